Context: an optimization exercise on an open-source flow, tuned for small area, a short achievable clock period and few clock cycles per item. The choices shown serve that exercise and are no tape-out recipe.
Where RTL was checked, it was by simulation tests only, not by an equivalence proof against the original.
The runs stand in the order in which they began. Some may have run side by side, so a run need not build on the results above it, and the first need not be the original design.
Not every run is shown, and edits may drop behaviour that the tests do not exercise.
Only the layout flow was run in runs 2 to 6, 9, 10, 12 to 18, 20 to 24, 27 to 30, 35, 37, 38, 40 and 43; the RTL was not checked for function there.

[design.v]
`timescale 1ns / 1ps
module Add_Sub #(parameter dw = 'h10)
(	input [dw-1: 0] a, b,
	input add,
	output [dw-1: 0] c
    );
assign c = add ? a + b : a - b;
endmodule
`timescale 1ns / 1ps
module arith_rsh #(parameter dw = 'h10, shw = 4)
(  input [shw-1:0] p,
	input [dw-1:0] i,
	output [dw-1:0] o
    );
assign o = $signed(i) >>> p;
endmodule
`timescale 1ns / 1ps
module cntr #(parameter rndw = 4)
(  input clk, clr, c_up,
	output reg [rndw-1:0] q
    );
always @(posedge clk) begin
	if(clr) q <= 0;
	if(c_up) q <= q + 1;
end
endmodule
`timescale 1ns / 1ps
module mux_sel1 #(parameter dw='h10)
(  input [dw-1:0] IN_0, IN_1,
	input sel,
	output [dw-1:0] OUT
    );
assign OUT = sel ? IN_1 : IN_0;
endmodule
`timescale 1ns / 1ps
module rgst #(parameter dw = 'h10, clr_val = {dw{1'b0}})
(  input ld,
	input [dw-1:0] d,
	input clr,
	input clk,
	output reg [dw-1:0] q
    );
always @(posedge clk) begin
	if(clr) q <= clr_val;
	if(ld) q <= d;
end
endmodule
`timescale 1ns / 1ps
module ROM_Mem #(parameter aw='h10, dw=8)
(	input [aw-1:0] addr,
	output [dw-1:0] data
    );
reg [dw-1:0] mem[0:2**aw-1];
initial $readmemh("rom_file_arctan.hex", mem, 0, 2**aw-1);
assign data = mem[addr];
endmodule
`timescale 1ns / 1ps
module cordicctrl #(parameter rndw = 4)
(	input bgn, clk, rst_b,
	input [rndw-1:0] itr,
	output reg init, ld, fin
    );
localparam S_WAIT = 2'b00;
localparam S_EXEC = 2'b01;
localparam S_END = 2'b10;
reg[1:0] state, state_next;
always @(posedge clk, negedge rst_b) begin
	if(rst_b == 0) state <= S_WAIT;
	else state <= state_next;
end
always @(state, bgn, itr) begin
	ld = 1'b0;
	init = 1'b0;
	fin = 1'b0;
	state_next = S_WAIT;
	case(state)
		S_WAIT: 
			if(bgn) begin
				ld = 1'b1;
				init = 1'b1;
				state_next = S_EXEC;
			end
			else begin
				state_next = S_WAIT;
			end
		S_EXEC:
			if(itr == 15) begin
				ld = 1'b1;
				state_next = S_END;
			end
			else begin
				ld = 1'b1;
				state_next = S_EXEC;
			end
		S_END:
			begin
				fin = 1'b1;
				state_next = S_WAIT;
			end
		default:
			state_next = S_WAIT;
		endcase
end
endmodule
`timescale 1ns / 1ps
module cordi_arch
(
	input [15:0] theta, 
	input bgn,
	input clk,
	input rst_b,
	output [15:0] cos,
	output fin
);
wire[15:0] Xi, Xi_add, Xi_reg, Xi_sh, Yi, Yi_add, Yi_reg, Yi_sh, Zi, Zi_add, Zi_reg, arctan_const;
wire init, ld;
wire[3:0] iter;
mux_sel1 #(.dw(16)) MUX_X (.IN_1(16'h26dd), .IN_0(Xi_add), .sel(init), .OUT(Xi_reg));
mux_sel1 #(.dw(16)) MUX_Y (.IN_1(0), .IN_0(Yi_add), .sel(init), .OUT(Yi_reg));
mux_sel1 #(.dw(16)) MUX_Z (.IN_1(theta), .IN_0(Zi_add), .sel(init), .OUT(Zi_reg));
rgst #(.dw(16)) rgst_X (.d(Xi_reg), .clr(1'b0), .clk(clk), .ld(ld), .q(Xi));
rgst #(.dw(16)) rgst_Y (.d(Yi_reg), .clr(1'b0), .clk(clk), .ld(ld), .q(Yi));
rgst #(.dw(16)) rgst_Z (.d(Zi_reg), .clr(1'b0), .clk(clk), .ld(ld), .q(Zi));
cntr #(.rndw(4)) cntr_ (.clk(clk), .clr(init), .c_up(~init & ld), .q(iter));
cordicctrl #(.rndw(4)) ctrl_ (.clk(clk), .init(init), .ld(ld), .fin(fin), .bgn(bgn), .itr(iter), .rst_b(rst_b));
ROM_Mem #(.aw(4), .dw(16)) rom (.addr(iter), .data(arctan_const));
arith_rsh #(.dw(16), .shw(4)) arshX (.i(Xi), .p(iter), .o(Xi_sh));
arith_rsh #(.dw(16), .shw(4)) arshY (.i(Yi), .p(iter), .o(Yi_sh));
Add_Sub #(.dw(16)) AddSub_X (.a(Xi), .b(Yi_sh), .c(Xi_add), .add(Zi[15]));
Add_Sub #(.dw(16)) AddSub_Y (.a(Yi), .b(Xi_sh), .c(Yi_add), .add(~Zi[15]));
Add_Sub #(.dw(16)) AddSub_Z (.a(Zi), .b(arctan_const), .c(Zi_add), .add(Zi[15]));
assign cos = Xi;
endmodule
[rom_file_arctan.hex]
3244
1dac
0fae
07f5
03ff
0200
0100
0080
0040
0020
0010
0008
0004
0002
0001
0000
[run.sh]
#!/bin/bash
# synth_recipe.tcl (not shown) runs the flow's synth.tcl, then flattens the netlist and writes it again
# the make line also repeats each setting of config.mk as NAME=value (left out here)
make -C /OpenROAD-flow-scripts/flow DESIGN_CONFIG=/design/flow/config.mk WORK_HOME=/design/flow/orfs CLKGATE_MAP_FILE= SYNTH_SCRIPT=/design/flow/synth_recipe.tcl finish
[config.mk]
export PLATFORM = sky130hd
export DESIGN_NAME = cordi_arch
export DESIGN_NICKNAME = cordi_arch
export VERILOG_FILES = /design/flow/design.v
export SDC_FILE = /design/flow/constraint.sdc
export NUM_CORES = 4
export LEC_CHECK = 0
export CAP_MARGIN = 20
export CORE_MARGIN = 2
export CORE_UTILIZATION = 40
export SLEW_MARGIN = 20
[constraint.sdc]
create_clock -name core_clock -period 10.0 [get_ports {clk}]
set_input_delay 2.0000 -clock core_clock [delete_from_list [all_inputs] [get_ports {clk}]]
set_output_delay 2.0000 -clock core_clock [all_outputs]
set_load 0.01 [all_outputs]
==> flow_summary.json, run 1 <==
{
  "outcome": "complete, no violations",
  "hold_depth": 3,
  "final_nets": 894,
  "postSynthCellCount": 793,
  "final_area_sq_mm": 0.00789,
  "reg2reg_to": "rgst_Y.q[14]",
  "num_vias": 5975,
  "critPathMaxStageDelay_ns": 0.57,
  "ff2ff_path_depth": 17,
  "synth-adder-area-share_pct": 11.2,
  "tritoncts": "built",
  "maxCapViolations": 0,
  "synth.top_cell.area_share_pct": 22.2,
  "place.gp.congestion": 0.891,
  "yosysTopAreaCell": "edfxtp_1",
  "grt_max_degree": 52,
  "synth_top_family_by_area": "compound AO/OA/AOI/OAI gates",
  "finalCriticalPeriod_ns": 5.25,
  "crit_arrival_ns": 5.33,
  "cts_setup_buffers": 0,
  "rsz0062_at_grt": "no",
  "fmax_ghz": 0.190,
  "drc_errors": 0,
  "overflow": 0,
  "crit_fanout": 51,
  "ys_warn_count": 5,
  "wl_mm": 18.0,
  "drive_gt1_share_pct": 8.67,
  "synth_area_leaders": "edfxtp_1, ha_1, mux4_2, xor2_1, a21oi_1",
  "slew_violations": 0,
  "syn_area_per_cell_sq_um": 8.88,
  "synthToLayoutAreaGrowth_pct": 12.0,
  "cts.htree.levels": 3,
  "worst_slew_pin_slew_ns": 0.817,
  "track_usage_pct": 20.1,
  "end_kind": "register",
  "antenna_found_initial": 0,
  "synth-seq-cells": 68,
  "postCtsHoldBufs": 0,
  "cts-resized-gates": 0,
  "critPathKind": "register to register",
  "hold_viol": 0,
  "diodes": 0,
  "clock_latency_ns": 0.36,
  "clk_pin_slew_ns": 0.06,
  "start_util_pct": 40.9,
  "die_area_sq_mm": 0.0187,
  "core_area_sq_mm": 0.0172,
  "cts-buffers-inserted": 9,
  "via_per_inst": 5.72,
  "synth-compound-area-share_pct": 19.3,
  "die-width_um": 137,
  "dp_hpwl_mm": 13.1,
  "synth_simple_gate_area_share_pct": 17.0,
  "hold_class": "register to register",
  "num_rows": 48,
  "cp-start-kind": "register",
  "grt_pass1_wl_mm": 29.3,
  "clockRootBuffer": "clkbuf_16",
  "clk_path_buf_depth": 2,
  "ant_nets": 0,
  "synth-xor-area-share_pct": 9.82,
  "relSlewSlack_pct": 44.9,
  "required_ns": 10.08,
  "crit_slowest_cell": "mux4_2",
  "syn-num-nets": 873,
  "clock_skew_ns": 0.0162,
  "fin_crit_sh_pct": 52.5,
  "io_buffers": 35,
  "path_common_cell": "o21ai_0",
  "drt_first_pass_iters": 5,
  "drt_iter0_drc": 550,
  "async_reset_ff_share_pct": 2.94,
  "worstPathCellList": "buf_4 > mux4_2 > nand2_1 > o21ai_0 > o21ai_0 > ha_1 > nor3b_1 > a21oi_1 > xnor2_1 > ha_1 > or3_1 > a21oi_1 > o21ai_0 > o41ai_1 > o21ai_0 > xnor2_1 > nor2_1",
  "setup_viol": 0,
  "place_area_sq_mm": 0.00759,
  "wl_per_cell_um": 17.3,
  "nFillCells": 1674,
  "hold_start": "ctrl_.state[1]",
  "grt_pass1_vias": 5604,
  "r2r-start": "cntr_.q[1]",
  "rrSetupSlack_ns": 4.75,
  "syn_area_sq_mm": 0.00705,
  "synth_ff_type": "edfxtp_1",
  "die_height_um": 137,
  "min_to": "ctrl_.state[0]",
  "synth_edf_count": 52,
  "cts.sinks": 68,
  "synthMuxAreaShare_pct": 11.6,
  "ys_seq_area_share_pct": 26.9,
  "fin_setup_tns_ns": 0,
  "ios": 36,
  "synth.distinct_cells": 70
}
## metrics by stage
| step | worst slack (ns) | instances | util [%] | hold WS, ns |
|---|---|---|---|---|
| global placement | 4.94 | 1028 | 44.0 | 0.607 |
| finish | 4.75 | 1044 | 45.8 | 0.624 |
| CTS | 4.80 | 1044 | 45.8 | 0.621 |
| floorplan | 5.39 | 793 | - | 0.537 |
| global route | 4.28 | 1044 | 45.8 | 0.678 |
| detailed placement | 4.81 | 1028 | 44.0 | 0.610 |
## per-layer routing
metal  vias to the layer above  GRT usage, %  wire length (um)
li1                       2976             -                 -
met1                      2791          28.3              8570
met2                       183          31.7              8240
met3                        25          2.41               879
met4                         0          7.06               352
met5                         -             0                 0
## cells by family (layout without fill, tap and decap cells)
| logic type | after synthesis | count (layout) |
|---|---|---|
| compound gates | 214 | 214 |
| xor+xnor | 79 | 79 |
| fa+ha+maj | 61 | 61 |
| buf+inv | 71 | 97 |
| flops | 68 | 68 |
| mux | 46 | 46 |
| simple gates | 254 | 254 |
## Yosys cell counts, drive strengths merged (14+ instances only)
cell    number
clkbuf      21
nand2       63
nor3        19
xnor2       35
nor2        95
edfxtp      52
xor2        44
inv         37
o21ai       38
ha          58
a21oi       74
mux4        27
dfxtp       14
a21o        15
## worst max path at each step
stage | to | from
floorplan | rgst_Y.q[15] | cntr_.q[3]
detailed placement | rgst_X.q[14] | cntr_.q[1]
global placement | rgst_X.q[14] | cntr_.q[1]
CTS | rgst_X.q[14] | cntr_.q[1]
global route | rgst_Y.q[15] | cntr_.q[1]
finish | rgst_Y.q[14] | cntr_.q[1]
## layout make-up
| type | count | area, sq um | share of cell area, % |
|---|---|---|---|
| timing repair buffer | 44 | 418 | 5.30 |
| clock buffer | 9 | 225 | 2.85 |
| inverter | 37 | 139 | 1.76 |
| tap | 225 | 282 | 3.57 |
| clock inverter | 7 | 75.1 | 0.952 |
| sequential | 68 | 1890 | 24.0 |
| multi-input combinational | 654 | 4860 | 61.6 |
## registers in the layout, summed over array words and instances, names as in the netlist
name         flops
ctrl_.state      2
AddSub_Z.b      14
rgst_X.q        16
rgst_Y.q        16
cntr_.q          4
rgst_Z.q        16
## cell usage in the layout (no fill, tap or decap), types with 10 or more instances in the layout
cell type        count
nand3_1             11
xor2_1              44
nor3_1              19
a21o_1              15
a31oi_1             11
inv_1               36
nand2b_1            10
edfxtp_1            52
a21oi_1             74
ha_1                58
dfxtp_1             14
clkdlybuf4s50_1     35
xnor2_1             35
o21ai_0             38
nor2_1              95
mux2i_1             10
nand2_1             62
mux4_2              24
nor2b_1             11
## critical path: cells and delay by family (launching register included)
kind	cells	cell delay, ns
buffers and inverters	1	0.49
AOI/OAI and AO/OA	7	1.72
xor gates and xnor gates	2	0.32
DFF	1	0.32
muxes	1	0.57
adders and majority gates	2	0.45
and+or+nand+nor	4	1.08
Testbench counts, summed over its fixed seeds: cycles 36,864, items 2,048.
Power of run 1 is left out: the tool's default activity adds up to more than one toggle a clock period on the data nets, which glitch-free logic cannot reach.
==> run 2: changes to the inputs <==
==> design.v (replaced) <==
module cordi_arch
(
	input [15:0] theta,
	input bgn,
	input clk,
	input rst_b,
	output [15:0] cos,
	output fin
);
reg [15:0] x, y, z;
reg [3:0] i;
reg busy, first, fin_r;
reg [15:0] atan;
always @(*) begin
	case (i)
	4'd0: atan = 16'h3244;
	4'd1: atan = 16'h1dac;
	4'd2: atan = 16'h0fae;
	4'd3: atan = 16'h07f5;
	4'd4: atan = 16'h03ff;
	4'd5: atan = 16'h0200;
	4'd6: atan = 16'h0100;
	4'd7: atan = 16'h0080;
	4'd8: atan = 16'h0040;
	4'd9: atan = 16'h0020;
	4'd10: atan = 16'h0010;
	4'd11: atan = 16'h0008;
	4'd12: atan = 16'h0004;
	4'd13: atan = 16'h0002;
	4'd14: atan = 16'h0001;
	default: atan = 16'h0000;
	endcase
end
wire neg = z[15];
wire [15:0] xs = $signed(x) >>> i;
wire [15:0] ys = $signed(y) >>> i;
wire [15:0] x_add = x + (ys ^ {16{~neg}}) + {15'd0, ~neg};
wire [15:0] y_add = y + (xs ^ {16{neg}}) + {15'd0, neg};
wire [15:0] z_add = z + (atan ^ {16{~neg}}) + {15'd0, ~neg};
always @(posedge clk) begin
	if (busy) x <= first ? 16'h26dd : x_add;
	y <= first ? (neg ? 16'hd923 : 16'h26dd) : y_add;
	z <= busy ? z_add : theta;
	i <= busy ? i + 4'd1 : 4'd0;
	first <= bgn & ~busy;
end
always @(posedge clk or negedge rst_b) begin
	if (!rst_b) begin
		busy <= 1'b0;
		fin_r <= 1'b0;
	end else begin
		busy <= busy ? (i != 4'd15) : bgn;
		fin_r <= busy & (i == 4'd15);
	end
end
assign cos = x;
assign fin = fin_r;
endmodule
removed: rom_file_arctan.hex
==> run 2 against run 1 <==
- still clean on timing, DRC and antenna
- final area shrank 14%
- die area down 14%
- maximum frequency increased by 15%
- critical path depth decreased by 1
==> flow_summary.json, run 2 <==
{
  "yosysTopAreaCell": "dfxtp_1",
  "syn-num-nets": 772,
  "fmax_ghz": 0.219,
  "io_buffers": 35,
  "crit_arrival_ns": 4.80,
  "final_nets": 788,
  "mostFrequentLayoutCells": "nand2_1, xnor2_1, a21oi_1",
  "ios": 36,
  "nFillCells": 1407,
  "num_vias": 5099,
  "antenna_found_initial": 0,
  "cts.htree.levels": 3,
  "yosysMostFrequentCell": "nand2_1",
  "r2r-start": "i[1]",
  "final_cells": 905,
  "clk_path_buf_depth": 2,
  "synthTopCellsByCount": "nand2_1, xnor2_1, a21oi_1",
  "synth.top_cell.area_share_pct": 17.0,
  "required_ns": 10.23,
  "diodes": 0,
  "grt_max_degree": 55,
  "wl_mm": 14.9,
  "reg2reg_to": "y[14]",
  "rrSetupSlack_ns": 5.43,
  "finalCriticalPeriod_ns": 4.57,
  "syn_area_per_cell_sq_um": 8.57,
  "end_kind": "register",
  "drt_first_pass_iters": 5,
  "cts-resized-gates": 0,
  "critPathKind": "register to register",
  "hold_viol": 0,
  "post-place-ws_ns": 5.46,
  "largestRegisters": "x: 16 flops, y: 16 flops, z: 16 flops",
  "num_rows": 44,
  "cts-buffers-inserted": 9,
  "drc_errors": 0,
  "final_util_pct": 46.3,
  "grt_pass1_vias": 5002,
  "clock_latency_ns": 0.35,
  "ff2ff_path_depth": 16,
  "clock_skew_ns": 0.00773,
  "synth_area_leaders": "dfxtp_1, ha_1, xnor2_1, edfxtp_1, mux2i_1",
  "die_height_um": 126,
  "maxCapViolations": 0,
  "worst_slew_pin_slew_ns": 1.02,
  "critPathCapture": "y[14]",
  "tritoncts": "built",
  "outcome": "complete, no violations",
  "clockRootBuffer": "clkbuf_16",
  "multi_input_area_sq_mm": 0.00421,
  "syn_area_sq_mm": 0.00600,
  "ys_warn_count": 1,
  "clk_pin_slew_ns": 0.07,
  "drt_iter0_drc": 312,
  "drive_gt1_share_pct": 7.91,
  "die-width_um": 126,
  "synth_ff_type": "dfxtp_1",
  "synthToLayoutAreaGrowth_pct": 12.5,
  "ant_nets": 0,
  "grt_pass1_wl_mm": 25.0,
  "start_util_pct": 41.1,
  "synth.distinct_cells": 60,
  "via_per_inst": 5.63,
  "die_area_sq_mm": 0.0160,
  "setup_viol": 0,
  "postCtsHoldBufs": 0,
  "cp-start-kind": "register",
  "place.gp.congestion": 0.856,
  "postSynthCellCount": 700,
  "async_reset_ff_share_pct": 2.90,
  "timing.final.ws_setup_ns": 5.43,
  "dp.cells": 889,
  "hold_class": "register to register",
  "seq_area_sq_mm": 0.00156,
  "dp_hpwl_mm": 10.9,
  "fin_crit_sh_pct": 45.7,
  "core_area_sq_mm": 0.0146,
  "rsz0062_at_grt": "no",
  "cts_setup_buffers": 0,
  "cts.sinks": 69,
  "crit_fanout": 42,
  "synth_edf_count": 16,
  "synth-seq-cells": 69,
  "final_common_cell": "nand2_1",
  "track_usage_pct": 19.2,
  "fin_setup_tns_ns": 0,
  "ys_seq_area_share_pct": 25.9,
  "overflow": 0,
  "wl_per_cell_um": 16.4,
  "startpoint": "i[1]",
  "slew_violations": 0,
  "relSlewSlack_pct": 32.3
}
==> run 2: critical path, stage by stage, from the launching register on <==
cell,delay [ns]
dfxtp_2,1.00
mux4_2,0.61
mux2_2,0.31
nand2_1,0.07
o21ai_1,0.12
nand2_1,0.11
o21ai_0,0.11
fa_1,0.44
a21o_1,0.17
a21oi_1,0.24
o21ai_1,0.15
a21o_1,0.19
a21oi_1,0.31
o211ai_1,0.15
a31oi_1,0.22
xor2_1,0.16
o21ai_1,0.07
==> run 2: worst min-delay path by stage <==
| stage | start | end | slack, ns | cells past startpoint |
|---|---|---|---|---|
| after floorplan | z[0] | z[0] | 0.46 | 2 |
| after global placement | z[0] | z[0] | 0.47 | 2 |
| after detailed placement | z[0] | z[0] | 0.49 | 2 |
| after global routing | z[0] | z[0] | 0.54 | 2 |
| after CTS | z[0] | z[0] | 0.50 | 2 |
| final | z[0] | z[0] | 0.50 | 2 |
==> run 2: logic make-up (layout without fill, tap and decap cells) <==
| kind of cell | after synthesis | count (layout) | synth area share, % |
|---|---|---|---|
| AOI/OAI and AO/OA | 189 | 189 | 19.6 |
| and+or+nand+nor | 189 | 189 | 14.5 |
| xor gates and xnor gates | 79 | 79 | 11.5 |
| DFF | 69 | 69 | 25.9 |
| muxes | 65 | 65 | 13.1 |
| buffers and inverters | 56 | 77 | 3.96 |
| adders and majority gates | 53 | 53 | 11.4 |
==> run 2: area by class of cell <==
cell class                      instances  area share (%)
Tap cell                              184            3.41
Inverter                               22            1.22
Clock inverter                          7           0.927
Multi-Input combinational cell        575            62.4
Timing Repair Buffer                   39            5.64
Clock buffer                            9            3.34
Sequential cell                        69            23.1
==> run 2: layer usage <==
| layer | routed length (um) | share of wire, % | GRT usage, % |
|---|---|---|---|
| met1 | 6720 | 45 | 24.6 |
| met2 | 7290 | 49 | 33.2 |
| met3 | 658 | 4.4 | 4.13 |
| met4 | 214 | 1.4 | 4.20 |
| met5 | 0 | 0 | 0 |
==> run 2: stage by stage <==
stage                     hold slack, ns  cell area, sq um
after floorplan                    0.459              6000
after global placement             0.474              6460
after detailed placement           0.487              6460
after CTS                          0.503              6750
after global routing               0.540              6750
final                              0.503              6750
Power of run 2 is left out for the same reason.
==> run 3: changes to the inputs <==
--- a/config.mk
+++ b/config.mk
@@ -7,2 +7,3 @@
 export LEC_CHECK = 0
+export ABC_CLOCK_PERIOD_IN_PS = 2500
 export CAP_MARGIN = 20
==> run 3 against run 2 <==
- final area stayed put
- worst hold slack stayed put
- worst setup slack stayed put
- critical endpoint unchanged
- still clean on timing, DRC and antenna
- synthesized cell count stayed put
- register-to-register slack hardly changed
- final cell count stayed put
- via count stayed put
==> flow_summary.json, run 3 <==
{
  "cts.sinks": 69,
  "final_common_cell": "nand2_1",
  "wl_mm": 14.9,
  "ff2ff_path_depth": 16,
  "via_per_inst": 5.63,
  "worstPathCellList": "mux4_2 > mux2_2 > nand2_1 > o21ai_1 > nand2_1 > o21ai_0 > fa_1 > a21o_1 > a21oi_1 > o21ai_1 > a21o_1 > a21oi_1 > o211ai_1 > a31oi_1 > xor2_1 > o21ai_1",
  "synthToLayoutAreaGrowth_pct": 12.5,
  "cts-resized-gates": 0,
  "fin_crit_sh_pct": 45.7,
  "fin_hold_ws_ns": 0.503,
  "ios": 36,
  "fin_setup_tns_ns": 0,
  "die-width_um": 126,
  "clock_skew_ns": 0.00773,
  "grt_pass1_vias": 5002,
  "largestRegisters": "x: 16 flops, y: 16 flops, z: 16 flops",
  "required_ns": 10.23,
  "relSlewSlack_pct": 32.3,
  "nFillCells": 1407,
  "num_rows": 44,
  "hold_viol": 0,
  "drt_first_pass_iters": 5,
  "path_common_cell": "o21ai_1",
  "reg2reg_to": "y[14]",
  "yosysTopAreaCell": "dfxtp_1",
  "clockRootBuffer": "clkbuf_16",
  "tritoncts": "built",
  "synth.top_cell.area_share_pct": 17.0,
  "synthTopCellsByCount": "nand2_1, xnor2_1, a21oi_1",
  "drc_errors": 0,
  "cp-start-kind": "register",
  "clock_latency_ns": 0.35,
  "crit_arrival_ns": 4.80,
  "min_to": "z[0]",
  "drive_gt1_share_pct": 7.91,
  "rrSetupSlack_ns": 5.43,
  "end_kind": "register",
  "rsz0062_at_grt": "no",
  "syn_area_per_cell_sq_um": 8.57,
  "syn-num-nets": 772,
  "start_util_pct": 41.1,
  "cts.htree.levels": 3,
  "diodes": 0,
  "mostFrequentLayoutCells": "nand2_1, xnor2_1, a21oi_1",
  "setup_viol": 0,
  "critPathMaxStageDelay_ns": 1.00,
  "synth_area_leaders": "dfxtp_1, ha_1, xnor2_1, edfxtp_1, mux2i_1",
  "io_buffers": 35,
  "die_height_um": 126,
  "place.gp.congestion": 0.856,
  "synth_edf_count": 16,
  "crit_slowest_cell": "dfxtp_2",
  "ant_nets": 0,
  "clk_path_buf_depth": 2,
  "die_area_sq_mm": 0.0160,
  "synth-seq-cells": 69,
  "overflow": 0,
  "worst_slew_pin_slew_ns": 1.02,
  "hold_start": "z[0]",
  "cts_setup_buffers": 0,
  "fmax_ghz": 0.219,
  "synth.distinct_cells": 60,
  "grt_pass1_wl_mm": 25.0,
  "synth_ff_type": "dfxtp_1",
  "num_vias": 5099,
  "r2r-start": "i[1]",
  "hold_depth": 2,
  "ys_warn_count": 1,
  "async_reset_ff_share_pct": 2.90,
  "antenna_found_initial": 0,
  "outcome": "complete, no violations",
  "final_nets": 788,
  "postCtsHoldBufs": 0,
  "ys_seq_area_share_pct": 25.9,
  "drt_iter0_drc": 312,
  "maxCapViolations": 0,
  "crit_fanout": 42,
  "syn_area_sq_mm": 0.00600,
  "clk_pin_slew_ns": 0.07,
  "critPathKind": "register to register",
  "track_usage_pct": 19.2,
  "yosysMostFrequentCell": "nand2_1",
  "cts-buffers-inserted": 9,
  "postSynthCellCount": 700,
  "wl_per_cell_um": 16.4,
  "grt_max_degree": 55,
  "slew_violations": 0,
  "core_area_sq_mm": 0.0146,
  "dp_hpwl_mm": 10.9,
  "hold_class": "register to register",
  "finalCriticalPeriod_ns": 4.57
}
## run 3: cell counts after synthesis
Identical to the previous run, type by type.
## run 3: cells by family (layout without fill, tap and decap cells)
family / count (synthesis) / after routing / synth area share [%]
adder cells (fa/ha/maj): 53 / 53 / 11.4
AO/OA/AOI/OAI: 189 / 189 / 19.6
multiplexers: 65 / 65 / 13.1
XOR/XNOR: 79 / 79 / 11.5
buffers and inverters: 56 / 77 / 3.96
flip-flops: 69 / 69 / 25.9
AND/OR/NAND/NOR: 189 / 189 / 14.5
## run 3: worst max-delay path by stage
stage / depth (start not counted) / from / to
4_1_cts: 16 / i[1] / y[14]
5_1_grt: 16 / i[1] / y[14]
3_5_place_dp: 16 / i[1] / y[14]
2_1_floorplan: 19 / i[2] / y[14]
3_3_place_gp: 16 / i[1] / y[14]
6_report: 16 / i[1] / y[14]
## run 3: layout make-up
cell class	instances	area [sq um]	area share, %
multi-input cells	575	4210	62.4
flip-flops and latches	69	1560	23.1
repair buffers	39	380	5.64
well taps	184	230	3.41
clock buffers	9	225	3.34
inverters	22	82.6	1.22
clock inverters	7	62.6	0.927
## run 3: routing by layer
metal / GRT usage (%) / routed length [um]
met5: 0 / 0
met4: 4.20 / 214
met3: 4.13 / 658
met2: 33.2 / 7290
met1: 24.6 / 6720
## run 3: through the flow
step                setup slack, ns  utilization, %  instances  instance area [sq um]
floorplan                      6.13               -        700                   6000
global placement               5.61            44.3        889                   6460
detailed placement             5.46            44.3        889                   6460
CTS                            5.46            46.3        905                   6750
global route                   5.09            46.3        905                   6750
finish                         5.43            46.3        905                   6750
## run 3: critical path: cells and delay by family (launching register included)
family	cells	cell delay [ns]
compound gates	10	1.73
xor+xnor	1	0.16
fa+ha+maj	1	0.44
flops	1	1.00
mux	2	0.92
simple gates	2	0.18
Power of run 3 is left out for the same reason.
==> run 4: changes to the inputs <==
==> flow/run.sh (new file) <==
#!/bin/bash
# Standard ORFS layout, with repair_timing aiming for a larger setup margin.
set -euo pipefail
bash standard.sh SETUP_SLACK_MARGIN=7.5 finish > standard_flow.log 2>&1
==> standard.sh (new file) <==
#!/bin/bash
# synth_recipe.tcl (not shown) runs the flow's synth.tcl, then flattens the netlist and writes it again
# the make line also repeats each setting of config.mk as NAME=value (left out here)
make -C /OpenROAD-flow-scripts/flow DESIGN_CONFIG=/design/flow/config.mk WORK_HOME=/design/flow/orfs CLKGATE_MAP_FILE= SYNTH_SCRIPT=/design/flow/synth_recipe.tcl "${@:-finish}"
--- a/config.mk
+++ b/config.mk
@@ -7,3 +7,2 @@
 export LEC_CHECK = 0
-export ABC_CLOCK_PERIOD_IN_PS = 2500
 export CAP_MARGIN = 20
removed: run.sh
==> run 4 against run 3 <==
- worst setup slack gained 0.96 ns
- critical path depth decreased by 3
- critical endpoint is now y[15]
- wire length rose by 15%
- via count grew 10%
- maximum frequency up 27%
- first-iteration DRC count rose by 8.7%
- non-clock buffer count grew 93
- final area grew 23%
- synthesized cell count stayed put
- count of clock-buffer cells in the layout rose by 7
==> flow_summary.json, run 4 <==
{
  "mostFrequentLayoutCells": "buf_4, nand2_1, xnor2_1",
  "synth-seq-cells": 69,
  "clock_skew_ns": 0.00721,
  "num_rows": 44,
  "final_util_pct": 56.8,
  "synthToLayoutAreaGrowth_pct": 38.2,
  "hold_class": "register to register",
  "finalCriticalPeriod_ns": 3.61,
  "syn_area_sq_mm": 0.00600,
  "async_reset_ff_share_pct": 2.90,
  "crit_arrival_ns": 3.82,
  "die_area_sq_mm": 0.0160,
  "synthTopCellsByCount": "nand2_1, xnor2_1, a21oi_1",
  "worst_slew_pin_slew_ns": 0.603,
  "final_common_cell": "buf_4",
  "end_kind": "register",
  "rsz0062_at_grt": "yes",
  "die-width_um": 126,
  "wl_per_cell_um": 17.2,
  "start_util_pct": 41.1,
  "critPathKind": "register to register",
  "overflow": 0,
  "ios": 36,
  "dp_hpwl_mm": 10.8,
  "fin_setup_tns_ns": 0,
  "crit_fanout": 6,
  "maxCapViolations": 0,
  "clockRootBuffer": "clkbuf_16",
  "hold_depth": 2,
  "synth.distinct_cells": 60,
  "die_height_um": 126,
  "fin_crit_sh_pct": 36.1,
  "num_vias": 5619,
  "ys_seq_area_share_pct": 25.9,
  "ys_warn_count": 1,
  "synth_area_leaders": "dfxtp_1, ha_1, xnor2_1, edfxtp_1, mux2i_1",
  "syn-num-nets": 772,
  "via_per_inst": 5.62,
  "largestRegisters": "x: 16 flops, y: 16 flops, z: 16 flops",
  "grt_max_degree": 55,
  "cp-start-kind": "register",
  "place.gp.congestion": 0.936,
  "cts.sinks": 69,
  "drive_gt1_share_pct": 31.6,
  "drt_first_pass_iters": 5,
  "synth_edf_count": 16,
  "grt_pass1_vias": 5688,
  "drc_errors": 0,
  "outcome": "complete, no violations",
  "dp.cells": 889,
  "ff2ff_path_depth": 13,
  "core_area_sq_mm": 0.0146,
  "final_cells": 1000,
  "fmax_ghz": 0.277,
  "final_nets": 883,
  "cts-buffers-inserted": 9,
  "nFillCells": 1240,
  "multi_input_area_sq_mm": 0.00482,
  "yosysTopAreaCell": "dfxtp_1",
  "io_buffers": 35,
  "final_area_sq_mm": 0.00829,
  "drt_iter0_drc": 339,
  "setup_viol": 0,
  "place_area_sq_mm": 0.00661,
  "grt_pass1_wl_mm": 28.0,
  "cts.htree.levels": 3,
  "postSynthCellCount": 700,
  "syn_area_per_cell_sq_um": 8.57,
  "ant_nets": 0,
  "rrSetupSlack_ns": 6.39,
  "clk_path_buf_depth": 2,
  "tritoncts": "built",
  "synth_ff_type": "dfxtp_1",
  "required_ns": 10.21,
  "postCtsHoldBufs": 0,
  "synth.top_cell.area_share_pct": 17.0,
  "slew_violations": 0,
  "clk_pin_slew_ns": 0.06,
  "seq_area_sq_mm": 0.00157,
  "clock_latency_ns": 0.35,
  "antenna_found_initial": 0,
  "relSlewSlack_pct": 59.8,
  "track_usage_pct": 21.7,
  "hold_viol": 0,
  "diodes": 0,
  "yosysMostFrequentCell": "nand2_1",
  "wl_mm": 17.2
}
[run 4: per-layer routing]
metal  share of wire [%]  vias to the layer above  track usage (%)
met5                   0                        -                0
met4                 2.4                        0             9.18
met3                 5.8                       43             3.50
met2                  47                      158             35.0
met1                  44                     2685             28.9
li1                    -                     2733                -
[run 4: path summary, 6_finish.rpt]
check / from / endpoint
worst max-delay path: i[0] / y[15]
worst min-delay path: z[0] / z[0]
worst max register to register: i[0] / y[15]
worst min register to register: z[0] / z[0]
max in group asynchronous: rst_b / busy
min in group asynchronous: rst_b / fin_r
[run 4: critical path, stage by stage, from the launching register on]
cell and delay [ns]:
dfxtp_4 0.42, buf_4 0.14, mux4_2 0.52, mux4_2 0.51, xnor2_2 0.21, ha_4 0.25, o21a_1 0.20, nor2_4 0.16
and4b_1 0.21, a221o_1 0.31, a31oi_2 0.19, xor2_1 0.16, nor2_1 0.06, xnor2_1 0.13
[run 4: timing repair]
| item | 4_1_cts | 5_1_grt |
|---|---|---|
| setup buffers | 77 | 15 |
| endpoints found under the setup margin | 58 | 58 |
| gates cloned | 3 | 0 |
| resized for setup | 150 | 68 |
| pin swaps | 46 | 34 |
[run 4: layout make-up]
type,instances,area share (%)
Sequential cell,69,18.9
Tap cell,184,2.78
Timing Repair Buffer,132,15.3
Clock buffer,16,3.65
Inverter,22,1.04
Timing Repair inverter,2,0.151
Multi-Input combinational cell,575,58.1
[run 4: cells by family after synthesis]
| family | Yosys count | share of synthesized area [%] |
|---|---|---|
| AO/OA/AOI/OAI | 189 | 19.6 |
| AND/OR/NAND/NOR | 189 | 14.5 |
| XOR/XNOR | 79 | 11.5 |
| flip-flops | 69 | 25.9 |
| multiplexers | 65 | 13.1 |
| buffers and inverters | 56 | 3.96 |
| adder cells (fa/ha/maj) | 53 | 11.4 |
[run 4: per-stage QoR]
| stage | hold slack, ns | setup slack [ns] |
|---|---|---|
| after floorplan | 0.459 | 6.59 |
| after global placement | 0.472 | 5.83 |
| after detailed placement | 0.478 | 5.74 |
| after CTS | 0.487 | 6.46 |
| after global routing | 0.522 | 6.24 |
| final | 0.491 | 6.39 |
Power of run 4 is left out for the same reason.
==> run 5: changes to the inputs <==
==> run.sh (new file) <==
#!/bin/bash
# synth_recipe.tcl (not shown) runs the flow's synth.tcl, then flattens the netlist and writes it again
# the make line also repeats each setting of config.mk as NAME=value (left out here)
make -C /OpenROAD-flow-scripts/flow DESIGN_CONFIG=/design/flow/config.mk WORK_HOME=/design/flow/orfs CLKGATE_MAP_FILE= SYNTH_SCRIPT=/design/flow/synth_recipe.tcl finish
--- a/config.mk
+++ b/config.mk
@@ -7,2 +7,3 @@
 export LEC_CHECK = 0
+export ABC_AREA = 1
 export CAP_MARGIN = 20
removed: flow/run.sh
removed: standard.sh
==> run 5 against run 4 <==
- still clean
- synthesized cell count up 23%
- first-iteration DRC count rose by 13%
- maximum frequency decreased by 14%
- wire length fell by 11%
- non-clock buffer count shrank 92
- sequential cell count did not move
- final area shrank 17%
- count of clock-buffer cells in the layout fell by 7
- clock skew up 0.0010 ns
- critical path type unchanged
==> flow_summary.json, run 5 <==
{
  "ys_seq_area_share_pct": 25.4,
  "core_area_sq_mm": 0.0151,
  "via_per_inst": 5.17,
  "crit_arrival_ns": 4.29,
  "wl_mm": 15.2,
  "setup_viol": 0,
  "dr_wl_met2_mm": 6.47,
  "critPathKind": "register to register",
  "async_reset_ff_share_pct": 2.90,
  "synthToLayoutAreaGrowth_pct": 12.0,
  "start_util_pct": 40.5,
  "grt_pass1_wl_mm": 25.7,
  "syn_area_sq_mm": 0.00611,
  "cts.htree.levels": 3,
  "mostFrequentLayoutCells": "nand2_1, nand3_1, inv_1",
  "hold_viol": 0,
  "ant_nets": 0,
  "finalCriticalPeriod_ns": 4.19,
  "outcome": "complete, no violations",
  "dr_wl_met3_um": 486,
  "clock_latency_ns": 0.34,
  "hold_class": "register to register",
  "cts-resized-gates": 0,
  "crit_fanout": 29,
  "synth-seq-cells": 69,
  "postSynthCellCount": 862,
  "drt-met1-wl_mm": 7.93,
  "synthTopCellsByCount": "nand2_1, nand3_1, inv_1",
  "drt_iter0_drc": 383,
  "yosysTopAreaCell": "dfxtp_1",
  "cts-buffers-inserted": 9,
  "drt_first_pass_iters": 5,
  "syn_area_per_cell_sq_um": 7.09,
  "drc_errors": 0,
  "diodes": 0,
  "clock_skew_ns": 0.00825,
  "synth_area_leaders": "dfxtp_1, nand2_1, ha_1, edfxtp_1, nand3_1",
  "clockRootBuffer": "clkbuf_16",
  "overflow": 0,
  "yosysMostFrequentCell": "nand2_1",
  "die-width_um": 128,
  "syn-num-nets": 934,
  "synth.distinct_cells": 49,
  "synth.top_cell.area_share_pct": 16.7,
  "cts.sinks": 69,
  "wl_per_cell_um": 14.2,
  "fin_crit_sh_pct": 41.9,
  "antenna_found_initial": 0,
  "postCtsHoldBufs": 0,
  "fmax_ghz": 0.239,
  "required_ns": 10.10,
  "slew_violations": 0,
  "tritoncts": "built",
  "ios": 36,
  "rsz0062_at_grt": "no",
  "dp_hpwl_mm": 11.4,
  "die_area_sq_mm": 0.0163,
  "io_buffers": 35,
  "place.gp.congestion": 0.879,
  "relSlewSlack_pct": 38.4,
  "worst_slew_pin_slew_ns": 0.923,
  "track_usage_pct": 19.7,
  "die_height_um": 128,
  "drive_gt1_share_pct": 9.39,
  "clk_path_buf_depth": 2,
  "num_rows": 45,
  "clk_pin_slew_ns": 0.06,
  "ys_warn_count": 1,
  "cts_setup_buffers": 0,
  "synth_edf_count": 16,
  "maxCapViolations": 0,
  "grt_max_degree": 41,
  "maxUsedRoutingLayer": "met4",
  "final_nets": 951,
  "largestRegisters": "x: 16 flops, y: 16 flops, z: 16 flops",
  "fin_setup_tns_ns": 0,
  "synth_ff_type": "dfxtp_1",
  "cp-start-kind": "register",
  "end_kind": "register",
  "final_common_cell": "nand2_1",
  "num_vias": 5547,
  "grt_pass1_vias": 5330
}
[run 5: worst paths after layout]
check | from | end | slack [ns] | depth (start not counted)
worst min register to register | atan[0] | z[0] | 0.51 | 2
worst max-delay path | i[2] | x[12] | 5.81 | 15
max in group asynchronous | rst_b | busy | 8.07 | 1
worst max register to register | i[2] | x[12] | 5.81 | 15
worst min-delay path | atan[0] | z[0] | 0.51 | 2
min in group asynchronous | rst_b | fin_r | 1.82 | 1
[run 5: cells by family after synthesis]
group           share of synthesized area [%]
compound gates                           16.8
mux                                     0.655
simple gates                             29.2
buf+inv                                  7.51
xor+xnor                                 9.15
fa+ha+maj                                11.2
flops                                    25.4
[run 5: routing by layer]
metal / track usage [%] / up-vias
met5: 0 / -
met3: 3.02 / 23
met1: 27.9 / 2484
li1: - / 2930
met4: 8.02 / 0
met2: 30.0 / 110
[run 5: layout make-up]
cell class | instances | area, sq um
clock buffers | 9 | 225
clock inverters | 7 | 73.8
fillers | 1597 | 8240
inverters | 72 | 270
multi-input cells | 687 | 4100
flip-flops and latches | 69 | 1550
well taps | 188 | 235
repair buffers | 40 | 388
[run 5: worst max-delay path, cell delays in order (launching register included)]
cell and delay (ns):
dfxtp_1 0.93, inv_1 0.67, nand2_1 0.24, o21ai_2 0.08, o22a_1 0.25, xor2_2 0.17, fa_1 0.43, o21ai_1 0.14
inv_1 0.07, o21a_1 0.20, o21ai_1 0.21, a31oi_1 0.17, o21ai_1 0.19, nand2_1 0.07, nand2_1 0.06, nor2_1 0.05
[run 5: metrics by stage]
| stage | hold WS, ns | utilization, % | std cells | cell area, sq um | worst slack [ns] |
|---|---|---|---|---|---|
| 2_1_floorplan | 0.471 | - | 862 | 6110 | 6.87 |
| 4_1_cts | 0.510 | 45.4 | 1072 | 6850 | 5.84 |
| 3_3_place_gp | 0.495 | 43.4 | 1056 | 6550 | 5.95 |
| 3_5_place_dp | 0.502 | 43.4 | 1056 | 6550 | 5.84 |
| 6_report | 0.507 | 45.4 | 1072 | 6850 | 5.81 |
| 5_1_grt | 0.565 | 45.4 | 1072 | 6850 | 5.34 |
Power of run 5 is left out for the same reason.
==> run 6: changes to the inputs <==
--- a/config.mk
+++ b/config.mk
@@ -11,2 +11,3 @@
 export CORE_UTILIZATION = 40
+export GPL_TIMING_DRIVEN = 0
 export SLEW_MARGIN = 20
==> run 6 against run 5 <==
- die area stayed put
- global-route usage is 2.6 points higher
- count of clock-buffer cells in the layout is 2 higher
- non-clock buffer count up 29
- final cell count grew 2.7%
- critical path type unchanged
- critical endpoint is now y[12]
==> flow_summary.json, run 6 <==
{
  "diodes": 0,
  "grt_max_degree": 19,
  "synth_edf_count": 16,
  "core_area_sq_mm": 0.0151,
  "num_vias": 5720,
  "synthToLayoutAreaGrowth_pct": 14.3,
  "cts-buffers-inserted": 9,
  "fin_setup_tns_ns": 0,
  "drc_errors": 0,
  "cts.htree.levels": 3,
  "clk_pin_slew_ns": 0.06,
  "clock_latency_ns": 0.35,
  "die-width_um": 128,
  "synth.distinct_cells": 49,
  "antenna_found_initial": 0,
  "setup_viol": 0,
  "syn-num-nets": 934,
  "cts.sinks": 69,
  "synth_ff_type": "dfxtp_1",
  "critPathMaxStageDelay_ns": 0.51,
  "path_buf_inv": 3,
  "syn_area_sq_mm": 0.00611,
  "place.gp.congestion": 0.949,
  "fin_crit_sh_pct": 38.2,
  "worstPathCellList": "buf_6 > buf_4 > buf_6 > nand2_1 > nand2_1 > nor2_1 > a31oi_1 > nand2_1 > nand3_1 > nand2_1 > xor2_1 > fa_1 > nand3_1 > nand2_1 > a21oi_1 > o21ai_1 > a21boi_1 > o21ai_1 > xor2_1 > o21ai_1",
  "outcome": "complete, no violations",
  "multi_input_area_sq_mm": 0.00410,
  "hold_viol": 0,
  "drt_first_pass_iters": 5,
  "final_util_pct": 46.3,
  "via_per_inst": 5.20,
  "overflow": 0,
  "synth.top_cell.area_share_pct": 16.7,
  "finalCriticalPeriod_ns": 3.82,
  "drive_gt1_share_pct": 9.97,
  "ys_seq_area_share_pct": 25.4,
  "clockRootBuffer": "clkbuf_16",
  "wl_mm": 17.3,
  "cp-start-kind": "register",
  "crit_arrival_ns": 4.04,
  "grt_pass1_wl_mm": 28.3,
  "die_height_um": 128,
  "ys_warn_count": 1,
  "cts_setup_buffers": 0,
  "hold_class": "register to register",
  "worst_slew_pin_slew_ns": 0.793,
  "io_buffers": 35,
  "grt_pass1_vias": 5493,
  "wl_per_cell_um": 15.7,
  "cts-resized-gates": 0,
  "synthTopCellsByCount": "nand2_1, nand3_1, inv_1",
  "rsz0062_at_grt": "no",
  "final_nets": 980,
  "end_kind": "register",
  "crit_slowest_cell": "dfxtp_1",
  "largestRegisters": "x: 16 flops, y: 16 flops, z: 16 flops",
  "yosysMostFrequentCell": "nand2_1",
  "start_util_pct": 40.5,
  "postSynthCellCount": 862,
  "clk_path_buf_depth": 2,
  "nFillCells": 1568,
  "fmax_ghz": 0.262,
  "seq_area_sq_mm": 0.00155,
  "cp_top_family": "compound AO/OA/AOI/OAI gates",
  "ant_nets": 0,
  "num_rows": 45,
  "critPathKind": "register to register",
  "track_usage_pct": 22.3,
  "async_reset_ff_share_pct": 2.90,
  "slew_violations": 0,
  "drt_iter0_drc": 516,
  "synth_area_leaders": "dfxtp_1, nand2_1, ha_1, edfxtp_1, nand3_1",
  "clock_skew_ns": 0.0147,
  "relSlewSlack_pct": 47.2,
  "die_area_sq_mm": 0.0163,
  "mostFrequentLayoutCells": "nand2_1, nand3_1, inv_1",
  "path_common_cell": "nand2_1",
  "final_common_cell": "nand2_1",
  "dp_hpwl_mm": 13.4,
  "crit_fanout": 10,
  "tritoncts": "built",
  "synth-seq-cells": 69,
  "required_ns": 10.21,
  "postCtsHoldBufs": 0,
  "syn_area_per_cell_sq_um": 7.09,
  "ios": 36,
  "maxCapViolations": 0,
  "yosysTopAreaCell": "dfxtp_1"
}
[run 6: cell counts after synthesis]
No cell type changed its count.
[run 6: area by class of cell]
type | count | share of cell area (%)
inverter | 72 | 3.87
clock buffer | 11 | 3.48
buffer | 34 | 2.71
tap | 188 | 3.37
clock inverter | 5 | 0.627
multi-input combinational | 687 | 58.7
timing repair buffer | 35 | 5.02
sequential | 69 | 22.2
[run 6: tightest hold or removal path: cells and delay by family, from the launching register on]
family / cells / cell delay [ns]
DFF: 1 / 0.33
and+or+nand+nor: 2 / 0.12
[run 6: per-layer routing]
metal / GRT usage [%] / part of all wire, %
met1: 31.3 / 51
met4: 6.08 / 1.8
met2: 34.2 / 43
met3: 5.19 / 5.0
met5: 0 / 0
[run 6: final timing paths]
kind / start / endpoint / slack [ns] / cells after the start
min in group asynchronous: rst_b / fin_r / 1.81 / 1
min: y[0] / y[0] / 0.50 / 2
max: i[0] / y[12] / 6.18 / 20
max reg2reg: i[0] / y[12] / 6.18 / 20
max in group asynchronous: rst_b / busy / 8.08 / 1
min reg2reg: y[0] / y[0] / 0.50 / 2
[run 6: logic make-up (layout without fill, tap and decap cells)]
logic type | after synthesis | after routing | synth area share [%]
simple gates | 384 | 384 | 29.2
compound gates | 183 | 183 | 16.8
buf+inv | 106 | 157 | 7.51
flops | 69 | 69 | 25.4
xor+xnor | 63 | 63 | 9.15
fa+ha+maj | 53 | 53 | 11.2
mux | 4 | 4 | 0.655
[run 6: per-stage QoR]
stage	hold WS [ns]	std cells	worst slack [ns]	instance area [sq um]
after floorplan	0.471	862	6.87	6110
after global placement	0.490	1085	6.27	6700
after detailed placement	0.495	1085	6.28	6700
after CTS	0.503	1101	6.22	6980
after global routing	0.536	1101	5.83	6980
final	0.501	1101	6.18	6980
Power of run 6 is left out for the same reason.
==> run 7: changes to the inputs <==
--- a/design.v
+++ b/design.v
@@ -11,3 +11,3 @@
 reg [3:0] i;
-reg busy, first, fin_r;
+reg busy, first, last, fin_r;
 reg [15:0] atan;
@@ -34,4 +34,26 @@
 wire neg = z[15];
-wire [15:0] xs = $signed(x) >>> i;
-wire [15:0] ys = $signed(y) >>> i;
+reg [3:0] hsx, lsx, hsy, lsy;
+function [15:0] ash;
+	input [15:0] v;
+	input [3:0] h, l;
+	reg [15:0] m;
+	integer j;
+	begin
+		for (j = 0; j < 16; j = j + 1)
+			m[j] = (h[0] & v[j]) | (h[1] & v[j+4 > 15 ? 15 : j+4]) |
+			       (h[2] & v[j+8 > 15 ? 15 : j+8]) | (h[3] & v[j+12 > 15 ? 15 : j+12]);
+		for (j = 0; j < 16; j = j + 1)
+			ash[j] = (l[0] & m[j]) | (l[1] & m[j+1 > 15 ? 15 : j+1]) |
+			         (l[2] & m[j+2 > 15 ? 15 : j+2]) | (l[3] & m[j+3 > 15 ? 15 : j+3]);
+	end
+endfunction
+wire [3:0] in = busy ? i + 4'd1 : 4'd0;
+wire [3:0] hn = 4'b0001 << in[3:2];
+wire [3:0] ln = 4'b0001 << in[1:0];
+always @(posedge clk) begin
+	hsx <= hn; lsx <= ln;
+	hsy <= ~hn; lsy <= ~ln;
+end
+wire [15:0] xs = ash(x, hsx, lsx);
+wire [15:0] ys = ash(y, ~hsy, ~lsy);
 wire [15:0] x_add = x + (ys ^ {16{~neg}}) + {15'd0, ~neg};
@@ -40,7 +62,8 @@
 always @(posedge clk) begin
-	if (busy) x <= first ? 16'h26dd : x_add;
-	y <= first ? (neg ? 16'hd923 : 16'h26dd) : y_add;
+	x <= first ? 16'h26dd : x_add;
+	y <= first ? (neg ? 16'hd923 : 16'h26dd) : ((busy & ~last) ? y_add : 16'h0000);
 	z <= busy ? z_add : theta;
-	i <= busy ? i + 4'd1 : 4'd0;
+	i <= in;
 	first <= bgn & ~busy;
+	last <= busy & (i == 4'd14);
 end
@@ -51,4 +74,4 @@
 	end else begin
-		busy <= busy ? (i != 4'd15) : bgn;
-		fin_r <= busy & (i == 4'd15);
+		busy <= busy ? ~last : bgn;
+		fin_r <= busy & last;
 	end
==> run 7 against run 6 <==
- die area is 1.2% higher
- count of clock-buffer cells in the layout fell by 2
- maximum frequency grew 1.7%
- synthesized cell count is 2.7% higher
- worst hold slack worse by 0.062 ns
- wire length decreased by 6.0%
- critical path depth is 2 lower
- synthesized area up 1.2%
- sequential share of layout area grew 2.3 points
==> flow_summary.json, run 7 <==
{
  "outcome": "complete, no violations",
  "critPathKind": "register to register",
  "path_common_cell": "nand2_1",
  "core_area_sq_mm": 0.0151,
  "num_vias": 5848,
  "track_usage_pct": 20.3,
  "hold_viol": 0,
  "yosysTopAreaCell": "dfxtp_1",
  "drt_first_pass_iters": 5,
  "via_per_inst": 5.20,
  "synthToLayoutAreaGrowth_pct": 14.0,
  "synthTopCellsByCount": "nand2_1, inv_1, dfxtp_1",
  "ios": 36,
  "dp_hpwl_mm": 12.8,
  "hold_class": "register to register",
  "postCtsHoldBufs": 0,
  "place.gp.congestion": 0.937,
  "syn_area_sq_mm": 0.00619,
  "cp-start-kind": "register",
  "syn-num-nets": 960,
  "slew_violations": 0,
  "synth-seq-cells": 86,
  "grt.met1_usage_pct": 28.9,
  "num_rows": 45,
  "grt_pass1_wl_mm": 26.3,
  "wl_per_cell_um": 14.5,
  "synth_ff_type": "dfxtp_1",
  "crit_slowest_cell": "fa_1",
  "die_height_um": 128,
  "io_buffers": 35,
  "clockRootBuffer": "clkbuf_16",
  "diodes": 0,
  "fmax_ghz": 0.266,
  "busiest_layer": "met2",
  "clk_path_buf_depth": 2,
  "final_common_cell": "nand2_1",
  "critPathMaxStageDelay_ns": 0.42,
  "finalCriticalPeriod_ns": 3.76,
  "synth.distinct_cells": 45,
  "drc_errors": 0,
  "fin_crit_sh_pct": 37.6,
  "maxCapViolations": 0,
  "drive_gt1_share_pct": 6.20,
  "cts_setup_buffers": 0,
  "synth_edf_count": 0,
  "post-place-ws_ns": 6.35,
  "cp_top_family": "compound AO/OA/AOI/OAI gates",
  "start_util_pct": 40.9,
  "die_area_sq_mm": 0.0165,
  "gr-usage-met3_pct": 4.37,
  "largestRegisters": "x: 16 flops, y: 16 flops, z: 16 flops",
  "mostFrequentLayoutCells": "nand2_1, inv_1, dfxtp_1",
  "rrSetupSlack_ns": 6.24,
  "crit_fanout": 10,
  "cts.sinks": 86,
  "synth.top_cell.area_share_pct": 27.2,
  "cts.htree.levels": 3,
  "crit_arrival_ns": 4.01,
  "grt_max_degree": 17,
  "async_reset_ff_share_pct": 2.33,
  "tritoncts": "built",
  "final_nets": 1006,
  "ys_seq_area_share_pct": 28.0,
  "worstPathCellList": "inv_2 > buf_6 > nand2_1 > nand2_1 > a221oi_1 > inv_1 > a21oi_1 > o221ai_1 > xor2_1 > fa_1 > o21ai_0 > a31oi_1 > o21ai_0 > a21boi_0 > o21ai_0 > nand2_1 > nand2_1 > nor2_1",
  "clock_latency_ns": 0.35,
  "clock_skew_ns": 0.00996,
  "grt_util_met2_pct": 31.1,
  "rsz0062_at_grt": "no",
  "worst_slew_pin_slew_ns": 0.903,
  "relSlewSlack_pct": 39.8,
  "overflow": 0,
  "die-width_um": 128,
  "cts-resized-gates": 0,
  "antenna_found_initial": 0,
  "grt_pass1_vias": 5254,
  "ys_warn_count": 1,
  "synth_area_leaders": "dfxtp_1, nand2_1, ha_1, inv_1, o21ai_0",
  "yosysMostFrequentCell": "nand2_1",
  "setup_viol": 0,
  "fin_setup_tns_ns": 0,
  "wl_mm": 16.3,
  "required_ns": 10.26,
  "postSynthCellCount": 885,
  "drt_iter0_drc": 444,
  "clk_pin_slew_ns": 0.07,
  "syn_area_per_cell_sq_um": 6.99,
  "cts-buffers-inserted": 9,
  "end_kind": "register",
  "ant_nets": 0,
  "timing.final.ws_setup_ns": 6.24,
  "path_buf_inv": 3
}
[run 7: cell types whose count changed after synthesis, moves of 14 or more]
| cell | previous run | this run |
|---|---|---|
| dfxtp_1 | 51 | 84 |
| inv_1 | 66 | 98 |
| nand2_2 | 23 | 9 |
| o21ai_0 | 41 | 68 |
| o21ai_1 | 44 | 8 |
| a221oi_1 | 1 | 19 |
| o22ai_1 | 0 | 15 |
| nor2_1 | 42 | 73 |
| edfxtp_1 | 16 | 0 |
| nand3_2 | 18 | 3 |
| nand3_1 | 68 | 30 |
[run 7: final cells by class]
class | instances | area (sq um)
well taps | 188 | 235
clock buffers | 9 | 225
repair buffers | 35 | 350
inverters | 103 | 387
flip-flops and latches | 86 | 1730
multi-input cells | 677 | 3980
plain buffers | 19 | 92.6
fillers | 1515 | 8090
clock inverters | 7 | 56.3
[run 7: final timing paths]
kind,startpoint,endpoint,cells past startpoint
min,last,fin_r,2
max,hsy[0],x[12],18
max reg2reg,hsy[0],x[12],18
min reg2reg,last,fin_r,2
min in group asynchronous,rst_b,busy,1
max in group asynchronous,rst_b,fin_r,1
[run 7: worst register-to-register path, cell delays in order, from the launching register on]
cell and delay, ns:
dfxtp_1 0.41, inv_2 0.06, buf_6 0.14, nand2_1 0.06
nand2_1 0.05, a221oi_1 0.33, inv_1 0.18, a21oi_1 0.15
o221ai_1 0.14, xor2_1 0.19, fa_1 0.42, o21ai_0 0.28
a31oi_1 0.19, o21ai_0 0.35, a21boi_0 0.21, o21ai_0 0.31
nand2_1 0.08, nand2_1 0.07, nor2_1 0.03
[run 7: routing by layer]
metal	up-vias	share of wire, %
met2	156	43
met5	-	0
met3	20	4.6
met4	0	1.5
li1	3044	-
met1	2628	51
[run 7: logic make-up after synthesis]
group	Yosys count	synth area share, %
xor+xnor	58	8.21
buf+inv	122	7.74
fa+ha+maj	56	11.7
simple gates	352	24.2
flops	86	28.0
compound gates	211	20.2
[run 7: through the flow]
| step | area [sq um] | hold WS, ns | utilization (%) | std cells |
|---|---|---|---|---|
| floorplan | 6190 | 0.411 | - | 885 |
| detailed placement | 6770 | 0.437 | 44.7 | 1108 |
| global placement | 6770 | 0.433 | 44.7 | 1108 |
| global route | 7060 | 0.463 | 46.6 | 1124 |
| CTS | 7060 | 0.446 | 46.6 | 1124 |
| finish | 7060 | 0.439 | 46.6 | 1124 |
Testbench counts for the RTL of run 7, summed over its fixed seeds: cycles 36,864, items 2,048.
Power of run 7 is left out for the same reason.
==> run 8: changes to the inputs <==
==> flow/run.sh (new file) <==
#!/bin/bash
# Standard ORFS layout; repair_timing aims for a larger setup margin.
set -euo pipefail
bash standard.sh SETUP_SLACK_MARGIN=7.2 finish > standard_flow.log 2>&1
==> standard.sh (new file) <==
#!/bin/bash
# synth_recipe.tcl (not shown) runs the flow's synth.tcl, then flattens the netlist and writes it again
# the make line also repeats each setting of config.mk as NAME=value (left out here)
make -C /OpenROAD-flow-scripts/flow DESIGN_CONFIG=/design/flow/config.mk WORK_HOME=/design/flow/orfs CLKGATE_MAP_FILE= SYNTH_SCRIPT=/design/flow/synth_recipe.tcl "${@:-finish}"
removed: run.sh
==> run 8 against run 7 <==
- still clean
- count of clock-buffer cells in the layout is 2 higher
- clock skew is 0.0034 ns lower
- die area stayed put
- worst setup slack better by 0.74 ns
- worst hold slack better by 0.0059 ns
- synthesized area stayed put
==> flow_summary.json, run 8 <==
{
  "postCtsHoldBufs": 0,
  "drt_iter0_drc": 325,
  "async_reset_ff_share_pct": 2.33,
  "drive_gt1_share_pct": 29.3,
  "critPathKind": "register to register",
  "postSynthCellCount": 885,
  "ios": 36,
  "crit_fanout": 8,
  "num_rows": 45,
  "hold_start": "last",
  "io_buffers": 35,
  "synth_ff_type": "dfxtp_1",
  "finalCriticalPeriod_ns": 3.02,
  "via_per_inst": 5.26,
  "largestRegisters": "x: 16 flops, y: 16 flops, z: 16 flops",
  "syn_area_sq_mm": 0.00619,
  "hold_viol": 0,
  "hold_class": "register to register",
  "path_buf_inv": 3,
  "grt_max_degree": 15,
  "synth_edf_count": 0,
  "dp_hpwl_mm": 12.9,
  "cts.sinks": 86,
  "wl_mm": 18.4,
  "fin_crit_sh_pct": 30.2,
  "maxCapViolations": 0,
  "start_util_pct": 40.9,
  "clk_pin_slew_ns": 0.07,
  "antenna_found_initial": 0,
  "synthToLayoutAreaGrowth_pct": 34.7,
  "reg2reg_to": "y[15]",
  "hold_depth": 2,
  "seq_area_sq_mm": 0.00181,
  "ys_warn_count": 1,
  "die-width_um": 128,
  "tritoncts": "built",
  "die_area_sq_mm": 0.0165,
  "clockRootBuffer": "clkbuf_16",
  "required_ns": 10.22,
  "min_to": "fin_r",
  "mostFrequentLayoutCells": "nand2_1, inv_1, nor2_1",
  "final_nets": 1057,
  "ant_nets": 0,
  "grt_pass1_vias": 5817,
  "r2r-start": "hsx[2]",
  "overflow": 0,
  "syn_area_per_cell_sq_um": 6.99,
  "cp-start-kind": "register",
  "setup_viol": 0,
  "wl_per_cell_um": 15.7,
  "rsz0062_at_grt": "yes",
  "yosysTopAreaCell": "dfxtp_1",
  "cts-buffers-inserted": 9,
  "yosysMostFrequentCell": "nand2_1",
  "synthTopCellsByCount": "nand2_1, inv_1, dfxtp_1",
  "worst_slew_pin_slew_ns": 0.748,
  "drt_first_pass_iters": 5,
  "track_usage_pct": 22.2,
  "clock_skew_ns": 0.00655,
  "relSlewSlack_pct": 50.1,
  "cts.htree.levels": 3,
  "ys_seq_area_share_pct": 28.0,
  "grt_pass1_wl_mm": 29.0,
  "nFillCells": 1436,
  "rrSetupSlack_ns": 6.98,
  "num_vias": 6177,
  "final_common_cell": "nand2_1",
  "final_util_pct": 55.1,
  "slew_violations": 0,
  "synth.distinct_cells": 45,
  "place.gp.congestion": 0.921,
  "ff2ff_path_depth": 18,
  "clock_latency_ns": 0.35,
  "end_kind": "register",
  "die_height_um": 128,
  "multi_input_area_sq_mm": 0.00470,
  "core_area_sq_mm": 0.0151,
  "fin_setup_tns_ns": 0,
  "crit_arrival_ns": 3.24,
  "synth_area_leaders": "dfxtp_1, nand2_1, ha_1, inv_1, o21ai_0",
  "outcome": "complete, no violations",
  "synth.top_cell.area_share_pct": 27.2,
  "drc_errors": 0,
  "synth-seq-cells": 86,
  "cp_top_family": "compound AO/OA/AOI/OAI gates",
  "fmax_ghz": 0.331,
  "syn-num-nets": 960,
  "clk_path_buf_depth": 2,
  "critPathMaxStageDelay_ns": 0.34,
  "crit_slowest_cell": "ha_2",
  "worstPathCellList": "buf_8 > o21ai_4 > o21ai_2 > inv_2 > o21ai_4 > nand2_2 > o21ai_2 > a221oi_2 > xor2_1 > ha_2 > a21oi_2 > inv_2 > a31oi_4 > nor2_2 > a211oi_2 > nand3_2 > nand3_2 > nand2_1",
  "diodes": 0
}
-- run 8: worst max-delay path by stage --
stage	from	cells after the start	to	slack [ns]
final	hsx[2]	18	y[15]	6.98
after global routing	hsx[0]	23	y[12]	6.85
after CTS	hsy[0]	22	x[15]	7.09
after detailed placement	z[15]	12	z[12]	6.57
after global placement	z[15]	12	z[12]	6.50
after floorplan	hsy[0]	16	x[12]	7.20
-- run 8: kinds of logic after synthesis --
family          count (synthesis)  synth area share [%]
simple gates                  352                  24.2
compound gates                211                  20.2
buf+inv                       122                  7.74
flops                          86                  28.0
xor+xnor                       58                  8.21
fa+ha+maj                      56                  11.7
-- run 8: metrics by stage --
step	cell area (sq um)	setup slack (ns)	cells	hold slack [ns]
2_1_floorplan	6190	7.20	885	0.411
3_3_place_gp	6780	6.50	1108	0.442
3_5_place_dp	6780	6.57	1108	0.446
4_1_cts	7840	7.09	1163	0.456
5_1_grt	8340	6.85	1174	0.478
6_report	8340	6.98	1174	0.445
-- run 8: layout make-up --
| type | count | share of cell area (%) |
|---|---|---|
| clock buffer | 11 | 3.03 |
| multi-input combinational | 677 | 56.4 |
| clock inverter | 4 | 0.660 |
| sequential | 86 | 21.7 |
| tap | 188 | 2.82 |
| buffer | 19 | 1.59 |
| timing repair buffer | 86 | 9.14 |
| inverter | 103 | 4.70 |
-- run 8: repair_timing --
item                                    in CTS  in global routing
gates cloned                                 1                  0
endpoints found under the setup margin      49                 46
gates resized for setup                    219                114
pin swaps                                   38                 52
setup buffers                               39                 11
-- run 8: worst reg2reg max path, delay by kind of cell (launching register included) --
| kind | cells | cell delay [ns] |
|---|---|---|
| AOI/OAI and AO/OA | 8 | 1.27 |
| adders and majority gates | 1 | 0.34 |
| DFF | 1 | 0.33 |
| and+or+nand+nor | 5 | 0.38 |
| buffers and inverters | 3 | 0.32 |
| xor gates and xnor gates | 1 | 0.25 |
-- run 8: metal layers --
layer / GRT usage (%) / share of wire [%] / vias up
met5: 0 / 0 / -
met4: 5.17 / 1.3 / 0
met3: 4.37 / 3.5 / 21
met2: 37.0 / 47 / 119
met1: 29.8 / 48 / 2893
li1: - / - / 3144
Power of run 8 is left out for the same reason.
==> run 9: changes to the inputs <==
==> design.v (replaced) <==
module cordi_arch
(
	input [15:0] theta,
	input bgn,
	input clk,
	input rst_b,
	output [15:0] cos,
	output fin
);
reg [15:0] x, y, z;
reg [3:0] i;
reg busy, first, last, fin_r;
reg xsub;
reg [3:0] hsx, lsx, hsy, lsy;
wire [3:0] in = busy ? i + 4'd1 : 4'd0;
wire [3:0] hn = 4'b0001 << in[3:2];
wire [3:0] ln = 4'b0001 << in[1:0];
wire [15:0] atan = (i == 4'd0) ? 16'h3244 :
                   (i == 4'd1) ? 16'h1dac :
                   (i == 4'd2) ? 16'h0fae :
                   (i == 4'd3) ? 16'h07f5 :
                   (i == 4'd4) ? 16'h03ff : (16'h4000 >> i);
function [15:0] ash;
	input [15:0] v;
	input [3:0] h, l;
	reg [15:0] m;
	integer j;
	begin
		for (j = 0; j < 16; j = j + 1)
			m[j] = (h[0] & v[j]) | (h[1] & v[j+4 > 15 ? 15 : j+4]) |
			       (h[2] & v[j+8 > 15 ? 15 : j+8]) | (h[3] & v[j+12 > 15 ? 15 : j+12]);
		for (j = 0; j < 16; j = j + 1)
			ash[j] = (l[0] & m[j]) | (l[1] & m[j+1 > 15 ? 15 : j+1]) |
			         (l[2] & m[j+2 > 15 ? 15 : j+2]) | (l[3] & m[j+3 > 15 ? 15 : j+3]);
	end
endfunction
wire neg = z[15];
wire [15:0] ysc = ash(y ^ {16{xsub}}, hsx, lsx);
wire [15:0] xsc = ash(x ^ {16{neg}}, ~hsy, ~lsy);
wire [15:0] x_add = x + ysc + {15'd0, xsub};
wire [15:0] y_add = y + xsc + {15'd0, neg};
wire [15:0] z_add = z + (atan ^ {16{~neg}}) + {15'd0, ~neg};
wire [15:0] z_nxt = busy ? z_add : theta;
always @(posedge clk) begin
	x <= first ? 16'h26dd : x_add;
	y <= first ? (neg ? 16'hd923 : 16'h26dd) : ((busy & ~last) ? y_add : 16'h0000);
	z <= z_nxt;
	xsub <= ~z_nxt[15];
	i <= in;
	hsx <= hn; lsx <= ln;
	hsy <= ~hn; lsy <= ~ln;
	first <= bgn & ~busy;
	last <= busy & (i == 4'd14);
end
always @(posedge clk or negedge rst_b) begin
	if (!rst_b) begin
		busy <= 1'b0;
		fin_r <= 1'b0;
	end else begin
		busy <= busy ? ~last : bgn;
		fin_r <= busy & last;
	end
end
assign cos = x;
assign fin = fin_r;
endmodule
==> run.sh (new file) <==
#!/bin/bash
# synth_recipe.tcl (not shown) runs the flow's synth.tcl, then flattens the netlist and writes it again
# the make line also repeats each setting of config.mk as NAME=value (left out here)
make -C /OpenROAD-flow-scripts/flow DESIGN_CONFIG=/design/flow/config.mk WORK_HOME=/design/flow/orfs CLKGATE_MAP_FILE= SYNTH_SCRIPT=/design/flow/synth_recipe.tcl finish
removed: flow/run.sh
removed: standard.sh
==> run 9 against run 8 <==
- critical endpoint is now y[14]
- final area shrank 13%
- die area grew 1.5%
- worst setup slack lost 0.44 ns
- non-clock buffer count shrank 49
- count of clock-buffer cells in the layout is the same
- clock skew grew 0.0037 ns
- wire length shrank 2.0%
- worst hold slack gained 0.013 ns
==> flow_summary.json, run 9 <==
{
  "syn_area_per_cell_sq_um": 6.50,
  "ys_seq_area_share_pct": 23.4,
  "fin_setup_tns_ns": 0,
  "final_nets": 1084,
  "overflow": 0,
  "relSlewSlack_pct": 55.8,
  "cts.htree.levels": 3,
  "fmax_ghz": 0.290,
  "num_rows": 45,
  "hold_depth": 2,
  "cts.sinks": 73,
  "tritoncts": "built",
  "yosysMostFrequentCell": "nand2_1",
  "hold_start": "last",
  "min_to": "fin_r",
  "synth-seq-cells": 73,
  "synth_edf_count": 0,
  "num_vias": 6499,
  "final_util_pct": 47.4,
  "die_area_sq_mm": 0.0167,
  "setup_viol": 0,
  "r2r-start": "z[15]",
  "yosysTopAreaCell": "dfxtp_1",
  "syn-num-nets": 1038,
  "wl_mm": 18.0,
  "hold_viol": 0,
  "cts-resized-gates": 0,
  "drive_gt1_share_pct": 6.19,
  "place.gp.congestion": 0.975,
  "clock_skew_ns": 0.0102,
  "finalCriticalPeriod_ns": 3.45,
  "crit_fanout": 10,
  "fin_crit_sh_pct": 34.5,
  "grt_pass1_vias": 5575,
  "slew_violations": 0,
  "syn_area_sq_mm": 0.00628,
  "postSynthCellCount": 966,
  "io_buffers": 35,
  "drc_errors": 0,
  "clock_latency_ns": 0.35,
  "worst_slew_pin_slew_ns": 0.663,
  "outcome": "complete, no violations",
  "synth.distinct_cells": 53,
  "mostFrequentLayoutCells": "nand2_1, inv_1, nor2_1",
  "fin_hold_ws_ns": 0.458,
  "core_area_sq_mm": 0.0153,
  "ios": 36,
  "maxCapViolations": 0,
  "clockRootBuffer": "clkbuf_16",
  "cts_setup_buffers": 0,
  "drt_iter0_drc": 607,
  "diodes": 0,
  "via_per_inst": 5.29,
  "drt_first_pass_iters": 5,
  "ff2ff_path_depth": 16,
  "cp-start-kind": "register",
  "hold_class": "register to register",
  "track_usage_pct": 22.0,
  "start_util_pct": 41.2,
  "synth_area_leaders": "dfxtp_1, nand2_1, ha_1, inv_1, a21oi_1",
  "synthTopCellsByCount": "nand2_1, inv_1, nor2_1",
  "required_ns": 10.21,
  "ys_warn_count": 1,
  "largestRegisters": "x: 16 flops, y: 16 flops, z: 16 flops",
  "rrSetupSlack_ns": 6.55,
  "final_common_cell": "nand2_1",
  "clk_path_buf_depth": 2,
  "grt_pass1_wl_mm": 28.8,
  "die_height_um": 129,
  "clk_pin_slew_ns": 0.06,
  "synthToLayoutAreaGrowth_pct": 15.1,
  "rsz0062_at_grt": "no",
  "synth.top_cell.area_share_pct": 22.6,
  "die-width_um": 129,
  "reg2reg_to": "y[14]",
  "ant_nets": 0,
  "cts-buffers-inserted": 9,
  "antenna_found_initial": 0,
  "end_kind": "register",
  "async_reset_ff_share_pct": 2.74,
  "postCtsHoldBufs": 0,
  "dp_hpwl_mm": 14.3,
  "wl_per_cell_um": 14.7,
  "grt_max_degree": 13,
  "crit_arrival_ns": 3.66,
  "critPathKind": "register to register",
  "synth_ff_type": "dfxtp_1"
}
[run 9: changes by cell type after synthesis, moves of 6 or more]
cell,change
nand2_1,+51
inv_1,+10
xor2_1,-17
a221oi_1,-18
dfxtp_1,-13
nor3_1,+11
a22oi_1,+10
o21ai_0,-9
nand3_1,+26
xnor2_1,-6
o2111ai_1,+10
o22ai_1,-9
[run 9: cell type report]
cell class / instances / area, sq um
Buffer: 21 / 123
Clock buffer: 11 / 233
Clock inverter: 5 / 104
Fill cell: 1609 / 8030
Inverter: 118 / 443
Multi-Input combinational cell: 754 / 4240
Sequential cell: 73 / 1470
Tap cell: 211 / 264
Timing Repair Buffer: 35 / 350
[run 9: metrics by stage]
stage | instances | setup slack [ns] | cell area, sq um
2_1_floorplan | 966 | 7.22 | 6280
3_3_place_gp | 1212 | 6.54 | 6900
3_5_place_dp | 1212 | 6.54 | 6900
4_1_cts | 1228 | 6.52 | 7230
5_1_grt | 1228 | 6.26 | 7230
6_report | 1228 | 6.55 | 7230
[run 9: cell families after synthesis]
kind of cell	share of synthesized area (%)
and+or+nand+nor	30.8
AOI/OAI and AO/OA	20.5
buffers and inverters	9.00
DFF	23.4
adders and majority gates	11.2
xor gates and xnor gates	5.14
[run 9: worst max-delay path, cell delays in order (launching register included)]
cell,delay [ns]
dfxtp_1,0.32
buf_6,0.15
buf_2,0.32
xnor2_1,0.22
o21ai_0,0.12
nor3_1,0.21
o22ai_1,0.10
nor3_1,0.38
fa_1,0.27
inv_1,0.06
fa_1,0.45
nand3_1,0.12
nand3_1,0.16
a21oi_1,0.23
nand2_1,0.07
nand2_1,0.05
o21ai_0,0.08
[run 9: layer usage]
layer	vias up	part of all wire, %	wire length [um]	global-route usage, %
met2	177	45	8120	34.7
li1	3330	-	-	-
met3	16	4.9	875	4.17
met1	2976	49	8770	31.1
met4	0	1.4	253	5.37
met5	-	0	0	0
[run 9: worst max path at each step]
stage,start,end,depth (start not counted)
after CTS,z[15],y[14],16
after global routing,z[15],y[14],16
after global placement,z[15],y[14],16
after floorplan,xsub,x[12],20
final,z[15],y[14],16
after detailed placement,z[15],y[14],16
Power of run 9 is left out for the same reason.
==> run 10: changes to the inputs <==
==> flow/run.sh (new file) <==
#!/bin/bash
# Standard ORFS layout; repair_timing aims for a larger setup margin.
set -euo pipefail
bash standard.sh SETUP_SLACK_MARGIN=6.8 finish > standard_flow.log 2>&1
==> standard.sh (new file) <==
#!/bin/bash
# synth_recipe.tcl (not shown) runs the flow's synth.tcl, then flattens the netlist and writes it again
# the make line also repeats each setting of config.mk as NAME=value (left out here)
make -C /OpenROAD-flow-scripts/flow DESIGN_CONFIG=/design/flow/config.mk WORK_HOME=/design/flow/orfs CLKGATE_MAP_FILE= SYNTH_SCRIPT=/design/flow/synth_recipe.tcl "${@:-finish}"
removed: run.sh
==> run 10 against run 9 <==
- synthesized area stayed put
- first-iteration DRC count grew 1.8%
- worst setup slack better by 0.27 ns
- via count rose by 1.0%
- count of clock-buffer cells in the layout stayed put
- global-route usage hardly changed
- worst hold slack improved by 0.0054 ns
- non-clock buffer count up 13
==> flow_summary.json, run 10 <==
{
  "drt_first_pass_iters": 5,
  "die_height_um": 129,
  "core_area_sq_mm": 0.0153,
  "final_common_cell": "nand2_1",
  "clk_pin_slew_ns": 0.06,
  "grt_pass1_vias": 5592,
  "ys_seq_area_share_pct": 23.4,
  "ant_nets": 0,
  "reg2reg_to": "x[12]",
  "async_reset_ff_share_pct": 2.74,
  "critPathKind": "register to register",
  "slew_violations": 0,
  "wl_per_cell_um": 15.0,
  "relSlewSlack_pct": 56.7,
  "place_area_sq_mm": 0.00690,
  "hold_depth": 2,
  "syn_area_per_cell_sq_um": 6.50,
  "rrSetupSlack_ns": 6.82,
  "num_rows": 45,
  "hold_class": "register to register",
  "via_per_inst": 5.29,
  "yosysTopAreaCell": "dfxtp_1",
  "min_to": "fin_r",
  "postCtsHoldBufs": 0,
  "overflow": 0,
  "synth_ff_type": "dfxtp_1",
  "final_area_sq_mm": 0.00775,
  "maxCapViolations": 0,
  "grt_max_degree": 13,
  "fin_setup_tns_ns": 0,
  "mostFrequentLayoutCells": "nand2_1, inv_1, nor2_1",
  "clock_latency_ns": 0.35,
  "drive_gt1_share_pct": 15.0,
  "ff2ff_path_depth": 23,
  "clk_path_buf_depth": 2,
  "outcome": "complete, no violations",
  "dp.cells": 1212,
  "syn_area_sq_mm": 0.00628,
  "rsz0062_at_grt": "yes",
  "synth_area_leaders": "dfxtp_1, nand2_1, ha_1, inv_1, a21oi_1",
  "fmax_ghz": 0.314,
  "hold_start": "last",
  "largestRegisters": "x: 16 flops, y: 16 flops, z: 16 flops",
  "syn-num-nets": 1038,
  "post-place-ws_ns": 6.54,
  "place.gp.congestion": 0.975,
  "wl_mm": 18.7,
  "grt_pass1_wl_mm": 28.8,
  "crit_arrival_ns": 3.45,
  "synth.distinct_cells": 53,
  "track_usage_pct": 22.0,
  "synth-seq-cells": 73,
  "die_area_sq_mm": 0.0167,
  "tritoncts": "built",
  "finalCriticalPeriod_ns": 3.18,
  "setup_viol": 0,
  "postSynthCellCount": 966,
  "cts.sinks": 73,
  "die-width_um": 129,
  "drc_errors": 0,
  "cp-start-kind": "register",
  "cts-buffers-inserted": 9,
  "ios": 36,
  "cts.htree.levels": 3,
  "crit_fanout": 5,
  "synthToLayoutAreaGrowth_pct": 23.4,
  "start_util_pct": 41.2,
  "ys_warn_count": 1,
  "diodes": 0,
  "synthTopCellsByCount": "nand2_1, inv_1, nor2_1",
  "num_vias": 6565,
  "required_ns": 10.27,
  "fin_crit_sh_pct": 31.8,
  "dp_hpwl_mm": 14.3,
  "antenna_found_initial": 0,
  "end_kind": "register",
  "io_buffers": 35,
  "yosysMostFrequentCell": "nand2_1",
  "final_nets": 1097,
  "timing.final.ws_setup_ns": 6.82,
  "hold_viol": 0,
  "startpoint": "xsub",
  "clock_skew_ns": 0.00959,
  "worst_slew_pin_slew_ns": 0.650,
  "clockRootBuffer": "clkbuf_16",
  "r2r-start": "xsub",
  "final_cells": 1241,
  "synth_edf_count": 0,
  "drt_iter0_drc": 618,
  "synth.top_cell.area_share_pct": 22.6
}
[run 10: worst max-delay path by stage]
| stage | to | slack (ns) | cells after the start |
|---|---|---|---|
| 6_report | x[12] | 6.82 | 23 |
| 5_1_grt | x[12] | 6.70 | 23 |
| 4_1_cts | y[14] | 6.76 | 16 |
| 3_5_place_dp | y[14] | 6.54 | 16 |
| 3_3_place_gp | y[14] | 6.54 | 16 |
| 2_1_floorplan | x[12] | 7.22 | 20 |
[run 10: stage by stage]
step / util, % / hold WS, ns
4_1_cts: 47.6 / 0.469
5_1_grt: 50.8 / 0.488
3_3_place_gp: 45.2 / 0.458
6_report: 50.8 / 0.464
3_5_place_dp: 45.2 / 0.461
2_1_floorplan: - / 0.410
[run 10: cell type report]
| class | count | area [sq um] |
|---|---|---|
| fillers | 1535 | 7510 |
| plain buffers | 21 | 169 |
| inverters | 118 | 445 |
| repair buffers | 48 | 459 |
| clock buffers | 11 | 233 |
| flip-flops and latches | 73 | 1490 |
| clock inverters | 5 | 104 |
| multi-input cells | 754 | 4580 |
| well taps | 211 | 264 |
[run 10: timing repair]
action                     4_1_cts  5_1_grt
buffers inserted                 0       10
pin swaps                        0       26
cloned                           0        3
setup endpoints to repair       27       26
resized for setup               38       86
[run 10: worst max-delay path: stages, from the launching register on]
cell and delay, ns:
dfxtp_2 0.33, buf_6 0.14, buf_12 0.14, xnor2_4 0.15, inv_2 0.05, nand2_1 0.05
nand2_1 0.05, o31ai_1 0.26, o21ai_1 0.12, nor3_2 0.25, fa_2 0.28, inv_2 0.06
fa_2 0.41, nand3_2 0.08, nand3_2 0.07, inv_2 0.08, o21bai_4 0.09, nand2_1 0.07
nand2_1 0.07, inv_2 0.07, o21ai_2 0.05, nand2_1 0.07, nand2_1 0.05, nor2_1 0.12
[run 10: per-layer routing]
metal  share of wire [%]  global-route usage [%]
met1                  47                    31.1
met4                 1.4                    4.60
met5                   0                       0
met2                  46                    35.2
met3                 5.2                    4.09
[run 10: logic make-up after synthesis]
kind of cell    after synthesis  synth area share (%)
compound gates              212                  20.5
flops                        73                  23.4
simple gates                453                  30.8
xor+xnor                     36                  5.14
buf+inv                     139                  9.00
fa+ha+maj                    53                  11.2
Power of run 10 is left out for the same reason.
==> run 11: changes to the inputs <==
--- a/design.v
+++ b/design.v
@@ -12,12 +12,25 @@
 reg busy, first, last, fin_r;
-reg xsub;
+reg [15:0] atan;
+always @(*) begin
+	case (i)
+	4'd0: atan = 16'h3244;
+	4'd1: atan = 16'h1dac;
+	4'd2: atan = 16'h0fae;
+	4'd3: atan = 16'h07f5;
+	4'd4: atan = 16'h03ff;
+	4'd5: atan = 16'h0200;
+	4'd6: atan = 16'h0100;
+	4'd7: atan = 16'h0080;
+	4'd8: atan = 16'h0040;
+	4'd9: atan = 16'h0020;
+	4'd10: atan = 16'h0010;
+	4'd11: atan = 16'h0008;
+	4'd12: atan = 16'h0004;
+	4'd13: atan = 16'h0002;
+	4'd14: atan = 16'h0001;
+	default: atan = 16'h0000;
+	endcase
+end
+wire neg = z[15];
 reg [3:0] hsx, lsx, hsy, lsy;
-wire [3:0] in = busy ? i + 4'd1 : 4'd0;
-wire [3:0] hn = 4'b0001 << in[3:2];
-wire [3:0] ln = 4'b0001 << in[1:0];
-wire [15:0] atan = (i == 4'd0) ? 16'h3244 :
-                   (i == 4'd1) ? 16'h1dac :
-                   (i == 4'd2) ? 16'h0fae :
-                   (i == 4'd3) ? 16'h07f5 :
-                   (i == 4'd4) ? 16'h03ff : (16'h4000 >> i);
 function [15:0] ash;
@@ -36,9 +49,14 @@
 endfunction
-wire neg = z[15];
-wire [15:0] ysc = ash(y ^ {16{xsub}}, hsx, lsx);
-wire [15:0] xsc = ash(x ^ {16{neg}}, ~hsy, ~lsy);
-wire [15:0] x_add = x + ysc + {15'd0, xsub};
-wire [15:0] y_add = y + xsc + {15'd0, neg};
+wire [3:0] in = busy ? i + 4'd1 : 4'd0;
+wire [3:0] hn = 4'b0001 << in[3:2];
+wire [3:0] ln = 4'b0001 << in[1:0];
+always @(posedge clk) begin
+	hsx <= hn; lsx <= ln;
+	hsy <= ~hn; lsy <= ~ln;
+end
+wire [15:0] xs = ash(x, hsx, lsx);
+wire [15:0] ys = ash(y, ~hsy, ~lsy);
+wire [15:0] x_add = x + (ys ^ {16{~neg}}) + {15'd0, ~neg};
+wire [15:0] y_add = y + (xs ^ {16{neg}}) + {15'd0, neg};
 wire [15:0] z_add = z + (atan ^ {16{~neg}}) + {15'd0, ~neg};
-wire [15:0] z_nxt = busy ? z_add : theta;
 always @(posedge clk) begin
@@ -46,7 +64,4 @@
 	y <= first ? (neg ? 16'hd923 : 16'h26dd) : ((busy & ~last) ? y_add : 16'h0000);
-	z <= z_nxt;
-	xsub <= ~z_nxt[15];
+	z <= busy ? z_add : theta;
 	i <= in;
-	hsx <= hn; lsx <= ln;
-	hsy <= ~hn; lsy <= ~ln;
 	first <= bgn & ~busy;
==> flow/run.sh (replaced) <==
#!/bin/bash
# Standard ORFS layout; repair_timing aims for a larger setup margin.
set -euo pipefail
bash standard.sh SETUP_SLACK_MARGIN=6.5 finish > standard_flow.log 2>&1
==> run 11 against run 10 <==
- synthesized area down 1.5%
- maximum frequency down 8.3%
- die area down 1.4%
- first-iteration DRC count down 34%
- critical path type is now register to primary output
- critical endpoint is now cos[8]
- largest cell class unchanged
- highest routed layer unchanged
==> flow_summary.json, run 11 <==
{
  "outcome": "complete, no violations",
  "cts.sinks": 86,
  "crit_slowest_cell": "clkdlybuf4s50_1",
  "synthToLayoutAreaGrowth_pct": 15.4,
  "diodes": 0,
  "dp_hpwl_mm": 12.8,
  "die_height_um": 128,
  "yosysTopAreaCell": "dfxtp_1",
  "postCtsHoldBufs": 0,
  "largestRegisters": "x: 16 flops, y: 16 flops, z: 16 flops",
  "antenna_found_initial": 0,
  "fin_setup_tns_ns": 0,
  "clockRootBuffer": "clkbuf_16",
  "required_ns": 8.00,
  "synth.distinct_cells": 45,
  "clock_skew_ns": 0.0107,
  "yosysMostFrequentCell": "nand2_1",
  "setup_viol": 0,
  "slew_violations": 0,
  "cts.htree.levels": 3,
  "grt_pass1_vias": 5253,
  "synth_area_leaders": "dfxtp_1, nand2_1, ha_1, inv_1, o21ai_0",
  "postSynthCellCount": 885,
  "ant_nets": 0,
  "via_per_inst": 5.17,
  "clk_pin_slew_ns": 0.06,
  "die_area_sq_mm": 0.0165,
  "tritoncts": "built",
  "cts-buffers-inserted": 9,
  "track_usage_pct": 20.3,
  "crit_arrival_ns": 1.47,
  "mostFrequentLayoutCells": "nand2_1, inv_1, dfxtp_1",
  "clock_latency_ns": 0.35,
  "nFillCells": 1517,
  "drt_iter0_drc": 405,
  "rsz0062_at_grt": "yes",
  "ys_seq_area_share_pct": 28.0,
  "syn_area_sq_mm": 0.00619,
  "io_buffers": 35,
  "cp_top_family": "buffers and inverters",
  "final_nets": 1007,
  "drt_first_pass_iters": 5,
  "critPathKind": "register to primary output",
  "worst_slew_pin_slew_ns": 0.903,
  "synth_edf_count": 0,
  "grt_max_degree": 17,
  "end_kind": "primary output",
  "relSlewSlack_pct": 39.8,
  "synth_ff_type": "dfxtp_1",
  "wl_mm": 16.5,
  "num_vias": 5817,
  "synth-seq-cells": 86,
  "wl_per_cell_um": 14.7,
  "fmax_ghz": 0.288,
  "synth.top_cell.area_share_pct": 27.2,
  "syn-num-nets": 960,
  "fin_crit_sh_pct": 34.7,
  "start_util_pct": 40.9,
  "grt_pass1_wl_mm": 26.3,
  "syn_area_per_cell_sq_um": 6.99,
  "drc_errors": 0,
  "num_rows": 45,
  "crit_fanout": 5,
  "finalCriticalPeriod_ns": 3.47,
  "cp-start-kind": "register",
  "drive_gt1_share_pct": 7.68,
  "hold_viol": 0,
  "hold_class": "register to register",
  "synthTopCellsByCount": "nand2_1, inv_1, dfxtp_1",
  "ys_warn_count": 1,
  "worstPathCellList": "clkdlybuf4s50_1",
  "clk_path_buf_depth": 2,
  "critPathMaxStageDelay_ns": 0.60,
  "path_buf_inv": 1,
  "core_area_sq_mm": 0.0151,
  "overflow": 0,
  "async_reset_ff_share_pct": 2.33,
  "final_common_cell": "nand2_1",
  "ios": 36,
  "die-width_um": 128,
  "place.gp.congestion": 0.937,
  "maxCapViolations": 0
}
run 11: changes by cell type after synthesis, sizes merged, moves of 6 or more:
| cell | change |
|---|---|
| nand3 | -27 |
| o2111ai | -10 |
| nor3 | -13 |
| o21bai | -6 |
| xnor2 | +6 |
| inv | -12 |
| dfxtp | +13 |
| xor2 | +16 |
| or2 | -6 |
| a22oi | -10 |
| a221oi | +18 |
| o22ai | +9 |
| nand2 | -46 |
run 11: worst min-delay path, delay by kind of cell, from the launching register on:
family                 cells  cell delay [ns]
flip-flops                 1             0.31
AND/OR/NAND/NOR            1             0.06
buffers and inverters      1             0.04
run 11: cell type report:
type	instances	area [sq um]	share of cell area, %
tap	188	235	3.29
sequential	86	1730	24.2
inverter	103	387	5.41
multi-input combinational	677	4050	56.7
clock inverter	7	56.3	0.788
timing repair buffer	36	358	5.01
buffer	19	96.3	1.35
clock buffer	9	225	3.15
run 11: logic make-up after synthesis:
kind of cell | Yosys count | share of synthesized area (%)
XOR/XNOR | 58 | 8.21
buffers and inverters | 122 | 7.74
adder cells (fa/ha/maj) | 56 | 11.7
flip-flops | 86 | 28.0
AND/OR/NAND/NOR | 352 | 24.2
AO/OA/AOI/OAI | 211 | 20.2
run 11: final timing paths:
path                             start      to  slack [ns]  cells past startpoint
worst max-delay path              x[8]  cos[8]        6.53                      1
worst min-delay path              last   fin_r        0.44                      2
worst max register to register  hsy[0]   x[12]        6.69                     18
worst min register to register    last   fin_r        0.44                      2
max in group asynchronous        rst_b   fin_r        8.05                      1
min in group asynchronous        rst_b    busy        1.82                      1
run 11: timing repair:
action                     CTS  global route
gates resized for setup      3            19
pin swaps                    0             2
setup endpoints to repair    3            15
buffers inserted             0             1
run 11: metrics by stage:
step                      utilization (%)  worst slack (ns)  instances  hold slack, ns  area [sq um]
after floorplan                         -              7.02        885           0.411          6190
after global placement               44.7              6.28       1108           0.433          6770
after detailed placement             44.7              6.35       1108           0.437          6770
after CTS                            46.6              6.52       1124           0.446          7060
after global routing                 47.2              6.37       1125           0.463          7140
final                                47.2              6.53       1125           0.439          7140
run 11: per-layer routing:
layer	GRT usage, %	vias to the layer above	wire length, um
li1	-	3044	-
met3	4.37	17	678
met5	0	-	0
met2	31.1	138	7140
met4	5.24	0	214
met1	28.9	2618	8450
Testbench counts for the RTL of run 11, summed over its fixed seeds: cycles 36,864, items 2,048.
Power of run 11 is left out for the same reason.
==> run 12: changes to the inputs <==
==> design.v (replaced) <==
module cordi_arch
(
	input [15:0] theta,
	input bgn,
	input clk,
	input rst_b,
	output [15:0] cos,
	output fin
);
reg [15:0] x, y, z;
reg [3:0] i;
reg busy, first, last, fin_r;
reg n1;
reg xsub;
reg [3:0] hsx, lsx, hsy, lsy;
wire [3:0] in = busy ? i + {3'd0, i == 4'd0} + 4'd1 : 4'd0;
wire [3:0] hn = 4'b0001 << in[3:2];
wire [3:0] ln = 4'b0001 << in[1:0];
wire neg = z[15];
wire [15:0] atan = (i == 4'd0) ? ((neg ^ n1) ? 16'h1498 : 16'h4ff0) :
                   (i == 4'd1) ? 16'h1dac :
                   (i == 4'd2) ? 16'h0fae :
                   (i == 4'd3) ? 16'h07f5 :
                   (i == 4'd4) ? 16'h03ff : (16'h4000 >> i);
function [15:0] ash;
	input [15:0] v;
	input [3:0] h, l;
	reg [15:0] m;
	integer j;
	begin
		for (j = 0; j < 16; j = j + 1)
			m[j] = (h[0] & v[j]) | (h[1] & v[j+4 > 15 ? 15 : j+4]) |
			       (h[2] & v[j+8 > 15 ? 15 : j+8]) | (h[3] & v[j+12 > 15 ? 15 : j+12]);
		for (j = 0; j < 16; j = j + 1)
			ash[j] = (l[0] & m[j]) | (l[1] & m[j+1 > 15 ? 15 : j+1]) |
			         (l[2] & m[j+2 > 15 ? 15 : j+2]) | (l[3] & m[j+3 > 15 ? 15 : j+3]);
	end
endfunction
wire [15:0] ysc = ash(y ^ {16{xsub}}, hsx, lsx);
wire [15:0] xsc = ash(x ^ {16{neg}}, ~hsy, ~lsy);
wire [15:0] x_add = x + ysc + {15'd0, xsub};
wire [15:0] y_add = y + xsc + {15'd0, neg};
wire [15:0] z_add = z + (atan ^ {16{~neg}}) + {15'd0, ~neg};
wire [15:0] z_nxt = busy ? z_add : theta;
wire busy_nxt = busy ? ~last : bgn;
wire [15:0] x2 = neg ? (n1 ? 16'd4974 : 16'd14924) : (n1 ? 16'd14923 : 16'd4975);
wire [15:0] y2 = neg ? (n1 ? -16'sd14923 : -16'sd4975) : (n1 ? 16'd4975 : 16'd14923);
wire n1_nxt = theta[14:0] < (theta[15] ? 15'h4dbc : 15'h3244);
always @(posedge clk) begin
	x <= first ? x2 : x_add;
	y <= first ? y2 : ((busy & ~last) ? y_add : 16'h0000);
	z <= z_nxt;
	xsub <= ~z_nxt[15] & busy_nxt;
	n1 <= n1_nxt;
	i <= in;
	hsx <= hn; lsx <= ln;
	hsy <= ~hn; lsy <= ~ln;
	first <= bgn & ~busy;
	last <= busy & (i == 4'd14);
end
always @(posedge clk or negedge rst_b) begin
	if (!rst_b) begin
		busy <= 1'b0;
		fin_r <= 1'b0;
	end else begin
		busy <= busy_nxt;
		fin_r <= busy & last;
	end
end
assign cos = x;
assign fin = fin_r;
endmodule
==> flow/run.sh (replaced) <==
#!/bin/bash
# Standard ORFS layout; repair_timing aims for a larger setup margin.
set -euo pipefail
bash standard.sh SETUP_SLACK_MARGIN=6.9 finish > standard_flow.log 2>&1
==> run 12 against run 11 <==
- still clean on timing, DRC and antenna
- maximum frequency rose by 12%
- global-route usage up 2.6 points
- worst setup slack improved by 0.36 ns
- synthesized cell count grew 14%
- critical endpoint is now n1
==> flow_summary.json, run 12 <==
{
  "outcome": "complete, no violations",
  "final_common_cell": "nand2_1",
  "largestRegisters": "x: 16 flops, y: 16 flops, z: 16 flops",
  "die_area_sq_mm": 0.0179,
  "cts.sinks": 74,
  "overflow": 0,
  "wl_per_cell_um": 15.6,
  "multi_input_area_sq_mm": 0.00498,
  "ys_seq_area_share_pct": 22.1,
  "synth-seq-cells": 74,
  "synth_edf_count": 0,
  "syn_area_per_cell_sq_um": 6.68,
  "drt_first_pass_iters": 5,
  "tritoncts": "built",
  "grt_pass1_vias": 6439,
  "ant_nets": 0,
  "relSlewSlack_pct": 58.1,
  "drc_errors": 0,
  "start_util_pct": 40.9,
  "core_area_sq_mm": 0.0165,
  "drive_gt1_share_pct": 16.9,
  "dp_hpwl_mm": 15.8,
  "cts.htree.levels": 3,
  "ios": 36,
  "finalCriticalPeriod_ns": 3.10,
  "num_rows": 47,
  "place_area_sq_mm": 0.00738,
  "synth_area_leaders": "dfxtp_1, nand2_1, ha_1, a21oi_1, inv_1",
  "final_nets": 1157,
  "yosysMostFrequentCell": "nand2_1",
  "fin_setup_tns_ns": 0,
  "yosysTopAreaCell": "dfxtp_1",
  "track_usage_pct": 22.9,
  "clockRootBuffer": "clkbuf_16",
  "hold_viol": 0,
  "clock_skew_ns": 0.00786,
  "clock_latency_ns": 0.35,
  "fmax_ghz": 0.322,
  "rrSetupSlack_ns": 6.99,
  "end_kind": "register",
  "seq_area_sq_mm": 0.00151,
  "post-place-ws_ns": 5.92,
  "die_height_um": 134,
  "mostFrequentLayoutCells": "nand2_1, inv_1, nor2_1",
  "io_buffers": 35,
  "worst_slew_pin_slew_ns": 0.628,
  "drt_iter0_drc": 420,
  "clk_path_buf_depth": 2,
  "synthTopCellsByCount": "nand2_1, inv_1, nor2_1",
  "fin_crit_sh_pct": 31.0,
  "rsz0062_at_grt": "yes",
  "hold_class": "register to register",
  "via_per_inst": 5.34,
  "postSynthCellCount": 1011,
  "final_area_sq_mm": 0.00818,
  "syn_area_sq_mm": 0.00676,
  "ys_warn_count": 1,
  "antenna_found_initial": 0,
  "setup_viol": 0,
  "cts-buffers-inserted": 9,
  "wl_mm": 20.3,
  "crit_fanout": 3,
  "synth.top_cell.area_share_pct": 21.3,
  "async_reset_ff_share_pct": 2.70,
  "required_ns": 10.24,
  "critPathKind": "input pin to register",
  "synth_ff_type": "dfxtp_1",
  "clk_pin_slew_ns": 0.06,
  "num_vias": 6948,
  "grt_max_degree": 13,
  "fin_hold_ws_ns": 0.466,
  "slew_violations": 0,
  "place.gp.congestion": 0.929,
  "crit_arrival_ns": 3.34,
  "synth.distinct_cells": 62,
  "maxCapViolations": 0,
  "die-width_um": 134,
  "nFillCells": 1674,
  "cp-start-kind": "input pin",
  "syn-num-nets": 1093,
  "synthToLayoutAreaGrowth_pct": 21.0,
  "diodes": 0,
  "timing.final.ws_setup_ns": 6.90,
  "grt_pass1_wl_mm": 32.6
}
run 12: what timing repair did:
action / in CTS / in global routing
gates resized for setup: 54 / 66
pin swaps: 2 / 20
gates cloned: 0 / 2
hold buffers: 0 / 0
setup buffers: 2 / 14
setup endpoints to repair: 28 / 28
run 12: cells by family (layout without fill, tap and decap cells):
| logic type | Yosys count | count (layout) | share of synthesized area, % |
|---|---|---|---|
| flops | 74 | 74 | 22.1 |
| fa+ha+maj | 63 | 63 | 12.2 |
| xor+xnor | 38 | 38 | 5.65 |
| mux | 1 | 1 | 0.167 |
| buf+inv | 138 | 207 | 8.50 |
| simple gates | 471 | 471 | 31.0 |
| compound gates | 226 | 226 | 20.4 |
run 12: final cells by class:
class | instances | area share (%)
Clock inverter | 4 | 0.306
Tap cell | 220 | 3.37
Timing Repair Buffer | 53 | 6.20
Clock buffer | 12 | 3.26
Multi-Input combinational cell | 799 | 60.9
Buffer | 25 | 2.23
Sequential cell | 74 | 18.5
Inverter | 113 | 5.23
run 12: worst max-delay path, cell delays in order:
cell and delay (ns):
clkdlybuf4s50_1 0.45, ha_4 0.29, nand4_1 0.11, o221ai_2 0.18, nand2_1 0.11, a21oi_2 0.14, nor2_1 0.06
run 12: per-stage QoR:
step                utilization [%]  instances
finish                         49.5       1300
global route                   49.5       1300
CTS                            47.1       1284
detailed placement             44.7       1266
global placement               44.7       1266
floorplan                         -       1011
run 12: worst paths after layout:
path | startpoint | to | depth (start not counted)
hold / removal | last | fin_r | 2
setup / recovery | theta[6] | n1 | 7
setup reg to reg | z[15] | y[6] | 19
max in group asynchronous | rst_b | busy | 1
hold reg to reg | last | fin_r | 2
min in group asynchronous | rst_b | fin_r | 1
run 12: layer usage:
layer / vias to the layer above / GRT usage (%) / routed length [um]
met3: 41 / 2.83 / 861
met5: - / 0 / 0
met4: 0 / 9.04 / 602
li1: 3552 / - / -
met1: 3182 / 30.3 / 9260
met2: 173 / 38.0 / 9540
Power of run 12 is left out for the same reason.
==> run 13: changes to the inputs <==
==> flow/run.sh (replaced) <==
#!/bin/bash
# Standard ORFS layout; repair_timing aims for a larger setup margin.
set -euo pipefail
bash standard.sh SETUP_SLACK_MARGIN=6.5 finish > standard_flow.log 2>&1
==> run 13 against run 12 <==
- still clean
- count of clock-buffer cells in the layout unchanged
- final area is 5.4% lower
- worst setup slack got worse by 0.28 ns
- critical endpoint is now cos[7]
- largest cell class unchanged
==> flow_summary.json, run 13 <==
{
  "ant_nets": 0,
  "synth.top_cell.area_share_pct": 21.3,
  "die_height_um": 134,
  "wl_per_cell_um": 15.4,
  "cp_top_family": "buffers and inverters",
  "die-width_um": 134,
  "outcome": "complete, no violations",
  "mostFrequentLayoutCells": "nand2_1, inv_1, nor2_1",
  "end_kind": "primary output",
  "synth_area_leaders": "dfxtp_1, nand2_1, ha_1, a21oi_1, inv_1",
  "dp.cells": 1266,
  "die_area_sq_mm": 0.0179,
  "synthToLayoutAreaGrowth_pct": 14.5,
  "place.gp.congestion": 0.929,
  "diodes": 0,
  "fin_setup_tns_ns": 0,
  "overflow": 0,
  "tritoncts": "built",
  "wl_mm": 19.8,
  "track_usage_pct": 22.8,
  "clock_skew_ns": 0.00734,
  "final_area_sq_mm": 0.00774,
  "final_cells": 1283,
  "grt_pass1_wl_mm": 32.4,
  "place_area_sq_mm": 0.00738,
  "start_util_pct": 40.9,
  "cts.htree.levels": 3,
  "ff2ff_path_depth": 18,
  "synthTopCellsByCount": "nand2_1, inv_1, nor2_1",
  "crit_arrival_ns": 1.38,
  "drt_first_pass_iters": 5,
  "yosysTopAreaCell": "dfxtp_1",
  "cp.depth": 1,
  "finalCriticalPeriod_ns": 3.38,
  "cp-start-kind": "register",
  "via_per_inst": 5.29,
  "drive_gt1_share_pct": 9.97,
  "clock_latency_ns": 0.34,
  "setup_viol": 0,
  "crit_slowest_cell": "clkdlybuf4s50_1",
  "syn_area_sq_mm": 0.00676,
  "final_nets": 1140,
  "core_area_sq_mm": 0.0165,
  "io_buffers": 35,
  "critPathMaxStageDelay_ns": 0.58,
  "maxCapViolations": 0,
  "ios": 36,
  "synth-seq-cells": 74,
  "yosysMostFrequentCell": "nand2_1",
  "path_buf_inv": 1,
  "nFillCells": 1710,
  "syn-num-nets": 1093,
  "clockRootBuffer": "clkbuf_16",
  "synth_edf_count": 0,
  "rsz0062_at_grt": "no",
  "drc_errors": 0,
  "fin_crit_sh_pct": 33.8,
  "crit_fanout": 3,
  "num_rows": 47,
  "hold_viol": 0,
  "final_common_cell": "nand2_1",
  "synth.distinct_cells": 62,
  "drt_iter0_drc": 360,
  "antenna_found_initial": 0,
  "synth_ff_type": "dfxtp_1",
  "largestRegisters": "x: 16 flops, y: 16 flops, z: 16 flops",
  "critPathKind": "register to primary output",
  "hold_depth": 2,
  "hold_class": "register to register",
  "async_reset_ff_share_pct": 2.70,
  "cts.sinks": 74,
  "worstPathCellList": "clkdlybuf4s50_1",
  "worst_slew_pin_slew_ns": 0.627,
  "dp_hpwl_mm": 15.8,
  "grt_pass1_vias": 6370,
  "slew_violations": 0,
  "clk_path_buf_depth": 2,
  "cts-buffers-inserted": 9,
  "postSynthCellCount": 1011,
  "required_ns": 8.00,
  "ys_warn_count": 1,
  "grt_max_degree": 13,
  "postCtsHoldBufs": 0,
  "num_vias": 6788,
  "relSlewSlack_pct": 58.2,
  "syn_area_per_cell_sq_um": 6.68,
  "fmax_ghz": 0.296,
  "ys_seq_area_share_pct": 22.1,
  "clk_pin_slew_ns": 0.06
}
[run 13: cell counts after synthesis]
Identical to the previous run, type by type.
[run 13: what timing repair did]
item,in CTS,in global routing
pin swaps,0,1
gates cloned,0,0
buffers inserted,0,1
gates resized for setup,3,13
endpoints found under the setup margin,2,8
endpoints found under the hold margin,0,0
[run 13: final cells by class]
type / instances / area (sq um) / area share, %
flip-flops and latches: 74 / 1490 / 19.3
plain buffers: 25 / 154 / 1.99
multi-input cells: 799 / 4740 / 61.3
clock buffers: 12 / 267 / 3.44
repair buffers: 36 / 358 / 4.62
well taps: 220 / 275 / 3.56
inverters: 113 / 424 / 5.48
clock inverters: 4 / 25.0 / 0.323
[run 13: cell families after synthesis]
kind of cell / count (synthesis) / synth area share, %
and+or+nand+nor: 471 / 31.0
AOI/OAI and AO/OA: 226 / 20.4
buffers and inverters: 138 / 8.50
DFF: 74 / 22.1
adders and majority gates: 63 / 12.2
xor gates and xnor gates: 38 / 5.65
muxes: 1 / 0.167
[run 13: final timing paths]
path,start,endpoint,slack (ns)
worst max-delay path,x[7],cos[7],6.62
worst min-delay path,last,fin_r,0.48
worst max register to register,xsub,x[14],6.72
worst min register to register,last,fin_r,0.48
max in group asynchronous,rst_b,busy,8.06
min in group asynchronous,rst_b,fin_r,1.82
[run 13: layer usage]
layer | vias to the layer above | track usage (%) | wire, um
met4 | 0 | 8.51 | 517
met5 | - | 0 | 0
met3 | 33 | 2.80 | 724
met1 | 3093 | 30.3 | 9250
met2 | 149 | 37.8 | 9300
li1 | 3513 | - | -
[run 13: per-stage QoR]
| step | hold WS [ns] | utilization (%) | worst slack (ns) |
|---|---|---|---|
| 6_report | 0.476 | 46.8 | 6.62 |
| 5_1_grt | 0.489 | 46.8 | 6.52 |
| 4_1_cts | 0.471 | 46.4 | 6.55 |
| 3_5_place_dp | 0.459 | 44.7 | 5.92 |
| 3_3_place_gp | 0.452 | 44.7 | 5.91 |
| 2_1_floorplan | 0.411 | - | 7.04 |
Power of run 13 is left out for the same reason.
==> run 14: changes to the inputs <==
--- a/design.v
+++ b/design.v
@@ -12,6 +12,6 @@
 reg busy, first, last, fin_r;
-reg n1;
+reg n1, n2;
 reg xsub;
 reg [3:0] hsx, lsx, hsy, lsy;
-wire [3:0] in = busy ? i + {3'd0, i == 4'd0} + 4'd1 : 4'd0;
+wire [3:0] in = busy ? ((i == 4'd0) ? 4'd3 : i + 4'd1) : 4'd0;
 wire [3:0] hn = 4'b0001 << in[3:2];
@@ -19,3 +19,4 @@
 wire neg = z[15];
-wire [15:0] atan = (i == 4'd0) ? ((neg ^ n1) ? 16'h1498 : 16'h4ff0) :
+wire [15:0] atan = (i == 4'd0) ? ((neg ^ n1) ? ((neg ^ n2) ? 16'h04ea : 16'h2446) :
+                                               ((neg ^ n2) ? 16'h4042 : 16'h5f9e)) :
                    (i == 4'd1) ? 16'h1dac :
@@ -45,8 +46,21 @@
 wire busy_nxt = busy ? ~last : bgn;
-wire [15:0] x2 = neg ? (n1 ? 16'd4974 : 16'd14924) : (n1 ? 16'd14923 : 16'd4975);
-wire [15:0] y2 = neg ? (n1 ? -16'sd14923 : -16'sd4975) : (n1 ? 16'd4975 : 16'd14923);
+reg [15:0] x3, y3;
+always @(*)
+	case ({neg, n1, n2})
+	3'b000: begin x3 = 16'd1245;  y3 = 16'd16166;   end
+	3'b001: begin x3 = 16'd8705;  y3 = 16'd13680;   end
+	3'b010: begin x3 = 16'd13680; y3 = 16'd8705;    end
+	3'b011: begin x3 = 16'd16166; y3 = 16'd1245;    end
+	3'b100: begin x3 = 16'd16168; y3 = -16'sd1244;  end
+	3'b101: begin x3 = 16'd13680; y3 = -16'sd8706;  end
+	3'b110: begin x3 = 16'd8705;  y3 = -16'sd13680; end
+	default: begin x3 = 16'd1243; y3 = -16'sd16166; end
+	endcase
 wire n1_nxt = theta[14:0] < (theta[15] ? 15'h4dbc : 15'h3244);
+wire n2_a = theta[14:0] < (theta[15] ? 15'h3010 : 15'h1498);
+wire n2_b = theta[14:0] < (theta[15] ? 15'h6b68 : 15'h4ff0);
+wire n2_nxt = n1_nxt ? n2_a : n2_b;
 always @(posedge clk) begin
-	x <= first ? x2 : x_add;
-	y <= first ? y2 : ((busy & ~last) ? y_add : 16'h0000);
+	x <= first ? x3 : x_add;
+	y <= first ? y3 : ((busy & ~last) ? y_add : 16'h0000);
 	z <= z_nxt;
@@ -54,2 +68,3 @@
 	n1 <= n1_nxt;
+	n2 <= n2_nxt;
 	i <= in;
==> flow/run.sh (replaced) <==
#!/bin/bash
# Standard ORFS layout; repair_timing aims for a larger setup margin.
set -euo pipefail
bash standard.sh SETUP_SLACK_MARGIN=6.9 finish > standard_flow.log 2>&1
==> run 14 against run 13 <==
- still clean
- global-route usage up 1.1 points
- utilization up 8.0 points
- critical path depth unchanged
- worst hold slack worse by 0.049 ns
- critical endpoint is now cos[9]
==> flow_summary.json, run 14 <==
{
  "clk_path_buf_depth": 2,
  "relSlewSlack_pct": 48.9,
  "place.gp.congestion": 0.993,
  "grt_pass1_vias": 7000,
  "drt_iter0_drc": 612,
  "cp_top_family": "flip-flops",
  "rsz0062_at_grt": "yes",
  "setup_viol": 0,
  "tritoncts": "built",
  "drive_gt1_share_pct": 28.2,
  "end_kind": "primary output",
  "nFillCells": 1704,
  "hold_viol": 0,
  "antenna_found_initial": 0,
  "synth-seq-cells": 75,
  "syn_area_per_cell_sq_um": 6.68,
  "synth.distinct_cells": 60,
  "die_height_um": 138,
  "finalCriticalPeriod_ns": 3.09,
  "slew_violations": 0,
  "async_reset_ff_share_pct": 2.67,
  "clock_latency_ns": 0.35,
  "cts-buffers-inserted": 9,
  "crit_arrival_ns": 1.09,
  "track_usage_pct": 23.9,
  "grt_pass1_wl_mm": 36.7,
  "dp_hpwl_mm": 18.0,
  "worst_slew_pin_slew_ns": 0.764,
  "overflow": 0,
  "cts.htree.levels": 3,
  "cts.sinks": 75,
  "synth_ff_type": "dfxtp_1",
  "clk_pin_slew_ns": 0.06,
  "clock_skew_ns": 0.00551,
  "die_area_sq_mm": 0.0191,
  "outcome": "complete, no violations",
  "clockRootBuffer": "clkbuf_16",
  "crit_slowest_cell": "dfxtp_2",
  "fmax_ghz": 0.324,
  "hold_class": "register to register",
  "ant_nets": 0,
  "dp.cells": 1340,
  "num_vias": 7902,
  "yosysTopAreaCell": "dfxtp_1",
  "worstPathCellList": "dlygate4sd2_1",
  "required_ns": 8.00,
  "via_per_inst": 5.55,
  "postSynthCellCount": 1076,
  "synth_edf_count": 0,
  "synth.top_cell.area_share_pct": 20.3,
  "critPathKind": "register to primary output",
  "final_cells": 1425,
  "drt_first_pass_iters": 5,
  "wl_per_cell_um": 17.1,
  "drc_errors": 0,
  "path_buf_inv": 1,
  "ys_warn_count": 1,
  "crit_fanout": 3,
  "fin_setup_tns_ns": 0,
  "io_buffers": 35,
  "fin_crit_sh_pct": 30.9,
  "syn-num-nets": 1173,
  "final_common_cell": "nand2_1",
  "start_util_pct": 40.4,
  "diodes": 0,
  "maxCapViolations": 0,
  "ios": 36,
  "critPathMaxStageDelay_ns": 0.44,
  "ys_seq_area_share_pct": 21.0,
  "wl_mm": 24.4,
  "largestRegisters": "x: 16 flops, y: 16 flops, z: 16 flops",
  "num_rows": 49,
  "mostFrequentLayoutCells": "nand2_1, inv_1, nor2_1",
  "syn_area_sq_mm": 0.00719,
  "final_nets": 1288,
  "grt_max_degree": 14,
  "synthTopCellsByCount": "nand2_1, inv_1, o21ai_0",
  "core_area_sq_mm": 0.0178,
  "cp-start-kind": "register",
  "die-width_um": 138,
  "yosysMostFrequentCell": "nand2_1",
  "synthToLayoutAreaGrowth_pct": 35.6,
  "synth_area_leaders": "dfxtp_1, nand2_1, ha_1, o21ai_0, inv_1"
}
## run 14: repair_timing
action                     CTS  global route
buffers inserted            31            35
hold buffers                 0             0
pin swaps                   35           103
gates cloned                 1             2
resized for setup          105           219
setup endpoints to repair   46            35
## run 14: logic make-up after synthesis
family / count (synthesis) / synth area share (%)
AO/OA/AOI/OAI: 266 / 22.1
AND/OR/NAND/NOR: 455 / 27.9
XOR/XNOR: 45 / 5.80
flip-flops: 75 / 21.0
adder cells (fa/ha/maj): 78 / 14.1
buffers and inverters: 157 / 9.07
## run 14: layout make-up
class | count | area (sq um) | area share [%]
multi-input cells | 844 | 6010 | 61.7
flip-flops and latches | 75 | 1540 | 15.8
repair buffers | 103 | 910 | 9.33
inverters | 129 | 518 | 5.31
well taps | 229 | 287 | 2.94
clock buffers | 10 | 239 | 2.45
plain buffers | 28 | 199 | 2.04
clock inverters | 6 | 41.3 | 0.423
repair inverters | 1 | 8.76 | 0.0898
## run 14: path summary, 6_finish.rpt
kind	from	end	slack [ns]	cells after the start
worst max register to register	z[15]	y[5]	6.94	16
worst min-delay path	last	fin_r	0.43	2
worst min register to register	last	fin_r	0.43	2
max in group asynchronous	rst_b	fin_r	8.06	1
worst max-delay path	x[9]	cos[9]	6.91	1
min in group asynchronous	rst_b	busy	1.81	1
## run 14: metrics by stage
| stage | instance area, sq um | setup WS (ns) | util (%) | hold WS (ns) |
|---|---|---|---|---|
| after detailed placement | 7840 | 5.62 | 44.1 | 0.425 |
| after CTS | 8620 | 6.69 | 48.5 | 0.434 |
| final | 9750 | 6.91 | 54.8 | 0.428 |
| after global placement | 7840 | 5.59 | 44.1 | 0.423 |
| after global routing | 9750 | 6.80 | 54.8 | 0.440 |
| after floorplan | 7200 | 6.80 | - | 0.411 |
## run 14: metal layers
metal	GRT usage [%]	wire length, um
met1	32.0	10800
met2	39.6	11500
met3	4.02	1460
met4	6.98	677
met5	0	0
Power of run 14 is left out for the same reason.
==> run 15: changes to the inputs <==
--- a/design.v
+++ b/design.v
@@ -12,6 +12,6 @@
 reg busy, first, last, fin_r;
-reg n1, n2;
+reg n1;
 reg xsub;
 reg [3:0] hsx, lsx, hsy, lsy;
-wire [3:0] in = busy ? ((i == 4'd0) ? 4'd3 : i + 4'd1) : 4'd0;
+wire [3:0] in = busy ? i + {3'd0, i == 4'd0} + 4'd1 : 4'd0;
 wire [3:0] hn = 4'b0001 << in[3:2];
@@ -19,4 +19,3 @@
 wire neg = z[15];
-wire [15:0] atan = (i == 4'd0) ? ((neg ^ n1) ? ((neg ^ n2) ? 16'h04ea : 16'h2446) :
-                                               ((neg ^ n2) ? 16'h4042 : 16'h5f9e)) :
+wire [15:0] atan = (i == 4'd0) ? ((neg ^ n1) ? 16'h1498 : 16'h4ff0) :
                    (i == 4'd1) ? 16'h1dac :
@@ -46,21 +45,8 @@
 wire busy_nxt = busy ? ~last : bgn;
-reg [15:0] x3, y3;
-always @(*)
-	case ({neg, n1, n2})
-	3'b000: begin x3 = 16'd1245;  y3 = 16'd16166;   end
-	3'b001: begin x3 = 16'd8705;  y3 = 16'd13680;   end
-	3'b010: begin x3 = 16'd13680; y3 = 16'd8705;    end
-	3'b011: begin x3 = 16'd16166; y3 = 16'd1245;    end
-	3'b100: begin x3 = 16'd16168; y3 = -16'sd1244;  end
-	3'b101: begin x3 = 16'd13680; y3 = -16'sd8706;  end
-	3'b110: begin x3 = 16'd8705;  y3 = -16'sd13680; end
-	default: begin x3 = 16'd1243; y3 = -16'sd16166; end
-	endcase
+wire [15:0] x2 = neg ? (n1 ? 16'd4974 : 16'd14924) : (n1 ? 16'd14923 : 16'd4975);
+wire [15:0] y2 = neg ? (n1 ? -16'sd14923 : -16'sd4975) : (n1 ? 16'd4975 : 16'd14923);
 wire n1_nxt = theta[14:0] < (theta[15] ? 15'h4dbc : 15'h3244);
-wire n2_a = theta[14:0] < (theta[15] ? 15'h3010 : 15'h1498);
-wire n2_b = theta[14:0] < (theta[15] ? 15'h6b68 : 15'h4ff0);
-wire n2_nxt = n1_nxt ? n2_a : n2_b;
 always @(posedge clk) begin
-	x <= first ? x3 : x_add;
-	y <= first ? y3 : ((busy & ~last) ? y_add : 16'h0000);
+	x <= first ? x2 : x_add;
+	y <= first ? y2 : ((busy & ~last) ? y_add : 16'h0000);
 	z <= z_nxt;
@@ -68,3 +54,2 @@
 	n1 <= n1_nxt;
-	n2 <= n2_nxt;
 	i <= in;
==> flow/run.sh (replaced) <==
#!/bin/bash
# Standard ORFS layout; repair_timing aims for a larger setup margin.
set -euo pipefail
bash standard.sh SETUP_SLACK_MARGIN=7.3 finish > standard_flow.log 2>&1
==> run 15 against run 14 <==
- sequential share of layout area increased by 0.77 points
- final cell count decreased by 4.7%
- synthesized cell count decreased by 6.0%
- register-to-register slack about the same
- critical path depth increased by 14
- largest cell class unchanged
- highest routed layer unchanged
==> flow_summary.json, run 15 <==
{
  "outcome": "complete, no violations",
  "clockRootBuffer": "clkbuf_16",
  "syn_area_sq_mm": 0.00676,
  "die_area_sq_mm": 0.0179,
  "synth.top_cell.area_share_pct": 21.3,
  "place_area_sq_mm": 0.00743,
  "critPathKind": "register to register",
  "synth-compound-area-share_pct": 20.4,
  "clock_skew_ns": 0.0120,
  "start_util_pct": 40.9,
  "ys_seq_area_share_pct": 22.1,
  "largestRegisters": "x: 16 flops, y: 16 flops, z: 16 flops",
  "post-place-ws_ns": 5.94,
  "synth.distinct_cells": 62,
  "async_reset_ff_share_pct": 2.70,
  "end_kind": "register",
  "grt_max_degree": 14,
  "hold_start": "last",
  "tritoncts": "built",
  "overflow": 0,
  "hold_class": "register to register",
  "final_cells": 1358,
  "synthMuxAreaShare_pct": 0.167,
  "ant_nets": 0,
  "slew_violations": 0,
  "clk_pin_slew_ns": 0.07,
  "final_nets": 1215,
  "clock_latency_ns": 0.35,
  "critPathMaxStageDelay_ns": 0.39,
  "synth-seq-cells": 74,
  "drc_errors": 0,
  "finalCriticalPeriod_ns": 3.07,
  "synth-xor-area-share_pct": 5.65,
  "antenna_found_initial": 0,
  "cts.htree.levels": 3,
  "setup_viol": 0,
  "postSynthCellCount": 1011,
  "syn_area_per_cell_sq_um": 6.68,
  "synthToLayoutAreaGrowth_pct": 39.3,
  "cts.sinks": 74,
  "yosysTopAreaCell": "dfxtp_1",
  "track_usage_pct": 23.7,
  "synth_ff_type": "dfxtp_1",
  "dp_hpwl_mm": 15.6,
  "clk_path_buf_depth": 2,
  "fmax_ghz": 0.326,
  "r2r-start": "xsub",
  "yosysMostFrequentCell": "nand2_1",
  "required_ns": 10.25,
  "num_rows": 47,
  "ys_warn_count": 1,
  "io_buffers": 35,
  "num_vias": 7380,
  "timing.final.ws_setup_ns": 6.93,
  "cp_top_family": "compound AO/OA/AOI/OAI gates",
  "ios": 36,
  "final_area_sq_mm": 0.00941,
  "rsz0062_at_grt": "yes",
  "place.gp.congestion": 0.913,
  "mostFrequentLayoutCells": "nand2_1, inv_1, nor2_1",
  "maxCapViolations": 0,
  "relSlewSlack_pct": 57.9,
  "die_height_um": 134,
  "drive_gt1_share_pct": 32.2,
  "cts-buffers-inserted": 9,
  "grt_pass1_vias": 6823,
  "synth-adder-area-share_pct": 12.2,
  "synth_simple_gate_area_share_pct": 31.0,
  "crit_slowest_cell": "dfxtp_4",
  "worst_slew_pin_slew_ns": 0.632,
  "grt_pass1_wl_mm": 33.9,
  "worstPathCellList": "buf_12 > xnor2_2 > o22ai_1 > nor2_2 > o211ai_1 > a21oi_4 > fa_2 > inv_2 > fa_2 > nand3_2 > nand2_4 > a21oi_4 > o21ai_2 > xnor2_2 > o21ai_0",
  "crit_arrival_ns": 3.32,
  "final_common_cell": "nand2_1",
  "dp.cells": 1266,
  "wl_mm": 22.2,
  "via_per_inst": 5.43,
  "die-width_um": 134,
  "synth_edf_count": 0,
  "fin_setup_tns_ns": 0,
  "synth_area_leaders": "dfxtp_1, nand2_1, ha_1, a21oi_1, inv_1",
  "syn-num-nets": 1093,
  "path_buf_inv": 2,
  "crit_fanout": 5,
  "diodes": 0,
  "cp-start-kind": "register",
  "drt_iter0_drc": 545,
  "core_area_sq_mm": 0.0165,
  "drt_first_pass_iters": 5,
  "wl_per_cell_um": 16.3,
  "hold_viol": 0,
  "startpoint": "xsub",
  "synthTopCellsByCount": "nand2_1, inv_1, nor2_1",
  "synth_top_family_by_area": "simple AND/OR/NAND/NOR gates",
  "fin_crit_sh_pct": 30.7
}
[run 15: final timing paths]
check	to	slack, ns	cells past startpoint
setup / recovery	x[8]	6.93	15
hold / removal	fin_r	0.47	2
setup reg to reg	x[8]	6.93	15
hold reg to reg	fin_r	0.47	2
max in group asynchronous	busy	8.06	1
min in group asynchronous	fin_r	1.82	1
[run 15: tightest hold or removal path, stage by stage (launching register included)]
cell and delay (ns):
dfxtp_1 0.33, nand2_1 0.07, inv_1 0.04
[run 15: kinds of logic after synthesis]
group,Yosys count
simple gates,471
compound gates,226
buf+inv,138
flops,74
fa+ha+maj,63
xor+xnor,38
mux,1
[run 15: metrics by stage]
stage	util, %	hold slack [ns]
5_1_grt	56.9	0.488
3_5_place_dp	45.0	0.452
2_1_floorplan	-	0.411
6_report	56.9	0.471
3_3_place_gp	45.0	0.455
4_1_cts	52.2	0.462
[run 15: area by class of cell]
cell class                      instances  area, sq um
Fill cell                            1541         7120
Tap cell                              220          275
Clock inverter                          7         70.1
Buffer                                 25          178
Clock buffer                            9          225
Inverter                              113          449
Multi-Input combinational cell        799         5630
Sequential cell                        74         1560
Timing Repair Buffer                  111         1020
[run 15: repair_timing]
action                     4_1_cts  5_1_grt
setup buffers                   49       25
pin swaps                       59       78
resized for setup              231      139
gates cloned                     1        1
hold buffers                     0        0
setup endpoints to repair       53       56
[run 15: routing by layer]
metal | share of wire (%) | vias to the layer above | GRT usage (%)
met5 | 0 | - | 0
met4 | 3.1 | 0 | 6.97
met3 | 4.7 | 56 | 4.23
met2 | 49 | 231 | 40.9
met1 | 43 | 3428 | 30.1
li1 | - | 3665 | -
Power of run 15 is left out for the same reason.
==> run 16: changes to the inputs <==
==> flow/run.sh (replaced) <==
#!/bin/bash
# Standard ORFS layout, with port buffers of a faster cell and repair_timing
# aiming for a larger setup margin.
set -euo pipefail
bash standard.sh "BUFFER_PORTS_ARGS=-buffer_cell sky130_fd_sc_hd__buf_4" SETUP_SLACK_MARGIN=6.9 finish > standard_flow.log 2>&1
==> run 16 against run 15 <==
- wire length decreased by 7.6%
- clock skew decreased by 0.0026 ns
- non-clock buffer count decreased by 46
- first-iteration DRC count decreased by 21%
- global-route usage decreased by 0.91 points
- via count decreased by 5.0%
- worst setup slack got worse by 0.00070 ns
- sequential share of layout area increased by 1.5 points
- synthesized cell count unchanged
- register-to-register slack about the same
- utilization decreased by 6.7 points
==> flow_summary.json, run 16 <==
{
  "relSlewSlack_pct": 55.4,
  "core_area_sq_mm": 0.0165,
  "io_buffers": 35,
  "start_util_pct": 40.9,
  "ios": 36,
  "fin_crit_sh_pct": 30.7,
  "hold_class": "register to register",
  "fmax_ghz": 0.326,
  "die_height_um": 134,
  "async_reset_ff_share_pct": 2.70,
  "fin_setup_tns_ns": 0,
  "antenna_found_initial": 0,
  "drt_iter0_drc": 433,
  "diodes": 0,
  "via_per_inst": 5.35,
  "tritoncts": "built",
  "finalCriticalPeriod_ns": 3.07,
  "synthTopCellsByCount": "nand2_1, inv_1, nor2_1",
  "critPathKind": "register to register",
  "die_area_sq_mm": 0.0179,
  "yosysTopAreaCell": "dfxtp_1",
  "seq_area_sq_mm": 0.00150,
  "syn_area_sq_mm": 0.00676,
  "worst_slew_pin_slew_ns": 0.670,
  "rsz0062_at_grt": "yes",
  "overflow": 0,
  "track_usage_pct": 22.8,
  "synth.distinct_cells": 62,
  "synth.top_cell.area_share_pct": 21.3,
  "slew_violations": 0,
  "wl_mm": 20.5,
  "outcome": "complete, no violations",
  "num_vias": 7010,
  "syn-num-nets": 1093,
  "num_rows": 47,
  "mostFrequentLayoutCells": "nand2_1, inv_1, nor2_1",
  "grt_pass1_vias": 6407,
  "maxCapViolations": 0,
  "synth_edf_count": 0,
  "crit_fanout": 6,
  "final_common_cell": "nand2_1",
  "clk_pin_slew_ns": 0.06,
  "drc_errors": 0,
  "clock_latency_ns": 0.35,
  "cp-start-kind": "register",
  "ys_warn_count": 1,
  "place.gp.congestion": 0.917,
  "wl_per_cell_um": 15.6,
  "yosysMostFrequentCell": "nand2_1",
  "ant_nets": 0,
  "postSynthCellCount": 1011,
  "grt_max_degree": 12,
  "crit_arrival_ns": 3.31,
  "drt_first_pass_iters": 5,
  "clock_skew_ns": 0.00941,
  "die-width_um": 134,
  "end_kind": "register",
  "dp_hpwl_mm": 15.7,
  "clockRootBuffer": "clkbuf_16",
  "cts.htree.levels": 3,
  "synth_ff_type": "dfxtp_1",
  "grt_pass1_wl_mm": 32.3,
  "synth_area_leaders": "dfxtp_1, nand2_1, ha_1, a21oi_1, inv_1",
  "required_ns": 10.24,
  "cts.sinks": 74,
  "synthToLayoutAreaGrowth_pct": 22.9,
  "final_nets": 1169,
  "drive_gt1_share_pct": 21.0,
  "synth-seq-cells": 74,
  "clk_path_buf_depth": 2,
  "setup_viol": 0,
  "largestRegisters": "x: 16 flops, y: 16 flops, z: 16 flops",
  "nFillCells": 1694,
  "syn_area_per_cell_sq_um": 6.68,
  "ys_seq_area_share_pct": 22.1,
  "hold_viol": 0,
  "cts-buffers-inserted": 9,
  "multi_input_area_sq_mm": 0.00510
}
run 16: cell counts after synthesis:
No cell type changed its count.
run 16: area by class of cell:
| cell class | instances | area share (%) |
|---|---|---|
| clock buffers | 13 | 3.01 |
| multi-input cells | 799 | 61.4 |
| flip-flops and latches | 74 | 18.1 |
| repair buffers | 65 | 6.71 |
| clock inverters | 2 | 0.166 |
| plain buffers | 25 | 2.14 |
| inverters | 113 | 5.20 |
| well taps | 220 | 3.32 |
run 16: cell families (layout without fill, tap and decap cells):
group / count (synthesis) / count (layout) / share of synthesized area, %
buffers and inverters: 138 / 218 / 8.50
muxes: 1 / 1 / 0.167
and+or+nand+nor: 471 / 471 / 31.0
DFF: 74 / 74 / 22.1
AOI/OAI and AO/OA: 226 / 226 / 20.4
xor gates and xnor gates: 38 / 38 / 5.65
adders and majority gates: 63 / 63 / 12.2
run 16: worst paths after layout:
check	cells after the start	slack (ns)	start	end
max in group asynchronous	1	8.48	rst_b	busy
worst min-delay path	2	0.47	last	fin_r
min in group asynchronous	1	1.42	rst_b	fin_r
worst max-delay path	20	6.93	z[15]	y[8]
worst min register to register	2	0.47	last	fin_r
worst max register to register	20	6.93	z[15]	y[8]
run 16: critical path: stages, from the launching register on:
cell	delay, ns
dfxtp_4	0.37
buf_8	0.14
buf_12	0.14
xor2_4	0.18
nand2_1	0.09
o21ai_2	0.09
nor3_2	0.07
o211ai_1	0.19
a21oi_2	0.07
fa_2	0.41
inv_2	0.07
fa_2	0.22
nand3_2	0.11
nand3_4	0.10
nand2_4	0.07
a21oi_4	0.24
nand3_1	0.10
nand2_1	0.10
a21oi_1	0.06
o21ai_1	0.08
nand2_1	0.06
run 16: timing repair:
item,CTS,global route
hold buffers,0,0
endpoints found under the hold margin,0,0
buffers inserted,2,25
gates resized for setup,20,93
pin swaps,3,39
cloned,0,3
endpoints found under the setup margin,12,30
run 16: through the flow:
step           worst slack (ns)  cells  util [%]  area, sq um  hold WS (ns)
3_3_place_gp               6.49   1266      44.1         7290         0.454
6_report                   6.93   1311      50.2         8300         0.468
3_5_place_dp               6.51   1266      44.1         7290         0.444
4_1_cts                    6.88   1283      46.3         7650         0.460
2_1_floorplan              7.04   1011         -         6760         0.411
5_1_grt                    6.77   1311      50.2         8300         0.470
run 16: layer usage:
metal  track usage (%)  up-vias  share of wire (%)  wire length, um
li1                  -     3570                  -                -
met1              29.7     3228                 45             9230
met2              37.0      168                 47             9690
met3              3.44       44                4.2              866
met4              10.7        0                3.3              680
met5                 0        -                  0                0
Power of run 16 is left out for the same reason.
==> run 17: changes to the inputs <==
--- a/design.v
+++ b/design.v
@@ -12,6 +12,6 @@
 reg busy, first, last, fin_r;
-reg n1;
+reg e1, e2;
 reg xsub;
 reg [3:0] hsx, lsx, hsy, lsy;
-wire [3:0] in = busy ? i + {3'd0, i == 4'd0} + 4'd1 : 4'd0;
+wire [3:0] in = busy ? ((i == 4'd0) ? 4'd3 : i + 4'd1) : 4'd0;
 wire [3:0] hn = 4'b0001 << in[3:2];
@@ -19,5 +19,3 @@
 wire neg = z[15];
-wire [15:0] atan = (i == 4'd0) ? ((neg ^ n1) ? 16'h1498 : 16'h4ff0) :
-                   (i == 4'd1) ? 16'h1dac :
-                   (i == 4'd2) ? 16'h0fae :
+wire [15:0] atan = first ? (e1 ? (e2 ? 16'h04ea : 16'h2446) : (e2 ? 16'h4042 : 16'h5f9e)) :
                    (i == 4'd3) ? 16'h07f5 :
@@ -45,11 +43,39 @@
 wire busy_nxt = busy ? ~last : bgn;
-wire [15:0] x2 = neg ? (n1 ? 16'd4974 : 16'd14924) : (n1 ? 16'd14923 : 16'd4975);
-wire [15:0] y2 = neg ? (n1 ? -16'sd14923 : -16'sd4975) : (n1 ? 16'd4975 : 16'd14923);
-wire n1_nxt = theta[14:0] < (theta[15] ? 15'h4dbc : 15'h3244);
+reg [15:0] x3, y3;
+always @(*)
+	case ({neg, e1 ^ neg, e2 ^ neg})
+	3'b000: begin x3 = 16'd1245;  y3 = 16'd16166;   end
+	3'b001: begin x3 = 16'd8705;  y3 = 16'd13680;   end
+	3'b010: begin x3 = 16'd13680; y3 = 16'd8705;    end
+	3'b011: begin x3 = 16'd16166; y3 = 16'd1245;    end
+	3'b100: begin x3 = 16'd16168; y3 = -16'sd1244;  end
+	3'b101: begin x3 = 16'd13680; y3 = -16'sd8706;  end
+	3'b110: begin x3 = 16'd8705;  y3 = -16'sd13680; end
+	default: begin x3 = 16'd1243; y3 = -16'sd16166; end
+	endcase
+function lt15;
+	input [14:0] t, c;
+	reg eq;
+	integer k;
+	begin
+		lt15 = 1'b0;
+		eq = 1'b1;
+		for (k = 14; k >= 0; k = k - 1) begin
+			lt15 = lt15 | (eq & c[k] & ~t[k]);
+			eq = eq & ~(c[k] ^ t[k]);
+		end
+	end
+endfunction
+wire [14:0] t = theta[14:0];
+wire n1_nxt = theta[15] ? lt15(t, 15'h4dbc) : lt15(t, 15'h3244);
+wire n2_a = theta[15] ? lt15(t, 15'h3010) : lt15(t, 15'h1498);
+wire n2_b = theta[15] ? lt15(t, 15'h6b68) : lt15(t, 15'h4ff0);
+wire n2_nxt = n1_nxt ? n2_a : n2_b;
 always @(posedge clk) begin
-	x <= first ? x2 : x_add;
-	y <= first ? y2 : ((busy & ~last) ? y_add : 16'h0000);
+	x <= first ? x3 : x_add;
+	y <= first ? y3 : ((busy & ~last) ? y_add : 16'h0000);
 	z <= z_nxt;
 	xsub <= ~z_nxt[15] & busy_nxt;
-	n1 <= n1_nxt;
+	e1 <= n1_nxt ^ theta[15];
+	e2 <= n2_nxt ^ theta[15];
 	i <= in;
==> flow/run.sh (replaced) <==
#!/bin/bash
# Standard ORFS layout; repair_timing aims for a larger setup margin.
set -euo pipefail
bash standard.sh SETUP_SLACK_MARGIN=6.9 finish > standard_flow.log 2>&1
--- a/config.mk
+++ b/config.mk
@@ -13 +13,2 @@
 export SLEW_MARGIN = 20
+export TNS_END_PERCENT = 0
==> run 17 against run 16 <==
- global-route usage rose by 1.9 points
- final cell count rose by 4.7%
- still clean on timing, DRC and antenna
- non-clock buffer count fell by 18
- utilization fell by 3.2 points
- sequential share of layout area rose by 0.91 points
==> flow_summary.json, run 17 <==
{
  "ys_warn_count": 1,
  "clock_latency_ns": 0.35,
  "post-place-ws_ns": 6.42,
  "diodes": 0,
  "cp-start-kind": "register",
  "slew_violations": 0,
  "setup_viol": 0,
  "relSlewSlack_pct": 51.9,
  "synth_edf_count": 0,
  "clk_pin_slew_ns": 0.06,
  "crit_slowest_cell": "clkdlybuf4s50_1",
  "drive_gt1_share_pct": 8.97,
  "track_usage_pct": 24.7,
  "synth.top_cell.area_share_pct": 21.1,
  "clk_path_buf_depth": 2,
  "drt_first_pass_iters": 5,
  "overflow": 0,
  "postCtsHoldBufs": 0,
  "final_nets": 1221,
  "antenna_found_initial": 0,
  "io_buffers": 35,
  "die_area_sq_mm": 0.0184,
  "cp.depth": 1,
  "yosysTopAreaCell": "dfxtp_1",
  "drt_iter0_drc": 546,
  "nFillCells": 1828,
  "grt_max_degree": 14,
  "multi_input_area_sq_mm": 0.00490,
  "critPathKind": "register to primary output",
  "ios": 36,
  "cts-buffers-inserted": 9,
  "seq_area_sq_mm": 0.00153,
  "end_kind": "primary output",
  "postSynthCellCount": 1087,
  "maxCapViolations": 0,
  "critPathMaxStageDelay_ns": 0.57,
  "die_height_um": 136,
  "hold_depth": 2,
  "fin_setup_tns_ns": 0,
  "start_util_pct": 40.4,
  "outcome": "complete, no violations",
  "synth-seq-cells": 75,
  "syn_area_sq_mm": 0.00692,
  "core_area_sq_mm": 0.0171,
  "cts.htree.levels": 3,
  "synthToLayoutAreaGrowth_pct": 16.4,
  "worst_slew_pin_slew_ns": 0.722,
  "clock_skew_ns": 0.00580,
  "cts.sinks": 75,
  "final_area_sq_mm": 0.00806,
  "finalCriticalPeriod_ns": 3.32,
  "yosysMostFrequentCell": "nand2_1",
  "cp_top_family": "buffers and inverters",
  "fmax_ghz": 0.301,
  "synth_ff_type": "dfxtp_1",
  "ff2ff_path_depth": 19,
  "final_common_cell": "nand2_1",
  "clockRootBuffer": "clkbuf_16",
  "worstPathCellList": "clkdlybuf4s50_1",
  "timing.final.ws_setup_ns": 6.68,
  "mostFrequentLayoutCells": "nand2_1, inv_1, nor2_1",
  "crit_fanout": 3,
  "path_buf_inv": 1,
  "synth.distinct_cells": 53,
  "rsz0062_at_grt": "yes",
  "hold_viol": 0,
  "tritoncts": "built",
  "ys_seq_area_share_pct": 21.8,
  "wl_mm": 22.3,
  "syn-num-nets": 1165,
  "num_vias": 7371,
  "grt_pass1_wl_mm": 35.3,
  "synthTopCellsByCount": "nand2_1, inv_1, nor2_1",
  "syn_area_per_cell_sq_um": 6.37,
  "place_area_sq_mm": 0.00755,
  "synth_area_leaders": "dfxtp_1, nand2_1, ha_1, o21ai_0, inv_1",
  "dp_hpwl_mm": 17.7,
  "wl_per_cell_um": 16.3,
  "largestRegisters": "x: 16 flops, y: 16 flops, z: 16 flops",
  "required_ns": 8.00,
  "via_per_inst": 5.37,
  "fin_crit_sh_pct": 33.2,
  "hold_class": "register to register",
  "drc_errors": 0,
  "crit_arrival_ns": 1.32,
  "grt_pass1_vias": 6754,
  "num_rows": 48,
  "async_reset_ff_share_pct": 2.67,
  "die-width_um": 136,
  "ant_nets": 0,
  "place.gp.congestion": 0.936
}
-- run 17: cell count changes in the layout (fill, tap and decap cells not counted), moves of 10 or more --
cell,change
nor2_1,+22
nand2_2,-15
nand3_1,+17
a21oi_2,-11
buf_4,-50
clkdlybuf4s50_1,+31
inv_1,+11
dfxtp_2,+10
o21ai_0,+41
nand2_1,+45
-- run 17: logic make-up after synthesis --
family	Yosys count	share of synthesized area [%]
buf+inv	144	8.64
compound gates	244	20.4
xor+xnor	44	5.79
simple gates	521	32.2
flops	75	21.8
fa+ha+maj	59	11.2
-- run 17: final cells by class --
cell class | instances | area share [%]
inverters | 117 | 5.48
clock buffers | 10 | 2.97
repair buffers | 45 | 5.36
clock inverters | 6 | 0.792
well taps | 225 | 3.49
plain buffers | 27 | 2.05
flip-flops and latches | 75 | 19.0
multi-input cells | 868 | 60.9
-- run 17: what timing repair did --
item                                    CTS  global route
setup buffers                             0            10
endpoints found under the setup margin   45            53
gates resized for setup                  14            26
pin swaps                                 0            10
-- run 17: final timing paths --
kind / start / endpoint / slack, ns
min reg2reg: last / fin_r / 0.46
min: last / fin_r / 0.46
max: x[7] / cos[7] / 6.68
max reg2reg: z[15] / y[14] / 6.78
min in group asynchronous: rst_b / fin_r / 1.82
max in group asynchronous: rst_b / busy / 8.06
-- run 17: per-stage QoR --
step	util, %	hold WS [ns]	std cells
final	47.1	0.463	1373
after global routing	47.1	0.494	1373
after CTS	46.0	0.460	1363
after detailed placement	44.1	0.453	1347
after global placement	44.1	0.447	1347
after floorplan	-	0.411	1087
-- run 17: metal layers --
metal,track usage [%],vias to the layer above,routed length (um)
met5,0,-,0
met4,8.62,0,563
met3,3.78,36,1160
met2,40.6,209,10300
met1,32.9,3371,10300
li1,-,3755,-
Power of run 17 is left out for the same reason.
==> run 18: changes to the inputs <==
==> design.v (replaced) <==
module cordi_arch
(
	input [15:0] theta,
	input bgn,
	input clk,
	input rst_b,
	output [15:0] cos,
	output fin
);
reg [15:0] x, y, z;
reg [3:0] i;
reg busy, first, last, fin_r;
reg n1;
reg xsub;
reg [3:0] hsx, lsx, hsy, lsy;
wire [3:0] in = busy ? i + {3'd0, i == 4'd0} + 4'd1 : 4'd0;
wire [3:0] hn = 4'b0001 << in[3:2];
wire [3:0] ln = 4'b0001 << in[1:0];
wire neg = z[15];
wire [15:0] atan = (i == 4'd0) ? ((neg ^ n1) ? 16'h1498 : 16'h4ff0) :
                   (i == 4'd1) ? 16'h1dac :
                   (i == 4'd2) ? 16'h0fae :
                   (i == 4'd3) ? 16'h07f5 :
                   (i == 4'd4) ? 16'h03ff : (16'h4000 >> i);
function [15:0] ash;
	input [15:0] v;
	input [3:0] h, l;
	reg [15:0] m;
	integer j;
	begin
		for (j = 0; j < 16; j = j + 1)
			m[j] = (h[0] & v[j]) | (h[1] & v[j+4 > 15 ? 15 : j+4]) |
			       (h[2] & v[j+8 > 15 ? 15 : j+8]) | (h[3] & v[j+12 > 15 ? 15 : j+12]);
		for (j = 0; j < 16; j = j + 1)
			ash[j] = (l[0] & m[j]) | (l[1] & m[j+1 > 15 ? 15 : j+1]) |
			         (l[2] & m[j+2 > 15 ? 15 : j+2]) | (l[3] & m[j+3 > 15 ? 15 : j+3]);
	end
endfunction
wire [15:0] ysc = ash(y ^ {16{xsub}}, hsx, lsx);
wire [15:0] xsc = ash(x ^ {16{neg}}, ~hsy, ~lsy);
wire [16:0] x_sum = {x, 1'b1} + {ysc, xsub};
wire [16:0] y_sum = {y, 1'b1} + {xsc, neg};
wire [16:0] z_sum = {z, 1'b1} + {atan ^ {16{~neg}}, ~neg};
wire [15:0] x_add = x_sum[16:1];
wire [15:0] y_add = y_sum[16:1];
wire [15:0] z_add = z_sum[16:1];
wire [15:0] z_nxt = busy ? z_add : theta;
wire busy_nxt = busy ? ~last : bgn;
wire [15:0] x2 = neg ? (n1 ? 16'd4974 : 16'd14924) : (n1 ? 16'd14923 : 16'd4975);
wire [15:0] y2 = neg ? (n1 ? -16'sd14923 : -16'sd4975) : (n1 ? 16'd4975 : 16'd14923);
function lt15;
	input [14:0] t, c;
	reg eq;
	integer k;
	begin
		lt15 = 1'b0;
		eq = 1'b1;
		for (k = 14; k >= 0; k = k - 1) begin
			lt15 = lt15 | (eq & c[k] & ~t[k]);
			eq = eq & ~(c[k] ^ t[k]);
		end
	end
endfunction
wire n1_nxt = theta[15] ? lt15(theta[14:0], 15'h4dbc) : lt15(theta[14:0], 15'h3244);
always @(posedge clk) begin
	x <= first ? x2 : x_add;
	y <= first ? y2 : ((busy & ~last) ? y_add : 16'h0000);
	z <= z_nxt;
	xsub <= ~z_nxt[15] & busy_nxt;
	n1 <= n1_nxt;
	i <= in;
	hsx <= hn; lsx <= ln;
	hsy <= ~hn; lsy <= ~ln;
	first <= bgn & ~busy;
	last <= busy & (i == 4'd14);
end
always @(posedge clk or negedge rst_b) begin
	if (!rst_b) begin
		busy <= 1'b0;
		fin_r <= 1'b0;
	end else begin
		busy <= busy_nxt;
		fin_r <= busy & last;
	end
end
assign cos = x;
assign fin = fin_r;
endmodule
==> run 18 against run 17 <==
- final cell count is 6.7% lower
- wire length is 11% lower
- synthesized cell count is 6.8% lower
- critical endpoint is now cos[13]
- global-route usage is 1.3 points lower
- sequential cell count is 1 lower
- final area is 6.9% lower
==> flow_summary.json, run 18 <==
{
  "outcome": "complete, no violations",
  "die_height_um": 131,
  "relSlewSlack_pct": 54.4,
  "final_area_sq_mm": 0.00750,
  "mostFrequentLayoutCells": "nand2_1, inv_1, a21oi_1",
  "path_buf_inv": 1,
  "tritoncts": "built",
  "cts.htree.levels": 3,
  "num_rows": 46,
  "clockRootBuffer": "clkbuf_16",
  "fin_setup_tns_ns": 0,
  "place.gp.congestion": 0.909,
  "r2r-start": "xsub",
  "ys_warn_count": 1,
  "synthMuxAreaShare_pct": 0.155,
  "synth.distinct_cells": 51,
  "fmax_ghz": 0.299,
  "drc_errors": 0,
  "clk_path_buf_depth": 2,
  "synth_simple_gate_area_share_pct": 31.1,
  "yosysMostFrequentCell": "nand2_1",
  "drt_first_pass_iters": 5,
  "end_kind": "primary output",
  "place_area_sq_mm": 0.00708,
  "track_usage_pct": 23.3,
  "finalCriticalPeriod_ns": 3.34,
  "final_util_pct": 47.4,
  "synth_edf_count": 0,
  "diodes": 0,
  "syn-num-nets": 1083,
  "reg2reg_to": "x[8]",
  "crit_fanout": 3,
  "crit_slowest_cell": "clkdlybuf4s50_1",
  "core_area_sq_mm": 0.0158,
  "ant_nets": 0,
  "nFillCells": 1662,
  "synth_area_leaders": "dfxtp_1, nand2_1, ha_1, a21oi_1, o21ai_0",
  "cp-start-kind": "register",
  "hold_class": "register to register",
  "worst_slew_pin_slew_ns": 0.684,
  "rrSetupSlack_ns": 6.80,
  "seq_area_sq_mm": 0.00151,
  "maxCapViolations": 0,
  "clock_latency_ns": 0.35,
  "required_ns": 8.00,
  "final_nets": 1130,
  "setup_viol": 0,
  "overflow": 0,
  "synth.top_cell.area_share_pct": 22.3,
  "crit_arrival_ns": 1.34,
  "clock_skew_ns": 0.00804,
  "cp_top_family": "buffers and inverters",
  "postSynthCellCount": 1013,
  "wl_per_cell_um": 15.6,
  "startpoint": "x[13]",
  "drt_iter0_drc": 337,
  "synth_ff_type": "dfxtp_1",
  "antenna_found_initial": 0,
  "critPathMaxStageDelay_ns": 0.57,
  "multi_input_area_sq_mm": 0.00448,
  "slew_violations": 0,
  "critPathKind": "register to primary output",
  "start_util_pct": 40.8,
  "synth-xor-area-share_pct": 4.86,
  "die-width_um": 131,
  "hold_viol": 0,
  "synth-adder-area-share_pct": 10.1,
  "drive_gt1_share_pct": 8.45,
  "worstPathCellList": "clkdlybuf4s50_1",
  "rsz0062_at_grt": "yes",
  "synth_top_family_by_area": "simple AND/OR/NAND/NOR gates",
  "synth-compound-area-share_pct": 22.4,
  "ys_seq_area_share_pct": 23.1,
  "grt_pass1_vias": 6288,
  "critPathCapture": "cos[13]",
  "async_reset_ff_share_pct": 2.70,
  "fin_crit_sh_pct": 33.4,
  "num_vias": 6750,
  "yosysTopAreaCell": "dfxtp_1",
  "io_buffers": 35,
  "dp_hpwl_mm": 16.0,
  "die_area_sq_mm": 0.0172,
  "synthToLayoutAreaGrowth_pct": 16.1,
  "syn_area_per_cell_sq_um": 6.38,
  "ios": 36,
  "ff2ff_path_depth": 19,
  "grt_max_degree": 14,
  "cts-buffers-inserted": 9,
  "synthTopCellsByCount": "nand2_1, inv_1, nor2_1",
  "grt_pass1_wl_mm": 32.3,
  "wl_mm": 19.9,
  "cp.depth": 1,
  "postCtsHoldBufs": 0,
  "cts.sinks": 74,
  "synth-seq-cells": 74,
  "clk_pin_slew_ns": 0.06,
  "via_per_inst": 5.27,
  "largestRegisters": "x: 16 flops, y: 16 flops, z: 16 flops",
  "syn_area_sq_mm": 0.00646,
  "final_common_cell": "nand2_1"
}
[run 18: cell count changes after synthesis, sizes merged, moves of 6 or more]
cell / previous run / this run
nand3b: 6 / 0
xor2: 27 / 20
nor3: 18 / 11
o21ai: 102 / 91
nor2: 109 / 91
or2: 18 / 9
a21oi: 77 / 84
inv: 113 / 106
o211ai: 3 / 10
[run 18: cells by family (layout without fill, tap and decap cells)]
family / count (synthesis) / in the layout
simple gates: 472 / 472
xor+xnor: 35 / 35
fa+ha+maj: 51 / 51
flops: 74 / 74
compound gates: 247 / 247
buf+inv: 133 / 185
mux: 1 / 1
[run 18: worst min path at each step]
stage,start,to,slack (ns),depth (start not counted)
final,last,fin_r,0.47,2
after CTS,last,fin_r,0.49,2
after global routing,last,fin_r,0.49,2
after detailed placement,last,fin_r,0.47,2
after global placement,last,fin_r,0.48,2
after floorplan,last,fin_r,0.41,2
[run 18: cell type report]
class,count,area share (%)
Inverter,110,5.50
Clock buffer,9,3.00
Timing Repair Buffer,36,4.79
Tap cell,216,3.60
Clock inverter,7,1.57
Multi-Input combinational cell,806,59.7
Sequential cell,74,20.1
Buffer,23,1.77
[run 18: timing repair]
item                       in CTS  in global routing
setup endpoints to repair      36                 53
resized for setup              10                 20
pin swaps                       0                  1
buffers inserted                0                  1
[run 18: per-layer routing]
metal,GRT usage (%),wire (um),up-vias
li1,-,-,3527
met1,30.2,9180,3036
met2,39.7,9470,156
met3,3.40,882,31
met4,8.03,400,0
met5,0,0,-
[run 18: metrics by stage]
step | cells | worst slack [ns] | hold WS (ns)
6_report | 1281 | 6.66 | 0.474
2_1_floorplan | 1013 | 7.20 | 0.411
5_1_grt | 1281 | 6.61 | 0.491
3_3_place_gp | 1264 | 6.59 | 0.475
4_1_cts | 1280 | 6.67 | 0.487
3_5_place_dp | 1264 | 6.57 | 0.474
Power of run 18 is left out for the same reason.
==> run 19: changes to the inputs <==
--- a/design.v
+++ b/design.v
@@ -40,8 +40,5 @@
 wire [15:0] xsc = ash(x ^ {16{neg}}, ~hsy, ~lsy);
-wire [16:0] x_sum = {x, 1'b1} + {ysc, xsub};
-wire [16:0] y_sum = {y, 1'b1} + {xsc, neg};
-wire [16:0] z_sum = {z, 1'b1} + {atan ^ {16{~neg}}, ~neg};
-wire [15:0] x_add = x_sum[16:1];
-wire [15:0] y_add = y_sum[16:1];
-wire [15:0] z_add = z_sum[16:1];
+wire [15:0] x_add = x + ysc + {15'd0, xsub};
+wire [15:0] y_add = y + xsc + {15'd0, neg};
+wire [15:0] z_add = z + (atan ^ {16{~neg}}) + {15'd0, ~neg};
 wire [15:0] z_nxt = busy ? z_add : theta;
==> run 19 against run 18 <==
- final area is 0.27% higher
- critical endpoint is now cos[10]
- synthesized area is 0.35% lower
- count of clock-buffer cells in the layout up 3
- largest cell class unchanged
- register-to-register slack improved by 0.03 ns
- worst hold slack got worse by 0.0016 ns
- first-iteration DRC count rose by 11%
- global-route usage increased by 0.28 points
- maximum frequency rose by 1.0%
- still clean
==> flow_summary.json, run 19 <==
{
  "fin_setup_tns_ns": 0,
  "critPathKind": "register to primary output",
  "fin_crit_sh_pct": 33.1,
  "crit_slowest_cell": "clkdlybuf4s50_1",
  "synth-seq-cells": 74,
  "synthToLayoutAreaGrowth_pct": 16.8,
  "crit_arrival_ns": 1.31,
  "maxUsedRoutingLayer": "met4",
  "startpoint": "x[10]",
  "grt_max_degree": 13,
  "synth_area_leaders": "dfxtp_1, nand2_1, ha_1, inv_1, nor2_1",
  "place.gp.congestion": 0.926,
  "maxCapViolations": 0,
  "hold_start": "last",
  "mostFrequentLayoutCells": "nand2_1, inv_1, nor2_1",
  "cp_top_family": "buffers and inverters",
  "overflow": 0,
  "cp-start-kind": "register",
  "postSynthCellCount": 1003,
  "relSlewSlack_pct": 59.2,
  "die_area_sq_mm": 0.0171,
  "synthTopCellsByCount": "nand2_1, inv_1, nor2_1",
  "drive_gt1_share_pct": 9.87,
  "yosysMostFrequentCell": "nand2_1",
  "drt-met1-wl_mm": 8.74,
  "antenna_found_initial": 0,
  "start_util_pct": 40.7,
  "finalCriticalPeriod_ns": 3.31,
  "drc_errors": 0,
  "postCtsHoldBufs": 0,
  "synth_ff_type": "dfxtp_1",
  "num_vias": 6717,
  "cts.sinks": 74,
  "clock_latency_ns": 0.35,
  "required_ns": 8.00,
  "track_usage_pct": 23.6,
  "syn_area_per_cell_sq_um": 6.42,
  "core_area_sq_mm": 0.0158,
  "synth.distinct_cells": 52,
  "synth_edf_count": 0,
  "diodes": 0,
  "drt_iter0_drc": 373,
  "clk_pin_slew_ns": 0.06,
  "wl_per_cell_um": 15.1,
  "worstPathCellList": "clkdlybuf4s50_1",
  "synth.top_cell.area_share_pct": 22.4,
  "ant_nets": 0,
  "io_buffers": 35,
  "crit_fanout": 3,
  "rsz0062_at_grt": "yes",
  "dp_hpwl_mm": 15.4,
  "async_reset_ff_share_pct": 2.70,
  "rrSetupSlack_ns": 6.83,
  "tritoncts": "built",
  "outcome": "complete, no violations",
  "die-width_um": 131,
  "yosysTopAreaCell": "dfxtp_1",
  "clk_path_buf_depth": 2,
  "wl_mm": 19.2,
  "grt_pass1_wl_mm": 31.4,
  "nFillCells": 1675,
  "grt_pass1_vias": 6281,
  "via_per_inst": 5.29,
  "largestRegisters": "x: 16 flops, y: 16 flops, z: 16 flops",
  "r2r-start": "xsub",
  "final_common_cell": "nand2_1",
  "critPathMaxStageDelay_ns": 0.56,
  "cts-buffers-inserted": 9,
  "clock_skew_ns": 0.00838,
  "cts.htree.levels": 3,
  "syn_area_sq_mm": 0.00644,
  "ios": 36,
  "final_nets": 1118,
  "hold_class": "register to register",
  "setup_viol": 0,
  "dr_wl_met2_mm": 9.21,
  "syn-num-nets": 1072,
  "slew_violations": 0,
  "fmax_ghz": 0.303,
  "path_buf_inv": 1,
  "dr_wl_met3_um": 780,
  "clockRootBuffer": "clkbuf_16",
  "ys_warn_count": 1,
  "drt_first_pass_iters": 5,
  "num_rows": 46,
  "die_height_um": 131,
  "ys_seq_area_share_pct": 23.2,
  "hold_viol": 0,
  "worst_slew_pin_slew_ns": 0.612,
  "end_kind": "primary output"
}
[run 19: cell count changes in the layout (fill, tap and decap cells not counted), sizes merged, moves of 4 or more]
| cell | before | now |
|---|---|---|
| nor2 | 91 | 101 |
| nand2 | 282 | 271 |
| o21ai | 91 | 75 |
| ha | 49 | 45 |
| o22ai | 15 | 19 |
| buf | 10 | 14 |
| inv | 106 | 117 |
| a21oi | 84 | 67 |
[run 19: logic make-up after synthesis]
kind of cell	Yosys count	synth area share, %
flops	74	23.2
compound gates	222	20.9
buf+inv	144	9.11
simple gates	475	31.3
xor+xnor	38	5.28
fa+ha+maj	50	10.3
[run 19: repair_timing]
item | 4_1_cts | 5_1_grt
setup endpoints to repair | 29 | 44
endpoints found under the hold margin | 0 | 0
resized for setup | 15 | 22
pin swaps | 0 | 3
buffers inserted | 0 | 0
[run 19: path summary, 6_finish.rpt]
check / to / cells after the start
min: fin_r / 2
min reg2reg: fin_r / 2
max reg2reg: x[8] / 15
max in group asynchronous: fin_r / 1
min in group asynchronous: busy / 1
max: cos[10] / 1
[run 19: final cells by class]
cell class,instances,area (sq um),area share (%)
multi-input cells,785,4460,59.3
flip-flops and latches,74,1510,20.0
inverters,121,457,6.07
repair buffers,35,352,4.67
well taps,216,270,3.59
clock buffers,12,267,3.54
plain buffers,23,135,1.80
clock inverters,4,72.6,0.965
[run 19: worst min-delay path: stages, from the launching register on]
cell,delay [ns]
dfxtp_1,0.31
nand2_1,0.08
inv_1,0.04
[run 19: metal layers]
layer	up-vias	track usage (%)
met5	-	0
met4	0	8.45
met3	30	3.14
met2	162	40.3
met1	3068	30.6
li1	3457	-
[run 19: metrics by stage]
step / cell area, sq um / hold slack (ns) / std cells / utilization [%] / setup slack (ns)
3_3_place_gp: 7060 / 0.482 / 1254 / 44.6 / 6.67
2_1_floorplan: 6440 / 0.411 / 1003 / - / 7.30
3_5_place_dp: 7060 / 0.470 / 1254 / 44.6 / 6.67
6_report: 7520 / 0.473 / 1270 / 47.5 / 6.69
5_1_grt: 7520 / 0.514 / 1270 / 47.5 / 6.64
4_1_cts: 7430 / 0.492 / 1270 / 47.0 / 6.68
Testbench counts for the RTL of run 19, summed over its fixed seeds: cycles 34,816, items 2,048.
Power of run 19 is left out for the same reason.
==> run 20: changes to the inputs <==
--- a/design.v
+++ b/design.v
@@ -40,5 +40,8 @@
 wire [15:0] xsc = ash(x ^ {16{neg}}, ~hsy, ~lsy);
-wire [15:0] x_add = x + ysc + {15'd0, xsub};
-wire [15:0] y_add = y + xsc + {15'd0, neg};
-wire [15:0] z_add = z + (atan ^ {16{~neg}}) + {15'd0, ~neg};
+wire [16:0] x_sum = {x, 1'b1} + {ysc, xsub};
+wire [16:0] y_sum = {y, 1'b1} + {xsc, neg};
+wire [16:0] z_sum = {z, 1'b1} + {atan ^ {16{~neg}}, ~neg};
+wire [15:0] x_add = x_sum[16:1];
+wire [15:0] y_add = y_sum[16:1];
+wire [15:0] z_add = z_sum[16:1];
 wire [15:0] z_nxt = busy ? z_add : theta;
==> flow/run.sh (replaced) <==
#!/bin/bash
# Standard ORFS layout, with buf_2 port buffers and repair_timing aiming for a
# larger setup margin (on the worst path only: TNS_END_PERCENT 0 in config.mk).
set -euo pipefail
bash standard.sh "BUFFER_PORTS_ARGS=-buffer_cell sky130_fd_sc_hd__buf_2" SETUP_SLACK_MARGIN=6.9 finish > standard_flow.log 2>&1
==> run 20 against run 19 <==
- still clean
- sequential cell count did not move
- critical endpoint is now cos[6]
- final area grew 1.2%
- first-iteration DRC count grew 10%
==> flow_summary.json, run 20 <==
{
  "outcome": "complete, no violations",
  "antenna_found_initial": 0,
  "syn_area_sq_mm": 0.00646,
  "cts.sinks": 74,
  "final_nets": 1139,
  "mostFrequentLayoutCells": "nand2_1, inv_1, nor2_1, o21ai_0, a21oi_1",
  "drt_iter0_drc": 411,
  "ant_nets": 0,
  "required_ns": 8.00,
  "track_usage_pct": 23.1,
  "num_vias": 6896,
  "clock_latency_ns": 0.35,
  "finalCriticalPeriod_ns": 3.08,
  "crit_slowest_cell": "dfxtp_1",
  "core_area_sq_mm": 0.0158,
  "synth-seq-cells": 74,
  "die_height_um": 131,
  "relSlewSlack_pct": 54.9,
  "ys_warn_count": 1,
  "yosysMostFrequentCell": "nand2_1",
  "worst_slew_pin_slew_ns": 0.676,
  "fin_setup_tns_ns": 0,
  "die_area_sq_mm": 0.0172,
  "postSynthCellCount": 1013,
  "synth_edf_count": 0,
  "syn-num-nets": 1083,
  "synth.top_cell.area_share_pct": 22.3,
  "tritoncts": "built",
  "rsz0062_at_grt": "yes",
  "maxCapViolations": 0,
  "wl_mm": 20.2,
  "cp_top_family": "flip-flops",
  "drive_gt1_share_pct": 14.7,
  "io_buffers": 35,
  "dp_hpwl_mm": 15.9,
  "async_reset_ff_share_pct": 2.70,
  "hold_class": "register to register",
  "ys_seq_area_share_pct": 23.1,
  "clockRootBuffer": "clkbuf_16",
  "clock_skew_ns": 0.0105,
  "crit_fanout": 3,
  "cts-buffers-inserted": 9,
  "crit_arrival_ns": 1.08,
  "synthToLayoutAreaGrowth_pct": 17.8,
  "final_util_pct": 48.1,
  "diodes": 0,
  "hold_viol": 0,
  "path_buf_inv": 1,
  "drc_errors": 0,
  "cts.htree.levels": 3,
  "drt_first_pass_iters": 5,
  "cp-start-kind": "register",
  "synth_area_leaders": "dfxtp_1, nand2_1, ha_1, a21oi_1, o21ai_0",
  "overflow": 0,
  "via_per_inst": 5.35,
  "grt_pass1_wl_mm": 32.1,
  "grt_max_degree": 13,
  "place.gp.congestion": 0.914,
  "grt_pass1_vias": 6366,
  "start_util_pct": 40.8,
  "synthTopCellsByCount": "nand2_1, inv_1, nor2_1",
  "critPathKind": "register to primary output",
  "ios": 36,
  "clk_path_buf_depth": 2,
  "yosysTopAreaCell": "dfxtp_1",
  "slew_violations": 0,
  "fmax_ghz": 0.325,
  "synth.distinct_cells": 51,
  "final_common_cell": "nand2_1",
  "fin_crit_sh_pct": 30.8,
  "wl_per_cell_um": 15.6,
  "end_kind": "primary output",
  "worstPathCellList": "buf_2",
  "synth_ff_type": "dfxtp_1",
  "num_rows": 46,
  "critPathMaxStageDelay_ns": 0.53,
  "syn_area_per_cell_sq_um": 6.38,
  "clk_pin_slew_ns": 0.06,
  "die-width_um": 131,
  "largestRegisters": "x: 16 flops, y: 16 flops, z: 16 flops",
  "setup_viol": 0,
  "nFillCells": 1632
}
[run 20: timing repair]
action | in CTS | in global routing
gates resized for setup | 9 | 62
endpoints found under the setup margin | 17 | 32
setup buffers | 1 | 9
pin swaps | 2 | 18
hold buffers | 0 | 0
[run 20: kinds of logic (layout without fill, tap and decap cells)]
| family | Yosys count | in the layout | share of synthesized area, % |
|---|---|---|---|
| AOI/OAI and AO/OA | 247 | 247 | 22.4 |
| and+or+nand+nor | 472 | 472 | 31.1 |
| adders and majority gates | 51 | 51 | 10.1 |
| muxes | 1 | 1 | 0.155 |
| buffers and inverters | 133 | 194 | 8.31 |
| xor gates and xnor gates | 35 | 35 | 4.86 |
| DFF | 74 | 74 | 23.1 |
[run 20: worst paths after layout]
kind / startpoint / endpoint / slack [ns] / depth (start not counted)
max reg2reg: xsub / x[8] / 6.98 / 19
min reg2reg: last / fin_r / 0.47 / 2
min in group asynchronous: rst_b / fin_r / 1.44 / 1
min: last / fin_r / 0.47 / 2
max: x[6] / cos[6] / 6.92 / 1
max in group asynchronous: rst_b / busy / 8.47 / 1
[run 20: metal layers]
metal  vias up  track usage (%)  wire [um]
met5         -                0          0
met4         0             8.15        447
met3        31             2.85        951
met2       204             39.3       9690
met1      3117             30.1       9100
li1       3544                -          -
[run 20: layout make-up]
class | count | area (sq um) | area share, %
clock inverters | 5 | 125 | 1.64
multi-input cells | 806 | 4660 | 61.2
plain buffers | 23 | 149 | 1.96
well taps | 216 | 270 | 3.55
flip-flops and latches | 74 | 1500 | 19.7
inverters | 110 | 417 | 5.47
clock buffers | 11 | 243 | 3.19
repair buffers | 45 | 250 | 3.29
[run 20: metrics by stage]
| stage | area [sq um] | setup WS [ns] | hold WS [ns] | std cells |
|---|---|---|---|---|
| 5_1_grt | 7610 | 6.81 | 0.528 | 1290 |
| 6_report | 7610 | 6.92 | 0.474 | 1290 |
| 2_1_floorplan | 6460 | 7.20 | 0.411 | 1013 |
| 3_5_place_dp | 6910 | 6.65 | 0.477 | 1264 |
| 3_3_place_gp | 6910 | 6.65 | 0.477 | 1264 |
| 4_1_cts | 7310 | 6.89 | 0.491 | 1281 |
Power of run 20 is left out for the same reason.
==> run 21: changes to the inputs <==
--- a/config.mk
+++ b/config.mk
@@ -11,2 +11,4 @@
 export CORE_UTILIZATION = 40
+export CTS_BUF_LIST = sky130_fd_sc_hd__clkbuf_8
+export CTS_CLUSTER_SIZE = 30
 export GPL_TIMING_DRIVEN = 0
==> run 21 against run 20 <==
- still clean on timing, DRC and antenna
- wire length rose by 0.59%
- synthesized cell count is the same
- count of clock-buffer cells in the layout fell by 1
- non-clock buffer count shrank 1
==> flow_summary.json, run 21 <==
{
  "grt_util_met2_pct": 39.3,
  "end_kind": "primary output",
  "synth.distinct_cells": 51,
  "setup_viol": 0,
  "fmax_ghz": 0.330,
  "outcome": "complete, no violations",
  "grt_pass1_vias": 6335,
  "finalCriticalPeriod_ns": 3.03,
  "synth-seq-cells": 74,
  "required_ns": 8.00,
  "gr-usage-met3_pct": 3.09,
  "syn-num-nets": 1083,
  "synthToLayoutAreaGrowth_pct": 17.9,
  "overflow": 0,
  "synthTopCellsByCount": "nand2_1, inv_1, nor2_1",
  "cp_top_family": "flip-flops",
  "hold_class": "register to register",
  "grt_max_degree": 13,
  "final_nets": 1138,
  "diodes": 0,
  "wl_per_cell_um": 15.8,
  "tritoncts": "built",
  "crit_fanout": 3,
  "path_buf_inv": 1,
  "ant_nets": 0,
  "syn_area_per_cell_sq_um": 6.38,
  "die-width_um": 131,
  "yosysTopAreaCell": "dfxtp_1",
  "maxCapViolations": 0,
  "cp-start-kind": "register",
  "grt_pass1_wl_mm": 32.1,
  "ys_seq_area_share_pct": 23.1,
  "final_common_cell": "nand2_1",
  "worstPathCellList": "buf_2",
  "antenna_found_initial": 0,
  "synth_ff_type": "dfxtp_1",
  "crit_slowest_cell": "dfxtp_1",
  "start_util_pct": 40.8,
  "slew_violations": 0,
  "synth_area_leaders": "dfxtp_1, nand2_1, ha_1, a21oi_1, o21ai_0",
  "via_per_inst": 5.32,
  "wl_mm": 20.3,
  "io_buffers": 35,
  "drt_first_pass_iters": 5,
  "ios": 36,
  "place.gp.congestion": 0.914,
  "drive_gt1_share_pct": 16.0,
  "critPathKind": "register to primary output",
  "synth.top_cell.area_share_pct": 22.3,
  "cts-buffers-inserted": 9,
  "clock_skew_ns": 0.0199,
  "synth_edf_count": 0,
  "core_area_sq_mm": 0.0158,
  "mostFrequentLayoutCells": "nand2_1, inv_1, nor2_1",
  "fin_crit_sh_pct": 30.3,
  "critPathMaxStageDelay_ns": 0.47,
  "clk_pin_slew_ns": 0.08,
  "grt.met1_usage_pct": 30.1,
  "rsz0062_at_grt": "yes",
  "num_rows": 46,
  "drc_errors": 0,
  "cts.sinks": 74,
  "yosysMostFrequentCell": "nand2_1",
  "ys_warn_count": 1,
  "clock_latency_ns": 0.39,
  "cts.htree.levels": 3,
  "die_height_um": 131,
  "dp_hpwl_mm": 15.9,
  "largestRegisters": "x: 16 flops, y: 16 flops, z: 16 flops",
  "postSynthCellCount": 1013,
  "final_area_sq_mm": 0.00762,
  "syn_area_sq_mm": 0.00646,
  "die_area_sq_mm": 0.0172,
  "track_usage_pct": 23.2,
  "num_vias": 6862,
  "busiest_layer": "met2",
  "fin_setup_tns_ns": 0,
  "clk_path_buf_depth": 2,
  "clockRootBuffer": "clkbuf_8",
  "hold_viol": 0,
  "worst_slew_pin_slew_ns": 0.698,
  "drt_iter0_drc": 404,
  "crit_arrival_ns": 1.03,
  "postCtsHoldBufs": 0,
  "place_area_sq_mm": 0.00691,
  "relSlewSlack_pct": 53.5,
  "async_reset_ff_share_pct": 2.70
}
run 21: timing repair:
action	in CTS	in global routing
endpoints found under the setup margin	18	32
hold endpoints to repair	0	0
gates resized for setup	6	93
setup buffers	1	8
pin swaps	1	25
run 21: area by class of cell:
class	count	area, sq um
multi-input combinational	806	4760
clock inverter	6	129
tap	216	270
sequential	74	1500
buffer	23	164
fill	1641	8210
inverter	110	417
clock buffer	10	138
timing repair buffer	44	243
run 21: cells by family (layout without fill, tap and decap cells):
family	after synthesis	in the layout	synth area share, %
buf+inv	133	193	8.31
xor+xnor	35	35	4.86
simple gates	472	472	31.1
compound gates	247	247	22.4
mux	1	1	0.155
fa+ha+maj	51	51	10.1
flops	74	74	23.1
run 21: metal layers:
layer / part of all wire (%) / vias up / wire length [um]
met5: 0 / - / 0
li1: - / 3538 / -
met4: 2.4 / 0 / 479
met2: 48 / 175 / 9740
met1: 46 / 3120 / 9250
met3: 4.1 / 29 / 836
run 21: through the flow:
stage / cells / setup WS, ns / utilization, % / hold WS, ns
3_5_place_dp: 1264 / 6.65 / 43.6 / 0.477
2_1_floorplan: 1013 / 7.20 / - / 0.411
5_1_grt: 1289 / 6.83 / 48.1 / 0.536
6_report: 1289 / 6.97 / 48.1 / 0.481
3_3_place_gp: 1264 / 6.65 / 43.6 / 0.477
4_1_cts: 1281 / 6.87 / 45.5 / 0.495
run 21: path summary, 6_finish.rpt:
path	start	end	slack (ns)	depth (start not counted)
setup / recovery	x[7]	cos[7]	6.97	1
hold / removal	last	fin_r	0.48	2
setup reg to reg	xsub	x[8]	6.99	19
hold reg to reg	last	fin_r	0.48	2
max in group asynchronous	rst_b	busy	8.51	1
min in group asynchronous	rst_b	fin_r	1.40	1
Power of run 21 is left out for the same reason.
==> run 22: changes to the inputs <==
--- a/design.v
+++ b/design.v
@@ -12,6 +12,6 @@
 reg busy, first, last, fin_r;
-reg n1;
+reg e1, e2;
 reg xsub;
 reg [3:0] hsx, lsx, hsy, lsy;
-wire [3:0] in = busy ? i + {3'd0, i == 4'd0} + 4'd1 : 4'd0;
+wire [3:0] in = busy ? ((i == 4'd0) ? 4'd3 : i + 4'd1) : 4'd0;
 wire [3:0] hn = 4'b0001 << in[3:2];
@@ -19,5 +19,3 @@
 wire neg = z[15];
-wire [15:0] atan = (i == 4'd0) ? ((neg ^ n1) ? 16'h1498 : 16'h4ff0) :
-                   (i == 4'd1) ? 16'h1dac :
-                   (i == 4'd2) ? 16'h0fae :
+wire [15:0] atan = first ? (e1 ? (e2 ? 16'h04ea : 16'h2446) : (e2 ? 16'h4042 : 16'h5f9e)) :
                    (i == 4'd3) ? 16'h07f5 :
@@ -48,4 +46,14 @@
 wire busy_nxt = busy ? ~last : bgn;
-wire [15:0] x2 = neg ? (n1 ? 16'd4974 : 16'd14924) : (n1 ? 16'd14923 : 16'd4975);
-wire [15:0] y2 = neg ? (n1 ? -16'sd14923 : -16'sd4975) : (n1 ? 16'd4975 : 16'd14923);
+reg [15:0] x3, y3;
+always @(*)
+	case ({neg, e1 ^ neg, e2 ^ neg})
+	3'b000: begin x3 = 16'd1245;  y3 = 16'd16166;   end
+	3'b001: begin x3 = 16'd8705;  y3 = 16'd13680;   end
+	3'b010: begin x3 = 16'd13680; y3 = 16'd8705;    end
+	3'b011: begin x3 = 16'd16166; y3 = 16'd1245;    end
+	3'b100: begin x3 = 16'd16168; y3 = -16'sd1244;  end
+	3'b101: begin x3 = 16'd13680; y3 = -16'sd8706;  end
+	3'b110: begin x3 = 16'd8705;  y3 = -16'sd13680; end
+	default: begin x3 = 16'd1243; y3 = -16'sd16166; end
+	endcase
 function lt15;
@@ -63,9 +71,14 @@
 endfunction
-wire n1_nxt = theta[15] ? lt15(theta[14:0], 15'h4dbc) : lt15(theta[14:0], 15'h3244);
+wire [14:0] t = theta[14:0];
+wire n1_nxt = theta[15] ? lt15(t, 15'h4dbc) : lt15(t, 15'h3244);
+wire n2_a = theta[15] ? lt15(t, 15'h3010) : lt15(t, 15'h1498);
+wire n2_b = theta[15] ? lt15(t, 15'h6b68) : lt15(t, 15'h4ff0);
+wire n2_nxt = n1_nxt ? n2_a : n2_b;
 always @(posedge clk) begin
-	x <= first ? x2 : x_add;
-	y <= first ? y2 : ((busy & ~last) ? y_add : 16'h0000);
+	x <= first ? x3 : x_add;
+	y <= first ? y3 : ((busy & ~last) ? y_add : 16'h0000);
 	z <= z_nxt;
 	xsub <= ~z_nxt[15] & busy_nxt;
-	n1 <= n1_nxt;
+	e1 <= n1_nxt ^ theta[15];
+	e2 <= n2_nxt ^ theta[15];
 	i <= in;
--- a/config.mk
+++ b/config.mk
@@ -11,4 +11,2 @@
 export CORE_UTILIZATION = 40
-export CTS_BUF_LIST = sky130_fd_sc_hd__clkbuf_8
-export CTS_CLUSTER_SIZE = 30
 export GPL_TIMING_DRIVEN = 0
==> run 22 against run 21 <==
- synthesized area rose by 10%
- maximum frequency decreased by 1.7%
- critical path depth is 18 higher
- sequential share of layout area fell by 0.95 points
- count of clock-buffer cells in the layout up 3
- non-clock buffer count rose by 3
- highest routed layer unchanged
==> flow_summary.json, run 22 <==
{
  "outcome": "complete, no violations",
  "final_nets": 1231,
  "synthTopCellsByCount": "nand2_1, inv_1, nor2_1",
  "rrSetupSlack_ns": 6.92,
  "final_common_cell": "nand2_1",
  "ys_warn_count": 1,
  "nFillCells": 1823,
  "grt_max_degree": 13,
  "hold_depth": 2,
  "die_area_sq_mm": 0.0189,
  "synth-seq-cells": 75,
  "crit_arrival_ns": 3.35,
  "postCtsHoldBufs": 0,
  "synth.distinct_cells": 56,
  "tritoncts": "built",
  "wl_per_cell_um": 15.9,
  "drt_first_pass_iters": 5,
  "hold_start": "last",
  "fin_crit_sh_pct": 30.8,
  "diodes": 0,
  "wl_mm": 21.9,
  "yosysMostFrequentCell": "nand2_1",
  "num_vias": 7361,
  "maxCapViolations": 0,
  "place.gp.congestion": 0.906,
  "hold_class": "register to register",
  "cts-buffers-inserted": 9,
  "crit_fanout": 7,
  "synthToLayoutAreaGrowth_pct": 13.7,
  "ios": 36,
  "relSlewSlack_pct": 60.0,
  "grt_pass1_vias": 6880,
  "start_util_pct": 41.0,
  "async_reset_ff_share_pct": 2.67,
  "syn-num-nets": 1181,
  "cts.sinks": 75,
  "syn_area_sq_mm": 0.00711,
  "setup_viol": 0,
  "drc_errors": 0,
  "dp.cells": 1362,
  "yosysTopAreaCell": "dfxtp_1",
  "final_cells": 1383,
  "finalCriticalPeriod_ns": 3.08,
  "hold_viol": 0,
  "worst_slew_pin_slew_ns": 0.600,
  "overflow": 0,
  "synth_ff_type": "dfxtp_1",
  "r2r-start": "z[15]",
  "ff2ff_path_depth": 19,
  "clock_skew_ns": 0.0118,
  "via_per_inst": 5.32,
  "rsz0062_at_grt": "yes",
  "end_kind": "register",
  "syn_area_per_cell_sq_um": 6.45,
  "drt_iter0_drc": 602,
  "clk_path_buf_depth": 2,
  "fmax_ghz": 0.324,
  "cts.htree.levels": 3,
  "core_area_sq_mm": 0.0174,
  "fin_setup_tns_ns": 0,
  "postSynthCellCount": 1103,
  "die-width_um": 137,
  "grt_pass1_wl_mm": 34.7,
  "antenna_found_initial": 0,
  "drive_gt1_share_pct": 13.0,
  "ant_nets": 0,
  "largestRegisters": "x: 16 flops, y: 16 flops, z: 16 flops",
  "slew_violations": 0,
  "min_to": "fin_r",
  "critPathKind": "register to register",
  "dp_hpwl_mm": 17.7,
  "clock_latency_ns": 0.35,
  "clk_pin_slew_ns": 0.06,
  "synth.top_cell.area_share_pct": 20.5,
  "synth_edf_count": 0,
  "num_rows": 48,
  "mostFrequentLayoutCells": "nand2_1, inv_1, nor2_1",
  "synth_area_leaders": "dfxtp_1, nand2_1, ha_1, inv_1, o21ai_0",
  "die_height_um": 137,
  "clockRootBuffer": "clkbuf_16",
  "ys_seq_area_share_pct": 21.2,
  "cp-start-kind": "register",
  "track_usage_pct": 23.7,
  "io_buffers": 34,
  "reg2reg_to": "y[9]",
  "required_ns": 10.27
}
==> run 22: changes by cell type after synthesis, moves of 5 or more <==
cell and change:
inv_1 +20, nand2_1 +19, nand3_1 +12, a21oi_1 -9
ha_1 +8, o22ai_1 +7, a22oi_1 +6, or2_1 +6
xor2_1 +6, nand3b_1 +5, nor2_2 -5, nor3_1 +5
o2111ai_1 -5
==> run 22: routing by layer <==
metal	vias to the layer above	share of wire, %	track usage, %	wire (um)
met3	31	3.8	4.01	834
met4	0	2.0	6.82	437
met5	-	0	0	0
li1	3800	-	-	-
met2	161	47	40.7	10300
met1	3369	47	30.6	10300
==> run 22: cell type report <==
cell class,count,area (sq um),area share (%)
clock buffer,13,270,3.34
timing repair buffer,39,208,2.57
tap,225,282,3.48
clock inverter,3,21.3,0.263
inverter,125,478,5.91
sequential,75,1520,18.7
multi-input combinational,872,5100,63.0
buffer,31,216,2.68
==> run 22: worst max-delay path, cell delays in order, from the launching register on <==
cell and delay, ns:
dfxtp_2 0.36, buf_8 0.15, clkinvlp_4 0.19, buf_8 0.18, o21ai_4 0.15, o21ai_0 0.12
a21oi_1 0.13, a21oi_1 0.07, nor2_1 0.17, nand3_4 0.15, fa_2 0.40, nand3_1 0.11
nand3_2 0.11, nand2_1 0.11, nand3_2 0.11, nand2_1 0.09, nand2_1 0.06, a21oi_1 0.12
o21ai_0 0.11, a21oi_1 0.13
==> run 22: kinds of logic after synthesis <==
group | synth area share [%]
simple gates | 32.5
fa+ha+maj | 10.6
compound gates | 20.0
buf+inv | 9.31
xor+xnor | 6.35
flops | 21.2
==> run 22: how the worst max path moves through the flow <==
stage             start     to  slack, ns  depth (start not counted)
2_1_floorplan  theta[6]     e2       7.02                         11
3_3_place_gp      z[15]   y[9]       6.48                         19
3_5_place_dp      z[15]   y[9]       6.48                         19
4_1_cts            xsub  x[13]       6.84                         17
5_1_grt           z[15]  y[13]       6.74                         18
6_report          z[15]   y[9]       6.92                         19
==> run 22: what timing repair did <==
item / CTS / global route
setup buffers: 1 / 4
resized for setup: 12 / 37
setup endpoints to repair: 13 / 33
pin swaps: 1 / 6
endpoints found under the hold margin: 0 / 0
cloned: 0 / 0
==> run 22: stage by stage <==
step / area, sq um / worst slack [ns] / hold slack [ns] / util, %
finish: 8090 / 6.92 / 0.457 / 46.6
global route: 8090 / 6.74 / 0.493 / 46.6
CTS: 7900 / 6.84 / 0.466 / 45.5
detailed placement: 7560 / 6.48 / 0.455 / 43.6
global placement: 7560 / 6.48 / 0.445 / 43.6
floorplan: 7110 / 7.02 / 0.411 / -
Power of run 22 is left out for the same reason.
==> run 23: changes to the inputs <==
--- a/design.v
+++ b/design.v
@@ -12,6 +12,6 @@
 reg busy, first, last, fin_r;
-reg e1, e2;
+reg n1;
 reg xsub;
 reg [3:0] hsx, lsx, hsy, lsy;
-wire [3:0] in = busy ? ((i == 4'd0) ? 4'd3 : i + 4'd1) : 4'd0;
+wire [3:0] in = busy ? i + {3'd0, i == 4'd0} + 4'd1 : 4'd0;
 wire [3:0] hn = 4'b0001 << in[3:2];
@@ -19,3 +19,5 @@
 wire neg = z[15];
-wire [15:0] atan = first ? (e1 ? (e2 ? 16'h04ea : 16'h2446) : (e2 ? 16'h4042 : 16'h5f9e)) :
+wire [15:0] atan = (i == 4'd0) ? ((neg ^ n1) ? 16'h1498 : 16'h4ff0) :
+                   (i == 4'd1) ? 16'h1dac :
+                   (i == 4'd2) ? 16'h0fae :
                    (i == 4'd3) ? 16'h07f5 :
@@ -46,14 +48,4 @@
 wire busy_nxt = busy ? ~last : bgn;
-reg [15:0] x3, y3;
-always @(*)
-	case ({neg, e1 ^ neg, e2 ^ neg})
-	3'b000: begin x3 = 16'd1245;  y3 = 16'd16166;   end
-	3'b001: begin x3 = 16'd8705;  y3 = 16'd13680;   end
-	3'b010: begin x3 = 16'd13680; y3 = 16'd8705;    end
-	3'b011: begin x3 = 16'd16166; y3 = 16'd1245;    end
-	3'b100: begin x3 = 16'd16168; y3 = -16'sd1244;  end
-	3'b101: begin x3 = 16'd13680; y3 = -16'sd8706;  end
-	3'b110: begin x3 = 16'd8705;  y3 = -16'sd13680; end
-	default: begin x3 = 16'd1243; y3 = -16'sd16166; end
-	endcase
+wire [15:0] x2 = neg ? (n1 ? 16'd4974 : 16'd14924) : (n1 ? 16'd14923 : 16'd4975);
+wire [15:0] y2 = neg ? (n1 ? -16'sd14923 : -16'sd4975) : (n1 ? 16'd4975 : 16'd14923);
 function lt15;
@@ -71,14 +63,9 @@
 endfunction
-wire [14:0] t = theta[14:0];
-wire n1_nxt = theta[15] ? lt15(t, 15'h4dbc) : lt15(t, 15'h3244);
-wire n2_a = theta[15] ? lt15(t, 15'h3010) : lt15(t, 15'h1498);
-wire n2_b = theta[15] ? lt15(t, 15'h6b68) : lt15(t, 15'h4ff0);
-wire n2_nxt = n1_nxt ? n2_a : n2_b;
+wire n1_nxt = theta[15] ? lt15(theta[14:0], 15'h4dbc) : lt15(theta[14:0], 15'h3244);
 always @(posedge clk) begin
-	x <= first ? x3 : x_add;
-	y <= first ? y3 : ((busy & ~last) ? y_add : 16'h0000);
+	x <= first ? x2 : x_add;
+	y <= first ? y2 : ((busy & ~last) ? y_add : 16'h0000);
 	z <= z_nxt;
 	xsub <= ~z_nxt[15] & busy_nxt;
-	e1 <= n1_nxt ^ theta[15];
-	e2 <= n2_nxt ^ theta[15];
+	n1 <= n1_nxt;
 	i <= in;
==> flow/run.sh (replaced) <==
#!/bin/bash
# Standard ORFS layout, with buf_2 port buffers and repair_timing aiming for a
# larger setup margin (on the worst path only: TNS_END_PERCENT 0 in config.mk).
set -euo pipefail
bash standard.sh "BUFFER_PORTS_ARGS=-buffer_cell sky130_fd_sc_hd__buf_2" SETUP_SLACK_MARGIN=7.1 finish > standard_flow.log 2>&1
--- a/config.mk
+++ b/config.mk
@@ -11,2 +11,4 @@
 export CORE_UTILIZATION = 40
+export CTS_BUF_LIST = sky130_fd_sc_hd__clkbuf_8
+export CTS_CLUSTER_SIZE = 30
 export GPL_TIMING_DRIVEN = 0
==> run 23 against run 22 <==
- register-to-register slack improved by 0.15 ns
- synthesized cell count fell by 8.2%
- worst setup slack improved by 0.057 ns
- sequential share of layout area fell by 0.15 points
- worst hold slack improved by 0.024 ns
- maximum frequency rose by 1.9%
- sequential cell count fell by 1
- via count fell by 3.9%
- wire length fell by 3.3%
- final cell count fell by 5.3%
- global-route usage fell by 0.22 points
- count of clock-buffer cells in the layout fell by 3
- still clean on timing, DRC and antenna
==> flow_summary.json, run 23 <==
{
  "syn_area_sq_mm": 0.00646,
  "synth.top_cell.area_share_pct": 22.3,
  "crit_arrival_ns": 1.03,
  "setup_viol": 0,
  "yosysTopAreaCell": "dfxtp_1",
  "hold_class": "register to register",
  "fin_setup_tns_ns": 0,
  "cts.htree.levels": 3,
  "clock_latency_ns": 0.39,
  "relSlewSlack_pct": 50.6,
  "crit_fanout": 3,
  "synth-seq-cells": 74,
  "required_ns": 8.00,
  "drc_errors": 0,
  "drive_gt1_share_pct": 22.9,
  "syn_area_per_cell_sq_um": 6.38,
  "critPathMaxStageDelay_ns": 0.46,
  "hold_viol": 0,
  "clk_pin_slew_ns": 0.08,
  "track_usage_pct": 23.5,
  "clk_path_buf_depth": 2,
  "overflow": 0,
  "slew_violations": 0,
  "drt_first_pass_iters": 6,
  "die_height_um": 131,
  "num_rows": 46,
  "maxCapViolations": 0,
  "rsz0062_at_grt": "yes",
  "diodes": 0,
  "end_kind": "primary output",
  "wl_mm": 21.2,
  "synth.distinct_cells": 51,
  "cp_top_family": "flip-flops",
  "num_vias": 7073,
  "synthTopCellsByCount": "nand2_1, inv_1, nor2_1",
  "via_per_inst": 5.40,
  "cp-start-kind": "register",
  "core_area_sq_mm": 0.0158,
  "async_reset_ff_share_pct": 2.70,
  "finalCriticalPeriod_ns": 3.03,
  "antenna_found_initial": 0,
  "cts.sinks": 74,
  "final_nets": 1159,
  "place.gp.congestion": 0.914,
  "cts-buffers-inserted": 9,
  "io_buffers": 35,
  "largestRegisters": "x: 16 flops, y: 16 flops, z: 16 flops",
  "final_common_cell": "nand2_1",
  "dp_hpwl_mm": 15.9,
  "fmax_ghz": 0.330,
  "syn-num-nets": 1083,
  "die_area_sq_mm": 0.0172,
  "worstPathCellList": "buf_2",
  "synthToLayoutAreaGrowth_pct": 25.6,
  "tritoncts": "built",
  "ant_nets": 0,
  "ys_seq_area_share_pct": 23.1,
  "critPathKind": "register to primary output",
  "synth_edf_count": 0,
  "mostFrequentLayoutCells": "nand2_1, inv_1, nor2_1",
  "clockRootBuffer": "clkbuf_8",
  "synth_ff_type": "dfxtp_1",
  "outcome": "complete, no violations",
  "die-width_um": 131,
  "drt_iter0_drc": 455,
  "path_buf_inv": 1,
  "crit_slowest_cell": "dfxtp_1",
  "synth_area_leaders": "dfxtp_1, nand2_1, ha_1, a21oi_1, o21ai_0",
  "ys_warn_count": 1,
  "wl_per_cell_um": 16.2,
  "start_util_pct": 40.8,
  "grt_pass1_wl_mm": 32.6,
  "worst_slew_pin_slew_ns": 0.741,
  "ios": 36,
  "yosysMostFrequentCell": "nand2_1",
  "grt_pass1_vias": 6416,
  "fin_crit_sh_pct": 30.3,
  "clock_skew_ns": 0.0166,
  "grt_max_degree": 13,
  "postSynthCellCount": 1013,
  "postCtsHoldBufs": 0
}
[run 23: changes by cell type after synthesis, sizes merged, moves of 8 or more]
cell / previous run / this run
a21oi: 75 / 84
a22oi: 13 / 5
ha: 57 / 49
inv: 124 / 106
nand2: 305 / 282
nand3: 81 / 67
[run 23: through the flow]
step	utilization [%]	worst slack, ns	std cells	area, sq um	hold slack [ns]
global placement	43.6	6.65	1264	6910	0.477
CTS	46.4	7.02	1285	7340	0.495
finish	51.3	6.97	1310	8120	0.481
floorplan	-	7.20	1013	6460	0.411
detailed placement	43.6	6.65	1264	6910	0.477
global route	51.3	6.89	1310	8120	0.535
[run 23: final timing paths]
| path | start | slack (ns) | endpoint | depth (start not counted) |
|---|---|---|---|---|
| max | x[13] | 6.97 | cos[13] | 1 |
| min | last | 0.48 | fin_r | 2 |
| max reg2reg | xsub | 7.07 | x[5] | 18 |
| min reg2reg | last | 0.48 | fin_r | 2 |
| max in group asynchronous | rst_b | 8.51 | busy | 1 |
| min in group asynchronous | rst_b | 1.40 | fin_r | 1 |
[run 23: kinds of logic (layout without fill, tap and decap cells)]
family / count (synthesis) / after routing / synth area share [%]
compound gates: 247 / 247 / 22.4
buf+inv: 133 / 214 / 8.31
fa+ha+maj: 51 / 51 / 10.1
simple gates: 472 / 472 / 31.1
flops: 74 / 74 / 23.1
mux: 1 / 1 / 0.155
xor+xnor: 35 / 35 / 4.86
[run 23: layer usage]
| metal | part of all wire (%) | global-route usage, % | routed length (um) | up-vias |
|---|---|---|---|---|
| met3 | 4.5 | 2.82 | 945 | 28 |
| met4 | 2.1 | 7.91 | 454 | 0 |
| met1 | 45 | 30.5 | 9480 | 3257 |
| met2 | 49 | 40.5 | 10300 | 204 |
| met5 | 0 | 0 | 0 | - |
| li1 | - | - | - | 3584 |
[run 23: what timing repair did]
| item | 4_1_cts | 5_1_grt |
|---|---|---|
| buffers inserted | 5 | 22 |
| gates resized for setup | 39 | 144 |
| pin swaps | 10 | 56 |
| cloned | 0 | 3 |
| hold endpoints to repair | 0 | 0 |
| endpoints found under the setup margin | 51 | 53 |
[run 23: cell type report]
class / count / area (sq um)
repair buffers: 65 / 453
clock inverters: 6 / 129
fillers: 1606 / 7710
inverters: 110 / 417
well taps: 216 / 270
flip-flops and latches: 74 / 1510
multi-input cells: 806 / 5030
plain buffers: 23 / 168
clock buffers: 10 / 138
Power of run 23 is left out for the same reason.
==> run 24: changes to the inputs <==
==> flow/run.sh (replaced) <==
#!/bin/bash
# Standard ORFS layout, with buf_2 port buffers and repair_timing aiming for a
# larger setup margin (on the worst path only: TNS_END_PERCENT 0 in config.mk).
set -euo pipefail
bash standard.sh "BUFFER_PORTS_ARGS=-buffer_cell sky130_fd_sc_hd__buf_2" SETUP_SLACK_MARGIN=6.9 finish > standard_flow.log 2>&1
--- a/config.mk
+++ b/config.mk
@@ -10,3 +10,3 @@
 export CORE_MARGIN = 2
-export CORE_UTILIZATION = 40
+export CORE_UTILIZATION = 65
 export CTS_BUF_LIST = sky130_fd_sc_hd__clkbuf_8
==> run 24 against run 23 <==
- synthesized cell count unchanged
- via count up 0.48%
- worst setup slack worse by 0.019 ns
- critical endpoint is now x[8]
- highest routed layer unchanged
==> flow_summary.json, run 24 <==
{
  "num_vias": 7107,
  "die_area_sq_mm": 0.0108,
  "async_reset_ff_share_pct": 2.70,
  "maxCapViolations": 0,
  "cts.htree.levels": 3,
  "clockRootBuffer": "clkbuf_8",
  "r2r-start": "xsub",
  "critPathKind": "register to register",
  "via_per_inst": 5.86,
  "clk_pin_slew_ns": 0.09,
  "fin_setup_tns_ns": 0,
  "slew_violations": 0,
  "largestRegisters": "x: 16 flops, y: 16 flops, z: 16 flops",
  "drt_first_pass_iters": 5,
  "final_cells": 1212,
  "finalCriticalPeriod_ns": 3.05,
  "start_util_pct": 66.4,
  "nFillCells": 862,
  "num_rows": 36,
  "worst_slew_pin_slew_ns": 0.687,
  "syn-num-nets": 1083,
  "setup_viol": 0,
  "grt_pass1_vias": 6229,
  "critPathMaxStageDelay_ns": 0.36,
  "clk_path_buf_depth": 2,
  "required_ns": 10.28,
  "synth.distinct_cells": 51,
  "cts.sinks": 74,
  "dp_hpwl_mm": 14.9,
  "diodes": 0,
  "synth_top_family_by_area": "simple AND/OR/NAND/NOR gates",
  "grt_pass1_wl_mm": 29.7,
  "rrSetupSlack_ns": 6.95,
  "wl_per_cell_um": 15.9,
  "antenna_found_initial": 0,
  "reg2reg_to": "x[8]",
  "clock_skew_ns": 0.0160,
  "synth_ff_type": "dfxtp_1",
  "synthTopCellsByCount": "nand2_1, inv_1, nor2_1",
  "yosysTopAreaCell": "dfxtp_1",
  "crit_arrival_ns": 3.32,
  "grt_util_met2_pct": 58.9,
  "hold_depth": 2,
  "busiest_layer": "met2",
  "path_common_cell": "nand2_1",
  "syn_area_per_cell_sq_um": 6.38,
  "hold_viol": 0,
  "track_usage_pct": 34.5,
  "relSlewSlack_pct": 54.2,
  "crit_slowest_cell": "dfxtp_4",
  "fmax_ghz": 0.328,
  "syn_area_sq_mm": 0.00646,
  "synth-adder-area-share_pct": 10.1,
  "mostFrequentLayoutCells": "nand2_1, inv_1, nor2_1",
  "clock_latency_ns": 0.37,
  "io_buffers": 35,
  "dp.cells": 1181,
  "worstPathCellList": "buf_6 > buf_6 > xnor2_2 > o22ai_1 > nor2_1 > nor2_1 > a21oi_1 > o221ai_1 > ha_1 > nand3_2 > a31oi_4 > nor2_2 > o21ai_2 > nand2_2 > nand2_1 > nand2_1 > nand3_1 > nand2_1",
  "ant_nets": 0,
  "synth_simple_gate_area_share_pct": 31.1,
  "gr-usage-met3_pct": 4.15,
  "synth_area_leaders": "dfxtp_1, nand2_1, ha_1, a21oi_1, o21ai_0",
  "yosysMostFrequentCell": "nand2_1",
  "fin_crit_sh_pct": 30.5,
  "tritoncts": "built",
  "die_height_um": 104,
  "synth_edf_count": 0,
  "seq_area_sq_mm": 0.00150,
  "cp_top_family": "compound AO/OA/AOI/OAI gates",
  "min_to": "fin_r",
  "drc_errors": 0,
  "crit_fanout": 10,
  "core_area_sq_mm": 0.00973,
  "ys_seq_area_share_pct": 23.1,
  "die-width_um": 104,
  "synth-xor-area-share_pct": 4.86,
  "drive_gt1_share_pct": 15.7,
  "postSynthCellCount": 1013,
  "final_nets": 1144,
  "ff2ff_path_depth": 18,
  "grt_max_degree": 15,
  "postCtsHoldBufs": 0,
  "rsz0062_at_grt": "yes",
  "drt_iter0_drc": 640,
  "wl_mm": 19.3,
  "cts-buffers-inserted": 9,
  "place.gp.congestion": 1.00,
  "multi_input_area_sq_mm": 0.00467,
  "hold_class": "register to register",
  "final_common_cell": "nand2_1",
  "end_kind": "register",
  "cp-start-kind": "register",
  "synth-seq-cells": 74,
  "grt.met1_usage_pct": 43.6,
  "synth.top_cell.area_share_pct": 22.3,
  "hold_start": "last",
  "overflow": 0,
  "synth-compound-area-share_pct": 22.4,
  "synthToLayoutAreaGrowth_pct": 13.8,
  "synthMuxAreaShare_pct": 0.155,
  "outcome": "complete, no violations",
  "ios": 36,
  "path_buf_inv": 2,
  "ys_warn_count": 1
}
-- run 24: repair_timing --
action | 4_1_cts | 5_1_grt
setup buffers | 0 | 15
setup endpoints to repair | 13 | 35
pin swaps | 0 | 25
gates resized for setup | 3 | 76
-- run 24: per-stage QoR --
step,utilization [%],setup slack (ns),hold slack [ns],cell area [sq um]
floorplan,-,7.20,0.411,6460
global placement,69.9,6.71,0.426,6800
detailed placement,69.9,6.67,0.436,6800
CTS,71.7,6.78,0.448,6980
global route,75.6,6.78,0.469,7350
finish,75.6,6.95,0.446,7350
-- run 24: worst max path at each step --
stage | start | to | depth (start not counted)
2_1_floorplan | theta[8] | n1 | 6
3_3_place_gp | xsub | x[13] | 21
3_5_place_dp | xsub | x[13] | 21
4_1_cts | xsub | x[13] | 21
5_1_grt | z[15] | y[10] | 15
6_report | xsub | x[8] | 18
-- run 24: tightest hold or removal path, cell delays in order, from the launching register on --
cell     delay (ns)
dfxtp_1        0.32
nand2_1        0.06
inv_1          0.04
-- run 24: final cells by class --
cell class | instances | area share (%)
multi-input combinational | 806 | 63.5
buffer | 23 | 1.97
timing repair buffer | 50 | 3.91
tap | 133 | 2.26
clock buffer | 9 | 1.68
sequential | 74 | 20.4
clock inverter | 7 | 0.630
inverter | 110 | 5.62
-- run 24: cell families after synthesis --
kind of cell    Yosys count
xor+xnor                 35
fa+ha+maj                51
mux                       1
compound gates          247
buf+inv                 133
simple gates            472
flops                    74
-- run 24: metal layers --
| layer | vias to the layer above | share of wire (%) |
|---|---|---|
| met3 | 38 | 7.4 |
| met2 | 265 | 47 |
| met5 | - | 0 |
| li1 | 3554 | - |
| met1 | 3250 | 42 |
| met4 | 0 | 3.3 |
Power of run 24 is left out for the same reason.
==> run 25: changes to the inputs <==
--- a/design.v
+++ b/design.v
@@ -10,3 +10,2 @@
 reg [15:0] x, y, z;
-reg [3:0] i;
 reg busy, first, last, fin_r;
@@ -15,11 +14,18 @@
 reg [3:0] hsx, lsx, hsy, lsy;
-wire [3:0] in = busy ? i + {3'd0, i == 4'd0} + 4'd1 : 4'd0;
-wire [3:0] hn = 4'b0001 << in[3:2];
-wire [3:0] ln = 4'b0001 << in[1:0];
+wire [3:0] ln = ~busy ? 4'b0001 : first ? 4'b0100 : {lsx[2:0], lsx[3]};
+wire [3:0] hn = ~busy ? 4'b0001 : lsx[3] ? {hsx[2:0], hsx[3]} : hsx;
 wire neg = z[15];
-wire [15:0] atan = (i == 4'd0) ? ((neg ^ n1) ? 16'h1498 : 16'h4ff0) :
-                   (i == 4'd1) ? 16'h1dac :
-                   (i == 4'd2) ? 16'h0fae :
-                   (i == 4'd3) ? 16'h07f5 :
-                   (i == 4'd4) ? 16'h03ff : (16'h4000 >> i);
+function [15:0] atan_tab;
+	input [3:0] h, l;
+	integer k;
+	reg [15:0] a;
+	begin
+		atan_tab = 16'h0000;
+		for (k = 2; k < 16; k = k + 1) begin
+			a = (k == 2) ? 16'h0fae : (k == 3) ? 16'h07f5 : (k == 4) ? 16'h03ff : (16'h4000 >> k);
+			if (h[k / 4] & l[k % 4]) atan_tab = atan_tab | a;
+		end
+	end
+endfunction
+wire [15:0] atan = first ? ((neg ^ n1) ? 16'h1498 : 16'h4ff0) : atan_tab(hsx, lsx);
 function [15:0] ash;
@@ -70,3 +76,2 @@
 	n1 <= n1_nxt;
-	i <= in;
 	hsx <= hn; lsx <= ln;
@@ -74,3 +79,3 @@
 	first <= bgn & ~busy;
-	last <= busy & (i == 4'd14);
+	last <= busy & hsx[3] & lsx[2];
 end
==> flow/run.sh (replaced) <==
#!/bin/bash
# Standard ORFS layout, with buf_2 port buffers and repair_timing aiming for a
# larger setup margin (on the worst path only: TNS_END_PERCENT 0 in config.mk).
set -euo pipefail
bash standard.sh "BUFFER_PORTS_ARGS=-buffer_cell sky130_fd_sc_hd__buf_2" SETUP_SLACK_MARGIN=6.7 finish > standard_flow.log 2>&1
--- a/config.mk
+++ b/config.mk
@@ -10,3 +10,3 @@
 export CORE_MARGIN = 2
-export CORE_UTILIZATION = 65
+export CORE_UTILIZATION = 40
 export CTS_BUF_LIST = sky130_fd_sc_hd__clkbuf_8
==> run 25 against run 24 <==
- still clean on timing, DRC and antenna
- wire length increased by 4.8%
- synthesized area increased by 0.35%
- synthesized cell count increased by 0.59%
- critical path depth decreased by 3
- maximum frequency decreased by 5.2%
- global-route usage decreased by 11 points
- first-iteration DRC count decreased by 22%
- worst setup slack got worse by 0.17 ns
- utilization decreased by 31 points
==> flow_summary.json, run 25 <==
{
  "relSlewSlack_pct": 52.4,
  "grt_pass1_vias": 6339,
  "slew_violations": 0,
  "r2r-start": "z[15]",
  "synth_edf_count": 0,
  "finalCriticalPeriod_ns": 3.21,
  "rsz0062_at_grt": "yes",
  "largestRegisters": "x: 16 flops, y: 16 flops, z: 16 flops",
  "crit_fanout": 10,
  "drc_errors": 0,
  "place.gp.congestion": 0.936,
  "clock_latency_ns": 0.37,
  "multi_input_area_sq_mm": 0.00453,
  "postCtsHoldBufs": 0,
  "clk_path_buf_depth": 2,
  "core_area_sq_mm": 0.0159,
  "final_nets": 1133,
  "synth.top_cell.area_share_pct": 21.0,
  "track_usage_pct": 23.6,
  "synth_ff_type": "dfxtp_1",
  "synth.distinct_cells": 56,
  "tritoncts": "built",
  "synth-seq-cells": 70,
  "synthToLayoutAreaGrowth_pct": 9.59,
  "overflow": 0,
  "final_common_cell": "nand2_1",
  "diodes": 0,
  "critPathKind": "register to register",
  "fin_crit_sh_pct": 32.1,
  "num_vias": 6893,
  "syn_area_per_cell_sq_um": 6.36,
  "synthTopCellsByCount": "nand2_1, inv_1, nor2_1",
  "ys_seq_area_share_pct": 21.8,
  "ios": 36,
  "cp-start-kind": "register",
  "ant_nets": 0,
  "syn_area_sq_mm": 0.00648,
  "ff2ff_path_depth": 15,
  "reg2reg_to": "y[5]",
  "syn-num-nets": 1087,
  "hold_viol": 0,
  "drt_iter0_drc": 498,
  "die-width_um": 131,
  "nFillCells": 1726,
  "clk_pin_slew_ns": 0.07,
  "min_to": "fin_r",
  "outcome": "complete, no violations",
  "worst_slew_pin_slew_ns": 0.714,
  "hold_class": "register to register",
  "wl_mm": 20.2,
  "start_util_pct": 40.8,
  "die_height_um": 131,
  "yosysTopAreaCell": "dfxtp_1",
  "cts_setup_buffers": 0,
  "setup_viol": 0,
  "ys_warn_count": 1,
  "wl_per_cell_um": 15.7,
  "hold_start": "last",
  "hold_depth": 2,
  "fmax_ghz": 0.311,
  "rrSetupSlack_ns": 6.79,
  "synth_area_leaders": "dfxtp_1, nand2_1, ha_1, a21oi_1, inv_1",
  "mostFrequentLayoutCells": "nand2_1, inv_1, nor2_1",
  "grt_max_degree": 12,
  "cts-buffers-inserted": 9,
  "grt_pass1_wl_mm": 32.8,
  "dp_hpwl_mm": 16.1,
  "die_area_sq_mm": 0.0172,
  "clockRootBuffer": "clkbuf_8",
  "clock_skew_ns": 0.0121,
  "required_ns": 10.25,
  "maxCapViolations": 0,
  "cts.sinks": 70,
  "drive_gt1_share_pct": 11.0,
  "async_reset_ff_share_pct": 2.86,
  "end_kind": "register",
  "seq_area_sq_mm": 0.00141,
  "num_rows": 46,
  "crit_arrival_ns": 3.46,
  "postSynthCellCount": 1019,
  "io_buffers": 35,
  "via_per_inst": 5.36,
  "yosysMostFrequentCell": "nand2_1",
  "antenna_found_initial": 0,
  "drt_first_pass_iters": 5,
  "cts.htree.levels": 3,
  "fin_setup_tns_ns": 0
}
[run 25: metal layers]
metal	share of wire (%)	global-route usage (%)	vias up
li1	-	-	3526
met1	48	32.2	3153
met2	46	39.4	192
met3	4.4	3.13	22
met4	1.5	5.92	0
met5	0	0	-
[run 25: how the worst max path moves through the flow]
stage               slack, ns     to  cells after the start     start
floorplan                7.33     n1                      7  theta[2]
global placement         6.64   y[5]                     17     z[15]
detailed placement       6.63   y[5]                     17     z[15]
CTS                      6.69  x[10]                     17      xsub
global route             6.59   y[9]                     18     z[15]
finish                   6.79   y[5]                     15     z[15]
[run 25: timing repair]
| item | 4_1_cts | 5_1_grt |
|---|---|---|
| endpoints found under the setup margin | 9 | 21 |
| gates resized for setup | 1 | 4 |
| pin swaps | 0 | 1 |
| gates cloned | 0 | 0 |
[run 25: area by class of cell]
type / instances / area share (%)
buffer: 26 / 2.02
clock buffer: 11 / 2.13
clock inverter: 4 / 0.229
inverter: 109 / 5.76
multi-input combinational: 814 / 63.7
sequential: 70 / 19.9
tap: 216 / 3.80
timing repair buffer: 35 / 2.46
[run 25: cells by family (layout without fill, tap and decap cells)]
kind of cell	Yosys count	count (layout)	share of synthesized area, %
and+or+nand+nor	491	491	32.5
AOI/OAI and AO/OA	237	237	22.0
buffers and inverters	135	185	8.53
DFF	70	70	21.8
adders and majority gates	49	49	9.69
xor gates and xnor gates	37	37	5.58
[run 25: metrics by stage]
| stage | utilization, % | area, sq um | worst slack, ns | cells | hold slack (ns) |
|---|---|---|---|---|---|
| floorplan | - | 6480 | 7.33 | 1019 | 0.411 |
| global route | 44.7 | 7110 | 6.59 | 1285 | 0.508 |
| CTS | 44.7 | 7100 | 6.69 | 1285 | 0.470 |
| detailed placement | 43.6 | 6930 | 6.63 | 1270 | 0.460 |
| finish | 44.7 | 7110 | 6.79 | 1285 | 0.469 |
| global placement | 43.6 | 6930 | 6.64 | 1270 | 0.457 |
[run 25: worst max-delay path: stages (launching register included)]
cell	delay [ns]
dfxtp_2	0.51
buf_4	0.26
xnor2_1	0.23
nor2_1	0.07
nor3_1	0.17
o21ai_1	0.13
a21oi_1	0.14
o211ai_1	0.22
fa_1	0.47
nand3_1	0.10
nand3_1	0.11
nand2_1	0.12
a21oi_2	0.10
o21ai_0	0.15
a21oi_1	0.05
or2_2	0.27
Testbench counts for the RTL of run 25, summed over its fixed seeds: cycles 34,816, items 2,048.
Power of run 25 is left out for the same reason.
==> run 26: changes to the inputs <==
==> flow/run.sh (replaced) <==
#!/bin/bash
# Standard ORFS layout, with buf_2 port buffers and repair_timing aiming for a
# larger setup margin (on the worst path only: TNS_END_PERCENT 0 in config.mk).
set -euo pipefail
bash standard.sh "BUFFER_PORTS_ARGS=-buffer_cell sky130_fd_sc_hd__buf_2" SETUP_SLACK_MARGIN=6.9 finish > standard_flow.log 2>&1
==> run 26 against run 25 <==
- register-to-register slack better by 0.16 ns
- global-route usage barely moved
- clock skew shrank 0.0023 ns
- final area up 4.8%
- synthesized area is the same
- maximum frequency rose by 4.7%
- worst hold slack lost 0.00085 ns
- still clean on timing, DRC and antenna
- highest routed layer unchanged
- critical path depth decreased by 14
- synthesized cell count unchanged
- sequential cell count unchanged
- utilization increased by 2.2 points
- die area is the same
==> flow_summary.json, run 26 <==
{
  "cp_top_family": "flip-flops",
  "track_usage_pct": 23.6,
  "clock_latency_ns": 0.37,
  "synth.top_cell.area_share_pct": 21.0,
  "synth.distinct_cells": 56,
  "worst_slew_pin_slew_ns": 0.705,
  "finalCriticalPeriod_ns": 3.07,
  "wl_per_cell_um": 16.0,
  "hold_class": "register to register",
  "io_buffers": 35,
  "fmax_ghz": 0.326,
  "place.gp.congestion": 0.936,
  "drc_errors": 0,
  "drive_gt1_share_pct": 14.8,
  "tritoncts": "built",
  "required_ns": 8.00,
  "synthTopCellsByCount": "nand2_1, inv_1, nor2_1",
  "path_buf_inv": 1,
  "crit_slowest_cell": "dfxtp_1",
  "ant_nets": 0,
  "place_area_sq_mm": 0.00693,
  "rrSetupSlack_ns": 6.95,
  "synth_ff_type": "dfxtp_1",
  "num_vias": 6936,
  "grt_max_degree": 12,
  "cts-buffers-inserted": 9,
  "start_util_pct": 40.8,
  "final_util_pct": 46.9,
  "multi_input_area_sq_mm": 0.00479,
  "maxCapViolations": 0,
  "ys_seq_area_share_pct": 21.8,
  "slew_violations": 0,
  "postSynthCellCount": 1019,
  "synth_area_leaders": "dfxtp_1, nand2_1, ha_1, a21oi_1, inv_1",
  "cts.htree.levels": 3,
  "end_kind": "primary output",
  "hold_start": "last",
  "final_area_sq_mm": 0.00745,
  "seq_area_sq_mm": 0.00142,
  "syn_area_sq_mm": 0.00648,
  "startpoint": "x[0]",
  "r2r-start": "z[15]",
  "critPathMaxStageDelay_ns": 0.51,
  "num_rows": 46,
  "overflow": 0,
  "ios": 36,
  "rsz0062_at_grt": "yes",
  "fin_setup_tns_ns": 0,
  "drt_first_pass_iters": 5,
  "hold_viol": 0,
  "clk_path_buf_depth": 2,
  "synthToLayoutAreaGrowth_pct": 14.9,
  "setup_viol": 0,
  "nFillCells": 1694,
  "cp-start-kind": "register",
  "dp_hpwl_mm": 16.1,
  "fin_hold_ws_ns": 0.468,
  "cts.sinks": 70,
  "mostFrequentLayoutCells": "nand2_1, inv_1, nor2_1",
  "wl_mm": 20.7,
  "relSlewSlack_pct": 53.0,
  "fin_crit_sh_pct": 30.7,
  "clk_pin_slew_ns": 0.08,
  "clock_skew_ns": 0.00977,
  "async_reset_ff_share_pct": 2.86,
  "via_per_inst": 5.37,
  "final_common_cell": "nand2_1",
  "crit_arrival_ns": 1.07,
  "final_nets": 1139,
  "die_area_sq_mm": 0.0172,
  "antenna_found_initial": 0,
  "grt_pass1_vias": 6339,
  "synth_edf_count": 0,
  "critPathKind": "register to primary output",
  "diodes": 0,
  "die-width_um": 131,
  "worstPathCellList": "buf_2",
  "ys_warn_count": 1,
  "synth-seq-cells": 70,
  "crit_fanout": 4,
  "outcome": "complete, no violations",
  "largestRegisters": "x: 16 flops, y: 16 flops, z: 16 flops",
  "grt_pass1_wl_mm": 32.8,
  "syn_area_per_cell_sq_um": 6.36,
  "yosysMostFrequentCell": "nand2_1",
  "syn-num-nets": 1087,
  "core_area_sq_mm": 0.0159,
  "die_height_um": 131,
  "drt_iter0_drc": 473,
  "yosysTopAreaCell": "dfxtp_1",
  "clockRootBuffer": "clkbuf_8"
}
run 26: cell counts after synthesis:
Identical to the previous run, type by type.
run 26: metrics by stage:
step                      setup slack (ns)  cells
after global placement                6.64   1270
after global routing                  6.83   1291
after floorplan                       7.33   1019
after CTS                             6.90   1285
after detailed placement              6.63   1270
final                                 6.93   1291
run 26: path summary, 6_finish.rpt:
kind | depth (start not counted) | to
max in group asynchronous | 1 | busy
max | 1 | cos[0]
min | 2 | fin_r
min reg2reg | 2 | fin_r
min in group asynchronous | 1 | fin_r
max reg2reg | 14 | y[5]
run 26: layout make-up:
cell class	instances	area share, %
Sequential cell	70	19.0
Inverter	109	5.53
Multi-Input combinational cell	814	64.3
Clock buffer	11	2.03
Timing Repair Buffer	41	2.96
Tap cell	216	3.63
Buffer	26	2.25
Clock inverter	4	0.218
run 26: logic make-up (layout without fill, tap and decap cells):
family | after synthesis | count (layout) | share of synthesized area (%)
AO/OA/AOI/OAI | 237 | 237 | 22.0
XOR/XNOR | 37 | 37 | 5.58
adder cells (fa/ha/maj) | 49 | 49 | 9.69
buffers and inverters | 135 | 191 | 8.53
flip-flops | 70 | 70 | 21.8
AND/OR/NAND/NOR | 491 | 491 | 32.5
run 26: routing by layer:
metal,global-route usage [%],up-vias,part of all wire (%)
li1,-,3538,-
met1,32.2,3171,47
met2,39.4,204,46
met3,3.13,23,4.9
met4,5.92,0,1.5
met5,0,-,0
run 26: what timing repair did:
action | 4_1_cts | 5_1_grt
setup endpoints to repair | 21 | 24
pin swaps | 0 | 15
gates resized for setup | 4 | 56
setup buffers | 0 | 6
hold buffers | 0 | 0
Power of run 26 is left out for the same reason.
==> run 27: changes to the inputs <==
--- a/design.v
+++ b/design.v
@@ -11,6 +11,6 @@
 reg busy, first, last, fin_r;
-reg n1;
+reg e1, e2;
 reg xsub;
 reg [3:0] hsx, lsx, hsy, lsy;
-wire [3:0] ln = ~busy ? 4'b0001 : first ? 4'b0100 : {lsx[2:0], lsx[3]};
+wire [3:0] ln = ~busy ? 4'b0001 : first ? 4'b1000 : {lsx[2:0], lsx[3]};
 wire [3:0] hn = ~busy ? 4'b0001 : lsx[3] ? {hsx[2:0], hsx[3]} : hsx;
@@ -23,4 +23,4 @@
 		atan_tab = 16'h0000;
-		for (k = 2; k < 16; k = k + 1) begin
-			a = (k == 2) ? 16'h0fae : (k == 3) ? 16'h07f5 : (k == 4) ? 16'h03ff : (16'h4000 >> k);
+		for (k = 3; k < 16; k = k + 1) begin
+			a = (k == 3) ? 16'h07f5 : (k == 4) ? 16'h03ff : (16'h4000 >> k);
 			if (h[k / 4] & l[k % 4]) atan_tab = atan_tab | a;
@@ -29,3 +29,4 @@
 endfunction
-wire [15:0] atan = first ? ((neg ^ n1) ? 16'h1498 : 16'h4ff0) : atan_tab(hsx, lsx);
+wire [15:0] atan = first ? (e1 ? (e2 ? 16'h04ea : 16'h2446) : (e2 ? 16'h4042 : 16'h5f9e)) :
+                   atan_tab(hsx, lsx);
 function [15:0] ash;
@@ -54,4 +55,14 @@
 wire busy_nxt = busy ? ~last : bgn;
-wire [15:0] x2 = neg ? (n1 ? 16'd4974 : 16'd14924) : (n1 ? 16'd14923 : 16'd4975);
-wire [15:0] y2 = neg ? (n1 ? -16'sd14923 : -16'sd4975) : (n1 ? 16'd4975 : 16'd14923);
+reg [15:0] x3, y3;
+always @(*)
+	case ({neg, e1 ^ neg, e2 ^ neg})
+	3'b000: begin x3 = 16'd1245;  y3 = 16'd16166;   end
+	3'b001: begin x3 = 16'd8705;  y3 = 16'd13680;   end
+	3'b010: begin x3 = 16'd13680; y3 = 16'd8705;    end
+	3'b011: begin x3 = 16'd16166; y3 = 16'd1245;    end
+	3'b100: begin x3 = 16'd16168; y3 = -16'sd1244;  end
+	3'b101: begin x3 = 16'd13680; y3 = -16'sd8706;  end
+	3'b110: begin x3 = 16'd8705;  y3 = -16'sd13680; end
+	default: begin x3 = 16'd1243; y3 = -16'sd16166; end
+	endcase
 function lt15;
@@ -69,9 +80,14 @@
 endfunction
-wire n1_nxt = theta[15] ? lt15(theta[14:0], 15'h4dbc) : lt15(theta[14:0], 15'h3244);
+wire [14:0] t = theta[14:0];
+wire n1_nxt = theta[15] ? lt15(t, 15'h4dbc) : lt15(t, 15'h3244);
+wire n2_a = theta[15] ? lt15(t, 15'h3010) : lt15(t, 15'h1498);
+wire n2_b = theta[15] ? lt15(t, 15'h6b68) : lt15(t, 15'h4ff0);
+wire n2_nxt = n1_nxt ? n2_a : n2_b;
 always @(posedge clk) begin
-	x <= first ? x2 : x_add;
-	y <= first ? y2 : ((busy & ~last) ? y_add : 16'h0000);
+	x <= first ? x3 : x_add;
+	y <= first ? y3 : ((busy & ~last) ? y_add : 16'h0000);
 	z <= z_nxt;
 	xsub <= ~z_nxt[15] & busy_nxt;
-	n1 <= n1_nxt;
+	e1 <= n1_nxt ^ theta[15];
+	e2 <= n2_nxt ^ theta[15];
 	hsx <= hn; lsx <= ln;
==> run 27 against run 26 <==
- still clean on timing, DRC and antenna
- worst setup slack got worse by 0.049 ns
- critical path depth rose by 16
- synthesized area up 5.1%
- largest cell class unchanged
==> flow_summary.json, run 27 <==
{
  "outcome": "complete, no violations",
  "ys_seq_area_share_pct": 21.0,
  "maxUsedRoutingLayer": "met4",
  "worstPathCellList": "buf_6 > buf_6 > or2_1 > nand2_1 > nor2_1 > nor3_2 > inv_1 > nand2_1 > o2111ai_1 > ha_1 > a21oi_1 > o21ai_0 > a21oi_1 > nand2_1 > or2_2 > nand3_1 > nand2_1",
  "worst_slew_pin_slew_ns": 0.654,
  "synthToLayoutAreaGrowth_pct": 12.3,
  "path_buf_inv": 3,
  "clk_path_buf_depth": 2,
  "synth_edf_count": 0,
  "async_reset_ff_share_pct": 2.82,
  "via_per_inst": 5.44,
  "die_area_sq_mm": 0.0181,
  "dr_wl_met3_mm": 1.26,
  "cp_top_family": "simple AND/OR/NAND/NOR gates",
  "syn_area_sq_mm": 0.00682,
  "cts.sinks": 71,
  "synth.distinct_cells": 53,
  "grt_pass1_wl_mm": 35.1,
  "dp_hpwl_mm": 17.9,
  "grt_pass1_vias": 6761,
  "largestRegisters": "x: 16 flops, y: 16 flops, z: 16 flops",
  "clockRootBuffer": "clkbuf_8",
  "postSynthCellCount": 1092,
  "grt_max_degree": 12,
  "drc_errors": 0,
  "syn-num-nets": 1164,
  "drt_first_pass_iters": 5,
  "setup_viol": 0,
  "required_ns": 10.27,
  "synth_simple_gate_area_share_pct": 33.1,
  "clock_skew_ns": 0.0171,
  "ys_warn_count": 1,
  "finalCriticalPeriod_ns": 3.12,
  "num_rows": 47,
  "crit_fanout": 10,
  "fin_crit_sh_pct": 31.2,
  "final_nets": 1212,
  "wl_mm": 22.3,
  "ant_nets": 0,
  "drt_iter0_drc": 568,
  "place.gp.congestion": 0.943,
  "postCtsHoldBufs": 0,
  "hold_start": "last",
  "crit_arrival_ns": 3.38,
  "hold_class": "register to register",
  "dr_wl_met2_mm": 10.4,
  "die-width_um": 135,
  "overflow": 0,
  "synth_top_family_by_area": "simple AND/OR/NAND/NOR gates",
  "drive_gt1_share_pct": 12.1,
  "crit_slowest_cell": "ha_1",
  "slew_violations": 0,
  "end_kind": "register",
  "synth-adder-area-share_pct": 9.95,
  "fin_hold_ws_ns": 0.452,
  "yosysMostFrequentCell": "nand2_1",
  "cts-buffers-inserted": 9,
  "critPathKind": "register to register",
  "critPathMaxStageDelay_ns": 0.39,
  "clock_latency_ns": 0.38,
  "antenna_found_initial": 0,
  "synth_ff_type": "dfxtp_1",
  "synthMuxAreaShare_pct": 0,
  "path_common_cell": "nand2_1",
  "synth-xor-area-share_pct": 5.63,
  "num_vias": 7421,
  "syn_area_per_cell_sq_um": 6.24,
  "track_usage_pct": 24.7,
  "wl_per_cell_um": 16.3,
  "synth-seq-cells": 71,
  "nFillCells": 1838,
  "startpoint": "xsub",
  "mostFrequentLayoutCells": "nand2_1, inv_1, a21oi_1",
  "diodes": 0,
  "yosysTopAreaCell": "dfxtp_1",
  "final_common_cell": "nand2_1",
  "synthTopCellsByCount": "nand2_1, inv_1, a21oi_1",
  "rsz0062_at_grt": "yes",
  "synth_area_leaders": "dfxtp_1, nand2_1, ha_1, a21oi_1, o21ai_0",
  "hold_viol": 0,
  "synth.top_cell.area_share_pct": 20.3,
  "synth-compound-area-share_pct": 21.8,
  "clk_pin_slew_ns": 0.09,
  "relSlewSlack_pct": 56.4,
  "fin_setup_tns_ns": 0,
  "fmax_ghz": 0.321,
  "drt-met1-wl_mm": 10.2,
  "die_height_um": 135,
  "cp-start-kind": "register",
  "maxCapViolations": 0,
  "start_util_pct": 41.0,
  "io_buffers": 35,
  "cts.htree.levels": 3,
  "ios": 36,
  "tritoncts": "built",
  "core_area_sq_mm": 0.0166,
  "r2r-start": "xsub"
}
==> run 27: final cells by class <==
type	instances	area (sq um)	area share (%)
clock inverter	6	53.8	0.703
buffer	29	169	2.21
multi-input combinational	881	4980	65.1
clock buffer	10	138	1.80
inverter	111	417	5.44
sequential	71	1430	18.7
timing repair buffer	37	190	2.48
tap	220	275	3.59
==> run 27: repair_timing <==
item | 4_1_cts | 5_1_grt
pin swaps | 1 | 5
endpoints found under the hold margin | 0 | 0
setup buffers | 1 | 1
setup endpoints to repair | 8 | 33
resized for setup | 5 | 35
==> run 27: per-layer routing <==
layer,track usage (%),vias up
met1,32.7,3417
met3,4.84,31
met5,0,-
met4,6.73,0
met2,41.2,202
li1,-,3771
==> run 27: kinds of logic after synthesis <==
family,Yosys count
buffers and inverters,140
and+or+nand+nor,529
AOI/OAI and AO/OA,256
DFF,71
adders and majority gates,53
xor gates and xnor gates,43
==> run 27: per-stage QoR <==
stage | cells | cell area [sq um] | worst slack (ns) | util [%]
after floorplan | 1092 | 6820 | 7.16 | -
after global placement | 1347 | 7270 | 6.75 | 43.7
after detailed placement | 1347 | 7270 | 6.71 | 43.7
after CTS | 1364 | 7500 | 6.86 | 45.1
after global routing | 1365 | 7660 | 6.70 | 46.0
final | 1365 | 7660 | 6.88 | 46.0
==> run 27: final timing paths <==
kind,end,slack (ns),depth (start not counted)
max in group asynchronous,busy,8.50,1
min,fin_r,0.45,2
min in group asynchronous,fin_r,1.40,1
max,x[9],6.88,17
max reg2reg,x[9],6.88,17
min reg2reg,fin_r,0.45,2
==> run 27: worst reg2reg max path, delay by kind of cell (launching register included) <==
family / cells / cell delay (ns)
compound gates: 4 / 0.70
buf+inv: 3 / 0.41
simple gates: 9 / 1.23
flops: 1 / 0.31
fa+ha+maj: 1 / 0.39
Power of run 27 is left out for the same reason.
==> run 28: changes to the inputs <==
==> design.v (replaced) <==
module cordi_arch
(
	input [15:0] theta,
	input bgn,
	input clk,
	input rst_b,
	output [15:0] cos,
	output fin
);
reg [15:0] x, y, z;
reg busy, first, last, fin_r;
reg n1;
reg xsub;
reg [3:0] hsx, lsx;
wire [3:0] ln = ~busy ? 4'b0001 : first ? 4'b0100 : {lsx[2:0], lsx[3]};
wire [3:0] hn = ~busy ? 4'b0001 : lsx[3] ? {hsx[2:0], hsx[3]} : hsx;
wire neg = z[15];
function [15:0] atan_tab;
	input [3:0] h, l;
	integer k;
	reg [15:0] a;
	begin
		atan_tab = 16'h0000;
		for (k = 2; k < 16; k = k + 1) begin
			a = (k == 2) ? 16'h0fae : (k == 3) ? 16'h07f5 : (k == 4) ? 16'h03ff : (16'h4000 >> k);
			if (h[k / 4] & l[k % 4]) atan_tab = atan_tab | a;
		end
	end
endfunction
wire [15:0] atan = first ? ((neg ^ n1) ? 16'h1498 : 16'h4ff0) : atan_tab(hsx, lsx);
function [15:0] ash;
	input [15:0] v;
	input [3:0] h, l;
	reg [15:0] m;
	integer j;
	begin
		for (j = 0; j < 16; j = j + 1)
			m[j] = (h[0] & v[j]) | (h[1] & v[j+4 > 15 ? 15 : j+4]) |
			       (h[2] & v[j+8 > 15 ? 15 : j+8]) | (h[3] & v[j+12 > 15 ? 15 : j+12]);
		for (j = 0; j < 16; j = j + 1)
			ash[j] = (l[0] & m[j]) | (l[1] & m[j+1 > 15 ? 15 : j+1]) |
			         (l[2] & m[j+2 > 15 ? 15 : j+2]) | (l[3] & m[j+3 > 15 ? 15 : j+3]);
	end
endfunction
wire [15:0] ysc = ash(y ^ {16{xsub}}, hsx, lsx);
wire [15:0] xsc = ash(x ^ {16{neg}}, hsx, lsx);
wire [16:0] x_sum = {x, 1'b1} + {ysc, xsub};
wire [16:0] y_sum = {y, 1'b1} + {xsc, neg};
wire [16:0] z_sum = {z, 1'b1} + {atan ^ {16{~neg}}, ~neg};
wire [15:0] x_add = x_sum[16:1];
wire [15:0] y_add = y_sum[16:1];
wire [15:0] z_add = z_sum[16:1];
wire [15:0] z_nxt = busy ? z_add : theta;
wire busy_nxt = busy ? ~last : bgn;
wire [15:0] x2 = neg ? (n1 ? 16'd4974 : 16'd14924) : (n1 ? 16'd14923 : 16'd4975);
wire [15:0] y2 = neg ? (n1 ? -16'sd14923 : -16'sd4975) : (n1 ? 16'd4975 : 16'd14923);
function lt15;
	input [14:0] t, c;
	reg eq;
	integer k;
	begin
		lt15 = 1'b0;
		eq = 1'b1;
		for (k = 14; k >= 0; k = k - 1) begin
			lt15 = lt15 | (eq & c[k] & ~t[k]);
			eq = eq & ~(c[k] ^ t[k]);
		end
	end
endfunction
wire n1_nxt = theta[15] ? lt15(theta[14:0], 15'h4dbc) : lt15(theta[14:0], 15'h3244);
always @(posedge clk) begin
	x <= first ? x2 : x_add;
	y <= first ? y2 : ((busy & ~last) ? y_add : 16'h0000);
	z <= z_nxt;
	xsub <= ~z_nxt[15] & busy_nxt;
	n1 <= n1_nxt;
	hsx <= hn; lsx <= ln;
	first <= bgn & ~busy;
	last <= busy & hsx[3] & lsx[2];
end
always @(posedge clk or negedge rst_b) begin
	if (!rst_b) begin
		busy <= 1'b0;
		fin_r <= 1'b0;
	end else begin
		busy <= busy_nxt;
		fin_r <= busy & last;
	end
end
assign cos = x;
assign fin = fin_r;
endmodule
==> run 28 against run 27 <==
- register-to-register slack better by 0.04 ns
- critical path type unchanged
- final area is 2.6% lower
- worst setup slack better by 0.043 ns
- non-clock buffer count is 13 higher
- synthesized cell count is 7.4% lower
- die area is 7.0% lower
- via count is 6.7% lower
- still clean on timing, DRC and antenna
- worst hold slack better by 0.0041 ns
- global-route usage is 1.4 points higher
- final cell count is 6.0% lower
==> flow_summary.json, run 28 <==
{
  "outcome": "complete, no violations",
  "nFillCells": 1673,
  "cts.sinks": 62,
  "syn_area_per_cell_sq_um": 6.26,
  "critPathKind": "register to register",
  "finalCriticalPeriod_ns": 3.07,
  "drc_errors": 0,
  "setup_viol": 0,
  "track_usage_pct": 26.1,
  "required_ns": 10.26,
  "final_common_cell": "nand2_1",
  "fin_crit_sh_pct": 30.7,
  "final_nets": 1135,
  "mostFrequentLayoutCells": "nand2_1, nor2_1, inv_1",
  "worst_slew_pin_slew_ns": 0.679,
  "hold_start": "last",
  "antenna_found_initial": 0,
  "clock_skew_ns": 0.0113,
  "cp-start-kind": "register",
  "core_area_sq_mm": 0.0153,
  "grt.met1_usage_pct": 34.7,
  "synthToLayoutAreaGrowth_pct": 17.8,
  "clk_path_buf_depth": 2,
  "syn-num-nets": 1079,
  "synth-seq-cells": 62,
  "grt_pass1_wl_mm": 33.8,
  "yosysTopAreaCell": "dfxtp_1",
  "hold_class": "register to register",
  "postSynthCellCount": 1011,
  "via_per_inst": 5.40,
  "clock_latency_ns": 0.38,
  "place.gp.congestion": 0.963,
  "fmax_ghz": 0.325,
  "fin_setup_tns_ns": 0,
  "tritoncts": "built",
  "cts-buffers-inserted": 9,
  "die_height_um": 130,
  "grt_pass1_vias": 6430,
  "overflow": 0,
  "drt_first_pass_iters": 5,
  "clk_pin_slew_ns": 0.08,
  "synth.top_cell.area_share_pct": 19.0,
  "ys_warn_count": 1,
  "ant_nets": 0,
  "synth_area_leaders": "dfxtp_1, nand2_1, ha_1, a21oi_1, o21ai_0",
  "die-width_um": 130,
  "startpoint": "z[15]",
  "synth_ff_type": "dfxtp_1",
  "start_util_pct": 41.3,
  "synth_edf_count": 0,
  "wl_per_cell_um": 16.7,
  "drive_gt1_share_pct": 17.5,
  "busiest_layer": "met2",
  "syn_area_sq_mm": 0.00633,
  "clockRootBuffer": "clkbuf_8",
  "worstPathCellList": "buf_12 > or2_2 > nand2_2 > o211ai_1 > nor2_1 > nor2_1 > a21oi_2 > o211ai_1 > ha_1 > nand3_2 > nand3_4 > nand2_4 > a21oi_4 > a21oi_1 > or2_2",
  "largestRegisters": "x: 16 flops, y: 16 flops, z: 16 flops",
  "end_kind": "register",
  "ys_seq_area_share_pct": 19.8,
  "async_reset_ff_share_pct": 3.23,
  "num_rows": 45,
  "hold_viol": 0,
  "die_area_sq_mm": 0.0168,
  "postCtsHoldBufs": 0,
  "r2r-start": "z[15]",
  "maxCapViolations": 0,
  "grt_max_degree": 12,
  "wl_mm": 21.4,
  "drt_iter0_drc": 547,
  "cts.htree.levels": 3,
  "io_buffers": 35,
  "gr-usage-met3_pct": 3.90,
  "crit_arrival_ns": 3.33,
  "crit_slowest_cell": "ha_1",
  "diodes": 0,
  "relSlewSlack_pct": 54.8,
  "slew_violations": 0,
  "crit_fanout": 11,
  "grt_util_met2_pct": 42.6,
  "ios": 36,
  "dp_hpwl_mm": 16.6,
  "critPathMaxStageDelay_ns": 0.45,
  "num_vias": 6924,
  "yosysMostFrequentCell": "nand2_1",
  "synthTopCellsByCount": "nand2_1, nor2_1, a21oi_1, inv_1, o21ai_0",
  "synth.distinct_cells": 56,
  "rsz0062_at_grt": "yes"
}
run 28: metal layers:
layer | up-vias | wire length, um | part of all wire, %
met1 | 3142 | 9280 | 43
met4 | 0 | 745 | 3.5
met3 | 50 | 1270 | 5.9
met5 | - | 0 | 0
li1 | 3500 | - | -
met2 | 232 | 10100 | 47
run 28: cell families (layout without fill, tap and decap cells):
kind of cell,count (synthesis),count (layout),share of synthesized area (%)
simple gates,506,506,34.4
flops,62,62,19.8
buf+inv,126,187,8.66
xor+xnor,38,38,6.03
compound gates,230,230,21.2
fa+ha+maj,49,49,9.93
run 28: final timing paths:
| kind | to | slack [ns] | cells after the start |
|---|---|---|---|
| setup / recovery | y[5] | 6.93 | 15 |
| hold / removal | fin_r | 0.46 | 2 |
| setup reg to reg | y[5] | 6.93 | 15 |
| hold reg to reg | fin_r | 0.46 | 2 |
| max in group asynchronous | busy | 8.51 | 1 |
| min in group asynchronous | fin_r | 1.39 | 1 |
run 28: area by class of cell:
cell class,instances,area (sq um),area share (%)
clock buffer,9,124,1.66
multi-input combinational,823,4850,65.1
sequential,62,1260,16.9
clock inverter,7,90.1,1.21
timing repair buffer,45,268,3.59
inverter,92,345,4.63
buffer,34,248,3.32
tap,211,264,3.54
run 28: what timing repair did:
item                                   4_1_cts  5_1_grt
pin swaps                                    1       22
setup endpoints to repair                   21       33
endpoints found under the hold margin        0        0
cloned                                       0        1
setup buffers                                1        8
gates resized for setup                      9       83
run 28: through the flow:
step	hold WS [ns]	std cells	worst slack, ns	instance area (sq um)	utilization (%)
after floorplan	0.419	1011	7.30	6330	-
after global placement	0.450	1257	6.72	6770	44.2
after detailed placement	0.451	1257	6.70	6770	44.2
after CTS	0.462	1274	6.84	7020	45.8
after global routing	0.484	1283	6.79	7450	48.7
final	0.456	1283	6.93	7450	48.7
run 28: critical path: cells and delay by family, from the launching register on:
kind | cells | cell delay, ns
AO/OA/AOI/OAI | 5 | 0.70
buffers and inverters | 1 | 0.15
flip-flops | 1 | 0.37
adder cells (fa/ha/maj) | 1 | 0.45
AND/OR/NAND/NOR | 8 | 1.27
Power of run 28 is left out for the same reason.
==> run 29: changes to the inputs <==
==> design.v: back to that of run 27 <==
--- a/config.mk
+++ b/config.mk
@@ -10,3 +10,3 @@
 export CORE_MARGIN = 2
-export CORE_UTILIZATION = 40
+export CORE_UTILIZATION = 55
 export CTS_BUF_LIST = sky130_fd_sc_hd__clkbuf_8
==> run 29 against run 28 <==
- still clean on timing, DRC and antenna
- clock skew decreased by 0.0026 ns
- wire length increased by 2.1%
- sequential share of layout area increased by 1.3 points
- synthesized area increased by 7.8%
- via count increased by 8.5%
- non-clock buffer count decreased by 4
- global-route usage increased by 7.3 points
- maximum frequency decreased by 0.20%
- count of clock-buffer cells in the layout unchanged
- first-iteration DRC count increased by 17%
==> flow_summary.json, run 29 <==
{
  "rsz0062_at_grt": "yes",
  "die_area_sq_mm": 0.0133,
  "num_rows": 40,
  "end_kind": "primary output",
  "place.gp.congestion": 0.987,
  "grt_max_degree": 14,
  "crit_slowest_cell": "dfxtp_1",
  "place_area_sq_mm": 0.00720,
  "final_util_pct": 65.4,
  "dp.cells": 1295,
  "cts-buffers-inserted": 9,
  "reg2reg_to": "y[10]",
  "r2r-start": "z[15]",
  "cts.htree.levels": 3,
  "yosysTopAreaCell": "dfxtp_1",
  "wl_mm": 21.8,
  "ant_nets": 0,
  "synth-seq-cells": 71,
  "wl_per_cell_um": 16.5,
  "finalCriticalPeriod_ns": 3.08,
  "drc_errors": 0,
  "required_ns": 8.00,
  "postCtsHoldBufs": 0,
  "clock_skew_ns": 0.00866,
  "outcome": "complete, no violations",
  "worstPathCellList": "buf_2",
  "final_cells": 1322,
  "synth_ff_type": "dfxtp_1",
  "antenna_found_initial": 0,
  "clock_latency_ns": 0.39,
  "setup_viol": 0,
  "critPathCapture": "cos[2]",
  "die_height_um": 115,
  "critPathMaxStageDelay_ns": 0.50,
  "relSlewSlack_pct": 54.6,
  "diodes": 0,
  "async_reset_ff_share_pct": 2.82,
  "final_nets": 1221,
  "clk_path_buf_depth": 2,
  "drt_first_pass_iters": 5,
  "fmax_ghz": 0.325,
  "ios": 36,
  "maxCapViolations": 0,
  "synth.distinct_cells": 53,
  "syn_area_sq_mm": 0.00682,
  "critPathKind": "register to primary output",
  "startpoint": "x[2]",
  "postSynthCellCount": 1092,
  "final_area_sq_mm": 0.00789,
  "mostFrequentLayoutCells": "nand2_1, inv_1, nor2_1",
  "via_per_inst": 5.68,
  "cp_top_family": "flip-flops",
  "syn_area_per_cell_sq_um": 6.24,
  "cp.depth": 1,
  "ff2ff_path_depth": 17,
  "synthToLayoutAreaGrowth_pct": 15.7,
  "yosysMostFrequentCell": "nand2_1",
  "syn-num-nets": 1164,
  "hold_viol": 0,
  "dp_hpwl_mm": 17.2,
  "start_util_pct": 56.5,
  "drt_iter0_drc": 639,
  "cp-start-kind": "register",
  "final_common_cell": "nand2_1",
  "synthTopCellsByCount": "nand2_1, inv_1, a21oi_1",
  "drive_gt1_share_pct": 15.9,
  "worst_slew_pin_slew_ns": 0.681,
  "synth_edf_count": 0,
  "fin_crit_sh_pct": 30.8,
  "overflow": 0,
  "busiest_layer": "met2",
  "core_area_sq_mm": 0.0121,
  "die-width_um": 115,
  "crit_fanout": 3,
  "clk_pin_slew_ns": 0.09,
  "crit_arrival_ns": 1.08,
  "slew_violations": 0,
  "clockRootBuffer": "clkbuf_8",
  "io_buffers": 35,
  "grt_pass1_vias": 6860,
  "tritoncts": "built",
  "largestRegisters": "x: 16 flops, y: 16 flops, z: 16 flops",
  "track_usage_pct": 33.4,
  "fin_setup_tns_ns": 0,
  "grt_pass1_wl_mm": 34.2,
  "rrSetupSlack_ns": 7.00,
  "num_vias": 7512,
  "path_buf_inv": 1,
  "synth_area_leaders": "dfxtp_1, nand2_1, ha_1, a21oi_1, o21ai_0",
  "grt_util_met2_pct": 54.3,
  "cts.sinks": 71,
  "hold_class": "register to register",
  "ys_warn_count": 1,
  "ys_seq_area_share_pct": 21.0,
  "gr-usage-met3_pct": 5.01,
  "grt.met1_usage_pct": 43.8,
  "synth.top_cell.area_share_pct": 20.3
}
-- run 29: cell types whose count changed after synthesis, moves of 6 or more --
cell | before | now
dfxtp_1 | 60 | 69
a21oi_1 | 80 | 94
xor2_1 | 19 | 31
nand4_1 | 7 | 14
o2111ai_1 | 13 | 7
nand3_1 | 61 | 72
nand2_1 | 291 | 303
inv_1 | 80 | 102
o21ai_1 | 5 | 11
-- run 29: layout make-up --
class / count / area (sq um)
Inverter: 111 / 417
Sequential cell: 71 / 1430
Buffer: 29 / 189
Fill cell: 1199 / 4180
Clock inverter: 7 / 66.3
Clock buffer: 9 / 124
Timing Repair Buffer: 46 / 258
Tap cell: 168 / 210
Multi-Input combinational cell: 881 / 5190
-- run 29: worst min-delay path by stage --
stage                     start  endpoint  slack [ns]  cells after the start
after floorplan            last     fin_r        0.41                      2
after global placement     last     fin_r        0.44                      2
after detailed placement   last     fin_r        0.44                      2
after CTS                  last     fin_r        0.45                      2
after global routing       last     fin_r        0.49                      2
final                      last     fin_r        0.45                      2
-- run 29: per-stage QoR --
stage / worst slack (ns) / hold slack (ns)
6_report: 6.92 / 0.450
5_1_grt: 6.81 / 0.487
4_1_cts: 6.89 / 0.453
3_5_place_dp: 6.81 / 0.440
3_3_place_gp: 6.79 / 0.443
2_1_floorplan: 7.16 / 0.411
-- run 29: timing repair --
item                       CTS  global route
gates resized for setup      7            85
setup endpoints to repair    5            34
setup buffers                0            11
pin swaps                    1            22
-- run 29: cells by family (layout without fill, tap and decap cells) --
group,Yosys count,after routing,share of synthesized area (%)
AND/OR/NAND/NOR,529,529,33.1
AO/OA/AOI/OAI,256,256,21.8
buffers and inverters,140,202,8.57
flip-flops,71,71,21.0
adder cells (fa/ha/maj),53,53,9.95
XOR/XNOR,43,43,5.63
-- run 29: worst reg2reg max path, cell delays in order (launching register included) --
cell      delay, ns
dfxtp_2        0.35
buf_6          0.14
or2_1          0.22
nand2_2        0.10
nor2_2         0.08
inv_2          0.11
nand2_4        0.08
inv_1          0.09
o211ai_1       0.19
a21oi_1        0.19
nand2_1        0.10
ha_1           0.39
a21oi_2        0.21
o21ai_0        0.17
a21oi_1        0.16
nand2_1        0.09
o21ai_0        0.14
o21ai_0        0.09
-- run 29: routing by layer --
metal  vias to the layer above  wire length, um  share of wire [%]
met5                         -                0                  0
met4                         0              812                3.7
met3                        50             1480                6.8
met2                       254            10200                 47
met1                      3419             9330                 43
li1                       3789                -                  -
Power of run 29 is left out for the same reason.
==> run 30: changes to the inputs <==
--- a/design.v
+++ b/design.v
@@ -13,3 +13,3 @@
 reg xsub;
-reg [3:0] hsx, lsx, hsy, lsy;
+reg [3:0] hsx, lsx;
 wire [3:0] ln = ~busy ? 4'b0001 : first ? 4'b1000 : {lsx[2:0], lsx[3]};
@@ -46,3 +46,3 @@
 wire [15:0] ysc = ash(y ^ {16{xsub}}, hsx, lsx);
-wire [15:0] xsc = ash(x ^ {16{neg}}, ~hsy, ~lsy);
+wire [15:0] xsc = ash(x ^ {16{neg}}, hsx, lsx);
 wire [16:0] x_sum = {x, 1'b1} + {ysc, xsub};
@@ -93,3 +93,2 @@
 	hsx <= hn; lsx <= ln;
-	hsy <= ~hn; lsy <= ~ln;
 	first <= bgn & ~busy;
--- a/config.mk
+++ b/config.mk
@@ -10,3 +10,3 @@
 export CORE_MARGIN = 2
-export CORE_UTILIZATION = 55
+export CORE_UTILIZATION = 40
 export CTS_BUF_LIST = sky130_fd_sc_hd__clkbuf_8
==> run 30 against run 29 <==
- worst setup slack got worse by 0.016 ns
- highest routed layer unchanged
- clock skew is 0.0015 ns higher
- die area up 32%
- global-route usage decreased by 7.8 points
==> flow_summary.json, run 30 <==
{
  "syn_area_per_cell_sq_um": 6.25,
  "postSynthCellCount": 1054,
  "ios": 36,
  "relSlewSlack_pct": 56.5,
  "cp.depth": 19,
  "syn_area_sq_mm": 0.00659,
  "synth.top_cell.area_share_pct": 18.5,
  "wl_per_cell_um": 17.4,
  "slew_violations": 0,
  "cp-start-kind": "register",
  "place.gp.congestion": 0.950,
  "grt_max_degree": 13,
  "largestRegisters": "x: 16 flops, y: 16 flops, z: 16 flops",
  "mostFrequentLayoutCells": "nand2_1, nor2_1, inv_1",
  "num_vias": 7502,
  "crit_fanout": 10,
  "path_buf_inv": 5,
  "synth_simple_gate_area_share_pct": 33.0,
  "ys_warn_count": 1,
  "critPathMaxStageDelay_ns": 0.38,
  "grt_pass1_wl_mm": 35.3,
  "synth-xor-area-share_pct": 6.88,
  "reg2reg_to": "y[10]",
  "cts.sinks": 63,
  "synth_top_family_by_area": "simple AND/OR/NAND/NOR gates",
  "fmax_ghz": 0.323,
  "core_area_sq_mm": 0.0160,
  "syn-num-nets": 1126,
  "clk_path_buf_depth": 2,
  "ys_seq_area_share_pct": 19.3,
  "drive_gt1_share_pct": 17.7,
  "crit_slowest_cell": "dfxtp_4",
  "critPathCapture": "y[10]",
  "synth_ff_type": "dfxtp_1",
  "async_reset_ff_share_pct": 3.17,
  "overflow": 0,
  "clockRootBuffer": "clkbuf_8",
  "rsz0062_at_grt": "yes",
  "hold_class": "register to register",
  "yosysTopAreaCell": "dfxtp_1",
  "setup_viol": 0,
  "ff2ff_path_depth": 19,
  "rrSetupSlack_ns": 6.90,
  "startpoint": "z[15]",
  "worst_slew_pin_slew_ns": 0.653,
  "synth-seq-cells": 63,
  "maxCapViolations": 0,
  "outcome": "complete, no violations",
  "tritoncts": "built",
  "yosysMostFrequentCell": "nand2_1",
  "die_area_sq_mm": 0.0175,
  "dp.cells": 1305,
  "synthTopCellsByCount": "nand2_1, nor2_1, o21ai_0",
  "drc_errors": 0,
  "synth-compound-area-share_pct": 22.4,
  "io_buffers": 35,
  "clock_skew_ns": 0.0101,
  "synth_edf_count": 0,
  "hold_viol": 0,
  "via_per_inst": 5.61,
  "drt_iter0_drc": 698,
  "synthMuxAreaShare_pct": 0,
  "path_common_cell": "nand2_1",
  "final_common_cell": "nand2_1",
  "final_cells": 1338,
  "fin_crit_sh_pct": 31.0,
  "finalCriticalPeriod_ns": 3.10,
  "final_nets": 1189,
  "required_ns": 10.26,
  "antenna_found_initial": 0,
  "track_usage_pct": 25.5,
  "die_height_um": 132,
  "clock_latency_ns": 0.37,
  "synthToLayoutAreaGrowth_pct": 17.4,
  "worstPathCellList": "buf_8 > inv_4 > buf_8 > nand2_1 > nand2_2 > nor2_1 > nor3_2 > inv_1 > nand2_1 > o2111ai_2 > ha_1 > buf_4 > nand2_1 > nor2_2 > nand3_1 > nand3_1 > a21oi_1 > o21ai_0 > o31ai_1",
  "cp_top_family": "simple AND/OR/NAND/NOR gates",
  "die-width_um": 132,
  "synth-adder-area-share_pct": 10.3,
  "cts-buffers-inserted": 9,
  "critPathKind": "register to register",
  "cts.htree.levels": 3,
  "diodes": 0,
  "ant_nets": 0,
  "synth_area_leaders": "dfxtp_1, nand2_1, ha_1, o21ai_0, a21oi_1",
  "clk_pin_slew_ns": 0.08,
  "num_rows": 46,
  "drt_first_pass_iters": 8,
  "r2r-start": "z[15]",
  "fin_setup_tns_ns": 0,
  "dp_hpwl_mm": 17.9,
  "postCtsHoldBufs": 0,
  "wl_mm": 23.3,
  "start_util_pct": 41.2,
  "grt_pass1_vias": 6625,
  "final_util_pct": 48.3,
  "synth.distinct_cells": 52,
  "end_kind": "register",
  "crit_arrival_ns": 3.35
}
[run 30: cell count changes after synthesis, moves of 8 or more]
cell     before  now
o21ai_0      83   95
nand3_1      72   63
xnor2_1      11   20
xor2_1       31   18
o21ai_1      11    1
nand2_1     303  291
nor2_1       88  103
dfxtp_1      69   61
a21oi_1      94   85
inv_1       102   82
o22ai_1      12   25
[run 30: logic make-up (layout without fill, tap and decap cells)]
| family | count (synthesis) | after routing |
|---|---|---|
| AND/OR/NAND/NOR | 513 | 513 |
| XOR/XNOR | 44 | 44 |
| adder cells (fa/ha/maj) | 53 | 53 |
| AO/OA/AOI/OAI | 257 | 257 |
| buffers and inverters | 124 | 192 |
| flip-flops | 63 | 63 |
[run 30: worst min-delay path by stage]
stage               slack (ns)  from  endpoint  cells after the start
floorplan                 0.44  last     fin_r                      2
global placement          0.47  last     fin_r                      2
detailed placement        0.48  last     fin_r                      2
CTS                       0.49  last     fin_r                      2
global route              0.53  last     fin_r                      2
finish                    0.48  last     fin_r                      2
[run 30: what timing repair did]
| action | CTS | global route |
|---|---|---|
| gates cloned | 0 | 1 |
| gates resized for setup | 2 | 104 |
| pin swaps | 1 | 18 |
| buffers inserted | 2 | 14 |
| hold endpoints to repair | 0 | 0 |
| setup endpoints to repair | 16 | 35 |
[run 30: area by class of cell]
class,instances,area [sq um]
clock inverter,6,45.0
fill,1737,8270
buffer,36,228
timing repair buffer,52,300
multi-input combinational,867,5130
clock buffer,10,138
tap,216,270
sequential,63,1290
inverter,88,339
[run 30: per-stage QoR]
step	setup slack (ns)	hold slack (ns)	instance area, sq um
floorplan	7.16	0.436	6590
CTS	6.79	0.489	7230
finish	6.90	0.484	7730
global placement	6.63	0.473	7030
detailed placement	6.68	0.476	7030
global route	6.74	0.525	7730
[run 30: routing by layer]
metal | up-vias | track usage [%] | part of all wire [%]
li1 | 3708 | - | -
met4 | 0 | 9.20 | 3.8
met2 | 284 | 40.9 | 45
met3 | 51 | 4.15 | 6.7
met5 | - | 0 | 0
met1 | 3459 | 34.6 | 45
[run 30: worst reg2reg max path: stages (launching register included)]
cell and delay, ns:
dfxtp_4 0.38, buf_8 0.15, inv_4 0.11, buf_8 0.17
nand2_1 0.08, nand2_2 0.12, nor2_1 0.07, nor3_2 0.25
inv_1 0.11, nand2_1 0.09, o2111ai_2 0.18, ha_1 0.37
buf_4 0.15, nand2_1 0.09, nor2_2 0.17, nand3_1 0.10
nand3_1 0.12, a21oi_1 0.07, o21ai_0 0.09, o31ai_1 0.09
Power of run 30 is left out for the same reason.
==> run 31: changes to the inputs <==
--- a/design.v
+++ b/design.v
@@ -12,3 +12,3 @@
 reg e1, e2;
-reg xsub;
+reg xsub, xsub_n, yneg, yneg_n;
 reg [3:0] hsx, lsx;
@@ -45,6 +45,6 @@
 endfunction
-wire [15:0] ysc = ash(y ^ {16{xsub}}, hsx, lsx);
-wire [15:0] xsc = ash(x ^ {16{neg}}, hsx, lsx);
+wire [15:0] ysc = ash(y ^ {{8{~xsub_n}}, {8{xsub}}}, hsx, lsx);
+wire [15:0] xsc = ash(x ^ {{8{~yneg_n}}, {8{yneg}}}, hsx, lsx);
 wire [16:0] x_sum = {x, 1'b1} + {ysc, xsub};
-wire [16:0] y_sum = {y, 1'b1} + {xsc, neg};
+wire [16:0] y_sum = {y, 1'b1} + {xsc, yneg};
 wire [16:0] z_sum = {z, 1'b1} + {atan ^ {16{~neg}}, ~neg};
@@ -90,2 +90,5 @@
 	xsub <= ~z_nxt[15] & busy_nxt;
+	xsub_n <= z_nxt[15] | ~busy_nxt;
+	yneg <= z_nxt[15] & busy_nxt;
+	yneg_n <= ~z_nxt[15] | ~busy_nxt;
 	e1 <= n1_nxt ^ theta[15];
==> run 31 against run 30 <==
- wire length grew 3.0%
- count of clock-buffer cells in the layout grew 2
- final cell count grew 2.8%
- maximum frequency grew 2.0%
- synthesized area grew 1.3%
- worst setup slack gained 0.060 ns
- clock skew grew 0.012 ns
- die area grew 1.2%
- sequential share of layout area grew 0.42 points
- synthesized cell count grew 3.8%
==> flow_summary.json, run 31 <==
{
  "num_rows": 47,
  "die_area_sq_mm": 0.0177,
  "setup_viol": 0,
  "overflow": 0,
  "wl_mm": 24.1,
  "clk_pin_slew_ns": 0.08,
  "fmax_ghz": 0.329,
  "worstPathCellList": "clkbuf_4 > xnor2_1 > o22ai_1 > nor2_1 > o21ai_0 > a21oi_1 > o211ai_1 > ha_1 > a21oi_1 > nand2_2 > nand2_1 > a31oi_4 > o21ai_0 > o21ai_0",
  "path_common_cell": "o21ai_0",
  "fin_crit_sh_pct": 30.4,
  "critPathKind": "register to register",
  "yosysTopAreaCell": "dfxtp_1",
  "cts.sinks": 66,
  "io_buffers": 35,
  "outcome": "complete, no violations",
  "synth-seq-cells": 66,
  "drc_errors": 0,
  "final_common_cell": "nand2_1",
  "cts.htree.levels": 3,
  "synth.distinct_cells": 53,
  "wl_per_cell_um": 17.5,
  "synth_edf_count": 0,
  "diodes": 0,
  "mostFrequentLayoutCells": "nand2_1, o21ai_0, inv_1",
  "synth_area_leaders": "dfxtp_1, nand2_1, ha_1, o21ai_0, a21oi_1",
  "synth.top_cell.area_share_pct": 19.2,
  "drt_iter0_drc": 666,
  "tritoncts": "built",
  "cp-start-kind": "register",
  "via_per_inst": 5.54,
  "grt_max_degree": 12,
  "cts-buffers-inserted": 9,
  "crit_arrival_ns": 3.28,
  "ys_seq_area_share_pct": 20.0,
  "worst_slew_pin_slew_ns": 0.729,
  "synth_ff_type": "dfxtp_1",
  "maxCapViolations": 0,
  "place.gp.congestion": 0.985,
  "ys_warn_count": 1,
  "slew_violations": 0,
  "synthToLayoutAreaGrowth_pct": 17.6,
  "postCtsHoldBufs": 0,
  "async_reset_ff_share_pct": 3.03,
  "largestRegisters": "x: 16 flops, y: 16 flops, z: 16 flops",
  "die_height_um": 133,
  "yosysMostFrequentCell": "nand2_1",
  "drive_gt1_share_pct": 16.1,
  "finalCriticalPeriod_ns": 3.04,
  "final_nets": 1222,
  "rsz0062_at_grt": "yes",
  "clock_skew_ns": 0.0218,
  "start_util_pct": 40.5,
  "crit_slowest_cell": "dfxtp_2",
  "grt_pass1_wl_mm": 37.0,
  "required_ns": 10.24,
  "fin_setup_tns_ns": 0,
  "ant_nets": 0,
  "dp_hpwl_mm": 18.8,
  "num_vias": 7617,
  "clock_latency_ns": 0.39,
  "hold_viol": 0,
  "postSynthCellCount": 1094,
  "track_usage_pct": 26.7,
  "critPathMaxStageDelay_ns": 0.41,
  "clk_path_buf_depth": 2,
  "syn_area_sq_mm": 0.00667,
  "grt_pass1_vias": 6962,
  "syn_area_per_cell_sq_um": 6.10,
  "antenna_found_initial": 0,
  "end_kind": "register",
  "relSlewSlack_pct": 51.4,
  "drt_first_pass_iters": 5,
  "syn-num-nets": 1166,
  "die-width_um": 133,
  "synthTopCellsByCount": "nand2_1, o21ai_0, a21oi_1, nor2_1, inv_1",
  "crit_fanout": 10,
  "ios": 36,
  "hold_class": "register to register",
  "core_area_sq_mm": 0.0165,
  "clockRootBuffer": "clkbuf_8"
}
-- run 31: changes by cell type in the layout (fill, tap and decap cells not counted), sizes merged, moves of 12 or more --
cell   before  now
a21oi      85   97
inv        88  102
nand2     301  319
o22ai      25    9
xnor2      26   10
xor2       18   34
-- run 31: worst max-delay path, delay by kind of cell, from the launching register on --
kind            cells  cell delay [ns]
buf+inv             1             0.24
simple gates        3             0.35
compound gates      8             1.38
flops               1             0.41
fa+ha+maj           1             0.36
xor+xnor            1             0.17
-- run 31: layout make-up --
type	count	area, sq um
plain buffers	38	240
clock buffers	12	165
inverters	101	385
well taps	220	275
flip-flops and latches	66	1340
clock inverters	4	42.5
multi-input cells	889	5130
fillers	1777	8620
repair buffers	45	263
-- run 31: routing by layer --
| metal | GRT usage, % | up-vias | share of wire (%) |
|---|---|---|---|
| met5 | 0 | - | 0 |
| met4 | 13.7 | 0 | 4.3 |
| met3 | 2.70 | 74 | 4.7 |
| met2 | 44.0 | 267 | 45 |
| met1 | 34.8 | 3503 | 46 |
| li1 | - | 3773 | - |
-- run 31: final timing paths --
kind,startpoint,to,slack (ns),cells past startpoint
setup reg to reg,yneg,y[4],6.96,14
setup / recovery,yneg,y[4],6.96,14
hold reg to reg,last,fin_r,0.54,2
hold / removal,last,fin_r,0.54,2
max in group asynchronous,rst_b,busy,8.50,1
min in group asynchronous,rst_b,fin_r,1.40,1
-- run 31: through the flow --
| step | instance area, sq um | setup slack, ns | hold WS, ns | utilization [%] | cells |
|---|---|---|---|---|---|
| final | 7840 | 6.96 | 0.541 | 47.6 | 1375 |
| after global routing | 7840 | 6.85 | 0.565 | 47.6 | 1375 |
| after CTS | 7390 | 6.80 | 0.524 | 44.9 | 1365 |
| after detailed placement | 7120 | 6.45 | 0.513 | 43.2 | 1349 |
| after global placement | 7120 | 6.43 | 0.511 | 43.2 | 1349 |
| after floorplan | 6670 | 7.16 | 0.436 | - | 1094 |
-- run 31: cells by family (layout without fill, tap and decap cells) --
logic type | Yosys count | count (layout) | share of synthesized area [%]
AO/OA/AOI/OAI | 257 | 257 | 21.6
XOR/XNOR | 44 | 44 | 5.78
adder cells (fa/ha/maj) | 53 | 53 | 10.2
buffers and inverters | 139 | 200 | 8.59
flip-flops | 66 | 66 | 20.0
AND/OR/NAND/NOR | 535 | 535 | 33.9
-- run 31: repair_timing --
item	CTS	global route
setup endpoints to repair	26	36
setup buffers	0	10
gates resized for setup	12	107
hold endpoints to repair	0	0
pin swaps	0	30
Testbench counts for the RTL of run 31, summed over its fixed seeds: cycles 32,768, items 2,048.
Power of run 31 is left out for the same reason.
==> run 32: changes to the inputs <==
==> flow/run.sh (replaced) <==
#!/bin/bash
# Standard ORFS layout, with buf_2 port buffers and repair_timing aiming for a
# larger setup margin (on the worst path only: TNS_END_PERCENT 0 in config.mk).
set -euo pipefail
bash standard.sh "BUFFER_PORTS_ARGS=-buffer_cell sky130_fd_sc_hd__buf_2" SETUP_SLACK_MARGIN=7.05 finish > standard_flow.log 2>&1
==> run 32 against run 31 <==
- die area did not move
- wire length rose by 1.7%
- clock skew fell by 0.0040 ns
- critical path depth fell by 13
- critical path type is now register to primary output
- largest cell class unchanged
==> flow_summary.json, run 32 <==
{
  "clock_skew_ns": 0.0179,
  "ys_warn_count": 1,
  "track_usage_pct": 26.9,
  "yosysTopAreaCell": "dfxtp_1",
  "setup_viol": 0,
  "synthTopCellsByCount": "nand2_1, o21ai_0, a21oi_1, nor2_1, inv_1",
  "clk_pin_slew_ns": 0.08,
  "final_common_cell": "nand2_1",
  "cts.htree.levels": 3,
  "die-width_um": 133,
  "wl_mm": 24.5,
  "io_buffers": 35,
  "antenna_found_initial": 0,
  "critPathKind": "register to primary output",
  "cp-start-kind": "register",
  "hold_class": "register to register",
  "syn-num-nets": 1166,
  "end_kind": "primary output",
  "dp_hpwl_mm": 18.8,
  "tritoncts": "built",
  "worstPathCellList": "buf_2",
  "synth-seq-cells": 66,
  "grt_pass1_wl_mm": 37.3,
  "timing.final.ws_setup_ns": 6.98,
  "syn_area_per_cell_sq_um": 6.10,
  "ios": 36,
  "hold_viol": 0,
  "worst_slew_pin_slew_ns": 0.718,
  "fin_crit_sh_pct": 30.2,
  "drc_errors": 0,
  "cts.sinks": 66,
  "finalCriticalPeriod_ns": 3.02,
  "num_rows": 47,
  "drive_gt1_share_pct": 20.0,
  "clk_path_buf_depth": 2,
  "maxCapViolations": 0,
  "ant_nets": 0,
  "clockRootBuffer": "clkbuf_8",
  "clock_latency_ns": 0.39,
  "grt_max_degree": 12,
  "required_ns": 8.00,
  "rrSetupSlack_ns": 7.04,
  "critPathMaxStageDelay_ns": 0.46,
  "syn_area_sq_mm": 0.00667,
  "postSynthCellCount": 1094,
  "async_reset_ff_share_pct": 3.03,
  "cp.depth": 1,
  "path_buf_inv": 1,
  "outcome": "complete, no violations",
  "final_nets": 1234,
  "postCtsHoldBufs": 0,
  "drt_iter0_drc": 696,
  "num_vias": 7688,
  "synthToLayoutAreaGrowth_pct": 22.5,
  "die_height_um": 133,
  "synth_edf_count": 0,
  "ff2ff_path_depth": 16,
  "place.gp.congestion": 0.985,
  "synth.distinct_cells": 53,
  "relSlewSlack_pct": 52.1,
  "synth.top_cell.area_share_pct": 19.2,
  "core_area_sq_mm": 0.0165,
  "rsz0062_at_grt": "yes",
  "slew_violations": 0,
  "fmax_ghz": 0.331,
  "post-place-ws_ns": 6.45,
  "grt_pass1_vias": 7045,
  "ys_seq_area_share_pct": 20.0,
  "yosysMostFrequentCell": "nand2_1",
  "diodes": 0,
  "cp_top_family": "flip-flops",
  "hold_depth": 2,
  "crit_fanout": 3,
  "fin_setup_tns_ns": 0,
  "wl_per_cell_um": 17.6,
  "die_area_sq_mm": 0.0177,
  "largestRegisters": "x: 16 flops, y: 16 flops, z: 16 flops",
  "mostFrequentLayoutCells": "nand2_1, inv_1, nor2_1, o21ai_0, a21oi_1",
  "crit_slowest_cell": "dfxtp_1",
  "synth_area_leaders": "dfxtp_1, nand2_1, ha_1, o21ai_0, a21oi_1",
  "overflow": 0,
  "crit_arrival_ns": 1.02,
  "synth_ff_type": "dfxtp_1",
  "start_util_pct": 40.5,
  "via_per_inst": 5.54,
  "drt_first_pass_iters": 5,
  "cts-buffers-inserted": 9
}
==> run 32: changes by cell type in the layout (fill, tap and decap cells not counted), moves of 4 or more <==
cell / change
buf_4: +8
nand2_1: -6
o21ai_0: -6
a21oi_1: -5
a21oi_2: +5
dfxtp_1: -5
buf_8: +4
dfxtp_2: +4
ha_2: -4
nand2_2: +4
o21ai_1: +4
==> run 32: path summary, 6_finish.rpt <==
| path | from | end |
|---|---|---|
| min in group asynchronous | rst_b | fin_r |
| setup / recovery | x[6] | cos[6] |
| max in group asynchronous | rst_b | busy |
| setup reg to reg | hsx[1] | y[4] |
| hold / removal | last | fin_r |
| hold reg to reg | last | fin_r |
==> run 32: final cells by class <==
type / count / area, sq um
tap: 220 / 275
clock buffer: 12 / 165
buffer: 38 / 274
timing repair buffer: 57 / 354
clock inverter: 4 / 42.5
multi-input combinational: 889 / 5330
inverter: 101 / 390
sequential: 66 / 1350
fill: 1759 / 8290
==> run 32: what timing repair did <==
| action | 4_1_cts | 5_1_grt |
|---|---|---|
| cloned | 0 | 1 |
| endpoints found under the setup margin | 44 | 53 |
| pin swaps | 4 | 43 |
| resized for setup | 37 | 148 |
| buffers inserted | 3 | 18 |
==> run 32: routing by layer <==
metal	vias up	GRT usage [%]	routed length, um	share of wire (%)
met5	-	0	0	0
met4	0	14.7	1160	4.7
met3	82	2.97	1370	5.6
met2	296	44.0	11200	46
met1	3516	34.9	10800	44
li1	3794	-	-	-
==> run 32: per-stage QoR <==
step                hold slack [ns]  util [%]  instances  cell area, sq um
floorplan                     0.436         -       1094              6670
global placement              0.511      43.2       1349              7120
detailed placement            0.513      43.2       1349              7120
CTS                           0.524      45.8       1368              7530
global route                  0.565      49.6       1387              8170
finish                        0.535      49.6       1387              8170
==> run 32: logic make-up (layout without fill, tap and decap cells) <==
group / count (synthesis) / after routing / share of synthesized area, %
simple gates: 535 / 535 / 33.9
compound gates: 257 / 257 / 21.6
buf+inv: 139 / 212 / 8.59
flops: 66 / 66 / 20.0
fa+ha+maj: 53 / 53 / 10.2
xor+xnor: 44 / 44 / 5.78
Power of run 32 is left out for the same reason.
==> run 33: changes to the inputs <==
--- a/design.v
+++ b/design.v
@@ -11,3 +11,3 @@
 reg busy, first, last, fin_r;
-reg e1, e2;
+reg e1, e2, n0, n1, n2;
 reg xsub, xsub_n, yneg, yneg_n;
@@ -57,3 +57,3 @@
 always @(*)
-	case ({neg, e1 ^ neg, e2 ^ neg})
+	case ({n0, n1, n2})
 	3'b000: begin x3 = 16'd1245;  y3 = 16'd16166;   end
@@ -95,2 +95,5 @@
 	e2 <= n2_nxt ^ theta[15];
+	n0 <= theta[15];
+	n1 <= n1_nxt;
+	n2 <= n2_nxt;
 	hsx <= hn; lsx <= ln;
==> flow/run.sh (replaced) <==
#!/bin/bash
# Standard ORFS layout, with buf_2 port buffers and repair_timing aiming for a
# larger setup margin (on the worst path only: TNS_END_PERCENT 0 in config.mk).
set -euo pipefail
bash standard.sh "BUFFER_PORTS_ARGS=-buffer_cell sky130_fd_sc_hd__buf_2" SETUP_SLACK_MARGIN=6.9 finish > standard_flow.log 2>&1
--- a/config.mk
+++ b/config.mk
@@ -14,2 +14,3 @@
 export GPL_TIMING_DRIVEN = 0
+export PLACE_DENSITY = 0.8
 export SLEW_MARGIN = 20
==> run 33 against run 32 <==
- clock skew shrank 0.0083 ns
- global-route usage shrank 1.6 points
- final area shrank 6.0%
- final cell count shrank 1.0%
- utilization shrank 3.1 points
- wire length shrank 7.4%
- synthesized area grew 1.1%
- count of clock-buffer cells in the layout shrank 3
- first-iteration DRC count grew 38%
- critical path depth grew 18
- critical path type is now register to register
- critical endpoint is now y[15]
==> flow_summary.json, run 33 <==
{
  "outcome": "complete, no violations",
  "hold_class": "register to register",
  "synthToLayoutAreaGrowth_pct": 14.0,
  "grt.met1_usage_pct": 32.7,
  "grt_pass1_wl_mm": 36.0,
  "hold_viol": 0,
  "cts.sinks": 69,
  "place.gp.congestion": 1.04,
  "cts.htree.levels": 3,
  "rsz0062_at_grt": "yes",
  "busiest_layer": "met2",
  "maxCapViolations": 0,
  "synth_area_leaders": "dfxtp_1, nand2_1, ha_1, o21ai_0, a21oi_1",
  "ys_seq_area_share_pct": 20.6,
  "final_common_cell": "nand2_1",
  "cp-start-kind": "register",
  "synth-compound-area-share_pct": 20.8,
  "relSlewSlack_pct": 58.5,
  "cts-buffers-inserted": 9,
  "async_reset_ff_share_pct": 2.90,
  "fin_crit_sh_pct": 31.2,
  "ant_nets": 0,
  "track_usage_pct": 25.3,
  "finalCriticalPeriod_ns": 3.12,
  "grt_util_met2_pct": 40.9,
  "setup_viol": 0,
  "synth_ff_type": "dfxtp_1",
  "syn-num-nets": 1167,
  "synthMuxAreaShare_pct": 0,
  "ys_warn_count": 1,
  "num_vias": 7802,
  "synth-adder-area-share_pct": 10.2,
  "clock_skew_ns": 0.00953,
  "wl_per_cell_um": 16.5,
  "clk_path_buf_depth": 2,
  "multi_input_area_sq_mm": 0.00501,
  "overflow": 0,
  "gr-usage-met3_pct": 5.67,
  "grt_max_degree": 14,
  "cp_top_family": "compound AO/OA/AOI/OAI gates",
  "path_buf_inv": 3,
  "postSynthCellCount": 1094,
  "synth-seq-cells": 69,
  "dp.cells": 1349,
  "synth.top_cell.area_share_pct": 19.9,
  "die_area_sq_mm": 0.0179,
  "critPathKind": "register to register",
  "antenna_found_initial": 0,
  "fin_setup_tns_ns": 0,
  "final_nets": 1221,
  "synth_simple_gate_area_share_pct": 35.0,
  "synthTopCellsByCount": "nand2_1, nor2_1, inv_1",
  "io_buffers": 35,
  "die_height_um": 134,
  "slew_violations": 0,
  "ios": 36,
  "final_cells": 1373,
  "crit_slowest_cell": "fa_2",
  "critPathMaxStageDelay_ns": 0.38,
  "crit_arrival_ns": 3.39,
  "dp_hpwl_mm": 17.4,
  "worst_slew_pin_slew_ns": 0.622,
  "synth_edf_count": 0,
  "nFillCells": 1713,
  "tritoncts": "built",
  "mostFrequentLayoutCells": "nand2_1, nor2_1, inv_1",
  "start_util_pct": 40.8,
  "drc_errors": 0,
  "fmax_ghz": 0.320,
  "drive_gt1_share_pct": 13.5,
  "drt_iter0_drc": 959,
  "required_ns": 10.27,
  "drt_first_pass_iters": 6,
  "core_area_sq_mm": 0.0165,
  "clockRootBuffer": "clkbuf_8",
  "synth.distinct_cells": 48,
  "crit_fanout": 5,
  "yosysMostFrequentCell": "nand2_1",
  "synth-xor-area-share_pct": 5.44,
  "via_per_inst": 5.68,
  "largestRegisters": "x: 16 flops, y: 16 flops, z: 16 flops",
  "grt_pass1_vias": 7223,
  "end_kind": "register",
  "num_rows": 47,
  "worstPathCellList": "buf_6 > clkinvlp_4 > buf_4 > a21oi_1 > o21ai_1 > o21ai_1 > a211oi_2 > nor2_1 > a21oi_2 > nand2_1 > fa_2 > nand3_1 > nand3_2 > nand2_1 > o211ai_1 > nand3_1 > nand2_1 > nor2_1 > o21ai_1",
  "seq_area_sq_mm": 0.00140,
  "die-width_um": 134,
  "postCtsHoldBufs": 0,
  "syn_area_sq_mm": 0.00674,
  "yosysTopAreaCell": "dfxtp_1",
  "clock_latency_ns": 0.38,
  "synth_top_family_by_area": "simple AND/OR/NAND/NOR gates",
  "wl_mm": 22.7,
  "syn_area_per_cell_sq_um": 6.16,
  "clk_pin_slew_ns": 0.09,
  "diodes": 0
}
==> run 33: cell count changes in the layout (fill, tap and decap cells not counted), sizes merged, moves of 5 or more <==
cell and delta:
nand2 +13, o21ai -10, a21oi -11, o221ai +5, clkbuf -5, nand3 +5, buf -17
==> run 33: cell families after synthesis <==
kind of cell,Yosys count
flops,69
buf+inv,130
fa+ha+maj,54
compound gates,245
simple gates,555
xor+xnor,41
==> run 33: final timing paths <==
kind / end / from / cells after the start / slack [ns]
setup / recovery: y[15] / hsx[0] / 19 / 6.88
hold / removal: fin_r / last / 2 / 0.45
setup reg to reg: y[15] / hsx[0] / 19 / 6.88
hold reg to reg: fin_r / last / 2 / 0.45
max in group asynchronous: fin_r / rst_b / 1 / 8.51
min in group asynchronous: busy / rst_b / 1 / 1.40
==> run 33: stage by stage <==
| step | setup slack (ns) | area, sq um | utilization, % | hold WS (ns) |
|---|---|---|---|---|
| 2_1_floorplan | 7.14 | 6740 | - | 0.424 |
| 4_1_cts | 6.89 | 7420 | 44.9 | 0.459 |
| 3_5_place_dp | 6.64 | 7190 | 43.5 | 0.447 |
| 6_report | 6.88 | 7690 | 46.5 | 0.454 |
| 3_3_place_gp | 6.70 | 7190 | 43.5 | 0.437 |
| 5_1_grt | 6.81 | 7690 | 46.5 | 0.496 |
==> run 33: worst reg2reg max path, stage by stage (launching register included) <==
cell and delay [ns]:
dfxtp_1 0.32, buf_6 0.13, clkinvlp_4 0.12, buf_4 0.15
a21oi_1 0.04, o21ai_1 0.17, o21ai_1 0.13, a211oi_2 0.32
nor2_1 0.11, a21oi_2 0.14, nand2_1 0.14, fa_2 0.38
nand3_1 0.11, nand3_2 0.11, nand2_1 0.08, o211ai_1 0.18
nand3_1 0.13, nand2_1 0.08, nor2_1 0.11, o21ai_1 0.07
==> run 33: repair_timing <==
| action | 4_1_cts | 5_1_grt |
|---|---|---|
| buffers inserted | 1 | 7 |
| gates resized for setup | 9 | 49 |
| cloned | 0 | 0 |
| pin swaps | 0 | 8 |
| setup endpoints to repair | 15 | 37 |
| hold endpoints to repair | 0 | 0 |
==> run 33: layout make-up <==
| cell class | count | area share [%] |
|---|---|---|
| Sequential cell | 69 | 18.2 |
| Clock inverter | 7 | 0.960 |
| Clock buffer | 9 | 1.61 |
| Tap cell | 220 | 3.58 |
| Multi-Input combinational cell | 895 | 65.2 |
| Timing Repair Buffer | 43 | 3.06 |
| Inverter | 97 | 4.82 |
| Buffer | 33 | 2.51 |
==> run 33: metal layers <==
| metal | wire [um] | share of wire [%] |
|---|---|---|
| met1 | 9360 | 41 |
| met2 | 10300 | 45 |
| met4 | 891 | 3.9 |
| met3 | 2140 | 9.4 |
| met5 | 0 | 0 |
Testbench counts for the RTL of run 33, summed over its fixed seeds: cycles 32,768, items 2,048.
Power of run 33 is left out for the same reason.
==> run 34: changes to the inputs <==
--- a/config.mk
+++ b/config.mk
@@ -14,3 +14,2 @@
 export GPL_TIMING_DRIVEN = 0
-export PLACE_DENSITY = 0.8
 export SLEW_MARGIN = 20
==> run 34 against run 33 <==
- register-to-register slack improved by 0.03 ns
- worst hold slack improved by 0.046 ns
- final area fell by 1.7%
- first-iteration DRC count fell by 27%
- via count fell by 4.2%
- worst setup slack improved by 0.029 ns
- non-clock buffer count fell by 2
- global-route usage rose by 0.37 points
- sequential cell count did not move
==> flow_summary.json, run 34 <==
{
  "outcome": "complete, no violations",
  "required_ns": 10.28,
  "setup_viol": 0,
  "synthTopCellsByCount": "nand2_1, nor2_1, inv_1",
  "clk_pin_slew_ns": 0.08,
  "synth.top_cell.area_share_pct": 19.9,
  "diodes": 0,
  "track_usage_pct": 25.7,
  "wl_mm": 22.9,
  "crit_fanout": 9,
  "finalCriticalPeriod_ns": 3.09,
  "gr-usage-met3_pct": 3.78,
  "reg2reg_to": "x[15]",
  "r2r-start": "xsub_n",
  "antenna_found_initial": 0,
  "fin_hold_ws_ns": 0.500,
  "syn_area_per_cell_sq_um": 6.16,
  "drt_iter0_drc": 696,
  "start_util_pct": 40.8,
  "mostFrequentLayoutCells": "nand2_1, nor2_1, inv_1",
  "slew_violations": 0,
  "ant_nets": 0,
  "critPathKind": "register to register",
  "cts-buffers-inserted": 9,
  "hold_depth": 2,
  "grt_pass1_vias": 6718,
  "clock_latency_ns": 0.39,
  "yosysMostFrequentCell": "nand2_1",
  "cp-start-kind": "register",
  "min_to": "fin_r",
  "synth_edf_count": 0,
  "rrSetupSlack_ns": 6.91,
  "grt_util_met2_pct": 40.3,
  "synth-seq-cells": 69,
  "die-width_um": 134,
  "largestRegisters": "x: 16 flops, y: 16 flops, z: 16 flops",
  "busiest_layer": "met2",
  "synth.distinct_cells": 48,
  "num_vias": 7473,
  "drive_gt1_share_pct": 12.3,
  "fin_setup_tns_ns": 0,
  "grt_max_degree": 12,
  "tritoncts": "built",
  "synth_ff_type": "dfxtp_1",
  "syn-num-nets": 1167,
  "synth_area_leaders": "dfxtp_1, nand2_1, ha_1, o21ai_0, a21oi_1",
  "drt_first_pass_iters": 6,
  "wl_per_cell_um": 16.7,
  "final_nets": 1219,
  "syn_area_sq_mm": 0.00674,
  "grt_pass1_wl_mm": 35.8,
  "die_height_um": 134,
  "postSynthCellCount": 1094,
  "overflow": 0,
  "place.gp.congestion": 0.973,
  "io_buffers": 35,
  "clock_skew_ns": 0.0227,
  "fin_crit_sh_pct": 30.9,
  "worst_slew_pin_slew_ns": 0.596,
  "relSlewSlack_pct": 60.3,
  "cts.htree.levels": 3,
  "num_rows": 47,
  "final_common_cell": "nand2_1",
  "final_util_pct": 45.7,
  "ios": 36,
  "postCtsHoldBufs": 0,
  "fmax_ghz": 0.323,
  "yosysTopAreaCell": "dfxtp_1",
  "synthToLayoutAreaGrowth_pct": 12.1,
  "die_area_sq_mm": 0.0179,
  "hold_class": "register to register",
  "rsz0062_at_grt": "yes",
  "hold_start": "last",
  "drc_errors": 0,
  "ff2ff_path_depth": 14,
  "via_per_inst": 5.45,
  "clockRootBuffer": "clkbuf_8",
  "end_kind": "register",
  "ys_seq_area_share_pct": 20.6,
  "core_area_sq_mm": 0.0165,
  "dp_hpwl_mm": 18.4,
  "hold_viol": 0,
  "maxCapViolations": 0,
  "cts.sinks": 69,
  "grt.met1_usage_pct": 34.8,
  "ys_warn_count": 1,
  "async_reset_ff_share_pct": 2.90,
  "crit_arrival_ns": 3.37,
  "clk_path_buf_depth": 2
}
==> run 34: final cells by class <==
| type | count | area [sq um] |
|---|---|---|
| fillers | 1819 | 8970 |
| multi-input cells | 895 | 4920 |
| clock inverters | 6 | 55.1 |
| repair buffers | 41 | 220 |
| inverters | 97 | 374 |
| clock buffers | 10 | 138 |
| well taps | 220 | 275 |
| plain buffers | 33 | 178 |
| flip-flops and latches | 69 | 1400 |
==> run 34: metal layers <==
layer	part of all wire (%)	wire, um
met4	3.9	892
met5	0	0
met2	43	9940
met1	47	10700
met3	6.0	1390
==> run 34: per-stage QoR <==
stage                     cell area [sq um]  worst slack, ns  cells
final                                  7560             6.91   1371
after global routing                   7560             6.73   1371
after CTS                              7400             6.85   1365
after detailed placement               7190             6.76   1349
after global placement                 7190             6.73   1349
after floorplan                        6740             7.14   1094
==> run 34: worst max-delay path by stage <==
stage	start	endpoint	slack, ns	cells after the start
floorplan	theta[10]	e2	7.14	9
global placement	hsx[2]	x[15]	6.73	15
detailed placement	hsx[0]	x[15]	6.76	16
CTS	yneg_n	y[15]	6.85	18
global route	yneg	y[15]	6.73	18
finish	xsub_n	x[15]	6.91	14
==> run 34: cells by family after synthesis <==
kind of cell             Yosys count  share of synthesized area (%)
AND/OR/NAND/NOR                  555                           35.0
AO/OA/AOI/OAI                    245                           20.8
buffers and inverters            130                           7.92
flip-flops                        69                           20.6
adder cells (fa/ha/maj)           54                           10.2
XOR/XNOR                          41                           5.44
==> run 34: worst max-delay path, stage by stage (launching register included) <==
cell	delay [ns]
dfxtp_1	0.34
buf_4	0.23
xor2_2	0.19
inv_1	0.14
nand2_1	0.13
o21ai_0	0.23
a22oi_1	0.22
nand3_1	0.22
ha_1	0.40
a21oi_1	0.27
o21ai_0	0.12
a21oi_1	0.29
nand3_1	0.12
nand2_1	0.07
nor2_1	0.04
==> run 34: timing repair <==
action / CTS / global route
pin swaps: 0 / 2
gates cloned: 0 / 0
buffers inserted: 0 / 6
endpoints found under the setup margin: 13 / 37
resized for setup: 5 / 34
Power of run 34 is left out for the same reason.
==> run 35: changes to the inputs <==
--- a/design.v
+++ b/design.v
@@ -14,4 +14,4 @@
 reg [3:0] hsx, lsx;
-wire [3:0] ln = ~busy ? 4'b0001 : first ? 4'b1000 : {lsx[2:0], lsx[3]};
-wire [3:0] hn = ~busy ? 4'b0001 : lsx[3] ? {hsx[2:0], hsx[3]} : hsx;
+wire [3:0] ln = (~busy | first) ? 4'b0001 : {lsx[2:0], lsx[3]};
+wire [3:0] hn = (~busy | first) ? 4'b0001 : lsx[3] ? {hsx[2:0], hsx[3]} : hsx;
 wire neg = z[15];
@@ -25,3 +25,3 @@
 			a = (k == 3) ? 16'h07f5 : (k == 4) ? 16'h03ff : (16'h4000 >> k);
-			if (h[k / 4] & l[k % 4]) atan_tab = atan_tab | a;
+			if (h[(k - 3) / 4] & l[(k - 3) % 4]) atan_tab = atan_tab | a;
 		end
@@ -38,4 +38,4 @@
 		for (j = 0; j < 16; j = j + 1)
-			m[j] = (h[0] & v[j]) | (h[1] & v[j+4 > 15 ? 15 : j+4]) |
-			       (h[2] & v[j+8 > 15 ? 15 : j+8]) | (h[3] & v[j+12 > 15 ? 15 : j+12]);
+			m[j] = (h[0] & v[j+3 > 15 ? 15 : j+3]) | (h[1] & v[j+7 > 15 ? 15 : j+7]) |
+			       (h[2] & v[j+11 > 15 ? 15 : j+11]) | (h[3] & v[15]);
 		for (j = 0; j < 16; j = j + 1)
@@ -47,4 +47,6 @@
 wire [15:0] xsc = ash(x ^ {{8{~yneg_n}}, {8{yneg}}}, hsx, lsx);
-wire [16:0] x_sum = {x, 1'b1} + {ysc, xsub};
-wire [16:0] y_sum = {y, 1'b1} + {xsc, yneg};
+wire ysgn = y[15] ^ ~xsub_n;
+wire xsgn = x[15] ^ ~yneg_n;
+wire [16:0] x_sum = {x, 1'b1} + {{4{ysgn}}, ysc[11:0], xsub};
+wire [16:0] y_sum = {y, 1'b1} + {{4{xsgn}}, xsc[11:0], yneg};
 wire [16:0] z_sum = {z, 1'b1} + {atan ^ {16{~neg}}, ~neg};
@@ -100,3 +102,3 @@
 	first <= bgn & ~busy;
-	last <= busy & hsx[3] & lsx[2];
+	last <= busy & hsx[2] & lsx[3];
 end
==> run 35 against run 34 <==
- still clean on timing, DRC and antenna
- final cell count is 4.9% lower
- synthesized cell count decreased by 6.0%
- die area shrank 4.6%
- wire length shrank 11%
- clock skew decreased by 0.011 ns
- non-clock buffer count decreased by 1
- via count down 8.4%
==> flow_summary.json, run 35 <==
{
  "outcome": "complete, no violations",
  "synth.distinct_cells": 51,
  "synthToLayoutAreaGrowth_pct": 13.7,
  "async_reset_ff_share_pct": 2.90,
  "relSlewSlack_pct": 48.1,
  "start_util_pct": 40.7,
  "worst_slew_pin_slew_ns": 0.779,
  "critPathKind": "register to primary output",
  "fin_setup_tns_ns": 0,
  "cts.htree.levels": 3,
  "cts-buffers-inserted": 9,
  "synth-seq-cells": 69,
  "place.gp.congestion": 0.979,
  "postCtsHoldBufs": 0,
  "post-place-ws_ns": 6.76,
  "crit_slowest_cell": "dfxtp_1",
  "drt_first_pass_iters": 6,
  "ys_seq_area_share_pct": 21.7,
  "ff2ff_path_depth": 18,
  "final_common_cell": "nand2_1",
  "clk_path_buf_depth": 2,
  "synth_ff_type": "dfxtp_1",
  "ios": 36,
  "io_buffers": 35,
  "core_area_sq_mm": 0.0158,
  "num_rows": 46,
  "cp-start-kind": "register",
  "drc_errors": 0,
  "end_kind": "primary output",
  "required_ns": 8.00,
  "cp_top_family": "flip-flops",
  "synth.top_cell.area_share_pct": 20.9,
  "wl_per_cell_um": 15.6,
  "syn-num-nets": 1101,
  "grt_pass1_wl_mm": 32.1,
  "crit_arrival_ns": 1.01,
  "clk_pin_slew_ns": 0.09,
  "clockRootBuffer": "clkbuf_8",
  "min_to": "fin_r",
  "largestRegisters": "x: 16 flops, y: 16 flops, z: 16 flops",
  "rsz0062_at_grt": "yes",
  "diodes": 0,
  "ant_nets": 0,
  "die-width_um": 131,
  "hold_depth": 2,
  "reg2reg_to": "x[14]",
  "drt_iter0_drc": 566,
  "fin_crit_sh_pct": 30.1,
  "clock_latency_ns": 0.38,
  "yosysMostFrequentCell": "nand2_1",
  "synth_edf_count": 0,
  "cts.sinks": 69,
  "wl_mm": 20.3,
  "via_per_inst": 5.25,
  "num_vias": 6843,
  "mostFrequentLayoutCells": "nand2_1, nor2_1, inv_1",
  "grt_pass1_vias": 6173,
  "yosysTopAreaCell": "dfxtp_1",
  "r2r-start": "xsub_n",
  "final_nets": 1156,
  "cp.depth": 1,
  "synthTopCellsByCount": "nand2_1, nor2_1, inv_1",
  "setup_viol": 0,
  "maxCapViolations": 0,
  "overflow": 0,
  "syn_area_sq_mm": 0.00642,
  "path_buf_inv": 1,
  "postSynthCellCount": 1028,
  "crit_fanout": 4,
  "drive_gt1_share_pct": 14.2,
  "ys_warn_count": 1,
  "fmax_ghz": 0.332,
  "antenna_found_initial": 0,
  "hold_viol": 0,
  "worstPathCellList": "buf_2",
  "timing.final.ws_setup_ns": 6.99,
  "synth_area_leaders": "dfxtp_1, nand2_1, ha_1, o21ai_0, a21oi_1",
  "grt_max_degree": 14,
  "finalCriticalPeriod_ns": 3.01,
  "clock_skew_ns": 0.0118,
  "die_height_um": 131,
  "syn_area_per_cell_sq_um": 6.25,
  "rrSetupSlack_ns": 7.02,
  "hold_class": "register to register",
  "tritoncts": "built",
  "dp_hpwl_mm": 16.4,
  "critPathMaxStageDelay_ns": 0.45,
  "slew_violations": 0,
  "die_area_sq_mm": 0.0171,
  "track_usage_pct": 24.5,
  "hold_start": "last"
}
run 35: cell types whose count changed in the layout (fill, tap and decap cells not counted), sizes merged, moves of 3 or more:
cell | before | now
nand3 | 78 | 73
a22oi | 9 | 3
nor2 | 103 | 92
xor2 | 32 | 27
clkbuf | 24 | 20
buf | 60 | 63
inv | 97 | 102
nand2 | 332 | 307
a21oi | 86 | 71
run 35: how the worst max path moves through the flow:
stage / start / end / slack [ns]
final: x[3] / cos[3] / 6.99
after global routing: xsub / x[14] / 6.83
after CTS: yneg_n / y[13] / 6.91
after detailed placement: theta[12] / e2 / 6.76
after global placement: theta[12] / e2 / 6.77
after floorplan: theta[8] / e2 / 7.05
run 35: layout make-up:
class	count	area, sq um
Fill cell	1745	8470
Timing Repair Buffer	44	243
Clock inverter	6	68.8
Buffer	29	161
Sequential cell	69	1390
Multi-Input combinational cell	828	4630
Tap cell	216	270
Inverter	102	394
Clock buffer	10	138
run 35: cell families (layout without fill, tap and decap cells):
| kind of cell | Yosys count | count (layout) | share of synthesized area [%] |
|---|---|---|---|
| and+or+nand+nor | 511 | 511 | 34.0 |
| AOI/OAI and AO/OA | 227 | 227 | 20.2 |
| xor gates and xnor gates | 36 | 36 | 4.91 |
| adders and majority gates | 54 | 54 | 10.8 |
| DFF | 69 | 69 | 21.7 |
| buffers and inverters | 131 | 191 | 8.40 |
run 35: worst register-to-register path: stages (launching register included):
cell and delay, ns:
dfxtp_1 0.31, buf_6 0.14, inv_4 0.07, nand2_1 0.05, nand2_2 0.14, nor2_1 0.08
inv_1 0.13, o21ai_0 0.13, nor2_2 0.25, buf_4 0.16, o2111ai_1 0.11, ha_1 0.37
nand2_1 0.14, o21ai_2 0.19, nor2_1 0.09, o21ai_2 0.20, nand3_1 0.13, a21oi_1 0.14
nor2_1 0.05
run 35: metrics by stage:
| step | utilization (%) | cells | area (sq um) | hold slack, ns |
|---|---|---|---|---|
| final | 46.3 | 1304 | 7300 | 0.486 |
| after global routing | 46.3 | 1304 | 7300 | 0.526 |
| after CTS | 44.9 | 1295 | 7070 | 0.490 |
| after detailed placement | 43.5 | 1279 | 6870 | 0.484 |
| after global placement | 43.5 | 1279 | 6870 | 0.479 |
| after floorplan | - | 1028 | 6420 | 0.424 |
run 35: repair_timing:
action,4_1_cts,5_1_grt
gates resized for setup,0,43
endpoints found under the setup margin,0,31
buffers inserted,0,9
endpoints found under the hold margin,0,0
run 35: per-layer routing:
metal	vias up	track usage (%)	wire length, um
met5	-	0	0
met1	3072	36.0	9910
li1	3565	-	-
met3	25	3.30	1280
met2	181	36.9	8800
met4	0	8.57	353
Power of run 35 is left out for the same reason.
==> run 36: changes to the inputs <==
--- a/design.v
+++ b/design.v
@@ -47,6 +47,4 @@
 wire [15:0] xsc = ash(x ^ {{8{~yneg_n}}, {8{yneg}}}, hsx, lsx);
-wire ysgn = y[15] ^ ~xsub_n;
-wire xsgn = x[15] ^ ~yneg_n;
-wire [16:0] x_sum = {x, 1'b1} + {{4{ysgn}}, ysc[11:0], xsub};
-wire [16:0] y_sum = {y, 1'b1} + {{4{xsgn}}, xsc[11:0], yneg};
+wire [16:0] x_sum = {x, 1'b1} + {ysc, xsub};
+wire [16:0] y_sum = {y, 1'b1} + {xsc, yneg};
 wire [16:0] z_sum = {z, 1'b1} + {atan ^ {16{~neg}}, ~neg};
==> run 36 against run 35 <==
- non-clock buffer count down 7
- synthesized cell count is 1.1% higher
- sequential cell count is the same
- utilization about the same
- still clean
- die area is 0.72% higher
- register-to-register slack better by 0.02 ns
- clock skew down 0.0013 ns
- via count grew 1.4%
- worst setup slack lost 0.035 ns
- sequential share of layout area decreased by 0.085 points
- final cell count grew 0.38%
- critical path depth stayed put
==> flow_summary.json, run 36 <==
{
  "outcome": "complete, no violations",
  "track_usage_pct": 24.2,
  "cp_top_family": "flip-flops",
  "num_rows": 46,
  "start_util_pct": 40.9,
  "fin_crit_sh_pct": 30.4,
  "synth.top_cell.area_share_pct": 20.7,
  "synth_ff_type": "dfxtp_1",
  "clk_path_buf_depth": 2,
  "dr_wl_met3_mm": 1.31,
  "ys_warn_count": 1,
  "drc_errors": 0,
  "clockRootBuffer": "clkbuf_8",
  "fmax_ghz": 0.329,
  "crit_fanout": 3,
  "syn_area_sq_mm": 0.00647,
  "critPathMaxStageDelay_ns": 0.47,
  "wl_per_cell_um": 16.1,
  "final_nets": 1161,
  "clock_skew_ns": 0.0105,
  "critPathKind": "register to primary output",
  "hold_class": "register to register",
  "fin_setup_tns_ns": 0,
  "relSlewSlack_pct": 59.2,
  "place.gp.congestion": 0.979,
  "nFillCells": 1717,
  "num_vias": 6940,
  "die-width_um": 131,
  "worstPathCellList": "buf_2",
  "core_area_sq_mm": 0.0158,
  "syn_area_per_cell_sq_um": 6.23,
  "crit_arrival_ns": 1.04,
  "multi_input_area_sq_mm": 0.00468,
  "finalCriticalPeriod_ns": 3.04,
  "async_reset_ff_share_pct": 2.90,
  "mostFrequentLayoutCells": "nand2_1, inv_1, o21ai_0",
  "die_height_um": 131,
  "dr_wl_met2_mm": 9.01,
  "synth.distinct_cells": 50,
  "synth_area_leaders": "dfxtp_1, nand2_1, ha_1, o21ai_0, a21oi_1",
  "cts.sinks": 69,
  "maxUsedRoutingLayer": "met4",
  "antenna_found_initial": 0,
  "drt_first_pass_iters": 5,
  "maxCapViolations": 0,
  "grt_pass1_wl_mm": 33.0,
  "clk_pin_slew_ns": 0.09,
  "synth-seq-cells": 69,
  "grt_max_degree": 14,
  "hold_viol": 0,
  "yosysTopAreaCell": "dfxtp_1",
  "grt_pass1_vias": 6249,
  "rsz0062_at_grt": "yes",
  "yosysMostFrequentCell": "nand2_1",
  "tritoncts": "built",
  "overflow": 0,
  "wl_mm": 21.1,
  "place_area_sq_mm": 0.00691,
  "clock_latency_ns": 0.39,
  "ant_nets": 0,
  "cts.htree.levels": 3,
  "dp_hpwl_mm": 16.8,
  "synthTopCellsByCount": "nand2_1, inv_1, o21ai_0",
  "required_ns": 8.00,
  "cp-start-kind": "register",
  "setup_viol": 0,
  "synth_edf_count": 0,
  "ios": 36,
  "io_buffers": 35,
  "postSynthCellCount": 1039,
  "drt-met1-wl_mm": 10.4,
  "end_kind": "primary output",
  "postCtsHoldBufs": 0,
  "diodes": 0,
  "final_common_cell": "nand2_1",
  "synthToLayoutAreaGrowth_pct": 13.4,
  "path_buf_inv": 1,
  "ys_seq_area_share_pct": 21.5,
  "seq_area_sq_mm": 0.00139,
  "syn-num-nets": 1112,
  "cts-buffers-inserted": 9,
  "largestRegisters": "x: 16 flops, y: 16 flops, z: 16 flops",
  "drive_gt1_share_pct": 12.9,
  "slew_violations": 0,
  "drt_iter0_drc": 546,
  "die_area_sq_mm": 0.0172,
  "via_per_inst": 5.30,
  "final_area_sq_mm": 0.00733,
  "worst_slew_pin_slew_ns": 0.612,
  "crit_slowest_cell": "dfxtp_1"
}
## run 36: changes by cell type after synthesis, sizes merged, moves of 6 or more
cell	previous run	this run
nor2	92	81
nand2	307	334
nand3	73	67
a21oi	71	80
xnor2	9	15
nand4	9	15
## run 36: per-stage QoR
stage | hold WS, ns | utilization (%) | cells | setup WS (ns)
5_1_grt | 0.530 | 46.3 | 1309 | 6.82
6_report | 0.489 | 46.3 | 1309 | 6.96
2_1_floorplan | 0.424 | - | 1039 | 7.03
4_1_cts | 0.494 | 45.3 | 1306 | 6.86
3_5_place_dp | 0.483 | 43.7 | 1290 | 6.73
3_3_place_gp | 0.492 | 43.7 | 1290 | 6.75
## run 36: final cells by class
| cell class | count | area share, % |
|---|---|---|
| multi-input cells | 841 | 63.8 |
| plain buffers | 28 | 2.17 |
| clock buffers | 10 | 1.88 |
| inverters | 101 | 5.24 |
| clock inverters | 6 | 1.59 |
| repair buffers | 38 | 2.70 |
| well taps | 216 | 3.68 |
| flip-flops and latches | 69 | 19.0 |
## run 36: per-layer routing
| layer | GRT usage [%] | vias to the layer above |
|---|---|---|
| met5 | 0 | - |
| met3 | 3.82 | 29 |
| met1 | 35.4 | 3108 |
| li1 | - | 3557 |
| met4 | 6.94 | 0 |
| met2 | 36.8 | 246 |
## run 36: logic make-up after synthesis
| logic type | count (synthesis) | synth area share [%] |
|---|---|---|
| AND/OR/NAND/NOR | 523 | 34.7 |
| AO/OA/AOI/OAI | 226 | 19.6 |
| buffers and inverters | 129 | 8.10 |
| flip-flops | 69 | 21.5 |
| adder cells (fa/ha/maj) | 54 | 10.7 |
| XOR/XNOR | 38 | 5.38 |
## run 36: path summary, 6_finish.rpt
path / startpoint / end / slack, ns / depth (start not counted)
max: x[14] / cos[14] / 6.96 / 1
min: last / fin_r / 0.49 / 2
max reg2reg: yneg_n / y[8] / 7.04 / 17
min reg2reg: last / fin_r / 0.49 / 2
max in group asynchronous: rst_b / busy / 8.52 / 1
min in group asynchronous: rst_b / fin_r / 1.38 / 1
## run 36: what timing repair did
item | CTS | global route
endpoints found under the setup margin | 5 | 30
cloned | 0 | 0
resized for setup | 2 | 40
endpoints found under the hold margin | 0 | 0
pin swaps | 0 | 6
buffers inserted | 0 | 3
## run 36: worst reg2reg max path, cell delays in order (launching register included)
cell     delay, ns
dfxtp_1       0.32
buf_6         0.16
xnor2_2       0.33
nand2_1       0.15
o21ai_0       0.10
nor2_1        0.09
o21ai_0       0.18
a21oi_1       0.06
o21ai_1       0.27
ha_1          0.31
nand3_1       0.08
nand3_1       0.14
nand2_1       0.10
nand3_1       0.15
nand3_1       0.11
nand2_1       0.08
o21ai_0       0.16
nand2_1       0.07
Testbench counts for the RTL of run 36, summed over its fixed seeds: cycles 32,768, items 2,048.
Power of run 36 is left out for the same reason.
==> run 37: changes to the inputs <==
--- a/design.v
+++ b/design.v
@@ -47,4 +47,6 @@
 wire [15:0] xsc = ash(x ^ {{8{~yneg_n}}, {8{yneg}}}, hsx, lsx);
-wire [16:0] x_sum = {x, 1'b1} + {ysc, xsub};
-wire [16:0] y_sum = {y, 1'b1} + {xsc, yneg};
+wire ysgn = y[15] ^ ~xsub_n;
+wire xsgn = x[15] ^ ~yneg_n;
+wire [16:0] x_sum = {x, 1'b1} + {{4{ysgn}}, ysc[11:0], xsub};
+wire [16:0] y_sum = {y, 1'b1} + {{4{xsgn}}, xsc[11:0], yneg};
 wire [16:0] z_sum = {z, 1'b1} + {atan ^ {16{~neg}}, ~neg};
--- a/config.mk
+++ b/config.mk
@@ -12,3 +12,3 @@
 export CTS_BUF_LIST = sky130_fd_sc_hd__clkbuf_8
-export CTS_CLUSTER_SIZE = 30
+export CTS_CLUSTER_SIZE = 50
 export GPL_TIMING_DRIVEN = 0
==> run 37 against run 36 <==
- still clean on timing, DRC and antenna
- clock skew up 0.0013 ns
- largest cell class unchanged
- via count down 1.4%
- final area down 0.44%
- die area down 0.72%
- count of clock-buffer cells in the layout unchanged
- synthesized area down 0.74%
- critical path depth unchanged
- worst setup slack better by 0.035 ns
- critical path type unchanged
==> flow_summary.json, run 37 <==
{
  "outcome": "complete, no violations",
  "overflow": 0,
  "clk_pin_slew_ns": 0.09,
  "num_vias": 6843,
  "hold_class": "register to register",
  "startpoint": "x[3]",
  "mostFrequentLayoutCells": "nand2_1, nor2_1, inv_1",
  "dp_hpwl_mm": 16.4,
  "synth_edf_count": 0,
  "clk_path_buf_depth": 2,
  "wl_per_cell_um": 15.6,
  "grt_pass1_vias": 6173,
  "drt_iter0_drc": 566,
  "final_nets": 1156,
  "cts.sinks": 69,
  "dp.cells": 1279,
  "fin_crit_sh_pct": 30.1,
  "ff2ff_path_depth": 18,
  "crit_fanout": 4,
  "drive_gt1_share_pct": 14.2,
  "synth-seq-cells": 69,
  "ant_nets": 0,
  "start_util_pct": 40.7,
  "rsz0062_at_grt": "yes",
  "worst_slew_pin_slew_ns": 0.779,
  "async_reset_ff_share_pct": 2.90,
  "slew_violations": 0,
  "finalCriticalPeriod_ns": 3.01,
  "syn-num-nets": 1101,
  "synthTopCellsByCount": "nand2_1, nor2_1, inv_1",
  "grt_max_degree": 14,
  "die_area_sq_mm": 0.0171,
  "drt_first_pass_iters": 6,
  "clock_latency_ns": 0.38,
  "syn_area_sq_mm": 0.00642,
  "grt_pass1_wl_mm": 32.1,
  "track_usage_pct": 24.5,
  "yosysTopAreaCell": "dfxtp_1",
  "synthToLayoutAreaGrowth_pct": 13.7,
  "cts-buffers-inserted": 9,
  "required_ns": 8.00,
  "num_rows": 46,
  "antenna_found_initial": 0,
  "hold_viol": 0,
  "final_cells": 1304,
  "syn_area_per_cell_sq_um": 6.25,
  "cp-start-kind": "register",
  "fmax_ghz": 0.332,
  "final_common_cell": "nand2_1",
  "rrSetupSlack_ns": 7.02,
  "critPathKind": "register to primary output",
  "postCtsHoldBufs": 0,
  "tritoncts": "built",
  "fin_setup_tns_ns": 0,
  "crit_slowest_cell": "dfxtp_1",
  "postSynthCellCount": 1028,
  "path_buf_inv": 1,
  "via_per_inst": 5.25,
  "critPathCapture": "cos[3]",
  "cp.depth": 1,
  "die-width_um": 131,
  "maxCapViolations": 0,
  "clock_skew_ns": 0.0118,
  "ys_seq_area_share_pct": 21.7,
  "cp_top_family": "flip-flops",
  "cts.htree.levels": 3,
  "diodes": 0,
  "synth_ff_type": "dfxtp_1",
  "critPathMaxStageDelay_ns": 0.45,
  "wl_mm": 20.3,
  "drc_errors": 0,
  "clockRootBuffer": "clkbuf_8",
  "place.gp.congestion": 0.979,
  "end_kind": "primary output",
  "r2r-start": "xsub_n",
  "io_buffers": 35,
  "largestRegisters": "x: 16 flops, y: 16 flops, z: 16 flops",
  "core_area_sq_mm": 0.0158,
  "synth_area_leaders": "dfxtp_1, nand2_1, ha_1, o21ai_0, a21oi_1",
  "synth.top_cell.area_share_pct": 20.9,
  "nFillCells": 1745,
  "crit_arrival_ns": 1.01,
  "worstPathCellList": "buf_2",
  "die_height_um": 131,
  "ys_warn_count": 1,
  "synth.distinct_cells": 51,
  "yosysMostFrequentCell": "nand2_1",
  "setup_viol": 0,
  "reg2reg_to": "x[14]",
  "ios": 36,
  "relSlewSlack_pct": 48.1
}
[run 37: cell families after synthesis]
group           synth area share (%)
flops                           21.7
buf+inv                         8.40
compound gates                  20.2
simple gates                    34.0
fa+ha+maj                       10.8
xor+xnor                        4.91
[run 37: timing repair]
action                                  in CTS  in global routing
setup buffers                                0                  9
endpoints found under the setup margin       0                 31
hold endpoints to repair                     0                  0
resized for setup                            0                 43
[run 37: worst min-delay path by stage]
stage | cells after the start | end | from
detailed placement | 2 | fin_r | last
CTS | 2 | fin_r | last
global placement | 2 | fin_r | last
global route | 2 | fin_r | last
finish | 2 | fin_r | last
floorplan | 2 | fin_r | last
[run 37: cell type report]
class                   instances  area [sq um]  share of cell area (%)
multi-input cells             828          4630                    63.5
flip-flops and latches         69          1390                    19.1
inverters                     102           394                    5.40
well taps                     216           270                    3.70
repair buffers                 44           243                    3.32
plain buffers                  29           161                    2.21
clock buffers                  10           138                    1.88
clock inverters                 6          68.8                   0.942
[run 37: through the flow]
stage               instance area [sq um]  utilization [%]  hold slack (ns)  setup WS, ns
finish                               7300             46.3            0.486          6.99
global route                         7300             46.3            0.526          6.83
CTS                                  7070             44.9            0.490          6.91
detailed placement                   6870             43.5            0.484          6.76
global placement                     6870             43.5            0.479          6.77
floorplan                            6420                -            0.424          7.05
[run 37: metal layers]
layer	part of all wire, %	track usage [%]
met1	49	36.0
met2	43	36.9
met3	6.3	3.30
met4	1.7	8.57
met5	0	0
Power of run 37 is left out for the same reason.
==> run 38: changes to the inputs <==
--- a/config.mk
+++ b/config.mk
@@ -12,3 +12,4 @@
 export CTS_BUF_LIST = sky130_fd_sc_hd__clkbuf_8
-export CTS_CLUSTER_SIZE = 50
+export CTS_CLUSTER_DIAMETER = 150
+export CTS_CLUSTER_SIZE = 40
 export GPL_TIMING_DRIVEN = 0
==> run 38 against run 37 <==
- sequential cell count unchanged
- synthesized cell count stayed put
- utilization unchanged
- global-route usage unchanged
- critical path depth did not move
- clock skew did not move
- count of clock-buffer cells in the layout did not move
- final area unchanged
- sequential share of layout area unchanged
- register-to-register slack hardly changed
==> flow_summary.json, run 38 <==
{
  "outcome": "complete, no violations",
  "fmax_ghz": 0.332,
  "clk_path_buf_depth": 2,
  "path_buf_inv": 1,
  "multi_input_area_sq_mm": 0.00463,
  "ios": 36,
  "hold_viol": 0,
  "wl_per_cell_um": 15.6,
  "yosysTopAreaCell": "dfxtp_1",
  "crit_arrival_ns": 1.01,
  "die_area_sq_mm": 0.0171,
  "place.gp.congestion": 0.979,
  "crit_fanout": 4,
  "synth.distinct_cells": 51,
  "die_height_um": 131,
  "r2r-start": "xsub_n",
  "hold_class": "register to register",
  "fin_setup_tns_ns": 0,
  "synthTopCellsByCount": "nand2_1, nor2_1, inv_1",
  "min_to": "fin_r",
  "synth-seq-cells": 69,
  "clock_skew_ns": 0.0118,
  "dp_hpwl_mm": 16.4,
  "synth_area_leaders": "dfxtp_1, nand2_1, ha_1, o21ai_0, a21oi_1",
  "syn_area_per_cell_sq_um": 6.25,
  "largestRegisters": "x: 16 flops, y: 16 flops, z: 16 flops",
  "async_reset_ff_share_pct": 2.90,
  "wl_mm": 20.3,
  "grt_pass1_vias": 6173,
  "rsz0062_at_grt": "yes",
  "io_buffers": 35,
  "synth_edf_count": 0,
  "cts-buffers-inserted": 9,
  "hold_depth": 2,
  "synth_ff_type": "dfxtp_1",
  "reg2reg_to": "x[14]",
  "drt_iter0_drc": 566,
  "maxCapViolations": 0,
  "nFillCells": 1745,
  "clk_pin_slew_ns": 0.09,
  "diodes": 0,
  "slew_violations": 0,
  "final_common_cell": "nand2_1",
  "antenna_found_initial": 0,
  "grt_max_degree": 14,
  "worstPathCellList": "buf_2",
  "cts.sinks": 69,
  "drt_first_pass_iters": 6,
  "setup_viol": 0,
  "grt_pass1_wl_mm": 32.1,
  "synth.top_cell.area_share_pct": 20.9,
  "fin_crit_sh_pct": 30.1,
  "drc_errors": 0,
  "num_rows": 46,
  "postSynthCellCount": 1028,
  "end_kind": "primary output",
  "ff2ff_path_depth": 18,
  "drive_gt1_share_pct": 14.2,
  "syn-num-nets": 1101,
  "track_usage_pct": 24.5,
  "crit_slowest_cell": "dfxtp_1",
  "num_vias": 6843,
  "overflow": 0,
  "clock_latency_ns": 0.38,
  "hold_start": "last",
  "synthToLayoutAreaGrowth_pct": 13.7,
  "worst_slew_pin_slew_ns": 0.779,
  "postCtsHoldBufs": 0,
  "die-width_um": 131,
  "relSlewSlack_pct": 48.1,
  "final_nets": 1156,
  "cp_top_family": "flip-flops",
  "syn_area_sq_mm": 0.00642,
  "cts.htree.levels": 3,
  "finalCriticalPeriod_ns": 3.01,
  "mostFrequentLayoutCells": "nand2_1, nor2_1, inv_1",
  "critPathKind": "register to primary output",
  "via_per_inst": 5.25,
  "ant_nets": 0,
  "core_area_sq_mm": 0.0158,
  "yosysMostFrequentCell": "nand2_1",
  "tritoncts": "built",
  "ys_warn_count": 1,
  "rrSetupSlack_ns": 7.02,
  "cp.depth": 1,
  "seq_area_sq_mm": 0.00139,
  "critPathMaxStageDelay_ns": 0.45,
  "start_util_pct": 40.7,
  "cp-start-kind": "register",
  "ys_seq_area_share_pct": 21.7,
  "required_ns": 8.00,
  "clockRootBuffer": "clkbuf_8"
}
## run 38: cell counts after synthesis
Identical to the previous run, type by type.
## run 38: worst max-delay path by stage
stage	from	endpoint
detailed placement	theta[12]	e2
global placement	theta[12]	e2
CTS	yneg_n	y[13]
floorplan	theta[8]	e2
finish	x[3]	cos[3]
global route	xsub	x[14]
## run 38: layout make-up
class                   count  share of cell area, %
multi-input cells         828                   63.5
flip-flops and latches     69                   19.1
inverters                 102                   5.40
well taps                 216                   3.70
repair buffers             44                   3.32
plain buffers              29                   2.21
clock buffers              10                   1.88
clock inverters             6                  0.942
## run 38: metrics by stage
stage	worst slack, ns	util [%]	area (sq um)	hold slack (ns)	cells
finish	6.99	46.3	7300	0.486	1304
global route	6.83	46.3	7300	0.526	1304
CTS	6.91	44.9	7070	0.490	1295
detailed placement	6.76	43.5	6870	0.484	1279
global placement	6.77	43.5	6870	0.479	1279
floorplan	7.05	-	6420	0.424	1028
## run 38: repair_timing
item                                    in CTS  in global routing
gates resized for setup                      0                 43
endpoints found under the setup margin       0                 31
buffers inserted                             0                  9
## run 38: cells by family (layout without fill, tap and decap cells)
group	count (synthesis)	after routing	synth area share, %
flops	69	69	21.7
xor+xnor	36	36	4.91
buf+inv	131	191	8.40
simple gates	511	511	34.0
fa+ha+maj	54	54	10.8
compound gates	227	227	20.2
## run 38: tightest hold or removal path, delay by kind of cell, from the launching register on
kind,cells,cell delay (ns)
simple gates,1,0.09
flops,1,0.33
buf+inv,1,0.04
## run 38: layer usage
metal,track usage (%),share of wire (%),up-vias
met5,0,0,-
met4,8.57,1.7,0
met3,3.30,6.3,25
met2,36.9,43,181
met1,36.0,49,3072
li1,-,-,3565
Power of run 38 is left out for the same reason.
==> run 39: changes to the inputs <==
--- a/design.v
+++ b/design.v
@@ -11,3 +11,3 @@
 reg busy, first, last, fin_r;
-reg e1, e2, n0, n1, n2;
+reg e1, e2, n0;
 reg xsub, xsub_n, yneg, yneg_n;
@@ -59,3 +59,3 @@
 always @(*)
-	case ({n0, n1, n2})
+	case ({n0, e1 ^ n0, e2 ^ n0})
 	3'b000: begin x3 = 16'd1245;  y3 = 16'd16166;   end
@@ -98,4 +98,2 @@
 	n0 <= theta[15];
-	n1 <= n1_nxt;
-	n2 <= n2_nxt;
 	hsx <= hn; lsx <= ln;
--- a/config.mk
+++ b/config.mk
@@ -12,4 +12,3 @@
 export CTS_BUF_LIST = sky130_fd_sc_hd__clkbuf_8
-export CTS_CLUSTER_DIAMETER = 150
-export CTS_CLUSTER_SIZE = 40
+export CTS_CLUSTER_SIZE = 30
 export GPL_TIMING_DRIVEN = 0
==> run 39 against run 38 <==
- clock skew grew 0.0011 ns
- critical path depth unchanged
- synthesized cell count decreased by 2.2%
- via count hardly changed
- wire length increased by 2.4%
- non-clock buffer count rose by 2
- register-to-register slack gained 0.04 ns
- utilization is 0.95 points higher
- first-iteration DRC count increased by 13%
- global-route usage increased by 0.62 points
- critical endpoint is now cos[8]
- highest routed layer unchanged
==> flow_summary.json, run 39 <==
{
  "synthTopCellsByCount": "nand2_1, o21ai_0, a21oi_1",
  "place.gp.congestion": 1.02,
  "synth-seq-cells": 67,
  "crit_fanout": 3,
  "cp-start-kind": "register",
  "via_per_inst": 5.35,
  "maxUsedRoutingLayer": "met4",
  "clock_skew_ns": 0.0129,
  "io_buffers": 35,
  "cts.sinks": 67,
  "diodes": 0,
  "slew_violations": 0,
  "syn-num-nets": 1077,
  "dr_wl_met3_mm": 1.05,
  "maxCapViolations": 0,
  "postCtsHoldBufs": 0,
  "ios": 36,
  "synth_ff_type": "dfxtp_1",
  "ys_warn_count": 1,
  "critPathKind": "register to primary output",
  "core_area_sq_mm": 0.0153,
  "rsz0062_at_grt": "yes",
  "async_reset_ff_share_pct": 2.99,
  "track_usage_pct": 25.2,
  "cp_top_family": "flip-flops",
  "wl_per_cell_um": 16.3,
  "die-width_um": 130,
  "synthToLayoutAreaGrowth_pct": 14.7,
  "relSlewSlack_pct": 56.1,
  "crit_arrival_ns": 0.99,
  "grt_max_degree": 14,
  "cts.htree.levels": 3,
  "ys_seq_area_share_pct": 21.4,
  "syn_area_per_cell_sq_um": 6.28,
  "ant_nets": 0,
  "synth_area_leaders": "dfxtp_1, nand2_1, ha_1, o21ai_0, a21oi_1",
  "outcome": "complete, no violations",
  "mostFrequentLayoutCells": "nand2_1, o21ai_0, inv_1",
  "setup_viol": 0,
  "largestRegisters": "x: 16 flops, y: 16 flops, z: 16 flops",
  "fin_setup_tns_ns": 0,
  "end_kind": "primary output",
  "dp_hpwl_mm": 16.4,
  "clk_pin_slew_ns": 0.09,
  "hold_class": "register to register",
  "nFillCells": 1676,
  "synth.top_cell.area_share_pct": 20.6,
  "finalCriticalPeriod_ns": 2.99,
  "clockRootBuffer": "clkbuf_8",
  "fin_crit_sh_pct": 29.9,
  "grt_pass1_vias": 6217,
  "start_util_pct": 41.2,
  "fmax_ghz": 0.334,
  "wl_mm": 20.8,
  "multi_input_area_sq_mm": 0.00458,
  "final_nets": 1135,
  "postSynthCellCount": 1005,
  "synth.distinct_cells": 53,
  "overflow": 0,
  "worstPathCellList": "buf_2",
  "rrSetupSlack_ns": 7.06,
  "required_ns": 8.00,
  "antenna_found_initial": 0,
  "drc_errors": 0,
  "die_height_um": 130,
  "critPathMaxStageDelay_ns": 0.44,
  "yosysTopAreaCell": "dfxtp_1",
  "dr_wl_met2_mm": 9.88,
  "syn_area_sq_mm": 0.00631,
  "worst_slew_pin_slew_ns": 0.659,
  "yosysMostFrequentCell": "nand2_1",
  "seq_area_sq_mm": 0.00135,
  "path_buf_inv": 1,
  "tritoncts": "built",
  "drt_iter0_drc": 642,
  "hold_viol": 0,
  "crit_slowest_cell": "dfxtp_1",
  "clock_latency_ns": 0.38,
  "die_area_sq_mm": 0.0168,
  "drt_first_pass_iters": 7,
  "num_vias": 6846,
  "drt-met1-wl_mm": 9.39,
  "grt_pass1_wl_mm": 32.7,
  "cts-buffers-inserted": 9,
  "clk_path_buf_depth": 2,
  "drive_gt1_share_pct": 14.4,
  "num_rows": 45,
  "final_common_cell": "nand2_1",
  "synth_edf_count": 0
}
[run 39: cell types whose count changed in the layout (fill, tap and decap cells not counted), sizes merged, moves of 3 or more]
cell,change
a21oi,+16
inv,-4
nand2,-23
nand3,-5
nand4,-3
nor2,-7
o211ai,+5
o21ai,+5
o221ai,-5
o22ai,-4
xnor2,+3
[run 39: area by class of cell]
class                   instances  share of cell area, %
multi-input cells             810                   63.3
flip-flops and latches         67                   18.7
inverters                     100                   5.33
repair buffers                 47                   3.67
well taps                     211                   3.65
plain buffers                  28                   2.26
clock buffers                   9                   1.71
clock inverters                 7                   1.40
[run 39: timing repair]
action	in CTS	in global routing
setup buffers	0	12
resized for setup	1	51
endpoints found under the setup margin	17	39
hold endpoints to repair	0	0
pin swaps	0	14
[run 39: kinds of logic after synthesis]
logic type      Yosys count  share of synthesized area (%)
simple gates            473                           32.1
compound gates          246                           22.2
buf+inv                 128                           8.21
flops                    67                           21.4
fa+ha+maj                53                           10.7
xor+xnor                 38                           5.27
[run 39: path summary, 6_finish.rpt]
| check | from | to | cells after the start |
|---|---|---|---|
| worst max register to register | yneg_n | y[15] | 18 |
| worst min-delay path | last | fin_r | 2 |
| max in group asynchronous | rst_b | fin_r | 1 |
| worst max-delay path | x[8] | cos[8] | 1 |
| worst min register to register | last | fin_r | 2 |
| min in group asynchronous | rst_b | busy | 1 |
[run 39: stage by stage]
step	setup WS [ns]	hold slack (ns)	std cells	utilization (%)	cell area [sq um]
2_1_floorplan	7.18	0.459	1005	-	6310
3_3_place_gp	6.75	0.487	1251	44.1	6750
3_5_place_dp	6.80	0.490	1251	44.1	6750
4_1_cts	6.82	0.499	1267	45.6	6980
5_1_grt	6.86	0.528	1279	47.3	7240
6_report	7.01	0.483	1279	47.3	7240
[run 39: metal layers]
layer | track usage (%) | vias to the layer above
li1 | - | 3499
met1 | 33.2 | 3105
met2 | 41.6 | 205
met3 | 3.67 | 37
met4 | 9.49 | 0
met5 | 0 | -
Testbench counts for the RTL of run 39, summed over its fixed seeds: cycles 32,768, items 2,048.
Power of run 39 is left out for the same reason.
==> run 40: changes to the inputs <==
--- a/design.v
+++ b/design.v
@@ -12,3 +12,3 @@
 reg e1, e2, n0;
-reg xsub, xsub_n, yneg, yneg_n;
+reg xsub, yneg;
 reg [3:0] hsx, lsx;
@@ -45,6 +45,6 @@
 endfunction
-wire [15:0] ysc = ash(y ^ {{8{~xsub_n}}, {8{xsub}}}, hsx, lsx);
-wire [15:0] xsc = ash(x ^ {{8{~yneg_n}}, {8{yneg}}}, hsx, lsx);
-wire ysgn = y[15] ^ ~xsub_n;
-wire xsgn = x[15] ^ ~yneg_n;
+wire [15:0] ysc = ash(y ^ {16{xsub}}, hsx, lsx);
+wire [15:0] xsc = ash(x ^ {16{yneg}}, hsx, lsx);
+wire ysgn = y[15] ^ xsub;
+wire xsgn = x[15] ^ yneg;
 wire [16:0] x_sum = {x, 1'b1} + {{4{ysgn}}, ysc[11:0], xsub};
@@ -92,5 +92,3 @@
 	xsub <= ~z_nxt[15] & busy_nxt;
-	xsub_n <= z_nxt[15] | ~busy_nxt;
 	yneg <= z_nxt[15] & busy_nxt;
-	yneg_n <= ~z_nxt[15] | ~busy_nxt;
 	e1 <= n1_nxt ^ theta[15];
==> run 40 against run 39 <==
- still clean on timing, DRC and antenna
- register-to-register slack lost 0.04 ns
- sequential cell count shrank 2
- clock skew is essentially flat
- critical endpoint is now cos[9]
- largest cell class unchanged
- highest routed layer unchanged
==> flow_summary.json, run 40 <==
{
  "nFillCells": 1613,
  "die_height_um": 129,
  "dp_hpwl_mm": 16.0,
  "num_vias": 6860,
  "yosysTopAreaCell": "dfxtp_1",
  "async_reset_ff_share_pct": 3.08,
  "path_buf_inv": 1,
  "relSlewSlack_pct": 59.7,
  "cp_top_family": "flip-flops",
  "crit_fanout": 3,
  "grt_pass1_wl_mm": 32.1,
  "crit_arrival_ns": 1.01,
  "drt_iter0_drc": 680,
  "fin_crit_sh_pct": 30.1,
  "required_ns": 8.00,
  "worst_slew_pin_slew_ns": 0.605,
  "start_util_pct": 41.1,
  "fin_setup_tns_ns": 0,
  "wl_per_cell_um": 16.4,
  "overflow": 0,
  "mostFrequentLayoutCells": "nand2_1, inv_1, o21ai_0",
  "ios": 36,
  "clk_pin_slew_ns": 0.08,
  "syn_area_per_cell_sq_um": 6.27,
  "die_area_sq_mm": 0.0166,
  "syn_area_sq_mm": 0.00624,
  "crit_slowest_cell": "dfxtp_1",
  "critPathMaxStageDelay_ns": 0.45,
  "end_kind": "primary output",
  "worstPathCellList": "buf_2",
  "drt_first_pass_iters": 5,
  "track_usage_pct": 24.8,
  "ant_nets": 0,
  "clock_skew_ns": 0.0130,
  "timing.final.ws_setup_ns": 6.99,
  "grt_max_degree": 12,
  "clk_path_buf_depth": 2,
  "postCtsHoldBufs": 0,
  "critPathKind": "register to primary output",
  "largestRegisters": "x: 16 flops, y: 16 flops, z: 16 flops",
  "final_nets": 1130,
  "rsz0062_at_grt": "yes",
  "slew_violations": 0,
  "synthTopCellsByCount": "nand2_1, o21ai_0, a21oi_1",
  "finalCriticalPeriod_ns": 3.01,
  "post-place-ws_ns": 6.82,
  "ys_seq_area_share_pct": 21.0,
  "syn-num-nets": 1068,
  "tritoncts": "built",
  "place.gp.congestion": 0.941,
  "antenna_found_initial": 0,
  "diodes": 0,
  "synth.distinct_cells": 55,
  "final_util_pct": 47.6,
  "io_buffers": 35,
  "postSynthCellCount": 996,
  "cp-start-kind": "register",
  "final_cells": 1251,
  "cts-buffers-inserted": 9,
  "via_per_inst": 5.48,
  "drc_errors": 0,
  "num_rows": 45,
  "dp.cells": 1219,
  "setup_viol": 0,
  "maxCapViolations": 0,
  "hold_class": "register to register",
  "synth.top_cell.area_share_pct": 20.2,
  "ys_warn_count": 1,
  "synth_area_leaders": "dfxtp_1, nand2_1, ha_1, o21ai_0, a21oi_1",
  "synth_ff_type": "dfxtp_1",
  "cts.htree.levels": 3,
  "clock_latency_ns": 0.37,
  "die-width_um": 129,
  "clockRootBuffer": "clkbuf_8",
  "grt_pass1_vias": 6253,
  "synth_edf_count": 0,
  "cts.sinks": 65,
  "core_area_sq_mm": 0.0152,
  "fmax_ghz": 0.333,
  "drive_gt1_share_pct": 15.2,
  "outcome": "complete, no violations",
  "synthToLayoutAreaGrowth_pct": 15.9,
  "yosysMostFrequentCell": "nand2_1",
  "synth-seq-cells": 65,
  "final_common_cell": "nand2_1",
  "wl_mm": 20.5,
  "hold_viol": 0
}
run 40: cell count changes in the layout (fill, tap and decap cells not counted), moves of 5 or more:
cell,change
inv_1,-5
o21ai_1,+8
nand2_1,+9
nand3_1,-5
ha_4,+5
inv_2,-5
o21ai_0,-7
dfxtp_1,-5
run 40: per-layer routing:
layer | vias up | part of all wire (%) | global-route usage (%)
li1 | 3485 | - | -
met1 | 3121 | 47 | 34.4
met2 | 235 | 46 | 40.1
met3 | 19 | 5.9 | 3.49
met4 | 0 | 1.5 | 7.03
met5 | - | 0 | 0
run 40: cell type report:
cell class,count,area (sq um),area share [%]
multi-input cells,812,4670,64.6
flip-flops and latches,65,1320,18.2
inverters,92,358,4.94
repair buffers,51,293,4.04
well taps,188,235,3.25
plain buffers,27,183,2.52
clock buffers,11,151,2.09
clock inverters,5,30.0,0.415
run 40: worst reg2reg max path, cell delays in order (launching register included):
cell	delay (ns)
dfxtp_2	0.37
buf_8	0.17
nand2_1	0.08
nand2_2	0.13
inv_2	0.13
o21ai_2	0.14
o211ai_1	0.22
nand2_1	0.11
nand4_1	0.21
ha_4	0.38
nand2_1	0.12
nor2_2	0.14
nand2_1	0.07
o211ai_1	0.18
nand3_1	0.14
nand2_2	0.11
nand2_1	0.05
nand2_1	0.05
o21ai_0	0.06
run 40: cell families after synthesis:
family                   share of synthesized area [%]
AND/OR/NAND/NOR                                   32.8
AO/OA/AOI/OAI                                     21.7
buffers and inverters                             8.03
flip-flops                                        21.0
adder cells (fa/ha/maj)                           10.9
XOR/XNOR                                          5.61
run 40: final timing paths:
kind / end / slack [ns] / depth (start not counted) / from
min in group asynchronous: busy / 1.41 / 1 / rst_b
worst max register to register: y[15] / 7.02 / 18 / yneg
worst max-delay path: cos[9] / 6.99 / 1 / x[9]
max in group asynchronous: fin_r / 8.49 / 1 / rst_b
worst min register to register: last / 0.51 / 2 / lsx[3]
worst min-delay path: last / 0.51 / 2 / lsx[3]
run 40: metrics by stage:
step | hold slack [ns] | area (sq um)
floorplan | 0.447 | 6240
global placement | 0.494 | 6660
detailed placement | 0.488 | 6660
CTS | 0.503 | 6840
global route | 0.536 | 7240
finish | 0.509 | 7240
run 40: repair_timing:
action	4_1_cts	5_1_grt
resized for setup	1	72
endpoints found under the setup margin	9	37
pin swaps	0	18
setup buffers	0	15
cloned	0	1
Power of run 40 is left out for the same reason.
==> run 41: changes to the inputs <==
--- a/design.v
+++ b/design.v
@@ -12,3 +12,3 @@
 reg e1, e2, n0;
-reg xsub, yneg;
+reg xsub, xsub_n, yneg, yneg_n;
 reg [3:0] hsx, lsx;
@@ -45,6 +45,6 @@
 endfunction
-wire [15:0] ysc = ash(y ^ {16{xsub}}, hsx, lsx);
-wire [15:0] xsc = ash(x ^ {16{yneg}}, hsx, lsx);
-wire ysgn = y[15] ^ xsub;
-wire xsgn = x[15] ^ yneg;
+wire [15:0] ysc = ash(y ^ {{8{~xsub_n}}, {8{xsub}}}, hsx, lsx);
+wire [15:0] xsc = ash(x ^ {{8{~yneg_n}}, {8{yneg}}}, hsx, lsx);
+wire ysgn = y[15] ^ ~xsub_n;
+wire xsgn = x[15] ^ ~yneg_n;
 wire [16:0] x_sum = {x, 1'b1} + {{4{ysgn}}, ysc[11:0], xsub};
@@ -92,3 +92,5 @@
 	xsub <= ~z_nxt[15] & busy_nxt;
+	xsub_n <= z_nxt[15] | ~busy_nxt;
 	yneg <= z_nxt[15] & busy_nxt;
+	yneg_n <= ~z_nxt[15] | ~busy_nxt;
 	e1 <= n1_nxt ^ theta[15];
--- a/config.mk
+++ b/config.mk
@@ -10,3 +10,3 @@
 export CORE_MARGIN = 2
-export CORE_UTILIZATION = 40
+export CORE_UTILIZATION = 50
 export CTS_BUF_LIST = sky130_fd_sc_hd__clkbuf_8
==> run 41 against run 40 <==
- largest cell class unchanged
- count of clock-buffer cells in the layout is 2 lower
- critical endpoint is now cos[7]
- first-iteration DRC count fell by 0.44%
- final area fell by 0.98%
- critical path depth is the same
==> flow_summary.json, run 41 <==
{
  "outcome": "complete, no violations",
  "finalCriticalPeriod_ns": 3.00,
  "num_vias": 6917,
  "cp_top_family": "flip-flops",
  "synth_area_leaders": "dfxtp_1, nand2_1, ha_1, o21ai_0, a21oi_1",
  "rsz0062_at_grt": "yes",
  "ios": 36,
  "syn-num-nets": 1077,
  "final_common_cell": "nand2_1",
  "async_reset_ff_share_pct": 2.99,
  "num_rows": 41,
  "cp-start-kind": "register",
  "fmax_ghz": 0.334,
  "ys_seq_area_share_pct": 21.4,
  "fin_crit_sh_pct": 30.0,
  "relSlewSlack_pct": 54.7,
  "final_nets": 1135,
  "maxCapViolations": 0,
  "syn_area_sq_mm": 0.00631,
  "grt_pass1_wl_mm": 32.3,
  "overflow": 0,
  "hold_class": "register to register",
  "via_per_inst": 5.58,
  "worstPathCellList": "buf_2",
  "diodes": 0,
  "mostFrequentLayoutCells": "nand2_1, o21ai_0, inv_1",
  "end_kind": "primary output",
  "nFillCells": 1309,
  "path_buf_inv": 1,
  "worst_slew_pin_slew_ns": 0.679,
  "synth.top_cell.area_share_pct": 20.6,
  "die-width_um": 116,
  "crit_slowest_cell": "dfxtp_1",
  "synthTopCellsByCount": "nand2_1, o21ai_0, a21oi_1",
  "ant_nets": 0,
  "critPathMaxStageDelay_ns": 0.44,
  "synth_ff_type": "dfxtp_1",
  "synth_edf_count": 0,
  "core_area_sq_mm": 0.0125,
  "cts.sinks": 67,
  "fin_setup_tns_ns": 0,
  "crit_fanout": 3,
  "cts-buffers-inserted": 9,
  "cts.htree.levels": 3,
  "io_buffers": 35,
  "seq_area_sq_mm": 0.00135,
  "critPathKind": "register to primary output",
  "start_util_pct": 50.6,
  "ys_warn_count": 1,
  "die_height_um": 116,
  "clk_path_buf_depth": 2,
  "synthToLayoutAreaGrowth_pct": 13.6,
  "grt_pass1_vias": 6116,
  "multi_input_area_sq_mm": 0.00460,
  "required_ns": 8.00,
  "clock_latency_ns": 0.39,
  "grt_max_degree": 16,
  "synth-seq-cells": 67,
  "largestRegisters": "x: 16 flops, y: 16 flops, z: 16 flops",
  "syn_area_per_cell_sq_um": 6.28,
  "yosysTopAreaCell": "dfxtp_1",
  "drc_errors": 0,
  "antenna_found_initial": 0,
  "tritoncts": "built",
  "wl_mm": 20.7,
  "crit_arrival_ns": 1.00,
  "drt_iter0_drc": 677,
  "slew_violations": 0,
  "place.gp.congestion": 0.984,
  "synth.distinct_cells": 53,
  "setup_viol": 0,
  "die_area_sq_mm": 0.0135,
  "wl_per_cell_um": 16.7,
  "clock_skew_ns": 0.0171,
  "hold_viol": 0,
  "dp_hpwl_mm": 16.2,
  "postSynthCellCount": 1005,
  "yosysMostFrequentCell": "nand2_1",
  "clk_pin_slew_ns": 0.10,
  "clockRootBuffer": "clkbuf_8",
  "drt_first_pass_iters": 7,
  "track_usage_pct": 31.4,
  "drive_gt1_share_pct": 15.3
}
## run 41: worst paths after layout
path / startpoint / to / slack [ns] / cells after the start
max: x[7] / cos[7] / 7.00 / 1
min in group asynchronous: rst_b / busy / 1.37 / 1
max in group asynchronous: rst_b / fin_r / 8.54 / 1
min: last / fin_r / 0.54 / 2
min reg2reg: last / fin_r / 0.54 / 2
max reg2reg: yneg_n / y[13] / 7.02 / 19
## run 41: worst reg2reg max path, stage by stage (launching register included)
cell      delay (ns)
dfxtp_1         0.32
buf_6           0.15
buf_4           0.15
xnor2_1         0.17
nand2_1         0.08
o211ai_1        0.11
nor2_2          0.18
nor2_1          0.07
a21oi_1         0.13
o211ai_1        0.16
ha_1            0.40
nand3_1         0.11
nand3_2         0.12
nand2_1         0.08
a21oi_1         0.27
nand2_1         0.09
nand2_1         0.11
a21oi_1         0.06
o21ai_0         0.07
nand2_1         0.06
## run 41: area by class of cell
| cell class | instances | share of cell area [%] |
|---|---|---|
| Buffer | 28 | 2.23 |
| Clock buffer | 9 | 1.73 |
| Clock inverter | 7 | 0.908 |
| Inverter | 100 | 5.34 |
| Multi-Input combinational cell | 810 | 64.2 |
| Sequential cell | 67 | 18.9 |
| Tap cell | 172 | 3.00 |
| Timing Repair Buffer | 47 | 3.70 |
## run 41: per-stage QoR
stage / utilization [%] / setup slack, ns / instance area, sq um / std cells / hold slack [ns]
final: 57.5 / 7.00 / 7170 / 1240 / 0.535
after global routing: 57.5 / 6.84 / 7170 / 1240 / 0.550
after CTS: 55.3 / 6.88 / 6900 / 1228 / 0.528
after detailed placement: 53.8 / 6.80 / 6700 / 1212 / 0.506
after global placement: 53.8 / 6.82 / 6700 / 1212 / 0.492
after floorplan: - / 7.18 / 6310 / 1005 / 0.459
## run 41: logic make-up after synthesis
family          share of synthesized area [%]
buf+inv                                  8.21
fa+ha+maj                                10.7
simple gates                             32.1
flops                                    21.4
xor+xnor                                 5.27
compound gates                           22.2
## run 41: repair_timing
item,in CTS,in global routing
pin swaps,0,12
setup buffers,0,12
endpoints found under the hold margin,0,0
endpoints found under the setup margin,14,38
hold buffers,0,0
gates resized for setup,2,53
## run 41: routing by layer
| layer | wire length, um | up-vias | global-route usage (%) |
|---|---|---|---|
| met5 | 0 | - | 0 |
| met4 | 722 | 0 | 13.2 |
| met3 | 1170 | 43 | 3.74 |
| met2 | 9810 | 240 | 52.1 |
| met1 | 9030 | 3128 | 41.5 |
| li1 | - | 3506 | - |
Testbench counts for the RTL of run 41, summed over its fixed seeds: cycles 32,768, items 2,048.
Power of run 41 is left out for the same reason.
==> run 42: changes to the inputs <==
==> flow/run.sh (replaced) <==
#!/bin/bash
# Standard ORFS layout, with buf_2 port buffers and repair_timing aiming for a
# larger setup margin (on the worst path only: TNS_END_PERCENT 0 in config.mk).
set -euo pipefail
bash standard.sh "BUFFER_PORTS_ARGS=-buffer_cell sky130_fd_sc_hd__buf_2" SETUP_SLACK_MARGIN=6.85 finish > standard_flow.log 2>&1
--- a/config.mk
+++ b/config.mk
@@ -10,3 +10,3 @@
 export CORE_MARGIN = 2
-export CORE_UTILIZATION = 50
+export CORE_UTILIZATION = 40
 export CTS_BUF_LIST = sky130_fd_sc_hd__clkbuf_8
==> run 42 against run 41 <==
- non-clock buffer count down 12
- critical endpoint is now x[7]
- sequential share of layout area up 0.24 points
- final cell count up 2.2%
- clock skew down 0.0041 ns
- highest routed layer unchanged
- critical path depth up 14
- register-to-register slack worse by 0.06 ns
- worst setup slack worse by 0.040 ns
- wire length down 0.33%
- die area up 24%
- synthesized cell count unchanged
==> flow_summary.json, run 42 <==
{
  "outcome": "complete, no violations",
  "clock_skew_ns": 0.0129,
  "io_buffers": 35,
  "synth.distinct_cells": 53,
  "ys_warn_count": 1,
  "final_nets": 1123,
  "crit_arrival_ns": 3.30,
  "clk_path_buf_depth": 2,
  "critPathKind": "register to register",
  "largestRegisters": "x: 16 flops, y: 16 flops, z: 16 flops",
  "required_ns": 10.26,
  "ant_nets": 0,
  "clk_pin_slew_ns": 0.09,
  "cts_setup_buffers": 0,
  "synth_top_family_by_area": "simple AND/OR/NAND/NOR gates",
  "synth-seq-cells": 67,
  "overflow": 0,
  "place.gp.congestion": 1.02,
  "synth-compound-area-share_pct": 22.2,
  "ys_seq_area_share_pct": 21.4,
  "synth_ff_type": "dfxtp_1",
  "syn_area_sq_mm": 0.00631,
  "synth-adder-area-share_pct": 10.7,
  "synthMuxAreaShare_pct": 0,
  "fmax_ghz": 0.329,
  "syn_area_per_cell_sq_um": 6.28,
  "drt_first_pass_iters": 7,
  "hold_class": "register to register",
  "clock_latency_ns": 0.39,
  "end_kind": "register",
  "yosysTopAreaCell": "dfxtp_1",
  "worst_slew_pin_slew_ns": 0.656,
  "grt_max_degree": 14,
  "hold_viol": 0,
  "num_vias": 6830,
  "syn-num-nets": 1077,
  "synthTopCellsByCount": "nand2_1, o21ai_0, a21oi_1",
  "fin_hold_ws_ns": 0.483,
  "crit_slowest_cell": "ha_1",
  "grt_pass1_vias": 6217,
  "track_usage_pct": 25.2,
  "synth.top_cell.area_share_pct": 20.6,
  "synth_area_leaders": "dfxtp_1, nand2_1, ha_1, o21ai_0, a21oi_1",
  "drive_gt1_share_pct": 12.0,
  "cts.htree.levels": 3,
  "mostFrequentLayoutCells": "nand2_1, o21ai_0, inv_1",
  "async_reset_ff_share_pct": 2.99,
  "final_util_pct": 46.1,
  "wl_per_cell_um": 16.3,
  "wl_mm": 20.7,
  "core_area_sq_mm": 0.0153,
  "critPathMaxStageDelay_ns": 0.34,
  "rsz0062_at_grt": "yes",
  "num_rows": 45,
  "cts-buffers-inserted": 9,
  "yosysMostFrequentCell": "nand2_1",
  "worstPathCellList": "buf_4 > inv_2 > buf_4 > nor2_1 > nor3_2 > inv_1 > a22oi_1 > nand3_1 > ha_1 > a21oi_1 > nand2_2 > a21boi_2 > o21ai_2 > o21ai_0 > o21ai_0",
  "final_common_cell": "nand2_1",
  "synth_simple_gate_area_share_pct": 32.1,
  "finalCriticalPeriod_ns": 3.04,
  "drt_iter0_drc": 669,
  "crit_fanout": 10,
  "antenna_found_initial": 0,
  "postSynthCellCount": 1005,
  "relSlewSlack_pct": 56.2,
  "via_per_inst": 5.39,
  "drc_errors": 0,
  "path_buf_inv": 4,
  "slew_violations": 0,
  "ios": 36,
  "start_util_pct": 41.2,
  "cp_top_family": "compound AO/OA/AOI/OAI gates",
  "cp-start-kind": "register",
  "dp_hpwl_mm": 16.4,
  "synth-xor-area-share_pct": 5.27,
  "cts.sinks": 67,
  "fin_setup_tns_ns": 0,
  "synth_edf_count": 0,
  "die_area_sq_mm": 0.0168,
  "maxCapViolations": 0,
  "clockRootBuffer": "clkbuf_8",
  "tritoncts": "built",
  "setup_viol": 0,
  "grt_pass1_wl_mm": 32.7,
  "die-width_um": 130,
  "diodes": 0,
  "die_height_um": 130,
  "fin_crit_sh_pct": 30.4,
  "synthToLayoutAreaGrowth_pct": 12.0
}
## run 42: cell counts after synthesis
Identical to the previous run, type by type.
## run 42: layer usage
metal / wire length [um] / vias up / share of wire (%) / GRT usage (%)
met4: 524 / 0 / 2.5 / 9.49
met2: 9690 / 219 / 47 / 41.6
met3: 1120 / 35 / 5.4 / 3.67
met1: 9320 / 3095 / 45 / 33.2
met5: 0 / - / 0 / 0
li1: - / 3481 / - / -
## run 42: layout make-up
type	instances	area, sq um
inverter	100	383
tap	211	264
buffer	28	151
timing repair buffer	35	175
clock inverter	7	101
fill	1683	8250
multi-input combinational	810	4520
clock buffer	9	124
sequential	67	1350
## run 42: worst paths after layout
kind | from | cells after the start | slack (ns) | to
hold reg to reg | last | 2 | 0.48 | fin_r
min in group asynchronous | rst_b | 1 | 1.38 | busy
setup / recovery | hsx[0] | 15 | 6.96 | x[7]
hold / removal | last | 2 | 0.48 | fin_r
max in group asynchronous | rst_b | 1 | 8.53 | fin_r
setup reg to reg | hsx[0] | 15 | 6.96 | x[7]
## run 42: cells by family (layout without fill, tap and decap cells)
kind of cell | count (synthesis) | after routing
xor gates and xnor gates | 38 | 38
DFF | 67 | 67
adders and majority gates | 53 | 53
and+or+nand+nor | 473 | 473
AOI/OAI and AO/OA | 246 | 246
buffers and inverters | 128 | 179
## run 42: worst register-to-register path, stage by stage (launching register included)
cell and delay, ns:
dfxtp_1 0.31, buf_4 0.17, inv_2 0.14, buf_4 0.22, nor2_1 0.09, nor3_2 0.18
inv_1 0.11, a22oi_1 0.18, nand3_1 0.11, ha_1 0.34, a21oi_1 0.25, nand2_2 0.12
a21boi_2 0.25, o21ai_2 0.11, o21ai_0 0.22, o21ai_0 0.12
## run 42: what timing repair did
item | 4_1_cts | 5_1_grt
hold buffers | 0 | 0
pin swaps | 0 | 1
setup endpoints to repair | 12 | 37
gates resized for setup | 1 | 25
## run 42: per-stage QoR
step	worst slack (ns)	instance area, sq um	std cells
global placement	6.75	6750	1251
global route	6.74	7070	1267
detailed placement	6.80	6750	1251
finish	6.96	7070	1267
floorplan	7.18	6310	1005
CTS	6.82	6980	1267
Power of run 42 is left out for the same reason.
==> run 43: changes to the inputs <==
==> design.v (replaced) <==
module cordi_arch
(
	input [15:0] theta,
	input bgn,
	input clk,
	input rst_b,
	output [15:0] cos,
	output fin
);
reg [15:0] x, y, z;
reg busy, first, last, fin_r;
reg e1, e2, e3, n0;
reg xsub, xsub_n, yneg, yneg_n;
reg [2:0] hsx;
reg [3:0] lsx;
wire [3:0] ln = (~busy | first) ? 4'b0001 : {lsx[2:0], lsx[3]};
wire [2:0] hn = (~busy | first) ? 3'b001 : lsx[3] ? {hsx[1:0], hsx[2]} : hsx;
wire neg = z[15];
function [15:0] atan_tab;
	input [2:0] h;
	input [3:0] l;
	integer k;
	reg [15:0] a;
	begin
		atan_tab = 16'h0000;
		for (k = 4; k < 16; k = k + 1) begin
			a = (k == 4) ? 16'h03ff : (16'h4000 >> k);
			if (h[(k - 4) / 4] & l[(k - 4) % 4]) atan_tab = atan_tab | a;
		end
	end
endfunction
reg [15:0] atan0;
always @(*)
	case ({e1, e2, e3})
	3'b000: atan0 = 16'h6793;
	3'b001: atan0 = 16'h57a9;
	3'b010: atan0 = 16'h4837;
	3'b011: atan0 = 16'h384d;
	3'b100: atan0 = 16'h2c3b;
	3'b101: atan0 = 16'h1c51;
	3'b110: atan0 = 16'h0cdf;
	default: atan0 = 16'hfcf5;
	endcase
wire [15:0] atan = first ? atan0 : atan_tab(hsx, lsx);
function [15:0] ash;
	input [15:0] v;
	input [2:0] h;
	input [3:0] l;
	reg [15:0] m;
	integer j;
	begin
		for (j = 0; j < 16; j = j + 1)
			m[j] = (h[0] & v[j+4 > 15 ? 15 : j+4]) | (h[1] & v[j+8 > 15 ? 15 : j+8]) |
			       (h[2] & v[j+12 > 15 ? 15 : j+12]);
		for (j = 0; j < 16; j = j + 1)
			ash[j] = (l[0] & m[j]) | (l[1] & m[j+1 > 15 ? 15 : j+1]) |
			         (l[2] & m[j+2 > 15 ? 15 : j+2]) | (l[3] & m[j+3 > 15 ? 15 : j+3]);
	end
endfunction
wire [15:0] ysc = ash(y ^ {{8{~xsub_n}}, {8{xsub}}}, hsx, lsx);
wire [15:0] xsc = ash(x ^ {{8{~yneg_n}}, {8{yneg}}}, hsx, lsx);
wire ysgn = y[15] ^ ~xsub_n;
wire xsgn = x[15] ^ ~yneg_n;
wire [16:0] x_sum = {x, 1'b1} + {{5{ysgn}}, ysc[10:0], xsub};
wire [16:0] y_sum = {y, 1'b1} + {{5{xsgn}}, xsc[10:0], yneg};
wire [16:0] z_sum = {z, 1'b1} + {atan ^ {16{~neg}}, ~neg};
wire [15:0] x_add = x_sum[16:1];
wire [15:0] y_add = y_sum[16:1];
wire [15:0] z_add = z_sum[16:1];
wire [15:0] z_nxt = busy ? z_add : theta;
wire busy_nxt = busy ? ~last : bgn;
reg [15:0] x4, y4;
always @(*)
	case ({n0, e1 ^ n0, e2 ^ n0, e3 ^ n0})
	4'b0000: begin x4 = -16'sd775;  y4 = 16'd16321;   end
	4'b0001: begin x4 = 16'd3265;   y4 = 16'd16011;   end
	4'b0010: begin x4 = 16'd6995;   y4 = 16'd14768;   end
	4'b0011: begin x4 = 16'd10415;  y4 = 16'd12592;   end
	4'b0100: begin x4 = 16'd12592;  y4 = 16'd10415;   end
	4'b0101: begin x4 = 16'd14768;  y4 = 16'd6995;    end
	4'b0110: begin x4 = 16'd16011;  y4 = 16'd3265;    end
	4'b0111: begin x4 = 16'd16321;  y4 = -16'sd775;   end
	4'b1000: begin x4 = 16'd16324;  y4 = 16'd777;     end
	4'b1001: begin x4 = 16'd16012;  y4 = -16'sd3265;  end
	4'b1010: begin x4 = 16'd14769;  y4 = -16'sd6996;  end
	4'b1011: begin x4 = 16'd12591;  y4 = -16'sd10416; end
	4'b1100: begin x4 = 16'd10415;  y4 = -16'sd12592; end
	4'b1101: begin x4 = 16'd6995;   y4 = -16'sd14768; end
	4'b1110: begin x4 = 16'd3264;   y4 = -16'sd16011; end
	default: begin x4 = -16'sd778;  y4 = -16'sd16321; end
	endcase
function lt15;
	input [14:0] t, c;
	reg eq;
	integer k;
	begin
		lt15 = 1'b0;
		eq = 1'b1;
		for (k = 14; k >= 0; k = k - 1) begin
			lt15 = lt15 | (eq & c[k] & ~t[k]);
			eq = eq & ~(c[k] ^ t[k]);
		end
	end
endfunction
wire [14:0] t = theta[14:0];
wire n1_nxt = theta[15] ? lt15(t, 15'h4dbc) : lt15(t, 15'h3244);
wire n2_a = theta[15] ? lt15(t, 15'h3010) : lt15(t, 15'h1498);
wire n2_b = theta[15] ? lt15(t, 15'h6b68) : lt15(t, 15'h4ff0);
wire n2_nxt = n1_nxt ? n2_a : n2_b;
wire n3_11 = theta[15] ? lt15(t, 15'h2062) : lt15(t, 15'h04ea);
wire n3_10 = theta[15] ? lt15(t, 15'h3fbe) : lt15(t, 15'h2446);
wire n3_01 = theta[15] ? lt15(t, 15'h5bba) : lt15(t, 15'h4042);
wire n3_00 = theta[15] ? lt15(t, 15'h7b16) : lt15(t, 15'h5f9e);
wire n3_nxt = n1_nxt ? (n2_nxt ? n3_11 : n3_10) : (n2_nxt ? n3_01 : n3_00);
always @(posedge clk) begin
	x <= first ? x4 : x_add;
	y <= first ? y4 : ((busy & ~last) ? y_add : 16'h0000);
	z <= z_nxt;
	xsub <= ~z_nxt[15] & busy_nxt;
	xsub_n <= z_nxt[15] | ~busy_nxt;
	yneg <= z_nxt[15] & busy_nxt;
	yneg_n <= ~z_nxt[15] | ~busy_nxt;
	e1 <= n1_nxt ^ theta[15];
	e2 <= n2_nxt ^ theta[15];
	e3 <= n3_nxt ^ theta[15];
	n0 <= theta[15];
	hsx <= hn; lsx <= ln;
	first <= bgn & ~busy;
	last <= busy & hsx[2] & lsx[2];
end
always @(posedge clk or negedge rst_b) begin
	if (!rst_b) begin
		busy <= 1'b0;
		fin_r <= 1'b0;
	end else begin
		busy <= busy_nxt;
		fin_r <= busy & last;
	end
end
assign cos = x;
assign fin = fin_r;
endmodule
==> flow/run.sh (replaced) <==
#!/bin/bash
# Standard ORFS layout, with buf_2 port buffers and repair_timing aiming for a
# larger setup margin (on the worst path only: TNS_END_PERCENT 0 in config.mk).
set -euo pipefail
bash standard.sh "BUFFER_PORTS_ARGS=-buffer_cell sky130_fd_sc_hd__buf_2" SETUP_SLACK_MARGIN=6.9 finish > standard_flow.log 2>&1
==> run 43 against run 42 <==
- critical path type is now register to primary output
- synthesized area is 9.9% higher
- sequential cell count unchanged
- critical path depth is 14 lower
- largest cell class unchanged
- still clean on timing, DRC and antenna
==> flow_summary.json, run 43 <==
{
  "outcome": "complete, no violations",
  "drive_gt1_share_pct": 17.3,
  "core_area_sq_mm": 0.0171,
  "ant_nets": 0,
  "clock_skew_ns": 0.0137,
  "setup_viol": 0,
  "final_nets": 1255,
  "hold_class": "register to register",
  "grt_pass1_vias": 6727,
  "die_area_sq_mm": 0.0184,
  "worst_slew_pin_slew_ns": 0.708,
  "yosysTopAreaCell": "dfxtp_1",
  "wl_mm": 23.0,
  "tritoncts": "built",
  "via_per_inst": 5.43,
  "synth_edf_count": 0,
  "fin_setup_tns_ns": 0,
  "io_buffers": 33,
  "worstPathCellList": "buf_2",
  "synthToLayoutAreaGrowth_pct": 15.3,
  "dp_hpwl_mm": 18.4,
  "place.gp.congestion": 0.944,
  "wl_per_cell_um": 16.4,
  "synth-seq-cells": 67,
  "start_util_pct": 40.5,
  "slew_violations": 0,
  "drc_errors": 0,
  "synth_ff_type": "dfxtp_1",
  "postCtsHoldBufs": 0,
  "num_vias": 7641,
  "clock_latency_ns": 0.38,
  "overflow": 0,
  "syn-num-nets": 1196,
  "crit_arrival_ns": 1.01,
  "cp_top_family": "flip-flops",
  "critPathKind": "register to primary output",
  "ys_seq_area_share_pct": 19.5,
  "mostFrequentLayoutCells": "nand2_1, inv_1, nor2_1",
  "rsz0062_at_grt": "yes",
  "largestRegisters": "x: 16 flops, y: 16 flops, z: 16 flops",
  "grt_pass1_wl_mm": 35.9,
  "clockRootBuffer": "clkbuf_8",
  "drt_first_pass_iters": 5,
  "syn_area_per_cell_sq_um": 6.21,
  "yosysMostFrequentCell": "nand2_1",
  "relSlewSlack_pct": 52.3,
  "cts-buffers-inserted": 9,
  "cts.htree.levels": 3,
  "fmax_ghz": 0.332,
  "final_common_cell": "nand2_1",
  "synth.distinct_cells": 57,
  "clk_path_buf_depth": 2,
  "ys_warn_count": 1,
  "required_ns": 8.00,
  "maxCapViolations": 0,
  "antenna_found_initial": 0,
  "drt_iter0_drc": 834,
  "cts.sinks": 67,
  "synthTopCellsByCount": "nand2_1, o21ai_0, inv_1",
  "finalCriticalPeriod_ns": 3.01,
  "fin_crit_sh_pct": 30.1,
  "synth.top_cell.area_share_pct": 18.8,
  "crit_slowest_cell": "dfxtp_1",
  "num_rows": 48,
  "hold_viol": 0,
  "grt_max_degree": 12,
  "clk_pin_slew_ns": 0.08,
  "cp-start-kind": "register",
  "end_kind": "primary output",
  "path_buf_inv": 1,
  "die_height_um": 136,
  "track_usage_pct": 25.1,
  "critPathMaxStageDelay_ns": 0.46,
  "postSynthCellCount": 1118,
  "syn_area_sq_mm": 0.00694,
  "diodes": 0,
  "die-width_um": 136,
  "ios": 36,
  "crit_fanout": 3,
  "async_reset_ff_share_pct": 2.99,
  "synth_area_leaders": "dfxtp_1, nand2_1, ha_1, o21ai_0, a21oi_1"
}
-- run 43: cell count changes after synthesis, sizes merged, moves of 7 or more --
| cell | previous run | this run |
|---|---|---|
| a21oi | 87 | 79 |
| xor2 | 26 | 33 |
| buf | 17 | 25 |
| inv | 97 | 116 |
| o21ai | 99 | 114 |
| a21o | 1 | 9 |
| o211ai | 16 | 9 |
| nand2 | 284 | 308 |
| nor2 | 85 | 104 |
-- run 43: area by class of cell --
class                   count  area [sq um]
multi-input cells         895          5210
fillers                  1860          9120
clock buffers               9           124
clock inverters             7          61.3
flip-flops and latches     67          1360
well taps                 225           282
plain buffers              36           218
repair buffers             48           278
inverters                 120           464
-- run 43: metrics by stage --
stage	util, %	cells	cell area, sq um	worst slack (ns)	hold WS, ns
after CTS	44.3	1392	7580	6.80	0.477
after global routing	46.7	1407	8000	6.84	0.500
after detailed placement	43.2	1376	7390	6.64	0.455
final	46.7	1407	8000	6.99	0.469
after global placement	43.2	1376	7390	6.67	0.469
after floorplan	-	1118	6940	6.91	0.411
-- run 43: cells by family (layout without fill, tap and decap cells) --
family	Yosys count	in the layout	synth area share [%]
flops	67	67	19.5
buf+inv	156	220	9.25
simple gates	520	520	31.9
fa+ha+maj	59	59	10.9
xor+xnor	47	47	5.93
compound gates	269	269	22.6
-- run 43: final timing paths --
check / startpoint / end / slack, ns / depth (start not counted)
min in group asynchronous: rst_b / fin_r / 1.40 / 1
worst min register to register: last / fin_r / 0.47 / 2
worst max-delay path: x[11] / cos[11] / 6.99 / 1
worst min-delay path: last / fin_r / 0.47 / 2
worst max register to register: hsx[1] / x[14] / 7.02 / 17
max in group asynchronous: rst_b / busy / 8.49 / 1
-- run 43: timing repair --
item,in CTS,in global routing
endpoints found under the setup margin,13,38
pin swaps,0,29
setup buffers,0,15
gates resized for setup,8,104
-- run 43: metal layers --
layer	share of wire, %	track usage, %
met5	0	0
met3	6.9	3.11
met1	49	38.1
met2	41	35.5
met4	3.5	10.0
Power of run 43 is left out for the same reason.

## re-timing with driven ports
No port has a modelled driver above. Below, the same layouts with a new extraction and two added sets of constraints. Step 1 (the two cells are an assumption about what drives the block):
set clk [get_ports {clk}]
set_driving_cell -lib_cell sky130_fd_sc_hd__clkbuf_16 $clk
set_driving_cell -lib_cell sky130_fd_sc_hd__buf_2 [delete_from_list [all_inputs] $clk]
Step 2 also shifts input and output timing later by t, the mid clock arrival at the registers, as if the neighbouring blocks saw the same clock. Three values: no drivers, after step 1, after step 2; two values: the first two.
| run | t (ns) | setup WS [ns] | worst setup path at the end | cell pins on the clock port's net |
|---|---|---|---|---|
| run 1 | 0.388 | 4.749 / 4.749 / 4.749 | register to register | 1 |
| run 2 | 0.384 | 5.428 / 5.428 / 5.428 | register to register | 1 |
| run 3 | 0.384 | 5.428 / 5.428 / 5.428 | register to register | 1 |
| run 4 | 0.389 | 6.390 / 6.390 / 6.390 | register to register | 1 |
| run 5 | 0.382 | 5.808 / 5.808 / 5.808 | register to register | 1 |
| run 6 | 0.389 | 6.177 / 6.177 / 6.177 | register to register | 1 |
| run 7 | 0.391 | 6.241 / 6.241 / 6.241 | register to register | 1 |
| run 8 | 0.388 | 6.982 / 6.982 / 6.982 | register to register | 1 |
| run 9 | 0.384 | 6.546 / 6.541 / 6.546 | register to register | 1 |
| run 10 | 0.385 | 6.820 / 6.820 / 6.820 | register to register | 1 |
| run 11 | 0.391 | 6.533 / 6.490 / 6.686 | register to register | 1 |
| run 12 | 0.387 | 6.898 / 6.888 / 6.533 | input to register | 1 |
| run 13 | 0.385 | 6.618 / 6.574 / 6.358 | input to register | 1 |
| run 14 | 0.396 | 6.915 / 6.870 / 6.614 | input to register | 1 |
| run 15 | 0.388 | 6.931 / 6.931 / 6.778 | input to register | 1 |
| run 16 | 0.386 | 6.930 / 6.911 / 6.577 | input to register | 1 |
| run 17 | 0.391 | 6.678 / 6.633 / 6.446 | input to register | 1 |
| run 18 | 0.388 | 6.660 / 6.618 / 6.567 | input to register | 1 |
| run 19 | 0.387 | 6.694 / 6.651 / 6.765 | input to register | 1 |
| run 20 | 0.385 | 6.922 / 6.881 / 6.925 | input to register | 1 |
| run 21 | 0.414 | 6.970 / 6.934 / 6.935 | input to register | 1 |
| run 22 | 0.385 | 6.917 / 6.917 / 6.739 | input to register | 1 |
| run 23 | 0.416 | 6.974 / 6.937 / 6.922 | input to register | 1 |
| run 24 | 0.405 | 6.955 / 6.925 / 6.896 | input to register | 1 |
| run 25 | 0.402 | 6.786 / 6.786 / 6.786 | register to register | 1 |
| run 26 | 0.400 | 6.931 / 6.893 / 6.951 | register to register | 1 |
| run 27 | 0.405 | 6.883 / 6.883 / 6.874 | input to register | 1 |
| run 28 | 0.410 | 6.925 / 6.925 / 6.925 | register to register | 1 |
| run 29 | 0.422 | 6.919 / 6.884 / 6.890 | input to register | 1 |
| run 30 | 0.405 | 6.903 / 6.903 / 6.853 | input to register | 1 |
| run 31 | 0.410 | 6.962 / 6.933 / 6.884 | input to register | 1 |
| run 32 | 0.411 | 6.976 / 6.942 / 6.880 | input to register | 1 |
| run 33 | 0.418 | 6.880 / 6.880 / 6.851 | input to register | 1 |
| run 34 | 0.411 | 6.909 / 6.909 / 6.854 | input to register | 1 |
| run 35 | 0.416 | 6.992 / 6.951 / 6.763 | input to register | 1 |
| run 36 | 0.427 | 6.956 / 6.911 / 6.757 | input to register | 1 |
| run 37 | 0.416 | 6.992 / 6.951 / 6.763 | input to register | 1 |
| run 38 | 0.416 | 6.992 / 6.951 / 6.763 | input to register | 1 |
| run 39 | 0.412 | 7.006 / 6.967 / 6.865 | input to register | 1 |
| run 40 | 0.403 | 6.995 / 6.959 / 6.863 | input to register | 1 |
| run 41 | 0.421 | 7.004 / 6.967 / 6.817 | input to register | 1 |
| run 42 | 0.419 | 6.964 / 6.956 / 6.867 | input to register | 1 |
| run 43 | 0.409 | 6.986 / 6.946 / 6.668 | input to register | 1 |
After both steps every run listed still meets setup and hold. For run 12, which loses most, drivers alone change the setup slack by -0.010 ns; drivers and shift together by -0.365 ns.
